This is an optimization exercise on Yosys and OpenROAD, whose aim is small area, not a production implementation.
Only simulation tests tie the RTL to the original design; equivalence was not proved.
Order is by start time. A run may have started before the one above it ended, and the first run may already hold edits.
The series may have gaps, and a smaller design here may also do less where the tests do not look.
Power figures rest on the tool's default switching activity, not on a simulated workload.

**flow/run.sh**
```bash
#!/bin/bash
# synth_recipe.tcl (not shown) runs the flow's synth.tcl, then flattens the netlist and writes it again
# the make line also repeats each setting of config.mk as NAME=value (left out here)
make -C /OpenROAD-flow-scripts/flow DESIGN_CONFIG=/design/flow/config.mk WORK_HOME=/design/flow/orfs CLKGATE_MAP_FILE= SYNTH_SCRIPT=/design/flow/synth_recipe.tcl finish
```
**flow/design.v**
```verilog
`timescale 1ns / 1ps
module PEv3(
    clk,
    rst, 
    in_en,
    data_horz,
    data_obli,
    data_vert,
    active,
    A,
    B,
    C,
    D,
    E,
    H,
    horz_out,
    obli_out,
    bypass_en,
    opsum
    );
    parameter iWIDTH = 16;
    parameter oWIDTH = 16;
    localparam M_WIDTH = oWIDTH;
    localparam A_WIDTH = oWIDTH;
    input clk, rst, active, in_en, A, B, C, D, E, H;
    input [iWIDTH-1:0] data_horz, data_obli;
    input [A_WIDTH-1:0] data_vert;
    output logic [A_WIDTH-1:0] opsum;
    output logic [iWIDTH-1:0] horz_out, obli_out;
    output logic bypass_en;
    logic [iWIDTH-1:0] data_a_reg;
    always@(posedge clk) begin
        if (rst == 0) begin
            data_a_reg <= 0;
        end
        else if (A_mux && in_en) begin
            data_a_reg <= data_horz;
        end
        else begin
            data_a_reg <= 0;
        end
    end
    logic [iWIDTH-1:0] data_b_reg;
    always@(posedge clk) begin
        if (rst == 0) begin
            data_b_reg <= 0;
        end
        else if (B_mux && in_en) begin
            data_b_reg <= (H_mux)? data_vert[iWIDTH-1:0]: data_obli;
        end 
        else begin
            data_b_reg <= 0;
        end
    end
    reg [M_WIDTH-1:0] m_reg;
    always@(posedge clk) begin
        if (rst == 0) begin
            m_reg <= 0;
        end
        else begin
            m_reg <= data_a_reg * data_b_reg;
        end
    end
    logic [A_WIDTH-1:0] a_wire;
    always@(m_reg or psum_mux) begin
        a_wire <= m_reg + psum_mux;
    end
    reg [A_WIDTH-1:0] psum_reg;
    always@(posedge clk) begin
        if (rst == 0) begin
            psum_reg <= 0;
        end
        else begin
            psum_reg <= a_wire;
        end
    end
    logic [A_WIDTH-1:0] psum_mux;
    always@(psum_reg or C_mux) begin
        if (C_mux == 1) begin
            psum_mux <= psum_reg;
        end
        else begin
            psum_mux <= 0;
        end
    end
    logic [A_WIDTH-1:0] opsum_mux;
    always@(a_wire or data_vert_mux or D_mux) begin
        if (D_mux == 1) begin
            opsum_mux <= a_wire;
        end
        else begin
            opsum_mux <= data_vert_mux;
        end
    end
    always@(posedge clk) begin
        if (rst == 0) begin
            opsum <= 0;
        end
        else begin
         opsum <= opsum_mux;
        end
    end
    logic [A_WIDTH-1:0] data_vert_mux;
    always@(data_vert or E_mux) begin
        if (E_mux == 1) begin
            data_vert_mux <= data_vert;
        end
        else begin
            data_vert_mux <= 0;
        end
    end
    wire A_mux;
    assign A_mux = (active)? A:0;
    wire B_mux;
    assign B_mux = (active)? B:0;
    wire C_mux;
    assign C_mux = (active)? C:0;
    wire D_mux;
    assign D_mux = (active)? D:0;
    wire E_mux;
    assign E_mux = E;
    wire H_mux;
    assign H_mux = (active)? H:0;
    assign horz_out = data_a_reg;
    assign obli_out = data_b_reg;
    always@(posedge clk) begin
        bypass_en <= in_en;
    end
endmodule
`timescale 1ns / 1ps
module ACv2(
    clk,
    rst,
    ipsum,
    bn_param_in_en,
    bn_param_in,
    config_bits,
    in_en,
    F,
    data_out,
    data_out_en,
    bn_param_out,
    bn_param_out_en
    );
    parameter IN_WIDTH = 32;  
    parameter ACC_WIDTH = 35;  
    parameter BN_SCALE_WIDTH = 16;
    parameter BN_SHIFT_WIDTH = 16;
    localparam BN_PARAM_WIDTH = BN_SCALE_WIDTH + BN_SHIFT_WIDTH;  
    input logic clk, rst, in_en, F, bn_param_in_en;
    input [2:0] config_bits;
    input logic [IN_WIDTH-1:0] ipsum;
    input [BN_PARAM_WIDTH-1:0] bn_param_in;
    output [ACC_WIDTH-1:0] data_out;
    output logic [BN_PARAM_WIDTH-1:0] bn_param_out;
    output logic bn_param_out_en, data_out_en;
    logic [IN_WIDTH-1:0] ipsum_reg;
    always@(posedge clk) begin
        if (~rst) begin
            ipsum_reg <= 0;
        end
        else if (in_en) begin
            ipsum_reg <= ipsum;
        end
        else begin
            ipsum_reg <= 0;
        end
    end
    logic [ACC_WIDTH-1:0] add_node;
    logic [ACC_WIDTH-1:0] psum_reg;
    always@(posedge clk) begin
        if (~rst) begin
            psum_reg <= 0;
        end
        else begin
            psum_reg <= add_node;
        end
    end
    logic in_en_dly;
    always@(posedge clk) begin
        in_en_dly <= in_en;
    end
    logic [ACC_WIDTH-1:0] psum_mux;
    assign psum_mux = (config_bits[2] & in_en_dly)? psum_reg:0;
    assign add_node = ipsum_reg + psum_mux;
    logic [BN_PARAM_WIDTH-1:0] bn_param_reg;
    always@(posedge clk) begin
        if (~rst) begin
            bn_param_reg <= 0;
        end
        else if (bn_param_in_en) begin
            bn_param_reg <= bn_param_in;
        end
    end
    logic [BN_SCALE_WIDTH-1:0] bn_scale;
    assign bn_scale = bn_param_reg[BN_PARAM_WIDTH-1:BN_PARAM_WIDTH-BN_SCALE_WIDTH];
    logic [BN_SHIFT_WIDTH-1:0] bn_shift;
    assign bn_shift = bn_param_reg[BN_SCALE_WIDTH-1:0];
    logic [BN_SCALE_WIDTH+ACC_WIDTH-1:0] bn_scale_node;
    assign bn_scale_node = add_node * bn_scale;
    logic [BN_SCALE_WIDTH+ACC_WIDTH:0] be_shift_node;
    assign be_shift_node = bn_scale_node + bn_shift;
    logic [BN_SCALE_WIDTH+ACC_WIDTH:0] bn_mux;
    assign bn_mux = (config_bits[0])? be_shift_node: add_node;
    logic [BN_SCALE_WIDTH+ACC_WIDTH:0] relu_node;
    assign relu_node = ($signed(bn_mux) > $signed(0))? bn_mux: 0;
    logic [BN_SCALE_WIDTH+ACC_WIDTH:0] relu_mux;
    assign relu_mux = (config_bits[1])? relu_node: bn_mux;
    assign data_out = relu_mux;
    assign data_out_en = F;
    always@(posedge clk) begin
        bn_param_out_en <= bn_param_in_en;
    end
    always@(posedge clk) begin
        bn_param_out <= bn_param_in;
    end
endmodule
`timescale 1ns / 1ps
module SystolicBank_v2(
	clk,
	rst,
	in_en,
	conv_mm,
	isac,
	isrelu,
	isbn,
	active_1,
	active_2,
	active_3,
	data_in_horz_1,
	data_in_horz_2,
	data_in_horz_3,
	data_in_obli_1,
	data_in_obli_2,
	data_in_obli_3,
	data_in_obli_4,
	data_in_obli_5,
	data_in_obli_6,
	bn_param_in,
	bn_param_in_en,
	A_1,
	A_2,
	A_3,
	A_4,
	B_1,
	B_2,
	B_3,
	B_4,
	C_1,
	C_2,
	C_3,
	C_4,
	D_1,
	D_2,
	D_3,
	D_4,
	E_1,
	E_2,
	E_3,
	E_4,
	F_1,
	F_2,
	F_3,
	F_4,
	G_1,
	G_2,
	G_3,
	G_4,
	H_1,
	H_2,
	H_3,
	H_4,
	dout_en_1,
	dout_en_2,
	dout_en_3,
	dout_en_4,
	dout_1,
	dout_2,
	dout_3,
	dout_4
);
	parameter nCols = 4;
	parameter nRows = 3;
	parameter iWidth = 8;
	parameter oWidth = 8;
	localparam MODE_CONV = 0; localparam MODE_MM = 1;
	input clk, rst, in_en, conv_mm, isac, isrelu, isbn;
	input active_1;
	input active_2;
	input active_3;
	input [7:0] data_in_horz_1;
	input [7:0] data_in_horz_2;
	input [7:0] data_in_horz_3;
	input [7:0] data_in_obli_1;
	input [7:0] data_in_obli_2;
	input [7:0] data_in_obli_3;
	input [7:0] data_in_obli_4;
	input [7:0] data_in_obli_5;
	input [7:0] data_in_obli_6;
	input [15:0] bn_param_in;
	input bn_param_in_en;
	input A_1;
	input A_2;
	input A_3;
	input A_4;
	input B_1;
	input B_2;
	input B_3;
	input B_4;
	input C_1;
	input C_2;
	input C_3;
	input C_4;
	input D_1;
	input D_2;
	input D_3;
	input D_4;
	input E_1;
	input E_2;
	input E_3;
	input E_4;
	input F_1;
	input F_2;
	input F_3;
	input F_4;
	input G_1;
	input G_2;
	input G_3;
	input G_4;
	input H_1;
	input H_2;
	input H_3;
	input H_4;
	output [7:0] dout_1;
	output [7:0] dout_2;
	output [7:0] dout_3;
	output [7:0] dout_4;
	output dout_en_1;
	output dout_en_2;
	output dout_en_3;
	output dout_en_4;
	logic bypass_en_1_0;
	logic bypass_en_1_1;
	logic bypass_en_1_2;
	logic bypass_en_1_3;
	logic bypass_en_1_4;
	logic bypass_en_2_0;
	logic bypass_en_2_1;
	logic bypass_en_2_2;
	logic bypass_en_2_3;
	logic bypass_en_2_4;
	logic bypass_en_3_0;
	logic bypass_en_3_1;
	logic bypass_en_3_2;
	logic bypass_en_3_3;
	logic bypass_en_3_4;
	logic [7:0] data_in_vert_1_1;
	logic [7:0] data_in_vert_1_2;
	logic [7:0] data_in_vert_1_3;
	logic [7:0] data_in_vert_1_4;
	logic [7:0] data_in_vert_2_1;
	logic [7:0] data_in_vert_2_2;
	logic [7:0] data_in_vert_2_3;
	logic [7:0] data_in_vert_2_4;
	logic [7:0] data_in_vert_3_1;
	logic [7:0] data_in_vert_3_2;
	logic [7:0] data_in_vert_3_3;
	logic [7:0] data_in_vert_3_4;
	logic [7:0] data_in_vert_4_1;
	logic [7:0] data_in_vert_4_2;
	logic [7:0] data_in_vert_4_3;
	logic [7:0] data_in_vert_4_4;
	logic [7:0] data_in_horz_1_0;
	logic [7:0] data_in_horz_1_1;
	logic [7:0] data_in_horz_1_2;
	logic [7:0] data_in_horz_1_3;
	logic [7:0] data_in_horz_1_4;
	logic [7:0] data_in_horz_2_0;
	logic [7:0] data_in_horz_2_1;
	logic [7:0] data_in_horz_2_2;
	logic [7:0] data_in_horz_2_3;
	logic [7:0] data_in_horz_2_4;
	logic [7:0] data_in_horz_3_0;
	logic [7:0] data_in_horz_3_1;
	logic [7:0] data_in_horz_3_2;
	logic [7:0] data_in_horz_3_3;
	logic [7:0] data_in_horz_3_4;
	logic [7:0] data_in_horz_4_0;
	logic [7:0] data_in_horz_4_1;
	logic [7:0] data_in_horz_4_2;
	logic [7:0] data_in_horz_4_3;
	logic [7:0] data_in_horz_4_4;
	logic [7:0] data_in_obli_1_0;
	logic [7:0] data_in_obli_1_1;
	logic [7:0] data_in_obli_1_2;
	logic [7:0] data_in_obli_1_3;
	logic [7:0] data_in_obli_1_4;
	logic [7:0] data_in_obli_2_0;
	logic [7:0] data_in_obli_2_1;
	logic [7:0] data_in_obli_2_2;
	logic [7:0] data_in_obli_2_3;
	logic [7:0] data_in_obli_2_4;
	logic [7:0] data_in_obli_3_0;
	logic [7:0] data_in_obli_3_1;
	logic [7:0] data_in_obli_3_2;
	logic [7:0] data_in_obli_3_3;
	logic [7:0] data_in_obli_3_4;
	logic [7:0] data_in_obli_4_0;
	logic [7:0] data_in_obli_4_1;
	logic [7:0] data_in_obli_4_2;
	logic [7:0] data_in_obli_4_3;
	logic [7:0] data_in_obli_4_4;
	logic [15:0] bn_param_out_1;
	logic [15:0] bn_param_out_2;
	logic [15:0] bn_param_out_3;
	logic [15:0] bn_param_out_4;
	logic bn_param_out_en_1;
	logic bn_param_out_en_2;
	logic bn_param_out_en_3;
	logic bn_param_out_en_4;
	assign data_in_vert_4_1 = (conv_mm == MODE_CONV)? 0: data_in_obli_3;
	assign data_in_vert_4_2 = (conv_mm == MODE_CONV)? 0: data_in_obli_4;
	assign data_in_vert_4_3 = (conv_mm == MODE_CONV)? 0: data_in_obli_5;
	assign data_in_vert_4_4 = (conv_mm == MODE_CONV)? 0: data_in_obli_6;
	assign bypass_en_1_0 = in_en;
	assign bypass_en_2_0 = in_en;
	assign bypass_en_3_0 = in_en;
	assign data_in_horz_1_0 = data_in_horz_1;
	assign data_in_horz_2_0 = data_in_horz_2;
	assign data_in_horz_3_0 = data_in_horz_3;
	assign data_in_obli_2_0 = (conv_mm == MODE_CONV)? data_in_obli_1: 0;
	assign data_in_obli_3_0 = (conv_mm == MODE_CONV)? data_in_obli_2: 0;
	assign data_in_obli_4_0 = (conv_mm == MODE_CONV)? data_in_obli_3: 0;
	assign data_in_obli_4_1 = (conv_mm == MODE_CONV)? data_in_obli_4: 0;
	assign data_in_obli_4_2 = (conv_mm == MODE_CONV)? data_in_obli_5: 0;
	assign data_in_obli_4_3 = (conv_mm == MODE_CONV)? data_in_obli_6: 0;
	PEv3 # (.iWIDTH(iWidth), .oWIDTH(oWidth)) p_1_1(.clk(clk), .rst(rst), .in_en(bypass_en_1_0), .data_vert(data_in_vert_2_1), .active(active_1), .data_horz(data_in_horz_1_0), .data_obli(data_in_obli_2_0), .A(A_1), .B(B_1), .C(C_1), .D(D_1), .E(E_1), .H(H_1), .horz_out(data_in_horz_1_1), .obli_out(data_in_obli_1_1), .bypass_en(bypass_en_1_1), .opsum(data_in_vert_1_1));
	PEv3 # (.iWIDTH(iWidth), .oWIDTH(oWidth)) p_1_2(.clk(clk), .rst(rst), .in_en(bypass_en_1_1), .data_vert(data_in_vert_2_2), .active(active_1), .data_horz(data_in_horz_1_1), .data_obli(data_in_obli_2_1), .A(A_2), .B(B_2), .C(C_2), .D(D_2), .E(E_2), .H(H_2), .horz_out(data_in_horz_1_2), .obli_out(data_in_obli_1_2), .bypass_en(bypass_en_1_2), .opsum(data_in_vert_1_2));
	PEv3 # (.iWIDTH(iWidth), .oWIDTH(oWidth)) p_1_3(.clk(clk), .rst(rst), .in_en(bypass_en_1_2), .data_vert(data_in_vert_2_3), .active(active_1), .data_horz(data_in_horz_1_2), .data_obli(data_in_obli_2_2), .A(A_3), .B(B_3), .C(C_3), .D(D_3), .E(E_3), .H(H_3), .horz_out(data_in_horz_1_3), .obli_out(data_in_obli_1_3), .bypass_en(bypass_en_1_3), .opsum(data_in_vert_1_3));
	PEv3 # (.iWIDTH(iWidth), .oWIDTH(oWidth)) p_1_4(.clk(clk), .rst(rst), .in_en(bypass_en_1_3), .data_vert(data_in_vert_2_4), .active(active_1), .data_horz(data_in_horz_1_3), .data_obli(data_in_obli_2_3), .A(A_4), .B(B_4), .C(C_4), .D(D_4), .E(E_4), .H(H_4), .horz_out(data_in_horz_1_4), .obli_out(data_in_obli_1_4), .bypass_en(bypass_en_1_4), .opsum(data_in_vert_1_4));
	PEv3 # (.iWIDTH(iWidth), .oWIDTH(oWidth)) p_2_1(.clk(clk), .rst(rst), .in_en(bypass_en_2_0), .data_vert(data_in_vert_3_1), .active(active_2), .data_horz(data_in_horz_2_0), .data_obli(data_in_obli_3_0), .A(A_1), .B(B_1), .C(C_1), .D(D_1), .E(E_1), .H(H_1), .horz_out(data_in_horz_2_1), .obli_out(data_in_obli_2_1), .bypass_en(bypass_en_2_1), .opsum(data_in_vert_2_1));
	PEv3 # (.iWIDTH(iWidth), .oWIDTH(oWidth)) p_2_2(.clk(clk), .rst(rst), .in_en(bypass_en_2_1), .data_vert(data_in_vert_3_2), .active(active_2), .data_horz(data_in_horz_2_1), .data_obli(data_in_obli_3_1), .A(A_2), .B(B_2), .C(C_2), .D(D_2), .E(E_2), .H(H_2), .horz_out(data_in_horz_2_2), .obli_out(data_in_obli_2_2), .bypass_en(bypass_en_2_2), .opsum(data_in_vert_2_2));
	PEv3 # (.iWIDTH(iWidth), .oWIDTH(oWidth)) p_2_3(.clk(clk), .rst(rst), .in_en(bypass_en_2_2), .data_vert(data_in_vert_3_3), .active(active_2), .data_horz(data_in_horz_2_2), .data_obli(data_in_obli_3_2), .A(A_3), .B(B_3), .C(C_3), .D(D_3), .E(E_3), .H(H_3), .horz_out(data_in_horz_2_3), .obli_out(data_in_obli_2_3), .bypass_en(bypass_en_2_3), .opsum(data_in_vert_2_3));
	PEv3 # (.iWIDTH(iWidth), .oWIDTH(oWidth)) p_2_4(.clk(clk), .rst(rst), .in_en(bypass_en_2_3), .data_vert(data_in_vert_3_4), .active(active_2), .data_horz(data_in_horz_2_3), .data_obli(data_in_obli_3_3), .A(A_4), .B(B_4), .C(C_4), .D(D_4), .E(E_4), .H(H_4), .horz_out(data_in_horz_2_4), .obli_out(data_in_obli_2_4), .bypass_en(bypass_en_2_4), .opsum(data_in_vert_2_4));
	PEv3 # (.iWIDTH(iWidth), .oWIDTH(oWidth)) p_3_1(.clk(clk), .rst(rst), .in_en(bypass_en_3_0), .data_vert(data_in_vert_4_1), .active(active_3), .data_horz(data_in_horz_3_0), .data_obli(data_in_obli_4_0), .A(A_1), .B(B_1), .C(C_1), .D(D_1), .E(E_1), .H(H_1), .horz_out(data_in_horz_3_1), .obli_out(data_in_obli_3_1), .bypass_en(bypass_en_3_1), .opsum(data_in_vert_3_1));
	PEv3 # (.iWIDTH(iWidth), .oWIDTH(oWidth)) p_3_2(.clk(clk), .rst(rst), .in_en(bypass_en_3_1), .data_vert(data_in_vert_4_2), .active(active_3), .data_horz(data_in_horz_3_1), .data_obli(data_in_obli_4_1), .A(A_2), .B(B_2), .C(C_2), .D(D_2), .E(E_2), .H(H_2), .horz_out(data_in_horz_3_2), .obli_out(data_in_obli_3_2), .bypass_en(bypass_en_3_2), .opsum(data_in_vert_3_2));
	PEv3 # (.iWIDTH(iWidth), .oWIDTH(oWidth)) p_3_3(.clk(clk), .rst(rst), .in_en(bypass_en_3_2), .data_vert(data_in_vert_4_3), .active(active_3), .data_horz(data_in_horz_3_2), .data_obli(data_in_obli_4_2), .A(A_3), .B(B_3), .C(C_3), .D(D_3), .E(E_3), .H(H_3), .horz_out(data_in_horz_3_3), .obli_out(data_in_obli_3_3), .bypass_en(bypass_en_3_3), .opsum(data_in_vert_3_3));
	PEv3 # (.iWIDTH(iWidth), .oWIDTH(oWidth)) p_3_4(.clk(clk), .rst(rst), .in_en(bypass_en_3_3), .data_vert(data_in_vert_4_4), .active(active_3), .data_horz(data_in_horz_3_3), .data_obli(data_in_obli_4_3), .A(A_4), .B(B_4), .C(C_4), .D(D_4), .E(E_4), .H(H_4), .horz_out(data_in_horz_3_4), .obli_out(data_in_obli_3_4), .bypass_en(bypass_en_3_4), .opsum(data_in_vert_3_4));
	ACv2 # (.IN_WIDTH(oWidth), .ACC_WIDTH(oWidth), .BN_SCALE_WIDTH(oWidth), .BN_SHIFT_WIDTH(oWidth)) ac_1(.clk(clk), .rst(rst), .config_bits({isac, isrelu, isbn}), .in_en(G_1), .ipsum(data_in_vert_1_1), .F(F_1), .bn_param_in_en(bn_param_in_en), .bn_param_in(bn_param_in), .bn_param_out(bn_param_out_1), .bn_param_out_en(bn_param_out_en_1), .data_out_en(dout_en_1), .data_out(dout_1));
	ACv2 # (.IN_WIDTH(oWidth), .ACC_WIDTH(oWidth), .BN_SCALE_WIDTH(oWidth), .BN_SHIFT_WIDTH(oWidth)) ac_2(.clk(clk), .rst(rst), .config_bits({isac, isrelu, isbn}), .in_en(G_2), .ipsum(data_in_vert_1_2), .F(F_2), .bn_param_in_en(bn_param_out_en_1), .bn_param_in(bn_param_out_1), .bn_param_out(bn_param_out_2), .bn_param_out_en(bn_param_out_en_2), .data_out_en(dout_en_2), .data_out(dout_2));
	ACv2 # (.IN_WIDTH(oWidth), .ACC_WIDTH(oWidth), .BN_SCALE_WIDTH(oWidth), .BN_SHIFT_WIDTH(oWidth)) ac_3(.clk(clk), .rst(rst), .config_bits({isac, isrelu, isbn}), .in_en(G_3), .ipsum(data_in_vert_1_3), .F(F_3), .bn_param_in_en(bn_param_out_en_2), .bn_param_in(bn_param_out_2), .bn_param_out(bn_param_out_3), .bn_param_out_en(bn_param_out_en_3), .data_out_en(dout_en_3), .data_out(dout_3));
	ACv2 # (.IN_WIDTH(oWidth), .ACC_WIDTH(oWidth), .BN_SCALE_WIDTH(oWidth), .BN_SHIFT_WIDTH(oWidth)) ac_4(.clk(clk), .rst(rst), .config_bits({isac, isrelu, isbn}), .in_en(G_4), .ipsum(data_in_vert_1_4), .F(F_4), .bn_param_in_en(bn_param_out_en_3), .bn_param_in(bn_param_out_3), .bn_param_out(bn_param_out_4), .bn_param_out_en(bn_param_out_en_4), .data_out_en(dout_en_4), .data_out(dout_4));
endmodule
`timescale 1ns / 1ps
module DFSMv2(
    clk,
    rst,
    start,
    config_bits,
    in_en,
    start_out,
    in_en_bypass,
    A, B, C, D, E, F, G, H
    );
    parameter MAX_nPERIOD = 8;
    parameter MAX_nLMAC = 3*512*8;
    parameter MAX_nSHFT = 192;
    localparam CONF_REG_LEN = $clog2(MAX_nPERIOD) + $clog2(MAX_nLMAC) + $clog2(MAX_nSHFT);
    localparam MAC_CNT_WIDTH = (MAX_nLMAC > MAX_nSHFT)? MAX_nLMAC:MAX_nSHFT;
    input clk, rst, start, in_en;
    input [CONF_REG_LEN:0] config_bits;
    output logic start_out, in_en_bypass, A, B, C, D, E, F, G, H;
    localparam S0 = 0; localparam S1 = 1; localparam S2 = 2; localparam S0p = 3;
    localparam mdCONV = 0; localparam mdMM = 1;
    logic mode;
    assign mode = config_bits[CONF_REG_LEN];
    logic [$clog2(MAX_nPERIOD)-1:0] config_nPeriod;
    assign config_nPeriod = config_bits[CONF_REG_LEN-1:CONF_REG_LEN-$clog2(MAX_nPERIOD)];
    logic [$clog2(MAX_nLMAC)-1:0] config_nLMAC;
    assign config_nLMAC = config_bits[CONF_REG_LEN-$clog2(MAX_nPERIOD)-1:CONF_REG_LEN-$clog2(MAX_nPERIOD)-$clog2(MAX_nLMAC)];
    logic [$clog2(MAX_nSHFT)-1:0] config_nSHFT;
    assign config_nSHFT = config_bits[CONF_REG_LEN-$clog2(MAX_nPERIOD)-$clog2(MAX_nLMAC)-1:0];
    reg [1:0] state;
    always@(posedge clk) begin
        if (rst == 0) begin
            state <= S0;
        end
        else begin
            case (state)
                S0: begin
                        if (start) begin
                            state <= S0p;
                        end
                    end
                S0p: begin
                        if (in_en) begin
                            state <= S1;
                        end
                     end
                S1: begin
                        if (!(mac_count < config_nLMAC-1)) begin
                            state <= S2;
                        end 
                        else begin
                            if (~in_en) begin
                                state <= S0p;
                            end
                        end
                    end
                S2: begin
                        if (!(mac_count < config_nSHFT-1)) begin
                            if (period_count < config_nPeriod-1) begin
                                state <= (in_en)? S1:S0p;
                            end
                            else begin
                                state <= S0;
                            end
                        end
                    end
            endcase
        end
    end
    reg [$clog2(MAC_CNT_WIDTH)-1:0] mac_count;
    always@(posedge clk) begin
        if (~rst) begin
            mac_count <= 0;
        end
        else begin
            if (state == S1) begin
                if (mac_count < config_nLMAC-1) begin
                    mac_count <= mac_count + 1;
                end
                else begin
                    mac_count <= 0;
                end
            end
            else if (state == S2) begin
                if (mac_count < config_nSHFT-1) begin
                    mac_count <= mac_count + 1;
                end
                else begin
                    mac_count <= 0;
                end
            end
            else if (state == S0p) begin
                mac_count <= mac_count;
            end
            else begin
                mac_count <= 0;
            end
        end
    end
    reg [$clog2(MAX_nPERIOD)-1:0] period_count;
    always@(posedge clk) begin
        if (rst == 0) begin
            period_count <= 0;
        end
        else if (state == S0) begin
            period_count <= 0;
        end
        else if (state == S2 && (!(mac_count == MAX_nSHFT-1))) begin
            if (period_count < config_nPeriod-1) begin
                period_count <= period_count + 1;
            end
            else begin
                period_count <= 0;
            end
        end
    end
    always@(state) begin
        if (state == S1) begin
            A = 1;
        end
        else begin
            A = 0;
        end
    end
    always@(state) begin
        if (state == S1 || state == S0p) begin
            B = 1;
        end
        else begin
            B = 0;
        end
    end
    always@(posedge clk) begin
        if (state == S1 || state == S0p) begin
            C <= 1;
        end
        else begin
            C <= 0;
        end
    end
    always@(posedge clk) begin
        if (state == S1) begin
            D <= 1;
        end
        else begin
            D <= 0;
        end
    end
    always@(posedge clk) begin
        if (state == S2) begin
            E <= 1;
        end
        else begin
            E <= 0;
        end
    end
    reg [MAX_nSHFT-1:0] F_dly;
    always@(posedge clk) begin
        if (rst == 0) begin
            F_dly <= 0;
        end
        else if (state == S2 && mac_count == 0) begin
            F_dly <= {F_dly[MAX_nSHFT-2:0], 1'b1};
        end
        else begin
            F_dly <= {F_dly[MAX_nSHFT-2:0], 1'b0};
        end
    end
    always@(posedge clk) begin
        if (rst == 0) begin
            F <= 0;
        end
        else begin
            F <= F_dly[config_nSHFT-1];
        end
    end
    always@(posedge clk) begin
        G <= (state == S2)? 1:0;
    end
    always@(posedge clk) begin
        H <= (mode == mdMM && state == S1)? 1: 0;
    end
    always@(posedge clk) begin
        in_en_bypass <= in_en;
    end
    always@(posedge clk) begin
        start_out <= start;
    end
endmodule
`timescale 1ns / 1ps
module DFSMv3(
    clk,
    rst,
    start,
    config_bits,
    all_data_rdy,
    in_en,
    start_out,
    in_en_bypass,
    data_preread,
    A, B, C, D, E, F, G, H
    );
    parameter MAX_nPERIOD = 8;
    parameter MAX_nLMAC = 3*512*8;
    parameter MAX_nSHFT = 192;
    localparam CONF_REG_LEN = $clog2(MAX_nPERIOD) + $clog2(MAX_nLMAC) + $clog2(MAX_nSHFT);
    localparam MAC_CNT_WIDTH = (MAX_nLMAC > MAX_nSHFT)? MAX_nLMAC:MAX_nSHFT;
    input clk, rst, start, all_data_rdy, in_en;
    input [CONF_REG_LEN:0] config_bits;
    output logic start_out, in_en_bypass, data_preread, A, B, C, D, E, F, G, H;
    localparam S0 = 0; localparam S1 = 1; localparam S2 = 2; localparam S0p = 3;
    localparam mdCONV = 0; localparam mdMM = 1;
    logic mode;
    assign mode = config_bits[CONF_REG_LEN];
    logic [$clog2(MAX_nPERIOD)-1:0] config_nPeriod;
    assign config_nPeriod = config_bits[CONF_REG_LEN-1:CONF_REG_LEN-$clog2(MAX_nPERIOD)];
    logic [$clog2(MAX_nLMAC)-1:0] config_nLMAC;
    assign config_nLMAC = config_bits[CONF_REG_LEN-$clog2(MAX_nPERIOD)-1:CONF_REG_LEN-$clog2(MAX_nPERIOD)-$clog2(MAX_nLMAC)];
    logic [$clog2(MAX_nSHFT)-1:0] config_nSHFT;
    assign config_nSHFT = config_bits[CONF_REG_LEN-$clog2(MAX_nPERIOD)-$clog2(MAX_nLMAC)-1:0];
    reg [1:0] state;
    always@(posedge clk) begin
        if (rst == 0) begin
            state <= S0;
        end
        else begin
            case (state)
                S0: begin
                        if (start) begin
                            state <= S0p;
                        end
                    end
                S0p: begin
                        if (all_data_rdy) begin
                            state <= S1;
                        end
                     end
                S1: begin
                        if (!(mac_count < config_nLMAC-1)) begin
                            state <= S2;
                        end 
                        else begin
                            if (~all_data_rdy) begin
                                state <= S0p;
                            end
                        end
                    end
                S2: begin
                        if (!(mac_count < config_nSHFT-1)) begin
                            if (period_count < config_nPeriod-1) begin
                                state <= (all_data_rdy)? S1:S0p;
                            end
                            else begin
                                state <= S0;
                            end
                        end
                    end
            endcase
        end
    end
    reg [$clog2(MAC_CNT_WIDTH)-1:0] mac_count;
    always@(posedge clk) begin
        if (~rst) begin
            mac_count <= 0;
        end
        else begin
            if (state == S1) begin
                if (mac_count < config_nLMAC-1) begin
                    mac_count <= mac_count + 1;
                end
                else begin
                    mac_count <= 0;
                end
            end
            else if (state == S2) begin
                if (mac_count < config_nSHFT-1) begin
                    mac_count <= mac_count + 1;
                end
                else begin
                    mac_count <= 0;
                end
            end
            else if (state == S0p) begin
                mac_count <= mac_count;
            end
            else begin
                mac_count <= 0;
            end
        end
    end
    reg [$clog2(MAX_nPERIOD)-1:0] period_count;
    always@(posedge clk) begin
        if (rst == 0) begin
            period_count <= 0;
        end
        else if (state == S0) begin
            period_count <= 0;
        end
        else if (state == S2 && (!(mac_count == MAX_nSHFT-1))) begin
            if (period_count < config_nPeriod-1) begin
                period_count <= period_count + 1;
            end
            else begin
                period_count <= 0;
            end
        end
    end
    logic A_dly;
    always@(posedge clk) begin
        if (state == S1) begin
            A_dly <= 1;
        end
        else begin
            A_dly <= 0;
        end
    end
    always@(posedge clk) begin
        A <= A_dly;
    end
    logic B_dly;
    always@(posedge clk) begin
        if (state == S1 || state == S0p) begin
            B_dly <= 1;
        end
        else begin
            B_dly <= 0;
        end
    end
    always@(posedge clk) begin
        B <= B_dly;
    end
    logic [1:0] C_dly;
    always@(posedge clk) begin
        if (state == S1 || state == S0p) begin
            C_dly <= {C_dly[0], 1'b1};
        end
        else begin
            C_dly <= {C_dly[0], 1'b0};
        end
    end
    always@(posedge clk) begin
        C <= C_dly[1];
    end
    logic [2:0] D_dly;
    always@(posedge clk) begin
        if (state == S1) begin
            D_dly <= {D_dly[1:0], 1'b1};
        end
        else begin
            D_dly <= {D_dly[1:0], 1'b0};
        end
    end
    always@(posedge clk) begin
        D <= D_dly[2];
    end
    logic [1:0] E_dly;
    always@(posedge clk) begin
        E_dly <= (state == S2)? {E_dly[0], 1'b1} : {E_dly[0], 1'b0}; 
    end
    always@(posedge clk) begin
        E <= E_dly[1];
    end
    reg [MAX_nSHFT+1:0] F_dly;
    always@(posedge clk) begin
        if (rst == 0) begin
            F_dly <= 0;
        end
        else if (state == S2 && mac_count == 0) begin
            F_dly <= {F_dly[MAX_nSHFT:0], 1'b1};
        end
        else begin
            F_dly <= {F_dly[MAX_nSHFT:0], 1'b0};
        end
    end
    always@(posedge clk) begin
        if (rst == 0) begin
            F <= 0;
        end
        else begin
            F <= F_dly[config_nSHFT+1];
        end
    end
    logic [1:0] G_dly;
    always@(posedge clk) begin
        G_dly <= (state == S2)? {G_dly[0], 1'b1}:{G_dly[0], 1'b0};
    end
    always@(posedge clk) begin
        G <= G_dly[1];
    end
    logic [1:0] H_dly;
    always@(posedge clk) begin
        H_dly <= (mode == mdMM && state == S1)? {H_dly[0], 1'b1}: {H_dly[0], 1'b0};
    end
    always@(posedge clk) begin
        H <= H_dly[1];
    end
    always@(posedge clk) begin
        in_en_bypass <= in_en;
    end
    always@(posedge clk) begin
        start_out <= start;
    end
    assign data_preread = (state == S1)? 1: 0;
endmodule
module SystolicCore(
	input clk,
	input rst,
	input start,
	input mode_conv_mm,
	input isac,
	input isrelu,
	input isbn,
	input [22:0] dfsm_config,
	input all_data_rdy,
	input pe_config_1_1,
	input pe_config_1_2,
	input pe_config_1_3,
	input pe_config_2_1,
	input pe_config_2_2,
	input pe_config_2_3,
	input [7:0] data_horz_1_1,
	input [7:0] data_horz_1_2,
	input [7:0] data_horz_1_3,
	input [7:0] data_horz_2_1,
	input [7:0] data_horz_2_2,
	input [7:0] data_horz_2_3,
	input [7:0] data_obli_1,
	input [7:0] data_obli_2,
	input [7:0] data_obli_3,
	input [7:0] data_obli_4,
	input [7:0] data_obli_5,
	input [7:0] data_obli_6,
	input [15:0] data_bn_1,
	input [15:0] data_bn_2,
	input data_bn_en,
	output data_preread,
	output [7:0] dout_1_1,
	output [7:0] dout_1_2,
	output [7:0] dout_1_3,
	output [7:0] dout_1_4,
	output [7:0] dout_2_1,
	output [7:0] dout_2_2,
	output [7:0] dout_2_3,
	output [7:0] dout_2_4,
	output dout_en_1_1,
	output dout_en_1_2,
	output dout_en_1_3,
	output dout_en_1_4,
	output dout_en_2_1,
	output dout_en_2_2,
	output dout_en_2_3,
	output dout_en_2_4
);
	parameter nCols = 4;
	parameter nRows = 3;
	parameter iWidth = 8;
	parameter oWidth = 8;
	parameter DFSM_MAX_nPERIOD = 512;
	parameter DFSM_MAX_nLMAC = 3072;
	parameter DFSM_MAX_nSHFT = 3;
	logic A_1, A_2, A_3, A_4;
	logic B_1, B_2, B_3, B_4;
	logic C_1, C_2, C_3, C_4;
	logic D_1, D_2, D_3, D_4;
	logic E_1, E_2, E_3, E_4;
	logic F_1, F_2, F_3, F_4;
	logic G_1, G_2, G_3, G_4;
	logic H_1, H_2, H_3, H_4;
	logic dfsm_data_en_1, dfsm_data_en_2, dfsm_data_en_3, dfsm_data_en_4;
	logic start_bypass_1, start_bypass_2, start_bypass_3, start_bypass_4;
	logic array_data_en;
	always@(posedge clk) begin
		if (~rst) begin
			array_data_en <= 0;
		end
		else begin
			array_data_en <= data_preread;
		end
	end
	SystolicBank_v2 # (.iWidth(iWidth), .oWidth(oWidth), .nRows(nRows), .nCols(nCols)) bank_1(.clk(clk), .rst(rst), .in_en(array_data_en), .conv_mm(mode_conv_mm), .isac(isac), .isrelu(isrelu), .isbn(isbn), .bn_param_in_en(data_bn_en), .bn_param_in(data_bn_1), .active_1(pe_config_1_1), .active_2(pe_config_1_2), .active_3(pe_config_1_3), .data_in_horz_1(data_horz_1_1), .data_in_horz_2(data_horz_1_2), .data_in_horz_3(data_horz_1_3), .data_in_obli_1(data_obli_1), .data_in_obli_2(data_obli_2), .data_in_obli_3(data_obli_3), .data_in_obli_4(data_obli_4), .data_in_obli_5(data_obli_5), .data_in_obli_6(data_obli_6), .A_1(A_1), .A_2(A_2), .A_3(A_3), .A_4(A_4), .B_1(B_1), .B_2(B_2), .B_3(B_3), .B_4(B_4), .C_1(C_1), .C_2(C_2), .C_3(C_3), .C_4(C_4), .D_1(D_1), .D_2(D_2), .D_3(D_3), .D_4(D_4), .E_1(E_1), .E_2(E_2), .E_3(E_3), .E_4(E_4), .F_1(F_1), .F_2(F_2), .F_3(F_3), .F_4(F_4), .G_1(G_1), .G_2(G_2), .G_3(G_3), .G_4(G_4), .H_1(H_1), .H_2(H_2), .H_3(H_3), .H_4(H_4), .dout_en_1(dout_en_1_1), .dout_en_2(dout_en_1_2), .dout_en_3(dout_en_1_3), .dout_en_4(dout_en_1_4), .dout_1(dout_1_1), .dout_2(dout_1_2), .dout_3(dout_1_3), .dout_4(dout_1_4));
	SystolicBank_v2 # (.iWidth(iWidth), .oWidth(oWidth), .nRows(nRows), .nCols(nCols)) bank_2(.clk(clk), .rst(rst), .in_en(array_data_en), .conv_mm(mode_conv_mm), .isac(isac), .isrelu(isrelu), .isbn(isbn), .bn_param_in_en(data_bn_en), .bn_param_in(data_bn_2), .active_1(pe_config_2_1), .active_2(pe_config_2_2), .active_3(pe_config_2_3), .data_in_horz_1(data_horz_2_1), .data_in_horz_2(data_horz_2_2), .data_in_horz_3(data_horz_2_3), .data_in_obli_1(data_obli_1), .data_in_obli_2(data_obli_2), .data_in_obli_3(data_obli_3), .data_in_obli_4(data_obli_4), .data_in_obli_5(data_obli_5), .data_in_obli_6(data_obli_6), .A_1(A_1), .A_2(A_2), .A_3(A_3), .A_4(A_4), .B_1(B_1), .B_2(B_2), .B_3(B_3), .B_4(B_4), .C_1(C_1), .C_2(C_2), .C_3(C_3), .C_4(C_4), .D_1(D_1), .D_2(D_2), .D_3(D_3), .D_4(D_4), .E_1(E_1), .E_2(E_2), .E_3(E_3), .E_4(E_4), .F_1(F_1), .F_2(F_2), .F_3(F_3), .F_4(F_4), .G_1(G_1), .G_2(G_2), .G_3(G_3), .G_4(G_4), .H_1(H_1), .H_2(H_2), .H_3(H_3), .H_4(H_4), .dout_en_1(dout_en_2_1), .dout_en_2(dout_en_2_2), .dout_en_3(dout_en_2_3), .dout_en_4(dout_en_2_4), .dout_1(dout_2_1), .dout_2(dout_2_2), .dout_3(dout_2_3), .dout_4(dout_2_4));
	DFSMv3 # (.MAX_nPERIOD(DFSM_MAX_nPERIOD), .MAX_nLMAC(DFSM_MAX_nLMAC), .MAX_nSHFT(DFSM_MAX_nSHFT)) fsm_1(.clk(clk), .rst(rst), .config_bits({mode_conv_mm, dfsm_config}), .all_data_rdy(all_data_rdy), .in_en(array_data_en), .start(start), .data_preread(data_preread), .in_en_bypass(dfsm_data_en_1), .start_out(start_bypass_1), .A(A_1), .B(B_1), .C(C_1), .D(D_1), .E(E_1), .F(F_1), .G(G_1), .H(H_1));
	DFSMv2 # (.MAX_nPERIOD(DFSM_MAX_nPERIOD), .MAX_nLMAC(DFSM_MAX_nLMAC), .MAX_nSHFT(DFSM_MAX_nSHFT)) fsm_2(.clk(clk), .rst(rst), .config_bits({mode_conv_mm, dfsm_config}), .in_en(dfsm_data_en_1), .start(start_bypass_1), .in_en_bypass(dfsm_data_en_2), .start_out(start_bypass_2), .A(A_2), .B(B_2), .C(C_2), .D(D_2), .E(E_2), .F(F_2), .G(G_2), .H(H_2));
	DFSMv2 # (.MAX_nPERIOD(DFSM_MAX_nPERIOD), .MAX_nLMAC(DFSM_MAX_nLMAC), .MAX_nSHFT(DFSM_MAX_nSHFT)) fsm_3(.clk(clk), .rst(rst), .config_bits({mode_conv_mm, dfsm_config}), .in_en(dfsm_data_en_2), .start(start_bypass_2), .in_en_bypass(dfsm_data_en_3), .start_out(start_bypass_3), .A(A_3), .B(B_3), .C(C_3), .D(D_3), .E(E_3), .F(F_3), .G(G_3), .H(H_3));
	DFSMv2 # (.MAX_nPERIOD(DFSM_MAX_nPERIOD), .MAX_nLMAC(DFSM_MAX_nLMAC), .MAX_nSHFT(DFSM_MAX_nSHFT)) fsm_4(.clk(clk), .rst(rst), .config_bits({mode_conv_mm, dfsm_config}), .in_en(dfsm_data_en_3), .start(start_bypass_3), .in_en_bypass(dfsm_data_en_4), .start_out(start_bypass_4), .A(A_4), .B(B_4), .C(C_4), .D(D_4), .E(E_4), .F(F_4), .G(G_4), .H(H_4));
endmodule
```
**flow/constraint.sdc**
```tcl
create_clock -name core_clock -period 12.0 [get_ports {clk}]
set_input_delay 2.4000 -clock core_clock [delete_from_list [all_inputs] [get_ports {clk}]]
set_output_delay 2.4000 -clock core_clock [all_outputs]
set_load 0.01 [all_outputs]
```
**flow/config.mk**
```make
export PLATFORM = sky130hd
export DESIGN_NAME = SystolicCore
export DESIGN_NICKNAME = SystolicCore
export VERILOG_FILES = /design/flow/design.v
export SDC_FILE = /design/flow/constraint.sdc
export NUM_CORES = 4
export LEC_CHECK = 0
export CAP_MARGIN = 20
export CORE_MARGIN = 2
export CORE_UTILIZATION = 45
export PLACE_DENSITY = 0.6
export SLEW_MARGIN = 20
```
==> results of run 1 <==
cell usage after synthesis, types with 269 or more instances:
| master | n | area, µm² |
|---|---|---|
| xnor2_1 | 439 | 3840 |
| dfxtp_1 | 1461 | 29200 |
| nor2_1 | 638 | 2390 |
| and2_1 | 1353 | 8460 |
| clkbuf_1 | 282 | 1060 |
| ha_1 | 1087 | 13600 |
| xor2_1 | 269 | 2360 |
| nand2_1 | 997 | 3740 |
| fa_1 | 672 | 13500 |
| nand3_1 | 307 | 1540 |
| a21oi_1 | 500 | 2500 |
| and3_1 | 324 | 2030 |
| inv_1 | 1233 | 4630 |
metal layers:
| metal | wire length [µm] | part of all wire |
|---|---|---|
| met2 | 120000 | 0.46 |
| met4 | 6700 | 0.026 |
| met5 | 67 | 0.00026 |
| met1 | 118000 | 0.45 |
| met3 | 14500 | 0.056 |
worst paths after layout:
| check | end | slack, ns |
|---|---|---|
| worst max-delay path | dout_2_4[7] | 0.26 |
| worst min-delay path | fsm_1.H_dly[1]$_DFF_P_ | 0.33 |
| worst max register to register | bank_2.p_3_1.m_reg[7]$_SDFF_PN0_ | 8.17 |
| worst min register to register | fsm_1.H_dly[1]$_DFF_P_ | 0.33 |
critical path, delay by kind of cell:
| family | cells | cell delay (ns) |
|---|---|---|
| adders and majority gates | 7 | 2.95 |
| AOI/OAI and AO/OA | 8 | 1.57 |
| buffers and inverters | 6 | 1.19 |
| and+or+nand+nor | 4 | 0.63 |
| xor gates and xnor gates | 1 | 0.44 |
| muxes | 1 | 0.11 |
repair_timing:
action,in CTS,in global routing
buffers inserted,0,1
setup endpoints to repair,0,20
resized for setup,0,12
kinds of logic (layout without fill, tap and decap cells):
kind of cell / Yosys count / after routing
and+or+nand+nor: 3885 / 3885
adders and majority gates: 1759 / 1759
buffers and inverters: 1541 / 1859
DFF: 1461 / 1461
AOI/OAI and AO/OA: 1042 / 1042
xor gates and xnor gates: 708 / 708
muxes: 183 / 183
other: 0 / 4
layout make-up:
type,instances,area (µm²)
sequential,1461,29300
timing repair buffer,316,3000
multi-input combinational,7577,61500
clock buffer,211,4550
fill,19600,105000
inverter,1233,4640
clock inverter,99,1440
tap,2821,3530
antenna,4,10.0
placed cells by master, fill, tap and decap left out, types with 14 or more instances in the layout:
cell type        count
nand4_1             31
clkinv_2            27
xnor2_1            435
o21ai_0            102
or3_1               23
nor3_1              60
nor2_1             638
nand3_1            307
xor2_1             268
buf_4               76
mux2i_1            179
fa_1               672
clkbuf_8            23
dfxtp_1           1458
a211oi_1            28
and3_1             324
ha_1              1087
nand2_1            997
nor4_1              18
a31oi_1             55
clkinv_4            15
a21o_1             133
bufinv_16           23
and2_1            1355
a2bb2oi_1           17
nand2b_1            14
o21bai_1            53
a21oi_1            498
nor3b_1             26
clkbuf_16          166
a41o_1              16
inv_1             1231
clkdlybuf4s50_1    229
o211ai_1            14
a32oi_1             16
nor2b_1             42
clkbuf_1            22
per-stage QoR:
stage          utilization  power, mW
2_1_floorplan            -       6.09
3_3_place_gp         0.479       6.71
3_5_place_dp         0.479       6.74
4_1_cts              0.507       12.2
5_1_grt              0.508       12.6
6_report             0.508       12.1
power by group through the flow:
stage | Sequential, mW | Combinational, mW | Clock [mW]
2_1_floorplan | 5.24 | 0.855 | 0
3_3_place_gp | 5.37 | 1.35 | 0
3_5_place_dp | 5.37 | 1.37 | 0
4_1_cts | 5.26 | 1.37 | 5.60
5_1_grt | 5.28 | 1.51 | 5.78
6_report | 5.26 | 1.38 | 5.49
==> summary.txt, run 1 <==
- Slowest-stage cell, CP: clkdlybuf4s50_1
- Critical path capture point type: primary output
- Clock latency at the later pin of the worst-skew pair: 0.84 ns
- Worst Skew: 0.0437 ns
- Final Cell Area: 108000 µm²
- Clock Tree Root: clkbuf_16
- Final setup fails: 0
- Worst-margin pin slew: 1.22 ns
- Run status: timing/DRC/antenna clean
- H-tree depth: 4
- Die extent in x: 467 µm
- GR Util met3: 0.0371
- Syn_area_per_cell: 9.12 µm²
- EDFF count, synth: 0
- Main combinational cell family by area after synthesis: adder cells
- Synth Area in Compound Gates: 0.0668
- R2R cell count: 12
- Initial Util: 0.454
- Tot GR Track Use: 0.239
- Clock Pin Slew Worst Setup and Hold Paths: 0.06 ns
- Synthesized net count: 12500
- Max-cap viol count: 0
- Detailed Place HPWL: 201 mm
- Detail Route Antenna Nets: 0
- Crit path time final: 11.74 ns
- Crit-path most repeated cell: fa_1
- Int Power: 8.69 mW
- YS warnings: 5
- WP data required: 9.60 ns
- Ratio of cells with drive above 1 in the final layout: 0.0385
- Pins Over Slew Limit: 0
- Critical R2R Launch: bank_2.p_3_1.data_b_reg[2]$_SDFF_PN0_
- Core ar.: 213000 µm²
- Die Y: 467 µm
- Cells after synthesis: 10600
- Clock Power Share: 0.452
- # IOs: 239
- Buffers added on ports: 238
- Headroom to the max-slew limit: 0.187
- Fin cells: 13700
- Final hold vios: 0
- Synth Area in XOR/XNOR: 0.0643
- Adder-cell share of the synthesized area: 0.280
- Worst slack, placed: 0.294 ns
- Critical Path AT: 9.34 ns
- Number of distinct library cells after synthesis: 74
- WS Path Type: in -> out
- Seq pwr share: 0.434
- Critical Path Fanout Max: 48
- Pwr dens: 112 nW/µm²
- Leakage Power: 52.4 nW
- Rows: 169
- Die area: 218000 µm²
- Fmax: 85.2 MHz
- Post-DP Area: 102000 µm²
- Fin Hold WS: 0.326 ns
- Congestion Overflow GR: 0
- CTS tree: built
- Comb pwr share: 0.114
- Total Wirelength: 260 mm
- Sw Share: 0.284
- Routed vias/inst: 5.21
- Delay of the slowest critical-path stage: 0.58 ns
- First-pass GRT wire length: 413 mm
- Sink Count: 1461
- HP Start: fsm_1.H_dly[0]$_DFF_P_
- 1st-pass router iterations: 6
- Setup tns final: 0 ns
- Num CTS Buffers: 165
- RSZ-0062 raised after global routing: false
- Cts hold-fix bufs: 0
- Vias in the first global route: 74000
- Vias: 71500
- Sequential share of the synthesized area: 0.303
- Clock Path Buffers: 3
- M1 GR Usage: 0.323
- Async set or reset register ratio after synthesis: 0
- Sw Pwr: 3.44 mW
- Antenna violations before repair: 10
- Crit path from: isac
- Most crowded layer after global routing: met2
- Simple-Gate Fraction of Synth Area: 0.206
- Top FF cell, synth: dfxtp_1
- Routed len/inst: 18.9 µm
- Dpl cells: 13400
- P&R area growth vs syn: 11.9%
- DRC violations left: 0
- Worst VDD drop: 0.148 mV
- Post-synthesis mux area share: 0.0192
- FF+latch count, synth: 1461
- Largest net degree at the start of global routing: 190
- Final worst slack: 0.263 ns
- Crit share post-route: 0.978
- Worst min path class: reg -> reg
- Mapped Area: 96500 µm²
- GPL Wtd Cong: 0.906
- CP Launch Type: input port
- Initial DRC count: 4248
- Met2 Resource Use GR: 0.396
- Nets@finish: 12700
- Hold Path Depth: 0
==> inputs of run 2 (changes only) <==
==> flow/design.v (replaced) <==
module PEv3(
    input clk,
    input rst,
    input in_en,
    input [7:0] data_horz,
    input [7:0] data_obli,
    input [7:0] data_vert,
    input active,
    input A, B, C, D, E, H,
    output logic [7:0] horz_out,
    output logic [7:0] obli_out,
    output logic bypass_en,
    output logic [7:0] opsum
    );
    parameter iWIDTH = 8;
    parameter oWIDTH = 8;
    logic [7:0] data_a_reg, data_b_reg, m_reg, psum_reg;
    logic [7:0] m_wire, a_wire, psum_mux;
    always @(posedge clk) begin
        data_a_reg <= (rst & active & A & in_en) ? data_horz : 8'd0;
        data_b_reg <= (rst & active & B & in_en) ? (H ? data_vert : data_obli) : 8'd0;
    end
    mul8lo u_mul(.a(data_a_reg), .b(data_b_reg), .p(m_wire));
    assign psum_mux = (active & C) ? psum_reg : 8'd0;
    assign a_wire = m_reg + psum_mux;
    always @(posedge clk) begin
        m_reg <= m_wire;
        psum_reg <= a_wire;
        opsum <= (active & D) ? a_wire : (E ? data_vert : 8'd0);
        bypass_en <= in_en;
    end
    assign horz_out = data_a_reg;
    assign obli_out = data_b_reg;
endmodule
module mul8lo(input [7:0] a, input [7:0] b, output [7:0] p);
  wire w1, w2, w3, w4, w5, w6, w7, w8, w9, w10, w11, w12, w13, w14, w15, w16, w17, w18, w19, w20, w21, w22, w23, w24, w25, w26, w27, w28, w29, w30, w31, w32, w33, w34, w35, w36, w37, w38, w39, w40, w41, w42;
  assign p[0] = (a[0] & b[0]);
  assign w1 = (a[0] & b[1]) ^ (a[1] & b[0]);
  assign w2 = (a[0] & b[1]) & (a[1] & b[0]);
  assign p[1] = w1;
  assign w3 = (a[0] & b[2]) ^ (a[1] & b[1]) ^ (a[2] & b[0]);
  assign w4 = ((a[0] & b[2]) & (a[1] & b[1])) | ((a[0] & b[2]) & (a[2] & b[0])) | ((a[1] & b[1]) & (a[2] & b[0]));
  assign w5 = w2 ^ w3;
  assign w6 = w2 & w3;
  assign p[2] = w5;
  assign w7 = (a[0] & b[3]) ^ (a[1] & b[2]) ^ (a[2] & b[1]);
  assign w8 = ((a[0] & b[3]) & (a[1] & b[2])) | ((a[0] & b[3]) & (a[2] & b[1])) | ((a[1] & b[2]) & (a[2] & b[1]));
  assign w9 = (a[3] & b[0]) ^ w4 ^ w6;
  assign w10 = ((a[3] & b[0]) & w4) | ((a[3] & b[0]) & w6) | (w4 & w6);
  assign w11 = w7 ^ w9;
  assign w12 = w7 & w9;
  assign p[3] = w11;
  assign w13 = (a[0] & b[4]) ^ (a[1] & b[3]) ^ (a[2] & b[2]);
  assign w14 = ((a[0] & b[4]) & (a[1] & b[3])) | ((a[0] & b[4]) & (a[2] & b[2])) | ((a[1] & b[3]) & (a[2] & b[2]));
  assign w15 = (a[3] & b[1]) ^ (a[4] & b[0]) ^ w8;
  assign w16 = ((a[3] & b[1]) & (a[4] & b[0])) | ((a[3] & b[1]) & w8) | ((a[4] & b[0]) & w8);
  assign w17 = w10 ^ w12 ^ w13;
  assign w18 = (w10 & w12) | (w10 & w13) | (w12 & w13);
  assign w19 = w15 ^ w17;
  assign w20 = w15 & w17;
  assign p[4] = w19;
  assign w21 = (a[0] & b[5]) ^ (a[1] & b[4]) ^ (a[2] & b[3]);
  assign w22 = ((a[0] & b[5]) & (a[1] & b[4])) | ((a[0] & b[5]) & (a[2] & b[3])) | ((a[1] & b[4]) & (a[2] & b[3]));
  assign w23 = (a[3] & b[2]) ^ (a[4] & b[1]) ^ (a[5] & b[0]);
  assign w24 = ((a[3] & b[2]) & (a[4] & b[1])) | ((a[3] & b[2]) & (a[5] & b[0])) | ((a[4] & b[1]) & (a[5] & b[0]));
  assign w25 = w14 ^ w16 ^ w18;
  assign w26 = (w14 & w16) | (w14 & w18) | (w16 & w18);
  assign w27 = w20 ^ w21 ^ w23;
  assign w28 = (w20 & w21) | (w20 & w23) | (w21 & w23);
  assign w29 = w25 ^ w27;
  assign w30 = w25 & w27;
  assign p[5] = w29;
  assign w31 = (a[0] & b[6]) ^ (a[1] & b[5]) ^ (a[2] & b[4]);
  assign w32 = ((a[0] & b[6]) & (a[1] & b[5])) | ((a[0] & b[6]) & (a[2] & b[4])) | ((a[1] & b[5]) & (a[2] & b[4]));
  assign w33 = (a[3] & b[3]) ^ (a[4] & b[2]) ^ (a[5] & b[1]);
  assign w34 = ((a[3] & b[3]) & (a[4] & b[2])) | ((a[3] & b[3]) & (a[5] & b[1])) | ((a[4] & b[2]) & (a[5] & b[1]));
  assign w35 = (a[6] & b[0]) ^ w22 ^ w24;
  assign w36 = ((a[6] & b[0]) & w22) | ((a[6] & b[0]) & w24) | (w22 & w24);
  assign w37 = w26 ^ w28 ^ w30;
  assign w38 = (w26 & w28) | (w26 & w30) | (w28 & w30);
  assign w39 = w31 ^ w33 ^ w35;
  assign w40 = (w31 & w33) | (w31 & w35) | (w33 & w35);
  assign w41 = w37 ^ w39;
  assign w42 = w37 & w39;
  assign p[6] = w41;
  assign p[7] = (a[0] & b[7]) ^ (a[1] & b[6]) ^ (a[2] & b[5]) ^ (a[3] & b[4]) ^ (a[4] & b[3]) ^ (a[5] & b[2]) ^ (a[6] & b[1]) ^ (a[7] & b[0]) ^ w32 ^ w34 ^ w36 ^ w38 ^ w40 ^ w42;
endmodule
module ACv2(
    input clk,
    input rst,
    input [7:0] ipsum,
    input bn_param_in_en,
    input [15:0] bn_param_in,
    input [2:0] config_bits,
    input in_en,
    input F,
    output [7:0] data_out,
    output logic data_out_en,
    output logic [15:0] bn_param_out,
    output logic bn_param_out_en
    );
    parameter IN_WIDTH = 8;
    parameter ACC_WIDTH = 8;
    parameter BN_SCALE_WIDTH = 8;
    parameter BN_SHIFT_WIDTH = 8;
    logic [7:0] ipsum_reg, psum_reg, add_node, bn_node;
    logic [15:0] bn_param_reg;
    logic in_en_dly;
    always @(posedge clk) begin
        ipsum_reg <= (rst & in_en) ? ipsum : 8'd0;
        psum_reg <= add_node;
        in_en_dly <= in_en;
        if (~rst)
            bn_param_reg <= 16'd0;
        else if (bn_param_in_en)
            bn_param_reg <= bn_param_in;
        bn_param_out_en <= bn_param_in_en;
        bn_param_out <= bn_param_in;
    end
    assign add_node = ipsum_reg + ((config_bits[2] & in_en_dly) ? psum_reg : 8'd0);
    muladd8lo u_bn(.a(add_node), .b(bn_param_reg[15:8]), .c(bn_param_reg[7:0]), .p(bn_node));
    assign data_out = config_bits[0] ? bn_node : add_node;
    assign data_out_en = F;
endmodule
module muladd8lo(input [7:0] a, input [7:0] b, input [7:0] c, output [7:0] p);
  wire w1, w2, w3, w4, w5, w6, w7, w8, w9, w10, w11, w12, w13, w14, w15, w16, w17, w18, w19, w20, w21, w22, w23, w24, w25, w26, w27, w28, w29, w30, w31, w32, w33, w34, w35, w36, w37, w38, w39, w40, w41, w42, w43, w44, w45, w46, w47, w48, w49, w50, w51, w52, w53, w54, w55, w56;
  assign w1 = (a[0] & b[0]) ^ c[0];
  assign w2 = (a[0] & b[0]) & c[0];
  assign p[0] = w1;
  assign w3 = (a[0] & b[1]) ^ (a[1] & b[0]) ^ c[1];
  assign w4 = ((a[0] & b[1]) & (a[1] & b[0])) | ((a[0] & b[1]) & c[1]) | ((a[1] & b[0]) & c[1]);
  assign w5 = w2 ^ w3;
  assign w6 = w2 & w3;
  assign p[1] = w5;
  assign w7 = (a[0] & b[2]) ^ (a[1] & b[1]) ^ (a[2] & b[0]);
  assign w8 = ((a[0] & b[2]) & (a[1] & b[1])) | ((a[0] & b[2]) & (a[2] & b[0])) | ((a[1] & b[1]) & (a[2] & b[0]));
  assign w9 = c[2] ^ w4 ^ w6;
  assign w10 = (c[2] & w4) | (c[2] & w6) | (w4 & w6);
  assign w11 = w7 ^ w9;
  assign w12 = w7 & w9;
  assign p[2] = w11;
  assign w13 = (a[0] & b[3]) ^ (a[1] & b[2]) ^ (a[2] & b[1]);
  assign w14 = ((a[0] & b[3]) & (a[1] & b[2])) | ((a[0] & b[3]) & (a[2] & b[1])) | ((a[1] & b[2]) & (a[2] & b[1]));
  assign w15 = (a[3] & b[0]) ^ c[3] ^ w8;
  assign w16 = ((a[3] & b[0]) & c[3]) | ((a[3] & b[0]) & w8) | (c[3] & w8);
  assign w17 = w10 ^ w12 ^ w13;
  assign w18 = (w10 & w12) | (w10 & w13) | (w12 & w13);
  assign w19 = w15 ^ w17;
  assign w20 = w15 & w17;
  assign p[3] = w19;
  assign w21 = (a[0] & b[4]) ^ (a[1] & b[3]) ^ (a[2] & b[2]);
  assign w22 = ((a[0] & b[4]) & (a[1] & b[3])) | ((a[0] & b[4]) & (a[2] & b[2])) | ((a[1] & b[3]) & (a[2] & b[2]));
  assign w23 = (a[3] & b[1]) ^ (a[4] & b[0]) ^ c[4];
  assign w24 = ((a[3] & b[1]) & (a[4] & b[0])) | ((a[3] & b[1]) & c[4]) | ((a[4] & b[0]) & c[4]);
  assign w25 = w14 ^ w16 ^ w18;
  assign w26 = (w14 & w16) | (w14 & w18) | (w16 & w18);
  assign w27 = w20 ^ w21 ^ w23;
  assign w28 = (w20 & w21) | (w20 & w23) | (w21 & w23);
  assign w29 = w25 ^ w27;
  assign w30 = w25 & w27;
  assign p[4] = w29;
  assign w31 = (a[0] & b[5]) ^ (a[1] & b[4]) ^ (a[2] & b[3]);
  assign w32 = ((a[0] & b[5]) & (a[1] & b[4])) | ((a[0] & b[5]) & (a[2] & b[3])) | ((a[1] & b[4]) & (a[2] & b[3]));
  assign w33 = (a[3] & b[2]) ^ (a[4] & b[1]) ^ (a[5] & b[0]);
  assign w34 = ((a[3] & b[2]) & (a[4] & b[1])) | ((a[3] & b[2]) & (a[5] & b[0])) | ((a[4] & b[1]) & (a[5] & b[0]));
  assign w35 = c[5] ^ w22 ^ w24;
  assign w36 = (c[5] & w22) | (c[5] & w24) | (w22 & w24);
  assign w37 = w26 ^ w28 ^ w30;
  assign w38 = (w26 & w28) | (w26 & w30) | (w28 & w30);
  assign w39 = w31 ^ w33 ^ w35;
  assign w40 = (w31 & w33) | (w31 & w35) | (w33 & w35);
  assign w41 = w37 ^ w39;
  assign w42 = w37 & w39;
  assign p[5] = w41;
  assign w43 = (a[0] & b[6]) ^ (a[1] & b[5]) ^ (a[2] & b[4]);
  assign w44 = ((a[0] & b[6]) & (a[1] & b[5])) | ((a[0] & b[6]) & (a[2] & b[4])) | ((a[1] & b[5]) & (a[2] & b[4]));
  assign w45 = (a[3] & b[3]) ^ (a[4] & b[2]) ^ (a[5] & b[1]);
  assign w46 = ((a[3] & b[3]) & (a[4] & b[2])) | ((a[3] & b[3]) & (a[5] & b[1])) | ((a[4] & b[2]) & (a[5] & b[1]));
  assign w47 = (a[6] & b[0]) ^ c[6] ^ w32;
  assign w48 = ((a[6] & b[0]) & c[6]) | ((a[6] & b[0]) & w32) | (c[6] & w32);
  assign w49 = w34 ^ w36 ^ w38;
  assign w50 = (w34 & w36) | (w34 & w38) | (w36 & w38);
  assign w51 = w40 ^ w42 ^ w43;
  assign w52 = (w40 & w42) | (w40 & w43) | (w42 & w43);
  assign w53 = w45 ^ w47 ^ w49;
  assign w54 = (w45 & w47) | (w45 & w49) | (w47 & w49);
  assign w55 = w51 ^ w53;
  assign w56 = w51 & w53;
  assign p[6] = w55;
  assign p[7] = (a[0] & b[7]) ^ (a[1] & b[6]) ^ (a[2] & b[5]) ^ (a[3] & b[4]) ^ (a[4] & b[3]) ^ (a[5] & b[2]) ^ (a[6] & b[1]) ^ (a[7] & b[0]) ^ c[7] ^ w44 ^ w46 ^ w48 ^ w50 ^ w52 ^ w54 ^ w56;
endmodule
`timescale 1ns / 1ps
module SystolicBank_v2(
	clk,
	rst,
	in_en,
	conv_mm,
	isac,
	isrelu,
	isbn,
	active_1,
	active_2,
	active_3,
	data_in_horz_1,
	data_in_horz_2,
	data_in_horz_3,
	data_in_obli_1,
	data_in_obli_2,
	data_in_obli_3,
	data_in_obli_4,
	data_in_obli_5,
	data_in_obli_6,
	bn_param_in,
	bn_param_in_en,
	A_1,
	A_2,
	A_3,
	A_4,
	B_1,
	B_2,
	B_3,
	B_4,
	C_1,
	C_2,
	C_3,
	C_4,
	D_1,
	D_2,
	D_3,
	D_4,
	E_1,
	E_2,
	E_3,
	E_4,
	F_1,
	F_2,
	F_3,
	F_4,
	G_1,
	G_2,
	G_3,
	G_4,
	H_1,
	H_2,
	H_3,
	H_4,
	dout_en_1,
	dout_en_2,
	dout_en_3,
	dout_en_4,
	dout_1,
	dout_2,
	dout_3,
	dout_4
);
	parameter nCols = 4;
	parameter nRows = 3;
	parameter iWidth = 8;
	parameter oWidth = 8;
	localparam MODE_CONV = 0; localparam MODE_MM = 1;
	input clk, rst, in_en, conv_mm, isac, isrelu, isbn;
	input active_1;
	input active_2;
	input active_3;
	input [7:0] data_in_horz_1;
	input [7:0] data_in_horz_2;
	input [7:0] data_in_horz_3;
	input [7:0] data_in_obli_1;
	input [7:0] data_in_obli_2;
	input [7:0] data_in_obli_3;
	input [7:0] data_in_obli_4;
	input [7:0] data_in_obli_5;
	input [7:0] data_in_obli_6;
	input [15:0] bn_param_in;
	input bn_param_in_en;
	input A_1;
	input A_2;
	input A_3;
	input A_4;
	input B_1;
	input B_2;
	input B_3;
	input B_4;
	input C_1;
	input C_2;
	input C_3;
	input C_4;
	input D_1;
	input D_2;
	input D_3;
	input D_4;
	input E_1;
	input E_2;
	input E_3;
	input E_4;
	input F_1;
	input F_2;
	input F_3;
	input F_4;
	input G_1;
	input G_2;
	input G_3;
	input G_4;
	input H_1;
	input H_2;
	input H_3;
	input H_4;
	output [7:0] dout_1;
	output [7:0] dout_2;
	output [7:0] dout_3;
	output [7:0] dout_4;
	output dout_en_1;
	output dout_en_2;
	output dout_en_3;
	output dout_en_4;
	logic bypass_en_1_0;
	logic bypass_en_1_1;
	logic bypass_en_1_2;
	logic bypass_en_1_3;
	logic bypass_en_1_4;
	logic bypass_en_2_0;
	logic bypass_en_2_1;
	logic bypass_en_2_2;
	logic bypass_en_2_3;
	logic bypass_en_2_4;
	logic bypass_en_3_0;
	logic bypass_en_3_1;
	logic bypass_en_3_2;
	logic bypass_en_3_3;
	logic bypass_en_3_4;
	logic [7:0] data_in_vert_1_1;
	logic [7:0] data_in_vert_1_2;
	logic [7:0] data_in_vert_1_3;
	logic [7:0] data_in_vert_1_4;
	logic [7:0] data_in_vert_2_1;
	logic [7:0] data_in_vert_2_2;
	logic [7:0] data_in_vert_2_3;
	logic [7:0] data_in_vert_2_4;
	logic [7:0] data_in_vert_3_1;
	logic [7:0] data_in_vert_3_2;
	logic [7:0] data_in_vert_3_3;
	logic [7:0] data_in_vert_3_4;
	logic [7:0] data_in_vert_4_1;
	logic [7:0] data_in_vert_4_2;
	logic [7:0] data_in_vert_4_3;
	logic [7:0] data_in_vert_4_4;
	logic [7:0] data_in_horz_1_0;
	logic [7:0] data_in_horz_1_1;
	logic [7:0] data_in_horz_1_2;
	logic [7:0] data_in_horz_1_3;
	logic [7:0] data_in_horz_1_4;
	logic [7:0] data_in_horz_2_0;
	logic [7:0] data_in_horz_2_1;
	logic [7:0] data_in_horz_2_2;
	logic [7:0] data_in_horz_2_3;
	logic [7:0] data_in_horz_2_4;
	logic [7:0] data_in_horz_3_0;
	logic [7:0] data_in_horz_3_1;
	logic [7:0] data_in_horz_3_2;
	logic [7:0] data_in_horz_3_3;
	logic [7:0] data_in_horz_3_4;
	logic [7:0] data_in_horz_4_0;
	logic [7:0] data_in_horz_4_1;
	logic [7:0] data_in_horz_4_2;
	logic [7:0] data_in_horz_4_3;
	logic [7:0] data_in_horz_4_4;
	logic [7:0] data_in_obli_1_0;
	logic [7:0] data_in_obli_1_1;
	logic [7:0] data_in_obli_1_2;
	logic [7:0] data_in_obli_1_3;
	logic [7:0] data_in_obli_1_4;
	logic [7:0] data_in_obli_2_0;
	logic [7:0] data_in_obli_2_1;
	logic [7:0] data_in_obli_2_2;
	logic [7:0] data_in_obli_2_3;
	logic [7:0] data_in_obli_2_4;
	logic [7:0] data_in_obli_3_0;
	logic [7:0] data_in_obli_3_1;
	logic [7:0] data_in_obli_3_2;
	logic [7:0] data_in_obli_3_3;
	logic [7:0] data_in_obli_3_4;
	logic [7:0] data_in_obli_4_0;
	logic [7:0] data_in_obli_4_1;
	logic [7:0] data_in_obli_4_2;
	logic [7:0] data_in_obli_4_3;
	logic [7:0] data_in_obli_4_4;
	logic [15:0] bn_param_out_1;
	logic [15:0] bn_param_out_2;
	logic [15:0] bn_param_out_3;
	logic [15:0] bn_param_out_4;
	logic bn_param_out_en_1;
	logic bn_param_out_en_2;
	logic bn_param_out_en_3;
	logic bn_param_out_en_4;
	assign data_in_vert_4_1 = (conv_mm == MODE_CONV)? 0: data_in_obli_3;
	assign data_in_vert_4_2 = (conv_mm == MODE_CONV)? 0: data_in_obli_4;
	assign data_in_vert_4_3 = (conv_mm == MODE_CONV)? 0: data_in_obli_5;
	assign data_in_vert_4_4 = (conv_mm == MODE_CONV)? 0: data_in_obli_6;
	assign bypass_en_1_0 = in_en;
	assign bypass_en_2_0 = in_en;
	assign bypass_en_3_0 = in_en;
	assign data_in_horz_1_0 = data_in_horz_1;
	assign data_in_horz_2_0 = data_in_horz_2;
	assign data_in_horz_3_0 = data_in_horz_3;
	assign data_in_obli_2_0 = (conv_mm == MODE_CONV)? data_in_obli_1: 0;
	assign data_in_obli_3_0 = (conv_mm == MODE_CONV)? data_in_obli_2: 0;
	assign data_in_obli_4_0 = (conv_mm == MODE_CONV)? data_in_obli_3: 0;
	assign data_in_obli_4_1 = (conv_mm == MODE_CONV)? data_in_obli_4: 0;
	assign data_in_obli_4_2 = (conv_mm == MODE_CONV)? data_in_obli_5: 0;
	assign data_in_obli_4_3 = (conv_mm == MODE_CONV)? data_in_obli_6: 0;
	PEv3 # (.iWIDTH(iWidth), .oWIDTH(oWidth)) p_1_1(.clk(clk), .rst(rst), .in_en(bypass_en_1_0), .data_vert(data_in_vert_2_1), .active(active_1), .data_horz(data_in_horz_1_0), .data_obli(data_in_obli_2_0), .A(A_1), .B(B_1), .C(C_1), .D(D_1), .E(E_1), .H(H_1), .horz_out(data_in_horz_1_1), .obli_out(data_in_obli_1_1), .bypass_en(bypass_en_1_1), .opsum(data_in_vert_1_1));
	PEv3 # (.iWIDTH(iWidth), .oWIDTH(oWidth)) p_1_2(.clk(clk), .rst(rst), .in_en(bypass_en_1_1), .data_vert(data_in_vert_2_2), .active(active_1), .data_horz(data_in_horz_1_1), .data_obli(data_in_obli_2_1), .A(A_2), .B(B_2), .C(C_2), .D(D_2), .E(E_2), .H(H_2), .horz_out(data_in_horz_1_2), .obli_out(data_in_obli_1_2), .bypass_en(bypass_en_1_2), .opsum(data_in_vert_1_2));
	PEv3 # (.iWIDTH(iWidth), .oWIDTH(oWidth)) p_1_3(.clk(clk), .rst(rst), .in_en(bypass_en_1_2), .data_vert(data_in_vert_2_3), .active(active_1), .data_horz(data_in_horz_1_2), .data_obli(data_in_obli_2_2), .A(A_3), .B(B_3), .C(C_3), .D(D_3), .E(E_3), .H(H_3), .horz_out(data_in_horz_1_3), .obli_out(data_in_obli_1_3), .bypass_en(bypass_en_1_3), .opsum(data_in_vert_1_3));
	PEv3 # (.iWIDTH(iWidth), .oWIDTH(oWidth)) p_1_4(.clk(clk), .rst(rst), .in_en(bypass_en_1_3), .data_vert(data_in_vert_2_4), .active(active_1), .data_horz(data_in_horz_1_3), .data_obli(data_in_obli_2_3), .A(A_4), .B(B_4), .C(C_4), .D(D_4), .E(E_4), .H(H_4), .horz_out(data_in_horz_1_4), .obli_out(data_in_obli_1_4), .bypass_en(bypass_en_1_4), .opsum(data_in_vert_1_4));
	PEv3 # (.iWIDTH(iWidth), .oWIDTH(oWidth)) p_2_1(.clk(clk), .rst(rst), .in_en(bypass_en_2_0), .data_vert(data_in_vert_3_1), .active(active_2), .data_horz(data_in_horz_2_0), .data_obli(data_in_obli_3_0), .A(A_1), .B(B_1), .C(C_1), .D(D_1), .E(E_1), .H(H_1), .horz_out(data_in_horz_2_1), .obli_out(data_in_obli_2_1), .bypass_en(bypass_en_2_1), .opsum(data_in_vert_2_1));
	PEv3 # (.iWIDTH(iWidth), .oWIDTH(oWidth)) p_2_2(.clk(clk), .rst(rst), .in_en(bypass_en_2_1), .data_vert(data_in_vert_3_2), .active(active_2), .data_horz(data_in_horz_2_1), .data_obli(data_in_obli_3_1), .A(A_2), .B(B_2), .C(C_2), .D(D_2), .E(E_2), .H(H_2), .horz_out(data_in_horz_2_2), .obli_out(data_in_obli_2_2), .bypass_en(bypass_en_2_2), .opsum(data_in_vert_2_2));
	PEv3 # (.iWIDTH(iWidth), .oWIDTH(oWidth)) p_2_3(.clk(clk), .rst(rst), .in_en(bypass_en_2_2), .data_vert(data_in_vert_3_3), .active(active_2), .data_horz(data_in_horz_2_2), .data_obli(data_in_obli_3_2), .A(A_3), .B(B_3), .C(C_3), .D(D_3), .E(E_3), .H(H_3), .horz_out(data_in_horz_2_3), .obli_out(data_in_obli_2_3), .bypass_en(bypass_en_2_3), .opsum(data_in_vert_2_3));
	PEv3 # (.iWIDTH(iWidth), .oWIDTH(oWidth)) p_2_4(.clk(clk), .rst(rst), .in_en(bypass_en_2_3), .data_vert(data_in_vert_3_4), .active(active_2), .data_horz(data_in_horz_2_3), .data_obli(data_in_obli_3_3), .A(A_4), .B(B_4), .C(C_4), .D(D_4), .E(E_4), .H(H_4), .horz_out(data_in_horz_2_4), .obli_out(data_in_obli_2_4), .bypass_en(bypass_en_2_4), .opsum(data_in_vert_2_4));
	PEv3 # (.iWIDTH(iWidth), .oWIDTH(oWidth)) p_3_1(.clk(clk), .rst(rst), .in_en(bypass_en_3_0), .data_vert(data_in_vert_4_1), .active(active_3), .data_horz(data_in_horz_3_0), .data_obli(data_in_obli_4_0), .A(A_1), .B(B_1), .C(C_1), .D(D_1), .E(E_1), .H(H_1), .horz_out(data_in_horz_3_1), .obli_out(data_in_obli_3_1), .bypass_en(bypass_en_3_1), .opsum(data_in_vert_3_1));
	PEv3 # (.iWIDTH(iWidth), .oWIDTH(oWidth)) p_3_2(.clk(clk), .rst(rst), .in_en(bypass_en_3_1), .data_vert(data_in_vert_4_2), .active(active_3), .data_horz(data_in_horz_3_1), .data_obli(data_in_obli_4_1), .A(A_2), .B(B_2), .C(C_2), .D(D_2), .E(E_2), .H(H_2), .horz_out(data_in_horz_3_2), .obli_out(data_in_obli_3_2), .bypass_en(bypass_en_3_2), .opsum(data_in_vert_3_2));
	PEv3 # (.iWIDTH(iWidth), .oWIDTH(oWidth)) p_3_3(.clk(clk), .rst(rst), .in_en(bypass_en_3_2), .data_vert(data_in_vert_4_3), .active(active_3), .data_horz(data_in_horz_3_2), .data_obli(data_in_obli_4_2), .A(A_3), .B(B_3), .C(C_3), .D(D_3), .E(E_3), .H(H_3), .horz_out(data_in_horz_3_3), .obli_out(data_in_obli_3_3), .bypass_en(bypass_en_3_3), .opsum(data_in_vert_3_3));
	PEv3 # (.iWIDTH(iWidth), .oWIDTH(oWidth)) p_3_4(.clk(clk), .rst(rst), .in_en(bypass_en_3_3), .data_vert(data_in_vert_4_4), .active(active_3), .data_horz(data_in_horz_3_3), .data_obli(data_in_obli_4_3), .A(A_4), .B(B_4), .C(C_4), .D(D_4), .E(E_4), .H(H_4), .horz_out(data_in_horz_3_4), .obli_out(data_in_obli_3_4), .bypass_en(bypass_en_3_4), .opsum(data_in_vert_3_4));
	ACv2 # (.IN_WIDTH(oWidth), .ACC_WIDTH(oWidth), .BN_SCALE_WIDTH(oWidth), .BN_SHIFT_WIDTH(oWidth)) ac_1(.clk(clk), .rst(rst), .config_bits({isac, isrelu, isbn}), .in_en(G_1), .ipsum(data_in_vert_1_1), .F(F_1), .bn_param_in_en(bn_param_in_en), .bn_param_in(bn_param_in), .bn_param_out(bn_param_out_1), .bn_param_out_en(bn_param_out_en_1), .data_out_en(dout_en_1), .data_out(dout_1));
	ACv2 # (.IN_WIDTH(oWidth), .ACC_WIDTH(oWidth), .BN_SCALE_WIDTH(oWidth), .BN_SHIFT_WIDTH(oWidth)) ac_2(.clk(clk), .rst(rst), .config_bits({isac, isrelu, isbn}), .in_en(G_2), .ipsum(data_in_vert_1_2), .F(F_2), .bn_param_in_en(bn_param_out_en_1), .bn_param_in(bn_param_out_1), .bn_param_out(bn_param_out_2), .bn_param_out_en(bn_param_out_en_2), .data_out_en(dout_en_2), .data_out(dout_2));
	ACv2 # (.IN_WIDTH(oWidth), .ACC_WIDTH(oWidth), .BN_SCALE_WIDTH(oWidth), .BN_SHIFT_WIDTH(oWidth)) ac_3(.clk(clk), .rst(rst), .config_bits({isac, isrelu, isbn}), .in_en(G_3), .ipsum(data_in_vert_1_3), .F(F_3), .bn_param_in_en(bn_param_out_en_2), .bn_param_in(bn_param_out_2), .bn_param_out(bn_param_out_3), .bn_param_out_en(bn_param_out_en_3), .data_out_en(dout_en_3), .data_out(dout_3));
	ACv2 # (.IN_WIDTH(oWidth), .ACC_WIDTH(oWidth), .BN_SCALE_WIDTH(oWidth), .BN_SHIFT_WIDTH(oWidth)) ac_4(.clk(clk), .rst(rst), .config_bits({isac, isrelu, isbn}), .in_en(G_4), .ipsum(data_in_vert_1_4), .F(F_4), .bn_param_in_en(bn_param_out_en_3), .bn_param_in(bn_param_out_3), .bn_param_out(bn_param_out_4), .bn_param_out_en(bn_param_out_en_4), .data_out_en(dout_en_4), .data_out(dout_4));
endmodule
module DFSMv2(
    input clk,
    input rst,
    input start,
    input [23:0] config_bits,
    input in_en,
    output logic start_out,
    output logic in_en_bypass,
    output logic A, B, C, D, E, F, G, H
    );
    parameter MAX_nPERIOD = 512;
    parameter MAX_nLMAC = 3072;
    parameter MAX_nSHFT = 3;
    localparam S0 = 2'd0, S1 = 2'd1, S2 = 2'd2, S0p = 2'd3;
    wire mode = config_bits[23];
    wire [8:0] config_nPeriod = config_bits[22:14];
    wire [11:0] config_nLMAC = config_bits[13:2];
    wire [1:0] config_nSHFT = config_bits[1:0];
    logic [1:0] state;
    logic [11:0] mac_count;
    logic [8:0] period_count;
    logic [2:0] F_dly;
    wire mac_more = mac_count < config_nLMAC - 12'd1;
    wire shft_more = mac_count[1:0] < config_nSHFT - 2'd1;
    wire per_more = period_count < config_nPeriod - 9'd1;
    always @(posedge clk) begin
        if (~rst) begin
            state <= S0;
            mac_count <= 12'd0;
            period_count <= 9'd0;
            F_dly <= 3'd0;
            F <= 1'b0;
        end
        else begin
            case (state)
                S0: begin
                    if (start) state <= S0p;
                    mac_count <= 12'd0;
                    period_count <= 9'd0;
                end
                S0p: begin
                    if (in_en) state <= S1;
                end
                S1: begin
                    if (!mac_more) state <= S2;
                    else if (~in_en) state <= S0p;
                    mac_count <= mac_more ? mac_count + 12'd1 : 12'd0;
                end
                S2: begin
                    if (!shft_more) state <= per_more ? (in_en ? S1 : S0p) : S0;
                    mac_count <= shft_more ? {10'd0, mac_count[1:0] + 2'd1} : 12'd0;
                    if (!mac_count[1]) period_count <= per_more ? period_count + 9'd1 : 9'd0;
                end
            endcase
            F_dly <= {F_dly[1:0], state == S2 && mac_count[1:0] == 2'd0};
            F <= F_dly[config_nSHFT - 2'd1];
        end
    end
    assign A = state == S1;
    assign B = state == S1 || state == S0p;
    always @(posedge clk) begin
        C <= state == S1 || state == S0p;
        D <= state == S1;
        E <= state == S2;
        H <= mode && state == S1;
        in_en_bypass <= in_en;
        start_out <= start;
    end
    assign G = E;
endmodule
module DFSMv3(
    input clk,
    input rst,
    input start,
    input [23:0] config_bits,
    input all_data_rdy,
    input in_en,
    output logic start_out,
    output logic in_en_bypass,
    output logic data_preread,
    output logic A, B, C, D, E, F, G, H
    );
    parameter MAX_nPERIOD = 512;
    parameter MAX_nLMAC = 3072;
    parameter MAX_nSHFT = 3;
    localparam S0 = 2'd0, S1 = 2'd1, S2 = 2'd2, S0p = 2'd3;
    wire mode = config_bits[23];
    wire [8:0] config_nPeriod = config_bits[22:14];
    wire [11:0] config_nLMAC = config_bits[13:2];
    wire [1:0] config_nSHFT = config_bits[1:0];
    logic [1:0] state;
    logic [11:0] mac_count;
    logic [8:0] period_count;
    logic [4:0] F_dly;
    wire mac_more = mac_count < config_nLMAC - 12'd1;
    wire shft_more = mac_count[1:0] < config_nSHFT - 2'd1;
    wire per_more = period_count < config_nPeriod - 9'd1;
    always @(posedge clk) begin
        if (~rst) begin
            state <= S0;
            mac_count <= 12'd0;
            period_count <= 9'd0;
            F_dly <= 5'd0;
            F <= 1'b0;
        end
        else begin
            case (state)
                S0: begin
                    if (start) state <= S0p;
                    mac_count <= 12'd0;
                    period_count <= 9'd0;
                end
                S0p: begin
                    if (all_data_rdy) state <= S1;
                end
                S1: begin
                    if (!mac_more) state <= S2;
                    else if (~all_data_rdy) state <= S0p;
                    mac_count <= mac_more ? mac_count + 12'd1 : 12'd0;
                end
                S2: begin
                    if (!shft_more) state <= per_more ? (all_data_rdy ? S1 : S0p) : S0;
                    mac_count <= shft_more ? {10'd0, mac_count[1:0] + 2'd1} : 12'd0;
                    if (!mac_count[1]) period_count <= per_more ? period_count + 9'd1 : 9'd0;
                end
            endcase
            F_dly <= {F_dly[3:0], state == S2 && mac_count[1:0] == 2'd0};
            F <= F_dly[{1'b0, config_nSHFT} + 3'd1];
        end
    end
    logic A_dly, B_dly, D_dly1, E_dly1, E_dly2, H_dly1, H_dly2;
    always @(posedge clk) begin
        A_dly <= state == S1;
        A <= A_dly;
        D_dly1 <= A;
        D <= D_dly1;
        B_dly <= state == S1 || state == S0p;
        B <= B_dly;
        C <= B;
        E_dly1 <= state == S2;
        E_dly2 <= E_dly1;
        E <= E_dly2;
        H_dly1 <= mode && state == S1;
        H_dly2 <= H_dly1;
        H <= H_dly2;
        in_en_bypass <= in_en;
        start_out <= start;
    end
    assign G = E;
    assign data_preread = state == S1;
endmodule
module SystolicCore(
	input clk,
	input rst,
	input start,
	input mode_conv_mm,
	input isac,
	input isrelu,
	input isbn,
	input [22:0] dfsm_config,
	input all_data_rdy,
	input pe_config_1_1,
	input pe_config_1_2,
	input pe_config_1_3,
	input pe_config_2_1,
	input pe_config_2_2,
	input pe_config_2_3,
	input [7:0] data_horz_1_1,
	input [7:0] data_horz_1_2,
	input [7:0] data_horz_1_3,
	input [7:0] data_horz_2_1,
	input [7:0] data_horz_2_2,
	input [7:0] data_horz_2_3,
	input [7:0] data_obli_1,
	input [7:0] data_obli_2,
	input [7:0] data_obli_3,
	input [7:0] data_obli_4,
	input [7:0] data_obli_5,
	input [7:0] data_obli_6,
	input [15:0] data_bn_1,
	input [15:0] data_bn_2,
	input data_bn_en,
	output data_preread,
	output [7:0] dout_1_1,
	output [7:0] dout_1_2,
	output [7:0] dout_1_3,
	output [7:0] dout_1_4,
	output [7:0] dout_2_1,
	output [7:0] dout_2_2,
	output [7:0] dout_2_3,
	output [7:0] dout_2_4,
	output dout_en_1_1,
	output dout_en_1_2,
	output dout_en_1_3,
	output dout_en_1_4,
	output dout_en_2_1,
	output dout_en_2_2,
	output dout_en_2_3,
	output dout_en_2_4
);
	parameter nCols = 4;
	parameter nRows = 3;
	parameter iWidth = 8;
	parameter oWidth = 8;
	parameter DFSM_MAX_nPERIOD = 512;
	parameter DFSM_MAX_nLMAC = 3072;
	parameter DFSM_MAX_nSHFT = 3;
	logic A_1, A_2, A_3, A_4;
	logic B_1, B_2, B_3, B_4;
	logic C_1, C_2, C_3, C_4;
	logic D_1, D_2, D_3, D_4;
	logic E_1, E_2, E_3, E_4;
	logic F_1, F_2, F_3, F_4;
	logic G_1, G_2, G_3, G_4;
	logic H_1, H_2, H_3, H_4;
	logic dfsm_data_en_1, dfsm_data_en_2, dfsm_data_en_3, dfsm_data_en_4;
	logic start_bypass_1, start_bypass_2, start_bypass_3, start_bypass_4;
	logic array_data_en;
	always@(posedge clk) begin
		array_data_en <= data_preread;
	end
	SystolicBank_v2 # (.iWidth(iWidth), .oWidth(oWidth), .nRows(nRows), .nCols(nCols)) bank_1(.clk(clk), .rst(rst), .in_en(array_data_en), .conv_mm(mode_conv_mm), .isac(isac), .isrelu(isrelu), .isbn(isbn), .bn_param_in_en(data_bn_en), .bn_param_in(data_bn_1), .active_1(pe_config_1_1), .active_2(pe_config_1_2), .active_3(pe_config_1_3), .data_in_horz_1(data_horz_1_1), .data_in_horz_2(data_horz_1_2), .data_in_horz_3(data_horz_1_3), .data_in_obli_1(data_obli_1), .data_in_obli_2(data_obli_2), .data_in_obli_3(data_obli_3), .data_in_obli_4(data_obli_4), .data_in_obli_5(data_obli_5), .data_in_obli_6(data_obli_6), .A_1(A_1), .A_2(A_2), .A_3(A_3), .A_4(A_4), .B_1(B_1), .B_2(B_2), .B_3(B_3), .B_4(B_4), .C_1(C_1), .C_2(C_2), .C_3(C_3), .C_4(C_4), .D_1(D_1), .D_2(D_2), .D_3(D_3), .D_4(D_4), .E_1(E_1), .E_2(E_2), .E_3(E_3), .E_4(E_4), .F_1(F_1), .F_2(F_2), .F_3(F_3), .F_4(F_4), .G_1(G_1), .G_2(G_2), .G_3(G_3), .G_4(G_4), .H_1(H_1), .H_2(H_2), .H_3(H_3), .H_4(H_4), .dout_en_1(dout_en_1_1), .dout_en_2(dout_en_1_2), .dout_en_3(dout_en_1_3), .dout_en_4(dout_en_1_4), .dout_1(dout_1_1), .dout_2(dout_1_2), .dout_3(dout_1_3), .dout_4(dout_1_4));
	SystolicBank_v2 # (.iWidth(iWidth), .oWidth(oWidth), .nRows(nRows), .nCols(nCols)) bank_2(.clk(clk), .rst(rst), .in_en(array_data_en), .conv_mm(mode_conv_mm), .isac(isac), .isrelu(isrelu), .isbn(isbn), .bn_param_in_en(data_bn_en), .bn_param_in(data_bn_2), .active_1(pe_config_2_1), .active_2(pe_config_2_2), .active_3(pe_config_2_3), .data_in_horz_1(data_horz_2_1), .data_in_horz_2(data_horz_2_2), .data_in_horz_3(data_horz_2_3), .data_in_obli_1(data_obli_1), .data_in_obli_2(data_obli_2), .data_in_obli_3(data_obli_3), .data_in_obli_4(data_obli_4), .data_in_obli_5(data_obli_5), .data_in_obli_6(data_obli_6), .A_1(A_1), .A_2(A_2), .A_3(A_3), .A_4(A_4), .B_1(B_1), .B_2(B_2), .B_3(B_3), .B_4(B_4), .C_1(C_1), .C_2(C_2), .C_3(C_3), .C_4(C_4), .D_1(D_1), .D_2(D_2), .D_3(D_3), .D_4(D_4), .E_1(E_1), .E_2(E_2), .E_3(E_3), .E_4(E_4), .F_1(F_1), .F_2(F_2), .F_3(F_3), .F_4(F_4), .G_1(G_1), .G_2(G_2), .G_3(G_3), .G_4(G_4), .H_1(H_1), .H_2(H_2), .H_3(H_3), .H_4(H_4), .dout_en_1(dout_en_2_1), .dout_en_2(dout_en_2_2), .dout_en_3(dout_en_2_3), .dout_en_4(dout_en_2_4), .dout_1(dout_2_1), .dout_2(dout_2_2), .dout_3(dout_2_3), .dout_4(dout_2_4));
	DFSMv3 # (.MAX_nPERIOD(DFSM_MAX_nPERIOD), .MAX_nLMAC(DFSM_MAX_nLMAC), .MAX_nSHFT(DFSM_MAX_nSHFT)) fsm_1(.clk(clk), .rst(rst), .config_bits({mode_conv_mm, dfsm_config}), .all_data_rdy(all_data_rdy), .in_en(array_data_en), .start(start), .data_preread(data_preread), .in_en_bypass(dfsm_data_en_1), .start_out(start_bypass_1), .A(A_1), .B(B_1), .C(C_1), .D(D_1), .E(E_1), .F(F_1), .G(G_1), .H(H_1));
	DFSMv2 # (.MAX_nPERIOD(DFSM_MAX_nPERIOD), .MAX_nLMAC(DFSM_MAX_nLMAC), .MAX_nSHFT(DFSM_MAX_nSHFT)) fsm_2(.clk(clk), .rst(rst), .config_bits({mode_conv_mm, dfsm_config}), .in_en(dfsm_data_en_1), .start(start_bypass_1), .in_en_bypass(dfsm_data_en_2), .start_out(start_bypass_2), .A(A_2), .B(B_2), .C(C_2), .D(D_2), .E(E_2), .F(F_2), .G(G_2), .H(H_2));
	DFSMv2 # (.MAX_nPERIOD(DFSM_MAX_nPERIOD), .MAX_nLMAC(DFSM_MAX_nLMAC), .MAX_nSHFT(DFSM_MAX_nSHFT)) fsm_3(.clk(clk), .rst(rst), .config_bits({mode_conv_mm, dfsm_config}), .in_en(dfsm_data_en_2), .start(start_bypass_2), .in_en_bypass(dfsm_data_en_3), .start_out(start_bypass_3), .A(A_3), .B(B_3), .C(C_3), .D(D_3), .E(E_3), .F(F_3), .G(G_3), .H(H_3));
	DFSMv2 # (.MAX_nPERIOD(DFSM_MAX_nPERIOD), .MAX_nLMAC(DFSM_MAX_nLMAC), .MAX_nSHFT(DFSM_MAX_nSHFT)) fsm_4(.clk(clk), .rst(rst), .config_bits({mode_conv_mm, dfsm_config}), .in_en(dfsm_data_en_3), .start(start_bypass_3), .in_en_bypass(dfsm_data_en_4), .start_out(start_bypass_4), .A(A_4), .B(B_4), .C(C_4), .D(D_4), .E(E_4), .F(F_4), .G(G_4), .H(H_4));
endmodule
==> summary.txt, run 2 <==
- Rows: 154 (-8.9%)
- Post-DP Area: 85000 µm² (-17%)
- Critical R2R Launch: bank_2.p_3_1.data_b_reg[1]$_SDFF_PN0_
- Pwr dens: 130 nW/µm² (+15%)
- Worst Skew: 0.0329 ns (-0.0108 ns)
- Sequential share of the synthesized area: 0.366 (+0.0626)
- Number of distinct library cells after synthesis: 79 (+6.8%)
- CP Launch Type: input port
- Run status: complete, but fails checks
- Final Util: 0.517 (+0.00925)
- Delay of the slowest critical-path stage: 0.51 ns (-0.07 ns)
- R2R cell count: 18 (+6)
- FF+latch count, synth: 1457 (-0.27%)
- RSZ-0062 raised after global routing: true
- Crit-path most repeated cell: fa_1
- Failed Checks: setup timing
- Detailed Place HPWL: 158 mm (-21%)
- H-tree depth: 4 (unchanged)
- Worst VDD drop: 0.126 mV (-15%)
- Worst-margin pin slew: 1.12 ns (-0.104 ns)
- Pins Over Slew Limit: 0 (unchanged)
- Vias in the first global route: 56800 (-23%)
- Syn_area_per_cell: 9.84 µm² (+8.0%)
- Most common cell in the synthesized netlist: dfxtp_1
- Die Y: 425 µm (-9.0%)
- Crit path time final: 12.05 ns (+0.309 ns)
- Routed len/inst: 19.0 µm (about the same)
- RR Endpoint: bank_2.p_3_1.m_reg[7]$_DFF_P_
- Mapped Area: 79700 µm² (-17%)
- Clock Pin Slew Worst Setup and Hold Paths: 0.06 ns (about the same)
- Final setup fails: 1 (+1)
- Largest net degree at the start of global routing: 86 (-55%)
- Antenna violations before repair: 13 (+3)
- HP Start: fsm_1.H_dly1$_DFF_P_
- Synth area leaders: dfxtp_1, fa_1, ha_1
- Critical Path AT: 9.65 ns (+0.31 ns)
- EDFF count, synth: 0 (unchanged)
- # IOs: 239 (unchanged)
- Fin Hold WS: 0.312 ns (-0.0139 ns)
- 1st-pass router iterations: 5 (-1)
- Max-cap viol count: 0 (unchanged)
- Initial DRC count: 3007 (-29%)
- Detail Route Antenna Nets: 0 (unchanged)
- WP data required: 9.60 ns (about the same)
- Sink Count: 1457 (-0.27%)
- Hold Path Depth: 0 (unchanged)
- Synthesized net count: 9354 (-25%)
- Final hold vios: 0 (unchanged)
- Clock latency at the later pin of the worst-skew pair: 0.81 ns (-0.03 ns)
- Clock Tree Root: clkbuf_16
- DRC violations left: 0 (unchanged)
- GPL Wtd Cong: 0.882 (-2.6%)
- Final Cell Area: 91100 µm² (-16%)
- Worst min path class: reg -> reg
- FF-to-FF setup slack: 6.91 ns (-1.26 ns)
- Final worst slack: -0.0460 ns (-0.309 ns)
- Fmax: 83.0 MHz (-2.6%)
- Die area: 181000 µm² (-17%)
- Most common cell after layout, fill and taps aside: dfxtp_1
- Routed vias/inst: 5.08 (-2.6%)
- WS Path Type: in -> out
- Initial Util: 0.453 (-0.00120)
- Die extent in x: 425 µm (-9.0%)
- Most instantiated cells after synthesis: dfxtp_1, and2_1, inv_1
- Core ar.: 176000 µm² (-17%)
- Tot GR Track Use: 0.229 (-0.0104)
- Top FF cell, synth: dfxtp_1
- Worst Hold End: fsm_1.H_dly2$_DFF_P_
- Top cell type's share of synthesized area: 0.366 (+0.0626)
- Total Wirelength: 206 mm (-21%)
- Ratio of cells with drive above 1 in the final layout: 0.0784 (+0.0399)
- Leakage Power: 42.1 nW (-20%)
- Cells after synthesis: 8100 (-23%)
- Nets@finish: 9636 (-24%)
- Critical path capture point type: primary output
- Buffers added on ports: 237 (-0.42%)
- Num CTS Buffers: 161 (-2.4%)
- Vias: 55100 (-23%)
- Critical Path Fanout Max: 8 (-83%)
- Headroom to the max-slew limit: 0.256 (+0.0690)
- Async set or reset register ratio after synthesis: 0 (unchanged)
- Commonest non-fill, non-tap cells in the layout: dfxtp_1, and2_1, inv_1
- Slowest-stage cell, CP: fa_1
- Congestion Overflow GR: 0 (unchanged)
- Clock Path Buffers: 3 (unchanged)
- CTS tree: built
- YS warnings: 5 (unchanged)
- Crit share post-route: 1.00 (+0.0258)
- First-pass GRT wire length: 325 mm (-21%)
- Area leader, netlist: dfxtp_1
- P&R area growth vs syn: 14.2%
-- run 2: cell types whose count changed in the layout (fill, tap and decap cells not counted), moves of 80 or more --
cell	before	now
a21o_1	133	53
a21oi_1	498	196
and2_1	1355	955
and3_1	324	404
fa_1	672	545
ha_1	1087	506
inv_1	1231	788
nand2_1	997	734
nor2_1	638	326
xor2_1	268	175
-- run 2: timing repair --
item	in CTS	in global routing
setup endpoints to repair	8	8
pin swaps	68	72
resized for setup	73	41
setup buffers	8	2
hold buffers	0	0
cloned	1	0
-- run 2: area by class of cell --
cell class	instances	area (µm²)
fill	16000	85100
multi-input combinational	5611	47000
sequential	1457	29200
clock buffer	213	4630
timing repair buffer	352	3270
inverter	799	3000
tap	2340	2930
clock inverter	80	1060
antenna	3	7.51
-- run 2: metal layers --
metal	global-route usage	up-vias	share of wire
met5	0	-	0.000078
met1	0.307	27000	0.45
met3	0.0291	297	0.043
met4	0.0643	2	0.027
met2	0.386	1094	0.48
li1	-	26700	-
-- run 2: critical path: cells and delay by family --
kind	cells	cell delay (ns)
AO/OA/AOI/OAI	3	0.42
XOR/XNOR	6	1.08
adder cells (fa/ha/maj)	13	4.34
buffers and inverters	10	0.75
AND/OR/NAND/NOR	3	0.63
-- run 2: through the flow --
step	power (mW)	TNS, ns	instances	setup WS [ns]
floorplan	6.08	-0.125	8100	-0.0431
global placement	6.64	-4.50	10500	-0.645
detailed placement	6.66	-5.21	10500	-0.737
CTS	11.9	-0.111	10900	-0.0765
global route	12.3	-1.77	10900	-0.332
finish	11.8	-0.0460	10900	-0.0460
-- run 2: kinds of logic after synthesis --
logic type / synth area share
muxes: 0.0381
adders and majority gates: 0.223
and+or+nand+nor: 0.186
AOI/OAI and AO/OA: 0.0558
DFF: 0.366
buffers and inverters: 0.0495
xor gates and xnor gates: 0.0814
-- run 2: how the worst max path moves through the flow --
stage               startpoint           to  slack [ns]
floorplan                 isac  dout_2_3[7]       -0.04
global placement          isac  dout_2_4[7]       -0.65
detailed placement        isac  dout_1_1[7]       -0.74
CTS                       isac  dout_1_1[7]       -0.08
global route              isac  dout_1_1[7]       -0.33
finish                    isac  dout_1_1[7]       -0.05
-- run 2: where the power goes --
group / internal, mW / total [mW] / switching [mW]
logic: 0.414 / 1.35 / 0.934
clock network: 3.16 / 5.26 / 2.10
registers: 5.00 / 5.22 / 0.221
total: 8.57 / 11.8 / 3.25
==> inputs of run 3 (changes only) <==
--- a/flow/design.v
+++ b/flow/design.v
@@ -117,77 +117,110 @@
         bn_param_out_en <= bn_param_in_en;
         bn_param_out <= bn_param_in;
     end
-    assign add_node = ipsum_reg + ((config_bits[2] & in_en_dly) ? psum_reg : 8'd0);
+    wire [7:0] acc_sum = ipsum_reg + psum_reg;
+    assign add_node = (config_bits[2] & in_en_dly) ? acc_sum : ipsum_reg;
     muladd8lo u_bn(.a(add_node), .b(bn_param_reg[15:8]), .c(bn_param_reg[7:0]), .p(bn_node));
     assign data_out = config_bits[0] ? bn_node : add_node;
     assign data_out_en = F;
 endmodule
 module muladd8lo(input [7:0] a, input [7:0] b, input [7:0] c, output [7:0] p);
-  wire w1, w2, w3, w4, w5, w6, w7, w8, w9, w10, w11, w12, w13, w14, w15, w16, w17, w18, w19, w20, w21, w22, w23, w24, w25, w26, w27, w28, w29, w30, w31, w32, w33, w34, w35, w36, w37, w38, w39, w40, w41, w42, w43, w44, w45, w46, w47, w48, w49, w50, w51, w52, w53, w54, w55, w56;
-  assign w1 = (a[0] & b[0]) ^ c[0];
-  assign w2 = (a[0] & b[0]) & c[0];
-  assign p[0] = w1;
-  assign w3 = (a[0] & b[1]) ^ (a[1] & b[0]) ^ c[1];
-  assign w4 = ((a[0] & b[1]) & (a[1] & b[0])) | ((a[0] & b[1]) & c[1]) | ((a[1] & b[0]) & c[1]);
-  assign w5 = w2 ^ w3;
-  assign w6 = w2 & w3;
-  assign p[1] = w5;
-  assign w7 = (a[0] & b[2]) ^ (a[1] & b[1]) ^ (a[2] & b[0]);
-  assign w8 = ((a[0] & b[2]) & (a[1] & b[1])) | ((a[0] & b[2]) & (a[2] & b[0])) | ((a[1] & b[1]) & (a[2] & b[0]));
-  assign w9 = c[2] ^ w4 ^ w6;
-  assign w10 = (c[2] & w4) | (c[2] & w6) | (w4 & w6);
-  assign w11 = w7 ^ w9;
-  assign w12 = w7 & w9;
-  assign p[2] = w11;
-  assign w13 = (a[0] & b[3]) ^ (a[1] & b[2]) ^ (a[2] & b[1]);
-  assign w14 = ((a[0] & b[3]) & (a[1] & b[2])) | ((a[0] & b[3]) & (a[2] & b[1])) | ((a[1] & b[2]) & (a[2] & b[1]));
-  assign w15 = (a[3] & b[0]) ^ c[3] ^ w8;
-  assign w16 = ((a[3] & b[0]) & c[3]) | ((a[3] & b[0]) & w8) | (c[3] & w8);
-  assign w17 = w10 ^ w12 ^ w13;
-  assign w18 = (w10 & w12) | (w10 & w13) | (w12 & w13);
-  assign w19 = w15 ^ w17;
-  assign w20 = w15 & w17;
-  assign p[3] = w19;
-  assign w21 = (a[0] & b[4]) ^ (a[1] & b[3]) ^ (a[2] & b[2]);
-  assign w22 = ((a[0] & b[4]) & (a[1] & b[3])) | ((a[0] & b[4]) & (a[2] & b[2])) | ((a[1] & b[3]) & (a[2] & b[2]));
-  assign w23 = (a[3] & b[1]) ^ (a[4] & b[0]) ^ c[4];
-  assign w24 = ((a[3] & b[1]) & (a[4] & b[0])) | ((a[3] & b[1]) & c[4]) | ((a[4] & b[0]) & c[4]);
-  assign w25 = w14 ^ w16 ^ w18;
-  assign w26 = (w14 & w16) | (w14 & w18) | (w16 & w18);
-  assign w27 = w20 ^ w21 ^ w23;
-  assign w28 = (w20 & w21) | (w20 & w23) | (w21 & w23);
-  assign w29 = w25 ^ w27;
-  assign w30 = w25 & w27;
-  assign p[4] = w29;
-  assign w31 = (a[0] & b[5]) ^ (a[1] & b[4]) ^ (a[2] & b[3]);
-  assign w32 = ((a[0] & b[5]) & (a[1] & b[4])) | ((a[0] & b[5]) & (a[2] & b[3])) | ((a[1] & b[4]) & (a[2] & b[3]));
-  assign w33 = (a[3] & b[2]) ^ (a[4] & b[1]) ^ (a[5] & b[0]);
-  assign w34 = ((a[3] & b[2]) & (a[4] & b[1])) | ((a[3] & b[2]) & (a[5] & b[0])) | ((a[4] & b[1]) & (a[5] & b[0]));
-  assign w35 = c[5] ^ w22 ^ w24;
-  assign w36 = (c[5] & w22) | (c[5] & w24) | (w22 & w24);
-  assign w37 = w26 ^ w28 ^ w30;
-  assign w38 = (w26 & w28) | (w26 & w30) | (w28 & w30);
-  assign w39 = w31 ^ w33 ^ w35;
-  assign w40 = (w31 & w33) | (w31 & w35) | (w33 & w35);
-  assign w41 = w37 ^ w39;
-  assign w42 = w37 & w39;
-  assign p[5] = w41;
-  assign w43 = (a[0] & b[6]) ^ (a[1] & b[5]) ^ (a[2] & b[4]);
-  assign w44 = ((a[0] & b[6]) & (a[1] & b[5])) | ((a[0] & b[6]) & (a[2] & b[4])) | ((a[1] & b[5]) & (a[2] & b[4]));
-  assign w45 = (a[3] & b[3]) ^ (a[4] & b[2]) ^ (a[5] & b[1]);
-  assign w46 = ((a[3] & b[3]) & (a[4] & b[2])) | ((a[3] & b[3]) & (a[5] & b[1])) | ((a[4] & b[2]) & (a[5] & b[1]));
-  assign w47 = (a[6] & b[0]) ^ c[6] ^ w32;
-  assign w48 = ((a[6] & b[0]) & c[6]) | ((a[6] & b[0]) & w32) | (c[6] & w32);
-  assign w49 = w34 ^ w36 ^ w38;
-  assign w50 = (w34 & w36) | (w34 & w38) | (w36 & w38);
-  assign w51 = w40 ^ w42 ^ w43;
-  assign w52 = (w40 & w42) | (w40 & w43) | (w42 & w43);
-  assign w53 = w45 ^ w47 ^ w49;
-  assign w54 = (w45 & w47) | (w45 & w49) | (w47 & w49);
-  assign w55 = w51 ^ w53;
-  assign w56 = w51 & w53;
-  assign p[6] = w55;
-  assign p[7] = (a[0] & b[7]) ^ (a[1] & b[6]) ^ (a[2] & b[5]) ^ (a[3] & b[4]) ^ (a[4] & b[3]) ^ (a[5] & b[2]) ^ (a[6] & b[1]) ^ (a[7] & b[0]) ^ c[7] ^ w44 ^ w46 ^ w48 ^ w50 ^ w52 ^ w54 ^ w56;
+  wire w1, w2, w3, w4, w5, w6, w7, w8, w9, w10, w11, w12, w13, w14, w15, w16, w17, w18, w19, w20, w21, w22, w23, w24, w25, w26, w27, w28, w29, w30, w31, w32, w33, w34, w35, w36, w37, w38, w39, w40, w41, w42, w43, w44, w45, w46, w47, w48, w49, w50, w51, w52, w53, w54, w55, w56, w57, w58, w59, w60, w61, w62, w63, w64, w65, w66, w67, w68, w69, w70, w71, w72, w73, w74, w75, w76, w77, w78, w79, w80, w81, w82, w83, w84, w85, w86, w87, w88;
+  assign w1 = (a[0] & b[5]) ^ (a[1] & b[4]);
+  assign w2 = (a[0] & b[5]) & (a[1] & b[4]);
+  assign w3 = (a[0] & b[6]) ^ (a[1] & b[5]) ^ (a[2] & b[4]);
+  assign w4 = ((a[0] & b[6]) & (a[1] & b[5])) | ((a[0] & b[6]) & (a[2] & b[4])) | ((a[1] & b[5]) & (a[2] & b[4]));
+  assign w5 = (a[3] & b[3]) ^ (a[4] & b[2]);
+  assign w6 = (a[3] & b[3]) & (a[4] & b[2]);
+  assign w7 = (a[0] & b[3]) ^ (a[1] & b[2]);
+  assign w8 = (a[0] & b[3]) & (a[1] & b[2]);
+  assign w9 = (a[0] & b[4]) ^ (a[1] & b[3]) ^ (a[2] & b[2]);
+  assign w10 = ((a[0] & b[4]) & (a[1] & b[3])) | ((a[0] & b[4]) & (a[2] & b[2])) | ((a[1] & b[3]) & (a[2] & b[2]));
+  assign w11 = (a[3] & b[1]) ^ (a[4] & b[0]);
+  assign w12 = (a[3] & b[1]) & (a[4] & b[0]);
+  assign w13 = w1 ^ (a[2] & b[3]) ^ (a[3] & b[2]);
+  assign w14 = (w1 & (a[2] & b[3])) | (w1 & (a[3] & b[2])) | ((a[2] & b[3]) & (a[3] & b[2]));
+  assign w15 = (a[4] & b[1]) ^ (a[5] & b[0]) ^ c[5];
+  assign w16 = ((a[4] & b[1]) & (a[5] & b[0])) | ((a[4] & b[1]) & c[5]) | ((a[5] & b[0]) & c[5]);
+  assign w17 = w3 ^ w5 ^ (a[5] & b[1]);
+  assign w18 = (w3 & w5) | (w3 & (a[5] & b[1])) | (w5 & (a[5] & b[1]));
+  assign w19 = (a[6] & b[0]) ^ c[6] ^ w2;
+  assign w20 = ((a[6] & b[0]) & c[6]) | ((a[6] & b[0]) & w2) | (c[6] & w2);
+  assign w21 = (a[0] & b[2]) ^ (a[1] & b[1]);
+  assign w22 = (a[0] & b[2]) & (a[1] & b[1]);
+  assign w23 = w7 ^ (a[2] & b[1]) ^ (a[3] & b[0]);
+  assign w24 = (w7 & (a[2] & b[1])) | (w7 & (a[3] & b[0])) | ((a[2] & b[1]) & (a[3] & b[0]));
+  assign w25 = w9 ^ w11 ^ c[4];
+  assign w26 = (w9 & w11) | (w9 & c[4]) | (w11 & c[4]);
+  assign w27 = w13 ^ w15 ^ w10;
+  assign w28 = (w13 & w15) | (w13 & w10) | (w15 & w10);
+  assign w29 = w17 ^ w19 ^ w14;
+  assign w30 = (w17 & w19) | (w17 & w14) | (w19 & w14);
+  assign w31 = (a[0] & b[1]) ^ (a[1] & b[0]);
+  assign w32 = (a[0] & b[1]) & (a[1] & b[0]);
+  assign w33 = w21 ^ (a[2] & b[0]) ^ c[2];
+  assign w34 = (w21 & (a[2] & b[0])) | (w21 & c[2]) | ((a[2] & b[0]) & c[2]);
+  assign w35 = w23 ^ c[3] ^ w22;
+  assign w36 = (w23 & c[3]) | (w23 & w22) | (c[3] & w22);
+  assign w37 = w25 ^ w8 ^ w24;
+  assign w38 = (w25 & w8) | (w25 & w24) | (w8 & w24);
+  assign w39 = w27 ^ w12 ^ w26;
+  assign w40 = (w27 & w12) | (w27 & w26) | (w12 & w26);
+  assign w41 = w29 ^ w16 ^ w28;
+  assign w42 = (w29 & w16) | (w29 & w28) | (w16 & w28);
+  assign w43 = (a[0] & b[0]) & c[0];
+  assign w44 = (a[0] & b[0]) ^ c[0];
+  assign w45 = w31 & c[1];
+  assign w46 = w31 ^ c[1];
+  assign w47 = w33 & w32;
+  assign w48 = w33 ^ w32;
+  assign w49 = w35 & w34;
+  assign w50 = w35 ^ w34;
+  assign w51 = w37 & w36;
+  assign w52 = w37 ^ w36;
+  assign w53 = w39 & w38;
+  assign w54 = w39 ^ w38;
+  assign w55 = w41 & w40;
+  assign w56 = w41 ^ w40;
+  assign w57 = w45 | (w46 & w43);
+  assign w58 = w46 & w44;
+  assign w59 = w49 | (w50 & w47);
+  assign w60 = w50 & w48;
+  assign w61 = w53 | (w54 & w51);
+  assign w62 = w54 & w52;
+  assign w63 = w47 | (w48 & w57);
+  assign w64 = w48 & w58;
+  assign w65 = w59 | (w60 & w57);
+  assign w66 = w60 & w58;
+  assign w67 = w55 | (w56 & w61);
+  assign w68 = w56 & w62;
+  assign w69 = w51 | (w52 & w65);
+  assign w70 = w52 & w66;
+  assign w71 = w61 | (w62 & w65);
+  assign w72 = w62 & w66;
+  assign w73 = w67 | (w68 & w65);
+  assign w74 = w68 & w66;
+  assign p[0] = w44;
+  assign p[1] = w46 ^ w43;
+  assign p[2] = w48 ^ w57;
+  assign p[3] = w50 ^ w63;
+  assign p[4] = w52 ^ w65;
+  assign p[5] = w54 ^ w69;
+  assign p[6] = w56 ^ w71;
+  assign w75 = (a[0] & b[7]) ^ (a[1] & b[6]);
+  assign w76 = (a[2] & b[5]) ^ (a[3] & b[4]);
+  assign w77 = (a[4] & b[3]) ^ (a[5] & b[2]);
+  assign w78 = (a[6] & b[1]) ^ (a[7] & b[0]);
+  assign w79 = c[7] ^ w4;
+  assign w80 = w6 ^ w18;
+  assign w81 = w20 ^ w30;
+  assign w82 = w75 ^ w76;
+  assign w83 = w77 ^ w78;
+  assign w84 = w79 ^ w80;
+  assign w85 = w81 ^ w42;
+  assign w86 = w82 ^ w83;
+  assign w87 = w84 ^ w85;
+  assign w88 = w86 ^ w87;
+  assign p[7] = w88 ^ w73;
 endmodule
 `timescale 1ns / 1ps
 module SystolicBank_v2(
@@ -447,9 +480,11 @@
     logic [11:0] mac_count;
     logic [8:0] period_count;
     logic [2:0] F_dly;
-    wire mac_more = mac_count < config_nLMAC - 12'd1;
+    wire [11:0] mac_inc = mac_count + 12'd1;
+    wire [8:0] period_inc = period_count + 9'd1;
+    wire mac_more = mac_inc < config_nLMAC;
     wire shft_more = mac_count[1:0] < config_nSHFT - 2'd1;
-    wire per_more = period_count < config_nPeriod - 9'd1;
+    wire per_more = period_inc < config_nPeriod;
     always @(posedge clk) begin
         if (~rst) begin
             state <= S0;
@@ -471,12 +506,12 @@
                 S1: begin
                     if (!mac_more) state <= S2;
                     else if (~in_en) state <= S0p;
-                    mac_count <= mac_more ? mac_count + 12'd1 : 12'd0;
+                    mac_count <= mac_more ? mac_inc : 12'd0;
                 end
                 S2: begin
                     if (!shft_more) state <= per_more ? (in_en ? S1 : S0p) : S0;
                     mac_count <= shft_more ? {10'd0, mac_count[1:0] + 2'd1} : 12'd0;
-                    if (!mac_count[1]) period_count <= per_more ? period_count + 9'd1 : 9'd0;
+                    if (!mac_count[1]) period_count <= per_more ? period_inc : 9'd0;
                 end
             endcase
             F_dly <= {F_dly[1:0], state == S2 && mac_count[1:0] == 2'd0};
@@ -519,9 +554,11 @@
     logic [11:0] mac_count;
     logic [8:0] period_count;
     logic [4:0] F_dly;
-    wire mac_more = mac_count < config_nLMAC - 12'd1;
+    wire [11:0] mac_inc = mac_count + 12'd1;
+    wire [8:0] period_inc = period_count + 9'd1;
+    wire mac_more = mac_inc < config_nLMAC;
     wire shft_more = mac_count[1:0] < config_nSHFT - 2'd1;
-    wire per_more = period_count < config_nPeriod - 9'd1;
+    wire per_more = period_inc < config_nPeriod;
     always @(posedge clk) begin
         if (~rst) begin
             state <= S0;
@@ -543,12 +580,12 @@
                 S1: begin
                     if (!mac_more) state <= S2;
                     else if (~all_data_rdy) state <= S0p;
-                    mac_count <= mac_more ? mac_count + 12'd1 : 12'd0;
+                    mac_count <= mac_more ? mac_inc : 12'd0;
                 end
                 S2: begin
                     if (!shft_more) state <= per_more ? (all_data_rdy ? S1 : S0p) : S0;
                     mac_count <= shft_more ? {10'd0, mac_count[1:0] + 2'd1} : 12'd0;
-                    if (!mac_count[1]) period_count <= per_more ? period_count + 9'd1 : 9'd0;
+                    if (!mac_count[1]) period_count <= per_more ? period_inc : 9'd0;
                 end
             endcase
             F_dly <= {F_dly[3:0], state == S2 && mac_count[1:0] == 2'd0};
--- a/flow/config.mk
+++ b/flow/config.mk
@@ -9,4 +9,5 @@
 export CORE_MARGIN = 2
 export CORE_UTILIZATION = 45
 export PLACE_DENSITY = 0.6
+export SETUP_SLACK_MARGIN = 0.3
 export SLEW_MARGIN = 20
==> summary.txt, run 3 <==
- Run status: timing/DRC/antenna clean
- Top cell type's share of synthesized area: 0.355 (-0.0105)
- Congestion Overflow GR: 0 (unchanged)
- M1 GR Usage: 0.315 (+0.00817)
- Die extent in x: 431 µm (+1.4%)
- Worst min path class: reg -> reg
- Clock latency at the later pin of the worst-skew pair: 0.82 ns (about the same)
- RSZ-0062 raised after global routing: true
- FF+latch count, synth: 1457 (unchanged)
- # fillers: 16500 (+3.1%)
- Clock Tree Root: clkbuf_16
- Commonest non-fill, non-tap cells in the layout: dfxtp_1, nand2_1, and2_1
- Nets@finish: 10000 (+4.2%)
- Most instantiated cells after synthesis: dfxtp_1, nand2_1, and2_1
- Ratio of cells with drive above 1 in the final layout: 0.0550 (-0.0234)
- Worst Skew: 0.0459 ns (+0.0130 ns)
- Fin Hold WS: 0.327 ns (+0.0153 ns)
- WS Path Type: in -> out
- Final Power: 12.1 mW (+2.8%)
- Vias in the first global route: 59500 (+4.7%)
- Tot GR Track Use: 0.231 (+0.00258)
- Routed vias/inst: 5.20 (+2.3%)
- CTS tree: built
- Synthesized net count: 9867 (+5.5%)
- Crit path from: isac
- Num CTS Buffers: 161 (unchanged)
- Vias: 58600 (+6.3%)
- # IOs: 239 (unchanged)
- Crit share post-route: 0.959 (-0.0448)
- 1st-pass router iterations: 6 (+1)
- Most common cell in the synthesized netlist: dfxtp_1
- DRC violations left: 0 (unchanged)
- YS warnings: 5 (unchanged)
- Most common cell after layout, fill and taps aside: dfxtp_1
- Number of distinct library cells after synthesis: 69 (-13%)
- Crit path time final: 11.51 ns (-0.538 ns)
- Syn_area_per_cell: 9.56 µm² (-2.9%)
- Buffers added on ports: 237 (unchanged)
- CP Launch Type: input port
- Worst VDD drop: 0.132 mV (+5.4%)
- Critical path capture point type: primary output
- Clock Power Share: 0.437 (-0.008)
- GR Util met3: 0.0297 (+0.000561)
- Max-cap viol count: 0 (unchanged)
- Initial DRC count: 3570 (+19%)
- Die Y: 431 µm (+1.4%)
- Pwr dens: 131 nW/µm² (+1.2%)
- Worst-margin pin slew: 1.12 ns (+0.00588 ns)
- H-tree depth: 4 (unchanged)
- Sw Share: 0.282 (+0.00692)
- Detailed Place HPWL: 167 mm (+5.8%)
- Cells after synthesis: 8589 (+6.0%)
- Critical Path AT: 9.11 ns (-0.54 ns)
- Sw Pwr: 3.43 mW (+5.3%)
- WP data required: 9.60 ns (about the same)
- HP Start: fsm_1.E_dly2$_DFF_P_
- Critical Path Fanout Max: 26 (+18)
- Area leader, netlist: dfxtp_1
- Fmax: 86.9 MHz (+4.7%)
- Critical R2R Launch: bank_2.p_3_1.data_b_reg[1]$_SDFF_PN0_
- Detail Route Antenna Nets: 0 (unchanged)
- Initial Util: 0.454 (+0.000907)
- Final worst slack: 0.492 ns (+0.538 ns)
- Clock Pin Slew Worst Setup and Hold Paths: 0.06 ns (about the same)
- Leakage Power: 41.4 nW (-1.7%)
- EDFF count, synth: 0 (unchanged)
- Met2 Resource Use GR: 0.382 (-0.00449)
- Seq pwr share: 0.434 (-0.007)
- Worst slack, placed: 0.516 ns (+1.25 ns)
- Post-DP Area: 86600 µm² (+1.9%)
- Core ar.: 181000 µm² (+2.7%)
- Most crowded layer after global routing: met2
- Total setup buffers inserted after CTS: 0 (-8)
- First-pass GRT wire length: 339 mm (+4.1%)
- Headroom to the max-slew limit: 0.249 (-0.00626)
- Antenna violations before repair: 14 (+1)
- Total Wirelength: 215 mm (+4.7%)
- Rows: 156 (+1.3%)
- Final hold vios: 0 (unchanged)
- Setup tns final: 0 ns (+0.0460 ns)
- Sink Count: 1457 (unchanged)
- Comb pwr share: 0.129 (+0.015)
- Die area: 186000 µm² (+2.9%)
- GPL Wtd Cong: 0.905 (+2.5%)
- Mapped Area: 82100 µm² (+2.9%)
- Sequential share of the synthesized area: 0.355 (-0.0105)
- Async set or reset register ratio after synthesis: 0 (unchanged)
- Synth area leaders: dfxtp_1, fa_1, ha_1
- Top FF cell, synth: dfxtp_1
- Routed len/inst: 19.1 µm (+0.75%)
- P&R area growth vs syn: 12.6%
- Int Power: 8.72 mW (+1.8%)
- Largest net degree at the start of global routing: 83 (-3.5%)
- Final setup fails: 0 (-1)
- Final Cell Area: 92400 µm² (+1.5%)
- Pins Over Slew Limit: 0 (unchanged)
- Clock Path Buffers: 3 (unchanged)
==> run 3: per-layer routing <==
layer,part of all wire,vias to the layer above
li1,-,28300
met3,0.045,326
met1,0.46,28600
met2,0.47,1349
met4,0.029,4
met5,0.00011,-
==> run 3: cell families after synthesis <==
family          Yosys count  share of synthesized area
simple gates           3021                      0.189
flops                  1457                      0.355
fa+ha+maj              1112                      0.219
buf+inv                1092                     0.0509
compound gates          935                     0.0737
xor+xnor                685                     0.0771
mux                     287                     0.0356
==> run 3: layout make-up <==
cell class	count	area (µm²)	area share
diodes	9	22.5	0.000244
clock buffers	207	4510	0.0488
clock inverters	88	1260	0.0137
inverters	834	3140	0.0339
multi-input cells	6040	48800	0.528
flip-flops and latches	1457	29200	0.316
well taps	2370	2970	0.0321
repair buffers	271	2590	0.0280
==> run 3: path summary, 6_finish.rpt <==
kind	to	slack, ns	cells past startpoint
max	dout_2_2[7]	0.49	21
min reg2reg	fsm_1.E$_DFF_P_	0.33	0
max reg2reg	bank_2.p_3_1.m_reg[7]$_DFF_P_	6.75	23
min	fsm_1.E$_DFF_P_	0.33	0
==> run 3: through the flow <==
step,std cells,utilization
detailed placement,11000,0.479
floorplan,8589,-
CTS,11300,0.511
finish,11300,0.511
global placement,11000,0.479
global route,11300,0.511
==> run 3: power groups by stage <==
| stage | clock, mW | sequential (mW) | combinational, mW |
|---|---|---|---|
| 2_1_floorplan | 0 | 5.20 | 1.07 |
| 3_3_place_gp | 0 | 5.37 | 1.52 |
| 3_5_place_dp | 0 | 5.37 | 1.56 |
| 4_1_cts | 5.42 | 5.27 | 1.56 |
| 5_1_grt | 5.62 | 5.29 | 1.71 |
| 6_report | 5.31 | 5.27 | 1.57 |
==> run 3: repair_timing <==
item	CTS	global route
gates resized for setup	0	1
endpoints found under the setup margin	0	3
hold buffers	0	0
==> run 3: worst max-delay path, stage by stage <==
cell and delay [ns]:
buf_2 0.36, and2_4 0.44, a31oi_1 0.16, or3_1 0.48, and2_1 0.20, ha_1 0.27, inv_1 0.05, fa_1 0.49
fa_1 0.53, fa_1 0.55, inv_1 0.05, ha_1 0.21, or3_1 0.37, a311oi_1 0.24, nor3_1 0.11, xor3_1 0.38
xnor3_1 0.39, xnor2_1 0.26, a21boi_1 0.10, o2bb2ai_1 0.41, clkdlybuf4s50_1 0.63
==> inputs of run 4 (changes only) <==
--- a/flow/design.v
+++ b/flow/design.v
@@ -22,7 +22,7 @@
     end
     mul8lo u_mul(.a(data_a_reg), .b(data_b_reg), .p(m_wire));
     assign psum_mux = (active & C) ? psum_reg : 8'd0;
-    assign a_wire = m_reg + psum_mux;
+    add8 u_add(.a(m_reg), .b(psum_mux), .s(a_wire));
     always @(posedge clk) begin
         m_reg <= m_wire;
         psum_reg <= a_wire;
@@ -85,6 +85,16 @@
   assign p[6] = w41;
   assign p[7] = (a[0] & b[7]) ^ (a[1] & b[6]) ^ (a[2] & b[5]) ^ (a[3] & b[4]) ^ (a[4] & b[3]) ^ (a[5] & b[2]) ^ (a[6] & b[1]) ^ (a[7] & b[0]) ^ w32 ^ w34 ^ w36 ^ w38 ^ w40 ^ w42;
 endmodule
+module add8(input [7:0] a, input [7:0] b, output [7:0] s);
+  wire [7:0] c;
+  assign s[0] = a[0] ^ b[0];
+  assign c[0] = a[0] & b[0];
+  genvar i;
+  generate for (i = 1; i < 8; i = i + 1) begin : g_bit
+    assign s[i] = a[i] ^ b[i] ^ c[i-1];
+    assign c[i] = (a[i] & b[i]) | (a[i] & c[i-1]) | (b[i] & c[i-1]);
+  end endgenerate
+endmodule
 module ACv2(
     input clk,
     input rst,
==> summary.txt, run 4 <==
- Run status: timing/DRC/antenna clean
- Critical Path Fanout Max: 46 (+77%)
- Clock Pin Slew Worst Setup and Hold Paths: 0.06 ns (about the same)
- Largest net degree at the start of global routing: 128 (+54%)
- Die area: 179000 µm² (-3.9%)
- Clock Path Buffers: 3 (unchanged)
- Routed len/inst: 18.8 µm (-1.3%)
- Clock latency at the later pin of the worst-skew pair: 0.81 ns (about the same)
- H-tree depth: 4 (unchanged)
- Die extent in x: 423 µm (-2.0%)
- # IOs: 239 (unchanged)
- Leakage Power: 40.0 nW (-3.4%)
- Initial Util: 0.453 (about the same)
- Crit share post-route: 0.907 (-0.0524)
- Headroom to the max-slew limit: 0.215 (-0.0340)
- Vias in the first global route: 55100 (-7.4%)
- PostCTS Resize Cnt: 0 (unchanged)
- DRC violations left: 0 (unchanged)
- Vias: 53800 (-8.1%)
- Clock Tree Root: clkbuf_16
- Worst VDD drop: 0.133 mV (+0.59%)
- Most crowded layer after global routing: met2
- Setup tns final: 0 ns (unchanged)
- Antenna violations before repair: 16 (+2)
- Congestion Overflow GR: 0 (unchanged)
- Fin cells: 10600 (-5.6%)
- Most instantiated cells after synthesis: dfxtp_1, nand2_1, and2_1
- Area leader, netlist: dfxtp_1
- Worst min path class: reg -> reg
- Worst Hold End: fsm_1.H$_DFF_P_
- Rows: 153 (-1.9%)
- Fin Hold WS: 0.326 ns (-0.00184 ns)
- 1st-pass router iterations: 6 (unchanged)
- WS Path Type: in -> out
- HP Start: fsm_1.H_dly2$_DFF_P_
- Nets@finish: 9439 (-6.0%)
- P&R area growth vs syn: 13.1%
- Cts hold-fix bufs: 0 (unchanged)
- Final hold vios: 0 (unchanged)
- Mapped Area: 78900 µm² (-3.9%)
- Commonest non-fill, non-tap cells in the layout: dfxtp_1, nand2_1, and2_1
- YS warnings: 5 (unchanged)
- Top FF cell, synth: dfxtp_1
- Detailed Place HPWL: 156 mm (-6.5%)
- CP Launch Type: input port
- Core ar.: 174000 µm² (-3.8%)
- Total setup buffers inserted after CTS: 0 (unchanged)
- Worst slack, placed: 1.10 ns (+0.589 ns)
- Synth area leaders: dfxtp_1, fa_1, ha_1
- FF-to-FF setup slack: 6.59 ns (-0.16 ns)
- Num CTS Buffers: 160 (-0.62%)
- CTS tree: built
- Die Y: 423 µm (-2.0%)
- GR Util met3: 0.0323 (+0.00258)
- Detail Route Antenna Nets: 0 (unchanged)
- Routed vias/inst: 5.06 (-2.7%)
- M1 GR Usage: 0.312 (-0.00283)
- FF+latch count, synth: 1457 (unchanged)
- Dpl cells: 10300 (-5.7%)
- Initial DRC count: 3189 (-11%)
- Top cell type's share of synthesized area: 0.370 (+0.0144)
- Total Wirelength: 201 mm (-6.8%)
- Most common cell after layout, fill and taps aside: dfxtp_1
- Critical R2R Launch: bank_1.p_2_1.data_a_reg[0]$_SDFF_PN0_
- Crit path time final: 10.88 ns (-0.629 ns)
- Hold Path Depth: 0 (unchanged)
- Worst-margin pin slew: 1.18 ns (+0.0529 ns)
- Buffers added on ports: 237 (unchanged)
- Fmax: 91.9 MHz (+5.8%)
- Worst Skew: 0.0440 ns (-0.00194 ns)
- Syn_area_per_cell: 9.89 µm² (+3.4%)
- Sequential share of the synthesized area: 0.370 (+0.0144)
- GPL Wtd Cong: 0.882 (-2.5%)
- Synthesized net count: 9233 (-6.4%)
- Critical path capture point type: primary output
- RSZ-0062 raised after global routing: false
- Ratio of cells with drive above 1 in the final layout: 0.0510 (-0.00398)
- R2R cell count: 22 (-4.3%)
- Met2 Resource Use GR: 0.367 (-0.0148)
- Pins Over Slew Limit: 0 (unchanged)
- WP data required: 9.60 ns (about the same)
- Final Util: 0.513 (+0.00183)
- Final setup fails: 0 (unchanged)
- Critical Path AT: 8.48 ns (-0.63 ns)
- Max-cap viol count: 0 (unchanged)
- Cells after synthesis: 7979 (-7.1%)
- First-pass GRT wire length: 317 mm (-6.3%)
- Sink Count: 1457 (unchanged)
- Tot GR Track Use: 0.226 (-0.00531)
- EDFF count, synth: 0 (unchanged)
- Final worst slack: 1.12 ns (+0.629 ns)
- Async set or reset register ratio after synthesis: 0 (unchanged)
- RR Endpoint: bank_1.p_2_1.m_reg[7]$_DFF_P_
- Most common cell in the synthesized netlist: dfxtp_1
- Number of distinct library cells after synthesis: 76 (+10%)
- Pwr dens: 131 nW/µm² (about the same)
==> run 4: routing by layer <==
| layer | up-vias | wire length (µm) | part of all wire |
|---|---|---|---|
| met1 | 26400 | 93000 | 0.46 |
| met4 | 2 | 5300 | 0.026 |
| met3 | 280 | 9350 | 0.047 |
| met5 | - | 13 | 0.000065 |
| met2 | 1201 | 92900 | 0.46 |
| li1 | 25900 | - | - |
==> run 4: logic make-up (layout without fill, tap and decap cells) <==
family,count (synthesis),in the layout,share of synthesized area
AO/OA/AOI/OAI,560,560,0.0456
adder cells (fa/ha/maj),1088,1088,0.235
multiplexers,282,282,0.0370
XOR/XNOR,572,572,0.0665
buffers and inverters,1004,1342,0.0487
flip-flops,1457,1457,0.370
AND/OR/NAND/NOR,3016,3016,0.197
other,0,7,0
==> run 4: worst max path at each step <==
stage	startpoint	to	slack [ns]	cells after the start
floorplan	isac	dout_1_2[7]	2.42	21
global placement	isac	dout_1_2[7]	1.13	20
detailed placement	isac	dout_1_2[7]	1.10	20
CTS	isac	dout_1_2[7]	1.08	20
global route	isac	dout_1_4[7]	0.78	22
finish	isac	dout_1_4[7]	1.12	22
==> run 4: metrics by stage <==
step,instance area [µm²],total power [mW]
final,89200,11.7
after global routing,89200,12.2
after detailed placement,83500,6.58
after CTS,89200,11.8
after global placement,83500,6.55
after floorplan,78900,6.06
==> run 4: layout make-up <==
cell class,instances,area [µm²]
Clock inverter,88,1220
Clock buffer,206,4490
Fill cell,15800,84800
Inverter,774,2910
Sequential cell,1457,29200
Tap cell,2325,2910
Multi-Input combinational cell,5518,45900
Timing Repair Buffer,274,2630
Antenna cell,7,17.5
==> run 4: power breakdown <==
group          internal (mW)  switching (mW)
sequential              4.99           0.219
clock                   3.13            2.13
combinational          0.434           0.831
total                   8.55            3.18
==> run 4: critical path: stages <==
cell             delay, ns
buf_2                 0.21
buf_12                0.26
and2_1                0.16
buf_4                 0.25
o221ai_1              0.16
nor3_1                0.54
nor2b_1               0.11
ha_1                  0.30
inv_1                 0.05
fa_1                  0.48
fa_1                  0.52
fa_1                  0.56
inv_1                 0.04
ha_1                  0.33
a21o_1                0.19
a31o_2                0.21
xnor2_1               0.14
xnor3_1               0.42
xnor2_1               0.21
a21o_1                0.14
a22o_1                0.20
clkdlybuf4s50_1       0.56
==> inputs of run 5 (changes only) <==
--- a/flow/config.mk
+++ b/flow/config.mk
@@ -8,6 +8,7 @@
 export CAP_MARGIN = 20
 export CORE_MARGIN = 2
 export CORE_UTILIZATION = 45
+export CTS_BUF_LIST = sky130_fd_sc_hd__clkbuf_8
 export PLACE_DENSITY = 0.6
 export SETUP_SLACK_MARGIN = 0.3
 export SLEW_MARGIN = 20
==> summary.txt, run 5 <==
- Crit-path most repeated cell: fa_1
- Slowest-stage cell, CP: fa_1
- WS Path Type: in -> out
- Setup tns final: 0 ns (unchanged)
- P&R area growth vs syn: 12.6%
- Critical path capture point type: primary output
- Pwr dens: 126 nW/µm² (-3.9%)
- # fillers: 16000 (+1.0%)
- Leakage Power: 40.1 nW (+0.43%)
- Headroom to the max-slew limit: 0.205 (-0.0103)
- Vias in the first global route: 55900 (+1.3%)
- Top FF cell, synth: dfxtp_1
- Run status: timing/DRC/antenna clean
- Total Wirelength: 202 mm (+0.56%)
- Congestion Overflow GR: 0 (unchanged)
- PostCTS Resize Cnt: 0 (unchanged)
- Initial DRC count: 3083 (-3.3%)
- Clock Pin Slew Worst Setup and Hold Paths: 0.06 ns (about the same)
- # IOs: 239 (unchanged)
- Sequential share of the synthesized area: 0.370 (unchanged)
- Die area: 179000 µm² (unchanged)
- Most instantiated cells after synthesis: dfxtp_1, nand2_1, and2_1
- Ratio of cells with drive above 1 in the final layout: 0.0622 (+0.0112)
- YS warnings: 5 (unchanged)
- CP Launch Type: input port
- Most common cell after layout, fill and taps aside: dfxtp_1
- Critical Path Fanout Max: 46 (unchanged)
- Final Cell Area: 88800 µm² (-0.47%)
- Detailed Place HPWL: 156 mm (unchanged)
- Num CTS Buffers: 240 (+50%)
- Cts hold-fix bufs: 0 (unchanged)
- DRC violations left: 0 (unchanged)
- Mapped Area: 78900 µm² (unchanged)
- Routed len/inst: 18.7 µm (-0.74%)
- Sink Count: 1457 (unchanged)
- Final setup fails: 0 (unchanged)
- Commonest non-fill, non-tap cells in the layout: dfxtp_1, nand2_1, and2_1
- Worst slack, placed: 1.10 ns (unchanged)
- CP Cell Sequence: buf_2 -> buf_12 -> and2_1 -> buf_4 -> o221ai_1 -> nor3_1 -> nor2b_1 -> ha_1 -> inv_1 -> fa_1 -> fa_1 -> fa_1 -> inv_1 -> ha_1 -> a21o_1 -> a31o_2 -> xnor2_1 -> xnor3_1 -> xnor2_1 -> a21o_1 -> a22o_1 -> clkdlybuf4s50_1
- Clock Tree Root: clkbuf_8
- Worst VDD drop: 0.108 mV (-19%)
- Max-cap viol count: 0 (unchanged)
- Crit share post-route: 0.905 (-0.00123)
- Pins Over Slew Limit: 0 (unchanged)
- Synth area leaders: dfxtp_1, fa_1, ha_1
- Post-DP Area: 83500 µm² (unchanged)
- Initial Util: 0.453 (unchanged)
- Cells after synthesis: 7979 (unchanged)
- FF+latch count, synth: 1457 (unchanged)
- Worst min path class: reg -> reg
- First-pass GRT wire length: 319 mm (+0.43%)
- RSZ-0062 raised after global routing: false
- Delay of the slowest critical-path stage: 0.56 ns (about the same)
- WP data required: 9.60 ns (about the same)
- Crit path time final: 10.86 ns (-0.0147 ns)
- Async set or reset register ratio after synthesis: 0 (unchanged)
- Total setup buffers inserted after CTS: 0 (unchanged)
- Number of distinct library cells after synthesis: 76 (unchanged)
- Area leader, netlist: dfxtp_1
- Antenna violations before repair: 17 (+1)
- Top cell type's share of synthesized area: 0.370 (unchanged)
- EDFF count, synth: 0 (unchanged)
- Cell class contributing the biggest share of worst-path delay: adder cells
- Syn_area_per_cell: 9.89 µm² (unchanged)
- Worst path bufs/invs: 6 (unchanged)
- Routed vias/inst: 5.04 (-0.39%)
- H-tree depth: 4 (unchanged)
- Clock Path Buffers: 3 (unchanged)
- Worst-margin pin slew: 1.19 ns (+0.0154 ns)
- Rows: 153 (unchanged)
- Synthesized net count: 9233 (unchanged)
- Largest net degree at the start of global routing: 128 (unchanged)
- Fin Hold WS: 0.326 ns (+0.000742 ns)
- Worst Skew: 0.0539 ns (+0.00997 ns)
- Core ar.: 174000 µm² (unchanged)
- Tot GR Track Use: 0.227 (+0.00102)
- Vias: 54300 (+0.91%)
- CTS tree: built
- Buffers added on ports: 237 (unchanged)
- Die extent in x: 423 µm (unchanged)
- Critical Path AT: 8.46 ns (-0.02 ns)
- Die Y: 423 µm (unchanged)
- GPL Wtd Cong: 0.882 (unchanged)
- 1st-pass router iterations: 8 (+2)
- Detail Route Antenna Nets: 0 (unchanged)
- Fmax: 92.0 MHz (+0.14%)
- Final hold vios: 0 (unchanged)
- Nets@finish: 9519 (+0.85%)
- Clock latency at the later pin of the worst-skew pair: 1.00 ns (+0.19 ns)
- Most common cell in the synthesized netlist: dfxtp_1
- Final worst slack: 1.14 ns (+0.0147 ns)
==> run 5: worst register-to-register path, delay by kind of cell, from the launching register on <==
| kind | cells | cell delay [ns] |
|---|---|---|
| DFF | 1 | 0.70 |
| adders and majority gates | 10 | 3.21 |
| xor gates and xnor gates | 4 | 0.82 |
| buffers and inverters | 7 | 0.38 |
| and+or+nand+nor | 1 | 0.17 |
==> run 5: report_power, final <==
group	total [mW]	switching (mW)	internal (mW)
Combinational	1.26	0.828	0.434
Clock	4.75	2.12	2.63
Sequential	5.21	0.219	4.99
Total	11.2	3.17	8.05
==> run 5: area by class of cell <==
cell class	instances	area, µm²	area share
Tap cell	2325	2910	0.0328
Multi-Input combinational cell	5518	45900	0.517
Inverter	774	2910	0.0327
Antenna cell	7	17.5	0.000197
Timing Repair Buffer	274	2630	0.0296
Clock inverter	139	1240	0.0140
Clock buffer	294	4050	0.0456
Sequential cell	1457	29200	0.329
==> run 5: final timing paths <==
check	from	to	slack, ns	cells past startpoint
worst max-delay path	isac	dout_1_4[7]	1.14	22
worst min-delay path	fsm_1.H_dly1$_DFF_P_	fsm_1.H_dly2$_DFF_P_	0.33	0
worst max register to register	bank_1.p_2_1.data_a_reg[0]$_SDFF_PN0_	bank_1.p_2_1.m_reg[7]$_DFF_P_	6.58	22
worst min register to register	fsm_1.H_dly1$_DFF_P_	fsm_1.H_dly2$_DFF_P_	0.33	0
==> run 5: metal layers <==
layer,share of wire,wire (µm),track usage
met4,0.028,5600,0.0694
met1,0.46,92400,0.311
met3,0.051,10400,0.0349
met5,0,0,0
met2,0.46,93300,0.370
==> run 5: logic make-up after synthesis <==
| kind of cell | synth area share |
|---|---|
| AO/OA/AOI/OAI | 0.0456 |
| XOR/XNOR | 0.0665 |
| adder cells (fa/ha/maj) | 0.235 |
| buffers and inverters | 0.0487 |
| flip-flops | 0.370 |
| multiplexers | 0.0370 |
| AND/OR/NAND/NOR | 0.197 |
==> run 5: per-stage QoR <==
stage               cells   util  total power [mW]
floorplan            7979      -              6.06
global placement    10300  0.480              6.55
detailed placement  10300  0.480              6.58
CTS                 10800  0.510              11.3
global route        10800  0.510              11.7
finish              10800  0.510              11.2
==> inputs of run 6 (changes only) <==
--- a/flow/config.mk
+++ b/flow/config.mk
@@ -7,8 +7,8 @@
 export LEC_CHECK = 0
 export CAP_MARGIN = 20
 export CORE_MARGIN = 2
-export CORE_UTILIZATION = 45
-export CTS_BUF_LIST = sky130_fd_sc_hd__clkbuf_8
-export PLACE_DENSITY = 0.6
+export CORE_UTILIZATION = 60
+export CTS_BUF_LIST = sky130_fd_sc_hd__clkbuf_4
+export PLACE_DENSITY = 0.7
 export SETUP_SLACK_MARGIN = 0.3
 export SLEW_MARGIN = 20
==> summary.txt, run 6 <==
- Run status: timing/DRC/antenna clean
- Worst Skew: 0.116 ns (+0.0625 ns)
- Die Y: 367 µm (-13%)
- Number of distinct library cells after synthesis: 76 (unchanged)
- DRC violations left: 0 (unchanged)
- Largest net degree at the start of global routing: 230 (+80%)
- Critical Path AT: 8.72 ns (+0.26 ns)
- Fmax: 89.9 MHz (-2.3%)
- Pins Over Slew Limit: 0 (unchanged)
- Most instantiated cells after synthesis: dfxtp_1, nand2_1, and2_1
- Vias: 55600 (+2.4%)
- Async set or reset register ratio after synthesis: 0 (unchanged)
- Final hold vios: 0 (unchanged)
- Total setup buffers inserted after CTS: 0 (unchanged)
- # IOs: 239 (unchanged)
- H-tree depth: 5 (+1)
- Buffers added on ports: 237 (unchanged)
- Worst Hold End: fsm_1.E$_DFF_P_
- Ratio of cells with drive above 1 in the final layout: 0.0804 (+0.0182)
- Worst-margin pin slew: 1.14 ns (-0.0549 ns)
- Leakage Power: 39.9 nW (-0.55%)
- Hold Path Depth: 0 (unchanged)
- WS Path Type: in -> out
- Worst min path class: reg -> reg
- Clock Path Buffers: 4 (+1)
- WP data required: 9.60 ns (about the same)
- Setup tns final: 0 ns (unchanged)
- Vias in the first global route: 57100 (+2.2%)
- Clock Tree Root: clkbuf_4
- Crit path time final: 11.12 ns (+0.256 ns)
- CP Launch Type: input port
- Critical Path Fanout Max: 23 (-50%)
- Detail Route Antenna Nets: 0 (unchanged)
- Die area: 134000 µm² (-25%)
- Synth area leaders: dfxtp_1, fa_1, ha_1
- Final Power: 10.6 mW (-5.1%)
- Clock Pin Slew Worst Setup and Hold Paths: 0.06 ns (about the same)
- RSZ-0062 raised after global routing: false
- Max-cap viol count: 0 (unchanged)
- Num CTS Buffers: 385 (+60%)
- Sequential share of the synthesized area: 0.370 (unchanged)
- Syn_area_per_cell: 9.89 µm² (unchanged)
- RR Endpoint: bank_2.p_2_3.m_reg[7]$_DFF_P_
- Total Wirelength: 194 mm (-3.8%)
- Congestion Overflow GR: 0 (unchanged)
- Rows: 133 (-13%)
- Pwr dens: 122 nW/µm² (-3.5%)
- Initial DRC count: 3499 (+13%)
- Worst VDD drop: 0.114 mV (+5.1%)
- Sink Count: 1457 (unchanged)
- Cts hold-fix bufs: 0 (unchanged)
- 1st-pass router iterations: 6 (-2)
- Core ar.: 131000 µm² (-25%)
- R2R cell count: 23 (+4.5%)
- Top cell type's share of synthesized area: 0.370 (unchanged)
- Detailed Place HPWL: 148 mm (-5.3%)
- P&R area growth vs syn: 10.7%
- Routed len/inst: 18.6 µm (-0.38%)
- Routed vias/inst: 5.34 (+6.0%)
- Area leader, netlist: dfxtp_1
- Mapped Area: 78900 µm² (unchanged)
- YS warnings: 5 (unchanged)
- Crit share post-route: 0.927 (+0.0213)
- CTS tree: built
- Die extent in x: 367 µm (-13%)
- Final setup fails: 0 (unchanged)
- Commonest non-fill, non-tap cells in the layout: dfxtp_1, nand2_1, and2_1
- FF-to-FF setup slack: 6.71 ns (+0.13 ns)
- Tot GR Track Use: 0.293 (+0.0658)
- Most common cell in the synthesized netlist: dfxtp_1
- Synthesized net count: 9233 (unchanged)
- HP Start: fsm_1.E_dly2$_DFF_P_
- Cells after synthesis: 7979 (unchanged)
- First-pass GRT wire length: 310 mm (-2.7%)
- PostCTS Resize Cnt: 0 (unchanged)
- Most common cell after layout, fill and taps aside: dfxtp_1
- Antenna violations before repair: 13 (-4)
- Nets@finish: 9659 (+1.5%)
- Critical path capture point type: primary output
- EDFF count, synth: 0 (unchanged)
- Critical R2R Launch: bank_2.p_2_3.data_b_reg[2]$_SDFF_PN0_
- Headroom to the max-slew limit: 0.243 (+0.0377)
- Top FF cell, synth: dfxtp_1
- FF+latch count, synth: 1457 (unchanged)
- Initial Util: 0.602 (+0.149)
- Clock latency at the later pin of the worst-skew pair: 1.34 ns (+0.34 ns)
- GPL Wtd Cong: 0.907 (+2.8%)
-- run 6: cell count changes in the layout (fill, tap and decap cells not counted), sizes merged, moves of 6 or more --
cell / before / now
buf: 45 / 39
bufinv: 18 / 7
clkbuf: 295 / 524
clkinv: 48 / 103
clkinvlp: 8 / 0
inv: 839 / 778
-- run 6: kinds of logic after synthesis --
group / count (synthesis) / share of synthesized area
AND/OR/NAND/NOR: 3016 / 0.197
XOR/XNOR: 572 / 0.0665
flip-flops: 1457 / 0.370
multiplexers: 282 / 0.0370
adder cells (fa/ha/maj): 1088 / 0.235
AO/OA/AOI/OAI: 560 / 0.0456
buffers and inverters: 1004 / 0.0487
-- run 6: area by class of cell --
cell class,instances,area [µm²]
multi-input cells,5518,45900
flip-flops and latches,1457,29200
clock inverters,114,637
fillers,10800,43600
clock buffers,523,3930
repair buffers,269,2590
inverters,774,2910
diodes,10,25.0
well taps,1755,2200
-- run 6: how the worst max path moves through the flow --
stage          start          end  slack (ns)  cells past startpoint
2_1_floorplan   isac  dout_1_2[7]        2.42                     21
3_3_place_gp    isac  dout_1_2[7]        0.99                     20
3_5_place_dp    isac  dout_1_2[7]        0.88                     20
4_1_cts         isac  dout_1_2[7]        0.87                     20
5_1_grt         isac  dout_2_2[7]        0.44                     21
6_report        isac  dout_2_2[7]        0.88                     21
-- run 6: stage by stage --
stage / hold slack, ns / worst slack (ns) / util / instance area [µm²] / instances
floorplan: 0.310 / 2.42 / - / 78900 / 7979
detailed placement: 0.312 / 0.879 / 0.632 / 82700 / 9773
global placement: 0.313 / 0.991 / 0.632 / 82700 / 9773
finish: 0.319 / 0.879 / 0.667 / 87300 / 10400
CTS: 0.306 / 0.872 / 0.667 / 87300 / 10400
global route: 0.325 / 0.435 / 0.667 / 87300 / 10400
-- run 6: where the power goes --
group | leakage [nW] | switching [mW] | total, mW | internal, mW
Combinational | 25.4 | 0.796 | 1.23 | 0.437
Sequential | 11.8 | 0.270 | 5.26 | 4.99
Clock | 2.73 | 2.00 | 4.16 | 2.16
Total | 39.9 | 3.07 | 10.6 | 7.58
-- run 6: per-layer routing --
metal / vias up / wire (µm) / track usage / part of all wire
met4: 0 / 6960 / 0.122 / 0.036
met5: - / 0 / 0 / 0
met2: 1717 / 88400 / 0.460 / 0.46
li1: 26600 / - / - / -
met1: 26900 / 87000 / 0.406 / 0.45
met3: 414 / 11800 / 0.0443 / 0.061
-- run 6: worst max-delay path, stage by stage --
cell and delay (ns):
buf_2 0.44, and2_1 0.45, buf_4 0.28, o221ai_1 0.16, nor3_1 0.60, nor2b_1 0.11, ha_1 0.31, inv_1 0.05
fa_1 0.47, fa_1 0.53, fa_1 0.54, inv_1 0.04, ha_1 0.33, a21o_1 0.17, a31o_2 0.22, xnor2_1 0.15
xnor3_1 0.42, xnor2_1 0.21, a21o_1 0.14, a22o_1 0.13, clkdlybuf4s50_1 0.55
==> inputs of run 7 (changes only) <==
--- a/flow/design.v
+++ b/flow/design.v
@@ -134,103 +134,71 @@
     assign data_out_en = F;
 endmodule
 module muladd8lo(input [7:0] a, input [7:0] b, input [7:0] c, output [7:0] p);
-  wire w1, w2, w3, w4, w5, w6, w7, w8, w9, w10, w11, w12, w13, w14, w15, w16, w17, w18, w19, w20, w21, w22, w23, w24, w25, w26, w27, w28, w29, w30, w31, w32, w33, w34, w35, w36, w37, w38, w39, w40, w41, w42, w43, w44, w45, w46, w47, w48, w49, w50, w51, w52, w53, w54, w55, w56, w57, w58, w59, w60, w61, w62, w63, w64, w65, w66, w67, w68, w69, w70, w71, w72, w73, w74, w75, w76, w77, w78, w79, w80, w81, w82, w83, w84, w85, w86, w87, w88;
-  assign w1 = (a[0] & b[5]) ^ (a[1] & b[4]);
-  assign w2 = (a[0] & b[5]) & (a[1] & b[4]);
-  assign w3 = (a[0] & b[6]) ^ (a[1] & b[5]) ^ (a[2] & b[4]);
-  assign w4 = ((a[0] & b[6]) & (a[1] & b[5])) | ((a[0] & b[6]) & (a[2] & b[4])) | ((a[1] & b[5]) & (a[2] & b[4]));
-  assign w5 = (a[3] & b[3]) ^ (a[4] & b[2]);
-  assign w6 = (a[3] & b[3]) & (a[4] & b[2]);
-  assign w7 = (a[0] & b[3]) ^ (a[1] & b[2]);
-  assign w8 = (a[0] & b[3]) & (a[1] & b[2]);
-  assign w9 = (a[0] & b[4]) ^ (a[1] & b[3]) ^ (a[2] & b[2]);
-  assign w10 = ((a[0] & b[4]) & (a[1] & b[3])) | ((a[0] & b[4]) & (a[2] & b[2])) | ((a[1] & b[3]) & (a[2] & b[2]));
-  assign w11 = (a[3] & b[1]) ^ (a[4] & b[0]);
-  assign w12 = (a[3] & b[1]) & (a[4] & b[0]);
-  assign w13 = w1 ^ (a[2] & b[3]) ^ (a[3] & b[2]);
-  assign w14 = (w1 & (a[2] & b[3])) | (w1 & (a[3] & b[2])) | ((a[2] & b[3]) & (a[3] & b[2]));
-  assign w15 = (a[4] & b[1]) ^ (a[5] & b[0]) ^ c[5];
-  assign w16 = ((a[4] & b[1]) & (a[5] & b[0])) | ((a[4] & b[1]) & c[5]) | ((a[5] & b[0]) & c[5]);
-  assign w17 = w3 ^ w5 ^ (a[5] & b[1]);
-  assign w18 = (w3 & w5) | (w3 & (a[5] & b[1])) | (w5 & (a[5] & b[1]));
-  assign w19 = (a[6] & b[0]) ^ c[6] ^ w2;
-  assign w20 = ((a[6] & b[0]) & c[6]) | ((a[6] & b[0]) & w2) | (c[6] & w2);
-  assign w21 = (a[0] & b[2]) ^ (a[1] & b[1]);
-  assign w22 = (a[0] & b[2]) & (a[1] & b[1]);
-  assign w23 = w7 ^ (a[2] & b[1]) ^ (a[3] & b[0]);
-  assign w24 = (w7 & (a[2] & b[1])) | (w7 & (a[3] & b[0])) | ((a[2] & b[1]) & (a[3] & b[0]));
-  assign w25 = w9 ^ w11 ^ c[4];
-  assign w26 = (w9 & w11) | (w9 & c[4]) | (w11 & c[4]);
-  assign w27 = w13 ^ w15 ^ w10;
-  assign w28 = (w13 & w15) | (w13 & w10) | (w15 & w10);
-  assign w29 = w17 ^ w19 ^ w14;
-  assign w30 = (w17 & w19) | (w17 & w14) | (w19 & w14);
-  assign w31 = (a[0] & b[1]) ^ (a[1] & b[0]);
-  assign w32 = (a[0] & b[1]) & (a[1] & b[0]);
-  assign w33 = w21 ^ (a[2] & b[0]) ^ c[2];
-  assign w34 = (w21 & (a[2] & b[0])) | (w21 & c[2]) | ((a[2] & b[0]) & c[2]);
-  assign w35 = w23 ^ c[3] ^ w22;
-  assign w36 = (w23 & c[3]) | (w23 & w22) | (c[3] & w22);
-  assign w37 = w25 ^ w8 ^ w24;
-  assign w38 = (w25 & w8) | (w25 & w24) | (w8 & w24);
-  assign w39 = w27 ^ w12 ^ w26;
-  assign w40 = (w27 & w12) | (w27 & w26) | (w12 & w26);
-  assign w41 = w29 ^ w16 ^ w28;
-  assign w42 = (w29 & w16) | (w29 & w28) | (w16 & w28);
-  assign w43 = (a[0] & b[0]) & c[0];
-  assign w44 = (a[0] & b[0]) ^ c[0];
-  assign w45 = w31 & c[1];
-  assign w46 = w31 ^ c[1];
-  assign w47 = w33 & w32;
-  assign w48 = w33 ^ w32;
-  assign w49 = w35 & w34;
-  assign w50 = w35 ^ w34;
-  assign w51 = w37 & w36;
-  assign w52 = w37 ^ w36;
-  assign w53 = w39 & w38;
-  assign w54 = w39 ^ w38;
-  assign w55 = w41 & w40;
-  assign w56 = w41 ^ w40;
-  assign w57 = w45 | (w46 & w43);
-  assign w58 = w46 & w44;
-  assign w59 = w49 | (w50 & w47);
-  assign w60 = w50 & w48;
-  assign w61 = w53 | (w54 & w51);
-  assign w62 = w54 & w52;
-  assign w63 = w47 | (w48 & w57);
-  assign w64 = w48 & w58;
-  assign w65 = w59 | (w60 & w57);
-  assign w66 = w60 & w58;
-  assign w67 = w55 | (w56 & w61);
-  assign w68 = w56 & w62;
-  assign w69 = w51 | (w52 & w65);
-  assign w70 = w52 & w66;
-  assign w71 = w61 | (w62 & w65);
-  assign w72 = w62 & w66;
-  assign w73 = w67 | (w68 & w65);
-  assign w74 = w68 & w66;
-  assign p[0] = w44;
-  assign p[1] = w46 ^ w43;
-  assign p[2] = w48 ^ w57;
-  assign p[3] = w50 ^ w63;
-  assign p[4] = w52 ^ w65;
-  assign p[5] = w54 ^ w69;
-  assign p[6] = w56 ^ w71;
-  assign w75 = (a[0] & b[7]) ^ (a[1] & b[6]);
-  assign w76 = (a[2] & b[5]) ^ (a[3] & b[4]);
-  assign w77 = (a[4] & b[3]) ^ (a[5] & b[2]);
-  assign w78 = (a[6] & b[1]) ^ (a[7] & b[0]);
-  assign w79 = c[7] ^ w4;
-  assign w80 = w6 ^ w18;
-  assign w81 = w20 ^ w30;
-  assign w82 = w75 ^ w76;
-  assign w83 = w77 ^ w78;
-  assign w84 = w79 ^ w80;
-  assign w85 = w81 ^ w42;
-  assign w86 = w82 ^ w83;
-  assign w87 = w84 ^ w85;
-  assign w88 = w86 ^ w87;
-  assign p[7] = w88 ^ w73;
+  wire w1, w2, w3, w4, w5, w6, w7, w8, w9, w10, w11, w12, w13, w14, w15, w16, w17, w18, w19, w20, w21, w22, w23, w24, w25, w26, w27, w28, w29, w30, w31, w32, w33, w34, w35, w36, w37, w38, w39, w40, w41, w42, w43, w44, w45, w46, w47, w48, w49, w50, w51, w52, w53, w54, w55, w56;
+  assign w1 = (a[0] & b[0]) ^ c[0];
+  assign w2 = (a[0] & b[0]) & c[0];
+  assign p[0] = w1;
+  assign w3 = (a[0] & b[1]) ^ (a[1] & b[0]) ^ c[1];
+  assign w4 = ((a[0] & b[1]) & (a[1] & b[0])) | ((a[0] & b[1]) & c[1]) | ((a[1] & b[0]) & c[1]);
+  assign w5 = w2 ^ w3;
+  assign w6 = w2 & w3;
+  assign p[1] = w5;
+  assign w7 = (a[0] & b[2]) ^ (a[1] & b[1]) ^ (a[2] & b[0]);
+  assign w8 = ((a[0] & b[2]) & (a[1] & b[1])) | ((a[0] & b[2]) & (a[2] & b[0])) | ((a[1] & b[1]) & (a[2] & b[0]));
+  assign w9 = c[2] ^ w4 ^ w6;
+  assign w10 = (c[2] & w4) | (c[2] & w6) | (w4 & w6);
+  assign w11 = w7 ^ w9;
+  assign w12 = w7 & w9;
+  assign p[2] = w11;
+  assign w13 = (a[0] & b[3]) ^ (a[1] & b[2]) ^ (a[2] & b[1]);
+  assign w14 = ((a[0] & b[3]) & (a[1] & b[2])) | ((a[0] & b[3]) & (a[2] & b[1])) | ((a[1] & b[2]) & (a[2] & b[1]));
+  assign w15 = (a[3] & b[0]) ^ c[3] ^ w8;
+  assign w16 = ((a[3] & b[0]) & c[3]) | ((a[3] & b[0]) & w8) | (c[3] & w8);
+  assign w17 = w10 ^ w12 ^ w13;
+  assign w18 = (w10 & w12) | (w10 & w13) | (w12 & w13);
+  assign w19 = w15 ^ w17;
+  assign w20 = w15 & w17;
+  assign p[3] = w19;
+  assign w21 = (a[0] & b[4]) ^ (a[1] & b[3]) ^ (a[2] & b[2]);
+  assign w22 = ((a[0] & b[4]) & (a[1] & b[3])) | ((a[0] & b[4]) & (a[2] & b[2])) | ((a[1] & b[3]) & (a[2] & b[2]));
+  assign w23 = (a[3] & b[1]) ^ (a[4] & b[0]) ^ c[4];
+  assign w24 = ((a[3] & b[1]) & (a[4] & b[0])) | ((a[3] & b[1]) & c[4]) | ((a[4] & b[0]) & c[4]);
+  assign w25 = w14 ^ w16 ^ w18;
+  assign w26 = (w14 & w16) | (w14 & w18) | (w16 & w18);
+  assign w27 = w20 ^ w21 ^ w23;
+  assign w28 = (w20 & w21) | (w20 & w23) | (w21 & w23);
+  assign w29 = w25 ^ w27;
+  assign w30 = w25 & w27;
+  assign p[4] = w29;
+  assign w31 = (a[0] & b[5]) ^ (a[1] & b[4]) ^ (a[2] & b[3]);
+  assign w32 = ((a[0] & b[5]) & (a[1] & b[4])) | ((a[0] & b[5]) & (a[2] & b[3])) | ((a[1] & b[4]) & (a[2] & b[3]));
+  assign w33 = (a[3] & b[2]) ^ (a[4] & b[1]) ^ (a[5] & b[0]);
+  assign w34 = ((a[3] & b[2]) & (a[4] & b[1])) | ((a[3] & b[2]) & (a[5] & b[0])) | ((a[4] & b[1]) & (a[5] & b[0]));
+  assign w35 = c[5] ^ w22 ^ w24;
+  assign w36 = (c[5] & w22) | (c[5] & w24) | (w22 & w24);
+  assign w37 = w26 ^ w28 ^ w30;
+  assign w38 = (w26 & w28) | (w26 & w30) | (w28 & w30);
+  assign w39 = w31 ^ w33 ^ w35;
+  assign w40 = (w31 & w33) | (w31 & w35) | (w33 & w35);
+  assign w41 = w37 ^ w39;
+  assign w42 = w37 & w39;
+  assign p[5] = w41;
+  assign w43 = (a[0] & b[6]) ^ (a[1] & b[5]) ^ (a[2] & b[4]);
+  assign w44 = ((a[0] & b[6]) & (a[1] & b[5])) | ((a[0] & b[6]) & (a[2] & b[4])) | ((a[1] & b[5]) & (a[2] & b[4]));
+  assign w45 = (a[3] & b[3]) ^ (a[4] & b[2]) ^ (a[5] & b[1]);
+  assign w46 = ((a[3] & b[3]) & (a[4] & b[2])) | ((a[3] & b[3]) & (a[5] & b[1])) | ((a[4] & b[2]) & (a[5] & b[1]));
+  assign w47 = (a[6] & b[0]) ^ c[6] ^ w32;
+  assign w48 = ((a[6] & b[0]) & c[6]) | ((a[6] & b[0]) & w32) | (c[6] & w32);
+  assign w49 = w34 ^ w36 ^ w38;
+  assign w50 = (w34 & w36) | (w34 & w38) | (w36 & w38);
+  assign w51 = w40 ^ w42 ^ w43;
+  assign w52 = (w40 & w42) | (w40 & w43) | (w42 & w43);
+  assign w53 = w45 ^ w47 ^ w49;
+  assign w54 = (w45 & w47) | (w45 & w49) | (w47 & w49);
+  assign w55 = w51 ^ w53;
+  assign w56 = w51 & w53;
+  assign p[6] = w55;
+  assign p[7] = (a[0] & b[7]) ^ (a[1] & b[6]) ^ (a[2] & b[5]) ^ (a[3] & b[4]) ^ (a[4] & b[3]) ^ (a[5] & b[2]) ^ (a[6] & b[1]) ^ (a[7] & b[0]) ^ c[7] ^ w44 ^ w46 ^ w48 ^ w50 ^ w52 ^ w54 ^ w56;
 endmodule
 `timescale 1ns / 1ps
 module SystolicBank_v2(
--- a/flow/config.mk
+++ b/flow/config.mk
@@ -7,8 +7,8 @@
 export LEC_CHECK = 0
 export CAP_MARGIN = 20
 export CORE_MARGIN = 2
-export CORE_UTILIZATION = 60
-export CTS_BUF_LIST = sky130_fd_sc_hd__clkbuf_4
-export PLACE_DENSITY = 0.7
+export CORE_UTILIZATION = 45
+export CTS_BUF_LIST = sky130_fd_sc_hd__clkbuf_8
+export PLACE_DENSITY = 0.6
 export SETUP_SLACK_MARGIN = 0.3
 export SLEW_MARGIN = 20
==> summary.txt, run 7 <==
- Run status: timing/DRC/antenna clean
- Setup crit end: dout_1_1[7]
- Top sig layer: met5
- Synth area leaders: dfxtp_1, fa_1, and2_1
- Syn_area_per_cell: 10.1 µm² (+1.9%)
- Critical Path Fanout Max: 5 (-78%)
- RR Endpoint: bank_2.p_2_2.m_reg[7]$_DFF_P_
- Async set or reset register ratio after synthesis: 0 (unchanged)
- Worst min path class: reg -> reg
- Max-cap viol count: 0 (unchanged)
- EDFF count, synth: 0 (unchanged)
- Total Wirelength: 202 mm (+3.9%)
- Most common cell after layout, fill and taps aside: dfxtp_1
- Final setup fails: 0 (unchanged)
- Crit path from: isac
- Routed vias/inst: 4.98 (-6.7%)
- DRC violations left: 0 (unchanged)
- H-tree depth: 5 (unchanged)
- Clock Pin Slew Worst Setup and Hold Paths: 0.06 ns (about the same)
- Final Power: 11.5 mW (+7.7%)
- Nets@finish: 9338 (-3.3%)
- P&R area growth vs syn: 13.9%
- Pwr dens: 129 nW/µm² (+5.8%)
- Clock Tree Root: clkbuf_8
- Tot GR Track Use: 0.231 (-0.0619)
- Buffers added on ports: 237 (unchanged)
- Initial DRC count: 3164 (-9.6%)
- Most common cell in the synthesized netlist: dfxtp_1
- Die Y: 420 µm (+15%)
- GPL Wtd Cong: 0.894 (-1.4%)
- Cts hold-fix bufs: 0 (unchanged)
- FF+latch count, synth: 1457 (unchanged)
- Sink Count: 1457 (unchanged)
- Area leader, netlist: dfxtp_1
- Top FF cell, synth: dfxtp_1
- Final hold vios: 0 (unchanged)
- CP Launch Type: input port
- Most instantiated cells after synthesis: dfxtp_1, nand2_1, and2_1
- Ratio of cells with drive above 1 in the final layout: 0.0830 (+0.00260)
- Routed len/inst: 19.0 µm (+2.1%)
- Clock Path Buffers: 4 (unchanged)
- Detailed Place HPWL: 156 mm (+5.1%)
- Sequential share of the synthesized area: 0.374 (+0.00424)
- WP data required: 9.60 ns (about the same)
- Met3 wire len: 9.29 mm (-21%)
- FF-to-FF setup slack: 6.90 ns (+0.19 ns)
- Delay of the slowest critical-path stage: 0.50 ns (-0.10 ns)
- Num CTS Buffers: 275 (-29%)
- Headroom to the max-slew limit: 0.228 (-0.0147)
- Initial Util: 0.454 (-0.149)
- Core ar.: 172000 µm² (+31%)
- Critical R2R Launch: bank_2.p_2_2.data_a_reg[0]$_SDFF_PN0_
- Vias: 52800 (-5.1%)
- Mapped Area: 78000 µm² (-1.1%)
- Critical path capture point type: primary output
- Cells after synthesis: 7739 (-3.0%)
- First-pass GRT wire length: 317 mm (+2.2%)
- Fmax: 86.4 MHz (-4.0%)
- CTS tree: built
- Leakage Power: 40.7 nW (+1.9%)
- Dpl cells: 10100 (+3.6%)
- Detail Route Antenna Nets: 0 (unchanged)
- RSZ-0062 raised after global routing: true
- # IOs: 239 (unchanged)
- Crit share post-route: 0.965 (+0.0382)
- Clock latency at the later pin of the worst-skew pair: 0.99 ns (-0.35 ns)
- Rows: 152 (+14%)
- R2R cell count: 18 (-22%)
- Metal1 wirelength: 92.8 mm (+6.7%)
- Commonest non-fill, non-tap cells in the layout: dfxtp_1, nand2_1, and2_1
- Crit path time final: 11.58 ns (+0.459 ns)
- Worst-margin pin slew: 1.16 ns (+0.0220 ns)
- Fin cells: 10600 (+1.7%)
- Critical Path AT: 9.18 ns (+0.46 ns)
- Antenna violations before repair: 16 (+3)
- Slowest-stage cell, CP: fa_1
- Worst Skew: 0.0505 ns (-0.0659 ns)
- YS warnings: 5 (unchanged)
- Vias in the first global route: 54300 (-4.9%)
- Worst VDD drop: 0.0761 mV (-33%)
- WS Path Type: in -> out
- Synthesized net count: 8977 (-2.8%)
- Pins Over Slew Limit: 0 (unchanged)
- Die area: 177000 µm² (+31%)
- Top cell type's share of synthesized area: 0.374 (+0.00424)
- Metal2 WL: 93.6 mm (+5.9%)
- Die extent in x: 420 µm (+15%)
- Congestion Overflow GR: 0 (unchanged)
- Largest net degree at the start of global routing: 106 (-54%)
- 1st-pass router iterations: 8 (+2)
- Number of distinct library cells after synthesis: 70 (-7.9%)
run 7: changes by cell type after synthesis, sizes merged, moves of 51 or more:
cell,previous run,this run
nor2,210,159
and3,284,339
inv,774,648
nand3,263,127
nand2,1058,983
o21ai,170,282
and2,835,943
run 7: where the power goes:
part | leakage, nW | internal, mW | switching [mW]
Clock | 3.10 | 2.88 | 2.11
Sequential | 11.8 | 4.99 | 0.227
Combinational | 25.8 | 0.427 | 0.836
run 7: cell type report:
| cell class | count | area, µm² |
|---|---|---|
| sequential | 1457 | 29200 |
| timing repair buffer | 329 | 3070 |
| clock inverter | 114 | 928 |
| multi-input combinational | 5389 | 45700 |
| tap | 2310 | 2890 |
| clock buffer | 339 | 4670 |
| fill | 15800 | 83100 |
| inverter | 648 | 2430 |
| antenna | 12 | 30.0 |
run 7: repair_timing:
| action | in CTS | in global routing |
|---|---|---|
| buffers inserted | 1 | 7 |
| gates resized for setup | 49 | 64 |
| pin swaps | 29 | 62 |
| cloned | 0 | 1 |
| endpoints found under the setup margin | 8 | 8 |
run 7: worst min-delay path by stage:
stage                                    start                    to  slack, ns  depth (start not counted)
after floorplan            fsm_1.B_dly$_DFF_P_       fsm_1.B$_DFF_P_       0.31                          0
after global placement    fsm_1.H_dly1$_DFF_P_  fsm_1.H_dly2$_DFF_P_       0.31                          0
after detailed placement  fsm_1.E_dly1$_DFF_P_  fsm_1.E_dly2$_DFF_P_       0.32                          0
after CTS                 fsm_1.H_dly2$_DFF_P_       fsm_1.H$_DFF_P_       0.32                          0
after global routing      fsm_1.H_dly2$_DFF_P_       fsm_1.H$_DFF_P_       0.33                          0
final                     fsm_1.H_dly2$_DFF_P_       fsm_1.H$_DFF_P_       0.32                          0
run 7: per-stage QoR:
stage | cell area, µm² | setup TNS [ns] | utilization | setup slack [ns] | hold WS (ns)
floorplan | 78000 | 0 | - | 0.553 | 0.310
global placement | 82900 | -4.20 | 0.482 | -0.653 | 0.313
detailed placement | 82900 | -4.94 | 0.482 | -0.768 | 0.317
CTS | 88500 | 0 | 0.515 | 0.302 | 0.319
global route | 88800 | 0 | 0.517 | 0.0717 | 0.326
finish | 88900 | 0 | 0.517 | 0.421 | 0.318
run 7: cell families after synthesis:
| kind of cell | Yosys count | synth area share |
|---|---|---|
| AND/OR/NAND/NOR | 2900 | 0.196 |
| flip-flops | 1457 | 0.374 |
| adder cells (fa/ha/maj) | 1072 | 0.237 |
| buffers and inverters | 893 | 0.0436 |
| XOR/XNOR | 554 | 0.0655 |
| AO/OA/AOI/OAI | 553 | 0.0421 |
| multiplexers | 310 | 0.0416 |
run 7: worst max-delay path: cells and delay by family:
family                     cells  cell delay [ns]
buffers and inverters         10             0.77
xor gates and xnor gates       6             1.14
adders and majority gates     12             3.98
muxes                          1             0.31
and+or+nand+nor                4             0.56
run 7: metal layers:
| layer | up-vias | GRT usage |
|---|---|---|
| li1 | 25300 | - |
| met1 | 25900 | 0.319 |
| met2 | 1128 | 0.373 |
| met3 | 347 | 0.0340 |
| met4 | 2 | 0.0737 |
| met5 | - | 0 |
==> inputs of run 8 (changes only) <==
==> flow/design.v: back to that of run 4 <==
==> flow/flow/run.sh (new file) <==
#!/bin/bash
# The standard layout, with the port buffers made of the smallest buffer.
set -e
export BUFFER_PORTS_ARGS="-buffer_cell sky130_fd_sc_hd__buf_1"
bash standard.sh > standard_flow.log 2>&1
==> flow/standard.sh (new file) <==
#!/bin/bash
# synth_recipe.tcl (not shown) runs the flow's synth.tcl, then flattens the netlist and writes it again
# the make line also repeats each setting of config.mk as NAME=value (left out here)
make -C /OpenROAD-flow-scripts/flow DESIGN_CONFIG=/design/flow/config.mk WORK_HOME=/design/flow/orfs CLKGATE_MAP_FILE= SYNTH_SCRIPT=/design/flow/synth_recipe.tcl "${@:-finish}"
--- a/flow/config.mk
+++ b/flow/config.mk
@@ -7,8 +7,8 @@
 export LEC_CHECK = 0
 export CAP_MARGIN = 20
 export CORE_MARGIN = 2
-export CORE_UTILIZATION = 45
-export CTS_BUF_LIST = sky130_fd_sc_hd__clkbuf_8
-export PLACE_DENSITY = 0.6
+export CORE_UTILIZATION = 60
+export CTS_BUF_LIST = sky130_fd_sc_hd__clkbuf_4
+export PLACE_DENSITY = 0.7
 export SETUP_SLACK_MARGIN = 0.3
 export SLEW_MARGIN = 20
removed: flow/run.sh
==> summary.txt, run 8 <==
- P&R area growth vs syn: 9.07%
- Routed len/inst: 18.6 µm (-2.4%)
- Area leader, netlist: dfxtp_1
- Final Cell Area: 86000 µm² (-3.2%)
- Critical path capture point type: primary output
- Synthesized net count: 9233 (+2.9%)
- Final hold vios: 0 (unchanged)
- Clock Tree Root: clkbuf_4
- Vias in the first global route: 57500 (+6.0%)
- Number of distinct library cells after synthesis: 76 (+8.6%)
- Crit share post-route: 0.913 (-0.0523)
- PostCTS Resize Cnt: 0 (-100%)
- First-pass GRT wire length: 310 mm (-2.1%)
- Clock Path Buffers: 4 (unchanged)
- Mapped Area: 78900 µm² (+1.1%)
- Total setup buffers inserted after CTS: 0 (-1)
- Die area: 134000 µm² (-24%)
- # fillers: 10800 (-31%)
- Core ar.: 131000 µm² (-24%)
- Cells after synthesis: 7979 (+3.1%)
- H-tree depth: 5 (unchanged)
- Sequential share of the synthesized area: 0.370 (-0.00424)
- Async set or reset register ratio after synthesis: 0 (unchanged)
- Num CTS Buffers: 389 (+41%)
- Pins Over Slew Limit: 0 (unchanged)
- DRC violations left: 0 (unchanged)
- Cell class contributing the biggest share of worst-path delay: adder cells
- Clock Pin Slew Worst Setup and Hold Paths: 0.07 ns (about the same)
- Clock latency at the later pin of the worst-skew pair: 1.34 ns (+0.35 ns)
- Delay of the slowest critical-path stage: 0.55 ns (+0.05 ns)
- Sw Pwr: 3.08 mW (-2.8%)
- Nets@finish: 9659 (+3.4%)
- Top FF cell, synth: dfxtp_1
- WS Path Type: in -> out
- YS warnings: 5 (unchanged)
- Comb pwr share: 0.110 (about the same)
- Setup tns final: 0 ns (unchanged)
- CTS tree: built
- Total Wirelength: 194 mm (-3.9%)
- Max-cap viol count: 0 (unchanged)
- Final setup fails: 0 (unchanged)
- Syn_area_per_cell: 9.89 µm² (-1.9%)
- Initial DRC count: 3820 (+21%)
- Post-DP Area: 81300 µm² (-1.9%)
- GPL Wtd Cong: 0.896 (+0.17%)
- Int Power: 7.61 mW (-8.3%)
- FF+latch count, synth: 1457 (unchanged)
- Tot GR Track Use: 0.293 (+0.0619)
- Largest net degree at the start of global routing: 231 (+120%)
- Antenna violations before repair: 12 (-4)
- CP Launch Type: input port
- Critical Path AT: 8.55 ns (-0.63 ns)
- Most common cell in the synthesized netlist: dfxtp_1
- WP data required: 9.60 ns (about the same)
- # IOs: 239 (unchanged)
- Routed vias/inst: 5.35 (+7.5%)
- Leakage Power: 39.4 nW (-3.2%)
- Initial Util: 0.602 (+0.149)
- Most instantiated cells after synthesis: dfxtp_1, nand2_1, and2_1
- EDFF count, synth: 0 (unchanged)
- 1st-pass router iterations: 6 (-2)
- Ratio of cells with drive above 1 in the final layout: 0.0820 (-0.00102)
- Worst-margin pin slew: 1.10 ns (-0.0542 ns)
- Synth area leaders: dfxtp_1, fa_1, ha_1
- Crit path time final: 10.95 ns (-0.627 ns)
- Fmax: 91.3 MHz (+5.7%)
- CP Cell Sequence: clkbuf_2 -> buf_4 -> nand2_1 -> nor4b_1 -> or3_1 -> and2_1 -> ha_1 -> inv_1 -> fa_1 -> fa_1 -> fa_1 -> inv_1 -> ha_1 -> a21o_1 -> a31o_2 -> xnor2_1 -> xnor3_1 -> xnor2_1 -> a21oi_1 -> o22ai_1 -> buf_1
- Cts hold-fix bufs: 0 (unchanged)
- Commonest non-fill, non-tap cells in the layout: dfxtp_1, nand2_1, and2_1
- Slowest-stage cell, CP: fa_1
- Pwr dens: 124 nW/µm² (-3.7%)
- RSZ-0062 raised after global routing: false
- Detailed Place HPWL: 148 mm (-5.0%)
- Top cell type's share of synthesized area: 0.370 (-0.00424)
- Vias: 55800 (+5.8%)
- Clock Power Share: 0.397 (-0.038)
- Most common cell after layout, fill and taps aside: dfxtp_1
- Buffers added on ports: 237 (unchanged)
- Die Y: 367 µm (-13%)
- Worst Skew: 0.0898 ns (+0.0393 ns)
- Congestion Overflow GR: 0 (unchanged)
- Crit-path most repeated cell: fa_1
- Critical Path Fanout Max: 40 (+35)
- Headroom to the max-slew limit: 0.264 (+0.0361)
- Die extent in x: 367 µm (-13%)
- Seq pwr share: 0.492 (+0.037)
- Worst min path class: reg -> reg
- Worst path bufs/invs: 5 (-5)
- Sink Count: 1457 (unchanged)
- Worst VDD drop: 0.101 mV (+33%)
- Sw Share: 0.288 (+0.0119)
- Run status: timing/DRC/antenna clean
- Rows: 133 (-13%)
- Detail Route Antenna Nets: 0 (unchanged)
run 8: power by group through the flow:
stage	Clock [mW]	Combinational, mW	Sequential [mW]
2_1_floorplan	0	0.878	5.18
5_1_grt	4.61	1.29	5.28
4_1_cts	4.35	1.16	5.26
3_3_place_gp	0	1.13	5.36
3_5_place_dp	0	1.16	5.36
6_report	4.25	1.18	5.26
run 8: path summary, 6_finish.rpt:
path | startpoint | end | slack, ns | cells past startpoint
worst min-delay path | fsm_1.H_dly1$_DFF_P_ | fsm_1.H_dly2$_DFF_P_ | 0.33 | 0
worst min register to register | fsm_1.H_dly1$_DFF_P_ | fsm_1.H_dly2$_DFF_P_ | 0.33 | 0
worst max register to register | bank_2.p_3_4.data_a_reg[0]$_SDFF_PN0_ | bank_2.p_3_4.m_reg[7]$_DFF_P_ | 6.76 | 23
worst max-delay path | isac | dout_1_2[7] | 1.05 | 21
run 8: final cells by class:
| type | instances | area (µm²) | area share |
|---|---|---|---|
| antenna | 18 | 45.0 | 0.000524 |
| clock buffer | 533 | 4000 | 0.0465 |
| clock inverter | 113 | 692 | 0.00804 |
| inverter | 774 | 2910 | 0.0338 |
| multi-input combinational | 5518 | 45900 | 0.533 |
| sequential | 1457 | 29200 | 0.339 |
| tap | 1755 | 2200 | 0.0255 |
| timing repair buffer | 265 | 1130 | 0.0131 |
run 8: layer usage:
metal / global-route usage / vias to the layer above / wire length, µm
met2: 0.464 / 1706 / 88600
met3: 0.0556 / 377 / 12400
li1: - / 26600 / -
met5: 0 / - / 13
met1: 0.398 / 27200 / 86300
met4: 0.114 / 2 / 6490
run 8: logic make-up (layout without fill, tap and decap cells):
| logic type | after synthesis | after routing | synth area share |
|---|---|---|---|
| adders and majority gates | 1088 | 1088 | 0.235 |
| buffers and inverters | 1004 | 1685 | 0.0487 |
| DFF | 1457 | 1457 | 0.370 |
| xor gates and xnor gates | 572 | 572 | 0.0665 |
| AOI/OAI and AO/OA | 560 | 560 | 0.0456 |
| other | 0 | 18 | 0 |
| muxes | 282 | 282 | 0.0370 |
| and+or+nand+nor | 3016 | 3016 | 0.197 |
run 8: per-stage QoR:
stage,setup WS (ns),hold WS [ns],total power [mW],cells,utilization
2_1_floorplan,2.42,0.310,6.06,7979,-
3_3_place_gp,1.25,0.312,6.49,9769,0.621
3_5_place_dp,1.17,0.312,6.52,9769,0.621
4_1_cts,1.16,0.328,10.8,10400,0.656
5_1_grt,0.763,0.340,11.2,10400,0.657
6_report,1.05,0.329,10.7,10400,0.657
==> inputs of run 9 (changes only) <==
==> flow/config.mk (replaced) <==
export PLATFORM = sky130hd
export DESIGN_NAME = SystolicCore
export DESIGN_NICKNAME = SystolicCore
export VERILOG_FILES = /design/flow/design.v
export SDC_FILE = /design/flow/constraint.sdc
export NUM_CORES = 4
export LEC_CHECK = 0
export CAP_MARGIN = 0
export CORE_MARGIN = 2
export CORE_UTILIZATION = 60
export CTS_BUF_LIST = sky130_fd_sc_hd__clkbuf_4
export PLACE_DENSITY = 0.7
export SLEW_MARGIN = 0
==> summary.txt, run 9 <==
- Vias: 55700 (-0.20%)
- Headroom to the max-slew limit: 0.206 (-0.0580)
- Sequential share of the synthesized area: 0.370 (unchanged)
- Crit-path most repeated cell: fa_1
- Congestion Overflow GR: 0 (unchanged)
- RSZ-0062 raised after global routing: false
- RR Endpoint: bank_2.p_3_4.m_reg[7]$_DFF_P_
- GR Util met3: 0.0556 (unchanged)
- Clock Pin Slew Worst Setup and Hold Paths: 0.07 ns (about the same)
- Total setup buffers inserted after CTS: 0 (unchanged)
- Delay of the slowest critical-path stage: 0.55 ns (about the same)
- Die extent in x: 367 µm (unchanged)
- Most common cell in the synthesized netlist: dfxtp_1
- Crit share post-route: 0.911 (-0.00209)
- Tot GR Track Use: 0.293 (unchanged)
- # IOs: 239 (unchanged)
- Synthesized net count: 9233 (unchanged)
- Max-cap viol count: 0 (unchanged)
- YS warnings: 5 (unchanged)
- Initial DRC count: 4004 (+4.8%)
- Worst min path class: reg -> reg
- Pins Over Slew Limit: 0 (unchanged)
- Reg area: 29200 µm² (about the same)
- Routed len/inst: 18.6 µm (about the same)
- Most crowded layer after global routing: met2
- Nets@finish: 9659 (unchanged)
- Buffers added on ports: 237 (unchanged)
- First-pass GRT wire length: 310 mm (unchanged)
- Mapped Area: 78900 µm² (unchanged)
- 1st-pass router iterations: 6 (unchanged)
- WP data required: 9.60 ns (about the same)
- Worst path bufs/invs: 5 (unchanged)
- Slowest-stage cell, CP: fa_1
- Critical path capture point type: primary output
- Met2 Resource Use GR: 0.464 (unchanged)
- Final setup fails: 0 (unchanged)
- Worst Skew: 0.0846 ns (-0.00524 ns)
- Syn_area_per_cell: 9.89 µm² (unchanged)
- Rows: 133 (unchanged)
- Number of distinct library cells after synthesis: 76 (unchanged)
- Final Power: 10.7 mW (about the same)
- CP Cell Sequence: clkbuf_2 -> buf_4 -> nand2_1 -> nor4b_1 -> or3_1 -> and2_1 -> ha_1 -> inv_1 -> fa_1 -> fa_1 -> fa_1 -> inv_1 -> ha_1 -> a21o_1 -> a31o_2 -> xnor2_1 -> xnor3_1 -> xnor2_1 -> a21oi_1 -> o22ai_1 -> buf_1
- Clock latency at the later pin of the worst-skew pair: 1.34 ns (about the same)
- H-tree depth: 5 (unchanged)
- Largest net degree at the start of global routing: 231 (unchanged)
- Critical Path AT: 8.53 ns (-0.02 ns)
- FF+latch count, synth: 1457 (unchanged)
- Most common cell after layout, fill and taps aside: dfxtp_1
- # fillers: 10800 (-0.018%)
- CP Launch Type: input port
- Fmax: 91.5 MHz (+0.23%)
- Synth area leaders: dfxtp_1, fa_1, ha_1
- CTS tree: built
- WS Path Type: in -> out
- Num CTS Buffers: 389 (unchanged)
- Vias in the first global route: 57500 (unchanged)
- Sink Count: 1457 (unchanged)
- Total Wirelength: 194 mm (about the same)
- Clock Tree Root: clkbuf_4
- Crit path time final: 10.93 ns (-0.0251 ns)
- Async set or reset register ratio after synthesis: 0 (unchanged)
- Critical R2R Launch: bank_2.p_3_4.data_a_reg[0]$_SDFF_PN0_
- Worst-margin pin slew: 1.16 ns (+0.0538 ns)
- Most instantiated cells after synthesis: dfxtp_1, nand2_1, and2_1
- Fin cells: 10400 (-0.029%)
- GPL Wtd Cong: 0.896 (unchanged)
- Critical Path Fanout Max: 40 (unchanged)
- Detail Route Antenna Nets: 0 (unchanged)
- Antenna violations before repair: 12 (unchanged)
- Clock Path Buffers: 4 (unchanged)
- Area leader, netlist: dfxtp_1
- Ratio of cells with drive above 1 in the final layout: 0.0816 (-0.000346)
- Cts hold-fix bufs: 0 (unchanged)
- Die area: 134000 µm² (unchanged)
- DRC violations left: 0 (unchanged)
- Setup tns final: 0 ns (unchanged)
- Commonest non-fill, non-tap cells in the layout: dfxtp_1, nand2_1, and2_1
- Hold Path Depth: 0 (unchanged)
- Worst VDD drop: 0.103 mV (+1.3%)
- Routed vias/inst: 5.34 (-0.17%)
- Dpl cells: 9769 (unchanged)
- Run status: timing/DRC/antenna clean
- Core ar.: 131000 µm² (unchanged)
- Leakage Power: 39.4 nW (about the same)
- Die Y: 367 µm (unchanged)
- Initial Util: 0.602 (unchanged)
- Footprint of the multi-input gates: 45900 µm² (about the same)
- Final hold vios: 0 (unchanged)
- Top FF cell, synth: dfxtp_1
- Detailed Place HPWL: 148 mm (unchanged)
- Final Util: 0.657 (about the same)
- FF-to-FF setup slack: 6.76 ns (about the same)
- R2R cell count: 23 (unchanged)
- M1 GR Usage: 0.398 (unchanged)
- EDFF count, synth: 0 (unchanged)
- PostCTS Resize Cnt: 0 (unchanged)
- Top cell type's share of synthesized area: 0.370 (unchanged)
- HP Start: fsm_1.H_dly1$_DFF_P_
- Cell class contributing the biggest share of worst-path delay: adder cells
- Pwr dens: 124 nW/µm² (about the same)
- P&R area growth vs syn: 9.04% (about the same)
- Cells after synthesis: 7979 (unchanged)
- Worst Hold End: fsm_1.H_dly2$_DFF_P_
==> run 9: cell type report <==
class | count | share of cell area
multi-input cells | 5518 | 0.533
clock buffers | 533 | 0.0465
well taps | 1755 | 0.0255
flip-flops and latches | 1457 | 0.339
repair buffers | 265 | 0.0131
clock inverters | 113 | 0.00804
diodes | 15 | 0.000436
inverters | 774 | 0.0338
==> run 9: power breakdown <==
group,internal [mW],leakage [nW],switching (mW),total (mW)
registers,4.99,11.8,0.269,5.26
logic,0.379,24.8,0.797,1.18
clock network,2.24,2.81,2.01,4.24
total,7.60,39.4,3.07,10.7
==> run 9: worst max-delay path by stage <==
stage	startpoint	to	slack, ns	cells after the start
global route	isac	dout_1_2[7]	0.76	21
global placement	isac	dout_1_2[7]	1.25	20
finish	isac	dout_1_2[7]	1.07	21
CTS	isac	dout_1_2[7]	1.16	21
detailed placement	isac	dout_1_2[7]	1.17	21
floorplan	isac	dout_1_2[7]	2.42	21
==> run 9: logic make-up (layout without fill, tap and decap cells) <==
group,count (synthesis),count (layout),synth area share
muxes,282,282,0.0370
xor gates and xnor gates,572,572,0.0665
AOI/OAI and AO/OA,560,560,0.0456
buffers and inverters,1004,1685,0.0487
and+or+nand+nor,3016,3016,0.197
DFF,1457,1457,0.370
other,0,15,0
adders and majority gates,1088,1088,0.235
==> run 9: metrics by stage <==
step           worst slack [ns]  hold WS [ns]  cell area [µm²]
2_1_floorplan              2.42         0.310            78900
3_3_place_gp               1.25         0.312            81300
3_5_place_dp               1.17         0.312            81300
4_1_cts                    1.16         0.328            86000
5_1_grt                   0.763         0.340            86000
6_report                   1.07         0.328            86000
==> run 9: metal layers <==
layer	vias to the layer above	routed length (µm)	share of wire
met2	1689	88900	0.46
met4	2	6400	0.033
met1	27100	85800	0.44
met5	-	13	0.000067
met3	375	12500	0.065
li1	26600	-	-
==> inputs of run 10 (changes only) <==
--- a/flow/config.mk
+++ b/flow/config.mk
@@ -9,5 +9,7 @@
 export CORE_MARGIN = 2
 export CORE_UTILIZATION = 60
 export CTS_BUF_LIST = sky130_fd_sc_hd__clkbuf_4
+export CTS_CLUSTER_DIAMETER = 35
+export CTS_CLUSTER_SIZE = 10
 export PLACE_DENSITY = 0.7
 export SLEW_MARGIN = 0
==> summary.txt, run 10 <==
- Post-DP Area: 81300 µm² (unchanged)
- R2R cell count: 23 (unchanged)
- Critical R2R Launch: bank_2.p_3_1.data_b_reg[2]$_SDFF_PN0_
- Tot GR Track Use: 0.291 (-0.00218)
- Main combinational cell family by area after synthesis: adder cells
- Largest net degree at the start of global routing: 231 (unchanged)
- Fin cells: 10200 (-2.2%)
- WP data required: 9.60 ns (about the same)
- Cts hold-fix bufs: 0 (unchanged)
- Critical Path AT: 8.46 ns (-0.07 ns)
- Final Util: 0.651 (-0.00544)
- Setup crit end: dout_1_2[7]
- Total Wirelength: 192 mm (-0.80%)
- DRC violations left: 0 (unchanged)
- Detail Route Antenna Nets: 0 (unchanged)
- Footprint of the multi-input gates: 45900 µm² (unchanged)
- YS warnings: 5 (unchanged)
- Reg area: 29200 µm² (unchanged)
- Crit share post-route: 0.905 (-0.00598)
- Ratio of cells with drive above 1 in the final layout: 0.0639 (-0.0177)
- Clock latency at the later pin of the worst-skew pair: 1.30 ns (-0.04 ns)
- Crit path from: isac
- Commonest non-fill, non-tap cells in the layout: dfxtp_1, nand2_1, and2_1
- Die Y: 367 µm (unchanged)
- Mapped Area: 78900 µm² (unchanged)
- Initial DRC count: 3914 (-2.2%)
- Core ar.: 131000 µm² (unchanged)
- Top cell type's share of synthesized area: 0.370 (unchanged)
- Sink Count: 1457 (unchanged)
- Headroom to the max-slew limit: 0.185 (-0.0218)
- H-tree depth: 4 (-1)
- Area leader, netlist: dfxtp_1
- Post-synthesis mux area share: 0.0370 (unchanged)
- Antenna violations before repair: 17 (+5)
- 1st-pass router iterations: 8 (+2)
- EDFF count, synth: 0 (unchanged)
- Pwr dens: 122 nW/µm² (-1.6%)
- Vias: 54900 (-1.4%)
- Final Cell Area: 85300 µm² (-0.83%)
- Congestion Overflow GR: 0 (unchanged)
- Final setup fails: 0 (unchanged)
- Clock Path Buffers: 3 (-1)
- Setup tns final: 0 ns (unchanged)
- Die extent in x: 367 µm (unchanged)
- Most common cell after layout, fill and taps aside: dfxtp_1
- Routed len/inst: 18.8 µm (+1.4%)
- Simple-Gate Fraction of Synth Area: 0.197 (unchanged)
- Crit path time final: 10.86 ns (-0.0717 ns)
- Total setup buffers inserted after CTS: 0 (unchanged)
- Synth Area in XOR/XNOR: 0.0665 (unchanged)
- Worst-margin pin slew: 1.22 ns (+0.0614 ns)
- Most common cell in the synthesized netlist: dfxtp_1
- Clock Pin Slew Worst Setup and Hold Paths: 0.09 ns (+0.02 ns)
- FF+latch count, synth: 1457 (unchanged)
- Fin Hold WS: 0.338 ns (+0.00918 ns)
- Worst min path class: reg -> reg
- Vias in the first global route: 56200 (-2.3%)
- # fillers: 10800 (-0.065%)
- Initial Util: 0.602 (unchanged)
- Final hold vios: 0 (unchanged)
- Synth Area in Compound Gates: 0.0456 (unchanged)
- Synth area leaders: dfxtp_1, fa_1, ha_1
- Rows: 133 (unchanged)
- CP Launch Type: input port
- Top FF cell, synth: dfxtp_1
- P&R area growth vs syn: 8.14%
- Leakage Power: 38.7 nW (-1.8%)
- Dpl cells: 9769 (unchanged)
- Async set or reset register ratio after synthesis: 0 (unchanged)
- Routed vias/inst: 5.38 (+0.79%)
- Die area: 134000 µm² (unchanged)
- Clock Tree Root: clkbuf_4
- Synthesized net count: 9233 (unchanged)
- # IOs: 239 (unchanged)
- Adder-cell share of the synthesized area: 0.235 (unchanged)
- Num CTS Buffers: 237 (-39%)
- RSZ-0062 raised after global routing: false
- Run status: timing/DRC/antenna clean
- FF-to-FF setup slack: 6.77 ns (about the same)
- Max-cap viol count: 0 (unchanged)
- RR Endpoint: bank_2.p_3_1.m_reg[7]$_DFF_P_
- Fmax: 92.1 MHz (+0.66%)
- PostCTS Resize Cnt: 0 (unchanged)
- Pins Over Slew Limit: 0 (unchanged)
- Critical Path Fanout Max: 40 (unchanged)
- Syn_area_per_cell: 9.89 µm² (unchanged)
- Critical path capture point type: primary output
- Number of distinct library cells after synthesis: 76 (unchanged)
- Most instantiated cells after synthesis: dfxtp_1, nand2_1, and2_1
- GPL Wtd Cong: 0.896 (unchanged)
- CTS tree: built
- Buffers added on ports: 237 (unchanged)
- WS Path Type: in -> out
- Nets@finish: 9507 (-1.6%)
- Cells after synthesis: 7979 (unchanged)
- Detailed Place HPWL: 148 mm (unchanged)
- Worst VDD drop: 0.111 mV (+7.9%)
- Sequential share of the synthesized area: 0.370 (unchanged)
- Worst Skew: 0.0650 ns (-0.0196 ns)
- First-pass GRT wire length: 308 mm (-0.84%)
==> run 10: cell counts after synthesis <==
Identical to the previous run, type by type.
==> run 10: layout make-up <==
type | instances | area share
antenna | 14 | 0.000411
inverter | 774 | 0.0341
multi-input combinational | 5518 | 0.538
clock inverter | 163 | 0.0240
clock buffer | 258 | 0.0227
tap | 1755 | 0.0257
sequential | 1457 | 0.342
timing repair buffer | 265 | 0.0132
==> run 10: worst min path at each step <==
| stage | startpoint | to | cells past startpoint |
|---|---|---|---|
| 2_1_floorplan | fsm_1.B_dly$_DFF_P_ | fsm_1.B$_DFF_P_ | 0 |
| 3_3_place_gp | fsm_1.H_dly1$_DFF_P_ | fsm_1.H_dly2$_DFF_P_ | 0 |
| 3_5_place_dp | fsm_1.H_dly1$_DFF_P_ | fsm_1.H_dly2$_DFF_P_ | 0 |
| 4_1_cts | fsm_1.H_dly1$_DFF_P_ | fsm_1.H_dly2$_DFF_P_ | 0 |
| 5_1_grt | fsm_1.H_dly1$_DFF_P_ | fsm_1.H_dly2$_DFF_P_ | 0 |
| 6_report | fsm_1.E_dly1$_DFF_P_ | fsm_1.E_dly2$_DFF_P_ | 0 |
==> run 10: report_power, final <==
group | internal [mW] | switching, mW | leakage (nW) | total (mW)
logic | 0.379 | 0.798 | 24.8 | 1.18
registers | 4.98 | 0.271 | 11.8 | 5.26
clock network | 1.98 | 2.01 | 2.11 | 3.99
==> run 10: logic make-up (layout without fill, tap and decap cells) <==
| logic type | count (synthesis) | after routing |
|---|---|---|
| compound gates | 560 | 560 |
| xor+xnor | 572 | 572 |
| fa+ha+maj | 1088 | 1088 |
| buf+inv | 1004 | 1460 |
| flops | 1457 | 1457 |
| mux | 282 | 282 |
| other cells | 0 | 14 |
| simple gates | 3016 | 3016 |
==> run 10: layer usage <==
| metal | up-vias | GRT usage | routed length, µm |
|---|---|---|---|
| li1 | 26200 | - | - |
| met1 | 26800 | 0.400 | 85400 |
| met2 | 1656 | 0.466 | 88300 |
| met3 | 357 | 0.0492 | 12400 |
| met4 | 2 | 0.100 | 6010 |
| met5 | - | 0 | 13 |
==> run 10: worst max-delay path: stages <==
cell and delay (ns):
clkbuf_2 0.28, buf_4 0.49, nand2_1 0.36, nor4b_1 0.46, or3_1 0.26, and2_1 0.15, ha_1 0.22, inv_1 0.07
fa_1 0.44, fa_1 0.52, fa_1 0.55, inv_1 0.04, ha_1 0.33, a21o_1 0.19, a31o_2 0.21, xnor2_1 0.13
xnor3_1 0.43, xnor2_1 0.22, a21oi_1 0.10, o22ai_1 0.36, buf_1 0.19
==> run 10: per-stage QoR <==
stage	total power, mW	setup WS, ns
after CTS	10.5	1.16
final	10.4	1.14
after global routing	10.9	0.780
after floorplan	6.06	2.42
after global placement	6.49	1.25
after detailed placement	6.52	1.17
==> inputs of run 11 (changes only) <==
--- a/flow/config.mk
+++ b/flow/config.mk
@@ -9,7 +9,7 @@
 export CORE_MARGIN = 2
 export CORE_UTILIZATION = 60
 export CTS_BUF_LIST = sky130_fd_sc_hd__clkbuf_4
-export CTS_CLUSTER_DIAMETER = 35
-export CTS_CLUSTER_SIZE = 10
+export CTS_CLUSTER_DIAMETER = 60
+export CTS_CLUSTER_SIZE = 8
 export PLACE_DENSITY = 0.7
 export SLEW_MARGIN = 0
==> summary.txt, run 11 <==
- Run status: timing/DRC/antenna clean
- Largest net degree at the start of global routing: 231 (unchanged)
- Sw Share: 0.298 (+0.00270)
- CP Launch Type: input port
- Sink Count: 1457 (unchanged)
- Most instantiated cells after synthesis: dfxtp_1, nand2_1, and2_1
- CTS tree: built
- Worst path bufs/invs: 5 (unchanged)
- Int Power: 6.41 mW (-13%)
- Cts hold-fix bufs: 0 (unchanged)
- Headroom to the max-slew limit: 0.198 (+0.0131)
- Clock Tree Root: clkbuf_4
- Num CTS Buffers: 207 (-13%)
- PostCTS Resize Cnt: 0 (unchanged)
- WS Path Type: in -> out
- Most common cell in the synthesized netlist: dfxtp_1
- RSZ-0062 raised after global routing: false
- Final worst slack: 1.11 ns (-0.0347 ns)
- Total setup buffers inserted after CTS: 0 (unchanged)
- Fin cells: 10000 (-1.7%)
- Worst VDD drop: 0.0839 mV (-24%)
- Critical Path Fanout Max: 40 (unchanged)
- Sw Pwr: 2.72 mW (-12%)
- Vias: 54300 (-1.1%)
- Seq pwr share: 0.575 (+0.071)
- Worst Skew: 0.0683 ns (+0.00334 ns)
- Clock Path Buffers: 3 (unchanged)
- Initial DRC count: 3719 (-5.0%)
- Fmax: 91.8 MHz (-0.32%)
- Top cell type's share of synthesized area: 0.370 (unchanged)
- Tot GR Track Use: 0.290 (-0.00113)
- Worst-margin pin slew: 1.17 ns (-0.0487 ns)
- Buffers added on ports: 237 (unchanged)
- Vias in the first global route: 55900 (-0.56%)
- Die area: 134000 µm² (unchanged)
- Dpl cells: 9769 (unchanged)
- Detail Route Antenna Nets: 0 (unchanged)
- Critical Path AT: 8.49 ns (+0.03 ns)
- Most common cell after layout, fill and taps aside: dfxtp_1
- Final Util: 0.636 (-0.0150)
- Comb pwr share: 0.129 (+0.016)
- Routed len/inst: 19.1 µm (+1.4%)
- Crit path time final: 10.89 ns (+0.0347 ns)
- First-pass GRT wire length: 307 mm (-0.37%)
- YS warnings: 5 (unchanged)
- Commonest non-fill, non-tap cells in the layout: dfxtp_1, nand2_1, and2_1
- Number of distinct library cells after synthesis: 76 (unchanged)
- H-tree depth: 4 (unchanged)
- Antenna violations before repair: 16 (-1)
- Synth area leaders: dfxtp_1, fa_1, ha_1
- Cell class contributing the biggest share of worst-path delay: adder cells
- Crit-path most repeated cell: fa_1
- GPL Wtd Cong: 0.896 (unchanged)
- WP data required: 9.60 ns (about the same)
- Die Y: 367 µm (unchanged)
- Clock latency at the later pin of the worst-skew pair: 1.21 ns (-0.09 ns)
- Top FF cell, synth: dfxtp_1
- Max-cap viol count: 0 (unchanged)
- Initial Util: 0.602 (unchanged)
- Leakage Power: 37.8 nW (-2.4%)
- # IOs: 239 (unchanged)
- Core ar.: 131000 µm² (unchanged)
- Final hold vios: 0 (unchanged)
- Slowest-stage cell, CP: fa_1
- Pwr dens: 110 nW/µm² (-10%)
- Critical path capture point type: primary output
- Worst slack, placed: 1.17 ns (unchanged)
- Worst min path class: reg -> reg
- Mapped Area: 78900 µm² (unchanged)
- Nets@finish: 9477 (-0.32%)
- EDFF count, synth: 0 (unchanged)
- Delay of the slowest critical-path stage: 0.55 ns (about the same)
- DRC violations left: 0 (unchanged)
- Crit share post-route: 0.908 (+0.00289)
- Setup tns final: 0 ns (unchanged)
- Ratio of cells with drive above 1 in the final layout: 0.0452 (-0.0187)
- FF+latch count, synth: 1457 (unchanged)
- Die extent in x: 367 µm (unchanged)
- Pins Over Slew Limit: 0 (unchanged)
- Total Wirelength: 192 mm (-0.27%)
- CP Cell Sequence: clkbuf_2 -> buf_4 -> nand2_1 -> nor4b_1 -> or3_1 -> and2_1 -> ha_1 -> inv_1 -> fa_1 -> fa_1 -> fa_1 -> inv_1 -> ha_1 -> a21o_1 -> a31o_2 -> xnor2_1 -> xnor3_1 -> xnor2_1 -> a21oi_1 -> o22ai_1 -> buf_1
- Detailed Place HPWL: 148 mm (unchanged)
- Synthesized net count: 9233 (unchanged)
- Routed vias/inst: 5.42 (+0.58%)
- Area leader, netlist: dfxtp_1
- Sequential share of the synthesized area: 0.370 (unchanged)
- Final setup fails: 0 (unchanged)
- Clock Power Share: 0.296 (-0.087)
- Clock Pin Slew Worst Setup and Hold Paths: 0.08 ns (about the same)
- Rows: 133 (unchanged)
- P&R area growth vs syn: 5.65%
- 1st-pass router iterations: 6 (-2)
- Cells after synthesis: 7979 (unchanged)
- Async set or reset register ratio after synthesis: 0 (unchanged)
- Syn_area_per_cell: 9.89 µm² (unchanged)
- Congestion Overflow GR: 0 (unchanged)
- Fin Hold WS: 0.333 ns (-0.00439 ns)
run 11: cell counts after synthesis:
No cell type changed its count.
run 11: cell type report:
cell class	instances	area (µm²)
Multi-Input combinational cell	5518	45900
Clock inverter	30	395
Sequential cell	1457	29200
Clock buffer	215	1610
Tap cell	1755	2200
Fill cell	11000	47600
Inverter	774	2910
Timing Repair Buffer	265	1130
Antenna cell	18	45.0
run 11: path summary, 6_finish.rpt:
path                                                       startpoint                            end  cells after the start  slack [ns]
worst max-delay path                                             isac                    dout_1_2[7]                     21        1.11
worst min-delay path                             fsm_1.H_dly1$_DFF_P_           fsm_1.H_dly2$_DFF_P_                      0        0.33
worst max register to register  bank_2.p_2_3.data_a_reg[0]$_SDFF_PN0_  bank_2.p_2_3.m_reg[7]$_DFF_P_                     23        6.75
worst min register to register                   fsm_1.H_dly1$_DFF_P_           fsm_1.H_dly2$_DFF_P_                      0        0.33
run 11: cell families (layout without fill, tap and decap cells):
logic type / after synthesis / after routing / share of synthesized area
and+or+nand+nor: 3016 / 3016 / 0.197
other: 0 / 18 / 0
muxes: 282 / 282 / 0.0370
buffers and inverters: 1004 / 1284 / 0.0487
DFF: 1457 / 1457 / 0.370
AOI/OAI and AO/OA: 560 / 560 / 0.0456
adders and majority gates: 1088 / 1088 / 0.235
xor gates and xnor gates: 572 / 572 / 0.0665
run 11: power groups by stage:
stage / Clock [mW] / Sequential (mW) / Combinational [mW]
floorplan: 0 / 5.18 / 0.878
global placement: 0 / 5.36 / 1.13
detailed placement: 0 / 5.36 / 1.16
CTS: 2.78 / 5.25 / 1.16
global route: 2.97 / 5.28 / 1.29
finish: 2.71 / 5.25 / 1.17
run 11: through the flow:
stage	power, mW	instance area [µm²]
floorplan	6.06	78900
global placement	6.49	81300
detailed placement	6.52	81300
CTS	9.20	83300
global route	9.53	83300
finish	9.13	83300
run 11: per-layer routing:
layer,vias to the layer above,GRT usage,routed length [µm]
met5,-,0,10
met2,1564,0.463,87600
met3,357,0.0469,11800
met1,26500,0.399,85600
li1,25900,-,-
met4,2,0.104,6540
==> inputs of run 12 (changes only) <==
--- a/flow/config.mk
+++ b/flow/config.mk
@@ -9,7 +9,7 @@
 export CORE_MARGIN = 2
 export CORE_UTILIZATION = 60
 export CTS_BUF_LIST = sky130_fd_sc_hd__clkbuf_4
-export CTS_CLUSTER_DIAMETER = 60
-export CTS_CLUSTER_SIZE = 8
+export CTS_CLUSTER_DIAMETER = 80
+export CTS_CLUSTER_SIZE = 9
 export PLACE_DENSITY = 0.7
 export SLEW_MARGIN = 0
==> summary.txt, run 12 <==
- Synth area leaders: dfxtp_1, fa_1, ha_1
- EDFF count, synth: 0 (unchanged)
- Critical Path Fanout Max: 40 (unchanged)
- Synthesized net count: 9233 (unchanged)
- Sequential share of the synthesized area: 0.370 (unchanged)
- Rows: 133 (unchanged)
- Crit-path most repeated cell: fa_1
- Congestion Overflow GR: 0 (unchanged)
- Detailed Place HPWL: 148 mm (unchanged)
- Die area: 134000 µm² (unchanged)
- Int Power: 6.16 mW (-4.0%)
- CP Cell Sequence: clkbuf_2 -> buf_4 -> nand2_1 -> nor4b_1 -> or3_1 -> and2_1 -> ha_1 -> inv_1 -> fa_1 -> fa_1 -> fa_1 -> inv_1 -> ha_1 -> a21o_1 -> a31o_2 -> xnor2_1 -> xnor3_1 -> xnor2_1 -> a21oi_1 -> o22ai_1 -> buf_1
- CTS tree: built
- Comb pwr share: 0.133 (+0.004)
- Hold Path Depth: 0 (unchanged)
- Mapped Area: 78900 µm² (unchanged)
- Crit share post-route: 0.911 (+0.00309)
- H-tree depth: 4 (unchanged)
- Syn_area_per_cell: 9.89 µm² (unchanged)
- FF+latch count, synth: 1457 (unchanged)
- Most common cell after layout, fill and taps aside: dfxtp_1
- # fillers: 11000 (-0.22%)
- Area leader, netlist: dfxtp_1
- Most instantiated cells after synthesis: dfxtp_1, nand2_1, and2_1
- Die extent in x: 367 µm (unchanged)
- Fmax: 91.5 MHz (-0.34%)
- Most common cell in the synthesized netlist: dfxtp_1
- Setup tns final: 0 ns (unchanged)
- Commonest non-fill, non-tap cells in the layout: dfxtp_1, nand2_1, and2_1
- Tot GR Track Use: 0.290 (about the same)
- GPL Wtd Cong: 0.896 (unchanged)
- Worst Skew: 0.0780 ns (+0.00964 ns)
- Clock Pin Slew Worst Setup and Hold Paths: 0.11 ns (+0.03 ns)
- Final Util: 0.633 (-0.00346)
- Top cell type's share of synthesized area: 0.370 (unchanged)
- Final setup fails: 0 (unchanged)
- Critical path capture point type: primary output
- P&R area growth vs syn: 5.07%
- DRC violations left: 0 (unchanged)
- Antenna violations before repair: 15 (-1)
- Post-DP Area: 81300 µm² (unchanged)
- Max-cap viol count: 0 (unchanged)
- Final Cell Area: 82900 µm² (-0.54%)
- Cts hold-fix bufs: 0 (unchanged)
- Routed vias/inst: 5.44 (+0.50%)
- Cells after synthesis: 7979 (unchanged)
- Die Y: 367 µm (unchanged)
- First-pass GRT wire length: 306 mm (about the same)
- Pwr dens: 107 nW/µm² (-2.7%)
- WS Path Type: in -> out
- Clock latency at the later pin of the worst-skew pair: 1.21 ns (about the same)
- Crit path time final: 10.93 ns (+0.0370 ns)
- Worst-margin pin slew: 1.21 ns (+0.0398 ns)
- Worst Hold End: fsm_1.E$_DFF_P_
- Clock Tree Root: clkbuf_4
- Routed len/inst: 19.2 µm (+0.60%)
- Worst min path class: reg -> reg
- Slowest-stage cell, CP: fa_1
- 1st-pass router iterations: 5 (-1)
- Nets@finish: 9450 (-0.28%)
- WP data required: 9.60 ns (about the same)
- Worst path bufs/invs: 5 (unchanged)
- Ratio of cells with drive above 1 in the final layout: 0.0407 (-0.00449)
- Num CTS Buffers: 180 (-13%)
- R2R cell count: 23 (unchanged)
- FF-to-FF setup slack: 6.74 ns (about the same)
- Pins Over Slew Limit: 0 (unchanged)
- Sink Count: 1457 (unchanged)
- Initial DRC count: 3862 (+3.8%)
- Fin Hold WS: 0.332 ns (-0.000939 ns)
- Seq pwr share: 0.594 (+0.019)
- Detail Route Antenna Nets: 0 (unchanged)
- Cell class contributing the biggest share of worst-path delay: adder cells
- PostCTS Resize Cnt: 0 (unchanged)
- Leakage Power: 37.5 nW (-0.66%)
- HP Start: fsm_1.E_dly2$_DFF_P_
- RSZ-0062 raised after global routing: false
- Final hold vios: 0 (unchanged)
- Sw Pwr: 2.68 mW (-1.5%)
- Clock Power Share: 0.273 (-0.023)
- Sw Share: 0.304 (+0.00536)
- Run status: timing/DRC/antenna clean
- Largest net degree at the start of global routing: 231 (unchanged)
- RR Endpoint: bank_2.p_2_3.m_reg[7]$_DFF_P_
- Number of distinct library cells after synthesis: 76 (unchanged)
- Buffers added on ports: 237 (unchanged)
- Vias in the first global route: 55600 (-0.50%)
- Total setup buffers inserted after CTS: 0 (unchanged)
- CP Launch Type: input port
- Headroom to the max-slew limit: 0.170 (-0.0273)
- Async set or reset register ratio after synthesis: 0 (unchanged)
- Core ar.: 131000 µm² (unchanged)
- Worst VDD drop: 0.0926 mV (+10%)
- # IOs: 239 (unchanged)
- Delay of the slowest critical-path stage: 0.55 ns (about the same)
- Clock Path Buffers: 3 (unchanged)
- Critical R2R Launch: bank_2.p_2_3.data_a_reg[0]$_SDFF_PN0_
- Total Wirelength: 192 mm (+0.12%)
- WP depth: 21 (unchanged)
- Initial Util: 0.602 (unchanged)
- Vias: 54300 (+0.020%)
- Critical Path AT: 8.53 ns (+0.04 ns)
- Top FF cell, synth: dfxtp_1
- YS warnings: 5 (unchanged)
==> run 12: cell types whose count changed in the layout (fill, tap and decap cells not counted) <==
cell       change
clkinv_2       -2
bufinv_16      -6
clkinv_1       -8
clkbuf_4      -33
clkinv_4       +2
diode_2        -1
==> run 12: final cells by class <==
type                       instances  area [µm²]  share of cell area
sequential                      1457       29200               0.352
tap                             1755        2200              0.0265
multi-input combinational       5518       45900               0.553
antenna                           17        42.5            0.000513
timing repair buffer             265        1130              0.0136
inverter                         774        2910              0.0351
clock inverter                    16         193             0.00232
clock buffer                     182        1370              0.0165
==> run 12: kinds of logic (layout without fill, tap and decap cells) <==
| logic type | count (synthesis) | count (layout) | share of synthesized area |
|---|---|---|---|
| compound gates | 560 | 560 | 0.0456 |
| xor+xnor | 572 | 572 | 0.0665 |
| fa+ha+maj | 1088 | 1088 | 0.235 |
| buf+inv | 1004 | 1237 | 0.0487 |
| flops | 1457 | 1457 | 0.370 |
| mux | 282 | 282 | 0.0370 |
| other cells | 0 | 17 | 0 |
| simple gates | 3016 | 3016 | 0.197 |
==> run 12: stage by stage <==
step	setup slack [ns]	total power, mW	cells
detailed placement	1.17	6.52	9769
global route	0.741	9.23	9979
CTS	1.16	8.89	9967
finish	1.07	8.84	9984
floorplan	2.42	6.06	7979
global placement	1.25	6.49	9769
==> run 12: layer usage <==
metal  GRT usage  part of all wire  vias up
met3      0.0427             0.060      351
met1       0.402              0.45    26500
li1            -                 -    25900
met5           0                 0        -
met2       0.464              0.46     1590
met4       0.100             0.033        0
==> run 12: power groups by stage <==
stage          Combinational [mW]  Sequential, mW  Clock, mW
2_1_floorplan               0.878            5.18          0
6_report                     1.18            5.26       2.41
3_3_place_gp                 1.13            5.36          0
4_1_cts                      1.17            5.25       2.47
5_1_grt                      1.29            5.28       2.66
3_5_place_dp                 1.16            5.36          0
==> run 12: worst max path at each step <==
stage / startpoint / endpoint
6_report: isac / dout_1_2[7]
5_1_grt: isac / dout_1_2[7]
4_1_cts: isac / dout_1_2[7]
3_5_place_dp: isac / dout_1_2[7]
3_3_place_gp: isac / dout_1_2[7]
2_1_floorplan: isac / dout_1_2[7]
==> run 12: worst reg2reg max path, cell delays in order, from the launching register on <==
cell	delay, ns
dfxtp_1	0.55
nand2_1	0.16
fa_1	0.56
inv_1	0.04
ha_1	0.16
inv_1	0.06
fa_1	0.40
inv_1	0.07
ha_1	0.13
inv_1	0.05
fa_1	0.43
inv_1	0.07
ha_1	0.14
inv_1	0.06
fa_1	0.53
inv_1	0.04
ha_1	0.18
fa_1	0.44
ha_1	0.22
xnor2_1	0.22
xnor2_1	0.17
xnor2_1	0.16
xnor2_1	0.15
xnor2_1	0.16
==> inputs of run 13 (changes only) <==
--- a/flow/config.mk
+++ b/flow/config.mk
@@ -8,7 +8,7 @@
 export CAP_MARGIN = 0
 export CORE_MARGIN = 2
 export CORE_UTILIZATION = 60
-export CTS_BUF_LIST = sky130_fd_sc_hd__clkbuf_4
+export CTS_BUF_LIST = sky130_fd_sc_hd__clkbuf_4 sky130_fd_sc_hd__clkbuf_8
 export CTS_CLUSTER_DIAMETER = 80
 export CTS_CLUSTER_SIZE = 9
 export PLACE_DENSITY = 0.7
==> summary.txt, run 13 <==
- Num CTS Buffers: 180 (unchanged)
- RSZ-0062 raised after global routing: false
- Worst-margin pin slew: 1.14 ns (-0.0704 ns)
- Tot GR Track Use: 0.291 (+0.00104)
- Critical Path AT: 8.52 ns (about the same)
- DRC violations left: 0 (unchanged)
- Initial Util: 0.602 (unchanged)
- WS Path Type: in -> out
- Buffers added on ports: 237 (unchanged)
- Total Wirelength: 192 mm (+0.22%)
- Delay of the slowest critical-path stage: 0.55 ns (about the same)
- H-tree depth: 4 (unchanged)
- Largest net degree at the start of global routing: 231 (unchanged)
- Pwr dens: 114 nW/µm² (+6.8%)
- Die Y: 367 µm (unchanged)
- Critical path capture point type: primary output
- Setup tns final: 0 ns (unchanged)
- Worst VDD drop: 0.108 mV (+16%)
- Ratio of cells with drive above 1 in the final layout: 0.0408 (+0.000122)
- Cells after synthesis: 7979 (unchanged)
- Sink Count: 1457 (unchanged)
- FF+latch count, synth: 1457 (unchanged)
- PostCTS Resize Cnt: 0 (unchanged)
- Async set or reset register ratio after synthesis: 0 (unchanged)
- Final Cell Area: 84000 µm² (+1.3%)
- Die area: 134000 µm² (unchanged)
- Die extent in x: 367 µm (unchanged)
- EDFF count, synth: 0 (unchanged)
- GPL Wtd Cong: 0.896 (unchanged)
- Vias in the first global route: 55700 (+0.22%)
- First-pass GRT wire length: 307 mm (+0.31%)
- Clock latency at the later pin of the worst-skew pair: 0.93 ns (-0.28 ns)
- Crit-path most repeated cell: fa_1
- Most common cell after layout, fill and taps aside: dfxtp_1
- Area leader, netlist: dfxtp_1
- WP data required: 9.60 ns (about the same)
- Crit path time final: 10.92 ns (-0.0115 ns)
- Cts hold-fix bufs: 0 (unchanged)
- Rows: 133 (unchanged)
- Worst Skew: 0.0482 ns (-0.0298 ns)
- Worst min path class: reg -> reg
- # IOs: 239 (unchanged)
- Total setup buffers inserted after CTS: 0 (unchanged)
- 1st-pass router iterations: 6 (+1)
- Clock Path Buffers: 3 (unchanged)
- Commonest non-fill, non-tap cells in the layout: dfxtp_1, nand2_1, and2_1
- Fin Hold WS: 0.326 ns (-0.00584 ns)
- Final worst slack: 1.08 ns (+0.0115 ns)
- Slowest-stage cell, CP: fa_1
- CP Cell Sequence: clkbuf_2 -> buf_4 -> nand2_1 -> nor4b_1 -> or3_1 -> and2_1 -> ha_1 -> inv_1 -> fa_1 -> fa_1 -> fa_1 -> inv_1 -> ha_1 -> a21o_1 -> a31o_2 -> xnor2_1 -> xnor3_1 -> xnor2_1 -> a21oi_1 -> o22ai_1 -> buf_1
- Number of distinct library cells after synthesis: 76 (unchanged)
- Routed vias/inst: 5.44 (about the same)
- Syn_area_per_cell: 9.89 µm² (unchanged)
- Critical Path Fanout Max: 40 (unchanged)
- CTS tree: built
- Synth area leaders: dfxtp_1, fa_1, ha_1
- CP Launch Type: input port
- Leakage Power: 38.0 nW (+1.2%)
- Antenna violations before repair: 15 (unchanged)
- Crit share post-route: 0.910 (-0.000955)
- Headroom to the max-slew limit: 0.219 (+0.0483)
- Detailed Place HPWL: 148 mm (unchanged)
- Run status: timing/DRC/antenna clean
- Worst slack, placed: 1.17 ns (unchanged)
- Sequential share of the synthesized area: 0.370 (unchanged)
- YS warnings: 5 (unchanged)
- P&R area growth vs syn: 6.48%
- Final hold vios: 0 (unchanged)
- Post-DP Area: 81300 µm² (unchanged)
- Top FF cell, synth: dfxtp_1
- Clock Tree Root: clkbuf_8
- Fmax: 91.6 MHz (+0.11%)
- Top cell type's share of synthesized area: 0.370 (unchanged)
- Nets@finish: 9450 (unchanged)
- Max-cap viol count: 0 (unchanged)
- Most instantiated cells after synthesis: dfxtp_1, nand2_1, and2_1
- Core ar.: 131000 µm² (unchanged)
- Vias: 54300 (-0.059%)
- Detail Route Antenna Nets: 0 (unchanged)
- Pins Over Slew Limit: 0 (unchanged)
- Synthesized net count: 9233 (unchanged)
- Initial DRC count: 3835 (-0.70%)
- Most common cell in the synthesized netlist: dfxtp_1
- Clock Pin Slew Worst Setup and Hold Paths: 0.07 ns (-0.04 ns)
- Congestion Overflow GR: 0 (unchanged)
- Final setup fails: 0 (unchanged)
- Mapped Area: 78900 µm² (unchanged)
- Routed len/inst: 19.3 µm (+0.29%)
==> run 13: logic make-up after synthesis <==
kind of cell | after synthesis | synth area share
adder cells (fa/ha/maj) | 1088 | 0.235
AND/OR/NAND/NOR | 3016 | 0.197
buffers and inverters | 1004 | 0.0487
XOR/XNOR | 572 | 0.0665
multiplexers | 282 | 0.0370
flip-flops | 1457 | 0.370
AO/OA/AOI/OAI | 560 | 0.0456
==> run 13: metrics by stage <==
stage	util	instances	total power, mW
floorplan	-	7979	6.06
global placement	0.621	9769	6.49
detailed placement	0.621	9769	6.52
CTS	0.641	9967	9.62
global route	0.641	9975	9.95
finish	0.641	9977	9.57
==> run 13: routing by layer <==
| metal | vias to the layer above | routed length (µm) | GRT usage |
|---|---|---|---|
| li1 | 25800 | - | - |
| met1 | 26600 | 86200 | 0.404 |
| met2 | 1532 | 88000 | 0.464 |
| met3 | 377 | 11400 | 0.0420 |
| met4 | 0 | 6620 | 0.104 |
| met5 | - | 0 | 0 |
==> run 13: layout make-up <==
| class | count | area (µm²) |
|---|---|---|
| fill | 10900 | 47000 |
| timing repair buffer | 265 | 1130 |
| antenna | 10 | 25.0 |
| clock buffer | 183 | 2510 |
| multi-input combinational | 5518 | 45900 |
| sequential | 1457 | 29200 |
| clock inverter | 15 | 174 |
| tap | 1755 | 2200 |
| inverter | 774 | 2910 |
==> run 13: path summary, 6_finish.rpt <==
path / start / end / slack, ns / depth (start not counted)
worst min-delay path: fsm_1.H_dly1$_DFF_P_ / fsm_1.H_dly2$_DFF_P_ / 0.33 / 0
worst min register to register: fsm_1.H_dly1$_DFF_P_ / fsm_1.H_dly2$_DFF_P_ / 0.33 / 0
worst max register to register: bank_2.p_2_3.data_a_reg[0]$_SDFF_PN0_ / bank_2.p_2_3.m_reg[7]$_DFF_P_ / 6.77 / 23
worst max-delay path: isac / dout_1_2[7] / 1.08 / 21
==> run 13: worst max-delay path, delay by kind of cell <==
kind | cells | cell delay [ns]
fa+ha+maj | 5 | 2.07
simple gates | 4 | 1.24
buf+inv | 5 | 1.11
compound gates | 4 | 0.89
xor+xnor | 3 | 0.78
==> run 13: power by group <==
group	switching (mW)	leakage, nW	total (mW)	internal, mW
logic	0.795	24.8	1.17	0.379
registers	0.271	11.8	5.26	4.99
clock network	1.75	1.38	3.14	1.39
==> inputs of run 14 (changes only) <==
--- a/flow/design.v
+++ b/flow/design.v
@@ -127,7 +127,8 @@
         bn_param_out_en <= bn_param_in_en;
         bn_param_out <= bn_param_in;
     end
-    wire [7:0] acc_sum = ipsum_reg + psum_reg;
+    wire [7:0] acc_sum;
+    add8 u_acc(.a(ipsum_reg), .b(psum_reg), .s(acc_sum));
     assign add_node = (config_bits[2] & in_en_dly) ? acc_sum : ipsum_reg;
     muladd8lo u_bn(.a(add_node), .b(bn_param_reg[15:8]), .c(bn_param_reg[7:0]), .p(bn_node));
     assign data_out = config_bits[0] ? bn_node : add_node;
--- a/flow/config.mk
+++ b/flow/config.mk
@@ -8,8 +8,8 @@
 export CAP_MARGIN = 0
 export CORE_MARGIN = 2
 export CORE_UTILIZATION = 60
-export CTS_BUF_LIST = sky130_fd_sc_hd__clkbuf_4 sky130_fd_sc_hd__clkbuf_8
+export CTS_BUF_LIST = sky130_fd_sc_hd__clkbuf_4
 export CTS_CLUSTER_DIAMETER = 80
-export CTS_CLUSTER_SIZE = 9
+export CTS_CLUSTER_SIZE = 8
 export PLACE_DENSITY = 0.7
 export SLEW_MARGIN = 0
==> summary.txt, run 14 <==
- Seq pwr share: 0.600 (+0.050)
- Critical R2R Launch: bank_1.p_3_1.data_b_reg[2]$_SDFF_PN0_
- Largest net degree at the start of global routing: 117 (-49%)
- Rows: 131 (-1.5%)
- Post-synthesis mux area share: 0.0381 (+0.00110)
- P&R area growth vs syn: 5.30%
- YS warnings: 5 (unchanged)
- Clock Path Buffers: 3 (unchanged)
- Final Util: 0.637 (-0.00451)
- RR Endpoint: bank_1.p_3_1.m_reg[7]$_DFF_P_
- Crit share post-route: 0.898 (-0.0114)
- Final worst slack: 1.22 ns (+0.137 ns)
- Critical Path Fanout Max: 4 (-90%)
- Num CTS Buffers: 200 (+11%)
- Final Cell Area: 81300 µm² (-3.2%)
- Clock Power Share: 0.277 (-0.051)
- FF+latch count, synth: 1457 (unchanged)
- GPL Wtd Cong: 0.898 (+0.31%)
- Die Y: 363 µm (-1.0%)
- DRC violations left: 0 (unchanged)
- Most instantiated cells after synthesis: dfxtp_1, and2_1, nand2_1
- RSZ-0062 raised after global routing: false
- Crit path time final: 10.78 ns (-0.137 ns)
- Pins Over Slew Limit: 0 (unchanged)
- Synth Area in XOR/XNOR: 0.0666 (+0.000100)
- First-pass GRT wire length: 294 mm (-4.3%)
- Die extent in x: 363 µm (-1.0%)
- Adder-cell share of the synthesized area: 0.243 (+0.00764)
- Synth area leaders: dfxtp_1, fa_1, and2_1
- Delay of the slowest critical-path stage: 0.70 ns (+0.15 ns)
- Post-DP Area: 79600 µm² (-2.0%)
- Most common cell after layout, fill and taps aside: dfxtp_1
- Cells after synthesis: 7647 (-4.2%)
- Routed len/inst: 19.4 µm (+0.79%)
- Congestion Overflow GR: 0 (unchanged)
- 1st-pass router iterations: 5 (-1)
- Worst Hold End: fsm_1.E$_DFF_P_
- Async set or reset register ratio after synthesis: 0 (unchanged)
- Headroom to the max-slew limit: 0.195 (-0.0235)
- Worst-margin pin slew: 1.20 ns (+0.0634 ns)
- Worst Skew: 0.110 ns (+0.0622 ns)
- Ratio of cells with drive above 1 in the final layout: 0.0412 (+0.000414)
- Total Wirelength: 186 mm (-3.1%)
- Sequential share of the synthesized area: 0.378 (+0.00794)
- Max-cap viol count: 0 (unchanged)
- Pwr dens: 109 nW/µm² (-4.7%)
- Int Power: 6.14 mW (-9.0%)
- # fillers: 10600 (-2.6%)
- Critical path capture point type: primary output
- Worst VDD drop: 0.108 mV (about the same)
- Main combinational cell family by area after synthesis: adder cells
- Area leader, netlist: dfxtp_1
- Total setup buffers inserted after CTS: 0 (unchanged)
- Vias: 51700 (-4.9%)
- Worst min path class: reg -> reg
- WS Path Type: reg -> out
- Syn_area_per_cell: 10.1 µm² (+2.1%)
- Cts hold-fix bufs: 0 (unchanged)
- Top cell type's share of synthesized area: 0.378 (+0.00794)
- Synthesized net count: 8893 (-3.7%)
- Cell class contributing the biggest share of worst-path delay: adder cells
- Final Power: 8.83 mW (-7.7%)
- Core ar.: 128000 µm² (-2.5%)
- Tot GR Track Use: 0.289 (-0.00199)
- # IOs: 239 (unchanged)
- Footprint of the multi-input gates: 44700 µm² (-2.5%)
- Hold Path Depth: 0 (unchanged)
- Fin cells: 9587 (-3.9%)
- Comb pwr share: 0.124 (about the same)
- EDFF count, synth: 0 (unchanged)
- Critical Path AT: 8.38 ns (-0.14 ns)
- H-tree depth: 4 (unchanged)
- Clock Tree Root: clkbuf_4
- WP data required: 9.60 ns (about the same)
- CTS tree: built
- Leakage Power: 36.3 nW (-4.4%)
- Antenna violations before repair: 17 (+2)
- Die area: 132000 µm² (-2.1%)
- PostCTS Resize Cnt: 0 (unchanged)
- Commonest non-fill, non-tap cells in the layout: dfxtp_1, and2_1, nand2_1
- Setup tns final: 0 ns (unchanged)
- Detailed Place HPWL: 143 mm (-3.0%)
- Fin Hold WS: 0.325 ns (-0.00184 ns)
- Vias in the first global route: 52600 (-5.5%)
- Final hold vios: 0 (unchanged)
- Reg area: 29200 µm² (about the same)
- Clock Pin Slew Worst Setup and Hold Paths: 0.09 ns (+0.02 ns)
- Worst slack, placed: 1.49 ns (+0.324 ns)
- Sink Count: 1457 (unchanged)
- FF-to-FF setup slack: 6.92 ns (+0.15 ns)
- Buffers added on ports: 237 (unchanged)
- Sw Share: 0.304 (+0.0101)
- HP Start: fsm_1.E_dly2$_DFF_P_
- Final setup fails: 0 (unchanged)
- Routed vias/inst: 5.39 (-1.0%)
- Clock latency at the later pin of the worst-skew pair: 1.27 ns (+0.34 ns)
- Top FF cell, synth: dfxtp_1
- Simple-Gate Fraction of Synth Area: 0.191 (-0.00687)
- Dpl cells: 9355 (-4.2%)
- Synth Area in Compound Gates: 0.0415 (-0.00414)
- CP Cell Sequence: ha_1 -> inv_1 -> fa_1 -> fa_1 -> fa_1 -> fa_1 -> fa_1 -> fa_1 -> o21ai_0 -> and2_1 -> fa_1 -> inv_1 -> fa_1 -> fa_1 -> xor2_1 -> xnor2_1 -> xnor2_1 -> xnor2_1 -> xnor3_1 -> xnor2_1 -> a21oi_1 -> buf_1
- Number of distinct library cells after synthesis: 59 (-22%)
- Nets@finish: 9141 (-3.3%)
- Initial Util: 0.605 (+0.00248)
- Initial DRC count: 3001 (-22%)
- Sw Pwr: 2.69 mW (-4.6%)
- Detail Route Antenna Nets: 0 (unchanged)
- R2R cell count: 17 (-26%)
- Slowest-stage cell, CP: o21ai_0
- Fmax: 92.8 MHz (+1.3%)
- Worst path bufs/invs: 3 (-2)
- Run status: timing/DRC/antenna clean
- CP Launch Type: register
- Crit-path most repeated cell: fa_1
- Most common cell in the synthesized netlist: dfxtp_1
- Mapped Area: 77200 µm² (-2.1%)
## run 14: worst max-delay path by stage
stage | startpoint | to | slack (ns) | cells past startpoint
detailed placement | isac | dout_2_2[7] | 1.49 | 17
CTS | bank_2.ac_2.ipsum_reg[0]$_SDFF_PN0_ | dout_2_2[7] | 1.05 | 22
finish | bank_1.ac_2.ipsum_reg[0]$_SDFF_PN0_ | dout_1_2[7] | 1.22 | 22
global placement | isac | dout_2_2[7] | 1.58 | 17
floorplan | isac | dout_2_2[7] | 2.80 | 18
global route | bank_1.ac_2.ipsum_reg[0]$_SDFF_PN0_ | dout_1_2[7] | 0.80 | 22
## run 14: area by class of cell
class / count / share of cell area
sequential: 1457 / 0.359
antenna: 14 / 0.000431
timing repair buffer: 275 / 0.0146
multi-input combinational: 5313 / 0.550
clock buffer: 203 / 0.0187
clock inverter: 15 / 0.00160
inverter: 648 / 0.0299
tap: 1662 / 0.0256
## run 14: power groups by stage
stage,registers (mW),clock network (mW),logic [mW]
finish,5.30,2.44,1.09
floorplan,5.18,0,0.836
CTS,5.30,2.51,1.08
detailed placement,5.41,0,1.08
global route,5.32,2.69,1.19
global placement,5.40,0,1.06
## run 14: cell families after synthesis
family	after synthesis
simple gates	2836
fa+ha+maj	1080
buf+inv	877
flops	1457
mux	287
xor+xnor	562
compound gates	548
## run 14: per-layer routing
| layer | global-route usage | wire length, µm |
|---|---|---|
| met5 | 0 | 0 |
| met4 | 0.107 | 6220 |
| met3 | 0.0449 | 11200 |
| met2 | 0.460 | 86000 |
| met1 | 0.399 | 82800 |
==> inputs of run 15 (changes only) <==
--- a/flow/config.mk
+++ b/flow/config.mk
@@ -9,7 +9,7 @@
 export CORE_MARGIN = 2
 export CORE_UTILIZATION = 60
 export CTS_BUF_LIST = sky130_fd_sc_hd__clkbuf_4
-export CTS_CLUSTER_DIAMETER = 80
+export CTS_CLUSTER_DIAMETER = 60
 export CTS_CLUSTER_SIZE = 8
 export PLACE_DENSITY = 0.7
 export SLEW_MARGIN = 0
==> summary.txt, run 15 <==
- H-tree depth: 4 (unchanged)
- RSZ-0062 raised after global routing: false
- Top FF cell, synth: dfxtp_1
- Async set or reset register ratio after synthesis: 0 (unchanged)
- Headroom to the max-slew limit: 0.148 (-0.0472)
- Nets@finish: 9144 (+0.033%)
- Most common cell in the synthesized netlist: dfxtp_1
- Critical R2R Launch: bank_1.p_3_1.data_b_reg[2]$_SDFF_PN0_
- Total setup buffers inserted after CTS: 0 (unchanged)
- Worst Skew: 0.0916 ns (-0.0188 ns)
- Num CTS Buffers: 203 (+1.5%)
- Synth area leaders: dfxtp_1, fa_1, and2_1
- Hold Path Depth: 0 (unchanged)
- Fmax: 92.9 MHz (about the same)
- Crit path time final: 10.77 ns (-0.0106 ns)
- Initial DRC count: 3412 (+14%)
- Vias in the first global route: 52700 (+0.17%)
- Number of distinct library cells after synthesis: 59 (unchanged)
- Tot GR Track Use: 0.289 (about the same)
- Initial Util: 0.605 (unchanged)
- Critical path capture point type: primary output
- WS Path Type: reg -> out
- Die extent in x: 363 µm (unchanged)
- Worst-margin pin slew: 1.27 ns (+0.0705 ns)
- CTS tree: built
- Die Y: 363 µm (unchanged)
- FF+latch count, synth: 1457 (unchanged)
- Detail Route Antenna Nets: 0 (unchanged)
- Max-cap viol count: 0 (unchanged)
- Worst Hold End: fsm_1.E$_DFF_P_
- Fin cells: 9606 (+0.20%)
- Run status: timing/DRC/antenna clean
- Buffers added on ports: 237 (unchanged)
- Worst VDD drop: 0.106 mV (-1.4%)
- FF-to-FF setup slack: 6.94 ns (+0.02 ns)
- Final worst slack: 1.23 ns (+0.0106 ns)
- HP Start: fsm_1.E_dly2$_DFF_P_
- Syn_area_per_cell: 10.1 µm² (unchanged)
- Pins Over Slew Limit: 0 (unchanged)
- DRC violations left: 0 (unchanged)
- Clock Pin Slew Worst Setup and Hold Paths: 0.09 ns (about the same)
- Congestion Overflow GR: 0 (unchanged)
- WP data required: 9.60 ns (about the same)
- First-pass GRT wire length: 294 mm (about the same)
- Final hold vios: 0 (unchanged)
- Final Util: 0.639 (+0.00181)
- Antenna violations before repair: 21 (+4)
- # IOs: 239 (unchanged)
- Reg area: 29200 µm² (unchanged)
- Commonest non-fill, non-tap cells in the layout: dfxtp_1, and2_1, nand2_1
- Vias: 51700 (+0.070%)
- Mapped Area: 77200 µm² (unchanged)
- Fin Hold WS: 0.325 ns (-0.000102 ns)
- Worst slack, placed: 1.49 ns (unchanged)
- Total Wirelength: 186 mm (about the same)
- Pwr dens: 110 nW/µm² (+1.5%)
- Clock latency at the later pin of the worst-skew pair: 1.26 ns (about the same)
- Critical Path AT: 8.37 ns (about the same)
- Core ar.: 128000 µm² (unchanged)
- Cts hold-fix bufs: 0 (unchanged)
- Ratio of cells with drive above 1 in the final layout: 0.0425 (+0.00132)
- Most common cell after layout, fill and taps aside: dfxtp_1
- GPL Wtd Cong: 0.898 (unchanged)
- CP Launch Type: register
- Crit share post-route: 0.897 (about the same)
- 1st-pass router iterations: 7 (+2)
- Synthesized net count: 8893 (unchanged)
- Area leader, netlist: dfxtp_1
- EDFF count, synth: 0 (unchanged)
- Top cell type's share of synthesized area: 0.378 (unchanged)
- Die area: 132000 µm² (unchanged)
- Detailed Place HPWL: 143 mm (unchanged)
- Leakage Power: 36.4 nW (+0.36%)
- Most instantiated cells after synthesis: dfxtp_1, and2_1, nand2_1
- Final setup fails: 0 (unchanged)
- R2R cell count: 17 (unchanged)
- Largest net degree at the start of global routing: 117 (unchanged)
- YS warnings: 5 (unchanged)
- Cells after synthesis: 7647 (unchanged)
- Sequential share of the synthesized area: 0.378 (unchanged)
- Routed vias/inst: 5.38 (-0.13%)
- # fillers: 10500 (-0.55%)
- Footprint of the multi-input gates: 44700 µm² (unchanged)
- Rows: 131 (unchanged)
- Clock Tree Root: clkbuf_4
- Sink Count: 1457 (unchanged)
- Routed len/inst: 19.4 µm (-0.17%)
- Clock Path Buffers: 3 (unchanged)
- Setup tns final: 0 ns (unchanged)
- PostCTS Resize Cnt: 0 (unchanged)
- RR Endpoint: bank_1.p_3_1.m_reg[7]$_DFF_P_
- Worst min path class: reg -> reg
- Critical Path Fanout Max: 4 (unchanged)
- Dpl cells: 9355 (unchanged)
- P&R area growth vs syn: 5.59%
run 15: routing by layer:
metal,vias to the layer above,part of all wire,GRT usage
met5,-,0,0
met4,0,0.033,0.108
met3,342,0.060,0.0437
met2,1508,0.46,0.461
met1,25300,0.44,0.399
li1,24600,-,-
run 15: cell families after synthesis:
logic type,Yosys count,share of synthesized area
buffers and inverters,877,0.0429
AND/OR/NAND/NOR,2836,0.191
flip-flops,1457,0.378
adder cells (fa/ha/maj),1080,0.243
XOR/XNOR,562,0.0666
AO/OA/AOI/OAI,548,0.0415
multiplexers,287,0.0381
run 15: area by class of cell:
| cell class | instances | share of cell area |
|---|---|---|
| Clock inverter | 19 | 0.00336 |
| Multi-Input combinational cell | 5313 | 0.549 |
| Antenna cell | 19 | 0.000583 |
| Timing Repair Buffer | 275 | 0.0146 |
| Inverter | 648 | 0.0298 |
| Sequential cell | 1457 | 0.358 |
| Tap cell | 1662 | 0.0255 |
| Clock buffer | 213 | 0.0196 |
run 15: power breakdown:
part,switching (mW),total (mW),internal [mW]
clock network,1.63,2.60,0.969
logic,0.741,1.09,0.354
registers,0.314,5.30,4.98
run 15: worst max path at each step:
| stage | end | slack [ns] | depth (start not counted) | from |
|---|---|---|---|---|
| floorplan | dout_2_2[7] | 2.80 | 18 | isac |
| global placement | dout_2_2[7] | 1.58 | 17 | isac |
| detailed placement | dout_2_2[7] | 1.49 | 17 | isac |
| CTS | dout_2_2[7] | 1.04 | 22 | bank_2.ac_2.ipsum_reg[0]$_SDFF_PN0_ |
| global route | dout_1_2[7] | 0.79 | 22 | bank_1.ac_2.ipsum_reg[0]$_SDFF_PN0_ |
| finish | dout_1_2[7] | 1.23 | 22 | bank_1.ac_2.psum_reg[0]$_DFF_P_ |
run 15: stage by stage:
step / cell area [µm²] / power [mW]
3_5_place_dp: 79600 / 6.49
5_1_grt: 81500 / 9.37
6_report: 81500 / 8.99
4_1_cts: 81500 / 9.05
2_1_floorplan: 77200 / 6.01
3_3_place_gp: 79600 / 6.46
run 15: critical path, cell delays in order (launching register included):
cell	delay, ns
dfxtp_1	0.33
ha_1	0.14
inv_1	0.06
fa_1	0.45
fa_1	0.46
fa_1	0.46
fa_1	0.47
fa_1	0.47
fa_1	0.49
o21ai_0	0.67
and2_1	0.26
fa_1	0.39
inv_1	0.09
fa_1	0.44
fa_1	0.45
xor2_1	0.18
xnor2_1	0.17
xnor2_1	0.16
xnor2_1	0.16
xnor3_1	0.37
xnor2_1	0.14
a21oi_1	0.20
buf_1	0.18
==> inputs of run 16 (changes only) <==
--- a/flow/config.mk
+++ b/flow/config.mk
@@ -10,6 +10,6 @@
 export CORE_UTILIZATION = 60
 export CTS_BUF_LIST = sky130_fd_sc_hd__clkbuf_4
 export CTS_CLUSTER_DIAMETER = 60
-export CTS_CLUSTER_SIZE = 8
+export CTS_CLUSTER_SIZE = 9
 export PLACE_DENSITY = 0.7
 export SLEW_MARGIN = 0
==> summary.txt, run 16 <==
- Critical Path AT: 8.36 ns (about the same)
- Run status: timing/DRC/antenna clean
- Sequential share of the synthesized area: 0.378 (unchanged)
- Headroom to the max-slew limit: 0.192 (+0.0444)
- Initial DRC count: 3149 (-7.7%)
- Async set or reset register ratio after synthesis: 0 (unchanged)
- Setup tns final: 0 ns (unchanged)
- Worst-margin pin slew: 1.21 ns (-0.0664 ns)
- Congestion Overflow GR: 0 (unchanged)
- Final setup fails: 0 (unchanged)
- Worst Skew: 0.0857 ns (-0.00588 ns)
- Critical Path Fanout Max: 4 (unchanged)
- Final Util: 0.638 (-0.00102)
- DRC violations left: 0 (unchanged)
- YS warnings: 5 (unchanged)
- FF-to-FF setup slack: 6.90 ns (-0.04 ns)
- Most common cell in the synthesized netlist: dfxtp_1
- R2R cell count: 17 (unchanged)
- Rows: 131 (unchanged)
- H-tree depth: 4 (unchanged)
- Critical path capture point type: primary output
- Initial Util: 0.605 (unchanged)
- Num CTS Buffers: 186 (-8.4%)
- Largest net degree at the start of global routing: 117 (unchanged)
- CP Cell Sequence: ha_1 -> inv_1 -> fa_1 -> fa_1 -> fa_1 -> fa_1 -> fa_1 -> fa_1 -> o21ai_0 -> and2_1 -> fa_1 -> inv_1 -> fa_1 -> fa_1 -> xor2_1 -> xnor2_1 -> xnor2_1 -> xnor2_1 -> xnor3_1 -> xnor2_1 -> a21oi_1 -> buf_1
- Worst Hold End: fsm_2.start_out$_DFF_P_
- Number of distinct library cells after synthesis: 59 (unchanged)
- Pins Over Slew Limit: 0 (unchanged)
- Post-DP Area: 79600 µm² (unchanged)
- Final Cell Area: 81400 µm² (-0.16%)
- Total Wirelength: 186 mm (about the same)
- Commonest non-fill, non-tap cells in the layout: dfxtp_1, and2_1, nand2_1
- Crit path time final: 10.76 ns (-0.0122 ns)
- Crit share post-route: 0.896 (-0.00102)
- CTS tree: built
- Hold Path Depth: 0 (unchanged)
- Buffers added on ports: 237 (unchanged)
- FF+latch count, synth: 1457 (unchanged)
- Slowest-stage cell, CP: o21ai_0
- Top cell type's share of synthesized area: 0.378 (unchanged)
- Clock latency at the later pin of the worst-skew pair: 1.25 ns (about the same)
- Critical R2R Launch: bank_1.p_3_1.data_a_reg[0]$_SDFF_PN0_
- Crit-path most repeated cell: fa_1
- Final hold vios: 0 (unchanged)
- Cells after synthesis: 7647 (unchanged)
- Sink Count: 1457 (unchanged)
- Leakage Power: 36.3 nW (-0.23%)
- Mapped Area: 77200 µm² (unchanged)
- Max-cap viol count: 0 (unchanged)
- Syn_area_per_cell: 10.1 µm² (unchanged)
- Synth area leaders: dfxtp_1, fa_1, and2_1
- P&R area growth vs syn: 5.43%
- WS Path Type: reg -> out
- HP Start: fsm_1.start_out$_DFF_P_
- Delay of the slowest critical-path stage: 0.65 ns (-0.02 ns)
- Detailed Place HPWL: 143 mm (unchanged)
- RSZ-0062 raised after global routing: false
- CP Launch Type: register
- Fin Hold WS: 0.298 ns (-0.0262 ns)
- First-pass GRT wire length: 294 mm (-0.11%)
- Clock Pin Slew Worst Setup and Hold Paths: 0.11 ns (+0.02 ns)
- Top FF cell, synth: dfxtp_1
- WP data required: 9.60 ns (about the same)
- Area leader, netlist: dfxtp_1
- GPL Wtd Cong: 0.898 (unchanged)
- Cts hold-fix bufs: 0 (unchanged)
- RR Endpoint: bank_1.p_3_1.m_reg[7]$_DFF_P_
- Total setup buffers inserted after CTS: 0 (unchanged)
- 1st-pass router iterations: 6 (-1)
- Worst min path class: reg -> reg
- Routed vias/inst: 5.38 (-0.10%)
- Antenna violations before repair: 19 (-9.5%)
- # IOs: 239 (unchanged)
- Die extent in x: 363 µm (unchanged)
- PostCTS Resize Cnt: 0 (unchanged)
- Pwr dens: 109 nW/µm² (-0.85%)
- Worst VDD drop: 0.104 mV (-2.0%)
- Vias: 51600 (-0.24%)
- Vias in the first global route: 52500 (-0.37%)
- EDFF count, synth: 0 (unchanged)
- Routed len/inst: 19.4 µm (+0.11%)
- Tot GR Track Use: 0.288 (-0.000431)
- Die area: 132000 µm² (unchanged)
- Fmax: 93.0 MHz (+0.11%)
- Clock Path Buffers: 3 (unchanged)
- Most instantiated cells after synthesis: dfxtp_1, and2_1, nand2_1
- Detail Route Antenna Nets: 0 (unchanged)
- Most common cell after layout, fill and taps aside: dfxtp_1
- Final Power: 8.90 mW (-1.0%)
- Core ar.: 128000 µm² (unchanged)
- Clock Tree Root: clkbuf_4
- Nets@finish: 9127 (-0.19%)
- Die Y: 363 µm (unchanged)
- Ratio of cells with drive above 1 in the final layout: 0.0409 (-0.00160)
- Synthesized net count: 8893 (unchanged)
run 16: cell counts after synthesis:
No cell type changed its count.
run 16: per-layer routing:
metal | vias up | GRT usage | wire length (µm)
met1 | 25300 | 0.399 | 83300
met5 | - | 0 | 0
met3 | 329 | 0.0448 | 10700
met4 | 0 | 0.106 | 6250
met2 | 1391 | 0.459 | 85900
li1 | 24500 | - | -
run 16: worst max path at each step:
stage                                        startpoint     endpoint  slack (ns)  cells past startpoint
CTS                 bank_2.ac_2.ipsum_reg[0]$_SDFF_PN0_  dout_2_2[7]        1.04                     22
floorplan                                          isac  dout_2_2[7]        2.80                     18
global placement                                   isac  dout_2_2[7]        1.58                     17
finish                  bank_1.ac_2.psum_reg[0]$_DFF_P_  dout_1_2[7]        1.24                     22
global route        bank_1.ac_2.ipsum_reg[0]$_SDFF_PN0_  dout_1_2[7]        0.77                     22
detailed placement                                 isac  dout_2_2[7]        1.49                     17
run 16: cells by family after synthesis:
group,Yosys count,share of synthesized area
muxes,287,0.0381
AOI/OAI and AO/OA,548,0.0415
adders and majority gates,1080,0.243
xor gates and xnor gates,562,0.0666
buffers and inverters,877,0.0429
DFF,1457,0.378
and+or+nand+nor,2836,0.191
run 16: stage by stage:
stage                     cells  worst slack (ns)
after floorplan            7647              2.80
after global placement     9355              1.58
after detailed placement   9355              1.49
after CTS                  9579              1.04
after global routing       9593             0.771
final                      9593              1.24
run 16: area by class of cell:
type | count | area, µm²
well taps | 1662 | 2080
clock buffers | 193 | 1450
inverters | 648 | 2430
repair buffers | 275 | 1190
fillers | 10600 | 46300
diodes | 14 | 35.0
multi-input cells | 5313 | 44700
clock inverters | 31 | 307
flip-flops and latches | 1457 | 29200
run 16: worst max-delay path: cells and delay by family (launching register included):
| family | cells | cell delay, ns |
|---|---|---|
| flops | 1 | 0.34 |
| buf+inv | 3 | 0.33 |
| fa+ha+maj | 10 | 4.23 |
| xor+xnor | 6 | 1.17 |
| simple gates | 1 | 0.26 |
| compound gates | 2 | 0.85 |
run 16: report_power, final:
group	switching, mW	leakage, nW	internal [mW]
Clock	1.64	1.03	0.867
Combinational	0.740	23.5	0.354
Sequential	0.315	11.8	4.98
==> inputs of run 17 (changes only) <==
--- a/flow/design.v
+++ b/flow/design.v
@@ -493,9 +493,10 @@
     logic [2:0] F_dly;
     wire [11:0] mac_inc = mac_count + 12'd1;
     wire [8:0] period_inc = period_count + 9'd1;
-    wire mac_more = mac_inc < config_nLMAC;
+    wire mac_more, per_more;
+    ult #(12) u_mac_lt(.a(mac_inc), .b(config_nLMAC), .lt(mac_more));
     wire shft_more = mac_count[1:0] < config_nSHFT - 2'd1;
-    wire per_more = period_inc < config_nPeriod;
+    ult #(9) u_per_lt(.a(period_inc), .b(config_nPeriod), .lt(per_more));
     always @(posedge clk) begin
         if (~rst) begin
             state <= S0;
@@ -541,6 +542,15 @@
     end
     assign G = E;
 endmodule
+module ult #(parameter W = 8) (input [W-1:0] a, input [W-1:0] b, output lt);
+  wire [W-1:0] l;
+  assign l[0] = ~a[0] & b[0];
+  genvar i;
+  generate for (i = 1; i < W; i = i + 1) begin : g_bit
+    assign l[i] = (b[i] & ~a[i]) | ((b[i] | ~a[i]) & l[i-1]);
+  end endgenerate
+  assign lt = l[W-1];
+endmodule
 module DFSMv3(
     input clk,
     input rst,
@@ -567,9 +577,10 @@
     logic [4:0] F_dly;
     wire [11:0] mac_inc = mac_count + 12'd1;
     wire [8:0] period_inc = period_count + 9'd1;
-    wire mac_more = mac_inc < config_nLMAC;
+    wire mac_more, per_more;
+    ult #(12) u_mac_lt(.a(mac_inc), .b(config_nLMAC), .lt(mac_more));
     wire shft_more = mac_count[1:0] < config_nSHFT - 2'd1;
-    wire per_more = period_inc < config_nPeriod;
+    ult #(9) u_per_lt(.a(period_inc), .b(config_nPeriod), .lt(per_more));
     always @(posedge clk) begin
         if (~rst) begin
             state <= S0;
--- a/flow/config.mk
+++ b/flow/config.mk
@@ -9,7 +9,7 @@
 export CORE_MARGIN = 2
 export CORE_UTILIZATION = 60
 export CTS_BUF_LIST = sky130_fd_sc_hd__clkbuf_4
-export CTS_CLUSTER_DIAMETER = 60
-export CTS_CLUSTER_SIZE = 9
+export CTS_CLUSTER_DIAMETER = 80
+export CTS_CLUSTER_SIZE = 8
 export PLACE_DENSITY = 0.7
 export SLEW_MARGIN = 0
==> summary.txt, run 17 <==
- Cts hold-fix bufs: 0 (unchanged)
- Fin cells: 9684 (+0.95%)
- Sink Count: 1457 (unchanged)
- Slowest-stage cell, CP: fa_1
- Simple-Gate Fraction of Synth Area: 0.191 (+0.000898)
- YS warnings: 5 (unchanged)
- Comb pwr share: 0.127 (+0.004)
- Clock Power Share: 0.281 (about the same)
- Detailed Place HPWL: 142 mm (-1.2%)
- WP data required: 9.60 ns (about the same)
- Critical Path AT: 8.24 ns (-0.12 ns)
- Critical path capture point type: primary output
- Synth Area in Compound Gates: 0.0486 (+0.00710)
- Fmax: 94.0 MHz (+1.1%)
- Most instantiated cells after synthesis: dfxtp_1, nand2_1, and2_1
- Final setup fails: 0 (unchanged)
- Die extent in x: 362 µm (-0.34%)
- # fillers: 10800 (+2.3%)
- Main combinational cell family by area after synthesis: adder cells
- Hold Path Depth: 0 (unchanged)
- Critical R2R Launch: bank_2.p_2_3.data_a_reg[0]$_SDFF_PN0_
- Clock latency at the later pin of the worst-skew pair: 1.28 ns (+0.03 ns)
- FF-to-FF setup slack: 6.89 ns (about the same)
- Synth Area in XOR/XNOR: 0.0663 (-0.000245)
- Synth area leaders: dfxtp_1, fa_1, and2_1
- Seq pwr share: 0.593 (-0.002)
- Total setup buffers inserted after CTS: 0 (unchanged)
- Setup tns final: 0 ns (unchanged)
- Sw Pwr: 2.64 mW (-2.2%)
- Cell class contributing the biggest share of worst-path delay: adder cells
- Top FF cell, synth: dfxtp_1
- Vias: 52400 (+1.6%)
- Top cell type's share of synthesized area: 0.380 (+0.00259)
- CTS tree: built
- Worst min path class: reg -> reg
- Number of distinct library cells after synthesis: 86 (+46%)
- Headroom to the max-slew limit: 0.205 (+0.0126)
- Adder-cell share of the synthesized area: 0.234 (-0.00897)
- FF+latch count, synth: 1457 (unchanged)
- R2R cell count: 18 (+1)
- Most common cell in the synthesized netlist: dfxtp_1
- Clock Tree Root: clkbuf_4
- PostCTS Resize Cnt: 0 (unchanged)
- Leakage Power: 35.5 nW (-2.2%)
- Sw Share: 0.300 (-0.00325)
- Commonest non-fill, non-tap cells in the layout: dfxtp_1, nand2_1, and2_1
- EDFF count, synth: 0 (unchanged)
- WS Path Type: reg -> out
- Sequential share of the synthesized area: 0.380 (+0.00259)
- Syn_area_per_cell: 9.86 µm² (-2.4%)
- Num CTS Buffers: 200 (+7.5%)
- Crit path time final: 10.64 ns (-0.118 ns)
- Die Y: 362 µm (-0.34%)
- Crit-path most repeated cell: fa_1
- Buffers added on ports: 237 (unchanged)
- Antenna violations before repair: 6 (-13)
- RSZ-0062 raised after global routing: false
- Dpl cells: 9455 (+1.1%)
- Worst Skew: 0.0725 ns (-0.0132 ns)
- Final worst slack: 1.36 ns (+0.118 ns)
- Total Wirelength: 184 mm (-1.3%)
- Tot GR Track Use: 0.284 (-0.00389)
- Vias in the first global route: 53300 (+1.4%)
- Pins Over Slew Limit: 0 (unchanged)
- H-tree depth: 4 (unchanged)
- Initial DRC count: 3248 (+3.1%)
- Worst-margin pin slew: 1.19 ns (-0.0144 ns)
- Ratio of cells with drive above 1 in the final layout: 0.0414 (+0.000518)
- Final hold vios: 0 (unchanged)
- Congestion Overflow GR: 0 (unchanged)
- Post-synthesis mux area share: 0.0344 (-0.00367)
- P&R area growth vs syn: 5.11%
- Run status: timing/DRC/antenna clean
- Routed len/inst: 19.0 µm (-2.2%)
- Clock Path Buffers: 3 (unchanged)
- Max-cap viol count: 0 (unchanged)
- Area leader, netlist: dfxtp_1
- Crit share post-route: 0.887 (-0.00982)
- Nets@finish: 9165 (+0.42%)
- Int Power: 6.16 mW (-0.66%)
- Critical Path Fanout Max: 4 (unchanged)
- Mapped Area: 76700 µm² (-0.68%)
- Rows: 131 (unchanged)
- Synthesized net count: 8951 (+0.65%)
- Detail Route Antenna Nets: 0 (unchanged)
- # IOs: 239 (unchanged)
- Worst VDD drop: 0.102 mV (-1.6%)
- HP Start: fsm_1.E_dly2$_DFF_P_
- Cells after synthesis: 7781 (+1.8%)
- Initial Util: 0.603 (-0.00179)
- Delay of the slowest critical-path stage: 0.55 ns (-0.10 ns)
- Pwr dens: 109 nW/µm² (-0.14%)
- Most common cell after layout, fill and taps aside: dfxtp_1
- Routed vias/inst: 5.41 (+0.67%)
- Clock Pin Slew Worst Setup and Hold Paths: 0.12 ns (about the same)
- CP Launch Type: register
- Die area: 131000 µm² (-0.67%)
- Core ar.: 127000 µm² (-0.39%)
- Largest net degree at the start of global routing: 85 (-27%)
- Worst slack, placed: 1.53 ns (+0.0375 ns)
- 1st-pass router iterations: 6 (unchanged)
- Worst path bufs/invs: 4 (+1)
- GPL Wtd Cong: 0.897 (-0.18%)
- CP Cell Sequence: ha_1 -> inv_1 -> fa_1 -> fa_1 -> fa_1 -> fa_1 -> fa_1 -> fa_1 -> o21ai_0 -> buf_4 -> and2_1 -> fa_1 -> inv_1 -> fa_1 -> fa_1 -> xor2_1 -> xnor2_1 -> xnor2_1 -> xnor2_1 -> xnor2_1 -> xnor2_1 -> xnor2_1 -> a21oi_1 -> buf_1
- Async set or reset register ratio after synthesis: 0 (unchanged)
- First-pass GRT wire length: 291 mm (-1.0%)
- DRC violations left: 0 (unchanged)
- Worst Hold End: fsm_1.E$_DFF_P_
- RR Endpoint: bank_2.p_2_3.m_reg[7]$_DFF_P_
## run 17: power groups by stage
stage | clock network, mW | registers, mW | logic (mW)
6_report | 2.47 | 5.22 | 1.12
5_1_grt | 2.72 | 5.24 | 1.23
4_1_cts | 2.54 | 5.21 | 1.11
3_5_place_dp | 0 | 5.33 | 1.10
3_3_place_gp | 0 | 5.32 | 1.08
2_1_floorplan | 0 | 5.18 | 0.811
## run 17: kinds of logic after synthesis
logic type,count (synthesis)
fa+ha+maj,1017
simple gates,2916
mux,259
xor+xnor,581
flops,1457
compound gates,645
buf+inv,906
## run 17: worst max path at each step
stage | start | to | slack [ns] | cells after the start
2_1_floorplan | isac | dout_1_3[7] | 3.02 | 16
3_3_place_gp | isac | dout_2_2[7] | 1.58 | 18
3_5_place_dp | isac | dout_2_1[7] | 1.53 | 18
4_1_cts | bank_2.ac_1.ipsum_reg[0]$_SDFF_PN0_ | dout_2_1[7] | 1.22 | 23
5_1_grt | bank_2.ac_1.ipsum_reg[0]$_SDFF_PN0_ | dout_2_1[7] | 0.91 | 23
6_report | bank_2.ac_2.ipsum_reg[0]$_SDFF_PN0_ | dout_2_2[7] | 1.36 | 24
## run 17: cell type report
type                            count  area (µm²)  share of cell area
Multi-Input combinational cell   5418       44100               0.547
Sequential cell                  1457       29200               0.362
Inverter                          650        2440              0.0303
Tap cell                         1662        2080              0.0258
Clock buffer                      204        1530              0.0190
Timing Repair Buffer              268        1140              0.0141
Clock inverter                     14         150             0.00186
Antenna cell                       11        27.5            0.000341
## run 17: worst register-to-register path, cell delays in order, from the launching register on
cell and delay, ns:
dfxtp_1 0.47, and2_1 0.26, fa_1 0.54, ha_1 0.14
inv_1 0.04, fa_1 0.47, inv_1 0.05, ha_1 0.20
fa_1 0.46, ha_1 0.22, fa_1 0.48, ha_1 0.21
fa_1 0.44, ha_1 0.22, xnor2_1 0.21, xnor2_1 0.16
xnor2_1 0.16, xnor2_1 0.16, xnor2_1 0.14
## run 17: routing by layer
layer  vias up  part of all wire  track usage
li1      25000                 -            -
met1     25600              0.43        0.376
met2      1440              0.48        0.470
met3       358             0.063       0.0511
met4         2             0.033       0.0993
met5         -          0.000038            0
## run 17: metrics by stage
stage	hold slack (ns)	total power, mW	area, µm²	utilization
2_1_floorplan	0.310	5.99	76700	-
3_3_place_gp	0.312	6.40	78900	0.620
3_5_place_dp	0.315	6.43	78900	0.620
4_1_cts	0.335	8.86	80600	0.634
5_1_grt	0.351	9.18	80600	0.634
6_report	0.336	8.80	80600	0.634
==> inputs of run 18 (changes only) <==
--- a/flow/config.mk
+++ b/flow/config.mk
@@ -9,7 +9,7 @@
 export CORE_MARGIN = 2
 export CORE_UTILIZATION = 60
 export CTS_BUF_LIST = sky130_fd_sc_hd__clkbuf_4
-export CTS_CLUSTER_DIAMETER = 80
+export CTS_CLUSTER_DIAMETER = 60
 export CTS_CLUSTER_SIZE = 8
 export PLACE_DENSITY = 0.7
 export SLEW_MARGIN = 0
==> summary.txt, run 18 <==
- Critical Path AT: 8.19 ns (-0.05 ns)
- Async set or reset register ratio after synthesis: 0 (unchanged)
- Fin Hold WS: 0.333 ns (-0.00330 ns)
- Leakage Power: 35.7 nW (+0.36%)
- Fin cells: 9702 (+0.19%)
- Run status: timing/DRC/antenna clean
- Die Y: 362 µm (unchanged)
- Top cell type's share of synthesized area: 0.380 (unchanged)
- Total setup buffers inserted after CTS: 0 (unchanged)
- WP data required: 9.60 ns (about the same)
- Top FF cell, synth: dfxtp_1
- Pwr dens: 111 nW/µm² (+1.9%)
- Largest net degree at the start of global routing: 85 (unchanged)
- Dpl cells: 9455 (unchanged)
- Crit path time final: 10.59 ns (-0.0525 ns)
- CTS tree: built
- Worst Skew: 0.0686 ns (-0.00390 ns)
- EDFF count, synth: 0 (unchanged)
- Headroom to the max-slew limit: 0.209 (+0.00365)
- Sequential share of the synthesized area: 0.380 (unchanged)
- Vias: 52400 (-0.025%)
- Clock Path Buffers: 3 (unchanged)
- YS warnings: 5 (unchanged)
- Core ar.: 127000 µm² (unchanged)
- P&R area growth vs syn: 5.49%
- M1 GR Usage: 0.377 (+0.000855)
- CP Launch Type: register
- Pins Over Slew Limit: 0 (unchanged)
- Worst slack, placed: 1.53 ns (unchanged)
- Antenna violations before repair: 7 (+1)
- RSZ-0062 raised after global routing: false
- 1st-pass router iterations: 6 (unchanged)
- Final setup fails: 0 (unchanged)
- First-pass GRT wire length: 291 mm (+0.10%)
- Synth area leaders: dfxtp_1, fa_1, and2_1
- FF+latch count, synth: 1457 (unchanged)
- Crit-path most repeated cell: fa_1
- Fmax: 94.5 MHz (+0.50%)
- Mapped Area: 76700 µm² (unchanged)
- Initial Util: 0.603 (unchanged)
- Final hold vios: 0 (unchanged)
- Worst min path class: reg -> reg
- CP Cell Sequence: ha_1 -> inv_1 -> fa_1 -> fa_1 -> fa_1 -> fa_1 -> fa_1 -> fa_1 -> o21ai_0 -> buf_4 -> and2_1 -> fa_1 -> inv_1 -> fa_1 -> fa_1 -> xor2_1 -> xnor2_1 -> xnor2_1 -> xnor2_1 -> xnor2_1 -> xnor2_1 -> xnor2_1 -> a21oi_1 -> buf_1
- Delay of the slowest critical-path stage: 0.55 ns (about the same)
- Commonest non-fill, non-tap cells in the layout: dfxtp_1, nand2_1, and2_1
- Most common cell after layout, fill and taps aside: dfxtp_1
- WS Path Type: reg -> out
- Syn_area_per_cell: 9.86 µm² (unchanged)
- Critical Path Fanout Max: 4 (unchanged)
- Vias in the first global route: 53400 (+0.16%)
- Sink Count: 1457 (unchanged)
- Most instantiated cells after synthesis: dfxtp_1, nand2_1, and2_1
- Detail Route Antenna Nets: 0 (unchanged)
- Number of distinct library cells after synthesis: 86 (unchanged)
- Final Util: 0.636 (+0.00229)
- Final worst slack: 1.41 ns (+0.0524 ns)
- Total Wirelength: 184 mm (about the same)
- GR Util met3: 0.0510 (-0.000148)
- Most crowded layer after global routing: met2
- Synthesized net count: 8951 (unchanged)
- Initial DRC count: 3298 (+1.5%)
- GPL Wtd Cong: 0.897 (unchanged)
- Clock Tree Root: clkbuf_4
- Worst VDD drop: 0.0965 mV (-5.7%)
- Die extent in x: 362 µm (unchanged)
- Critical path capture point type: primary output
- # IOs: 239 (unchanged)
- Met2 Resource Use GR: 0.470 (about the same)
- Area leader, netlist: dfxtp_1
- Tot GR Track Use: 0.285 (about the same)
- Max-cap viol count: 0 (unchanged)
- Cells after synthesis: 7781 (unchanged)
- Routed len/inst: 18.9 µm (-0.16%)
- Rows: 131 (unchanged)
- Worst path bufs/invs: 4 (unchanged)
- Num CTS Buffers: 205 (+2.5%)
- Ratio of cells with drive above 1 in the final layout: 0.0435 (+0.00201)
- Die area: 131000 µm² (unchanged)
- PostCTS Resize Cnt: 0 (unchanged)
- Congestion Overflow GR: 0 (unchanged)
- Clock latency at the later pin of the worst-skew pair: 1.26 ns (-0.02 ns)
- Most common cell in the synthesized netlist: dfxtp_1
- Routed vias/inst: 5.40 (-0.21%)
- Cts hold-fix bufs: 0 (unchanged)
- Clock Pin Slew Worst Setup and Hold Paths: 0.09 ns (-0.03 ns)
- Cell class contributing the biggest share of worst-path delay: adder cells
- DRC violations left: 0 (unchanged)
- Crit share post-route: 0.882 (-0.00437)
- Nets@finish: 9170 (+0.055%)
- Worst-margin pin slew: 1.19 ns (-0.00547 ns)
- Slowest-stage cell, CP: fa_1
- Detailed Place HPWL: 142 mm (unchanged)
- Buffers added on ports: 237 (unchanged)
- Setup tns final: 0 ns (unchanged)
- H-tree depth: 4 (unchanged)
-- run 18: changes by cell type in the layout (fill, tap and decap cells not counted) --
cell	previous run	this run
clkbuf_4	206	213
bufinv_16	3	9
clkinv_1	2	6
inv_2	4	0
clkinv_4	0	3
clkinvlp_4	2	5
diode_2	11	8
inv_6	3	5
-- run 18: metal layers --
metal	routed length [µm]	vias to the layer above
met5	7	-
met4	5500	2
met3	11200	330
met2	87800	1434
met1	79200	25600
li1	-	25000
-- run 18: per-stage QoR --
stage	total power, mW	area (µm²)
after floorplan	5.99	76700
after global placement	6.40	78900
final	9.01	80900
after CTS	9.06	80900
after detailed placement	6.43	78900
after global routing	9.39	80900
-- run 18: power by group --
part	leakage (nW)	total (mW)	switching [mW]	internal (mW)
registers	11.8	5.22	0.232	4.98
logic	22.7	1.12	0.784	0.331
clock network	1.14	2.67	1.66	1.02
total	35.7	9.01	2.67	6.33
-- run 18: cell type report --
type	instances	area (µm²)
diodes	8	20.0
repair buffers	268	1140
flip-flops and latches	1457	29200
well taps	1662	2080
clock inverters	28	397
clock buffers	211	1580
multi-input cells	5418	44100
inverters	650	2440
fillers	10800	46300
-- run 18: kinds of logic after synthesis --
| group | Yosys count | share of synthesized area |
|---|---|---|
| AOI/OAI and AO/OA | 645 | 0.0486 |
| adders and majority gates | 1017 | 0.234 |
| xor gates and xnor gates | 581 | 0.0663 |
| and+or+nand+nor | 2916 | 0.191 |
| DFF | 1457 | 0.380 |
| buffers and inverters | 906 | 0.0452 |
| muxes | 259 | 0.0344 |
-- run 18: worst register-to-register path, cell delays in order, from the launching register on --
cell,delay (ns)
dfxtp_1,0.46
and2_1,0.26
fa_1,0.54
ha_1,0.14
inv_1,0.04
fa_1,0.48
inv_1,0.06
ha_1,0.21
fa_1,0.46
ha_1,0.22
fa_1,0.49
ha_1,0.21
fa_1,0.44
ha_1,0.22
xnor2_1,0.21
xnor2_1,0.16
xnor2_1,0.16
xnor2_1,0.16
xnor2_1,0.13
-- run 18: final timing paths --
check,startpoint,slack [ns],cells after the start,end
worst min register to register,fsm_1.E_dly2$_DFF_P_,0.33,0,fsm_1.E$_DFF_P_
worst max-delay path,bank_2.ac_2.ipsum_reg[0]$_SDFF_PN0_,1.41,24,dout_2_2[7]
worst min-delay path,fsm_1.E_dly2$_DFF_P_,0.33,0,fsm_1.E$_DFF_P_
worst max register to register,bank_2.p_2_3.data_a_reg[0]$_SDFF_PN0_,6.88,18,bank_2.p_2_3.m_reg[7]$_DFF_P_
==> inputs of run 19 (changes only) <==
--- a/flow/design.v
+++ b/flow/design.v
@@ -491,8 +491,10 @@
     logic [11:0] mac_count;
     logic [8:0] period_count;
     logic [2:0] F_dly;
-    wire [11:0] mac_inc = mac_count + 12'd1;
-    wire [8:0] period_inc = period_count + 9'd1;
+    wire [11:0] mac_inc;
+    inc #(12) u_mac_inc(.a(mac_count), .y(mac_inc));
+    wire [8:0] period_inc;
+    inc #(9) u_per_inc(.a(period_count), .y(period_inc));
     wire mac_more, per_more;
     ult #(12) u_mac_lt(.a(mac_inc), .b(config_nLMAC), .lt(mac_more));
     wire shft_more = mac_count[1:0] < config_nSHFT - 2'd1;
@@ -551,6 +553,16 @@
   end endgenerate
   assign lt = l[W-1];
 endmodule
+module inc #(parameter W = 8) (input [W-1:0] a, output [W-1:0] y);
+  wire [W-1:0] c;
+  assign y[0] = ~a[0];
+  assign c[0] = a[0];
+  genvar i;
+  generate for (i = 1; i < W; i = i + 1) begin : g_bit
+    assign y[i] = a[i] ^ c[i-1];
+    assign c[i] = a[i] & c[i-1];
+  end endgenerate
+endmodule
 module DFSMv3(
     input clk,
     input rst,
@@ -575,8 +587,10 @@
     logic [11:0] mac_count;
     logic [8:0] period_count;
     logic [4:0] F_dly;
-    wire [11:0] mac_inc = mac_count + 12'd1;
-    wire [8:0] period_inc = period_count + 9'd1;
+    wire [11:0] mac_inc;
+    inc #(12) u_mac_inc(.a(mac_count), .y(mac_inc));
+    wire [8:0] period_inc;
+    inc #(9) u_per_inc(.a(period_count), .y(period_inc));
     wire mac_more, per_more;
     ult #(12) u_mac_lt(.a(mac_inc), .b(config_nLMAC), .lt(mac_more));
     wire shft_more = mac_count[1:0] < config_nSHFT - 2'd1;
--- a/flow/config.mk
+++ b/flow/config.mk
@@ -9,7 +9,7 @@
 export CORE_MARGIN = 2
 export CORE_UTILIZATION = 60
 export CTS_BUF_LIST = sky130_fd_sc_hd__clkbuf_4
-export CTS_CLUSTER_DIAMETER = 60
+export CTS_CLUSTER_DIAMETER = 80
 export CTS_CLUSTER_SIZE = 8
 export PLACE_DENSITY = 0.7
 export SLEW_MARGIN = 0
==> summary.txt, run 19 <==
- Run status: timing/DRC/antenna clean
- Critical Path AT: 8.15 ns (-0.04 ns)
- Worst min path class: reg -> reg
- Largest net degree at the start of global routing: 91 (+7.1%)
- Pins Over Slew Limit: 0 (unchanged)
- Congestion Overflow GR: 0 (unchanged)
- YS warnings: 5 (unchanged)
- Detailed Place HPWL: 142 mm (+0.23%)
- Headroom to the max-slew limit: 0.200 (-0.00866)
- P&R area growth vs syn: 5.39% (about the same)
- Most common cell after layout, fill and taps aside: dfxtp_1
- Top cell type's share of synthesized area: 0.385 (+0.00441)
- Crit path time final: 10.55 ns (-0.0378 ns)
- Sequential share of the synthesized area: 0.385 (+0.00441)
- Most common cell in the synthesized netlist: dfxtp_1
- Final setup fails: 0 (unchanged)
- Ratio of cells with drive above 1 in the final layout: 0.0394 (-0.00407)
- Synthesized net count: 8721 (-2.6%)
- Clock Tree Root: clkbuf_4
- # fillers: 10500 (-2.2%)
- Rows: 130 (-0.76%)
- H-tree depth: 4 (unchanged)
- Synth Area in Compound Gates: 0.0424 (-0.00619)
- EDFF count, synth: 0 (unchanged)
- Detail Route Antenna Nets: 0 (unchanged)
- Buffers added on ports: 237 (unchanged)
- CP Launch Type: register
- Sink Count: 1457 (unchanged)
- Fmax: 94.8 MHz (+0.36%)
- Top FF cell, synth: dfxtp_1
- Clock Pin Slew Worst Setup and Hold Paths: 0.08 ns (about the same)
- Die Y: 359 µm (-0.57%)
- Worst-margin pin slew: 1.19 ns (+0.00579 ns)
- WS Path Type: reg -> out
- Final hold vios: 0 (unchanged)
- Clock Path Buffers: 3 (unchanged)
- 1st-pass router iterations: 7 (+1)
- Final Power: 8.83 mW (-2.0%)
- Post-synthesis mux area share: 0.0378 (+0.00340)
- FF+latch count, synth: 1457 (unchanged)
- Final Cell Area: 79900 µm² (-1.2%)
- Critical Path Fanout Max: 4 (unchanged)
- Syn_area_per_cell: 10.1 µm² (+2.7%)
- DRC violations left: 0 (unchanged)
- Async set or reset register ratio after synthesis: 0 (unchanged)
- WP data required: 9.60 ns (about the same)
- Dpl cells: 9179 (-2.9%)
- Initial DRC count: 3133 (-5.0%)
- Reg area: 29200 µm² (unchanged)
- Worst VDD drop: 0.0976 mV (+1.1%)
- RSZ-0062 raised after global routing: false
- Critical path capture point type: primary output
- Pwr dens: 110 nW/µm² (-0.76%)
- Mapped Area: 75800 µm² (-1.1%)
- Final Util: 0.636 (about the same)
- Footprint of the multi-input gates: 43300 µm² (-1.7%)
- Most instantiated cells after synthesis: dfxtp_1, and2_1, nand2_1
- Synth Area in XOR/XNOR: 0.0616 (-0.00474)
- Cells after synthesis: 7491 (-3.7%)
- Routed vias/inst: 5.40 (about the same)
- Cts hold-fix bufs: 0 (unchanged)
- Fin cells: 9412 (-3.0%)
- Core ar.: 126000 µm² (-1.3%)
- First-pass GRT wire length: 294 mm (+0.74%)
- Crit share post-route: 0.879 (-0.00315)
- Commonest non-fill, non-tap cells in the layout: dfxtp_1, and2_1, nand2_1
- Vias in the first global route: 52200 (-2.1%)
- Antenna violations before repair: 13 (+6)
- Max-cap viol count: 0 (unchanged)
- Tot GR Track Use: 0.291 (+0.00621)
- PostCTS Resize Cnt: 0 (unchanged)
- Simple-Gate Fraction of Synth Area: 0.183 (-0.00854)
- # IOs: 239 (unchanged)
- Area leader, netlist: dfxtp_1
- Worst Skew: 0.0913 ns (+0.0228 ns)
- Die area: 129000 µm² (-1.1%)
- Main combinational cell family by area after synthesis: adder cells
- Die extent in x: 359 µm (-0.57%)
- Leakage Power: 35.9 nW (+0.62%)
- FF-to-FF setup slack: 6.86 ns (-0.02 ns)
- Setup tns final: 0 ns (unchanged)
- GPL Wtd Cong: 0.902 (+0.60%)
- Nets@finish: 8961 (-2.3%)
- Vias: 50900 (-2.9%)
- Synth area leaders: dfxtp_1, fa_1, and2_1
- CTS tree: built
- Num CTS Buffers: 200 (-2.4%)
- Number of distinct library cells after synthesis: 84 (-2.3%)
- Routed len/inst: 19.6 µm (+3.3%)
- Clock latency at the later pin of the worst-skew pair: 1.26 ns (about the same)
- Total Wirelength: 184 mm (+0.18%)
- Initial Util: 0.604 (+0.000782)
- Total setup buffers inserted after CTS: 0 (unchanged)
- Adder-cell share of the synthesized area: 0.247 (+0.0130)
- Post-DP Area: 78100 µm² (-0.98%)
run 19: changes by cell type in the layout (fill, tap and decap cells not counted), moves of 45 or more:
cell     change
nand2_1     -73
a21oi_1     -45
and3_1      -57
ha_1        +60
o21ai_0     -92
xnor2_1     -47
run 19: layout make-up:
cell class                 instances  area share
multi-input combinational       5154       0.542
sequential                      1457       0.365
inverter                         655      0.0308
tap                             1650      0.0258
clock buffer                     203      0.0191
timing repair buffer             263      0.0137
clock inverter                    13     0.00254
antenna                           17    0.000532
run 19: logic make-up after synthesis:
| family | after synthesis |
|---|---|
| mux | 282 |
| buf+inv | 880 |
| compound gates | 521 |
| flops | 1457 |
| simple gates | 2755 |
| xor+xnor | 516 |
| fa+ha+maj | 1080 |
run 19: through the flow:
step	hold slack (ns)	worst slack (ns)
floorplan	0.310	2.69
global placement	0.311	1.52
detailed placement	0.315	1.42
CTS	0.334	1.29
global route	0.343	0.958
finish	0.333	1.45
run 19: path summary, 6_finish.rpt:
path	startpoint	cells past startpoint	end
worst max register to register	bank_2.p_3_1.data_a_reg[0]$_SDFF_PN0_	18	bank_2.p_3_1.m_reg[7]$_DFF_P_
worst max-delay path	bank_2.ac_3.ipsum_reg[0]$_SDFF_PN0_	22	dout_2_3[7]
worst min-delay path	fsm_1.H_dly1$_DFF_P_	0	fsm_1.H_dly2$_DFF_P_
worst min register to register	fsm_1.H_dly1$_DFF_P_	0	fsm_1.H_dly2$_DFF_P_
run 19: report_power, final:
group          internal [mW]  total (mW)  switching (mW)
registers               4.98        5.22           0.239
logic                  0.326        1.09           0.761
clock network          0.887        2.52            1.64
run 19: per-layer routing:
layer,share of wire,track usage
met1,0.45,0.404
met2,0.46,0.464
met3,0.060,0.0457
met4,0.033,0.103
met5,0.000071,0
run 19: critical path, cell delays in order (launching register included):
cell	delay [ns]
dfxtp_1	0.34
ha_1	0.15
inv_1	0.06
fa_1	0.44
fa_1	0.47
fa_1	0.46
fa_1	0.47
fa_1	0.46
fa_1	0.54
mux2i_1	0.13
and2_1	0.24
fa_1	0.54
inv_1	0.06
fa_1	0.49
fa_1	0.46
xor2_1	0.17
xnor2_1	0.20
xnor2_1	0.16
xnor3_1	0.34
xnor3_1	0.21
xnor2_1	0.13
a21oi_1	0.23
buf_1	0.22
==> inputs of run 20 (changes only) <==
--- a/flow/config.mk
+++ b/flow/config.mk
@@ -9,7 +9,7 @@
 export CORE_MARGIN = 2
 export CORE_UTILIZATION = 60
 export CTS_BUF_LIST = sky130_fd_sc_hd__clkbuf_4
-export CTS_CLUSTER_DIAMETER = 80
+export CTS_CLUSTER_DIAMETER = 60
 export CTS_CLUSTER_SIZE = 8
 export PLACE_DENSITY = 0.7
 export SLEW_MARGIN = 0
==> summary.txt, run 20 <==
- Worst min path class: reg -> reg
- DRC violations left: 0 (unchanged)
- Synth Area in Compound Gates: 0.0424 (unchanged)
- PostCTS Resize Cnt: 0 (unchanged)
- # IOs: 239 (unchanged)
- Routed vias/inst: 5.39 (-0.16%)
- Fmax: 94.8 MHz (about the same)
- Congestion Overflow GR: 0 (unchanged)
- Initial Util: 0.604 (unchanged)
- Main combinational cell family by area after synthesis: adder cells
- P&R area growth vs syn: 5.53%
- Critical path capture point type: primary output
- Total setup buffers inserted after CTS: 0 (unchanged)
- Footprint of the multi-input gates: 43300 µm² (unchanged)
- Setup tns final: 0 ns (unchanged)
- EDFF count, synth: 0 (unchanged)
- Pins Over Slew Limit: 0 (unchanged)
- Cts hold-fix bufs: 0 (unchanged)
- First-pass GRT wire length: 293 mm (about the same)
- YS warnings: 5 (unchanged)
- Nets@finish: 8964 (+0.033%)
- Tot GR Track Use: 0.290 (-0.000782)
- Cell class contributing the biggest share of worst-path delay: adder cells
- Clock Path Buffers: 3 (unchanged)
- Clock Tree Root: clkbuf_4
- CTS tree: built
- Top FF cell, synth: dfxtp_1
- WS Path Type: reg -> out
- Fin cells: 9422 (+0.11%)
- Delay of the slowest critical-path stage: 0.54 ns (about the same)
- Worst Skew: 0.107 ns (+0.0158 ns)
- # fillers: 10500 (-0.24%)
- Buffers added on ports: 237 (unchanged)
- Synth area leaders: dfxtp_1, fa_1, and2_1
- Initial DRC count: 3093 (-1.3%)
- Area leader, netlist: dfxtp_1
- Number of distinct library cells after synthesis: 84 (unchanged)
- GPL Wtd Cong: 0.902 (unchanged)
- Crit share post-route: 0.879 (about the same)
- Routed len/inst: 19.5 µm (-0.22%)
- Most instantiated cells after synthesis: dfxtp_1, and2_1, nand2_1
- Adder-cell share of the synthesized area: 0.247 (unchanged)
- Die area: 129000 µm² (unchanged)
- Clock latency at the later pin of the worst-skew pair: 1.22 ns (-0.04 ns)
- Post-synthesis mux area share: 0.0378 (unchanged)
- Headroom to the max-slew limit: 0.205 (+0.00485)
- Core ar.: 126000 µm² (unchanged)
- Detail Route Antenna Nets: 0 (unchanged)
- Mapped Area: 75800 µm² (unchanged)
- Fin Hold WS: 0.323 ns (-0.0101 ns)
- Leakage Power: 36.0 nW (+0.20%)
- RSZ-0062 raised after global routing: false
- Vias: 50800 (-0.057%)
- Final worst slack: 1.45 ns (-0.00317 ns)
- Num CTS Buffers: 203 (+1.5%)
- Pwr dens: 111 nW/µm² (+0.75%)
- Detailed Place HPWL: 142 mm (unchanged)
- Sink Count: 1457 (unchanged)
- Worst slack, placed: 1.42 ns (unchanged)
- Critical Path AT: 8.15 ns (about the same)
- Vias in the first global route: 52300 (+0.16%)
- Slowest-stage cell, CP: fa_1
- Worst-margin pin slew: 1.19 ns (-0.00723 ns)
- Max-cap viol count: 0 (unchanged)
- CP Launch Type: register
- Critical Path Fanout Max: 4 (unchanged)
- Syn_area_per_cell: 10.1 µm² (unchanged)
- Synth Area in XOR/XNOR: 0.0616 (unchanged)
- Antenna violations before repair: 14 (+1)
- Total Wirelength: 184 mm (-0.11%)
- Most common cell in the synthesized netlist: dfxtp_1
- Synthesized net count: 8721 (unchanged)
- Worst path bufs/invs: 3 (unchanged)
- Top cell type's share of synthesized area: 0.385 (unchanged)
- H-tree depth: 4 (unchanged)
- FF-to-FF setup slack: 6.85 ns (about the same)
- FF+latch count, synth: 1457 (unchanged)
- Die extent in x: 359 µm (unchanged)
- 1st-pass router iterations: 6 (-1)
- Most common cell after layout, fill and taps aside: dfxtp_1
- Crit-path most repeated cell: fa_1
- Sequential share of the synthesized area: 0.385 (unchanged)
- Final setup fails: 0 (unchanged)
- Ratio of cells with drive above 1 in the final layout: 0.0405 (+0.00109)
- Largest net degree at the start of global routing: 91 (unchanged)
- Rows: 130 (unchanged)
- Async set or reset register ratio after synthesis: 0 (unchanged)
- WP data required: 9.60 ns (about the same)
- Cells after synthesis: 7491 (unchanged)
- Commonest non-fill, non-tap cells in the layout: dfxtp_1, and2_1, nand2_1
- Run status: timing/DRC/antenna clean
- Crit path time final: 10.55 ns (+0.00317 ns)
- Dpl cells: 9179 (unchanged)
- Reg area: 29200 µm² (unchanged)
- Die Y: 359 µm (unchanged)
- CP Cell Sequence: ha_1 -> inv_1 -> fa_1 -> fa_1 -> fa_1 -> fa_1 -> fa_1 -> fa_1 -> mux2i_1 -> and2_1 -> fa_1 -> inv_1 -> fa_1 -> fa_1 -> xor2_1 -> xnor2_1 -> xnor2_1 -> xnor3_1 -> xnor3_1 -> xnor2_1 -> a21oi_1 -> buf_1
- Clock Pin Slew Worst Setup and Hold Paths: 0.08 ns (about the same)
- Final hold vios: 0 (unchanged)
- Worst VDD drop: 0.0982 mV (+0.67%)
- Simple-Gate Fraction of Synth Area: 0.183 (unchanged)
[run 20: cell counts after synthesis]
No cell type changed its count.
[run 20: final cells by class]
class	instances	share of cell area
repair buffers	263	0.0137
diodes	13	0.000407
inverters	655	0.0308
clock buffers	208	0.0195
multi-input cells	5154	0.542
clock inverters	22	0.00352
well taps	1650	0.0258
flip-flops and latches	1457	0.365
[run 20: metal layers]
layer	up-vias	track usage	wire length, µm
li1	24100	-	-
met1	25100	0.403	82700
met2	1312	0.464	84600
met3	347	0.0432	10300
met4	6	0.102	6240
met5	-	0	38
[run 20: worst paths after layout]
kind | from | end | depth (start not counted)
worst max-delay path | bank_2.ac_3.ipsum_reg[0]$_SDFF_PN0_ | dout_2_3[7] | 22
worst max register to register | bank_2.p_3_1.data_a_reg[0]$_SDFF_PN0_ | bank_2.p_3_1.m_reg[7]$_DFF_P_ | 18
worst min register to register | fsm_1.H_dly1$_DFF_P_ | fsm_1.H_dly2$_DFF_P_ | 0
worst min-delay path | fsm_1.H_dly1$_DFF_P_ | fsm_1.H_dly2$_DFF_P_ | 0
[run 20: worst register-to-register path: stages (launching register included)]
cell and delay, ns:
dfxtp_1 0.42, and2_1 0.24, fa_1 0.54, ha_1 0.14, inv_1 0.05, fa_1 0.48, inv_1 0.04, ha_1 0.19
fa_1 0.46, ha_1 0.21, fa_1 0.50, ha_1 0.22, fa_1 0.44, ha_1 0.22, xnor2_1 0.13, xnor2_1 0.18
xnor2_1 0.17, xnor2_1 0.14, xnor2_1 0.29
[run 20: logic make-up (layout without fill, tap and decap cells)]
kind of cell | Yosys count | in the layout
and+or+nand+nor | 2755 | 2755
DFF | 1457 | 1457
adders and majority gates | 1080 | 1080
buffers and inverters | 880 | 1148
AOI/OAI and AO/OA | 521 | 521
xor gates and xnor gates | 516 | 516
muxes | 282 | 282
other | 0 | 13
[run 20: where the power goes]
group / internal (mW) / switching [mW]
logic: 0.326 / 0.764
clock network: 0.952 / 1.64
registers: 4.98 / 0.240
total: 6.26 / 2.65
[run 20: metrics by stage]
stage                util  power (mW)  cell area [µm²]
finish              0.637        8.90            80000
CTS                 0.637        8.95            80000
floorplan               -        5.94            75800
detailed placement  0.622        6.40            78100
global route        0.637        9.27            80000
global placement    0.622        6.38            78100
==> inputs of run 21 (changes only) <==
--- a/flow/design.v
+++ b/flow/design.v
@@ -115,15 +115,14 @@
     parameter BN_SHIFT_WIDTH = 8;
     logic [7:0] ipsum_reg, psum_reg, add_node, bn_node;
     logic [15:0] bn_param_reg;
-    logic in_en_dly;
+    logic in_en_dly, bn_valid;
     always @(posedge clk) begin
         ipsum_reg <= (rst & in_en) ? ipsum : 8'd0;
         psum_reg <= add_node;
         in_en_dly <= in_en;
-        if (~rst)
-            bn_param_reg <= 16'd0;
-        else if (bn_param_in_en)
+        if (bn_param_in_en)
             bn_param_reg <= bn_param_in;
+        bn_valid <= rst & (bn_valid | bn_param_in_en);
         bn_param_out_en <= bn_param_in_en;
         bn_param_out <= bn_param_in;
     end
@@ -131,7 +130,7 @@
     add8 u_acc(.a(ipsum_reg), .b(psum_reg), .s(acc_sum));
     assign add_node = (config_bits[2] & in_en_dly) ? acc_sum : ipsum_reg;
     muladd8lo u_bn(.a(add_node), .b(bn_param_reg[15:8]), .c(bn_param_reg[7:0]), .p(bn_node));
-    assign data_out = config_bits[0] ? bn_node : add_node;
+    assign data_out = config_bits[0] ? (bn_valid ? bn_node : 8'd0) : add_node;
     assign data_out_en = F;
 endmodule
 module muladd8lo(input [7:0] a, input [7:0] b, input [7:0] c, output [7:0] p);
--- a/flow/config.mk
+++ b/flow/config.mk
@@ -9,7 +9,7 @@
 export CORE_MARGIN = 2
 export CORE_UTILIZATION = 60
 export CTS_BUF_LIST = sky130_fd_sc_hd__clkbuf_4
-export CTS_CLUSTER_DIAMETER = 60
+export CTS_CLUSTER_DIAMETER = 80
 export CTS_CLUSTER_SIZE = 8
 export PLACE_DENSITY = 0.7
 export SLEW_MARGIN = 0
==> summary.txt, run 21 <==
- Run status: timing/DRC/antenna clean
- Initial DRC count: 3122 (+0.94%)
- Critical Path AT: 8.19 ns (+0.04 ns)
- Die Y: 359 µm (about the same)
- Die area: 129000 µm² (about the same)
- Setup tns final: 0 ns (unchanged)
- Routed len/inst: 19.3 µm (-1.1%)
- Most instantiated cells after synthesis: dfxtp_1, nand2_1, and2_1
- # fillers: 10300 (-1.7%)
- Critical path capture point type: primary output
- Most common cell after layout, fill and taps aside: dfxtp_1
- Worst Skew: 0.0705 ns (-0.0367 ns)
- Max-cap viol count: 0 (unchanged)
- Initial Util: 0.604 (about the same)
- Worst-margin pin slew: 1.12 ns (-0.0668 ns)
- Final hold vios: 0 (unchanged)
- Area leader, netlist: dfxtp_1
- Detail Route Antenna Nets: 0 (unchanged)
- EDFF count, synth: 128 (+128)
- CP Launch Type: input port
- Number of distinct library cells after synthesis: 74 (-12%)
- Vias: 50000 (-1.7%)
- Buffers added on ports: 237 (unchanged)
- PostCTS Resize Cnt: 0 (unchanged)
- Core ar.: 125000 µm² (-0.13%)
- Mapped Area: 75800 µm² (about the same)
- Pins Over Slew Limit: 0 (unchanged)
- Nets@finish: 8789 (-2.0%)
- Largest net degree at the start of global routing: 69 (-24%)
- Post-DP Area: 78200 µm² (+0.15%)
- Clock latency at the later pin of the worst-skew pair: 1.21 ns (about the same)
- Clock Path Buffers: 3 (unchanged)
- GPL Wtd Cong: 0.926 (+2.7%)
- Detailed Place HPWL: 138 mm (-2.6%)
- Top cell type's share of synthesized area: 0.353 (-0.0314)
- Final Power: 8.91 mW (about the same)
- Leakage Power: 35.6 nW (-1.0%)
- Final setup fails: 0 (unchanged)
- Worst min path class: reg -> reg
- Sink Count: 1465 (+0.55%)
- Crit share post-route: 0.883 (+0.00362)
- Clock Tree Root: clkbuf_4
- Most common cell in the synthesized netlist: dfxtp_1
- Num CTS Buffers: 201 (-0.99%)
- Clock Pin Slew Worst Setup and Hold Paths: 0.09 ns (about the same)
- Vias in the first global route: 52200 (-0.22%)
- Sequential share of the synthesized area: 0.404 (+0.0194)
- Tot GR Track Use: 0.283 (-0.00667)
- Fmax: 94.4 MHz (-0.41%)
- DRC violations left: 0 (unchanged)
- Pwr dens: 111 nW/µm² (about the same)
- Synth area leaders: dfxtp_1, fa_1, and2_1
- Synthesized net count: 8506 (-2.5%)
- Cells after synthesis: 7276 (-2.9%)
- Async set or reset register ratio after synthesis: 0 (unchanged)
- P&R area growth vs syn: 5.83%
- Critical Path Fanout Max: 20 (+16)
- Total setup buffers inserted after CTS: 0 (unchanged)
- Routed vias/inst: 5.39 (about the same)
- First-pass GRT wire length: 286 mm (-2.6%)
- Ratio of cells with drive above 1 in the final layout: 0.0440 (+0.00356)
- Cts hold-fix bufs: 0 (unchanged)
- Worst VDD drop: 0.104 mV (+5.4%)
- # IOs: 239 (unchanged)
- WP data required: 9.60 ns (about the same)
- Total Wirelength: 179 mm (-2.7%)
- Top FF cell, synth: dfxtp_1
- Final Cell Area: 80200 µm² (+0.20%)
- 1st-pass router iterations: 6 (unchanged)
- Headroom to the max-slew limit: 0.248 (+0.0436)
- Commonest non-fill, non-tap cells in the layout: dfxtp_1, nand2_1, and2_1
- Crit path time final: 10.59 ns (+0.0435 ns)
- H-tree depth: 4 (unchanged)
- FF+latch count, synth: 1465 (+0.55%)
- CTS tree: built
- Syn_area_per_cell: 10.4 µm² (+2.9%)
- Rows: 130 (unchanged)
- Congestion Overflow GR: 0 (unchanged)
- YS warnings: 5 (unchanged)
- RSZ-0062 raised after global routing: false
- Die extent in x: 359 µm (about the same)
- Antenna violations before repair: 12 (-2)
- WS Path Type: in -> out
[run 21: cell count changes in the layout (fill, tap and decap cells not counted), sizes merged, moves of 37 or more]
cell | before | now
edfxtp | 0 | 128
nor2 | 374 | 246
dfxtp | 1457 | 1337
mux2i | 255 | 135
and2 | 1008 | 925
a21oi | 130 | 76
nor2b | 45 | 96
and3 | 243 | 280
[run 21: worst paths after layout]
check / from / end / slack, ns / cells after the start
hold reg to reg: fsm_1.H_dly1$_DFF_P_ / fsm_1.H_dly2$_DFF_P_ / 0.30 / 0
hold / removal: fsm_1.H_dly1$_DFF_P_ / fsm_1.H_dly2$_DFF_P_ / 0.30 / 0
setup / recovery: isac / dout_2_2[7] / 1.41 / 17
setup reg to reg: bank_2.p_3_1.data_b_reg[2]$_SDFF_PN0_ / bank_2.p_3_1.m_reg[7]$_DFF_P_ / 6.87 / 18
[run 21: report_power, final]
group / leakage [nW] / switching [mW] / internal (mW)
clock network: 1.16 / 1.66 / 0.930
logic: 22.4 / 0.689 / 0.296
registers: 12.1 / 0.250 / 5.09
[run 21: kinds of logic (layout without fill, tap and decap cells)]
kind of cell               after synthesis  after routing  synth area share
adders and majority gates             1080           1080             0.247
muxes                                  140            140            0.0193
DFF                                   1465           1465             0.404
xor gates and xnor gates               508            508            0.0615
buffers and inverters                  868           1201            0.0436
other                                    0              8                 0
and+or+nand+nor                       2695           2695             0.181
AOI/OAI and AO/OA                      520            520            0.0434
[run 21: cell type report]
type / instances / area, µm² / share of cell area
clock buffer: 239 / 1790 / 0.0224
sequential: 1465 / 30600 / 0.382
antenna: 8 / 20.0 / 0.000250
tap: 1650 / 2060 / 0.0258
clock inverter: 14 / 103 / 0.00128
inverter: 670 / 2510 / 0.0314
multi-input combinational: 4943 / 41800 / 0.522
timing repair buffer: 278 / 1210 / 0.0151
[run 21: metrics by stage]
step	setup slack, ns	hold WS, ns	util	cells
floorplan	2.97	0.310	-	7276
global placement	1.48	0.310	0.624	9006
detailed placement	1.36	0.312	0.624	9006
CTS	1.26	0.300	0.639	9259
global route	0.956	0.302	0.639	9266
finish	1.41	0.302	0.639	9267
[run 21: metal layers]
layer,share of wire,routed length (µm),GRT usage,up-vias
met5,0.000089,16,0,-
met4,0.038,6750,0.109,2
met3,0.065,11700,0.0544,366
met2,0.47,83900,0.458,1436
met1,0.43,76600,0.379,24500
li1,-,-,-,23600
[run 21: worst max-delay path, stage by stage]
cell and delay [ns]:
buf_1 0.35, nand2_1 0.72, mux2i_1 0.87, and2_1 0.25, fa_1 0.44, fa_1 0.54, inv_1 0.06, fa_1 0.50
fa_1 0.44, xor2_1 0.16, xnor2_1 0.17, xnor2_1 0.17, xnor2_1 0.14, xnor3_1 0.44, nor3b_1 0.20, a221o_1 0.17
buf_1 0.16
==> inputs of run 22 (changes only) <==
--- a/flow/config.mk
+++ b/flow/config.mk
@@ -9,7 +9,7 @@
 export CORE_MARGIN = 2
 export CORE_UTILIZATION = 60
 export CTS_BUF_LIST = sky130_fd_sc_hd__clkbuf_4
-export CTS_CLUSTER_DIAMETER = 80
+export CTS_CLUSTER_DIAMETER = 60
 export CTS_CLUSTER_SIZE = 8
 export PLACE_DENSITY = 0.7
 export SLEW_MARGIN = 0
==> summary.txt, run 22 <==
- Run status: timing/DRC/antenna clean
- Num CTS Buffers: 204 (+1.5%)
- Crit-path most repeated cell: fa_1
- Pins Over Slew Limit: 0 (unchanged)
- Headroom to the max-slew limit: 0.208 (-0.0404)
- Antenna violations before repair: 11 (-1)
- Fmax: 94.3 MHz (about the same)
- Crit path time final: 10.60 ns (+0.00724 ns)
- Total setup buffers inserted after CTS: 0 (unchanged)
- Congestion Overflow GR: 0 (unchanged)
- CP Launch Type: input port
- Critical Path AT: 8.20 ns (about the same)
- Vias: 50000 (+0.18%)
- Routed vias/inst: 5.39 (about the same)
- Die Y: 359 µm (unchanged)
- Most common cell in the synthesized netlist: dfxtp_1
- Area leader, netlist: dfxtp_1
- Synthesized net count: 8506 (unchanged)
- Slowest-stage cell, CP: mux2i_1
- EDFF count, synth: 128 (unchanged)
- Syn_area_per_cell: 10.4 µm² (unchanged)
- Top cell type's share of synthesized area: 0.353 (unchanged)
- Ratio of cells with drive above 1 in the final layout: 0.0448 (+0.000736)
- Number of distinct library cells after synthesis: 74 (unchanged)
- Die area: 129000 µm² (unchanged)
- DRC violations left: 0 (unchanged)
- Total Wirelength: 179 mm (about the same)
- Final hold vios: 0 (unchanged)
- # IOs: 239 (unchanged)
- H-tree depth: 4 (unchanged)
- Worst-margin pin slew: 1.18 ns (+0.0602 ns)
- Clock Path Buffers: 3 (unchanged)
- First-pass GRT wire length: 286 mm (about the same)
- CTS tree: built
- Top FF cell, synth: dfxtp_1
- Die extent in x: 359 µm (unchanged)
- Delay of the slowest critical-path stage: 0.91 ns (+0.04 ns)
- YS warnings: 5 (unchanged)
- Async set or reset register ratio after synthesis: 0 (unchanged)
- Worst VDD drop: 0.105 mV (+1.6%)
- Pwr dens: 112 nW/µm² (+0.57%)
- Worst min path class: reg -> reg
- CP Cell Sequence: buf_1 -> nand2_1 -> mux2i_1 -> and2_1 -> fa_1 -> fa_1 -> inv_1 -> fa_1 -> fa_1 -> xor2_1 -> xnor2_1 -> xnor2_1 -> xnor2_1 -> xnor3_1 -> nor3b_1 -> a221o_1 -> buf_1
- # fillers: 10300 (-0.097%)
- Commonest non-fill, non-tap cells in the layout: dfxtp_1, nand2_1, and2_1
- Setup tns final: 0 ns (unchanged)
- Initial Util: 0.604 (unchanged)
- Tot GR Track Use: 0.283 (about the same)
- Mapped Area: 75800 µm² (unchanged)
- Largest net degree at the start of global routing: 69 (unchanged)
- Worst Skew: 0.0719 ns (+0.00144 ns)
- Vias in the first global route: 52200 (-0.0019%)
- RSZ-0062 raised after global routing: false
- Critical Path Fanout Max: 20 (unchanged)
- Synth area leaders: dfxtp_1, fa_1, and2_1
- Final setup fails: 0 (unchanged)
- Detail Route Antenna Nets: 0 (unchanged)
- Core ar.: 125000 µm² (unchanged)
- Clock Pin Slew Worst Setup and Hold Paths: 0.09 ns (about the same)
- Clock Tree Root: clkbuf_4
- PostCTS Resize Cnt: 0 (unchanged)
- WP data required: 9.60 ns (about the same)
- Worst path bufs/invs: 3 (unchanged)
- Sink Count: 1465 (unchanged)
- GPL Wtd Cong: 0.926 (unchanged)
- 1st-pass router iterations: 6 (unchanged)
- Leakage Power: 35.6 nW (+0.12%)
- Cts hold-fix bufs: 0 (unchanged)
- Sequential share of the synthesized area: 0.404 (unchanged)
- Rows: 130 (unchanged)
- Most common cell after layout, fill and taps aside: dfxtp_1
- WS Path Type: in -> out
- P&R area growth vs syn: 5.95%
- Clock latency at the later pin of the worst-skew pair: 1.25 ns (+0.04 ns)
- Initial DRC count: 3267 (+4.6%)
- Nets@finish: 8792 (+0.034%)
- Routed len/inst: 19.3 µm (-0.13%)
- Critical path capture point type: primary output
- Cell class contributing the biggest share of worst-path delay: adder cells
- Footprint of the multi-input gates: 41800 µm² (unchanged)
- FF+latch count, synth: 1465 (unchanged)
- Cells after synthesis: 7276 (unchanged)
- Final Power: 8.97 mW (+0.69%)
- Detailed Place HPWL: 138 mm (unchanged)
- Buffers added on ports: 237 (unchanged)
- Crit share post-route: 0.883 (about the same)
- Most instantiated cells after synthesis: dfxtp_1, nand2_1, and2_1
- Max-cap viol count: 0 (unchanged)
- Reg area: 30600 µm² (unchanged)
## run 22: cell types whose count changed in the layout (fill, tap and decap cells not counted)
cell and change:
clkinv_1 +3, clkbuf_4 +5, inv_2 -2, diode_2 +1
bufinv_16 +1, clkinv_4 +2
## run 22: stage by stage
step | hold slack, ns | std cells | cell area, µm² | util | setup slack (ns)
after floorplan | 0.310 | 7276 | 75800 | - | 2.97
after global placement | 0.310 | 9006 | 78200 | 0.624 | 1.48
after detailed placement | 0.312 | 9006 | 78200 | 0.624 | 1.36
after CTS | 0.319 | 9268 | 80200 | 0.640 | 1.23
after global routing | 0.314 | 9273 | 80200 | 0.640 | 0.945
final | 0.321 | 9277 | 80300 | 0.640 | 1.40
## run 22: worst paths after layout
kind / start / to / slack, ns / cells after the start
max: isac / dout_2_2[7] / 1.40 / 17
min: fsm_1.H_dly1$_DFF_P_ / fsm_1.H_dly2$_DFF_P_ / 0.32 / 0
max reg2reg: bank_2.p_3_1.data_b_reg[2]$_SDFF_PN0_ / bank_2.p_3_1.m_reg[7]$_DFF_P_ / 6.85 / 18
min reg2reg: fsm_1.H_dly1$_DFF_P_ / fsm_1.H_dly2$_DFF_P_ / 0.32 / 0
## run 22: cell families after synthesis
family                     after synthesis  share of synthesized area
adders and majority gates             1080                      0.247
and+or+nand+nor                       2695                      0.181
AOI/OAI and AO/OA                      520                     0.0434
muxes                                  140                     0.0193
xor gates and xnor gates               508                     0.0615
buffers and inverters                  868                     0.0436
DFF                                   1465                      0.404
## run 22: routing by layer
layer | part of all wire | wire [µm] | GRT usage
met1 | 0.43 | 77000 | 0.379
met2 | 0.47 | 84100 | 0.459
met3 | 0.064 | 11400 | 0.0543
met4 | 0.036 | 6450 | 0.105
met5 | 0.00016 | 28 | 0
## run 22: power breakdown
part	switching (mW)	internal (mW)
Combinational	0.690	0.296
Sequential	0.250	5.09
Clock	1.68	0.973
## run 22: layout make-up
type | instances | area share
flip-flops and latches | 1465 | 0.382
clock inverters | 18 | 0.00192
multi-input cells | 4943 | 0.521
well taps | 1650 | 0.0257
inverters | 670 | 0.0313
diodes | 9 | 0.000281
clock buffers | 244 | 0.0228
repair buffers | 278 | 0.0151
## run 22: worst register-to-register path: stages, from the launching register on
cell,delay [ns]
dfxtp_1,0.46
and2_1,0.24
fa_1,0.54
ha_1,0.14
inv_1,0.05
fa_1,0.49
inv_1,0.05
ha_1,0.19
fa_1,0.46
ha_1,0.22
fa_1,0.49
ha_1,0.21
fa_1,0.44
ha_1,0.23
xnor2_1,0.14
xnor2_1,0.19
xnor2_1,0.15
xnor2_1,0.10
xnor2_1,0.26
==> inputs of run 23 (changes only) <==
--- a/flow/design.v
+++ b/flow/design.v
@@ -115,14 +115,15 @@
     parameter BN_SHIFT_WIDTH = 8;
     logic [7:0] ipsum_reg, psum_reg, add_node, bn_node;
     logic [15:0] bn_param_reg;
-    logic in_en_dly, bn_valid;
+    logic in_en_dly;
     always @(posedge clk) begin
         ipsum_reg <= (rst & in_en) ? ipsum : 8'd0;
         psum_reg <= add_node;
         in_en_dly <= in_en;
-        if (bn_param_in_en)
+        if (~rst)
+            bn_param_reg <= 16'd0;
+        else if (bn_param_in_en)
             bn_param_reg <= bn_param_in;
-        bn_valid <= rst & (bn_valid | bn_param_in_en);
         bn_param_out_en <= bn_param_in_en;
         bn_param_out <= bn_param_in;
     end
@@ -130,7 +131,7 @@
     add8 u_acc(.a(ipsum_reg), .b(psum_reg), .s(acc_sum));
     assign add_node = (config_bits[2] & in_en_dly) ? acc_sum : ipsum_reg;
     muladd8lo u_bn(.a(add_node), .b(bn_param_reg[15:8]), .c(bn_param_reg[7:0]), .p(bn_node));
-    assign data_out = config_bits[0] ? (bn_valid ? bn_node : 8'd0) : add_node;
+    assign data_out = config_bits[0] ? bn_node : add_node;
     assign data_out_en = F;
 endmodule
 module muladd8lo(input [7:0] a, input [7:0] b, input [7:0] c, output [7:0] p);
--- a/flow/config.mk
+++ b/flow/config.mk
@@ -7,9 +7,9 @@
 export LEC_CHECK = 0
 export CAP_MARGIN = 0
 export CORE_MARGIN = 2
-export CORE_UTILIZATION = 60
+export CORE_UTILIZATION = 55
 export CTS_BUF_LIST = sky130_fd_sc_hd__clkbuf_4
-export CTS_CLUSTER_DIAMETER = 60
+export CTS_CLUSTER_DIAMETER = 80
 export CTS_CLUSTER_SIZE = 8
-export PLACE_DENSITY = 0.7
+export PLACE_DENSITY = 0.65
 export SLEW_MARGIN = 0
==> summary.txt, run 23 <==
- PostCTS Resize Cnt: 0 (unchanged)
- Congestion Overflow GR: 0 (unchanged)
- Sink Count: 1457 (-0.55%)
- Worst min path class: reg -> reg
- Buffers added on ports: 237 (unchanged)
- # fillers: 12100 (+18%)
- Critical Path AT: 8.29 ns (+0.09 ns)
- Setup tns final: 0 ns (unchanged)
- P&R area growth vs syn: 5.68%
- H-tree depth: 4 (unchanged)
- Area leader, netlist: dfxtp_1
- Worst slack, placed: 1.42 ns (+0.0618 ns)
- Cts hold-fix bufs: 0 (unchanged)
- Syn_area_per_cell: 10.1 µm² (-2.8%)
- Synthesized net count: 8721 (+2.5%)
- First-pass GRT wire length: 296 mm (+3.6%)
- Run status: timing/DRC/antenna clean
- Number of distinct library cells after synthesis: 84 (+14%)
- CTS tree: built
- Most common cell after layout, fill and taps aside: dfxtp_1
- Fin cells: 9565 (+3.1%)
- Slowest-stage cell, CP: fa_1
- YS warnings: 5 (unchanged)
- Detailed Place HPWL: 144 mm (+4.3%)
- Clock Pin Slew Worst Setup and Hold Paths: 0.10 ns (about the same)
- Critical Path Fanout Max: 4 (-80%)
- Pins Over Slew Limit: 0 (unchanged)
- Mapped Area: 75800 µm² (about the same)
- Final setup fails: 0 (unchanged)
- FF+latch count, synth: 1457 (-0.55%)
- Initial DRC count: 3024 (-7.4%)
- Final worst slack: 1.31 ns (-0.0895 ns)
- Die extent in x: 375 µm (+4.4%)
- GPL Wtd Cong: 0.900 (-2.8%)
- Vias: 50400 (+0.80%)
- Dpl cells: 9331 (+3.6%)
- Final Cell Area: 80100 µm² (-0.17%)
- Nets@finish: 8970 (+2.0%)
- Most instantiated cells after synthesis: dfxtp_1, and2_1, nand2_1
- Top cell type's share of synthesized area: 0.385 (+0.0314)
- 1st-pass router iterations: 5 (-1)
- Commonest non-fill, non-tap cells in the layout: dfxtp_1, and2_1, nand2_1
- Die area: 141000 µm² (+9.1%)
- Top FF cell, synth: dfxtp_1
- Routed vias/inst: 5.27 (-2.2%)
- Vias in the first global route: 52400 (+0.43%)
- Crit path time final: 10.69 ns (+0.0895 ns)
- Critical path capture point type: primary output
- Max-cap viol count: 0 (unchanged)
- Ratio of cells with drive above 1 in the final layout: 0.0411 (-0.00365)
- Total Wirelength: 186 mm (+4.2%)
- Pwr dens: 110 nW/µm² (-1.7%)
- Headroom to the max-slew limit: 0.204 (-0.00403)
- Detail Route Antenna Nets: 0 (unchanged)
- CP Launch Type: register
- Num CTS Buffers: 201 (-1.5%)
- Routed len/inst: 19.5 µm (+1.1%)
- Fin Hold WS: 0.269 ns (-0.0525 ns)
- Crit share post-route: 0.891 (+0.00745)
- Clock Path Buffers: 3 (unchanged)
- Final Util: 0.584 (-0.0558)
- Synth area leaders: dfxtp_1, fa_1, and2_1
- Die Y: 375 µm (+4.4%)
- Fmax: 93.5 MHz (-0.84%)
- CP Cell Sequence: ha_1 -> inv_1 -> fa_1 -> fa_1 -> fa_1 -> fa_1 -> fa_1 -> fa_1 -> mux2i_1 -> and2_1 -> fa_1 -> inv_1 -> fa_1 -> fa_1 -> xor2_1 -> xnor2_1 -> xnor2_1 -> xnor3_1 -> xnor3_1 -> xnor2_1 -> a21oi_1 -> buf_1
- Largest net degree at the start of global routing: 81 (+17%)
- Post-DP Area: 78400 µm² (+0.16%)
- Rows: 136 (+4.6%)
- Clock Tree Root: clkbuf_4
- Antenna violations before repair: 12 (+1)
- FF-to-FF setup slack: 6.88 ns (+0.03 ns)
- Sequential share of the synthesized area: 0.385 (-0.0194)
- Async set or reset register ratio after synthesis: 0 (unchanged)
- Worst Skew: 0.0986 ns (+0.0267 ns)
- WP data required: 9.60 ns (about the same)
- EDFF count, synth: 0 (-100%)
- Most common cell in the synthesized netlist: dfxtp_1
- # IOs: 239 (unchanged)
- RSZ-0062 raised after global routing: false
- Worst VDD drop: 0.0829 mV (-21%)
- Core ar.: 137000 µm² (+9.4%)
- WS Path Type: reg -> out
- Clock latency at the later pin of the worst-skew pair: 1.27 ns (+0.02 ns)
- Leakage Power: 35.9 nW (+0.88%)
- Total setup buffers inserted after CTS: 0 (unchanged)
- Delay of the slowest critical-path stage: 0.55 ns (-0.36 ns)
- Cells after synthesis: 7491 (+3.0%)
- Worst-margin pin slew: 1.19 ns (+0.0151 ns)
- DRC violations left: 0 (unchanged)
- Initial Util: 0.553 (-0.0512)
- Tot GR Track Use: 0.271 (-0.0119)
- Final Power: 8.81 mW (-1.9%)
- Final hold vios: 0 (unchanged)
- Crit-path most repeated cell: fa_1
==> run 23: changes by cell type in the layout (fill, tap and decap cells not counted), moves of 27 or more <==
cell,previous run,this run
dfxtp_1,1330,1447
o2bb2ai_1,32,0
and2_1,925,1008
edfxtp_1,128,0
nor2b_1,96,45
clkbuf_4,245,210
a21oi_1,76,129
mux2i_1,128,255
nor2_1,245,374
o21ai_0,218,191
and3_1,280,243
==> run 23: area by class of cell <==
| class | instances | area [µm²] | area share |
|---|---|---|---|
| Antenna cell | 12 | 30.0 | 0.000375 |
| Clock buffer | 208 | 1560 | 0.0195 |
| Clock inverter | 14 | 156 | 0.00195 |
| Inverter | 655 | 2460 | 0.0307 |
| Multi-Input combinational cell | 5154 | 43300 | 0.541 |
| Sequential cell | 1457 | 29200 | 0.364 |
| Tap cell | 1794 | 2240 | 0.0280 |
| Timing Repair Buffer | 271 | 1160 | 0.0145 |
==> run 23: report_power, final <==
part           switching [mW]  internal, mW  total [mW]  leakage, nW
Combinational           0.738         0.327        1.06         23.1
Sequential              0.263          4.98        5.24         11.8
Clock                    1.64         0.864        2.50         1.04
Total                    2.64          6.17        8.81         35.9
==> run 23: cells by family after synthesis <==
logic type	share of synthesized area
AO/OA/AOI/OAI	0.0424
AND/OR/NAND/NOR	0.183
flip-flops	0.385
multiplexers	0.0378
buffers and inverters	0.0438
adder cells (fa/ha/maj)	0.247
XOR/XNOR	0.0616
==> run 23: path summary, 6_finish.rpt <==
path	start	to	cells past startpoint
worst max-delay path	bank_2.ac_3.ipsum_reg[0]$_SDFF_PN0_	dout_2_3[7]	22
worst min-delay path	fsm_1.H_dly2$_DFF_P_	fsm_1.H$_DFF_P_	0
worst max register to register	bank_2.p_3_1.data_b_reg[0]$_SDFF_PN0_	bank_2.p_3_1.m_reg[7]$_DFF_P_	18
worst min register to register	fsm_1.H_dly2$_DFF_P_	fsm_1.H$_DFF_P_	0
==> run 23: metal layers <==
metal / global-route usage / share of wire
met2: 0.426 / 0.45
met3: 0.0518 / 0.058
met4: 0.0972 / 0.036
met1: 0.375 / 0.45
met5: 0 / 0.00012
==> run 23: critical path, delay by kind of cell, from the launching register on <==
kind	cells	cell delay [ns]
fa+ha+maj	10	4.45
xor+xnor	6	1.25
flops	1	0.36
buf+inv	3	0.31
compound gates	1	0.27
simple gates	1	0.25
mux	1	0.15
==> inputs of run 24 (changes only) <==
--- a/flow/config.mk
+++ b/flow/config.mk
@@ -7,9 +7,9 @@
 export LEC_CHECK = 0
 export CAP_MARGIN = 0
 export CORE_MARGIN = 2
-export CORE_UTILIZATION = 55
+export CORE_UTILIZATION = 65
 export CTS_BUF_LIST = sky130_fd_sc_hd__clkbuf_4
 export CTS_CLUSTER_DIAMETER = 80
 export CTS_CLUSTER_SIZE = 8
-export PLACE_DENSITY = 0.65
+export PLACE_DENSITY = 0.75
 export SLEW_MARGIN = 0
==> summary.txt, run 24 <==
- Run status: timing/DRC/antenna clean
- Comb pwr share: 0.126 (+0.005)
- Final Power: 8.88 mW (+0.80%)
- Vias in the first global route: 53200 (+1.6%)
- Worst-margin pin slew: 1.19 ns (-0.00313 ns)
- Largest net degree at the start of global routing: 107 (+32%)
- Synthesized net count: 8721 (unchanged)
- FF+latch count, synth: 1457 (unchanged)
- Ratio of cells with drive above 1 in the final layout: 0.0404 (-0.000752)
- # IOs: 239 (unchanged)
- Initial DRC count: 3389 (+12%)
- CP Launch Type: input port
- Clock Tree Root: clkbuf_4
- Total Wirelength: 182 mm (-2.4%)
- Crit path time final: 10.54 ns (-0.153 ns)
- Leakage Power: 36.0 nW (about the same)
- Initial Util: 0.654 (+0.101)
- WS Path Type: in -> out
- Worst Skew: 0.0767 ns (-0.0220 ns)
- Cts hold-fix bufs: 0 (unchanged)
- Syn_area_per_cell: 10.1 µm² (unchanged)
- Critical path capture point type: primary output
- Cells after synthesis: 7491 (unchanged)
- Rows: 125 (-8.1%)
- Area leader, netlist: dfxtp_1
- GPL Wtd Cong: 0.921 (+2.3%)
- Simple-Gate Fraction of Synth Area: 0.183 (unchanged)
- Clock latency at the later pin of the worst-skew pair: 1.20 ns (-0.07 ns)
- CTS tree: built
- Top cell type's share of synthesized area: 0.385 (unchanged)
- Clock Power Share: 0.290 (+0.006)
- Number of distinct library cells after synthesis: 84 (unchanged)
- Final Util: 0.689 (+0.105)
- Headroom to the max-slew limit: 0.201 (-0.00271)
- Mapped Area: 75800 µm² (unchanged)
- 1st-pass router iterations: 5 (unchanged)
- Most instantiated cells after synthesis: dfxtp_1, and2_1, nand2_1
- Top FF cell, synth: dfxtp_1
- Worst path bufs/invs: 3 (unchanged)
- Detail Route Antenna Nets: 0 (unchanged)
- Worst min path class: reg -> reg
- Pwr dens: 111 nW/µm² (+1.1%)
- R2R cell count: 18 (unchanged)
- Antenna violations before repair: 8 (-4)
- Crit share post-route: 0.878 (-0.0127)
- Synth area leaders: dfxtp_1, fa_1, and2_1
- Buffers added on ports: 237 (unchanged)
- HP Start: fsm_1.H_dly2$_DFF_P_
- Sw Pwr: 2.62 mW (-0.90%)
- Delay of the slowest critical-path stage: 0.73 ns (+0.18 ns)
- Synth Area in XOR/XNOR: 0.0616 (unchanged)
- Die area: 119000 µm² (-15%)
- Sequential share of the synthesized area: 0.385 (unchanged)
- Nets@finish: 8967 (-0.033%)
- Sw Share: 0.295 (-0.00506)
- Worst Hold End: fsm_1.H$_DFF_P_
- EDFF count, synth: 0 (unchanged)
- CP Cell Sequence: buf_1 -> nand2_1 -> o21ai_1 -> and2_1 -> fa_1 -> fa_1 -> inv_1 -> fa_1 -> fa_1 -> xnor2_1 -> xnor2_1 -> xnor2_1 -> xnor3_1 -> xnor3_1 -> xnor2_1 -> a21oi_1 -> buf_1
- Vias: 51400 (+1.8%)
- Total setup buffers inserted after CTS: 0 (unchanged)
- Seq pwr share: 0.584 (-0.011)
- First-pass GRT wire length: 292 mm (-1.4%)
- Sink Count: 1457 (unchanged)
- Cell class contributing the biggest share of worst-path delay: adder cells
- Slowest-stage cell, CP: o21ai_1
- RR Endpoint: bank_2.p_2_2.m_reg[7]$_DFF_P_
- Async set or reset register ratio after synthesis: 0 (unchanged)
- Congestion Overflow GR: 0 (unchanged)
- FF-to-FF setup slack: 6.81 ns (-0.07 ns)
- Critical R2R Launch: bank_2.p_2_2.data_a_reg[0]$_SDFF_PN0_
- Die Y: 346 µm (-7.9%)
- Commonest non-fill, non-tap cells in the layout: dfxtp_1, and2_1, nand2_1
- Final setup fails: 0 (unchanged)
- Core ar.: 116000 µm² (-16%)
- Hold Path Depth: 0 (unchanged)
- H-tree depth: 4 (unchanged)
- Detailed Place HPWL: 141 mm (-2.3%)
- YS warnings: 5 (unchanged)
- RSZ-0062 raised after global routing: false
- P&R area growth vs syn: 5.32%
- Tot GR Track Use: 0.311 (+0.0396)
- Critical Path AT: 8.14 ns (-0.15 ns)
- Pins Over Slew Limit: 0 (unchanged)
- Fmax: 94.9 MHz (+1.4%)
- Int Power: 6.26 mW (+1.5%)
- Clock Path Buffers: 3 (unchanged)
- Setup tns final: 0 ns (unchanged)
- Die extent in x: 346 µm (-7.9%)
- Max-cap viol count: 0 (unchanged)
- Routed vias/inst: 5.53 (+4.9%)
- Post-synthesis mux area share: 0.0378 (unchanged)
- Worst VDD drop: 0.0915 mV (+10%)
- Critical Path Fanout Max: 23 (+19)
- Adder-cell share of the synthesized area: 0.247 (unchanged)
- DRC violations left: 0 (unchanged)
- Most common cell after layout, fill and taps aside: dfxtp_1
- Routed len/inst: 19.6 µm (+0.52%)
- Clock Pin Slew Worst Setup and Hold Paths: 0.08 ns (-0.02 ns)
- Num CTS Buffers: 201 (unchanged)
- WP data required: 9.60 ns (about the same)
- Final hold vios: 0 (unchanged)
- Main combinational cell family by area after synthesis: adder cells
- Synth Area in Compound Gates: 0.0424 (unchanged)
- PostCTS Resize Cnt: 0 (unchanged)
- Most common cell in the synthesized netlist: dfxtp_1
==> run 24: routing by layer <==
metal  vias up  GRT usage  wire length (µm)
li1      24100          -                 -
met1     25300      0.431             79800
met2      1622      0.496             84000
met3       386     0.0480             11700
met4         8      0.116              6300
met5         -          0                54
==> run 24: cell families (layout without fill, tap and decap cells) <==
| group | after synthesis | in the layout |
|---|---|---|
| AOI/OAI and AO/OA | 521 | 521 |
| and+or+nand+nor | 2755 | 2755 |
| muxes | 282 | 282 |
| xor gates and xnor gates | 516 | 516 |
| adders and majority gates | 1080 | 1080 |
| buffers and inverters | 880 | 1144 |
| other | 0 | 7 |
| DFF | 1457 | 1457 |
==> run 24: per-stage QoR <==
stage	cell area, µm²	hold slack, ns	setup slack [ns]	instances
6_report	79800	0.331	1.46	9286
5_1_grt	79800	0.340	1.06	9281
4_1_cts	79800	0.333	1.31	9279
3_5_place_dp	78000	0.313	1.38	9058
3_3_place_gp	78000	0.312	1.52	9058
2_1_floorplan	75800	0.310	2.69	7491
==> run 24: layout make-up <==
| cell class | instances | area (µm²) |
|---|---|---|
| diodes | 7 | 17.5 |
| clock buffers | 204 | 1530 |
| clock inverters | 17 | 288 |
| fillers | 9015 | 36000 |
| inverters | 655 | 2460 |
| multi-input cells | 5154 | 43300 |
| flip-flops and latches | 1457 | 29200 |
| well taps | 1524 | 1910 |
| repair buffers | 268 | 1140 |
==> run 24: worst max-delay path by stage <==
stage	from	endpoint	slack [ns]	cells after the start
2_1_floorplan	isac	dout_1_1[7]	2.69	19
3_3_place_gp	isac	dout_1_1[7]	1.52	17
3_5_place_dp	isac	dout_1_1[7]	1.38	17
4_1_cts	bank_1.ac_1.ipsum_reg[0]$_SDFF_PN0_	dout_1_1[7]	1.31	22
5_1_grt	bank_2.ac_3.ipsum_reg[0]$_SDFF_PN0_	dout_2_3[7]	1.06	22
6_report	isac	dout_1_1[7]	1.46	17
==> run 24: power by group through the flow <==
| stage | Sequential, mW | Clock, mW | Combinational, mW |
|---|---|---|---|
| final | 5.19 | 2.57 | 1.12 |
| after global placement | 5.29 | 0 | 1.08 |
| after floorplan | 5.17 | 0 | 0.778 |
| after global routing | 5.20 | 2.82 | 1.21 |
| after detailed placement | 5.29 | 0 | 1.10 |
| after CTS | 5.18 | 2.63 | 1.11 |
==> inputs of run 25 (changes only) <==
--- a/flow/design.v
+++ b/flow/design.v
@@ -135,7 +135,7 @@
     assign data_out_en = F;
 endmodule
 module muladd8lo(input [7:0] a, input [7:0] b, input [7:0] c, output [7:0] p);
-  wire w1, w2, w3, w4, w5, w6, w7, w8, w9, w10, w11, w12, w13, w14, w15, w16, w17, w18, w19, w20, w21, w22, w23, w24, w25, w26, w27, w28, w29, w30, w31, w32, w33, w34, w35, w36, w37, w38, w39, w40, w41, w42, w43, w44, w45, w46, w47, w48, w49, w50, w51, w52, w53, w54, w55, w56, w57, w58, w59, w60, w61, w62, w63, w64, w65, w66, w67, w68, w69, w70, w71, w72, w73, w74, w75, w76, w77, w78, w79, w80, w81, w82, w83, w84, w85, w86, w87, w88;
+  wire w1, w2, w3, w4, w5, w6, w7, w8, w9, w10, w11, w12, w13, w14, w15, w16, w17, w18, w19, w20, w21, w22, w23, w24, w25, w26, w27, w28, w29, w30, w31, w32, w33, w34, w35, w36, w37, w38, w39, w40, w41, w42, w43, w44, w45, w46, w47, w48, w49, w50, w51, w52, w53, w54, w55, w56;
   assign w1 = (a[0] & b[5]) ^ (a[1] & b[4]);
   assign w2 = (a[0] & b[5]) & (a[1] & b[4]);
   assign w3 = (a[0] & b[6]) ^ (a[1] & b[5]) ^ (a[2] & b[4]);
@@ -178,60 +178,28 @@
   assign w40 = (w27 & w12) | (w27 & w26) | (w12 & w26);
   assign w41 = w29 ^ w16 ^ w28;
   assign w42 = (w29 & w16) | (w29 & w28) | (w16 & w28);
-  assign w43 = (a[0] & b[0]) & c[0];
-  assign w44 = (a[0] & b[0]) ^ c[0];
-  assign w45 = w31 & c[1];
-  assign w46 = w31 ^ c[1];
-  assign w47 = w33 & w32;
-  assign w48 = w33 ^ w32;
-  assign w49 = w35 & w34;
-  assign w50 = w35 ^ w34;
-  assign w51 = w37 & w36;
-  assign w52 = w37 ^ w36;
-  assign w53 = w39 & w38;
-  assign w54 = w39 ^ w38;
-  assign w55 = w41 & w40;
-  assign w56 = w41 ^ w40;
-  assign w57 = w45 | (w46 & w43);
-  assign w58 = w46 & w44;
-  assign w59 = w49 | (w50 & w47);
-  assign w60 = w50 & w48;
-  assign w61 = w53 | (w54 & w51);
-  assign w62 = w54 & w52;
-  assign w63 = w47 | (w48 & w57);
-  assign w64 = w48 & w58;
-  assign w65 = w59 | (w60 & w57);
-  assign w66 = w60 & w58;
-  assign w67 = w55 | (w56 & w61);
-  assign w68 = w56 & w62;
-  assign w69 = w51 | (w52 & w65);
-  assign w70 = w52 & w66;
-  assign w71 = w61 | (w62 & w65);
-  assign w72 = w62 & w66;
-  assign w73 = w67 | (w68 & w65);
-  assign w74 = w68 & w66;
-  assign p[0] = w44;
-  assign p[1] = w46 ^ w43;
-  assign p[2] = w48 ^ w57;
-  assign p[3] = w50 ^ w63;
-  assign p[4] = w52 ^ w65;
-  assign p[5] = w54 ^ w69;
-  assign p[6] = w56 ^ w71;
-  assign w75 = (a[0] & b[7]) ^ (a[1] & b[6]);
-  assign w76 = (a[2] & b[5]) ^ (a[3] & b[4]);
-  assign w77 = (a[4] & b[3]) ^ (a[5] & b[2]);
-  assign w78 = (a[6] & b[1]) ^ (a[7] & b[0]);
-  assign w79 = c[7] ^ w4;
-  assign w80 = w6 ^ w18;
-  assign w81 = w20 ^ w30;
-  assign w82 = w75 ^ w76;
-  assign w83 = w77 ^ w78;
-  assign w84 = w79 ^ w80;
-  assign w85 = w81 ^ w42;
-  assign w86 = w82 ^ w83;
-  assign w87 = w84 ^ w85;
-  assign w88 = w86 ^ w87;
-  assign p[7] = w88 ^ w73;
+  assign w43 = (a[0] & b[0]) ^ c[0];
+  assign w44 = (a[0] & b[0]) & c[0];
+  assign p[0] = w43;
+  assign w45 = w31 ^ c[1] ^ w44;
+  assign w46 = (w31 & c[1]) | (w31 & w44) | (c[1] & w44);
+  assign p[1] = w45;
+  assign w47 = w33 ^ w32 ^ w46;
+  assign w48 = (w33 & w32) | (w33 & w46) | (w32 & w46);
+  assign p[2] = w47;
+  assign w49 = w35 ^ w34 ^ w48;
+  assign w50 = (w35 & w34) | (w35 & w48) | (w34 & w48);
+  assign p[3] = w49;
+  assign w51 = w37 ^ w36 ^ w50;
+  assign w52 = (w37 & w36) | (w37 & w50) | (w36 & w50);
+  assign p[4] = w51;
+  assign w53 = w39 ^ w38 ^ w52;
+  assign w54 = (w39 & w38) | (w39 & w52) | (w38 & w52);
+  assign p[5] = w53;
+  assign w55 = w41 ^ w40 ^ w54;
+  assign w56 = (w41 & w40) | (w41 & w54) | (w40 & w54);
+  assign p[6] = w55;
+  assign p[7] = (a[0] & b[7]) ^ (a[1] & b[6]) ^ (a[2] & b[5]) ^ (a[3] & b[4]) ^ (a[4] & b[3]) ^ (a[5] & b[2]) ^ (a[6] & b[1]) ^ (a[7] & b[0]) ^ c[7] ^ w4 ^ w6 ^ w18 ^ w20 ^ w30 ^ w42 ^ w56;
 endmodule
 `timescale 1ns / 1ps
 module SystolicBank_v2(
--- a/flow/config.mk
+++ b/flow/config.mk
@@ -7,9 +7,9 @@
 export LEC_CHECK = 0
 export CAP_MARGIN = 0
 export CORE_MARGIN = 2
-export CORE_UTILIZATION = 65
+export CORE_UTILIZATION = 60
 export CTS_BUF_LIST = sky130_fd_sc_hd__clkbuf_4
 export CTS_CLUSTER_DIAMETER = 80
 export CTS_CLUSTER_SIZE = 8
-export PLACE_DENSITY = 0.75
+export PLACE_DENSITY = 0.7
 export SLEW_MARGIN = 0
==> summary.txt, run 25 <==
- Final Util: 0.634 (-0.0547)
- Vias: 50200 (-2.3%)
- Top cell type's share of synthesized area: 0.387 (+0.00236)
- Antenna violations before repair: 4 (-4)
- 1st-pass router iterations: 5 (unchanged)
- Ratio of cells with drive above 1 in the final layout: 0.0427 (+0.00239)
- Buffers added on ports: 237 (unchanged)
- Fmax: 91.1 MHz (-4.0%)
- Mapped Area: 75400 µm² (-0.61%)
- Total setup buffers inserted after CTS: 0 (unchanged)
- Vias in the first global route: 51500 (-3.3%)
- P&R area growth vs syn: 5.28% (about the same)
- FF-to-FF setup slack: 6.84 ns (+0.03 ns)
- Async set or reset register ratio after synthesis: 0 (unchanged)
- Most common cell after layout, fill and taps aside: dfxtp_1
- CP Launch Type: register
- Setup tns final: 0 ns (unchanged)
- FF+latch count, synth: 1457 (unchanged)
- Clock Path Buffers: 3 (unchanged)
- Crit share post-route: 0.915 (+0.0369)
- Sequential share of the synthesized area: 0.387 (+0.00236)
- Clock Tree Root: clkbuf_4
- Initial Util: 0.602 (-0.0518)
- Most common cell in the synthesized netlist: dfxtp_1
- Cells after synthesis: 7426 (-0.87%)
- Routed len/inst: 19.2 µm (-2.1%)
- Run status: timing/DRC/antenna clean
- Tot GR Track Use: 0.285 (-0.0258)
- Syn_area_per_cell: 10.1 µm² (+0.26%)
- Final hold vios: 0 (unchanged)
- Number of distinct library cells after synthesis: 85 (+1.2%)
- Max-cap viol count: 0 (unchanged)
- Initial DRC count: 3691 (+8.9%)
- First-pass GRT wire length: 284 mm (-2.8%)
- Detail Route Antenna Nets: 0 (unchanged)
- Rows: 130 (+4.0%)
- Crit path time final: 10.98 ns (+0.442 ns)
- Critical Path Fanout Max: 4 (-83%)
- Clock Pin Slew Worst Setup and Hold Paths: 0.09 ns (about the same)
- Worst VDD drop: 0.0910 mV (-0.59%)
- GPL Wtd Cong: 0.894 (-2.9%)
- Critical path capture point type: primary output
- RSZ-0062 raised after global routing: false
- CTS tree: built
- Nets@finish: 8872 (-1.1%)
- Num CTS Buffers: 201 (unchanged)
- Pwr dens: 111 nW/µm² (-0.59%)
- EDFF count, synth: 0 (unchanged)
- Congestion Overflow GR: 0 (unchanged)
- # fillers: 10600 (+17%)
- Worst min path class: reg -> reg
- Clock latency at the later pin of the worst-skew pair: 1.18 ns (-0.02 ns)
- WS Path Type: reg -> out
- Worst Skew: 0.0808 ns (+0.00413 ns)
- Die area: 128000 µm² (+7.6%)
- Pins Over Slew Limit: 0 (unchanged)
- Total Wirelength: 179 mm (-1.7%)
- Footprint of the multi-input gates: 42600 µm² (-1.6%)
- Cts hold-fix bufs: 0 (unchanged)
- Worst slack, placed: 1.08 ns (-0.302 ns)
- PostCTS Resize Cnt: 0 (unchanged)
- Die Y: 358 µm (+3.7%)
- Largest net degree at the start of global routing: 106 (-0.93%)
- Headroom to the max-slew limit: 0.160 (-0.0409)
- Worst-margin pin slew: 1.25 ns (+0.0639 ns)
- Final worst slack: 1.02 ns (-0.442 ns)
- Reg area: 29200 µm² (unchanged)
- Most instantiated cells after synthesis: dfxtp_1, and2_1, nand2_1
- DRC violations left: 0 (unchanged)
- Commonest non-fill, non-tap cells in the layout: dfxtp_1, and2_1, nand2_1
- Sink Count: 1457 (unchanged)
- Final setup fails: 0 (unchanged)
- H-tree depth: 4 (unchanged)
- WP data required: 9.60 ns (about the same)
- Top FF cell, synth: dfxtp_1
- Critical Path AT: 8.58 ns (+0.44 ns)
- Detailed Place HPWL: 138 mm (-2.1%)
- Die extent in x: 358 µm (+3.7%)
- Routed vias/inst: 5.38 (-2.8%)
- Synthesized net count: 8640 (-0.93%)
- Leakage Power: 35.1 nW (-2.5%)
- Synth area leaders: dfxtp_1, fa_1, and2_1
- Area leader, netlist: dfxtp_1
- Core ar.: 125000 µm² (+7.9%)
- YS warnings: 5 (unchanged)
- # IOs: 239 (unchanged)
==> run 25: kinds of logic (layout without fill, tap and decap cells) <==
family	Yosys count	in the layout	synth area share
multiplexers	294	294	0.0398
other	0	5	0
buffers and inverters	936	1183	0.0474
XOR/XNOR	501	501	0.0582
adder cells (fa/ha/maj)	1071	1071	0.249
flip-flops	1457	1457	0.387
AND/OR/NAND/NOR	2716	2716	0.182
AO/OA/AOI/OAI	451	451	0.0368
==> run 25: area by class of cell <==
class                           instances  share of cell area
Clock inverter                         14             0.00200
Clock buffer                          204              0.0193
Sequential cell                      1457               0.368
Inverter                              696              0.0330
Antenna cell                            5            0.000158
Tap cell                             1650              0.0260
Timing Repair Buffer                  269              0.0144
Multi-Input combinational cell       5033               0.537
==> run 25: final timing paths <==
| path | endpoint | start | cells after the start |
|---|---|---|---|
| setup / recovery | dout_1_1[7] | bank_1.ac_1.ipsum_reg[0]$_SDFF_PN0_ | 25 |
| hold / removal | bank_1.ac_2.bn_param_out[2]$_DFF_P_ | bank_1.ac_1.bn_param_out[2]$_DFF_P_ | 0 |
| setup reg to reg | bank_2.p_2_1.m_reg[7]$_DFF_P_ | bank_2.p_2_1.data_b_reg[1]$_SDFF_PN0_ | 18 |
| hold reg to reg | bank_1.ac_2.bn_param_out[2]$_DFF_P_ | bank_1.ac_1.bn_param_out[2]$_DFF_P_ | 0 |
==> run 25: layer usage <==
| metal | track usage | part of all wire | vias up |
|---|---|---|---|
| met5 | 0 | 0 | - |
| met4 | 0.0939 | 0.030 | 0 |
| met3 | 0.0457 | 0.060 | 282 |
| met2 | 0.451 | 0.46 | 1389 |
| met1 | 0.401 | 0.45 | 24800 |
| li1 | - | - | 23700 |
==> run 25: through the flow <==
step / power (mW) / instance area (µm²) / hold slack, ns / std cells
after floorplan: 5.96 / 75400 / 0.310 / 7426
after global routing: 9.14 / 79300 / 0.331 / 9328
final: 8.77 / 79300 / 0.320 / 9328
after global placement: 6.36 / 77600 / 0.311 / 9105
after detailed placement: 6.38 / 77600 / 0.313 / 9105
after CTS: 8.82 / 79300 / 0.321 / 9323
==> run 25: power breakdown <==
part | internal, mW | switching [mW] | total (mW) | leakage, nW
registers | 4.98 | 0.208 | 5.19 | 11.8
clock network | 0.851 | 1.63 | 2.48 | 1.02
logic | 0.318 | 0.782 | 1.10 | 22.2
total | 6.15 | 2.62 | 8.77 | 35.1
==> run 25: worst max-delay path, stage by stage, from the launching register on <==
cell and delay (ns):
dfxtp_1 0.34, ha_1 0.14, inv_1 0.05, fa_1 0.45, fa_1 0.46, fa_1 0.47
fa_1 0.47, fa_1 0.46, fa_1 0.54, o21ai_0 0.20, and2_1 0.25, fa_1 0.53
inv_1 0.06, fa_1 0.50, inv_1 0.06, fa_1 0.52, inv_1 0.05, fa_1 0.43
xnor2_1 0.22, xnor2_1 0.16, xnor2_1 0.15, xnor2_1 0.15, xnor2_1 0.18, o21ai_1 0.09
a32o_1 0.30, buf_1 0.15
==> inputs of run 26 (changes only) <==
--- a/flow/config.mk
+++ b/flow/config.mk
@@ -9,7 +9,7 @@
 export CORE_MARGIN = 2
 export CORE_UTILIZATION = 60
 export CTS_BUF_LIST = sky130_fd_sc_hd__clkbuf_4
-export CTS_CLUSTER_DIAMETER = 80
+export CTS_CLUSTER_DIAMETER = 60
 export CTS_CLUSTER_SIZE = 8
 export PLACE_DENSITY = 0.7
 export SLEW_MARGIN = 0
==> summary.txt, run 26 <==
- Sequential share of the synthesized area: 0.387 (unchanged)
- Setup tns final: 0 ns (unchanged)
- Critical path capture point type: primary output
- Top FF cell, synth: dfxtp_1
- FF-to-FF setup slack: 6.83 ns (about the same)
- Antenna violations before repair: 4 (unchanged)
- Worst min path class: reg -> reg
- Area leader, netlist: dfxtp_1
- Max-cap viol count: 0 (unchanged)
- Slowest-stage cell, CP: fa_1
- Core ar.: 125000 µm² (unchanged)
- Mapped Area: 75400 µm² (unchanged)
- Tot GR Track Use: 0.285 (about the same)
- Crit share post-route: 0.917 (+0.00191)
- Num CTS Buffers: 205 (+2.0%)
- Ratio of cells with drive above 1 in the final layout: 0.0442 (+0.00145)
- GPL Wtd Cong: 0.894 (unchanged)
- Comb pwr share: 0.124 (-0.002)
- Routed vias/inst: 5.36 (-0.36%)
- Crit-path most repeated cell: fa_1
- Pins Over Slew Limit: 0 (unchanged)
- Top cell type's share of synthesized area: 0.387 (unchanged)
- Worst slack, placed: 1.08 ns (unchanged)
- Leakage Power: 35.2 nW (+0.25%)
- Vias: 50100 (-0.098%)
- Synthesized net count: 8640 (unchanged)
- Detail Route Antenna Nets: 0 (unchanged)
- Nets@finish: 8876 (+0.045%)
- Clock Tree Root: clkbuf_4
- Crit path time final: 11.00 ns (+0.0229 ns)
- Headroom to the max-slew limit: 0.174 (+0.0133)
- Synth area leaders: dfxtp_1, fa_1, and2_1
- Int Power: 6.25 mW (+1.6%)
- Rows: 130 (unchanged)
- P&R area growth vs syn: 5.55%
- Clock Power Share: 0.292 (+0.009)
- CTS tree: built
- Detailed Place HPWL: 138 mm (unchanged)
- Total setup buffers inserted after CTS: 0 (unchanged)
- # IOs: 239 (unchanged)
- EDFF count, synth: 0 (unchanged)
- Cts hold-fix bufs: 0 (unchanged)
- Die Y: 358 µm (unchanged)
- CP Launch Type: register
- Vias in the first global route: 51500 (-0.056%)
- FF+latch count, synth: 1457 (unchanged)
- PostCTS Resize Cnt: 0 (unchanged)
- Clock Pin Slew Worst Setup and Hold Paths: 0.09 ns (about the same)
- Delay of the slowest critical-path stage: 0.54 ns (about the same)
- Total Wirelength: 179 mm (about the same)
- Commonest non-fill, non-tap cells in the layout: dfxtp_1, and2_1, nand2_1
- Final setup fails: 0 (unchanged)
- Sw Pwr: 2.63 mW (+0.54%)
- Die area: 128000 µm² (unchanged)
- 1st-pass router iterations: 5 (unchanged)
- Fmax: 90.9 MHz (-0.21%)
- Clock latency at the later pin of the worst-skew pair: 1.23 ns (+0.05 ns)
- DRC violations left: 0 (unchanged)
- Largest net degree at the start of global routing: 106 (unchanged)
- Seq pwr share: 0.584 (-0.008)
- Sink Count: 1457 (unchanged)
- Routed len/inst: 19.1 µm (-0.21%)
- Initial DRC count: 3690 (-0.027%)
- RSZ-0062 raised after global routing: false
- Async set or reset register ratio after synthesis: 0 (unchanged)
- Most common cell in the synthesized netlist: dfxtp_1
- WP data required: 9.60 ns (about the same)
- Most common cell after layout, fill and taps aside: dfxtp_1
- Worst VDD drop: 0.0964 mV (+5.9%)
- Cells after synthesis: 7426 (unchanged)
- Syn_area_per_cell: 10.1 µm² (unchanged)
- Fin Hold WS: 0.328 ns (+0.00764 ns)
- Die extent in x: 358 µm (unchanged)
- Final worst slack: 0.996 ns (-0.0229 ns)
- Initial Util: 0.602 (unchanged)
- Final hold vios: 0 (unchanged)
- Final Power: 8.88 mW (+1.3%)
- Critical Path AT: 8.60 ns (+0.02 ns)
- Run status: timing/DRC/antenna clean
- Critical R2R Launch: bank_2.p_2_1.data_b_reg[0]$_SDFF_PN0_
- Worst Skew: 0.0815 ns (+0.000747 ns)
- Number of distinct library cells after synthesis: 85 (unchanged)
- Crit path from: bank_1.ac_1.ipsum_reg[0]$_SDFF_PN0_
- HP Start: fsm_1.B_dly$_DFF_P_
- YS warnings: 5 (unchanged)
- Worst path bufs/invs: 5 (unchanged)
- H-tree depth: 4 (unchanged)
- Most instantiated cells after synthesis: dfxtp_1, and2_1, nand2_1
- WS Path Type: reg -> out
- Worst-margin pin slew: 1.24 ns (-0.0199 ns)
- Critical Path Fanout Max: 4 (unchanged)
- Sw Share: 0.297 (-0.00225)
- Cell class contributing the biggest share of worst-path delay: adder cells
- Buffers added on ports: 237 (unchanged)
- Clock Path Buffers: 3 (unchanged)
- Congestion Overflow GR: 0 (unchanged)
- First-pass GRT wire length: 284 mm (about the same)
- Pwr dens: 112 nW/µm² (+1.0%)
==> run 26: cell counts after synthesis <==
Identical to the previous run, type by type.
==> run 26: power by group through the flow <==
stage	Sequential [mW]	Combinational, mW	Clock, mW
after floorplan	5.17	0.788	0
after global placement	5.29	1.07	0
after detailed placement	5.30	1.09	0
after CTS	5.19	1.09	2.66
after global routing	5.21	1.20	2.86
final	5.19	1.10	2.59
==> run 26: final timing paths <==
check / endpoint / cells past startpoint
worst max-delay path: dout_1_1[7] / 25
worst max register to register: bank_2.p_2_1.m_reg[7]$_DFF_P_ / 18
worst min-delay path: fsm_1.B$_DFF_P_ / 0
worst min register to register: fsm_1.B$_DFF_P_ / 0
==> run 26: worst register-to-register path, delay by kind of cell (launching register included) <==
| family | cells | cell delay [ns] |
|---|---|---|
| xor+xnor | 5 | 0.82 |
| fa+ha+maj | 10 | 3.20 |
| simple gates | 1 | 0.22 |
| flops | 1 | 0.62 |
| buf+inv | 2 | 0.13 |
==> run 26: kinds of logic (layout without fill, tap and decap cells) <==
logic type | after synthesis | in the layout | synth area share
AOI/OAI and AO/OA | 451 | 451 | 0.0368
xor gates and xnor gates | 501 | 501 | 0.0582
adders and majority gates | 1071 | 1071 | 0.249
buffers and inverters | 936 | 1202 | 0.0474
DFF | 1457 | 1457 | 0.387
muxes | 294 | 294 | 0.0398
other | 0 | 11 | 0
and+or+nand+nor | 2716 | 2716 | 0.182
==> run 26: cell type report <==
class,count,area [µm²]
Antenna cell,11,27.5
Clock buffer,213,1600
Clock inverter,24,277
Fill cell,10600,45500
Inverter,696,2620
Multi-Input combinational cell,5033,42600
Sequential cell,1457,29200
Tap cell,1650,2060
Timing Repair Buffer,269,1150
==> run 26: stage by stage <==
stage / instances / util / area (µm²)
6_report: 9353 / 0.636 / 79500
5_1_grt: 9351 / 0.636 / 79500
4_1_cts: 9342 / 0.636 / 79500
3_5_place_dp: 9105 / 0.621 / 77600
3_3_place_gp: 9105 / 0.621 / 77600
2_1_floorplan: 7426 / - / 75400
==> run 26: layer usage <==
metal / GRT usage / routed length, µm
met3: 0.0454 / 10800
met5: 0 / 0
met2: 0.452 / 82100
met4: 0.0912 / 5150
met1: 0.401 / 80900

==> static timing again, ports no longer ideal <==
No port has a modelled driver above. Below, the same layouts with a new extraction and two added sets of constraints. Step 1 (the two cells are an assumption about what drives the block):
set clk [get_ports {clk}]
set_driving_cell -lib_cell sky130_fd_sc_hd__clkbuf_16 $clk
set_driving_cell -lib_cell sky130_fd_sc_hd__buf_2 [delete_from_list [all_inputs] $clk]
Step 2 times the ports against the registers' clock, not the clock port: input delays grow and output delays shrink by t, the midpoint of the rising clock arrivals with the driver on. Three values: ideal ports, drivers, drivers and shift; two values: the first two.
run	t (ns)	setup slack, ns	worst setup path at the end	slew at the worst register clock pin (ns)
run 1	0.911	0.263 / 0.243 / 0.243	input to output	0.07 / 0.07
run 2	0.879	-0.046 / -0.106 / -0.106	input to output	0.07 / 0.07
run 3	0.878	0.492 / 0.427 / 0.427	input to output	0.07 / 0.07
run 4	0.873	1.121 / 1.046 / 1.046	input to output	0.07 / 0.07
run 5	1.051	1.135 / 1.062 / 1.062	input to output	0.07 / 0.07
run 6	1.351	0.879 / 0.813 / 0.813	input to output	0.08 / 0.08
run 7	1.034	0.421 / 0.390 / 0.390	input to output	0.07 / 0.07
run 8	1.371	1.048 / 0.982 / 0.982	input to output	0.08 / 0.08
run 9	1.382	1.073 / 1.007 / 1.007	input to output	0.08 / 0.08
run 10	1.352	1.144 / 1.083 / 1.083	input to output	0.11 / 0.11
run 11	1.250	1.110 / 1.048 / 1.048	input to output	0.12 / 0.12
run 12	1.248	1.073 / 1.011 / 1.011	input to output	0.12 / 0.12
run 13	0.981	1.084 / 1.023 / 1.023	input to output	0.08 / 0.08
run 14	1.291	1.221 / 1.147 / 1.508	input to output	0.11 / 0.11
run 15	1.284	1.232 / 1.157 / 1.520	input to output	0.12 / 0.12
run 16	1.274	1.244 / 1.170 / 1.475	input to output	0.11 / 0.11
run 17	1.304	1.362 / 1.292 / 1.479	input to output	0.12 / 0.12
run 18	1.278	1.414 / 1.345 / 1.535	input to output	0.11 / 0.11
run 19	1.298	1.452 / 1.370 / 1.444	input to output	0.12 / 0.12
run 20	1.246	1.449 / 1.375 / 1.435	input to output	0.11 / 0.11
run 21	1.253	1.405 / 1.384 / 1.384	input to output	0.11 / 0.11
run 22	1.284	1.398 / 1.364 / 1.377	input to output	0.11 / 0.11
run 23	1.303	1.309 / 1.238 / 1.447	input to output	0.11 / 0.11
run 24	1.235	1.461 / 1.393 / 1.434	input to output	0.11 / 0.11
run 25	1.232	1.019 / 0.945 / 1.080	input to output	0.12 / 0.12
run 26	1.267	0.996 / 0.920 / 1.113	input to output	0.11 / 0.11
The setup slack of run 4, which loses most, moves by -0.075 ns with the drivers and by -0.075 ns with both steps.
